This design comes from an exercise in tuning for small area and a short achievable clock period on the open sky130 flow, not from production work.
At most, simulation tests tie the RTL to the original design; equivalence was not proved.
The runs stand in the order in which they began. Some may have run side by side, so a run need not build on the results above it, and the first need not be the original design.
Some runs may be left out. An edit can pass the tests and still lose a function that they never use.
Only the layout flow was run in runs 3 to 8, 11, 18, 20 to 24, 27, 28, 31, 33, 34 and 37; the RTL was not checked for function there.
Power and IR drop assume default switching activity.

===== flow/run.sh =====
#!/bin/bash
# synth_recipe.tcl (not shown) runs the flow's synth.tcl, then flattens the netlist and writes it again
# the make line also repeats each setting of config.mk as NAME=value (left out here)
make -C /OpenROAD-flow-scripts/flow DESIGN_CONFIG=/design/flow/config.mk WORK_HOME=/design/flow/orfs CLKGATE_MAP_FILE= SYNTH_SCRIPT=/design/flow/synth_recipe.tcl finish

===== flow/config.mk =====
export PLATFORM = sky130hd
export DESIGN_NAME = rtc_top
export DESIGN_NICKNAME = rtc_top
export VERILOG_FILES = /design/flow/design.v
export SDC_FILE = /design/flow/constraint.sdc
export NUM_CORES = 4
export LEC_CHECK = 0
export CAP_MARGIN = 20
export CORE_MARGIN = 2
export CORE_UTILIZATION = 40
export SLEW_MARGIN = 20

===== flow/constraint.sdc =====
create_clock -name core_clock -period 5.0 [get_ports {clk_i}]
set_input_delay 1.0000 -clock core_clock [delete_from_list [all_inputs] [get_ports {clk_i}]]
set_output_delay 1.0000 -clock core_clock [all_outputs]
set_load 0.01 [all_outputs]

===== flow/design.v =====
module rtc_clock (
                  input logic         clk_i,
                  input logic         rstn_i,
                  input logic         clock_update_i,
                  output logic [21:0] clock_o,
                  input logic [21:0]  clock_i,
                  input logic [9:0]   init_sec_cnt_i,
                  input logic         calibre_update_i,
                  input logic [15:0]  calibre_sec_cnt_i,
                  output logic [15:0] calibre_sec_cnt_o,
                  input logic         timer_update_i,
                  input logic         timer_enable_i,
                  input logic         timer_retrig_i,
                  input logic [16:0]  timer_target_i,
                  output logic [16:0] timer_value_o,
                  input logic         alarm_enable_i,
                  input logic [5:0]   alarm_mask_i,
                  input logic         alarm_update_clock_i,
                  input logic [21:0]  alarm_clock_i,
                  output logic [21:0] alarm_clock_o,
                  input logic         alarm_update_date_i,
                  input logic [31:0]  alarm_date_i,
                  output logic [31:0] alarm_date_o,
                  input logic [31:0]  date_i,
                  input logic         event_flag_update_i,
                  input logic [1:0]   event_flag_i ,
                  output logic [1:0]  event_flag_o,
                  output logic        event_o,
                  output logic        update_day_o
                  );
   logic [7:0]                        r_seconds;
   logic [7:0]                        r_minutes;
   logic [5:0]                        r_hours;
   logic [7:0]                        s_seconds;
   logic [7:0]                        s_minutes;
   logic [5:0]                        s_hours;
   logic [7:0]                        r_alarm_seconds;
   logic [7:0]                        r_alarm_minutes;
   logic [5:0]                        r_alarm_hours;
   logic [13:0]                       r_alarm_year;
   logic [4:0]                        r_alarm_month;
   logic [5:0]                        r_alarm_day;
   logic [5:0]                        r_alarm_mask;
   logic                              r_alarm_enable;
   logic [7:0]                        s_alarm_seconds;
   logic [7:0]                        s_alarm_minutes;
   logic [5:0]                        s_alarm_hours;
   logic [13:0]                       s_alarm_year;
   logic [4:0]                        s_alarm_month;
   logic [5:0]                        s_alarm_day;
   logic [13:0]                       s_year;
   logic [4:0]                        s_month;
   logic [5:0]                        s_day;
   logic [15:0]                       r_sec_counter;
   logic [15:0]                       r_sec_cnt_calibre;
   logic                              s_update_seconds;
   logic                              s_update_minutes;
   logic                              s_update_hours;
   logic                              s_alarm_match;
   logic                              r_alarm_match;
   logic                              s_alarm_event;
   logic                              s_timer_event;
   logic                              s_match_year;
   logic                              s_match_month;
   logic                              s_match_day;
   logic                              s_match_hours;
   logic                              s_match_minutes;
   logic                              s_match_seconds;
   logic [16:0]                       r_timer;
   logic [16:0]                       r_timer_target;
   logic                              r_timer_en;
   logic                              r_timer_retrig;
   logic [1:0]                        r_event_flag;
   assign s_seconds = clock_i[7:0];
   assign s_minutes = clock_i[15:8];
   assign s_hours   = clock_i[21:16];
   assign s_day    = date_i[5:0];
   assign s_month  = date_i[12:8];
   assign s_year   = date_i[29:16];
   assign s_alarm_seconds = alarm_clock_i[7:0];
   assign s_alarm_minutes = alarm_clock_i[15:8];
   assign s_alarm_hours   = alarm_clock_i[21:16];
   assign s_alarm_day   = alarm_date_i[5:0];
   assign s_alarm_month = alarm_date_i[12:8];
   assign s_alarm_year  = alarm_date_i[29:16];
   assign s_match_year    = r_alarm_mask[5] | ( s_year    == r_alarm_year );
   assign s_match_month   = r_alarm_mask[4] | ( s_month   == r_alarm_month );
   assign s_match_day     = r_alarm_mask[3] | ( s_day     == r_alarm_day );
   assign s_match_hours   = r_alarm_mask[2] | ( r_hours   == r_alarm_hours );
   assign s_match_minutes = r_alarm_mask[1] | ( r_minutes == r_alarm_minutes );
   assign s_match_seconds = r_alarm_mask[0] | ( r_seconds == r_alarm_seconds );
   assign s_alarm_match = s_match_year & s_match_month & s_match_day &
                          s_match_hours & s_match_minutes & s_match_seconds;
   assign s_alarm_event = r_alarm_enable & s_alarm_match & ~r_alarm_match;  
   assign s_timer_match = r_timer == r_timer_target;
   assign s_timer_event = r_timer_en & s_timer_match;
   assign s_update_seconds = (r_sec_counter == r_sec_cnt_calibre);
   assign s_update_minutes = s_update_seconds & (r_seconds == 8'h59);
   assign s_update_hours   = s_update_minutes & (r_minutes == 8'h59);
   assign event_o        = s_alarm_event | s_timer_event;
   assign update_day_o   = s_update_hours & (r_hours == 6'h23);
   assign clock_o        = {r_hours,r_minutes,r_seconds};
   assign alarm_clock_o  = {r_alarm_hours,r_alarm_minutes,r_alarm_seconds};
   assign alarm_date_o   = {2'b00,r_alarm_year,3'b000,r_alarm_month,2'b00,r_alarm_day};
   assign timer_value_o     = r_timer;
   assign calibre_sec_cnt_o = r_sec_cnt_calibre;
   assign event_flag_o      = r_event_flag;
   always @ (posedge clk_i or negedge rstn_i)
     begin
        if(~rstn_i)
          r_event_flag <= 'h0;
        else
          begin
             if (event_flag_update_i)
               begin
                  if (event_flag_i[0])
                    r_event_flag[0] <= 1'b0;
                  if (event_flag_i[1])
                    r_event_flag[1] <= 1'b0;
               end  
             else if (s_alarm_event)
               begin
                  r_event_flag[0] <= 1'b1;
               end
             else if (s_timer_event)
               begin
                  r_event_flag[1] <= 1'b1;
               end
          end
     end
   always @ (posedge clk_i or negedge rstn_i)
     begin
        if(~rstn_i)
          begin
             r_alarm_seconds <= 'h0;
             r_alarm_minutes <= 'h0;
             r_alarm_hours   <= 'h0;
             r_alarm_enable  <= 'h0;
             r_alarm_mask    <= 'h0;
             r_alarm_year    <= 'h0;
             r_alarm_month   <= 'h0;
             r_alarm_day     <= 'h0;
          end
        else
          begin
             if (alarm_update_clock_i)
               begin
                  r_alarm_enable  <= alarm_enable_i;
                  r_alarm_seconds <= s_alarm_seconds;
                  r_alarm_minutes <= s_alarm_minutes;
                  r_alarm_hours   <= s_alarm_hours  ;
                  r_alarm_mask    <= alarm_mask_i;
               end
             else if(s_alarm_event)  
               r_alarm_enable <= 'h0;
             if (alarm_update_date_i)
               begin
                  r_alarm_year    <= s_alarm_year;
                  r_alarm_month   <= s_alarm_month;
                  r_alarm_day     <= s_alarm_day;
               end
          end
     end
   always @ (posedge clk_i or negedge rstn_i)
     begin
        if(~rstn_i)
          r_alarm_match <= 'h0;
        else
          r_alarm_match <= s_alarm_match;
     end
   always @ (posedge clk_i or negedge rstn_i)
     begin
        if(~rstn_i)
          begin
             r_timer_en     <= 'h0;
             r_timer_target <= 'h0;
             r_timer        <= 'h0;
             r_timer_retrig <= 'h0;
          end
        else
          begin
             if (timer_update_i)
               begin
                  r_timer_en     <= timer_enable_i;
                  r_timer_target <= timer_target_i;
                  r_timer_retrig <= timer_retrig_i;
                  r_timer        <= 'h0;
               end
             else if(r_timer_en)
               begin
                  if(s_timer_match)
                    begin
                       if(!r_timer_retrig)
                         r_timer_en <= 0;
                       r_timer    <= 'h0;
                    end
                  else
                    r_timer <= r_timer + 1;
               end
          end
     end
   always @ (posedge clk_i or negedge rstn_i)
     begin
        if(~rstn_i)
          r_sec_cnt_calibre <= 'h7FFF;
        else
          begin
             if (calibre_update_i)
               r_sec_cnt_calibre <= calibre_sec_cnt_i;
          end
     end
   always @ (posedge clk_i or negedge rstn_i)
     begin
        if(~rstn_i)
          r_sec_counter <= 'h0;
        else
          begin
             if (clock_update_i)
               r_sec_counter <= {1'b0, init_sec_cnt_i, 5'h0};
             else
               begin
                  if (s_update_seconds)
                    r_sec_counter <= 'h0;
                  else
                    r_sec_counter <= r_sec_counter + 1;
               end
          end
     end
   always @(posedge clk_i or negedge rstn_i)
     begin
        if(~rstn_i)
          begin
             r_seconds <= 0;
             r_minutes <= 0;
             r_hours   <= 0;
          end
        else
          begin
             if (clock_update_i)
               begin
                  r_seconds <= s_seconds;
                  r_minutes <= s_minutes;
                  r_hours   <= s_hours;
               end
             else
               begin
                  if (s_update_seconds)
                    begin  
                       if (r_seconds[3:0] >= 4'h9)
                         r_seconds[3:0] <= 4'h0;
                       else
                         r_seconds[3:0] <= r_seconds[3:0] + 4'h1;
                       if (r_seconds >= 8'h59)
                         r_seconds[7:4] <= 4'h0;
                       else if (r_seconds[3:0] >= 4'h9)
                         r_seconds[7:4] <= r_seconds[7:4] + 4'h1;
                    end
                  if (s_update_minutes)
                    begin  
                       if (r_minutes[3:0] >= 4'h9)
                         r_minutes[3:0] <= 4'h0;
                       else
                         r_minutes[3:0] <= r_minutes[3:0] + 4'h1;
                       if (r_minutes >= 8'h59)
                         r_minutes[7:4] <= 4'h0;
                       else if (r_minutes[3:0] >= 4'h9)
                         r_minutes[7:4] <= r_minutes[7:4] + 4'h1;
                    end
                  if (s_update_hours)
                    begin  
                       if (r_hours >= 6'h23)
                         begin
                            r_hours <= 6'h00;
                         end else if (r_hours[3:0] >= 4'h9)
                           begin
                              r_hours[3:0] <= 4'h0;
                              r_hours[5:4] <= r_hours[5:4] + 2'h1;
                           end else begin
                              r_hours[3:0] <= r_hours[3:0] + 4'h1;
                           end
                    end
               end
          end
     end
endmodule
module rtc_date(
	input  logic clk_i,
	input  logic rstn_i,
	input  logic        date_update_i,
	input  logic [31:0] date_i,
	output logic [31:0] date_o,
	input logic new_day_i
);
	logic	[5:0]	s_day;
	logic	[4:0]	s_month;
	logic	[13:0]	s_year;
	logic   [5:0]   r_day;
	logic   [4:0]   r_month;
	logic   [13:0]  r_year;
	logic s_end_of_month;
	logic s_end_of_year;
	logic s_year_century;
	logic s_year_400;
	logic s_year_leap;
	logic s_year_div_4;
	assign s_day    = date_i[5:0];
	assign s_month  = date_i[12:8];
	assign s_year   = date_i[29:16];
	assign date_o = {2'b00,r_year,3'b000,r_month,2'b00,r_day};
	assign s_end_of_year = s_end_of_month & (r_month == 5'h12);
	always_comb
	begin
		case(r_month)
		5'h01: s_end_of_month = (r_day == 6'h31);  
		5'h02: s_end_of_month = (r_day == 6'h29) || ((~s_year_leap)&&(r_day == 6'h28));
		5'h03: s_end_of_month = (r_day == 6'h31);  
		5'h04: s_end_of_month = (r_day == 6'h30);  
		5'h05: s_end_of_month = (r_day == 6'h31);  
		5'h06: s_end_of_month = (r_day == 6'h30);  
		5'h07: s_end_of_month = (r_day == 6'h31);  
		5'h08: s_end_of_month = (r_day == 6'h31);  
		5'h09: s_end_of_month = (r_day == 6'h30);  
		5'h10: s_end_of_month = (r_day == 6'h31);  
		5'h11: s_end_of_month = (r_day == 6'h30);  
		5'h12: s_end_of_month = (r_day == 6'h31);  
		default: s_end_of_month = 1'b0;
		endcase
	end
	assign s_year_div_4   = ((~r_year[0])&&(r_year[4]==r_year[1]));
	assign s_year_century = (r_year[7:0] == 8'h00);
	assign s_year_400     = ((~r_year[8])&&((r_year[12]==r_year[9])));
	assign s_year_leap    = (s_year_div_4) && ( (~s_year_century) || ((s_year_century)&&(s_year_400)) );
	always_ff @(posedge clk_i or negedge rstn_i) begin : proc_r_day
		if(~rstn_i) begin
			r_day <= 6'h1;
		end else begin
		if (date_update_i)
			r_day <= s_day;
		else if ((new_day_i)&&(s_end_of_month))
			r_day <= 6'h01;
		else if ((new_day_i)&&(r_day[3:0] != 4'h9))
			r_day[3:0] <= r_day[3:0] + 4'h1;
		else if (new_day_i)
		begin
			r_day[3:0] <= 4'h0;
			r_day[5:4] <= r_day[5:4] + 2'h1;
		end
		end
	end
	always_ff @(posedge clk_i or negedge rstn_i) begin : proc_r_month
		if(~rstn_i) begin
			r_month <= 5'h01;
		end else begin
			if (date_update_i)
				r_month <= s_month;
			else if ((new_day_i)&&(s_end_of_year))
				r_month <= 5'h01;
			else if ((new_day_i)&&(s_end_of_month)&&(r_month[3:0] != 4'h9))
				r_month[3:0] <= r_month[3:0] + 4'h1;
			else if ((new_day_i)&&(s_end_of_month))
			begin
				r_month[3:0] <= 4'h0;
				r_month[4] <= 1;
			end
		end
	end  
	always_ff @(posedge clk_i or negedge rstn_i) begin : proc_r_year
	 	if(~rstn_i) begin
	 		r_year <= 14'h2000;
	 	end else begin
	 		if (date_update_i)
	 			r_year <= s_year;
	 		else if ((new_day_i)&&(s_end_of_year))
			begin
				if (r_year[3:0] != 4'h9)
					r_year[3:0] <= r_year[3:0] + 4'h1;
				else begin
					r_year[3:0] <= 4'h0;
					if (r_year[7:4] != 4'h9)
						r_year[7:4] <= r_year[7:4] + 4'h1;
					else begin
						r_year[7:4] <= 4'h0;
						if (r_year[11:8] != 4'h9)
							r_year[11:8] <= r_year[11:8]+4'h1;
						else begin
							r_year[11:8] <= 4'h0;
							r_year[13:12] <= r_year[13:12]+2'h1;
						end
					end
				end
			end 
	 	end
	end
endmodule
module rtc_top (
                input logic         clk_i,
                input logic         rstn_i,
                input logic         date_update_i,
                input logic [31:0]  date_i,
                output logic [31:0] date_o,
                input logic         clock_update_i,
                output logic [21:0] clock_o,
                input logic [21:0]  clock_i,
                input logic [9:0]   init_sec_cnt_i,
                input logic         calibre_update_i,
                input logic [15:0]  calibre_sec_cnt_i,
                output logic [15:0] calibre_sec_cnt_o,
                input logic         timer_update_i,
                input logic         timer_enable_i,
                input logic         timer_retrig_i,
                input logic [16:0]  timer_target_i,
                output logic [16:0] timer_value_o,
                input logic         alarm_enable_i,
                input logic [5:0]   alarm_mask_i,
                input logic         alarm_update_clock_i,
                input logic [21:0]  alarm_clock_i,
                output logic [21:0] alarm_clock_o,
                input logic         alarm_update_date_i,
                input logic [31:0]  alarm_date_i,
                output logic [31:0] alarm_date_o,
                input logic         event_flag_update_i,
                input logic [1:0]   event_flag_i,
                output logic [1:0]  event_flag_o,
                output logic        event_o
                );
   logic                            s_rtc_update_day;
   logic [31:0]                     s_date;
   assign date_o = s_date;
   rtc_clock i_rtc_clock
     (
      .clk_i                ( clk_i                ),
      .rstn_i               ( rstn_i               ),
      .clock_update_i       ( clock_update_i       ),
      .clock_o              ( clock_o              ),
      .clock_i              ( clock_i              ),
      .init_sec_cnt_i       ( init_sec_cnt_i       ),
      .calibre_update_i     ( calibre_update_i     ),
      .calibre_sec_cnt_i    ( calibre_sec_cnt_i    ),
      .calibre_sec_cnt_o    ( calibre_sec_cnt_o    ),
      .timer_update_i       ( timer_update_i       ),
      .timer_enable_i       ( timer_enable_i       ),
      .timer_retrig_i       ( timer_retrig_i       ),
      .timer_target_i       ( timer_target_i       ),
      .timer_value_o        ( timer_value_o        ),
      .alarm_enable_i       ( alarm_enable_i       ),
      .alarm_mask_i         ( alarm_mask_i         ),
      .alarm_update_clock_i ( alarm_update_clock_i ),
      .alarm_clock_i        ( alarm_clock_i        ),
      .alarm_clock_o        ( alarm_clock_o        ),
      .date_i               ( s_date               ),
      .alarm_update_date_i  ( alarm_update_date_i  ),
      .alarm_date_i         ( alarm_date_i         ),
      .alarm_date_o         ( alarm_date_o         ),
      .event_flag_update_i  ( event_flag_update_i  ),
      .event_flag_i         ( event_flag_i         ),
      .event_flag_o         ( event_flag_o         ),
      .event_o              ( event_o              ),
      .update_day_o         ( s_rtc_update_day     )
      );
   rtc_date i_rtc_date
     (
      .clk_i           ( clk_i            ),
      .rstn_i          ( rstn_i           ),
      .date_update_i   ( date_update_i    ),
      .date_i          ( date_i           ),
      .date_o          ( s_date           ),
      .new_day_i       ( s_rtc_update_day )
      );
endmodule  

==> impl_metrics.env, run 1 <==
export IMPL_status="finished clean"
export IMPL_cts_tree="yes"
export IMPL_drtIter0Drc=332
export IMPL_slew_headroom=0.4962
export IMPL_syn_to_final_growth_pct=38.59
export IMPL_endpoint="event_o"
export IMPL_cp_startpoint="i_rtc_clock.r_seconds[6]"
export IMPL_dp_cells=1491
export IMPL_synth_edff_count=0
export IMPL_fmax_mhz=224.6
export IMPL_ios=315
export IMPL_clock_root_buffer="clkbuf_16"
export IMPL_hold_start="i_rtc_clock.r_alarm_mask[0]"
export IMPL_gp_congestion=0.8191
export IMPL_min_period_ns=4.452
export IMPL_grt_pass1_vias=7562
export IMPL_path_max_fanout=7
export IMPL_synth_seq_cells=172
export IMPL_synth_mux_area_frac=0.1092
export IMPL_final_setup_worst_slack_ns=0.5484
export IMPL_ys_warnings_count=3
export IMPL_setup_tns_ns=0
export IMPL_grt_use_total=0.2121
export IMPL_hold_viol_final=0
export IMPL_synth_xor_xnor_area_share=0.1056
export IMPL_yosysSeqAreaShare=0.4534
export IMPL_via_per_inst=5.058
export IMPL_grt_setup_unrepaired="no"
export IMPL_grt_max_degree=77
export IMPL_cts_setup_buffers=0
export IMPL_ys_top_cells_by_area="dfrtp_1 (40%), mux2_2 (11%), xor2_1 (6.0%), dfstp_2 (5.0%), xnor2_1 (4.6%)"
export IMPL_synth_distinct_cells=77
export IMPL_cp_arrival_ns=3.45
export IMPL_routed_wl_microns=26170
export IMPL_setup_violations=0
export IMPL_final_nets=1388
export IMPL_tightest_slew_ns=0.7556
export IMPL_ctsResizeCount=0
export IMPL_critPathKind="reg2out"
export IMPL_critPathLaunchType="register"
export IMPL_start_util=0.4065
export IMPL_drv_cap=0
export IMPL_clk_pin_slew_ns=0.07
export IMPL_ys_flop_type="dfrtp_1"
export IMPL_detailedPlace_worstSlack_ns=0.9764
export IMPL_die_h_microns=158.4
export IMPL_dp_hpwl_microns=19650
export IMPL_cts_sinks=172
export IMPL_endpoint_kind="output pin"
export IMPL_pwr_density_cell_nw_per_um2=293.2
export IMPL_n_antenna_cell=0
export IMPL_synth_top_family_by_area="simple AND/OR/NAND/NOR gates"
export IMPL_hold_buffers=0
export IMPL_cts_buffers=17
export IMPL_finalClockSkew_ns=0.01774
export IMPL_insertion_delay_ns=0.44
export IMPL_antenna_found_initial=1
export IMPL_grt_overflow=0
export IMPL_drtAntennaViolNets=0
export IMPL_drive_gt1_frac=0.1337
export IMPL_wl_per_cell_microns=17.18
export IMPL_fin_cells=1523
export IMPL_syn_area_sq_um=9542
export IMPL_required_ns=4.00
export IMPL_p_leak_nw=5.340
export IMPL_min_period_over_period=0.8903
export IMPL_hold_path_class="reg2reg"
export IMPL_synthArstFlopShare=1.000
export IMPL_r2r_worst_path_cells=9
export IMPL_cts_htree_levels=4
export IMPL_grt_first_pass_wirelength_microns=41260
export IMPL_ctsLongestPathBuffers=2
export IMPL_fillCellCount=2157
export IMPL_final_max_slew_viol_count=0
export IMPL_synth_compound_area_frac=0.1159
export IMPL_synth_fa_ha_area_frac=0.03409
export IMPL_vias=7703
export IMPL_drc=0
export IMPL_r2r_end="i_rtc_date.r_day[5]"
export IMPL_die_x_microns=158.4
export IMPL_synth_top_cell_area_share=0.4039
export IMPL_dieArea_sq_um=25100
export IMPL_syn_instance_count=922
export IMPL_holdWs_ns=0.5159
export IMPL_firstDrtPassIters=4
export IMPL_netlist_top_cell_by_area="dfrtp_1"
export IMPL_synth_simple_area_share=0.1374
export IMPL_r2r_slack_ns=1.96
export IMPL_utilization=0.5634
export IMPL_r2r_start="i_rtc_clock.r_seconds[5]"
export IMPL_ir_drop_v=0.0001507
export IMPL_rows=56
export IMPL_io_buffer_count=286
export IMPL_core_sq_um=23470
export IMPL_syn_avg_cell_area_sq_um=10.35
[per-stage QoR]
stage | cell area, sq um | power [W]
floorplan | 9590 | 0.002101
global placement | 12620 | 0.002544
detailed placement | 12620 | 0.002553
global route | 13220 | 0.004079
CTS | 13220 | 0.003930
finish | 13220 | 0.003878
[power by group]
group | leakage, nW | switching (W) | internal, W
Combinational | 2.99 | 0.000336 | 0.000482
Sequential | 2.06 | 0.000176 | 0.00153
Clock | 0.292 | 0.000599 | 0.000760
Total | 5.34 | 0.00111 | 0.00277
[worst max-delay path, cell delays in order (launching register included)]
cell and delay (ns):
dfrtp_1 0.45, xor2_1 0.20, nor4_2 0.33, a21oi_1 0.11, or3_1 0.43, or4_1 0.46
or3b_4 0.43, nand2_1 0.08, clkdlybuf4s50_1 0.53
[cell usage in the layout, fill, tap and decap left out, types with 5 or more instances in the layout]
cell             Yosys  layout
clkdlybuf4s50_1      0     284
dfrtp_1            154     154
mux2_2              89      89
nand2_1             81      81
xor2_1              65      65
nor2_1              55      55
xnor2_1             50      50
o21ai_1             45      45
inv_1               31      31
a21oi_1             27      27
ha_1                26      26
nand3_1             24      24
clkbuf_16            0      18
dfstp_2             18      18
o21ai_0             16      16
nand4_1             15      15
conb_1               1      14
nor4_1              13      12
a31oi_1             11      11
o31ai_1             10      10
nor2b_1              9       9
o21a_1               9       9
buf_4               14       8
nor3_1               7       7
nand2b_1             7       7
nor3b_1              6       6
a211oi_1             6       6
and2_1               5       5
a22oi_1              5       5
[synth_stat cells, types with 13 or more instances]
library cell  count
nor2_1           55
xor2_1           65
inv_1            31
dfstp_2          18
xnor2_1          50
nand2_1          81
a21oi_1          27
nand4_1          15
dfrtp_1         154
buf_4            14
nand3_1          24
ha_1             26
o21ai_1          45
o21ai_0          16
clkbuf_1         33
mux2_2           89
nor4_1           13
[layout make-up]
| cell class | count | area (sq um) | share of cell area |
|---|---|---|---|
| clock buffers | 21 | 481.7 | 0.03643 |
| clock inverters | 11 | 122.6 | 0.009272 |
| inverters | 33 | 123.9 | 0.009367 |
| multi-input cells | 673 | 4851 | 0.3668 |
| flip-flops and latches | 172 | 4327 | 0.3272 |
| well taps | 319 | 399.1 | 0.03018 |
| repair buffers | 294 | 2919 | 0.2207 |
[kinds of logic (layout without fill, tap and decap cells)]
family | Yosys count | in the layout
simple gates | 256 | 256
flops | 172 | 172
compound gates | 169 | 169
xor+xnor | 115 | 115
mux | 93 | 93
buf+inv | 90 | 359
fa+ha+maj | 26 | 26
other cells | 1 | 14
[sequential cells by signal, indices dropped and copies added, names as in the netlist, 2 cells and up]
name,count
i_rtc_clock.r_alarm_month,5
i_rtc_clock.r_sec_counter,16
i_rtc_clock.r_event_flag,2
i_rtc_clock.r_timer_target,17
i_rtc_clock.r_alarm_year,14
i_rtc_clock.r_sec_cnt_calibre,16
i_rtc_date.r_day,6
i_rtc_clock.r_alarm_mask,6
i_rtc_clock.r_seconds,8
i_rtc_clock.r_alarm_day,6
i_rtc_clock.r_alarm_hours,6
i_rtc_clock.r_alarm_seconds,8
i_rtc_clock.r_alarm_minutes,8
i_rtc_date.r_year,14
i_rtc_clock.r_hours,6
i_rtc_clock.r_timer,17
i_rtc_date.r_month,5
i_rtc_clock.r_minutes,8
[layer usage]
layer | vias up | GRT usage | wire length, microns
li1 | 3755 | - | -
met1 | 3700 | 0.2904 | 12080
met2 | 216 | 0.3335 | 12030
met3 | 30 | 0.05471 | 1591
met4 | 2 | 0.05877 | 449
met5 | - | 0 | 13
[how the worst min path moves through the flow]
stage | end | cells after the start
6_report | i_rtc_clock.r_alarm_mask[0] | 1
4_1_cts | i_rtc_clock.r_alarm_mask[0] | 1
3_3_place_gp | i_rtc_clock.r_alarm_mask[0] | 1
2_1_floorplan | i_rtc_clock.r_timer_retrig | 1
5_1_grt | i_rtc_clock.r_alarm_mask[0] | 1
3_5_place_dp | i_rtc_clock.r_timer_retrig | 1
==> run 2, diff against run 1 <==
==> flow/flow/run.sh (new file) <==
#!/bin/bash
set -euo pipefail
export BUFFER_PORTS_ARGS="-buffer_cell sky130_fd_sc_hd__buf_1"
bash standard.sh finish > standard.log 2>&1
==> flow/standard.sh (new file) <==
#!/bin/bash
# synth_recipe.tcl (not shown) runs the flow's synth.tcl, then flattens the netlist and writes it again
# the make line also repeats each setting of config.mk as NAME=value (left out here)
make -C /OpenROAD-flow-scripts/flow DESIGN_CONFIG=/design/flow/config.mk WORK_HOME=/design/flow/orfs CLKGATE_MAP_FILE= SYNTH_SCRIPT=/design/flow/synth_recipe.tcl "${@:-finish}"
removed: flow/run.sh
==> run 2 against run 1 <==
- still clean
- clock skew fell by 0.0023 ns
- global-route usage fell by 1.4 points
- power fell by 4.2%
- clock-buffer cell count fell by 2
- clock power barely moved
- fmax rose by 7.7%
- sequential share of layout area rose by 5.0 points
- worst setup slack improved by 0.32 ns
- flip-flop and latch count did not move
- critical path depth did not move
- register-to-register slack got worse by 0.22 ns
==> impl_metrics.env, run 2 <==
export IMPL_drtAntennaViolNets=0
export IMPL_drv_cap=0
export IMPL_antenna_found_initial=2
export IMPL_slew_headroom=0.4010
export IMPL_syn_to_final_growth_pct=20.10
export IMPL_synth_edff_count=0
export IMPL_netlist_top_cell_by_area="dfrtp_1"
export IMPL_grt_setup_unrepaired="no"
export IMPL_syn_instance_count=922
export IMPL_crit_chain="xor2_1 -> nor4_1 -> a21oi_1 -> or3_1 -> or4_1 -> or3b_4 -> nand2_1 -> buf_1"
export IMPL_tightest_slew_ns=0.8985
export IMPL_whs_path_depth=1
export IMPL_r2r_end="i_rtc_date.r_year[3]"
export IMPL_r2r_worst_path_cells=7
export IMPL_hold_path_class="reg2reg"
export IMPL_required_ns=4.00
export IMPL_fin_cells=1523
export IMPL_syn_area_sq_um=9542
export IMPL_r2r_start="i_rtc_clock.r_sec_cnt_calibre[5]"
export IMPL_critPathLaunchType="register"
export IMPL_clk_pin_slew_ns=0.08
export IMPL_setup_tns_ns=0
export IMPL_cts_tree="yes"
export IMPL_dp_hpwl_microns=18310
export IMPL_grt_use_total=0.1978
export IMPL_fmax_mhz=241.9
export IMPL_yosysSeqAreaShare=0.4534
export IMPL_hold_viol_final=0
export IMPL_insertion_delay_ns=0.43
export IMPL_rows=56
export IMPL_core_sq_um=23470
export IMPL_p_leak_nw=4.582
export IMPL_whs_endpoint="i_rtc_clock.r_timer_retrig"
export IMPL_dieArea_sq_um=25100
export IMPL_ctsResizeCount=0
export IMPL_slowest_delay_ns=0.51
export IMPL_cts_htree_levels=4
export IMPL_cp_arrival_ns=3.13
export IMPL_pwr_density_cell_nw_per_um2=324.2
export IMPL_ys_top_cells_by_area="dfrtp_1 (40%), mux2_2 (11%), xor2_1 (6.0%), dfstp_2 (5.0%), xnor2_1 (4.6%)"
export IMPL_firstDrtPassIters=4
export IMPL_hold_buffers=0
export IMPL_synth_top_cell_area_share=0.4039
export IMPL_wl_per_cell_microns=16.26
export IMPL_cp_top_family="simple AND/OR/NAND/NOR gates"
export IMPL_min_period_ns=4.134
export IMPL_synth_seq_cells=172
export IMPL_ctsLongestPathBuffers=2
export IMPL_grt_first_pass_wirelength_microns=38850
export IMPL_clock_root_buffer="clkbuf_16"
export IMPL_mostFrequentLayoutCells="buf_1 (282), dfrtp_1 (154), mux2_2 (89)"
export IMPL_min_period_over_period=0.8267
export IMPL_synth_distinct_cells=77
export IMPL_final_setup_worst_slack_ns=0.8663
export IMPL_io_buffer_count=286
export IMPL_die_h_microns=158.4
export IMPL_cts_sinks=172
export IMPL_utilization=0.4882
export IMPL_grt_max_degree=127
export IMPL_drtIter0Drc=292
export IMPL_ys_flop_type="dfrtp_1"
export IMPL_drc=0
export IMPL_cp_buffers_inverters=1
export IMPL_setup_violations=0
export IMPL_synth_most_common_cell="dfrtp_1"
export IMPL_detailedPlace_worstSlack_ns=1.296
export IMPL_cts_setup_buffers=0
export IMPL_hold_start="i_rtc_clock.r_timer_retrig"
export IMPL_dp_cells=1490
export IMPL_final_nets=1387
export IMPL_ios=315
export IMPL_drive_gt1_frac=0.1338
export IMPL_critPathKind="reg2out"
export IMPL_final_max_slew_viol_count=0
export IMPL_ys_top_cells_by_count="dfrtp_1 (154), mux2_2 (89), nand2_1 (81)"
export IMPL_status="finished clean"
export IMPL_grt_overflow=0
export IMPL_final_common_cell="buf_1"
export IMPL_vias=7674
export IMPL_r2r_slack_ns=1.74
export IMPL_syn_avg_cell_area_sq_um=10.35
export IMPL_holdWs_ns=0.5154
export IMPL_routed_wl_microns=24770
export IMPL_start_util=0.4065
export IMPL_ys_warnings_count=3
export IMPL_grt_pass1_vias=7361
export IMPL_finalClockSkew_ns=0.01539
export IMPL_die_x_microns=158.4
export IMPL_path_max_fanout=6
export IMPL_synthArstFlopShare=1.000
export IMPL_cp_slowest_cell="or4_1"
export IMPL_cts_buffers=17
export IMPL_via_per_inst=5.039
export IMPL_gp_congestion=0.8218
export IMPL_top_regs="i_rtc_clock.r_timer x17, i_rtc_clock.r_timer_target x17"
export IMPL_endpoint_kind="output pin"
export IMPL_ir_drop_v=0.0001476
==> run 2: cell counts after synthesis <==
No cell type changed its count.
==> run 2: metal layers <==
| metal | GRT usage | share of wire | vias up |
|---|---|---|---|
| li1 | - | - | 3761 |
| met1 | 0.2723 | 0.47 | 3679 |
| met2 | 0.3199 | 0.46 | 213 |
| met3 | 0.04083 | 0.054 | 19 |
| met4 | 0.04934 | 0.0097 | 2 |
| met5 | 0 | 0.00048 | - |
==> run 2: layout make-up <==
class / count / area [sq um]
flip-flops and latches: 172 / 4327
well taps: 319 / 399.1
fillers: 2263 / 12010
multi-input cells: 673 / 4851
clock inverters: 13 / 177.7
diodes: 1 / 2.502
repair buffers: 293 / 1146
clock buffers: 19 / 432.9
inverters: 33 / 123.9
==> run 2: cells by family (layout without fill, tap and decap cells) <==
| kind of cell | Yosys count | after routing | synth area share |
|---|---|---|---|
| AND/OR/NAND/NOR | 256 | 256 | 0.1374 |
| flip-flops | 172 | 172 | 0.4534 |
| AO/OA/AOI/OAI | 169 | 169 | 0.1159 |
| XOR/XNOR | 115 | 115 | 0.1056 |
| multiplexers | 93 | 93 | 0.1092 |
| buffers and inverters | 90 | 358 | 0.04393 |
| adder cells (fa/ha/maj) | 26 | 26 | 0.03409 |
| other | 1 | 15 | 0.0003930 |
==> run 2: worst max path at each step <==
| stage | start | to | slack, ns | cells past startpoint |
|---|---|---|---|---|
| after CTS | i_rtc_clock.r_minutes[5] | event_o | 0.81 | 8 |
| after detailed placement | i_rtc_clock.r_seconds[6] | event_o | 1.30 | 8 |
| after global routing | i_rtc_clock.r_minutes[5] | event_o | 0.74 | 8 |
| final | i_rtc_clock.r_minutes[4] | event_o | 0.87 | 8 |
| after floorplan | i_rtc_clock.r_seconds[3] | event_o | 1.71 | 8 |
| after global placement | i_rtc_clock.r_minutes[5] | event_o | 1.31 | 8 |
==> run 2: power breakdown <==
group / internal [W] / total (W) / switching [W]
combinational: 0.000289 / 0.000618 / 0.000329
sequential: 0.00153 / 0.00170 / 0.000177
clock: 0.000800 / 0.00139 / 0.000595
total: 0.00261 / 0.00371 / 0.00110
==> run 2: stage by stage <==
step           power (W)  area, sq um
2_1_floorplan   0.002101         9590
3_3_place_gp    0.002342        10850
3_5_place_dp    0.002355        10850
4_1_cts         0.003769        11460
5_1_grt         0.003914        11460
6_report        0.003715        11460
==> run 3, diff against run 2 <==
==> flow/design.v (replaced) <==
module rtc_top (
                input logic         clk_i,
                input logic         rstn_i,
                input logic         date_update_i,
                input logic [31:0]  date_i,
                output logic [31:0] date_o,
                input logic         clock_update_i,
                output logic [21:0] clock_o,
                input logic [21:0]  clock_i,
                input logic [9:0]   init_sec_cnt_i,
                input logic         calibre_update_i,
                input logic [15:0]  calibre_sec_cnt_i,
                output logic [15:0] calibre_sec_cnt_o,
                input logic         timer_update_i,
                input logic         timer_enable_i,
                input logic         timer_retrig_i,
                input logic [16:0]  timer_target_i,
                output logic [16:0] timer_value_o,
                input logic         alarm_enable_i,
                input logic [5:0]   alarm_mask_i,
                input logic         alarm_update_clock_i,
                input logic [21:0]  alarm_clock_i,
                output logic [21:0] alarm_clock_o,
                input logic         alarm_update_date_i,
                input logic [31:0]  alarm_date_i,
                output logic [31:0] alarm_date_o,
                input logic         event_flag_update_i,
                input logic [1:0]   event_flag_i,
                output logic [1:0]  event_flag_o,
                output logic        event_o
                );
   logic [7:0]  r_seconds, r_minutes;
   logic [5:0]  r_hours;
   logic [5:0]  r_day;
   logic [4:0]  r_month;
   logic [13:0] r_year;
   logic [15:0] r_sec_counter, r_sec_cnt_calibre;
   logic        r_tick;           
   logic [16:0] r_timer, r_timer_target;
   logic        r_timer_en, r_timer_retrig;
   logic        r_timer_match;    
   logic [7:0]  r_alarm_seconds, r_alarm_minutes;
   logic [5:0]  r_alarm_hours;
   logic [13:0] r_alarm_year;
   logic [4:0]  r_alarm_month;
   logic [5:0]  r_alarm_day;
   logic [5:0]  r_alarm_mask;
   logic        r_alarm_enable;
   logic        r_match;          
   logic        r_alarm_match;    
   logic [1:0]  r_event_flag;
   logic [7:0]  n_seconds, n_minutes;
   logic [5:0]  n_hours;
   logic [5:0]  n_day;
   logic [4:0]  n_month;
   logic [13:0] n_year;
   logic [15:0] n_sec_counter, n_sec_cnt_calibre;
   logic [16:0] n_timer, n_timer_target;
   logic        n_timer_en;
   logic [7:0]  n_alarm_seconds, n_alarm_minutes;
   logic [5:0]  n_alarm_hours;
   logic [13:0] n_alarm_year;
   logic [4:0]  n_alarm_month;
   logic [5:0]  n_alarm_day;
   logic [5:0]  n_alarm_mask;
   logic        n_alarm_enable;
   logic        n_match;
   logic [1:0]  n_event_flag;
   logic        s_alarm_event, s_timer_event;
   logic        s_upd_min, s_upd_hour, s_new_day;
   logic        s_end_of_month, s_end_of_year, s_leap;
   assign s_alarm_event = r_alarm_enable & r_match & ~r_alarm_match;
   assign s_timer_event = r_timer_en & r_timer_match;
   assign event_o       = s_alarm_event | s_timer_event;
   assign date_o            = {2'b00, r_year, 3'b000, r_month, 2'b00, r_day};
   assign clock_o           = {r_hours, r_minutes, r_seconds};
   assign calibre_sec_cnt_o = r_sec_cnt_calibre;
   assign timer_value_o     = r_timer;
   assign alarm_clock_o     = {r_alarm_hours, r_alarm_minutes, r_alarm_seconds};
   assign alarm_date_o      = {2'b00, r_alarm_year, 3'b000, r_alarm_month, 2'b00, r_alarm_day};
   assign event_flag_o      = r_event_flag;
   always_comb begin
      n_sec_cnt_calibre = calibre_update_i ? calibre_sec_cnt_i : r_sec_cnt_calibre;
      if (clock_update_i)
        n_sec_counter = {1'b0, init_sec_cnt_i, 5'h0};
      else if (r_tick)
        n_sec_counter = 16'h0;
      else
        n_sec_counter = r_sec_counter + 16'h1;
   end
   assign s_upd_min  = r_tick & (r_seconds == 8'h59);
   assign s_upd_hour = s_upd_min & (r_minutes == 8'h59);
   assign s_new_day  = s_upd_hour & (r_hours == 6'h23);
   always_comb begin
      n_seconds = r_seconds;
      n_minutes = r_minutes;
      n_hours   = r_hours;
      if (clock_update_i) begin
         n_seconds = clock_i[7:0];
         n_minutes = clock_i[15:8];
         n_hours   = clock_i[21:16];
      end else begin
         if (r_tick) begin
            n_seconds[3:0] = (r_seconds[3:0] >= 4'h9) ? 4'h0 : r_seconds[3:0] + 4'h1;
            if (r_seconds >= 8'h59)
              n_seconds[7:4] = 4'h0;
            else if (r_seconds[3:0] >= 4'h9)
              n_seconds[7:4] = r_seconds[7:4] + 4'h1;
         end
         if (s_upd_min) begin
            n_minutes[3:0] = (r_minutes[3:0] >= 4'h9) ? 4'h0 : r_minutes[3:0] + 4'h1;
            if (r_minutes >= 8'h59)
              n_minutes[7:4] = 4'h0;
            else if (r_minutes[3:0] >= 4'h9)
              n_minutes[7:4] = r_minutes[7:4] + 4'h1;
         end
         if (s_upd_hour) begin
            if (r_hours >= 6'h23)
              n_hours = 6'h00;
            else if (r_hours[3:0] >= 4'h9)
              n_hours = {r_hours[5:4] + 2'h1, 4'h0};
            else
              n_hours[3:0] = r_hours[3:0] + 4'h1;
         end
      end
   end
   assign s_leap = (~r_year[0] & (r_year[4] == r_year[1])) &
                   ((r_year[7:0] != 8'h00) | (~r_year[8] & (r_year[12] == r_year[9])));
   always_comb begin
      case (r_month)
        5'h01, 5'h03, 5'h05, 5'h07, 5'h08, 5'h10, 5'h12:
          s_end_of_month = (r_day == 6'h31);
        5'h04, 5'h06, 5'h09, 5'h11:
          s_end_of_month = (r_day == 6'h30);
        5'h02:
          s_end_of_month = (r_day == 6'h29) | (~s_leap & (r_day == 6'h28));
        default:
          s_end_of_month = 1'b0;
      endcase
   end
   assign s_end_of_year = s_end_of_month & (r_month == 5'h12);
   always_comb begin
      n_day   = r_day;
      n_month = r_month;
      n_year  = r_year;
      if (date_update_i) begin
         n_day   = date_i[5:0];
         n_month = date_i[12:8];
         n_year  = date_i[29:16];
      end else if (s_new_day) begin
         if (s_end_of_month)
           n_day = 6'h01;
         else if (r_day[3:0] != 4'h9)
           n_day[3:0] = r_day[3:0] + 4'h1;
         else
           n_day = {r_day[5:4] + 2'h1, 4'h0};
         if (s_end_of_year)
           n_month = 5'h01;
         else if (s_end_of_month) begin
            if (r_month[3:0] != 4'h9)
              n_month[3:0] = r_month[3:0] + 4'h1;
            else
              n_month = {1'b1, 4'h0};
         end
         if (s_end_of_year) begin
            if (r_year[3:0] != 4'h9)
              n_year[3:0] = r_year[3:0] + 4'h1;
            else begin
               n_year[3:0] = 4'h0;
               if (r_year[7:4] != 4'h9)
                 n_year[7:4] = r_year[7:4] + 4'h1;
               else begin
                  n_year[7:4] = 4'h0;
                  if (r_year[11:8] != 4'h9)
                    n_year[11:8] = r_year[11:8] + 4'h1;
                  else begin
                     n_year[11:8]  = 4'h0;
                     n_year[13:12] = r_year[13:12] + 2'h1;
                  end
               end
            end
         end
      end
   end
   always_comb begin
      n_alarm_seconds = r_alarm_seconds;
      n_alarm_minutes = r_alarm_minutes;
      n_alarm_hours   = r_alarm_hours;
      n_alarm_mask    = r_alarm_mask;
      n_alarm_enable  = r_alarm_enable;
      if (alarm_update_clock_i) begin
         n_alarm_enable  = alarm_enable_i;
         n_alarm_seconds = alarm_clock_i[7:0];
         n_alarm_minutes = alarm_clock_i[15:8];
         n_alarm_hours   = alarm_clock_i[21:16];
         n_alarm_mask    = alarm_mask_i;
      end else if (s_alarm_event)
        n_alarm_enable = 1'b0;
      n_alarm_year  = r_alarm_year;
      n_alarm_month = r_alarm_month;
      n_alarm_day   = r_alarm_day;
      if (alarm_update_date_i) begin
         n_alarm_year  = alarm_date_i[29:16];
         n_alarm_month = alarm_date_i[12:8];
         n_alarm_day   = alarm_date_i[5:0];
      end
   end
   assign n_match = (n_alarm_mask[5] | (n_year    == n_alarm_year))    &
                    (n_alarm_mask[4] | (n_month   == n_alarm_month))   &
                    (n_alarm_mask[3] | (n_day     == n_alarm_day))     &
                    (n_alarm_mask[2] | (n_hours   == n_alarm_hours))   &
                    (n_alarm_mask[1] | (n_minutes == n_alarm_minutes)) &
                    (n_alarm_mask[0] | (n_seconds == n_alarm_seconds));
   always_comb begin
      n_timer_target = r_timer_target;
      n_timer_en     = r_timer_en;
      n_timer        = r_timer;
      if (timer_update_i) begin
         n_timer_en     = timer_enable_i;
         n_timer_target = timer_target_i;
         n_timer        = 17'h0;
      end else if (r_timer_en) begin
         if (r_timer_match) begin
            if (!r_timer_retrig)
              n_timer_en = 1'b0;
            n_timer = 17'h0;
         end else
           n_timer = r_timer + 17'h1;
      end
   end
   always_comb begin
      n_event_flag = r_event_flag;
      if (event_flag_update_i) begin
         if (event_flag_i[0]) n_event_flag[0] = 1'b0;
         if (event_flag_i[1]) n_event_flag[1] = 1'b0;
      end else if (s_alarm_event)
        n_event_flag[0] = 1'b1;
      else if (s_timer_event)
        n_event_flag[1] = 1'b1;
   end
   always_ff @(posedge clk_i or negedge rstn_i) begin
      if (~rstn_i) begin
         r_seconds         <= 8'h0;
         r_minutes         <= 8'h0;
         r_hours           <= 6'h0;
         r_day             <= 6'h01;
         r_month           <= 5'h01;
         r_year            <= 14'h2000;
         r_sec_counter     <= 16'h0;
         r_sec_cnt_calibre <= 16'h7FFF;
         r_tick            <= 1'b0;
         r_timer           <= 17'h0;
         r_timer_target    <= 17'h0;
         r_timer_en        <= 1'b0;
         r_timer_retrig    <= 1'b0;
         r_timer_match     <= 1'b1;
         r_alarm_seconds   <= 8'h0;
         r_alarm_minutes   <= 8'h0;
         r_alarm_hours     <= 6'h0;
         r_alarm_year      <= 14'h0;
         r_alarm_month     <= 5'h0;
         r_alarm_day       <= 6'h0;
         r_alarm_mask      <= 6'h0;
         r_alarm_enable    <= 1'b0;
         r_match           <= 1'b0;
         r_alarm_match     <= 1'b0;
         r_event_flag      <= 2'h0;
      end else begin
         r_seconds         <= n_seconds;
         r_minutes         <= n_minutes;
         r_hours           <= n_hours;
         r_day             <= n_day;
         r_month           <= n_month;
         r_year            <= n_year;
         r_sec_counter     <= n_sec_counter;
         r_sec_cnt_calibre <= n_sec_cnt_calibre;
         r_tick            <= (n_sec_counter == n_sec_cnt_calibre);
         r_timer           <= n_timer;
         r_timer_target    <= n_timer_target;
         r_timer_en        <= n_timer_en;
         if (timer_update_i)
           r_timer_retrig  <= timer_retrig_i;
         r_timer_match     <= (n_timer == n_timer_target);
         r_alarm_seconds   <= n_alarm_seconds;
         r_alarm_minutes   <= n_alarm_minutes;
         r_alarm_hours     <= n_alarm_hours;
         r_alarm_year      <= n_alarm_year;
         r_alarm_month     <= n_alarm_month;
         r_alarm_day       <= n_alarm_day;
         r_alarm_mask      <= n_alarm_mask;
         r_alarm_enable    <= n_alarm_enable;
         r_match           <= n_match;
         r_alarm_match     <= r_match;
         r_event_flag      <= n_event_flag;
      end
   end
endmodule  
==> run 3 against run 2 <==
- still clean
- sequential power shrank 2%
- first-iteration DRC count is 100% higher
- die area up 3.9%
- area after synthesis rose by 4.0%
- critical path type is now reg2reg
- critical endpoint is now r_match
==> impl_metrics.env, run 3 <==
export IMPL_clock_root_buffer="clkbuf_16"
export IMPL_synthArstFlopShare=1.000
export IMPL_ys_top_cells_by_area="dfrtp_1 (39%), mux2_2 (9.8%), xnor2_1 (5.9%), dfstp_2 (5.0%), xor2_1 (4.0%)"
export IMPL_share_comb_of_total_power=0.187
export IMPL_top_regs="r_timer x17, r_timer_target x17"
export IMPL_final_nets=1449
export IMPL_r2r_worst_path_cells=13
export IMPL_critPathKind="reg2reg"
export IMPL_finalClockSkew_ns=0.01523
export IMPL_grt_overflow=0
export IMPL_min_period_ns=3.837
export IMPL_start_util=0.4081
export IMPL_dieArea_sq_um=26090
export IMPL_ys_warnings_count=1
export IMPL_crit_chain="inv_1 -> ha_1 -> nand4_1 -> or3_1 -> nor3_2 -> buf_4 -> o2111ai_1 -> or4b_1 -> nand4_1 -> o2111ai_1 -> or4_1 -> nor2_1 -> o2111a_1"
export IMPL_rows=57
export IMPL_synth_edff_count=0
export IMPL_utilization=0.4906
export IMPL_wl_per_cell_microns=16.77
export IMPL_syn_instance_count=978
export IMPL_final_max_slew_viol_count=0
export IMPL_min_period_over_period=0.7673
export IMPL_wl_met1_microns=11950
export IMPL_mostFrequentLayoutCells="buf_1 (282), dfrtp_1 (156), mux2_2 (86)"
export IMPL_required_ns=5.36
export IMPL_antenna_found_initial=1
export IMPL_syn_area_sq_um=9925
export IMPL_pwr_density_cell_nw_per_um2=312.5
export IMPL_r2r_start="r_seconds[1]"
export IMPL_slowest_delay_ns=0.58
export IMPL_grt_first_pass_wirelength_microns=42650
export IMPL_drtIter0Drc=596
export IMPL_p_leak_nw=4.772
export IMPL_pwr_share_seq=0.446
export IMPL_dp_hpwl_microns=20250
export IMPL_drc=0
export IMPL_ys_top_cells_by_count="dfrtp_1 (156), mux2_2 (86), nand2_1 (79)"
export IMPL_netlist_top_cell_by_area="dfrtp_1"
export IMPL_cp_startpoint="r_seconds[1]"
export IMPL_synth_distinct_cells=80
export IMPL_setup_violations=0
export IMPL_seqCellArea_sq_um=4403
export IMPL_ys_flop_type="dfrtp_1"
export IMPL_path_max_fanout=16
export IMPL_synth_most_common_cell="dfrtp_1"
export IMPL_cts_htree_levels=4
export IMPL_synth_seq_cells=175
export IMPL_met2_wirelength_microns=12730
export IMPL_grt_pass1_vias=8238
export IMPL_core_sq_um=24320
export IMPL_hold_viol_final=0
export IMPL_die_x_microns=161.5
export IMPL_routed_wl_microns=26720
export IMPL_setup_tns_ns=0
export IMPL_insertion_delay_ns=0.43
export IMPL_io_buffer_count=286
export IMPL_cts_buffers=17
export IMPL_endpoint="r_match"
export IMPL_p_int_w=0.002530
export IMPL_die_h_microns=161.5
export IMPL_hold_path_class="reg2reg"
export IMPL_critPathLaunchType="register"
export IMPL_syn_avg_cell_area_sq_um=10.15
export IMPL_fmax_mhz=260.6
export IMPL_cts_sinks=175
export IMPL_cp_arrival_ns=4.19
export IMPL_via_per_inst=5.175
export IMPL_fillCellCount=2382
export IMPL_wl_met3_microns=1778
export IMPL_r2r_slack_ns=1.16
export IMPL_switchingPower_w=0.001198
export IMPL_cts_setup_buffers=0
export IMPL_power_switching_share=0.3214
export IMPL_clkPwrFrac=0.368
export IMPL_firstDrtPassIters=5
export IMPL_topRoutingLayerUsed="met4"
export IMPL_gp_congestion=0.8371
export IMPL_clk_pin_slew_ns=0.08
export IMPL_status="finished clean"
export IMPL_syn_to_final_growth_pct=20.21
export IMPL_grt_setup_unrepaired="no"
export IMPL_ir_drop_v=0.0001549
export IMPL_tightest_slew_ns=0.6887
export IMPL_endpoint_kind="register"
export IMPL_ctsResizeCount=0
export IMPL_ios=315
export IMPL_multi_input_area_sq_um=5132
export IMPL_vias=8249
export IMPL_grt_max_degree=73
export IMPL_cp_slowest_cell="or3_1"
export IMPL_drive_gt1_frac=0.1316
export IMPL_ctsLongestPathBuffers=2
export IMPL_drtAntennaViolNets=0
export IMPL_slew_headroom=0.5409
export IMPL_hold_buffers=0
export IMPL_r2r_end="r_match"
export IMPL_yosysSeqAreaShare=0.4436
export IMPL_cts_tree="yes"
export IMPL_synth_top_cell_area_share=0.3933
export IMPL_grt_use_total=0.2045
export IMPL_drv_cap=0
export IMPL_final_common_cell="buf_1"
## run 3: changes by cell type after synthesis, sizes merged, moves of 7 or more
cell    previous run  this run
nor3               7        23
xor2              65        45
mux2i              4        13
o211ai             1        14
inv               32        42
nor2              55        62
a41oi              0         8
and3               4        14
o21ai             62        53
xnor2             50        67
## run 3: kinds of logic (layout without fill, tap and decap cells)
| group | Yosys count | after routing | synth area share |
|---|---|---|---|
| compound gates | 175 | 175 | 0.1194 |
| xor+xnor | 112 | 112 | 0.09884 |
| buf+inv | 99 | 377 | 0.04463 |
| other cells | 1 | 15 | 0.0003779 |
| fa+ha+maj | 22 | 22 | 0.02774 |
| simple gates | 294 | 294 | 0.1536 |
| flops | 175 | 175 | 0.4436 |
| mux | 100 | 100 | 0.1118 |
## run 3: layer usage
metal	up-vias	track usage
met5	-	0
met4	0	0.04099
met3	15	0.05033
met2	257	0.3411
met1	3973	0.2714
li1	4004	-
## run 3: worst max-delay path: cells and delay by family (launching register included)
| family | cells | cell delay, ns |
|---|---|---|
| fa+ha+maj | 1 | 0.18 |
| simple gates | 7 | 2.29 |
| compound gates | 3 | 0.56 |
| buf+inv | 2 | 0.32 |
| flops | 1 | 0.43 |
## run 3: worst min-delay path by stage
stage,to,cells past startpoint,from
floorplan,r_alarm_match,0,r_match
global placement,r_alarm_match,0,r_match
detailed placement,r_alarm_match,0,r_match
CTS,r_alarm_match,0,r_match
global route,r_alarm_match,0,r_match
finish,r_alarm_match,0,r_match
## run 3: layout make-up
cell class,instances,area share
flip-flops and latches,175,0.3691
clock inverters,15,0.01594
diodes,1,0.0002098
inverters,44,0.01384
repair buffers,301,0.1011
well taps,324,0.03398
multi-input cells,717,0.4302
clock buffers,17,0.03566
## run 3: metrics by stage
step	hold slack [ns]	setup slack [ns]	std cells	total power [W]	instance area, sq um
2_1_floorplan	0.3537	1.630	991	0.002131	9973
3_3_place_gp	0.3668	1.156	1561	0.002376	11310
3_5_place_dp	0.3661	1.119	1561	0.002388	11310
4_1_cts	0.3835	1.094	1593	0.003775	11930
5_1_grt	0.3926	0.8473	1594	0.003940	11930
6_report	0.3789	1.163	1594	0.003728	11930
## run 3: power groups by stage
| stage | clock network [W] | logic (W) | registers, W |
|---|---|---|---|
| 4_1_cts | 0.00141 | 0.000706 | 0.00166 |
| 6_report | 0.00137 | 0.000696 | 0.00166 |
| 5_1_grt | 0.00148 | 0.000779 | 0.00168 |
| 3_5_place_dp | 0 | 0.000701 | 0.00169 |
| 3_3_place_gp | 0 | 0.000694 | 0.00168 |
| 2_1_floorplan | 0 | 0.000434 | 0.00170 |
==> run 4, diff against run 3 <==
--- a/flow/config.mk
+++ b/flow/config.mk
@@ -5,7 +5,9 @@
 export SDC_FILE = /design/flow/constraint.sdc
 export NUM_CORES = 4
 export LEC_CHECK = 0
+export ABC_CLOCK_PERIOD_IN_PS = 2000
 export CAP_MARGIN = 20
 export CORE_MARGIN = 2
 export CORE_UTILIZATION = 40
+export SETUP_SLACK_MARGIN = 2.8
 export SLEW_MARGIN = 20
==> run 4 against run 3 <==
- clock skew is 0.0028 ns lower
- worst setup slack better by 0.33 ns
- hold slack better by 0.062 ns
- still clean on timing, DRC and antenna
==> impl_metrics.env, run 4 <==
export IMPL_utilization=0.5348
export IMPL_ys_warnings_count=1
export IMPL_synthArstFlopShare=1.000
export IMPL_drive_gt1_frac=0.2496
export IMPL_min_period_over_period=0.7014
export IMPL_grt_use_total=0.2154
export IMPL_start_util=0.4081
export IMPL_clock_root_buffer="clkbuf_16"
export IMPL_whs_path_depth=0
export IMPL_critPathKind="reg2reg"
export IMPL_share_comb_of_total_power=0.214
export IMPL_antenna_found_initial=1
export IMPL_gp_congestion=0.8360
export IMPL_core_sq_um=24320
export IMPL_grt_setup_unrepaired="yes"
export IMPL_ys_top_cells_by_count="dfrtp_1 (156), mux2_2 (86), nand2_1 (79)"
export IMPL_fin_area_sq_um=13010
export IMPL_ys_flop_type="dfrtp_1"
export IMPL_slowest_delay_ns=0.50
export IMPL_top_regs="r_timer x17, r_timer_target x17"
export IMPL_rows=57
export IMPL_dieArea_sq_um=26090
export IMPL_path_max_fanout=7
export IMPL_r2r_end="r_match"
export IMPL_insertion_delay_ns=0.43
export IMPL_required_ns=5.36
export IMPL_critPathLaunchType="register"
export IMPL_synth_most_common_cell="dfrtp_1"
export IMPL_yosysSeqAreaShare=0.4436
export IMPL_pwr_share_seq=0.447
export IMPL_io_buffer_count=286
export IMPL_final_max_slew_viol_count=0
export IMPL_hold_buffers=0
export IMPL_final_nets=1516
export IMPL_die_x_microns=161.5
export IMPL_clkPwrFrac=0.339
export IMPL_die_h_microns=161.5
export IMPL_drv_cap=0
export IMPL_power_switching_share=0.3142
export IMPL_grt_overflow=0
export IMPL_p_leak_nw=5.235
export IMPL_status="finished clean"
export IMPL_pwr_density_cell_nw_per_um2=286.0
export IMPL_r2r_start="r_day[3]"
export IMPL_grt_pass1_vias=8691
export IMPL_vias=8599
export IMPL_cp_slowest_cell="or4b_4"
export IMPL_ys_top_cells_by_area="dfrtp_1 (39%), mux2_2 (9.8%), xnor2_1 (5.9%), dfstp_2 (5.0%), xor2_1 (4.0%)"
export IMPL_cts_htree_levels=4
export IMPL_slew_headroom=0.4221
export IMPL_fmax_mhz=285.1
export IMPL_endpoint_kind="register"
export IMPL_switchingPower_w=0.001169
export IMPL_ir_drop_v=0.0001681
export IMPL_grt_max_degree=81
export IMPL_r2r_worst_path_cells=12
export IMPL_wl_per_cell_microns=17.10
export IMPL_cts_sinks=175
export IMPL_endpoint="r_match"
export IMPL_synth_top_cell_area_share=0.3933
export IMPL_synth_edff_count=0
export IMPL_hold_viol_final=0
export IMPL_setup_tns_ns=0
export IMPL_p_int_w=0.002551
export IMPL_ios=315
export IMPL_dp_hpwl_microns=20310
export IMPL_via_per_inst=5.183
export IMPL_syn_instance_count=978
export IMPL_cp_arrival_ns=3.87
export IMPL_hold_path_class="reg2reg"
export IMPL_cts_tree="yes"
export IMPL_drtIter0Drc=487
export IMPL_synth_distinct_cells=80
export IMPL_netlist_top_cell_by_area="dfrtp_1"
export IMPL_drc=0
export IMPL_drtAntennaViolNets=0
export IMPL_cp_startpoint="r_day[3]"
export IMPL_final_common_cell="buf_1"
export IMPL_mostFrequentLayoutCells="buf_1 (275), dfrtp_1 (141), mux2_2 (83)"
export IMPL_finalClockSkew_ns=0.01247
export IMPL_cp_common_cell="buf_4"
export IMPL_r2r_slack_ns=1.49
export IMPL_clk_pin_slew_ns=0.07
export IMPL_syn_to_final_growth_pct=31.05
export IMPL_setup_violations=0
export IMPL_cts_buffers=17
export IMPL_syn_area_sq_um=9925
export IMPL_ctsLongestPathBuffers=2
export IMPL_crit_chain="or4b_4 -> a221o_1 -> buf_4 -> a311oi_4 -> buf_4 -> a41oi_2 -> o31a_1 -> xnor2_1 -> o2111ai_1 -> or4_4 -> nor2_4 -> o2111a_1"
export IMPL_dpl_cell_area_sq_um=11400
export IMPL_syn_avg_cell_area_sq_um=10.15
export IMPL_synth_seq_cells=175
export IMPL_grt_first_pass_wirelength_microns=44690
export IMPL_tightest_slew_ns=0.8669
export IMPL_routed_wl_microns=28360
export IMPL_min_period_ns=3.507
export IMPL_firstDrtPassIters=7
## run 4: cell types whose count changed in the layout (fill, tap and decap cells not counted), sizes merged
cell and delta:
clkinv -6, inv +3, buf +67, clkinvlp +1
## run 4: worst min path at each step
stage,to,slack (ns),startpoint
after floorplan,r_alarm_match,0.35,r_match
after detailed placement,r_alarm_match,0.42,r_match
after global routing,r_alarm_match,0.47,r_match
after CTS,r_alarm_match,0.47,r_match
after global placement,r_alarm_match,0.43,r_match
final,r_alarm_match,0.44,r_match
## run 4: stage by stage
stage | setup slack (ns) | instances | hold WS (ns) | power (W)
floorplan | 1.788 | 991 | 0.3537 | 0.002145
global placement | 1.120 | 1559 | 0.4263 | 0.002388
detailed placement | 1.062 | 1559 | 0.4231 | 0.002399
CTS | 1.483 | 1639 | 0.4696 | 0.003732
global route | 1.372 | 1658 | 0.4731 | 0.003921
finish | 1.493 | 1659 | 0.4409 | 0.003720
## run 4: cells by family after synthesis
family / count (synthesis) / synth area share
other: 1 / 0.0003779
adders and majority gates: 22 / 0.02774
DFF: 175 / 0.4436
buffers and inverters: 99 / 0.04463
muxes: 100 / 0.1118
and+or+nand+nor: 294 / 0.1536
xor gates and xnor gates: 112 / 0.09884
AOI/OAI and AO/OA: 175 / 0.1194
## run 4: repair_timing
| action | CTS | global route |
|---|---|---|
| resized for setup | 104 | 50 |
| buffers inserted | 50 | 19 |
| endpoints found under the setup margin | 61 | 45 |
| pin swaps | 50 | 35 |
## run 4: critical path: cells and delay by family (launching register included)
family,cells,cell delay (ns)
AOI/OAI and AO/OA,6,1.34
and+or+nand+nor,3,1.13
DFF,1,0.46
buffers and inverters,2,0.35
xor gates and xnor gates,1,0.16
## run 4: area by class of cell
class / count / area (sq um)
Antenna cell: 1 / 2.502
Clock buffer: 17 / 425.4
Tap cell: 324 / 405.4
Timing Repair Buffer: 368 / 1821
Fill cell: 2271 / 11310
Clock inverter: 13 / 106.4
Inverter: 44 / 172.7
Sequential cell: 175 / 4422
Multi-Input combinational cell: 717 / 5652
## run 4: per-layer routing
layer | routed length, microns | global-route usage | part of all wire
met3 | 1705 | 0.05342 | 0.060
met4 | 295 | 0.05519 | 0.010
met2 | 14130 | 0.3656 | 0.50
met1 | 12230 | 0.2755 | 0.43
met5 | 0 | 0 | 0
## run 4: power by group through the flow
stage	clock network [W]	logic (W)	registers, W
2_1_floorplan	0	0.000447	0.00170
3_3_place_gp	0	0.000703	0.00168
3_5_place_dp	0	0.000711	0.00169
4_1_cts	0.00130	0.000776	0.00166
5_1_grt	0.00136	0.000879	0.00168
6_report	0.00126	0.000794	0.00166
==> run 5, diff against run 4 <==
--- a/flow/design.v
+++ b/flow/design.v
@@ -46,6 +46,9 @@
    logic [5:0]  r_alarm_day;
    logic [5:0]  r_alarm_mask;
    logic        r_alarm_enable;
+   logic        r_sec59, r_min59, r_hour23;   
+   logic        r_eom, r_eoy;     
+   logic        n_eom;
    logic        r_match;          
    logic        r_alarm_match;    
    logic [1:0]  r_event_flag;
@@ -68,7 +71,7 @@
    logic [1:0]  n_event_flag;
    logic        s_alarm_event, s_timer_event;
    logic        s_upd_min, s_upd_hour, s_new_day;
-   logic        s_end_of_month, s_end_of_year, s_leap;
+   logic        s_end_of_month, s_end_of_year;
    assign s_alarm_event = r_alarm_enable & r_match & ~r_alarm_match;
    assign s_timer_event = r_timer_en & r_timer_match;
    assign event_o       = s_alarm_event | s_timer_event;
@@ -79,6 +82,31 @@
    assign alarm_clock_o     = {r_alarm_hours, r_alarm_minutes, r_alarm_seconds};
    assign alarm_date_o      = {2'b00, r_alarm_year, 3'b000, r_alarm_month, 2'b00, r_alarm_day};
    assign event_flag_o      = r_event_flag;
+   function automatic [16:0] inc17(input [16:0] x);
+      logic [16:0] c;
+      integer i;
+      c[0] = 1'b1;
+      for (i = 1; i < 17; i = i + 1) c[i] = c[i-1] & x[i-1];
+      inc17 = x ^ c;
+   endfunction
+   function automatic [3:0] inc4(input [3:0] x);
+      inc4 = {x[3] ^ (&x[2:0]), x[2] ^ (&x[1:0]), x[1] ^ x[0], ~x[0]};
+   endfunction
+   function automatic [1:0] inc2(input [1:0] x);
+      inc2 = {x[1] ^ x[0], ~x[0]};
+   endfunction
+   function automatic eom(input [5:0] d, input [4:0] m, input [13:0] y);
+      logic leap;
+      leap = (~y[0] & (y[4] == y[1])) & ((y[7:0] != 8'h00) | (~y[8] & (y[12] == y[9])));
+      case (m)
+        5'h01, 5'h03, 5'h05, 5'h07, 5'h08, 5'h10, 5'h12: eom = (d == 6'h31);
+        5'h04, 5'h06, 5'h09, 5'h11:                      eom = (d == 6'h30);
+        5'h02:   eom = (d == 6'h29) | (~leap & (d == 6'h28));
+        default: eom = 1'b0;
+      endcase
+   endfunction
+   logic [16:0] s_cnt_inc;
+   assign s_cnt_inc = inc17({1'b0, r_sec_counter});
    always_comb begin
       n_sec_cnt_calibre = calibre_update_i ? calibre_sec_cnt_i : r_sec_cnt_calibre;
       if (clock_update_i)
@@ -86,11 +114,11 @@
       else if (r_tick)
         n_sec_counter = 16'h0;
       else
-        n_sec_counter = r_sec_counter + 16'h1;
+        n_sec_counter = s_cnt_inc[15:0];
    end
-   assign s_upd_min  = r_tick & (r_seconds == 8'h59);
-   assign s_upd_hour = s_upd_min & (r_minutes == 8'h59);
-   assign s_new_day  = s_upd_hour & (r_hours == 6'h23);
+   assign s_upd_min  = r_tick & r_sec59;
+   assign s_upd_hour = r_tick & r_sec59 & r_min59;
+   assign s_new_day  = r_tick & r_sec59 & r_min59 & r_hour23;
    always_comb begin
       n_seconds = r_seconds;
       n_minutes = r_minutes;
@@ -101,44 +129,41 @@
          n_hours   = clock_i[21:16];
       end else begin
          if (r_tick) begin
-            n_seconds[3:0] = (r_seconds[3:0] >= 4'h9) ? 4'h0 : r_seconds[3:0] + 4'h1;
+            n_seconds[3:0] = (r_seconds[3:0] >= 4'h9) ? 4'h0 : inc4(r_seconds[3:0]);
             if (r_seconds >= 8'h59)
               n_seconds[7:4] = 4'h0;
             else if (r_seconds[3:0] >= 4'h9)
-              n_seconds[7:4] = r_seconds[7:4] + 4'h1;
+              n_seconds[7:4] = inc4(r_seconds[7:4]);
          end
          if (s_upd_min) begin
-            n_minutes[3:0] = (r_minutes[3:0] >= 4'h9) ? 4'h0 : r_minutes[3:0] + 4'h1;
+            n_minutes[3:0] = (r_minutes[3:0] >= 4'h9) ? 4'h0 : inc4(r_minutes[3:0]);
             if (r_minutes >= 8'h59)
               n_minutes[7:4] = 4'h0;
             else if (r_minutes[3:0] >= 4'h9)
-              n_minutes[7:4] = r_minutes[7:4] + 4'h1;
+              n_minutes[7:4] = inc4(r_minutes[7:4]);
          end
          if (s_upd_hour) begin
             if (r_hours >= 6'h23)
               n_hours = 6'h00;
             else if (r_hours[3:0] >= 4'h9)
-              n_hours = {r_hours[5:4] + 2'h1, 4'h0};
+              n_hours = {inc2(r_hours[5:4]), 4'h0};
             else
-              n_hours[3:0] = r_hours[3:0] + 4'h1;
+              n_hours[3:0] = inc4(r_hours[3:0]);
          end
       end
    end
-   assign s_leap = (~r_year[0] & (r_year[4] == r_year[1])) &
-                   ((r_year[7:0] != 8'h00) | (~r_year[8] & (r_year[12] == r_year[9])));
+   assign s_end_of_month = r_eom;
+   assign s_end_of_year  = r_eoy;
    always_comb begin
-      case (r_month)
-        5'h01, 5'h03, 5'h05, 5'h07, 5'h08, 5'h10, 5'h12:
-          s_end_of_month = (r_day == 6'h31);
-        5'h04, 5'h06, 5'h09, 5'h11:
-          s_end_of_month = (r_day == 6'h30);
-        5'h02:
-          s_end_of_month = (r_day == 6'h29) | (~s_leap & (r_day == 6'h28));
-        default:
-          s_end_of_month = 1'b0;
-      endcase
+      if (date_update_i)
+        n_eom = eom(date_i[5:0], date_i[12:8], date_i[29:16]);
+      else if (s_new_day)
+        n_eom = ~r_eom & eom((r_day[3:0] != 4'h9) ? {r_day[5:4], inc4(r_day[3:0])}
+                                                  : {inc2(r_day[5:4]), 4'h0},
+                             r_month, r_year);
+      else
+        n_eom = r_eom;
    end
-   assign s_end_of_year = s_end_of_month & (r_month == 5'h12);
    always_comb begin
       n_day   = r_day;
       n_month = r_month;
@@ -151,31 +176,31 @@
          if (s_end_of_month)
            n_day = 6'h01;
          else if (r_day[3:0] != 4'h9)
-           n_day[3:0] = r_day[3:0] + 4'h1;
+           n_day[3:0] = inc4(r_day[3:0]);
          else
-           n_day = {r_day[5:4] + 2'h1, 4'h0};
+           n_day = {inc2(r_day[5:4]), 4'h0};
          if (s_end_of_year)
            n_month = 5'h01;
          else if (s_end_of_month) begin
             if (r_month[3:0] != 4'h9)
-              n_month[3:0] = r_month[3:0] + 4'h1;
+              n_month[3:0] = inc4(r_month[3:0]);
             else
               n_month = {1'b1, 4'h0};
          end
          if (s_end_of_year) begin
             if (r_year[3:0] != 4'h9)
-              n_year[3:0] = r_year[3:0] + 4'h1;
+              n_year[3:0] = inc4(r_year[3:0]);
             else begin
                n_year[3:0] = 4'h0;
                if (r_year[7:4] != 4'h9)
-                 n_year[7:4] = r_year[7:4] + 4'h1;
+                 n_year[7:4] = inc4(r_year[7:4]);
                else begin
                   n_year[7:4] = 4'h0;
                   if (r_year[11:8] != 4'h9)
-                    n_year[11:8] = r_year[11:8] + 4'h1;
+                    n_year[11:8] = inc4(r_year[11:8]);
                   else begin
                      n_year[11:8]  = 4'h0;
-                     n_year[13:12] = r_year[13:12] + 2'h1;
+                     n_year[13:12] = inc2(r_year[13:12]);
                   end
                end
             end
@@ -225,7 +250,7 @@
               n_timer_en = 1'b0;
             n_timer = 17'h0;
          end else
-           n_timer = r_timer + 17'h1;
+           n_timer = inc17(r_timer);
       end
    end
    always_comb begin
@@ -262,6 +287,11 @@
          r_alarm_day       <= 6'h0;
          r_alarm_mask      <= 6'h0;
          r_alarm_enable    <= 1'b0;
+         r_sec59           <= 1'b0;
+         r_min59           <= 1'b0;
+         r_hour23          <= 1'b0;
+         r_eom             <= 1'b0;
+         r_eoy             <= 1'b0;
          r_match           <= 1'b0;
          r_alarm_match     <= 1'b0;
          r_event_flag      <= 2'h0;
@@ -289,6 +319,11 @@
          r_alarm_day       <= n_alarm_day;
          r_alarm_mask      <= n_alarm_mask;
          r_alarm_enable    <= n_alarm_enable;
+         r_sec59           <= (n_seconds == 8'h59);
+         r_min59           <= (n_minutes == 8'h59);
+         r_hour23          <= (n_hours == 6'h23);
+         r_eom             <= n_eom;
+         r_eoy             <= n_eom & (n_month == 5'h12);
          r_match           <= n_match;
          r_alarm_match     <= r_match;
          r_event_flag      <= n_event_flag;
==> flow/config.mk (replaced) <==
export PLATFORM = sky130hd
export DESIGN_NAME = rtc_top
export DESIGN_NICKNAME = rtc_top
export VERILOG_FILES = /design/flow/design.v
export SDC_FILE = /design/flow/constraint.sdc
export NUM_CORES = 4
export LEC_CHECK = 0
export CAP_MARGIN = 20
export CORE_MARGIN = 2
export CORE_UTILIZATION = 40
export SLEW_MARGIN = 20
==> run 5 against run 4 <==
- via count shrank 2.6%
- clock-buffer cell count grew 1
- fmax shrank 17%
- largest power group unchanged
==> impl_metrics.env, run 5 <==
export IMPL_syn_area_sq_um=10310
export IMPL_fin_cells=1590
export IMPL_r2r_end="r_timer_match"
export IMPL_yosysSeqAreaShare=0.4390
export IMPL_io_buffer_count=286
export IMPL_drtIter0Drc=564
export IMPL_ctsLongestPathBuffers=2
export IMPL_hold_viol_final=0
export IMPL_synth_seq_cells=180
export IMPL_dp_cells=1558
export IMPL_hold_buffers=0
export IMPL_n_antenna_cell=0
export IMPL_synth_edff_count=0
export IMPL_met2_wirelength_microns=13220
export IMPL_ys_warnings_count=1
export IMPL_setup_violations=0
export IMPL_finalClockSkew_ns=0.01129
export IMPL_cp_arrival_ns=4.59
export IMPL_clk_pin_slew_ns=0.08
export IMPL_syn_to_final_growth_pct=19.04
export IMPL_mostFrequentLayoutCells="buf_1 (282), dfrtp_1 (161), mux2_2 (80)"
export IMPL_drive_gt1_frac=0.1317
export IMPL_grt_pass1_vias=8329
export IMPL_synth_distinct_cells=78
export IMPL_drc=0
export IMPL_ir_drop_v=0.0002196
export IMPL_cts_buffers=17
export IMPL_clock_root_buffer="clkbuf_16"
export IMPL_p_int_w=0.002591
export IMPL_power_switching_share=0.3198
export IMPL_ys_top_cells_by_count="dfrtp_1 (161), mux2_2 (80), nand2_1 (64)"
export IMPL_die_x_microns=164.6
export IMPL_cts_tree="yes"
export IMPL_grt_first_pass_wirelength_microns=44730
export IMPL_endpoint_kind="register"
export IMPL_grt_use_total=0.2113
export IMPL_ctsResizeCount=0
export IMPL_gp_congestion=0.8892
export IMPL_netlist_top_cell_by_area="dfrtp_1"
export IMPL_start_util=0.4084
export IMPL_endpoint="r_timer_match"
export IMPL_min_period_ns=4.220
export IMPL_rows=58
export IMPL_critPathKind="reg2reg"
export IMPL_final_max_slew_viol_count=0
export IMPL_r2r_slack_ns=0.78
export IMPL_pwr_density_cell_nw_per_um2=310.2
export IMPL_core_sq_um=25250
export IMPL_cp_startpoint="r_timer[0]"
export IMPL_utilization=0.4862
export IMPL_path_max_fanout=3
export IMPL_grt_overflow=0
export IMPL_via_per_inst=5.266
export IMPL_min_period_over_period=0.8440
export IMPL_pwr_share_seq=0.444
export IMPL_firstDrtPassIters=5
export IMPL_r2r_worst_path_cells=20
export IMPL_cts_htree_levels=4
export IMPL_wl_met3_microns=1860
export IMPL_cts_sinks=180
export IMPL_critPathLaunchType="register"
export IMPL_grt_max_degree=109
export IMPL_status="finished clean"
export IMPL_antenna_found_initial=0
export IMPL_grt_setup_unrepaired="no"
export IMPL_synth_top_cell_area_share=0.3906
export IMPL_routed_wl_microns=28200
export IMPL_share_comb_of_total_power=0.190
export IMPL_synth_most_common_cell="dfrtp_1"
export IMPL_vias=8373
export IMPL_required_ns=5.37
export IMPL_fin_total_pwr_w=0.003809
export IMPL_wl_met1_microns=12590
export IMPL_setup_tns_ns=0
export IMPL_p_leak_nw=5.159
export IMPL_switchingPower_w=0.001218
export IMPL_fmax_mhz=237.0
export IMPL_synthArstFlopShare=1.000
export IMPL_topRoutingLayerUsed="met4"
export IMPL_drv_cap=0
export IMPL_dp_hpwl_microns=21410
export IMPL_tightest_slew_ns=0.9884
export IMPL_die_h_microns=164.6
export IMPL_clkPwrFrac=0.365
export IMPL_hold_path_class="reg2reg"
export IMPL_ys_top_cells_by_area="dfrtp_1 (39%), mux2_2 (8.7%), ha_1 (6.6%), dfstp_2 (4.8%), xnor2_1 (4.2%)"
export IMPL_ios=315
export IMPL_dieArea_sq_um=27090
export IMPL_insertion_delay_ns=0.43
export IMPL_wl_per_cell_microns=17.74
export IMPL_ys_flop_type="dfrtp_1"
export IMPL_slew_headroom=0.3321
export IMPL_syn_instance_count=973
export IMPL_final_nets=1472
export IMPL_cts_setup_buffers=0
export IMPL_top_regs="r_timer x17, r_timer_target x17"
export IMPL_drtAntennaViolNets=0
export IMPL_r2r_start="r_timer[0]"
export IMPL_syn_avg_cell_area_sq_um=10.60
export IMPL_final_common_cell="buf_1"
export IMPL_holdWs_ns=0.4078
-- run 5: worst min-delay path by stage --
stage          depth (start not counted)                to     from  slack (ns)
2_1_floorplan                          0     r_alarm_match  r_match        0.35
3_3_place_gp                           0     r_alarm_match  r_match        0.40
3_5_place_dp                           0     r_alarm_match  r_match        0.40
4_1_cts                                1  r_alarm_hours[0]   rstn_i        0.42
5_1_grt                                1  r_alarm_hours[0]   rstn_i        0.43
6_report                               0     r_alarm_match  r_match        0.41
-- run 5: per-layer routing --
metal / vias to the layer above / global-route usage
met4: 0 / 0.06126
met1: 4044 / 0.2804
met5: - / 0
li1: 4034 / -
met2: 259 / 0.3437
met3: 36 / 0.05148
-- run 5: area by class of cell --
class                   instances  area [sq um]
clock inverters                14         177.7
well taps                     330         412.9
multi-input cells             713          5403
flip-flops and latches        180          4528
clock buffers                  18         439.2
fillers                      2441         12970
inverters                      38         142.6
repair buffers                297          1176
-- run 5: cells by family (layout without fill, tap and decap cells) --
group,Yosys count,count (layout),synth area share
xor gates and xnor gates,84,84,0.07132
muxes,112,112,0.1196
DFF,180,180,0.4390
adders and majority gates,54,54,0.06550
buffers and inverters,93,367,0.04197
other,1,14,0.0003636
and+or+nand+nor,282,282,0.1517
AOI/OAI and AO/OA,167,167,0.1105
-- run 5: critical path, cell delays in order, from the launching register on --
cell	delay, ns
dfrtp_1	0.41
ha_1	0.21
ha_1	0.18
ha_1	0.18
ha_1	0.19
ha_1	0.18
ha_1	0.18
ha_1	0.18
ha_1	0.18
ha_1	0.18
ha_1	0.18
ha_1	0.19
ha_1	0.18
ha_1	0.18
ha_1	0.27
mux2i_1	0.16
nor2_1	0.10
xnor2_1	0.19
nand4_1	0.12
nor3_1	0.31
and4b_1	0.23
-- run 5: power by group through the flow --
stage / clock [W] / combinational (W) / sequential [W]
finish: 0.00139 / 0.000725 / 0.00169
global route: 0.00150 / 0.000814 / 0.00171
CTS: 0.00144 / 0.000735 / 0.00169
detailed placement: 0 / 0.000731 / 0.00172
global placement: 0 / 0.000724 / 0.00171
floorplan: 0 / 0.000441 / 0.00173
-- run 5: stage by stage --
stage                     area, sq um  setup slack (ns)
after floorplan                 10360             1.183
after global placement          11660            0.8648
after detailed placement        11660            0.7749
after CTS                       12280            0.7539
after global routing            12280            0.5132
final                           12280            0.7801
==> run 6, diff against run 5 <==
--- a/flow/config.mk
+++ b/flow/config.mk
@@ -5,6 +5,7 @@
 export SDC_FILE = /design/flow/constraint.sdc
 export NUM_CORES = 4
 export LEC_CHECK = 0
+export ABC_CLOCK_PERIOD_IN_PS = 1800
 export CAP_MARGIN = 20
 export CORE_MARGIN = 2
 export CORE_UTILIZATION = 40
==> run 6 against run 5 <==
- area after synthesis unchanged
- still clean
- clock skew unchanged
- hold slack unchanged
- first-iteration DRC count unchanged
- combinational power about the same
==> impl_metrics.env, run 6 <==
export IMPL_finalClockSkew_ns=0.01129
export IMPL_ys_flop_type="dfrtp_1"
export IMPL_syn_area_sq_um=10310
export IMPL_clock_root_buffer="clkbuf_16"
export IMPL_min_period_ns=4.220
export IMPL_fillCellCount=2441
export IMPL_hold_path_class="reg2reg"
export IMPL_ios=315
export IMPL_start_util=0.4084
export IMPL_grt_max_degree=109
export IMPL_ir_drop_v=0.0002196
export IMPL_final_common_cell="buf_1"
export IMPL_rows=58
export IMPL_cts_htree_levels=4
export IMPL_grt_overflow=0
export IMPL_critPathLaunchType="register"
export IMPL_wl_per_cell_microns=17.74
export IMPL_grt_setup_unrepaired="no"
export IMPL_fmax_mhz=237.0
export IMPL_grt_use_total=0.2113
export IMPL_syn_instance_count=973
export IMPL_min_period_over_period=0.8440
export IMPL_synth_edff_count=0
export IMPL_cts_buffers=17
export IMPL_setup_tns_ns=0
export IMPL_synth_seq_cells=180
export IMPL_tightest_slew_ns=0.9884
export IMPL_grt_first_pass_wirelength_microns=44730
export IMPL_routed_wl_microns=28200
export IMPL_cts_setup_buffers=0
export IMPL_insertion_delay_ns=0.43
export IMPL_drive_gt1_frac=0.1317
export IMPL_grt_pass1_vias=8329
export IMPL_mostFrequentLayoutCells="buf_1 (282), dfrtp_1 (161), mux2_2 (80)"
export IMPL_final_max_slew_viol_count=0
export IMPL_endpoint_kind="register"
export IMPL_status="finished clean"
export IMPL_n_antenna_cell=0
export IMPL_synth_distinct_cells=78
export IMPL_synth_most_common_cell="dfrtp_1"
export IMPL_detailedPlace_worstSlack_ns=0.7749
export IMPL_drc=0
export IMPL_clk_pin_slew_ns=0.08
export IMPL_ys_top_cells_by_count="dfrtp_1 (161), mux2_2 (80), nand2_1 (64)"
export IMPL_pwr_density_cell_nw_per_um2=310.2
export IMPL_holdWs_ns=0.4078
export IMPL_firstDrtPassIters=5
export IMPL_netlist_top_cell_by_area="dfrtp_1"
export IMPL_gp_congestion=0.8892
export IMPL_top_regs="r_timer x17, r_timer_target x17"
export IMPL_die_x_microns=164.6
export IMPL_ctsLongestPathBuffers=2
export IMPL_cts_sinks=180
export IMPL_synth_top_cell_area_share=0.3906
export IMPL_path_max_fanout=3
export IMPL_setup_violations=0
export IMPL_final_nets=1472
export IMPL_cp_arrival_ns=4.59
export IMPL_syn_to_final_growth_pct=19.04
export IMPL_slew_headroom=0.3321
export IMPL_ys_warnings_count=1
export IMPL_dp_hpwl_microns=21410
export IMPL_cts_tree="yes"
export IMPL_p_leak_nw=5.159
export IMPL_hold_buffers=0
export IMPL_drv_cap=0
export IMPL_drtIter0Drc=564
export IMPL_yosysSeqAreaShare=0.4390
export IMPL_ctsResizeCount=0
export IMPL_synthArstFlopShare=1.000
export IMPL_core_sq_um=25250
export IMPL_final_setup_worst_slack_ns=0.7801
export IMPL_via_per_inst=5.266
export IMPL_critPathKind="reg2reg"
export IMPL_dieArea_sq_um=27090
export IMPL_hold_viol_final=0
export IMPL_ys_top_cells_by_area="dfrtp_1 (39%), mux2_2 (8.7%), ha_1 (6.6%), dfstp_2 (4.8%), xnor2_1 (4.2%)"
export IMPL_drtAntennaViolNets=0
export IMPL_required_ns=5.37
export IMPL_die_h_microns=164.6
export IMPL_antenna_found_initial=0
export IMPL_vias=8373
export IMPL_syn_avg_cell_area_sq_um=10.60
export IMPL_io_buffer_count=286
run 6: cell counts in the layout (fill, tap and decap cells not counted):
Identical to the previous run, type by type.
run 6: path summary, 6_finish.rpt:
kind,cells past startpoint,slack [ns],from,endpoint
worst min register to register,0,0.41,r_match,r_alarm_match
worst max register to register,20,0.78,r_timer[0],r_timer_match
min in group asynchronous,1,0.44,rstn_i,r_alarm_hours[0]
worst min-delay path,0,0.41,r_match,r_alarm_match
worst max-delay path,20,0.78,r_timer[0],r_timer_match
max in group asynchronous,2,3.50,rstn_i,r_timer_target[7]
run 6: final cells by class:
cell class | count | area (sq um) | area share
Sequential cell | 180 | 4528 | 0.3688
Tap cell | 330 | 412.9 | 0.03363
Multi-Input combinational cell | 713 | 5403 | 0.4400
Timing Repair Buffer | 297 | 1176 | 0.09578
Inverter | 38 | 142.6 | 0.01162
Clock buffer | 18 | 439.2 | 0.03577
Clock inverter | 14 | 177.7 | 0.01447
run 6: per-stage QoR:
| step | power (W) | utilization | cell area [sq um] | std cells |
|---|---|---|---|---|
| floorplan | 0.002173 | - | 10360 | 986 |
| global placement | 0.002439 | 0.4618 | 11660 | 1558 |
| global route | 0.004025 | 0.4862 | 12280 | 1590 |
| detailed placement | 0.002449 | 0.4618 | 11660 | 1558 |
| finish | 0.003809 | 0.4862 | 12280 | 1590 |
| CTS | 0.003868 | 0.4862 | 12280 | 1590 |
run 6: critical path: stages (launching register included):
cell and delay [ns]:
dfrtp_1 0.41, ha_1 0.21, ha_1 0.18, ha_1 0.18
ha_1 0.19, ha_1 0.18, ha_1 0.18, ha_1 0.18
ha_1 0.18, ha_1 0.18, ha_1 0.18, ha_1 0.19
ha_1 0.18, ha_1 0.18, ha_1 0.27, mux2i_1 0.16
nor2_1 0.10, xnor2_1 0.19, nand4_1 0.12, nor3_1 0.31
and4b_1 0.23
run 6: metal layers:
layer  track usage  up-vias  wire length [microns]
li1              -     4034                      -
met1        0.2804     4044                  12590
met2        0.3437      259                  13220
met3       0.05148       36                   1860
met4       0.06126        0                    527
met5             0        -                      0
run 6: cells by family after synthesis:
group,after synthesis,synth area share
muxes,112,0.1196
other,1,0.0003636
and+or+nand+nor,282,0.1517
adders and majority gates,54,0.06550
buffers and inverters,93,0.04197
AOI/OAI and AO/OA,167,0.1105
xor gates and xnor gates,84,0.07132
DFF,180,0.4390
run 6: where the power goes:
| part | switching (W) | internal (W) |
|---|---|---|
| sequential | 0.000107 | 0.00158 |
| clock | 0.000696 | 0.000695 |
| combinational | 0.000415 | 0.000311 |
==> run 7, diff against run 6 <==
--- a/flow/design.v
+++ b/flow/design.v
@@ -82,13 +82,6 @@
    assign alarm_clock_o     = {r_alarm_hours, r_alarm_minutes, r_alarm_seconds};
    assign alarm_date_o      = {2'b00, r_alarm_year, 3'b000, r_alarm_month, 2'b00, r_alarm_day};
    assign event_flag_o      = r_event_flag;
-   function automatic [16:0] inc17(input [16:0] x);
-      logic [16:0] c;
-      integer i;
-      c[0] = 1'b1;
-      for (i = 1; i < 17; i = i + 1) c[i] = c[i-1] & x[i-1];
-      inc17 = x ^ c;
-   endfunction
    function automatic [3:0] inc4(input [3:0] x);
       inc4 = {x[3] ^ (&x[2:0]), x[2] ^ (&x[1:0]), x[1] ^ x[0], ~x[0]};
    endfunction
@@ -105,16 +98,35 @@
         default: eom = 1'b0;
       endcase
    endfunction
-   logic [16:0] s_cnt_inc;
-   assign s_cnt_inc = inc17({1'b0, r_sec_counter});
+   logic [15:0] s_cnt_inc, n_count;
+   assign s_cnt_inc[0] = ~r_sec_counter[0];
+   assign s_cnt_inc[1] = r_sec_counter[1] ^ (&r_sec_counter[0:0]);
+   assign s_cnt_inc[2] = r_sec_counter[2] ^ (&r_sec_counter[1:0]);
+   assign s_cnt_inc[3] = r_sec_counter[3] ^ (&r_sec_counter[2:0]);
+   assign s_cnt_inc[4] = r_sec_counter[4] ^ (&r_sec_counter[3:0]);
+   assign s_cnt_inc[5] = r_sec_counter[5] ^ (&r_sec_counter[4:0]);
+   assign s_cnt_inc[6] = r_sec_counter[6] ^ (&r_sec_counter[5:0]);
+   assign s_cnt_inc[7] = r_sec_counter[7] ^ (&r_sec_counter[6:0]);
+   assign s_cnt_inc[8] = r_sec_counter[8] ^ (&r_sec_counter[7:0]);
+   assign s_cnt_inc[9] = r_sec_counter[9] ^ (&r_sec_counter[8:0]);
+   assign s_cnt_inc[10] = r_sec_counter[10] ^ (&r_sec_counter[9:0]);
+   assign s_cnt_inc[11] = r_sec_counter[11] ^ (&r_sec_counter[10:0]);
+   assign s_cnt_inc[12] = r_sec_counter[12] ^ (&r_sec_counter[11:0]);
+   assign s_cnt_inc[13] = r_sec_counter[13] ^ (&r_sec_counter[12:0]);
+   assign s_cnt_inc[14] = r_sec_counter[14] ^ (&r_sec_counter[13:0]);
+   assign s_cnt_inc[15] = r_sec_counter[15] ^ (&r_sec_counter[14:0]);
    always_comb begin
       n_sec_cnt_calibre = calibre_update_i ? calibre_sec_cnt_i : r_sec_cnt_calibre;
-      if (clock_update_i)
-        n_sec_counter = {1'b0, init_sec_cnt_i, 5'h0};
-      else if (r_tick)
-        n_sec_counter = 16'h0;
-      else
-        n_sec_counter = s_cnt_inc[15:0];
+      if (clock_update_i) begin
+         n_count       = {1'b0, init_sec_cnt_i, 5'h0};
+         n_sec_counter = {1'b0, init_sec_cnt_i, 5'h1};
+      end else if (r_tick) begin
+         n_count       = 16'h0;
+         n_sec_counter = 16'h1;
+      end else begin
+         n_count       = r_sec_counter;
+         n_sec_counter = s_cnt_inc;
+      end
    end
    assign s_upd_min  = r_tick & r_sec59;
    assign s_upd_hour = r_tick & r_sec59 & r_min59;
@@ -236,6 +248,24 @@
                     (n_alarm_mask[2] | (n_hours   == n_alarm_hours))   &
                     (n_alarm_mask[1] | (n_minutes == n_alarm_minutes)) &
                     (n_alarm_mask[0] | (n_seconds == n_alarm_seconds));
+   logic [16:0] s_timer_inc;
+   assign s_timer_inc[0] = ~r_timer[0];
+   assign s_timer_inc[1] = r_timer[1] ^ (&r_timer[0:0]);
+   assign s_timer_inc[2] = r_timer[2] ^ (&r_timer[1:0]);
+   assign s_timer_inc[3] = r_timer[3] ^ (&r_timer[2:0]);
+   assign s_timer_inc[4] = r_timer[4] ^ (&r_timer[3:0]);
+   assign s_timer_inc[5] = r_timer[5] ^ (&r_timer[4:0]);
+   assign s_timer_inc[6] = r_timer[6] ^ (&r_timer[5:0]);
+   assign s_timer_inc[7] = r_timer[7] ^ (&r_timer[6:0]);
+   assign s_timer_inc[8] = r_timer[8] ^ (&r_timer[7:0]);
+   assign s_timer_inc[9] = r_timer[9] ^ (&r_timer[8:0]);
+   assign s_timer_inc[10] = r_timer[10] ^ (&r_timer[9:0]);
+   assign s_timer_inc[11] = r_timer[11] ^ (&r_timer[10:0]);
+   assign s_timer_inc[12] = r_timer[12] ^ (&r_timer[11:0]);
+   assign s_timer_inc[13] = r_timer[13] ^ (&r_timer[12:0]);
+   assign s_timer_inc[14] = r_timer[14] ^ (&r_timer[13:0]);
+   assign s_timer_inc[15] = r_timer[15] ^ (&r_timer[14:0]);
+   assign s_timer_inc[16] = r_timer[16] ^ (&r_timer[15:0]);
    always_comb begin
       n_timer_target = r_timer_target;
       n_timer_en     = r_timer_en;
@@ -250,7 +280,7 @@
               n_timer_en = 1'b0;
             n_timer = 17'h0;
          end else
-           n_timer = inc17(r_timer);
+           n_timer = s_timer_inc;
       end
    end
    always_comb begin
@@ -271,7 +301,7 @@
          r_day             <= 6'h01;
          r_month           <= 5'h01;
          r_year            <= 14'h2000;
-         r_sec_counter     <= 16'h0;
+         r_sec_counter     <= 16'h1;
          r_sec_cnt_calibre <= 16'h7FFF;
          r_tick            <= 1'b0;
          r_timer           <= 17'h0;
@@ -304,7 +334,7 @@
          r_year            <= n_year;
          r_sec_counter     <= n_sec_counter;
          r_sec_cnt_calibre <= n_sec_cnt_calibre;
-         r_tick            <= (n_sec_counter == n_sec_cnt_calibre);
+         r_tick            <= (n_count == n_sec_cnt_calibre);
          r_timer           <= n_timer;
          r_timer_target    <= n_timer_target;
          r_timer_en        <= n_timer_en;
--- a/flow/config.mk
+++ b/flow/config.mk
@@ -5,7 +5,6 @@
 export SDC_FILE = /design/flow/constraint.sdc
 export NUM_CORES = 4
 export LEC_CHECK = 0
-export ABC_CLOCK_PERIOD_IN_PS = 1800
 export CAP_MARGIN = 20
 export CORE_MARGIN = 2
 export CORE_UTILIZATION = 40
==> run 7 against run 6 <==
- combinational power is 3.9% higher
- highest routed layer unchanged
- largest power group unchanged
- critical endpoint is now r_match
- area after synthesis is 1.6% higher
- register-to-register slack better by 0.96 ns
- clock skew is 0.0055 ns higher
- power is 0.58% higher
- clock-buffer cell count is 1 higher
- wire length is 1.2% higher
- global-route usage is 0.48 points lower
==> impl_metrics.env, run 7 <==
export IMPL_status="finished clean"
export IMPL_tightest_slew_ns=0.9493
export IMPL_syn_area_sq_um=10480
export IMPL_cts_tree="yes"
export IMPL_synth_distinct_cells=79
export IMPL_mostFrequentLayoutCells="buf_1 (283), dfrtp_1 (160), mux2_2 (77)"
export IMPL_ys_top_cells_by_area="dfrtp_1 (38%), mux2_2 (8.3%), dfstp_2 (5.0%), xnor2_1 (4.9%), ha_1 (4.9%)"
export IMPL_grt_first_pass_wirelength_microns=45910
export IMPL_io_buffer_count=286
export IMPL_top_regs="r_timer x17, r_timer_target x17"
export IMPL_grt_overflow=0
export IMPL_rows=59
export IMPL_r2r_worst_path_cells=8
export IMPL_drv_cap=0
export IMPL_synthArstFlopShare=1.000
export IMPL_fin_total_pwr_w=0.003831
export IMPL_crit_chain="and4_4 -> nand4_1 -> mux2i_1 -> a211o_1 -> a32o_1 -> nor4_1 -> a41oi_1 -> nor4b_2"
export IMPL_final_setup_worst_slack_ns=1.742
export IMPL_grt_setup_unrepaired="no"
export IMPL_endpoint="r_match"
export IMPL_dp_hpwl_microns=21820
export IMPL_ir_drop_v=0.0001688
export IMPL_p_int_w=0.002669
export IMPL_r2r_end="r_match"
export IMPL_fmax_mhz=307.0
export IMPL_pwr_share_seq=0.443
export IMPL_ys_flop_type="dfrtp_1"
export IMPL_switchingPower_w=0.001162
export IMPL_r2r_slack_ns=1.74
export IMPL_synth_top_cell_area_share=0.3821
export IMPL_via_per_inst=5.242
export IMPL_ctsResizeCount=0
export IMPL_hold_start="r_match"
export IMPL_setup_violations=0
export IMPL_cts_htree_levels=4
export IMPL_grt_pass1_vias=8653
export IMPL_utilization=0.4801
export IMPL_setup_tns_ns=0
export IMPL_power_switching_share=0.3034
export IMPL_netlist_top_cell_by_area="dfrtp_1"
export IMPL_cp_buffers_inverters=0
export IMPL_final_common_cell="buf_1"
export IMPL_finalClockSkew_ns=0.01682
export IMPL_core_sq_um=25910
export IMPL_firstDrtPassIters=5
export IMPL_synth_seq_cells=180
export IMPL_critPathKind="reg2reg"
export IMPL_hold_path_class="reg2reg"
export IMPL_die_h_microns=165.9
export IMPL_drc=0
export IMPL_drtIter0Drc=466
export IMPL_wl_per_cell_microns=17.38
export IMPL_critPathLaunchType="register"
export IMPL_dieArea_sq_um=27510
export IMPL_synth_most_common_cell="dfrtp_1"
export IMPL_hold_buffers=0
export IMPL_required_ns=5.33
export IMPL_path_max_fanout=22
export IMPL_cp_arrival_ns=3.59
export IMPL_p_leak_nw=5.212
export IMPL_drive_gt1_frac=0.1209
export IMPL_vias=8608
export IMPL_ios=315
export IMPL_grt_max_degree=73
export IMPL_endpoint_kind="register"
export IMPL_grt_use_total=0.2065
export IMPL_n_antenna_cell=0
export IMPL_ys_top_cells_by_count="dfrtp_1 (160), mux2_2 (77), nand2_1 (75)"
export IMPL_cp_top_family="simple AND/OR/NAND/NOR gates"
export IMPL_cts_sinks=180
export IMPL_clock_root_buffer="clkbuf_16"
export IMPL_routed_wl_microns=28540
export IMPL_antenna_found_initial=0
export IMPL_syn_avg_cell_area_sq_um=10.26
export IMPL_final_max_slew_viol_count=0
export IMPL_drtAntennaViolNets=0
export IMPL_insertion_delay_ns=0.43
export IMPL_synth_edff_count=0
export IMPL_syn_to_final_growth_pct=18.72
export IMPL_cts_buffers=17
export IMPL_clk_pin_slew_ns=0.08
export IMPL_cp_slowest_cell="dfrtp_1"
export IMPL_detailedPlace_worstSlack_ns=1.128
export IMPL_start_util=0.4044
export IMPL_min_period_over_period=0.6515
export IMPL_r2r_start="r_tick"
export IMPL_crit_cells=8
export IMPL_die_x_microns=165.9
export IMPL_ctsLongestPathBuffers=2
export IMPL_hold_viol_final=0
export IMPL_min_period_ns=3.258
export IMPL_slew_headroom=0.3671
export IMPL_slowest_delay_ns=0.65
export IMPL_ys_warnings_count=1
export IMPL_gp_congestion=0.8956
export IMPL_cp_startpoint="r_tick"
export IMPL_cts_setup_buffers=0
export IMPL_share_comb_of_total_power=0.196
export IMPL_clkPwrFrac=0.361
export IMPL_holdWs_ns=0.3754
export IMPL_final_nets=1506
export IMPL_yosysSeqAreaShare=0.4322
export IMPL_syn_instance_count=1021
export IMPL_pwr_density_cell_nw_per_um2=307.9
-- run 7: cell count changes after synthesis, moves of 7 or more --
cell	previous run	this run
a21boi_0	0	10
clkbuf_1	20	27
ha_1	54	41
inv_1	38	47
mux2i_1	31	24
nand2_1	64	75
nand2b_1	17	10
xnor2_1	49	59
xor2_1	35	44
-- run 7: through the flow --
stage	instance area, sq um	cells
finish	12440	1642
global route	12440	1642
detailed placement	11850	1610
CTS	12440	1642
global placement	11850	1610
floorplan	10530	1034
-- run 7: worst register-to-register path, cell delays in order (launching register included) --
cell and delay [ns]:
dfrtp_1 0.65, and4_4 0.50, nand4_1 0.36, mux2i_1 0.25, a211o_1 0.32, a32o_1 0.23
nor4_1 0.30, a41oi_1 0.24, nor4b_2 0.32
-- run 7: how the worst min path moves through the flow --
| stage | to | slack (ns) | cells after the start |
|---|---|---|---|
| floorplan | r_alarm_match | 0.35 | 0 |
| CTS | r_alarm_match | 0.38 | 0 |
| global placement | r_alarm_match | 0.38 | 0 |
| global route | r_alarm_match | 0.39 | 0 |
| finish | r_alarm_match | 0.38 | 0 |
| detailed placement | r_alarm_match | 0.36 | 0 |
-- run 7: final cells by class --
type,count,area (sq um)
inverter,47,176.4
clock buffer,19,442.9
timing repair buffer,298,1182
tap,335,419.2
sequential,180,4529
multi-input combinational,750,5543
clock inverter,13,147.6
fill,2489,13470
-- run 7: metal layers --
layer	vias up	GRT usage	wire length (microns)
met5	-	0	0
met4	0	0.05860	465
met3	24	0.03241	1349
met2	247	0.3338	13250
met1	4164	0.2885	13480
li1	4173	-	-
-- run 7: cells by family (layout without fill, tap and decap cells) --
group / Yosys count / count (layout) / synth area share
AO/OA/AOI/OAI: 193 / 193 / 0.1264
XOR/XNOR: 103 / 103 / 0.08609
adder cells (fa/ha/maj): 41 / 41 / 0.04896
buffers and inverters: 104 / 377 / 0.04394
flip-flops: 180 / 180 / 0.4322
multiplexers: 101 / 101 / 0.1057
other: 1 / 14 / 0.0003579
AND/OR/NAND/NOR: 298 / 298 / 0.1563
-- run 7: power by group through the flow --
| stage | Combinational, W | Clock, W | Sequential [W] |
|---|---|---|---|
| floorplan | 0.000458 | 0 | 0.00174 |
| CTS | 0.000762 | 0.00142 | 0.00170 |
| finish | 0.000753 | 0.00138 | 0.00170 |
| detailed placement | 0.000757 | 0 | 0.00172 |
| global route | 0.000841 | 0.00148 | 0.00172 |
| global placement | 0.000748 | 0 | 0.00172 |
==> run 8, diff against run 7 <==
--- a/flow/design.v
+++ b/flow/design.v
@@ -49,7 +49,8 @@
    logic        r_sec59, r_min59, r_hour23;   
    logic        r_eom, r_eoy;     
    logic        n_eom;
-   logic        r_match;          
+   logic        r_match_date;     
+   logic        r_match_time;     
    logic        r_alarm_match;    
    logic [1:0]  r_event_flag;
    logic [7:0]  n_seconds, n_minutes;
@@ -67,12 +68,12 @@
    logic [5:0]  n_alarm_day;
    logic [5:0]  n_alarm_mask;
    logic        n_alarm_enable;
-   logic        n_match;
+   logic        n_match_date, n_match_time;
    logic [1:0]  n_event_flag;
    logic        s_alarm_event, s_timer_event;
    logic        s_upd_min, s_upd_hour, s_new_day;
    logic        s_end_of_month, s_end_of_year;
-   assign s_alarm_event = r_alarm_enable & r_match & ~r_alarm_match;
+   assign s_alarm_event = r_alarm_enable & r_match_date & r_match_time & ~r_alarm_match;
    assign s_timer_event = r_timer_en & r_timer_match;
    assign event_o       = s_alarm_event | s_timer_event;
    assign date_o            = {2'b00, r_year, 3'b000, r_month, 2'b00, r_day};
@@ -242,12 +243,12 @@
          n_alarm_day   = alarm_date_i[5:0];
       end
    end
-   assign n_match = (n_alarm_mask[5] | (n_year    == n_alarm_year))    &
-                    (n_alarm_mask[4] | (n_month   == n_alarm_month))   &
-                    (n_alarm_mask[3] | (n_day     == n_alarm_day))     &
-                    (n_alarm_mask[2] | (n_hours   == n_alarm_hours))   &
-                    (n_alarm_mask[1] | (n_minutes == n_alarm_minutes)) &
-                    (n_alarm_mask[0] | (n_seconds == n_alarm_seconds));
+   assign n_match_date = (n_alarm_mask[5] | (n_year    == n_alarm_year))    &
+                         (n_alarm_mask[4] | (n_month   == n_alarm_month))   &
+                         (n_alarm_mask[3] | (n_day     == n_alarm_day));
+   assign n_match_time = (n_alarm_mask[2] | (n_hours   == n_alarm_hours))   &
+                         (n_alarm_mask[1] | (n_minutes == n_alarm_minutes)) &
+                         (n_alarm_mask[0] | (n_seconds == n_alarm_seconds));
    logic [16:0] s_timer_inc;
    assign s_timer_inc[0] = ~r_timer[0];
    assign s_timer_inc[1] = r_timer[1] ^ (&r_timer[0:0]);
@@ -322,7 +323,8 @@
          r_hour23          <= 1'b0;
          r_eom             <= 1'b0;
          r_eoy             <= 1'b0;
-         r_match           <= 1'b0;
+         r_match_date      <= 1'b0;
+         r_match_time      <= 1'b0;
          r_alarm_match     <= 1'b0;
          r_event_flag      <= 2'h0;
       end else begin
@@ -354,8 +356,9 @@
          r_hour23          <= (n_hours == 6'h23);
          r_eom             <= n_eom;
          r_eoy             <= n_eom & (n_month == 5'h12);
-         r_match           <= n_match;
-         r_alarm_match     <= r_match;
+         r_match_date      <= n_match_date;
+         r_match_time      <= n_match_time;
+         r_alarm_match     <= r_match_date & r_match_time;
          r_event_flag      <= n_event_flag;
       end
    end
==> run 8 against run 7 <==
- still clean
- hold slack gained 0.088 ns
- die area grew 0.66%
- sequential power is essentially flat
- final cell count grew 1.6%
- area after synthesis grew 0.68%
- power shrank 0.45%
- worst setup slack lost 0.43 ns
- clock power is essentially flat
- cell area grew 0.48%
- largest cell class unchanged
==> impl_metrics.env, run 8 <==
export IMPL_tightest_slew_ns=0.9577
export IMPL_grt_max_degree=72
export IMPL_synthArstFlopShare=1.000
export IMPL_r2r_start="r_tick"
export IMPL_syn_instance_count=1053
export IMPL_dieArea_sq_um=27690
export IMPL_synth_edff_count=0
export IMPL_cts_sinks=181
export IMPL_r2r_worst_path_cells=8
export IMPL_cp_startpoint="r_tick"
export IMPL_fillCellCount=2591
export IMPL_fmax_mhz=271.4
export IMPL_cp_top_family="simple AND/OR/NAND/NOR gates"
export IMPL_antenna_found_initial=0
export IMPL_cts_setup_buffers=0
export IMPL_ys_warnings_count=1
export IMPL_final_nets=1533
export IMPL_hold_path_class="in2async"
export IMPL_fin_total_pwr_w=0.003814
export IMPL_cts_buffers=17
export IMPL_final_max_slew_viol_count=0
export IMPL_ios=315
export IMPL_wl_per_cell_microns=16.74
export IMPL_start_util=0.4060
export IMPL_rows=59
export IMPL_r2r_slack_ns=1.32
export IMPL_drc=0
export IMPL_ir_drop_v=0.0001836
export IMPL_ys_top_cells_by_count="dfrtp_1 (161), nand2_1 (70), mux2_2 (68)"
export IMPL_crit_chain="nand4_4 -> nor2_1 -> a31oi_1 -> o21ai_0 -> xnor2_1 -> nand4_1 -> or4b_1 -> a222oi_1"
export IMPL_min_period_over_period=0.7369
export IMPL_min_period_ns=3.684
export IMPL_cts_tree="yes"
export IMPL_syn_to_final_growth_pct=18.49
export IMPL_utilization=0.4811
export IMPL_critPathLaunchType="register"
export IMPL_drtAntennaViolNets=0
export IMPL_multi_input_area_sq_um=5485
export IMPL_gp_congestion=0.8771
export IMPL_r2r_end="r_match_date"
export IMPL_grt_setup_unrepaired="no"
export IMPL_clock_root_buffer="clkbuf_16"
export IMPL_insertion_delay_ns=0.42
export IMPL_synth_top_cell_area_share=0.3819
export IMPL_ctsLongestPathBuffers=2
export IMPL_synth_most_common_cell="dfrtp_1"
export IMPL_drv_cap=0
export IMPL_die_h_microns=166.4
export IMPL_drtIter0Drc=549
export IMPL_final_common_cell="buf_1"
export IMPL_grt_first_pass_wirelength_microns=44750
export IMPL_slew_headroom=0.3615
export IMPL_grt_use_total=0.1995
export IMPL_vias=8681
export IMPL_mostFrequentLayoutCells="buf_1 (283), dfrtp_1 (161), nand2_1 (70)"
export IMPL_n_antenna_cell=0
export IMPL_synth_distinct_cells=81
export IMPL_finalClockSkew_ns=0.01245
export IMPL_netlist_top_cell_by_area="dfrtp_1"
export IMPL_via_per_inst=5.201
export IMPL_cp_slowest_cell="dfrtp_1"
export IMPL_holdWs_ns=0.4639
export IMPL_grt_overflow=0
export IMPL_ctsResizeCount=0
export IMPL_critPathKind="reg2reg"
export IMPL_required_ns=5.31
export IMPL_grt_pass1_vias=8321
export IMPL_status="finished clean"
export IMPL_cts_htree_levels=4
export IMPL_ys_flop_type="dfrtp_1"
export IMPL_hold_buffers=0
export IMPL_seqCellArea_sq_um=4554
export IMPL_ys_top_cells_by_area="dfrtp_1 (38%), mux2_2 (7.3%), dfstp_2 (5.0%), ha_1 (4.9%), xnor2_1 (4.5%)"
export IMPL_io_buffer_count=286
export IMPL_slowest_delay_ns=0.78
export IMPL_hold_viol_final=0
export IMPL_setup_tns_ns=0
export IMPL_setup_violations=0
export IMPL_core_sq_um=25980
export IMPL_syn_avg_cell_area_sq_um=10.02
export IMPL_endpoint_kind="register"
export IMPL_cp_buffers_inverters=0
export IMPL_pwr_density_cell_nw_per_um2=305.1
export IMPL_die_x_microns=166.4
export IMPL_dp_hpwl_microns=21290
export IMPL_clk_pin_slew_ns=0.08
export IMPL_cp_arrival_ns=3.99
export IMPL_synth_seq_cells=181
export IMPL_routed_wl_microns=27940
export IMPL_syn_area_sq_um=10550
export IMPL_yosysSeqAreaShare=0.4317
export IMPL_p_leak_nw=5.186
export IMPL_path_max_fanout=24
export IMPL_firstDrtPassIters=5
export IMPL_drive_gt1_frac=0.1117
export IMPL_top_regs="r_timer x17, r_timer_target x17"
run 8: cell count changes after synthesis, sizes merged, moves of 10 or more:
cell   previous run  this run
a21oi            29        63
inv              47        68
mux2i            24        35
nor4              8        18
run 8: power breakdown:
part           total [W]  internal (W)  switching, W
logic           0.000722      0.000306      0.000416
clock network    0.00139      0.000722      0.000670
registers        0.00170       0.00159      0.000105
run 8: how the worst max path moves through the flow:
stage	to	slack (ns)	depth (start not counted)
after floorplan	r_match_date	1.80	8
after global placement	r_match_date	1.10	9
after global routing	r_match_date	0.96	8
final	r_match_date	1.32	8
after detailed placement	r_match_date	1.06	9
after CTS	r_match_date	1.30	8
run 8: routing by layer:
metal / GRT usage / vias up / part of all wire
li1: - / 4248 / -
met1: 0.2811 / 4169 / 0.47
met2: 0.3148 / 245 / 0.46
met3: 0.04361 / 19 / 0.057
met4: 0.04648 / 0 / 0.013
met5: 0 / - / 0
run 8: cell families after synthesis:
family,share of synthesized area
AO/OA/AOI/OAI,0.1292
XOR/XNOR,0.07471
adder cells (fa/ha/maj),0.04862
AND/OR/NAND/NOR,0.1552
buffers and inverters,0.05301
flip-flops,0.4317
multiplexers,0.1072
other,0.0003554
run 8: layout make-up:
class / instances / area share
clock buffers: 17 / 0.03403
flip-flops and latches: 181 / 0.3643
well taps: 335 / 0.03353
repair buffers: 297 / 0.09399
inverters: 68 / 0.02042
multi-input cells: 756 / 0.4388
clock inverters: 15 / 0.01491
run 8: through the flow:
stage / cell area [sq um] / cells / setup slack [ns]
6_report: 12500 / 1669 / 1.316
4_1_cts: 12500 / 1669 / 1.298
5_1_grt: 12500 / 1669 / 0.9562
3_3_place_gp: 11890 / 1637 / 1.098
2_1_floorplan: 10600 / 1066 / 1.797
3_5_place_dp: 11890 / 1637 / 1.057
==> run 9, diff against run 8 <==
--- a/flow/design.v
+++ b/flow/design.v
@@ -165,6 +165,18 @@
          end
       end
    end
+   logic n_sec59, n_min59, n_hour23;
+   always_comb begin
+      if (clock_update_i) begin
+         n_sec59  = (clock_i[7:0]   == 8'h59);
+         n_min59  = (clock_i[15:8]  == 8'h59);
+         n_hour23 = (clock_i[21:16] == 6'h23);
+      end else begin
+         n_sec59  = r_tick     ? (r_seconds == 8'h58) : r_sec59;
+         n_min59  = s_upd_min  ? (r_minutes == 8'h58) : r_min59;
+         n_hour23 = s_upd_hour ? (r_hours   == 6'h22) : r_hour23;
+      end
+   end
    assign s_end_of_month = r_eom;
    assign s_end_of_year  = r_eoy;
    always_comb begin
@@ -267,6 +279,17 @@
    assign s_timer_inc[14] = r_timer[14] ^ (&r_timer[13:0]);
    assign s_timer_inc[15] = r_timer[15] ^ (&r_timer[14:0]);
    assign s_timer_inc[16] = r_timer[16] ^ (&r_timer[15:0]);
+   logic n_timer_match;
+   always_comb begin
+      if (timer_update_i)
+        n_timer_match = (timer_target_i == 17'h0);
+      else if (r_timer_en & r_timer_match)
+        n_timer_match = (r_timer_target == 17'h0);
+      else if (r_timer_en)
+        n_timer_match = (s_timer_inc == r_timer_target);
+      else
+        n_timer_match = r_timer_match;
+   end
    always_comb begin
       n_timer_target = r_timer_target;
       n_timer_en     = r_timer_en;
@@ -342,7 +365,7 @@
          r_timer_en        <= n_timer_en;
          if (timer_update_i)
            r_timer_retrig  <= timer_retrig_i;
-         r_timer_match     <= (n_timer == n_timer_target);
+         r_timer_match     <= n_timer_match;
          r_alarm_seconds   <= n_alarm_seconds;
          r_alarm_minutes   <= n_alarm_minutes;
          r_alarm_hours     <= n_alarm_hours;
@@ -351,11 +374,11 @@
          r_alarm_day       <= n_alarm_day;
          r_alarm_mask      <= n_alarm_mask;
          r_alarm_enable    <= n_alarm_enable;
-         r_sec59           <= (n_seconds == 8'h59);
-         r_min59           <= (n_minutes == 8'h59);
-         r_hour23          <= (n_hours == 6'h23);
+         r_sec59           <= n_sec59;
+         r_min59           <= n_min59;
+         r_hour23          <= n_hour23;
          r_eom             <= n_eom;
-         r_eoy             <= n_eom & (n_month == 5'h12);
+         r_eoy             <= n_eom & (date_update_i ? (date_i[12:8] == 5'h12) : (r_month == 5'h12));
          r_match_date      <= n_match_date;
          r_match_time      <= n_match_time;
          r_alarm_match     <= r_match_date & r_match_time;
==> run 9 against run 8 <==
- still clean on timing, DRC and antenna
- core utilization is 0.42 points lower
- hold slack better by 0.018 ns
- global-route usage is 0.50 points higher
- synthesized cell count is 2.8% higher
- clock-buffer cell count is 2 higher
- non-clock buffer count is 1 higher
- fmax is 6.5% higher
- die area is 4.0% higher
- area after synthesis is 4.1% higher
- critical path type unchanged
==> impl_metrics.env, run 9 <==
export IMPL_required_ns=5.31
export IMPL_ys_top_cells_by_area="dfrtp_1 (37%), mux2_2 (7.6%), dfstp_2 (4.8%), ha_1 (4.8%), xnor2_1 (3.7%)"
export IMPL_ios=315
export IMPL_clkPwrFrac=0.354
export IMPL_path_max_fanout=17
export IMPL_ir_drop_v=0.0002431
export IMPL_core_sq_um=26950
export IMPL_rows=60
export IMPL_syn_avg_cell_area_sq_um=10.14
export IMPL_final_max_slew_viol_count=0
export IMPL_netlist_top_cell_by_area="dfrtp_1"
export IMPL_slew_headroom=0.3832
export IMPL_synth_top_family_by_area="simple AND/OR/NAND/NOR gates"
export IMPL_synth_top_cell_area_share=0.3669
export IMPL_cp_arrival_ns=3.77
export IMPL_clock_root_buffer="clkbuf_16"
export IMPL_gp_congestion=0.8637
export IMPL_min_period_ns=3.460
export IMPL_ys_flop_type="dfrtp_1"
export IMPL_yosysSeqAreaShare=0.4148
export IMPL_final_nets=1556
export IMPL_switchingPower_w=0.001233
export IMPL_finalClockSkew_ns=0.01317
export IMPL_dp_hpwl_microns=21900
export IMPL_via_per_inst=5.484
export IMPL_top_regs="r_timer x17, r_timer_target x17"
export IMPL_syn_to_final_growth_pct=17.04
export IMPL_setup_violations=0
export IMPL_dieArea_sq_um=28790
export IMPL_synth_fa_ha_area_frac=0.04786
export IMPL_endpoint_kind="register"
export IMPL_synth_most_common_cell="dfrtp_1"
export IMPL_hold_buffers=0
export IMPL_ys_top_cells_by_count="dfrtp_1 (161), mux2_2 (74), nand2_1 (73)"
export IMPL_r2r_worst_path_cells=7
export IMPL_cts_htree_levels=4
export IMPL_critPathKind="reg2reg"
export IMPL_whs_path_depth=1
export IMPL_drive_gt1_frac=0.1261
export IMPL_fin_cells=1697
export IMPL_share_comb_of_total_power=0.198
export IMPL_synth_xor_xnor_area_share=0.07338
export IMPL_cts_sinks=181
export IMPL_cts_setup_buffers=0
export IMPL_firstDrtPassIters=7
export IMPL_clk_pin_slew_ns=0.08
export IMPL_grt_pass1_vias=8865
export IMPL_grt_overflow=0
export IMPL_drv_cap=0
export IMPL_power_switching_share=0.3200
export IMPL_drc=0
export IMPL_hold_path_class="reg2reg"
export IMPL_syn_area_sq_um=10980
export IMPL_drtIter0Drc=659
export IMPL_die_x_microns=169.7
export IMPL_grt_first_pass_wirelength_microns=47150
export IMPL_synth_edff_count=0
export IMPL_pwr_density_cell_nw_per_um2=299.9
export IMPL_synth_simple_area_share=0.1578
export IMPL_ys_warnings_count=1
export IMPL_status="finished clean"
export IMPL_mostFrequentLayoutCells="buf_1 (282), dfrtp_1 (161), mux2_2 (74)"
export IMPL_synth_seq_cells=181
export IMPL_ctsResizeCount=0
export IMPL_min_period_over_period=0.6920
export IMPL_p_int_w=0.002621
export IMPL_ctsLongestPathBuffers=2
export IMPL_die_h_microns=169.7
export IMPL_fillCellCount=2599
export IMPL_cts_buffers=17
export IMPL_setup_tns_ns=0
export IMPL_drtAntennaViolNets=0
export IMPL_critPathLaunchType="register"
export IMPL_cts_tree="yes"
export IMPL_grt_setup_unrepaired="no"
export IMPL_synth_distinct_cells=88
export IMPL_insertion_delay_ns=0.43
export IMPL_start_util=0.4074
export IMPL_dp_cells=1664
export IMPL_vias=9306
export IMPL_grt_max_degree=182
export IMPL_holdWs_ns=0.4814
export IMPL_pwr_share_seq=0.448
export IMPL_synth_compound_area_frac=0.1558
export IMPL_synthArstFlopShare=1.000
export IMPL_wl_per_cell_microns=17.53
export IMPL_io_buffer_count=286
export IMPL_hold_viol_final=0
export IMPL_n_antenna_cell=0
export IMPL_tightest_slew_ns=0.9252
export IMPL_p_leak_nw=5.261
export IMPL_synth_mux_area_frac=0.09594
export IMPL_routed_wl_microns=29740
export IMPL_syn_instance_count=1083
export IMPL_grt_use_total=0.2045
export IMPL_fmax_mhz=289.0
export IMPL_antenna_found_initial=0
export IMPL_final_common_cell="buf_1"
run 9: final timing paths:
check	start	end	slack [ns]
setup / recovery	r_sec59	r_match_date	1.54
hold / removal	r_sec_counter[0]	r_sec_counter[0]	0.48
setup reg to reg	r_sec59	r_match_date	1.54
hold reg to reg	r_sec_counter[0]	r_sec_counter[0]	0.48
max in group asynchronous	rstn_i	r_tick	3.48
min in group asynchronous	rstn_i	r_timer[7]	0.57
run 9: area by class of cell:
type,count,area [sq um],share of cell area
Tap cell,341,426.7,0.03320
Sequential cell,181,4554,0.3544
Clock inverter,13,128.9,0.01003
Multi-Input combinational cell,791,5881,0.4576
Inverter,54,202.7,0.01577
Clock buffer,19,454.2,0.03534
Timing Repair Buffer,298,1204,0.09366
run 9: cells by family after synthesis:
| group | count (synthesis) |
|---|---|
| and+or+nand+nor | 306 |
| AOI/OAI and AO/OA | 241 |
| DFF | 181 |
| buffers and inverters | 124 |
| muxes | 96 |
| xor gates and xnor gates | 92 |
| adders and majority gates | 42 |
| other | 1 |
run 9: worst max-delay path: stages, from the launching register on:
cell	delay, ns
dfrtp_1	0.55
nand4_1	0.62
buf_4	0.44
or4_1	0.58
o311a_1	0.35
a22oi_1	0.23
nand4_1	0.23
a222oi_1	0.33
run 9: power groups by stage:
| stage | Sequential, W | Combinational (W) | Clock (W) |
|---|---|---|---|
| finish | 0.00173 | 0.000763 | 0.00136 |
| floorplan | 0.00176 | 0.000469 | 0 |
| detailed placement | 0.00175 | 0.000764 | 0 |
| global placement | 0.00175 | 0.000755 | 0 |
| CTS | 0.00173 | 0.000769 | 0.00140 |
| global route | 0.00175 | 0.000850 | 0.00146 |
run 9: through the flow:
step	util	setup slack, ns	total power, W	area, sq um
final	0.4768	1.540	0.003854	12850
after global routing	0.4768	1.222	0.004058	12850
after CTS	0.4758	1.490	0.003897	12820
after detailed placement	0.4542	1.452	0.002517	12240
after global placement	0.4542	1.470	0.002504	12240
after floorplan	-	1.976	0.002230	11030
run 9: metal layers:
| metal | global-route usage | wire length (microns) |
|---|---|---|
| met5 | 0 | 0 |
| met2 | 0.3363 | 14290 |
| met3 | 0.04174 | 1715 |
| met1 | 0.2800 | 13420 |
| met4 | 0.04236 | 314 |
==> run 10, diff against run 9 <==
--- a/flow/config.mk
+++ b/flow/config.mk
@@ -7,5 +7,6 @@
 export LEC_CHECK = 0
 export CAP_MARGIN = 20
 export CORE_MARGIN = 2
-export CORE_UTILIZATION = 40
+export CORE_UTILIZATION = 65
+export SETUP_SLACK_MARGIN = 2.6
 export SLEW_MARGIN = 20
==> run 10 against run 9 <==
- still clean on timing, DRC and antenna
- non-clock buffer count is 38 higher
- clock skew is 0.00093 ns lower
- wire length is 2.7% higher
- critical path depth is 2 higher
- final cell count is 4.8% lower
==> impl_metrics.env, run 10 <==
export IMPL_final_common_cell="buf_1"
export IMPL_r2r_slack_ns=2.20
export IMPL_path_max_fanout=4
export IMPL_cp_top_family="compound AO/OA/AOI/OAI gates"
export IMPL_crit_chain="inv_1 -> ha_1 -> or3b_2 -> a21oi_4 -> o221a_2 -> xor2_1 -> or2_2 -> o41a_1 -> a211oi_2"
export IMPL_ys_top_cells_by_count="dfrtp_1 (161), mux2_2 (74), nand2_1 (73)"
export IMPL_start_util=0.6645
export IMPL_io_buffer_count=286
export IMPL_syn_instance_count=1083
export IMPL_ys_warnings_count=1
export IMPL_cp_arrival_ns=3.15
export IMPL_final_nets=1594
export IMPL_cts_tree="yes"
export IMPL_ir_drop_v=0.0002696
export IMPL_wl_per_cell_microns=18.89
export IMPL_finalClockSkew_ns=0.01224
export IMPL_clk_pin_slew_ns=0.07
export IMPL_critPathKind="reg2reg"
export IMPL_required_ns=5.35
export IMPL_yosysSeqAreaShare=0.4148
export IMPL_ys_top_cells_by_area="dfrtp_1 (37%), mux2_2 (7.6%), dfstp_2 (4.8%), ha_1 (4.8%), xnor2_1 (3.7%)"
export IMPL_slew_headroom=0.3964
export IMPL_setup_tns_ns=0
export IMPL_dp_cells=1541
export IMPL_synth_seq_cells=181
export IMPL_routed_wl_microns=30530
export IMPL_cp_buffers_inverters=1
export IMPL_cp_slowest_cell="or3b_2"
export IMPL_hold_path_class="reg2reg"
export IMPL_drtIter0Drc=878
export IMPL_critPathLaunchType="register"
export IMPL_synth_edff_count=0
export IMPL_final_max_slew_viol_count=0
export IMPL_syn_to_final_growth_pct=21.74
export IMPL_fmax_mhz=356.6
export IMPL_cts_buffers=17
export IMPL_p_leak_nw=5.555
export IMPL_cts_htree_levels=4
export IMPL_dp_hpwl_microns=21580
export IMPL_ios=315
export IMPL_pwr_density_cell_nw_per_um2=297.9
export IMPL_syn_area_sq_um=10980
export IMPL_gp_congestion=0.9139
export IMPL_drive_gt1_frac=0.1923
export IMPL_drtAntennaViolNets=0
export IMPL_netlist_top_cell_by_area="dfrtp_1"
export IMPL_tightest_slew_ns=0.9054
export IMPL_via_per_inst=6.130
export IMPL_synth_distinct_cells=88
export IMPL_grt_use_total=0.3357
export IMPL_status="finished clean"
export IMPL_min_period_over_period=0.5609
export IMPL_synth_most_common_cell="dfrtp_1"
export IMPL_mostFrequentLayoutCells="buf_1 (279), dfrtp_1 (152), nand2_1 (73)"
export IMPL_firstDrtPassIters=8
export IMPL_ctsLongestPathBuffers=2
export IMPL_endpoint_kind="register"
export IMPL_synth_top_cell_area_share=0.3669
export IMPL_min_period_ns=2.804
export IMPL_slowest_delay_ns=0.53
export IMPL_grt_max_degree=82
export IMPL_r2r_start="r_seconds[0]"
export IMPL_core_sq_um=16520
export IMPL_drc=0
export IMPL_r2r_worst_path_cells=9
export IMPL_synthArstFlopShare=1.000
export IMPL_holdWs_ns=0.4791
export IMPL_dieArea_sq_um=17950
export IMPL_setup_violations=0
export IMPL_hold_start="r_alarm_mask[3]"
export IMPL_top_regs="r_timer x17, r_timer_target x17"
export IMPL_syn_avg_cell_area_sq_um=10.14
export IMPL_ys_flop_type="dfrtp_1"
export IMPL_r2r_end="r_match_time"
export IMPL_grt_setup_unrepaired="yes"
export IMPL_hold_buffers=0
export IMPL_hold_viol_final=0
export IMPL_cts_sinks=181
export IMPL_insertion_delay_ns=0.44
export IMPL_fillCellCount=1098
export IMPL_grt_overflow=0
export IMPL_whs_path_depth=2
export IMPL_fin_cells=1616
export IMPL_antenna_found_initial=0
export IMPL_grt_pass1_vias=9597
export IMPL_die_h_microns=134.0
export IMPL_rows=47
export IMPL_fin_area_sq_um=13370
export IMPL_drv_cap=0
export IMPL_die_x_microns=134.0
export IMPL_whs_endpoint="r_alarm_mask[3]"
export IMPL_dpl_cell_area_sq_um=12180
export IMPL_vias=9906
export IMPL_clock_root_buffer="clkbuf_16"
export IMPL_grt_first_pass_wirelength_microns=48060
-- run 10: cell counts after synthesis --
No cell type changed its count.
-- run 10: cells by family after synthesis --
kind of cell,share of synthesized area
buf+inv,0.05412
compound gates,0.1558
fa+ha+maj,0.04786
other cells,0.0003415
xor+xnor,0.07338
flops,0.4148
simple gates,0.1578
mux,0.09594
-- run 10: layout make-up --
type	count	area, sq um	share of cell area
multi-input cells	791	6218	0.4652
flip-flops and latches	181	4566	0.3415
repair buffers	336	1493	0.1117
clock buffers	19	432.9	0.03238
well taps	220	275.3	0.02059
inverters	54	205.2	0.01535
clock inverters	13	172.7	0.01292
diodes	2	5.005	0.0003744
-- run 10: timing repair --
item / in CTS / in global routing
gates resized for setup: 32 / 43
endpoints found under the setup margin: 6 / 10
pin swaps: 8 / 24
setup buffers: 20 / 21
-- run 10: through the flow --
stage,utilization,power [W],worst slack [ns]
2_1_floorplan,-,0.002246,2.250
3_3_place_gp,0.7370,0.002495,1.499
3_5_place_dp,0.7370,0.002521,1.466
4_1_cts,0.7894,0.003949,2.206
5_1_grt,0.8087,0.004144,2.139
6_report,0.8090,0.003982,2.196
-- run 10: where the power goes --
part / internal, W / total (W) / switching, W
combinational: 0.000369 / 0.000839 / 0.000470
clock: 0.000797 / 0.00141 / 0.000616
sequential: 0.00160 / 0.00173 / 0.000130
total: 0.00277 / 0.00398 / 0.00122
-- run 10: worst max path at each step --
stage | startpoint | to | depth (start not counted)
finish | r_seconds[0] | r_match_time | 9
floorplan | r_minutes[1] | r_match_time | 10
CTS | r_day[1] | r_match_date | 8
global route | r_day[1] | r_match_date | 8
global placement | alarm_update_date_i | r_match_date | 8
detailed placement | alarm_update_clock_i | r_match_time | 8
-- run 10: tightest hold or removal path, stage by stage (launching register included) --
cell and delay, ns:
dfrtp_1 0.32, mux2i_1 0.07, inv_1 0.05
-- run 10: routing by layer --
metal,track usage,wire length (microns),up-vias,part of all wire
met5,0,0,-,0
met4,0.1407,1024,0,0.034
met3,0.07370,2456,77,0.080
met2,0.5547,15100,489,0.49
met1,0.4297,11960,4786,0.39
li1,-,-,4554,-
==> run 11, diff against run 10 <==
--- a/flow/design.v
+++ b/flow/design.v
@@ -365,7 +365,7 @@
          r_timer_en        <= n_timer_en;
          if (timer_update_i)
            r_timer_retrig  <= timer_retrig_i;
-         r_timer_match     <= n_timer_match;
+         r_timer_match     <= (n_timer == n_timer_target);
          r_alarm_seconds   <= n_alarm_seconds;
          r_alarm_minutes   <= n_alarm_minutes;
          r_alarm_hours     <= n_alarm_hours;
--- a/flow/config.mk
+++ b/flow/config.mk
@@ -7,6 +7,6 @@
 export LEC_CHECK = 0
 export CAP_MARGIN = 20
 export CORE_MARGIN = 2
-export CORE_UTILIZATION = 65
+export CORE_UTILIZATION = 40
 export SETUP_SLACK_MARGIN = 2.6
 export SLEW_MARGIN = 20
==> run 11 against run 10 <==
- still clean on timing, DRC and antenna
- clock power down 4%
- combinational power down 6.0%
- wire length down 6.5%
- synthesized cell count fell by 7.5%
- worst setup slack worse by 0.25 ns
- final cell count increased by 3.6%
- register-to-register slack got worse by 0.25 ns
- first-iteration DRC count shrank 31%
- area after synthesis is 6.8% lower
- critical path type unchanged
- highest routed layer is now met5
==> impl_metrics.env, run 11 <==
export IMPL_hold_start="r_sec_counter[0]"
export IMPL_cts_sinks=181
export IMPL_ios=315
export IMPL_synth_fa_ha_area_frac=0.05137
export IMPL_cp_arrival_ns=3.39
export IMPL_setup_violations=0
export IMPL_hold_buffers=0
export IMPL_hold_path_class="reg2reg"
export IMPL_hold_viol_final=0
export IMPL_r2r_slack_ns=1.94
export IMPL_cts_buffers=17
export IMPL_syn_avg_cell_area_sq_um=10.21
export IMPL_cp_slowest_cell="or4_1"
export IMPL_drtIter0Drc=606
export IMPL_synth_simple_area_share=0.1588
export IMPL_synth_compound_area_frac=0.1101
export IMPL_drtAntennaViolNets=0
export IMPL_slew_headroom=0.5820
export IMPL_grt_overflow=0
export IMPL_path_max_fanout=4
export IMPL_min_period_over_period=0.6118
export IMPL_synth_most_common_cell="dfrtp_1"
export IMPL_top_regs="r_timer x17, r_timer_target x17"
export IMPL_ctsLongestPathBuffers=2
export IMPL_final_common_cell="buf_1"
export IMPL_antenna_found_initial=3
export IMPL_dieArea_sq_um=26870
export IMPL_via_per_inst=5.195
export IMPL_start_util=0.4062
export IMPL_pwr_density_cell_nw_per_um2=294.3
export IMPL_cts_htree_levels=4
export IMPL_mostFrequentLayoutCells="buf_1 (277), dfrtp_1 (155), nand2_1 (72)"
export IMPL_final_max_slew_viol_count=0
export IMPL_syn_instance_count=1002
export IMPL_grt_max_degree=106
export IMPL_required_ns=5.33
export IMPL_grt_first_pass_wirelength_microns=44620
export IMPL_min_period_ns=3.059
export IMPL_setup_tns_ns=0
export IMPL_routed_wl_microns=28540
export IMPL_cp_startpoint="r_year[0]"
export IMPL_cts_tree="yes"
export IMPL_grt_pass1_vias=8550
export IMPL_drive_gt1_frac=0.2191
export IMPL_firstDrtPassIters=5
export IMPL_ys_top_cells_by_area="dfrtp_1 (39%), mux2_2 (8.5%), xnor2_1 (5.5%), dfstp_2 (5.1%), ha_1 (5.1%)"
export IMPL_vias=8697
export IMPL_synth_top_cell_area_share=0.3938
export IMPL_insertion_delay_ns=0.43
export IMPL_critPathKind="reg2reg"
export IMPL_r2r_start="r_year[0]"
export IMPL_ys_warnings_count=1
export IMPL_clk_pin_slew_ns=0.08
export IMPL_fmax_mhz=326.9
export IMPL_synth_top_family_by_area="simple AND/OR/NAND/NOR gates"
export IMPL_synthArstFlopShare=1.000
export IMPL_slowest_delay_ns=0.52
export IMPL_synth_seq_cells=181
export IMPL_p_leak_nw=5.398
export IMPL_die_h_microns=163.9
export IMPL_dp_hpwl_microns=20950
export IMPL_fin_total_pwr_w=0.003856
export IMPL_tightest_slew_ns=0.6269
export IMPL_syn_area_sq_um=10230
export IMPL_ys_top_cells_by_count="dfrtp_1 (161), mux2_2 (77), nand2_1 (73)"
export IMPL_synth_mux_area_frac=0.1053
export IMPL_synth_edff_count=0
export IMPL_critPathLaunchType="register"
export IMPL_syn_to_final_growth_pct=28.08
export IMPL_detailedPlace_worstSlack_ns=1.389
export IMPL_synth_distinct_cells=69
export IMPL_final_nets=1542
export IMPL_synth_xor_xnor_area_share=0.08647
export IMPL_drc=0
export IMPL_crit_chain="ha_4 -> and3b_2 -> nand4_4 -> buf_4 -> nor4_2 -> a221o_1 -> xor2_1 -> or4_1 -> or4_4 -> a222oi_1"
export IMPL_rows=58
export IMPL_finalClockSkew_ns=0.01182
export IMPL_holdWs_ns=0.4793
export IMPL_core_sq_um=25180
export IMPL_gp_congestion=0.8393
export IMPL_ys_flop_type="dfrtp_1"
export IMPL_grt_use_total=0.2116
export IMPL_die_x_microns=163.9
export IMPL_endpoint_kind="register"
export IMPL_io_buffer_count=286
export IMPL_drv_cap=0
export IMPL_status="finished clean"
export IMPL_netlist_top_cell_by_area="dfrtp_1"
export IMPL_yosysSeqAreaShare=0.4452
export IMPL_grt_setup_unrepaired="yes"
export IMPL_wl_per_cell_microns=17.05
export IMPL_ir_drop_v=0.0001567
export IMPL_final_setup_worst_slack_ns=1.941
export IMPL_clock_root_buffer="clkbuf_16"
export IMPL_utilization=0.5203
## run 11: cell count changes in the layout (fill, tap and decap cells not counted), sizes merged, moves of 11 or more
| cell | previous run | this run |
|---|---|---|
| a21oi | 31 | 45 |
| nor4 | 24 | 13 |
| nor2 | 45 | 63 |
| buf | 332 | 348 |
| nand4 | 21 | 10 |
| xnor2 | 46 | 64 |
## run 11: cell type report
| type | count | area (sq um) |
|---|---|---|
| antenna | 2 | 5.005 |
| clock buffer | 18 | 429.2 |
| clock inverter | 14 | 161.4 |
| fill | 2343 | 12080 |
| inverter | 44 | 168.9 |
| multi-input combinational | 733 | 5733 |
| sequential | 181 | 4562 |
| tap | 330 | 412.9 |
| timing repair buffer | 351 | 1625 |
| timing repair inverter | 1 | 5.005 |
## run 11: stage by stage
step                      area, sq um  cells
after global placement          11720   1583
after detailed placement        11720   1583
final                           13100   1674
after floorplan                 10510   1015
after CTS                       12910   1665
after global routing            13100   1672
## run 11: where the power goes
| part | switching [W] | internal, W |
|---|---|---|
| combinational | 0.000435 | 0.000353 |
| clock | 0.000688 | 0.000675 |
| sequential | 0.000107 | 0.00160 |
| total | 0.00123 | 0.00263 |
## run 11: cell families (layout without fill, tap and decap cells)
logic type               after synthesis  count (layout)
other                                  1              16
XOR/XNOR                             101             101
buffers and inverters                101             428
AO/OA/AOI/OAI                        179             179
multiplexers                          98              98
AND/OR/NAND/NOR                      299             299
flip-flops                           181             181
adder cells (fa/ha/maj)               42              42
## run 11: critical path, delay by kind of cell (launching register included)
family	cells	cell delay, ns
flip-flops	1	0.43
AO/OA/AOI/OAI	2	0.63
AND/OR/NAND/NOR	5	1.45
XOR/XNOR	1	0.15
adder cells (fa/ha/maj)	1	0.17
buffers and inverters	1	0.12
## run 11: worst paths after layout
| path | end | cells after the start |
|---|---|---|
| min reg2reg | r_sec_counter[0] | 1 |
| max reg2reg | r_match_date | 10 |
| min | r_sec_counter[0] | 1 |
| max | r_match_date | 10 |
| max in group asynchronous | r_year[0] | 2 |
| min in group asynchronous | r_minutes[7] | 1 |
## run 11: per-layer routing
layer	global-route usage	share of wire	wire, microns	vias to the layer above
met5	0	0.00046	13	-
met4	0.05662	0.013	379	2
met3	0.05328	0.061	1743	24
met2	0.3466	0.47	13540	255
met1	0.2793	0.45	12870	4225
li1	-	-	-	4191
## run 11: timing repair
| item | in CTS | in global routing |
|---|---|---|
| setup endpoints to repair | 6 | 10 |
| pin swaps | 37 | 27 |
| setup buffers | 49 | 7 |
| gates cloned | 1 | 0 |
| resized for setup | 56 | 40 |
==> run 12, diff against run 11 <==
--- a/flow/design.v
+++ b/flow/design.v
@@ -365,7 +365,7 @@
          r_timer_en        <= n_timer_en;
          if (timer_update_i)
            r_timer_retrig  <= timer_retrig_i;
-         r_timer_match     <= (n_timer == n_timer_target);
+         r_timer_match     <= n_timer_match;
          r_alarm_seconds   <= n_alarm_seconds;
          r_alarm_minutes   <= n_alarm_minutes;
          r_alarm_hours     <= n_alarm_hours;
==> run 12 against run 11 <==
- via count rose by 9.4%
- largest power group unchanged
- register-to-register slack improved by 0.21 ns
- flip-flop and latch count did not move
- sequential share of layout area fell by 0.67 points
==> impl_metrics.env, run 12 <==
export IMPL_ios=315
export IMPL_ctsLongestPathBuffers=2
export IMPL_drtAntennaViolNets=0
export IMPL_routed_wl_microns=31060
export IMPL_grt_setup_unrepaired="yes"
export IMPL_path_max_fanout=6
export IMPL_syn_area_sq_um=10980
export IMPL_r2r_start="r_minutes[0]"
export IMPL_drc=0
export IMPL_cp_arrival_ns=3.19
export IMPL_syn_instance_count=1083
export IMPL_hold_buffers=0
export IMPL_vias=9512
export IMPL_grt_use_total=0.2139
export IMPL_hold_start="r_sec_counter[0]"
export IMPL_clk_pin_slew_ns=0.09
export IMPL_drv_cap=0
export IMPL_synth_distinct_cells=88
export IMPL_crit_chain="inv_2 -> ha_4 -> or3b_4 -> a221o_1 -> a21oi_4 -> a221oi_2 -> a211o_1 -> or4_4 -> a211oi_2"
export IMPL_setup_tns_ns=0
export IMPL_cts_tree="yes"
export IMPL_ir_drop_v=0.0001948
export IMPL_antenna_found_initial=0
export IMPL_grt_first_pass_wirelength_microns=48950
export IMPL_n_antenna_cell=0
export IMPL_pwr_density_cell_nw_per_um2=291.1
export IMPL_final_nets=1585
export IMPL_cts_htree_levels=4
export IMPL_grt_pass1_vias=9046
export IMPL_grt_max_degree=80
export IMPL_whs_endpoint="r_sec_counter[0]"
export IMPL_cts_buffers=17
export IMPL_syn_to_final_growth_pct=21.64
export IMPL_ys_top_cells_by_area="dfrtp_1 (37%), mux2_2 (7.6%), dfstp_2 (4.8%), ha_1 (4.8%), xnor2_1 (3.7%)"
export IMPL_r2r_worst_path_cells=9
export IMPL_ys_warnings_count=1
export IMPL_status="finished clean"
export IMPL_via_per_inst=5.511
export IMPL_synthArstFlopShare=1.000
export IMPL_synth_seq_cells=181
export IMPL_critPathLaunchType="register"
export IMPL_firstDrtPassIters=5
export IMPL_insertion_delay_ns=0.44
export IMPL_whs_path_depth=1
export IMPL_min_period_ns=2.848
export IMPL_drtIter0Drc=573
export IMPL_slew_headroom=0.5270
export IMPL_synth_most_common_cell="dfrtp_1"
export IMPL_cp_buffers_inverters=1
export IMPL_final_max_slew_viol_count=0
export IMPL_hold_path_class="reg2reg"
export IMPL_start_util=0.4074
export IMPL_ys_flop_type="dfrtp_1"
export IMPL_top_regs="r_timer x17, r_timer_target x17"
export IMPL_netlist_top_cell_by_area="dfrtp_1"
export IMPL_critPathKind="reg2reg"
export IMPL_final_common_cell="buf_1"
export IMPL_io_buffer_count=286
export IMPL_dieArea_sq_um=28790
export IMPL_dp_hpwl_microns=23100
export IMPL_drive_gt1_frac=0.1812
export IMPL_synth_edff_count=0
export IMPL_mostFrequentLayoutCells="buf_1 (278), dfrtp_1 (156), nand2_1 (72)"
export IMPL_core_sq_um=26950
export IMPL_min_period_over_period=0.5697
export IMPL_ys_top_cells_by_count="dfrtp_1 (161), mux2_2 (74), nand2_1 (73)"
export IMPL_holdWs_ns=0.4834
export IMPL_endpoint_kind="register"
export IMPL_fmax_mhz=351.1
export IMPL_rows=60
export IMPL_cts_sinks=181
export IMPL_tightest_slew_ns=0.7087
export IMPL_grt_overflow=0
export IMPL_yosysSeqAreaShare=0.4148
export IMPL_slowest_delay_ns=0.52
export IMPL_die_x_microns=169.7
export IMPL_die_h_microns=169.7
export IMPL_synth_top_cell_area_share=0.3669
export IMPL_setup_violations=0
export IMPL_r2r_slack_ns=2.15
export IMPL_finalClockSkew_ns=0.01730
export IMPL_gp_congestion=0.8586
export IMPL_hold_viol_final=0
export IMPL_cp_top_family="compound AO/OA/AOI/OAI gates"
export IMPL_required_ns=5.34
export IMPL_r2r_end="r_match_time"
export IMPL_clock_root_buffer="clkbuf_16"
export IMPL_cp_slowest_cell="or4_4"
export IMPL_wl_per_cell_microns=18.00
export IMPL_p_leak_nw=5.465
export IMPL_syn_avg_cell_area_sq_um=10.14
[run 12: worst reg2reg max path: stages, from the launching register on]
cell and delay [ns]:
dfrtp_2 0.43, inv_2 0.08, ha_4 0.13, or3b_4 0.40
a221o_1 0.35, a21oi_4 0.27, a221oi_2 0.10, a211o_1 0.32
or4_4 0.52, a211oi_2 0.18
[run 12: worst max path at each step]
stage / start / to / slack [ns] / cells past startpoint
finish: r_minutes[0] / r_match_time / 2.15 / 9
global placement: r_tick / r_match_date / 1.35 / 8
floorplan: r_minutes[1] / r_match_time / 2.25 / 10
global route: r_year[1] / r_match_date / 2.06 / 9
detailed placement: r_tick / r_match_date / 1.27 / 8
CTS: r_minutes[0] / r_match_time / 2.11 / 9
[run 12: layout make-up]
class | instances | area [sq um]
fill | 2573 | 13590
multi-input combinational | 791 | 6153
sequential | 181 | 4561
timing repair buffer | 327 | 1419
tap | 341 | 426.7
clock buffer | 17 | 425.4
inverter | 54 | 209.0
clock inverter | 15 | 162.7
[run 12: where the power goes]
group          internal [W]  total [W]  switching [W]
Sequential          0.00160    0.00173       0.000132
Combinational      0.000352   0.000803       0.000451
Clock              0.000672    0.00135       0.000683
[run 12: per-layer routing]
metal / share of wire / global-route usage / wire length, microns
met1: 0.45 / 0.2905 / 14110
met5: 0 / 0 / 0
met2: 0.47 / 0.3505 / 14630
met3: 0.064 / 0.04967 / 1997
met4: 0.010 / 0.04348 / 322
[run 12: through the flow]
step	instances	area (sq um)	worst slack (ns)	util	total power, W
final	1726	13360	2.152	0.4956	0.003888
after global placement	1664	12350	1.350	0.4581	0.002519
after global routing	1726	13360	2.063	0.4956	0.004095
after floorplan	1096	11190	2.250	-	0.002246
after CTS	1715	13160	2.108	0.4884	0.003916
after detailed placement	1664	12350	1.270	0.4581	0.002532
[run 12: logic make-up after synthesis]
family                     Yosys count  synth area share
buffers and inverters              124           0.05412
DFF                                181            0.4148
AOI/OAI and AO/OA                  241            0.1558
xor gates and xnor gates            92           0.07338
other                                1         0.0003415
adders and majority gates           42           0.04786
muxes                               96           0.09594
and+or+nand+nor                    306            0.1578
[run 12: what timing repair did]
item / in CTS / in global routing
resized for setup: 20 / 31
buffers inserted: 19 / 11
pin swaps: 10 / 13
gates cloned: 0 / 0
endpoints found under the hold margin: 0 / 0
endpoints found under the setup margin: 29 / 10
==> run 13, diff against run 12 <==
--- a/flow/config.mk
+++ b/flow/config.mk
@@ -8,5 +8,5 @@
 export CAP_MARGIN = 20
 export CORE_MARGIN = 2
 export CORE_UTILIZATION = 40
-export SETUP_SLACK_MARGIN = 2.6
+export SETUP_SLACK_MARGIN = 3.0
 export SLEW_MARGIN = 20
==> run 13 against run 12 <==
- register-to-register slack better by 0.03 ns
- global-route usage grew 0.29 points
- clock power up 3%
- wire length up 2.6%
- final cell count increased by 3.4%
- sequential share of layout area shrank 2.4 points
- combinational power grew 17%
- die area stayed put
- worst setup slack improved by 0.031 ns
- critical endpoint unchanged
- largest cell class unchanged
==> impl_metrics.env, run 13 <==
export IMPL_status="finished clean"
export IMPL_endpoint_kind="register"
export IMPL_ir_drop_v=0.0002039
export IMPL_ys_flop_type="dfrtp_1"
export IMPL_min_period_over_period=0.5635
export IMPL_required_ns=5.35
export IMPL_drive_gt1_frac=0.3075
export IMPL_syn_area_sq_um=10980
export IMPL_drtIter0Drc=543
export IMPL_mostFrequentLayoutCells="buf_1 (203), dfrtp_1 (121), buf_4 (81)"
export IMPL_hold_path_class="reg2reg"
export IMPL_path_max_fanout=8
export IMPL_setup_tns_ns=0
export IMPL_core_sq_um=26950
export IMPL_clock_root_buffer="clkbuf_16"
export IMPL_netlist_top_cell_by_area="dfrtp_1"
export IMPL_grt_overflow=0
export IMPL_grt_first_pass_wirelength_microns=50070
export IMPL_fin_total_pwr_w=0.004060
export IMPL_hold_buffers=0
export IMPL_die_h_microns=169.7
export IMPL_yosysSeqAreaShare=0.4148
export IMPL_n_antenna_cell=0
export IMPL_ys_top_cells_by_area="dfrtp_1 (37%), mux2_2 (7.6%), dfstp_2 (4.8%), ha_1 (4.8%), xnor2_1 (3.7%)"
export IMPL_vias=9787
export IMPL_top_regs="r_timer x17, r_timer_target x17"
export IMPL_syn_instance_count=1083
export IMPL_min_period_ns=2.818
export IMPL_ios=315
export IMPL_cts_buffers=17
export IMPL_whs_path_depth=2
export IMPL_final_max_slew_viol_count=0
export IMPL_synth_distinct_cells=88
export IMPL_cp_arrival_ns=3.16
export IMPL_hold_viol_final=0
export IMPL_ys_warnings_count=1
export IMPL_critPathKind="reg2reg"
export IMPL_drtAntennaViolNets=0
export IMPL_cts_sinks=181
export IMPL_dp_hpwl_microns=22600
export IMPL_synth_edff_count=0
export IMPL_insertion_delay_ns=0.44
export IMPL_synth_most_common_cell="dfrtp_1"
export IMPL_cts_htree_levels=4
export IMPL_r2r_worst_path_cells=9
export IMPL_p_leak_nw=6.114
export IMPL_via_per_inst=5.483
export IMPL_start_util=0.4074
export IMPL_syn_to_final_growth_pct=32.21
export IMPL_ys_top_cells_by_count="dfrtp_1 (161), mux2_2 (74), nand2_1 (73)"
export IMPL_slew_headroom=0.5598
export IMPL_cts_tree="yes"
export IMPL_grt_max_degree=107
export IMPL_grt_use_total=0.2168
export IMPL_wl_per_cell_microns=17.85
export IMPL_grt_setup_unrepaired="yes"
export IMPL_finalClockSkew_ns=0.01779
export IMPL_critPathLaunchType="register"
export IMPL_clk_pin_slew_ns=0.07
export IMPL_gp_congestion=0.8430
export IMPL_routed_wl_microns=31860
export IMPL_synthArstFlopShare=1.000
export IMPL_fmax_mhz=354.9
export IMPL_firstDrtPassIters=5
export IMPL_synth_top_cell_area_share=0.3669
export IMPL_synth_seq_cells=181
export IMPL_final_nets=1644
export IMPL_io_buffer_count=286
export IMPL_pwr_density_cell_nw_per_um2=279.6
export IMPL_final_common_cell="buf_1"
export IMPL_setup_violations=0
export IMPL_drv_cap=0
export IMPL_dieArea_sq_um=28790
export IMPL_syn_avg_cell_area_sq_um=10.14
export IMPL_rows=60
export IMPL_ctsLongestPathBuffers=2
export IMPL_die_x_microns=169.7
export IMPL_grt_pass1_vias=9535
export IMPL_drc=0
export IMPL_antenna_found_initial=0
export IMPL_tightest_slew_ns=0.6603
==> run 13: cell types whose count changed in the layout (fill, tap and decap cells not counted), sizes merged <==
cell / before / now
clkinv: 9 / 8
clkbuf: 24 / 35
bufinv: 0 / 1
inv: 59 / 58
buf: 320 / 369
==> run 13: report_power, final <==
part / leakage (nW) / switching [W] / total (W) / internal [W]
clock: 0.299 / 0.000663 / 0.00139 / 0.000728
sequential: 2.12 / 0.000128 / 0.00173 / 0.00160
combinational: 3.70 / 0.000485 / 0.000937 / 0.000452
==> run 13: cells by family (layout without fill, tap and decap cells) <==
kind of cell	after synthesis	count (layout)	synth area share
multiplexers	96	96	0.09594
adder cells (fa/ha/maj)	42	42	0.04786
other	1	14	0.0003415
buffers and inverters	124	472	0.05412
XOR/XNOR	92	92	0.07338
AO/OA/AOI/OAI	241	241	0.1558
flip-flops	181	181	0.4148
AND/OR/NAND/NOR	306	306	0.1578
==> run 13: area by class of cell <==
class	count	area [sq um]
fill	2473	12430
multi-input combinational	791	6306
sequential	181	4604
timing repair buffer	386	2366
clock buffer	18	439.2
tap	341	426.7
inverter	54	209.0
clock inverter	14	166.4
==> run 13: what timing repair did <==
action / in CTS / in global routing
gates cloned: 0 / 0
resized for setup: 182 / 110
setup endpoints to repair: 130 / 114
pin swaps: 23 / 16
setup buffers: 64 / 26
==> run 13: worst max-delay path, stage by stage, from the launching register on <==
cell      delay, ns
dfrtp_2        0.44
inv_2          0.08
ha_4           0.12
or3b_4         0.43
a221o_1        0.35
a21oi_4        0.24
a221oi_2       0.09
a211o_1        0.30
or4_4          0.49
a211oi_2       0.19
==> run 13: metal layers <==
metal,up-vias,track usage,routed length [microns]
li1,4654,-,-
met1,4800,0.2895,14140
met2,303,0.3626,15380
met3,30,0.03871,1829
met4,0,0.05946,507
met5,-,0,0
==> run 13: final timing paths <==
path	startpoint	to	slack [ns]
min in group asynchronous	rstn_i	r_alarm_year[13]	0.58
worst max register to register	r_minutes[0]	r_match_time	2.18
worst min register to register	r_alarm_mask[3]	r_alarm_mask[3]	0.49
worst max-delay path	r_minutes[0]	r_match_time	2.18
worst min-delay path	r_alarm_mask[3]	r_alarm_mask[3]	0.49
max in group asynchronous	rstn_i	r_minutes[3]	3.79
==> run 13: through the flow <==
stage                     worst slack (ns)  cell area, sq um  hold slack, ns    util  std cells
after global placement               1.456             12380          0.4655  0.4595       1662
after global routing                 2.080             14520          0.5100  0.5387       1785
final                                2.182             14520          0.4865  0.5387       1785
after detailed placement             1.398             12390          0.4663  0.4596       1662
after floorplan                      2.250             11320          0.4455       -       1096
after CTS                            2.156             13950          0.4953  0.5178       1758
==> run 14, diff against run 13 <==
==> flow/flow/run.sh (replaced) <==
#!/bin/bash
# The standard layout, with two changes:
#  - synthesis maps the logic with flow/abc_map.script instead of ORFS's abc_speed.script
#    (flow/synth_abc.tcl is synth_recipe.tcl with that abc call swapped);
#  - the port buffers are made from the smallest buffer cell.
# Each tool writes its full log under orfs/logs; the make output goes to standard.log.
set -euo pipefail
HERE=$(pwd)
export ABC_SCRIPT=$HERE/flow/abc_map.script
export ABC_D=2000
export BUFFER_PORTS_ARGS="-buffer_cell sky130_fd_sc_hd__buf_1"
bash standard.sh SYNTH_SCRIPT=$HERE/flow/synth_abc.tcl finish > standard.log 2>&1
==> flow/flow/abc_map.script (new file) <==
strash
&get -n
&fraig -x
&put
scorr
dc2
dretime
strash
&get -n
&dch -f
&nf {D}
&put
buffer -c
upsize {D}
dnsize {D}
stime -p
==> flow/flow/synth_abc.tcl (new file) <==
proc synth {args} { yosys synth -nofsm -noshare {*}$args }
# abc with the mapping script named by ABC_SCRIPT and the delay target ABC_D (ps);
# the rest is synth_recipe.tcl unchanged
proc abc {args} {
  set i [lsearch -exact $args -script]
  if { $i >= 0 } { set args [lreplace $args [expr {$i + 1}] [expr {$i + 1}] $::env(ABC_SCRIPT)] }
  set j [lsearch -exact $args -D]
  if { $j >= 0 && [info exists ::env(ABC_D)] } { set args [lreplace $args [expr {$j + 1}] [expr {$j + 1}] $::env(ABC_D)] }
  yosys abc {*}$args
}
source $::env(SCRIPTS_DIR)/synth.tcl
# left out here: clear keep_hierarchy, flatten, clean up, hide names made inside functions, write 1_2_yosys.v
--- a/flow/config.mk
+++ b/flow/config.mk
@@ -8,5 +8,5 @@
 export CAP_MARGIN = 20
 export CORE_MARGIN = 2
 export CORE_UTILIZATION = 40
-export SETUP_SLACK_MARGIN = 3.0
+export SETUP_SLACK_MARGIN = 2.6
 export SLEW_MARGIN = 20
==> run 14 against run 13 <==
- power decreased by 4.5%
- via count decreased by 14%
- hold slack got worse by 0.0011 ns
- non-clock buffer count decreased by 63
- flip-flop and latch count unchanged
- final cell count decreased by 10%
- clock power increased by 3%
- critical path type is now in2reg
- largest power group unchanged
==> impl_metrics.env, run 14 <==
export IMPL_status="finished clean"
export IMPL_power_switching_share=0.3068
export IMPL_slew_headroom=0.5007
export IMPL_p_leak_nw=5.282
export IMPL_synth_distinct_cells=81
export IMPL_via_per_inst=5.213
export IMPL_required_ns=5.34
export IMPL_synth_most_common_cell="dfrtp_1"
export IMPL_mostFrequentLayoutCells="buf_1 (281), dfrtp_1 (155), nand2_1 (85)"
export IMPL_wl_per_cell_microns=17.10
export IMPL_start_util=0.4047
export IMPL_syn_area_sq_um=10100
export IMPL_pwr_share_seq=0.441
export IMPL_hold_buffers=0
export IMPL_die_x_microns=162.9
export IMPL_yosysSeqAreaShare=0.4508
export IMPL_drc=0
export IMPL_cp_common_cell="nor3_1"
export IMPL_routed_wl_microns=27480
export IMPL_path_max_fanout=21
export IMPL_core_sq_um=24960
export IMPL_slowest_delay_ns=0.42
export IMPL_fmax_mhz=371.2
export IMPL_drtIter0Drc=530
export IMPL_drv_cap=0
export IMPL_syn_to_final_growth_pct=24.57
export IMPL_die_h_microns=162.9
export IMPL_drtAntennaViolNets=0
export IMPL_ys_flop_type="dfrtp_1"
export IMPL_grt_use_total=0.2062
export IMPL_critPathKind="in2reg"
export IMPL_setup_tns_ns=0
export IMPL_cp_top_family="compound AO/OA/AOI/OAI gates"
export IMPL_hold_viol_final=0
export IMPL_synth_top_cell_area_share=0.3988
export IMPL_cp_buffers_inverters=2
export IMPL_setup_violations=0
export IMPL_insertion_delay_ns=0.44
export IMPL_ir_drop_v=0.0001811
export IMPL_share_comb_of_total_power=0.190
export IMPL_grt_max_degree=108
export IMPL_tightest_slew_ns=0.7482
export IMPL_firstDrtPassIters=5
export IMPL_final_nets=1476
export IMPL_cts_htree_levels=4
export IMPL_netlist_top_cell_by_area="dfrtp_1"
export IMPL_endpoint_kind="register"
export IMPL_cts_tree="yes"
export IMPL_grt_first_pass_wirelength_microns=43130
export IMPL_gp_congestion=0.8370
export IMPL_io_buffer_count=286
export IMPL_synth_seq_cells=181
export IMPL_top_regs="r_timer x17, r_timer_target x17"
export IMPL_synthArstFlopShare=1.000
export IMPL_fillCellCount=2395
export IMPL_ys_top_cells_by_count="dfrtp_1 (161), nand2_1 (86), mux2_2 (79)"
export IMPL_holdWs_ns=0.4854
export IMPL_cp_slowest_cell="a221o_1"
export IMPL_vias=8377
export IMPL_seqCellArea_sq_um=4564
export IMPL_pwr_density_cell_nw_per_um2=307.9
export IMPL_dieArea_sq_um=26540
export IMPL_grt_overflow=0
export IMPL_ctsLongestPathBuffers=2
export IMPL_clk_pin_slew_ns=0.07
export IMPL_drive_gt1_frac=0.1857
export IMPL_multi_input_area_sq_um=5450
export IMPL_switchingPower_w=0.001189
export IMPL_syn_avg_cell_area_sq_um=10.56
export IMPL_cts_sinks=181
export IMPL_clock_root_buffer="clkbuf_16"
export IMPL_min_period_ns=2.694
export IMPL_p_int_w=0.002686
export IMPL_critPathLaunchType="primary input"
export IMPL_min_period_over_period=0.5388
export IMPL_final_common_cell="buf_1"
export IMPL_cts_buffers=17
export IMPL_ys_warnings_count=1
export IMPL_crit_chain="buf_1 -> buf_6 -> a21oi_2 -> a221o_1 -> xor2_1 -> nor3_1 -> o211ai_1 -> nand4b_1 -> o21ba_1 -> nor3_1"
export IMPL_ys_top_cells_by_area="dfrtp_1 (40%), mux2_2 (8.8%), dfstp_2 (5.2%), ha_1 (5.2%), xnor2_1 (3.5%)"
export IMPL_antenna_found_initial=1
export IMPL_clkPwrFrac=0.369
export IMPL_synth_edff_count=0
export IMPL_finalClockSkew_ns=0.01278
export IMPL_cp_arrival_ns=3.03
export IMPL_syn_instance_count=957
export IMPL_grt_setup_unrepaired="yes"
export IMPL_dp_hpwl_microns=20670
export IMPL_final_max_slew_viol_count=0
export IMPL_rows=58
export IMPL_hold_path_class="reg2reg"
export IMPL_ios=315
export IMPL_grt_pass1_vias=8313
-- run 14: changes by cell type after synthesis, moves of 7 or more --
cell      delta
inv_1       -17
nand2_1     +13
o21ai_0     -11
mux2i_1      -9
nand4_1     -10
xor2_1       -7
nor4_1       -7
a31oi_1      -7
nor4b_1      -9
clkbuf_1    -15
-- run 14: worst reg2reg max path: cells and delay by family, from the launching register on --
| kind | cells | cell delay, ns |
|---|---|---|
| and+or+nand+nor | 5 | 1.15 |
| adders and majority gates | 1 | 0.19 |
| xor gates and xnor gates | 1 | 0.20 |
| buffers and inverters | 1 | 0.09 |
| AOI/OAI and AO/OA | 2 | 0.55 |
| DFF | 1 | 0.44 |
-- run 14: path summary, 6_finish.rpt --
check / startpoint / end / slack [ns] / depth (start not counted)
worst max register to register: r_year[1] / r_match_date / 2.31 / 10
max in group asynchronous: rstn_i / r_tick / 3.38 / 2
worst min register to register: r_event_flag[1] / r_event_flag[1] / 0.49 / 2
min in group asynchronous: rstn_i / r_alarm_year[3] / 0.58 / 1
worst min-delay path: r_event_flag[1] / r_event_flag[1] / 0.49 / 2
worst max-delay path: date_update_i / r_match_date / 2.31 / 10
-- run 14: cell type report --
class | count | share of cell area
well taps | 330 | 0.03281
multi-input cells | 702 | 0.4331
clock inverters | 14 | 0.01462
clock buffers | 18 | 0.03410
repair buffers | 323 | 0.1109
diodes | 1 | 0.0001988
inverters | 38 | 0.01163
flip-flops and latches | 181 | 0.3627
-- run 14: per-layer routing --
metal  track usage  part of all wire  up-vias
met1        0.2792              0.46     4066
met2        0.3301              0.47      239
met4       0.07039             0.018        0
met3       0.04202             0.053       28
li1              -                 -     4044
met5             0                 0        -
-- run 14: repair_timing --
action | 4_1_cts | 5_1_grt
endpoints found under the hold margin | 0 | 0
setup buffers | 14 | 14
cloned | 0 | 0
resized for setup | 33 | 25
endpoints found under the setup margin | 9 | 9
pin swaps | 17 | 14
-- run 14: per-stage QoR --
stage	util	setup slack (ns)	total power (W)	instances	instance area [sq um]
floorplan	-	2.315	0.002163	970	10230
global placement	0.4612	1.422	0.002426	1546	11510
detailed placement	0.4613	1.479	0.002434	1546	11520
CTS	0.4958	2.179	0.003902	1592	12380
global route	0.5041	2.144	0.004076	1607	12580
finish	0.5041	2.306	0.003875	1607	12580
-- run 14: logic make-up (layout without fill, tap and decap cells) --
logic type,Yosys count,after routing,synth area share
xor gates and xnor gates,86,86,0.08360
adders and majority gates,42,42,0.05202
AOI/OAI and AO/OA,194,194,0.1315
and+or+nand+nor,274,274,0.1417
DFF,181,181,0.4508
other,1,15,0.0003712
muxes,92,92,0.1009
buffers and inverters,87,393,0.03901
-- run 14: power groups by stage --
| stage | Clock, W | Combinational [W] | Sequential, W |
|---|---|---|---|
| after floorplan | 0 | 0.000405 | 0.00176 |
| after global placement | 0 | 0.000691 | 0.00173 |
| after detailed placement | 0 | 0.000696 | 0.00174 |
| after CTS | 0.00147 | 0.000727 | 0.00171 |
| after global routing | 0.00153 | 0.000819 | 0.00173 |
| final | 0.00143 | 0.000735 | 0.00171 |
==> run 15, diff against run 14 <==
--- a/flow/config.mk
+++ b/flow/config.mk
@@ -8,5 +8,5 @@
 export CAP_MARGIN = 20
 export CORE_MARGIN = 2
 export CORE_UTILIZATION = 40
-export SETUP_SLACK_MARGIN = 2.6
+export SETUP_SLACK_MARGIN = 2.3
 export SLEW_MARGIN = 20
==> run 15 against run 14 <==
- still clean
- core utilization fell by 0.40 points
- cell area fell by 0.80%
- non-clock buffer count fell by 7
- register-to-register slack improved by 0.04 ns
- global-route usage fell by 0.22 points
- worst setup slack improved by 0.017 ns
- area after synthesis did not move
- flip-flop and latch count did not move
- hold slack got worse by 0.0033 ns
- first-iteration DRC count fell by 2.8%
- critical path type unchanged
- largest power group unchanged
==> impl_metrics.env, run 15 <==
export IMPL_r2r_slack_ns=2.35
export IMPL_wl_per_cell_microns=17.21
export IMPL_synth_top_cell_area_share=0.3988
export IMPL_synth_edff_count=0
export IMPL_final_common_cell="buf_1"
export IMPL_start_util=0.4047
export IMPL_clock_root_buffer="clkbuf_16"
export IMPL_setup_tns_ns=0
export IMPL_ir_drop_v=0.0001698
export IMPL_ys_top_cells_by_count="dfrtp_1 (161), nand2_1 (86), mux2_2 (79)"
export IMPL_finalClockSkew_ns=0.01548
export IMPL_ys_top_cells_by_area="dfrtp_1 (40%), mux2_2 (8.8%), dfstp_2 (5.2%), ha_1 (5.2%), xnor2_1 (3.5%)"
export IMPL_pwr_share_seq=0.448
export IMPL_core_sq_um=24960
export IMPL_firstDrtPassIters=6
export IMPL_endpoint_kind="register"
export IMPL_syn_instance_count=957
export IMPL_whs_path_depth=1
export IMPL_mostFrequentLayoutCells="buf_1 (281), dfrtp_1 (156), nand2_1 (86)"
export IMPL_ios=315
export IMPL_hold_start="r_sec_counter[3]"
export IMPL_path_max_fanout=34
export IMPL_grt_pass1_vias=8193
export IMPL_dp_hpwl_microns=20700
export IMPL_critPathLaunchType="primary input"
export IMPL_die_h_microns=162.9
export IMPL_via_per_inst=5.195
export IMPL_grt_max_degree=87
export IMPL_cp_buffers_inverters=2
export IMPL_tightest_slew_ns=0.8544
export IMPL_ctsLongestPathBuffers=2
export IMPL_ys_flop_type="dfrtp_1"
export IMPL_whs_endpoint="r_sec_counter[3]"
export IMPL_switchingPower_w=0.001148
export IMPL_drv_cap=0
export IMPL_synth_seq_cells=181
export IMPL_status="finished clean"
export IMPL_syn_avg_cell_area_sq_um=10.56
export IMPL_slowest_delay_ns=0.52
export IMPL_netlist_top_cell_by_area="dfrtp_1"
export IMPL_grt_first_pass_wirelength_microns=42660
export IMPL_synth_distinct_cells=81
export IMPL_ys_warnings_count=1
export IMPL_cts_tree="yes"
export IMPL_r2r_worst_path_cells=11
export IMPL_min_period_over_period=0.5353
export IMPL_synth_most_common_cell="dfrtp_1"
export IMPL_grt_overflow=0
export IMPL_p_int_w=0.002677
export IMPL_r2r_end="r_match_time"
export IMPL_fillCellCount=2414
export IMPL_min_period_ns=2.677
export IMPL_vias=8317
export IMPL_cts_buffers=17
export IMPL_syn_to_final_growth_pct=23.58
export IMPL_routed_wl_microns=27560
export IMPL_cp_slowest_cell="or4_4"
export IMPL_fmax_mhz=373.6
export IMPL_yosysSeqAreaShare=0.4508
export IMPL_crit_chain="clkbuf_8 -> buf_6 -> nor2_1 -> a32o_1 -> xor2_1 -> or4_4 -> nor4_4 -> a21oi_2 -> nor3_2"
export IMPL_cts_htree_levels=4
export IMPL_synthArstFlopShare=1.000
export IMPL_cts_sinks=181
export IMPL_die_x_microns=162.9
export IMPL_final_max_slew_viol_count=0
export IMPL_clkPwrFrac=0.360
export IMPL_grt_use_total=0.2040
export IMPL_cp_top_family="simple AND/OR/NAND/NOR gates"
export IMPL_insertion_delay_ns=0.43
export IMPL_rows=58
export IMPL_pwr_density_cell_nw_per_um2=306.3
export IMPL_hold_buffers=0
export IMPL_gp_congestion=0.8670
export IMPL_dieArea_sq_um=26540
export IMPL_top_regs="r_timer x17, r_timer_target x17"
export IMPL_drc=0
export IMPL_fin_cells=1601
export IMPL_p_leak_nw=5.210
export IMPL_drtAntennaViolNets=0
export IMPL_cp_arrival_ns=3.02
export IMPL_power_switching_share=0.3002
export IMPL_antenna_found_initial=3
export IMPL_r2r_start="r_minutes[0]"
export IMPL_syn_area_sq_um=10100
export IMPL_hold_viol_final=0
export IMPL_share_comb_of_total_power=0.192
export IMPL_final_nets=1469
export IMPL_required_ns=5.35
export IMPL_critPathKind="in2reg"
export IMPL_io_buffer_count=286
export IMPL_drtIter0Drc=515
export IMPL_dp_cells=1546
export IMPL_clk_pin_slew_ns=0.08
export IMPL_hold_path_class="reg2reg"
export IMPL_setup_violations=0
export IMPL_grt_setup_unrepaired="yes"
export IMPL_drive_gt1_frac=0.1781
export IMPL_slew_headroom=0.4304
[run 15: cells by family after synthesis]
family / Yosys count / synth area share
compound gates: 194 / 0.1315
xor+xnor: 86 / 0.08360
fa+ha+maj: 42 / 0.05202
buf+inv: 87 / 0.03901
flops: 181 / 0.4508
mux: 92 / 0.1009
other cells: 1 / 0.0003712
simple gates: 274 / 0.1417
[run 15: final cells by class]
| class | instances | area (sq um) | area share |
|---|---|---|---|
| Sequential cell | 181 | 4563 | 0.3655 |
| Inverter | 38 | 146.4 | 0.01173 |
| Antenna cell | 2 | 5.005 | 0.0004009 |
| Tap cell | 330 | 412.9 | 0.03307 |
| Multi-Input combinational cell | 702 | 5429 | 0.4349 |
| Clock buffer | 19 | 442.9 | 0.03548 |
| Timing Repair Buffer | 316 | 1343 | 0.1075 |
| Clock inverter | 13 | 142.6 | 0.01143 |
[run 15: worst max-delay path by stage]
stage,endpoint,slack [ns],depth (start not counted),start
after global routing,r_timer_match,2.14,13,r_timer[1]
after floorplan,r_timer_match,2.31,13,r_timer[0]
after CTS,r_timer_match,2.21,13,r_timer[1]
after detailed placement,r_match_date,1.15,10,date_update_i
after global placement,r_match_date,1.18,10,date_update_i
final,r_match_time,2.32,9,clock_update_i
[run 15: worst register-to-register path, delay by kind of cell (launching register included)]
family,cells,cell delay (ns)
simple gates,5,1.29
compound gates,3,0.52
flops,1,0.43
fa+ha+maj,1,0.15
xor+xnor,1,0.12
buf+inv,1,0.06
[run 15: repair_timing]
action | 4_1_cts | 5_1_grt
setup endpoints to repair | 4 | 4
pin swaps | 13 | 15
buffers inserted | 13 | 8
resized for setup | 32 | 34
[run 15: power by group through the flow]
stage                     Clock [W]  Combinational [W]  Sequential [W]
final                       0.00138           0.000734         0.00171
after global routing        0.00148           0.000817         0.00173
after CTS                   0.00142           0.000720         0.00171
after detailed placement          0           0.000693         0.00174
after global placement            0           0.000684         0.00174
after floorplan                   0           0.000400         0.00176
[run 15: through the flow]
stage / setup slack, ns / util / hold WS, ns / area, sq um / power (W)
finish: 2.323 / 0.5001 / 0.4821 / 12480 / 0.003825
global route: 2.140 / 0.5000 / 0.5110 / 12480 / 0.004028
CTS: 2.205 / 0.4921 / 0.4871 / 12290 / 0.003851
detailed placement: 1.148 / 0.4598 / 0.4767 / 11480 / 0.002431
global placement: 1.177 / 0.4598 / 0.4623 / 11480 / 0.002420
floorplan: 2.306 / - / 0.4472 / 10160 / 0.002157
[run 15: layer usage]
layer / global-route usage / share of wire / vias to the layer above
met4: 0.06516 / 0.022 / 2
met2: 0.3249 / 0.47 / 241
li1: - / - / 4017
met3: 0.04456 / 0.050 / 35
met1: 0.2775 / 0.46 / 4022
met5: 0 / 0.00047 / -
==> run 16, diff against run 15 <==
--- a/flow/config.mk
+++ b/flow/config.mk
@@ -8,5 +8,5 @@
 export CAP_MARGIN = 20
 export CORE_MARGIN = 2
 export CORE_UTILIZATION = 40
-export SETUP_SLACK_MARGIN = 2.3
+export SETUP_SLACK_MARGIN = 2.7
 export SLEW_MARGIN = 20
==> run 16 against run 15 <==
- non-clock buffer count increased by 23
- synthesized cell count stayed put
- via count grew 2.1%
- clock-buffer cell count decreased by 1
- hold slack worse by 0.0079 ns
- combinational power increased by 3.4%
- largest power group unchanged
- register-to-register slack worse by 0.08 ns
- sequential share of layout area is 1.0 points lower
- still clean on timing, DRC and antenna
- wire length grew 1.2%
- clock power about the same
- final cell count grew 1.4%
==> impl_metrics.env, run 16 <==
export IMPL_ir_drop_v=0.0001964
export IMPL_synth_seq_cells=181
export IMPL_synth_distinct_cells=81
export IMPL_routed_wl_microns=27890
export IMPL_power_switching_share=0.3169
export IMPL_finalClockSkew_ns=0.01214
export IMPL_min_period_ns=2.728
export IMPL_pwr_density_cell_nw_per_um2=297.4
export IMPL_critPathLaunchType="primary input"
export IMPL_pwr_share_seq=0.449
export IMPL_synth_edff_count=0
export IMPL_crit_cells=10
export IMPL_firstDrtPassIters=5
export IMPL_p_int_w=0.002609
export IMPL_crit_chain="buf_4 -> buf_6 -> a21oi_2 -> a221o_1 -> xor2_1 -> nor3_2 -> o211ai_1 -> nand4b_1 -> o21ba_1 -> nor3_1"
export IMPL_detailedPlace_worstSlack_ns=1.291
export IMPL_drive_gt1_frac=0.2128
export IMPL_whs_path_depth=2
export IMPL_insertion_delay_ns=0.43
export IMPL_rows=58
export IMPL_drv_cap=0
export IMPL_drtAntennaViolNets=0
export IMPL_hold_buffers=0
export IMPL_drtIter0Drc=466
export IMPL_ys_top_cells_by_area="dfrtp_1 (40%), mux2_2 (8.8%), dfstp_2 (5.2%), ha_1 (5.2%), xnor2_1 (3.5%)"
export IMPL_synth_most_common_cell="dfrtp_1"
export IMPL_required_ns=5.35
export IMPL_synthArstFlopShare=1.000
export IMPL_mostFrequentLayoutCells="buf_1 (279), dfrtp_1 (155), nand2_1 (84)"
export IMPL_syn_to_final_growth_pct=27.14
export IMPL_grt_pass1_vias=8264
export IMPL_start_util=0.4047
export IMPL_io_buffer_count=286
export IMPL_syn_avg_cell_area_sq_um=10.56
export IMPL_ios=315
export IMPL_netlist_top_cell_by_area="dfrtp_1"
export IMPL_dieArea_sq_um=26540
export IMPL_endpoint_kind="register"
export IMPL_die_x_microns=162.9
export IMPL_min_period_over_period=0.5457
export IMPL_holdWs_ns=0.4742
export IMPL_syn_instance_count=957
export IMPL_switchingPower_w=0.001211
export IMPL_clock_root_buffer="clkbuf_16"
export IMPL_cp_arrival_ns=3.08
export IMPL_syn_area_sq_um=10100
export IMPL_status="finished clean"
export IMPL_slowest_delay_ns=0.42
export IMPL_grt_max_degree=73
export IMPL_cp_slowest_cell="a221o_1"
export IMPL_fillCellCount=2374
export IMPL_setup_violations=0
export IMPL_final_nets=1492
export IMPL_hold_viol_final=0
export IMPL_share_comb_of_total_power=0.199
export IMPL_clk_pin_slew_ns=0.07
export IMPL_seqCellArea_sq_um=4564
export IMPL_cts_tree="yes"
export IMPL_tightest_slew_ns=0.6710
export IMPL_cts_htree_levels=4
export IMPL_ys_warnings_count=1
export IMPL_critPathKind="in2reg"
export IMPL_cp_top_family="compound AO/OA/AOI/OAI gates"
export IMPL_dpl_cell_area_sq_um=11540
export IMPL_slew_headroom=0.5526
export IMPL_vias=8488
export IMPL_r2r_worst_path_cells=9
export IMPL_hold_path_class="reg2reg"
export IMPL_synth_top_cell_area_share=0.3988
export IMPL_final_max_slew_viol_count=0
export IMPL_ys_flop_type="dfrtp_1"
export IMPL_cts_buffers=17
export IMPL_ys_top_cells_by_count="dfrtp_1 (161), nand2_1 (86), mux2_2 (79)"
export IMPL_yosysSeqAreaShare=0.4508
export IMPL_grt_use_total=0.2076
export IMPL_drc=0
export IMPL_fin_area_sq_um=12840
export IMPL_multi_input_area_sq_um=5578
export IMPL_final_setup_worst_slack_ns=2.272
export IMPL_wl_per_cell_microns=17.18
export IMPL_final_common_cell="buf_1"
export IMPL_cp_buffers_inverters=2
export IMPL_grt_first_pass_wirelength_microns=43170
export IMPL_fmax_mhz=366.5
export IMPL_clkPwrFrac=0.353
export IMPL_utilization=0.5145
export IMPL_p_leak_nw=5.327
export IMPL_grt_setup_unrepaired="yes"
export IMPL_dp_hpwl_microns=20950
export IMPL_ctsLongestPathBuffers=2
export IMPL_die_h_microns=162.9
export IMPL_gp_congestion=0.8689
export IMPL_antenna_found_initial=1
export IMPL_top_regs="r_timer x17, r_timer_target x17"
export IMPL_setup_tns_ns=0
export IMPL_via_per_inst=5.230
export IMPL_cts_sinks=181
export IMPL_core_sq_um=24960
export IMPL_path_max_fanout=24
export IMPL_grt_overflow=0
==> run 16: cell counts after synthesis <==
No cell type changed its count.
==> run 16: routing by layer <==
| metal | vias to the layer above | part of all wire | global-route usage |
|---|---|---|---|
| met5 | - | 0 | 0 |
| met4 | 0 | 0.020 | 0.07160 |
| met3 | 35 | 0.056 | 0.04456 |
| met2 | 238 | 0.48 | 0.3409 |
| met1 | 4140 | 0.45 | 0.2720 |
| li1 | 4075 | - | - |
==> run 16: per-stage QoR <==
stage | power [W] | std cells
after global routing | 0.004017 | 1623
after global placement | 0.002427 | 1548
after detailed placement | 0.002438 | 1549
after floorplan | 0.002167 | 970
after CTS | 0.003828 | 1612
final | 0.003820 | 1623
==> run 16: cell type report <==
cell class	instances	share of cell area
clock buffer	18	0.03419
timing repair buffer	339	0.1218
clock inverter	14	0.01062
tap	330	0.03215
sequential	181	0.3554
inverter	38	0.01140
multi-input combinational	702	0.4343
antenna	1	0.0001948
==> run 16: final timing paths <==
| path | startpoint | to | slack, ns |
|---|---|---|---|
| worst max-delay path | date_update_i | r_match_date | 2.27 |
| worst min register to register | r_event_flag[1] | r_event_flag[1] | 0.47 |
| min in group asynchronous | rstn_i | r_alarm_year[13] | 0.61 |
| worst max register to register | r_tick | r_match_date | 2.27 |
| worst min-delay path | r_event_flag[1] | r_event_flag[1] | 0.47 |
| max in group asynchronous | rstn_i | r_tick | 3.30 |
==> run 16: power groups by stage <==
| stage | Combinational (W) | Sequential (W) | Clock (W) |
|---|---|---|---|
| floorplan | 0.000410 | 0.00176 | 0 |
| global placement | 0.000690 | 0.00174 | 0 |
| detailed placement | 0.000699 | 0.00174 | 0 |
| CTS | 0.000737 | 0.00171 | 0.00138 |
| global route | 0.000838 | 0.00173 | 0.00145 |
| finish | 0.000759 | 0.00171 | 0.00135 |
==> run 16: cell families (layout without fill, tap and decap cells) <==
logic type               Yosys count  after routing  synth area share
AND/OR/NAND/NOR                  274            274            0.1417
AO/OA/AOI/OAI                    194            194            0.1315
flip-flops                       181            181            0.4508
multiplexers                      92             92            0.1009
buffers and inverters             87            409           0.03901
XOR/XNOR                          86             86           0.08360
adder cells (fa/ha/maj)           42             42           0.05202
other                              1             15         0.0003712
==> run 16: timing repair <==
action,4_1_cts,5_1_grt
buffers inserted,31,10
endpoints found under the setup margin,15,17
resized for setup,41,66
pin swaps,21,35
cloned,0,0
==> run 16: worst reg2reg max path: cells and delay by family, from the launching register on <==
kind,cells,cell delay (ns)
AO/OA/AOI/OAI,3,0.65
XOR/XNOR,1,0.17
flip-flops,1,0.58
AND/OR/NAND/NOR,5,1.23
==> run 17, diff against run 16 <==
--- a/flow/config.mk
+++ b/flow/config.mk
@@ -8,5 +8,7 @@
 export CAP_MARGIN = 20
 export CORE_MARGIN = 2
 export CORE_UTILIZATION = 40
-export SETUP_SLACK_MARGIN = 2.7
+export CTS_BUF_LIST = sky130_fd_sc_hd__clkbuf_8
+export CTS_CLUSTER_SIZE = 10
+export SETUP_SLACK_MARGIN = 2.3
 export SLEW_MARGIN = 20
==> run 17 against run 16 <==
- sequential power about the same
- highest routed layer is now met5
- sequential share of layout area increased by 1.5 points
- clock power down 23%
- register-to-register slack improved by 0.06 ns
- still clean
- power shrank 8.8%
==> impl_metrics.env, run 17 <==
export IMPL_rows=58
export IMPL_p_leak_nw=5.145
export IMPL_status="finished clean"
export IMPL_ios=315
export IMPL_synth_top_cell_area_share=0.3988
export IMPL_p_int_w=0.002381
export IMPL_grt_overflow=0
export IMPL_pwr_share_seq=0.492
export IMPL_slew_headroom=0.4322
export IMPL_synth_most_common_cell="dfrtp_1"
export IMPL_synth_edff_count=0
export IMPL_start_util=0.4047
export IMPL_netlist_top_cell_by_area="dfrtp_1"
export IMPL_clock_root_buffer="clkbuf_8"
export IMPL_drtAntennaViolNets=0
export IMPL_grt_pass1_vias=8192
export IMPL_r2r_start="r_minutes[0]"
export IMPL_grt_first_pass_wirelength_microns=42710
export IMPL_top_regs="r_timer x17, r_timer_target x17"
export IMPL_cts_tree="yes"
export IMPL_gp_congestion=0.8670
export IMPL_wl_per_cell_microns=17.17
export IMPL_ctsLongestPathBuffers=2
export IMPL_drc=0
export IMPL_synthArstFlopShare=1.000
export IMPL_hold_buffers=0
export IMPL_yosysSeqAreaShare=0.4508
export IMPL_grt_setup_unrepaired="yes"
export IMPL_ys_warnings_count=1
export IMPL_switchingPower_w=0.001102
export IMPL_ys_flop_type="dfrtp_1"
export IMPL_syn_avg_cell_area_sq_um=10.56
export IMPL_share_comb_of_total_power=0.211
export IMPL_clk_pin_slew_ns=0.10
export IMPL_routed_wl_microns=27550
export IMPL_setup_violations=0
export IMPL_min_period_over_period=0.5385
export IMPL_ys_top_cells_by_count="dfrtp_1 (161), nand2_1 (86), mux2_2 (79)"
export IMPL_core_sq_um=24960
export IMPL_cts_buffers=17
export IMPL_power_switching_share=0.3164
export IMPL_die_h_microns=162.9
export IMPL_tightest_slew_ns=0.8517
export IMPL_detailedPlace_worstSlack_ns=1.148
export IMPL_die_x_microns=162.9
export IMPL_endpoint_kind="register"
export IMPL_drtIter0Drc=537
export IMPL_fmax_mhz=371.4
export IMPL_grt_use_total=0.2043
export IMPL_mostFrequentLayoutCells="buf_1 (281), dfrtp_1 (156), nand2_1 (85)"
export IMPL_dpl_cell_area_sq_um=11480
export IMPL_cp_arrival_ns=3.08
export IMPL_firstDrtPassIters=5
export IMPL_insertion_delay_ns=0.46
export IMPL_syn_instance_count=957
export IMPL_min_period_ns=2.692
export IMPL_dp_hpwl_microns=20700
export IMPL_final_max_slew_viol_count=0
export IMPL_hold_start="r_sec_counter[3]"
export IMPL_final_nets=1473
export IMPL_dieArea_sq_um=26540
export IMPL_clkPwrFrac=0.298
export IMPL_multi_input_area_sq_um=5439
export IMPL_holdWs_ns=0.4833
export IMPL_hold_viol_final=0
export IMPL_pwr_density_cell_nw_per_um2=282.6
export IMPL_syn_area_sq_um=10100
export IMPL_cp_startpoint="clock_update_i"
export IMPL_final_setup_worst_slack_ns=2.308
export IMPL_fin_area_sq_um=12320
export IMPL_synth_seq_cells=181
export IMPL_seqCellArea_sq_um=4563
export IMPL_drive_gt1_frac=0.1838
export IMPL_final_common_cell="buf_1"
export IMPL_cts_htree_levels=4
export IMPL_io_buffer_count=286
export IMPL_required_ns=5.39
export IMPL_critPathLaunchType="primary input"
export IMPL_grt_max_degree=87
export IMPL_vias=8353
export IMPL_ys_top_cells_by_area="dfrtp_1 (40%), mux2_2 (8.8%), dfstp_2 (5.2%), ha_1 (5.2%), xnor2_1 (3.5%)"
export IMPL_via_per_inst=5.204
export IMPL_syn_to_final_growth_pct=21.97
export IMPL_drv_cap=0
export IMPL_finalClockSkew_ns=0.01905
export IMPL_critPathKind="in2reg"
export IMPL_synth_distinct_cells=81
export IMPL_hold_path_class="reg2reg"
export IMPL_path_max_fanout=34
export IMPL_cts_sinks=181
export IMPL_fillCellCount=2426
export IMPL_ir_drop_v=0.0001316
export IMPL_antenna_found_initial=3
export IMPL_setup_tns_ns=0
[run 17: through the flow]
step	utilization	std cells	power, W
after floorplan	-	970	0.002157
after global placement	0.4598	1546	0.002420
after detailed placement	0.4598	1546	0.002431
after CTS	0.4846	1591	0.003511
after global routing	0.4935	1604	0.003689
final	0.4936	1605	0.003483
[run 17: layer usage]
layer / vias up / part of all wire / track usage
li1: 4032 / - / -
met1: 4043 / 0.45 / 0.2771
met2: 242 / 0.47 / 0.3292
met3: 34 / 0.052 / 0.04125
met4: 2 / 0.019 / 0.06436
met5: - / 0.00047 / 0
[run 17: path summary, 6_finish.rpt]
check,end,slack (ns),depth (start not counted)
min in group asynchronous,r_sec_counter[1],0.66,1
worst min-delay path,r_sec_counter[3],0.48,1
max in group asynchronous,r_day[0],3.29,2
worst max-delay path,r_match_time,2.31,9
worst max register to register,r_match_time,2.33,11
worst min register to register,r_sec_counter[3],0.48,1
[run 17: kinds of logic (layout without fill, tap and decap cells)]
logic type | count (synthesis) | after routing | share of synthesized area
and+or+nand+nor | 274 | 274 | 0.1417
AOI/OAI and AO/OA | 194 | 194 | 0.1315
DFF | 181 | 181 | 0.4508
muxes | 92 | 92 | 0.1009
buffers and inverters | 87 | 390 | 0.03901
xor gates and xnor gates | 86 | 86 | 0.08360
adders and majority gates | 42 | 42 | 0.05202
other | 1 | 16 | 0.0003712
[run 17: cell type report]
cell class,instances,share of cell area
Multi-Input combinational cell,702,0.4414
Sequential cell,181,0.3703
Timing Repair Buffer,320,0.1108
Tap cell,330,0.03351
Clock buffer,18,0.02011
Clock inverter,14,0.01188
Inverter,38,0.01158
Antenna cell,2,0.0004062
[run 17: critical path: stages]
cell and delay [ns]:
clkbuf_8 0.25, buf_4 0.26, nor2_1 0.07, a32o_1 0.28, xor2_1 0.15, or4_4 0.52
nor4_4 0.29, a21oi_2 0.09, nor3_2 0.15
[run 17: what timing repair did]
| item | 4_1_cts | 5_1_grt |
|---|---|---|
| endpoints found under the setup margin | 3 | 4 |
| setup buffers | 13 | 12 |
| resized for setup | 33 | 35 |
| pin swaps | 16 | 15 |
[run 17: power by group through the flow]
stage | Clock, W | Combinational [W] | Sequential (W)
after global placement | 0 | 0.000684 | 0.00174
after global routing | 0.00114 | 0.000819 | 0.00173
after CTS | 0.00108 | 0.000720 | 0.00171
after detailed placement | 0 | 0.000693 | 0.00174
final | 0.00104 | 0.000734 | 0.00171
after floorplan | 0 | 0.000400 | 0.00176
==> run 18, diff against run 17 <==
--- a/flow/design.v
+++ b/flow/design.v
@@ -262,6 +262,24 @@
                          (n_alarm_mask[1] | (n_minutes == n_alarm_minutes)) &
                          (n_alarm_mask[0] | (n_seconds == n_alarm_seconds));
    logic [16:0] s_timer_inc;
+   logic [16:0] s_timer_carry;
+   assign s_timer_carry[0] = 1'b1;
+   assign s_timer_carry[1] = &r_timer[0:0];
+   assign s_timer_carry[2] = &r_timer[1:0];
+   assign s_timer_carry[3] = &r_timer[2:0];
+   assign s_timer_carry[4] = &r_timer[3:0];
+   assign s_timer_carry[5] = &r_timer[4:0];
+   assign s_timer_carry[6] = &r_timer[5:0];
+   assign s_timer_carry[7] = &r_timer[6:0];
+   assign s_timer_carry[8] = &r_timer[7:0];
+   assign s_timer_carry[9] = &r_timer[8:0];
+   assign s_timer_carry[10] = &r_timer[9:0];
+   assign s_timer_carry[11] = &r_timer[10:0];
+   assign s_timer_carry[12] = &r_timer[11:0];
+   assign s_timer_carry[13] = &r_timer[12:0];
+   assign s_timer_carry[14] = &r_timer[13:0];
+   assign s_timer_carry[15] = &r_timer[14:0];
+   assign s_timer_carry[16] = &r_timer[15:0];
    assign s_timer_inc[0] = ~r_timer[0];
    assign s_timer_inc[1] = r_timer[1] ^ (&r_timer[0:0]);
    assign s_timer_inc[2] = r_timer[2] ^ (&r_timer[1:0]);
@@ -286,7 +304,7 @@
       else if (r_timer_en & r_timer_match)
         n_timer_match = (r_timer_target == 17'h0);
       else if (r_timer_en)
-        n_timer_match = (s_timer_inc == r_timer_target);
+        n_timer_match = ((r_timer ^ r_timer_target) == s_timer_carry);
       else
         n_timer_match = r_timer_match;
    end
--- a/flow/config.mk
+++ b/flow/config.mk
@@ -8,7 +8,5 @@
 export CAP_MARGIN = 20
 export CORE_MARGIN = 2
 export CORE_UTILIZATION = 40
-export CTS_BUF_LIST = sky130_fd_sc_hd__clkbuf_8
-export CTS_CLUSTER_SIZE = 10
 export SETUP_SLACK_MARGIN = 2.3
 export SLEW_MARGIN = 20
==> run 18 against run 17 <==
- still clean on timing, DRC and antenna
- worst setup slack lost 0.17 ns
- core utilization increased by 0.37 points
- area after synthesis is 0.26% higher
- sequential power is essentially flat
- clock power up 29%
- sequential share of layout area is 0.37 points lower
- non-clock buffer count fell by 4
- fmax is 6.0% lower
- die area increased by 0.25%
==> impl_metrics.env, run 18 <==
export IMPL_status="finished clean"
export IMPL_switchingPower_w=0.001199
export IMPL_n_antenna_cell=0
export IMPL_syn_to_final_growth_pct=22.93
export IMPL_final_common_cell="buf_1"
export IMPL_cts_htree_levels=4
export IMPL_dpl_cell_area_sq_um=11510
export IMPL_ir_drop_v=0.0002274
export IMPL_synth_top_cell_area_share=0.3978
export IMPL_r2r_start="r_year[1]"
export IMPL_grt_overflow=0
export IMPL_drc=0
export IMPL_drtAntennaViolNets=0
export IMPL_ys_top_cells_by_count="dfrtp_1 (161), nand2_1 (82), mux2_2 (71)"
export IMPL_synth_seq_cells=181
export IMPL_insertion_delay_ns=0.43
export IMPL_slowest_delay_ns=0.52
export IMPL_r2r_end="r_match_date"
export IMPL_setup_tns_ns=0
export IMPL_cp_arrival_ns=3.20
export IMPL_grt_use_total=0.2119
export IMPL_via_per_inst=5.284
export IMPL_cts_buffers=17
export IMPL_top_regs="r_timer x17, r_timer_target x17"
export IMPL_endpoint_kind="register"
export IMPL_mostFrequentLayoutCells="buf_1 (282), dfrtp_1 (153), nand2_1 (82)"
export IMPL_ys_top_cells_by_area="dfrtp_1 (40%), mux2_2 (7.9%), dfstp_2 (5.2%), ha_1 (5.2%), xnor2_1 (3.9%)"
export IMPL_hold_viol_final=0
export IMPL_clk_pin_slew_ns=0.07
export IMPL_ctsLongestPathBuffers=2
export IMPL_whs_endpoint="r_event_flag[1]"
export IMPL_multi_input_area_sq_um=5400
export IMPL_ys_flop_type="dfrtp_1"
export IMPL_pwr_share_seq=0.451
export IMPL_min_period_ns=2.863
export IMPL_finalClockSkew_ns=0.01301
export IMPL_die_h_microns=163.1
export IMPL_rows=58
export IMPL_share_comb_of_total_power=0.194
export IMPL_ys_warnings_count=1
export IMPL_grt_first_pass_wirelength_microns=44150
export IMPL_min_period_over_period=0.5727
export IMPL_synthArstFlopShare=1.000
export IMPL_hold_buffers=0
export IMPL_dieArea_sq_um=26610
export IMPL_io_buffer_count=286
export IMPL_slew_headroom=0.4142
export IMPL_syn_area_sq_um=10130
export IMPL_synth_distinct_cells=74
export IMPL_cts_sinks=181
export IMPL_clock_root_buffer="clkbuf_16"
export IMPL_required_ns=5.33
export IMPL_firstDrtPassIters=5
export IMPL_tightest_slew_ns=0.8788
export IMPL_fmax_mhz=349.2
export IMPL_netlist_top_cell_by_area="dfrtp_1"
export IMPL_dp_hpwl_microns=21310
export IMPL_grt_max_degree=107
export IMPL_seqCellArea_sq_um=4564
export IMPL_cp_slowest_cell="or4b_4"
export IMPL_hold_start="r_event_flag[1]"
export IMPL_power_switching_share=0.3165
export IMPL_drv_cap=0
export IMPL_setup_violations=0
export IMPL_antenna_found_initial=1
export IMPL_grt_pass1_vias=8324
export IMPL_synth_most_common_cell="dfrtp_1"
export IMPL_critPathLaunchType="register"
export IMPL_drtIter0Drc=466
export IMPL_core_sq_um=25040
export IMPL_syn_instance_count=962
export IMPL_synth_edff_count=0
export IMPL_p_int_w=0.002589
export IMPL_drive_gt1_frac=0.1671
export IMPL_p_leak_nw=5.234
export IMPL_start_util=0.4045
export IMPL_critPathKind="reg2reg"
export IMPL_syn_avg_cell_area_sq_um=10.53
export IMPL_fin_area_sq_um=12450
export IMPL_final_setup_worst_slack_ns=2.137
export IMPL_pwr_density_cell_nw_per_um2=304.2
export IMPL_clkPwrFrac=0.354
export IMPL_path_max_fanout=4
export IMPL_vias=8449
export IMPL_fillCellCount=2375
export IMPL_crit_chain="inv_2 -> ha_4 -> nand3b_1 -> o41a_1 -> o31ai_4 -> xnor2_1 -> nand4_1 -> or4b_4 -> nor4_4 -> a31oi_1 -> nor3_1"
export IMPL_whs_path_depth=2
export IMPL_cts_tree="yes"
export IMPL_ios=315
export IMPL_r2r_worst_path_cells=11
export IMPL_die_x_microns=163.1
export IMPL_routed_wl_microns=28210
export IMPL_final_max_slew_viol_count=0
export IMPL_gp_congestion=0.8580
export IMPL_grt_setup_unrepaired="yes"
export IMPL_detailedPlace_worstSlack_ns=1.348
export IMPL_r2r_slack_ns=2.14
export IMPL_final_nets=1469
export IMPL_hold_path_class="reg2reg"
export IMPL_yosysSeqAreaShare=0.4497
export IMPL_wl_per_cell_microns=17.64
run 18: cell types whose count changed in the layout (fill, tap and decap cells not counted), moves of 6 or more:
cell / before / now
mux2_2: 79 / 71
xor2_1: 39 / 33
mux2i_1: 13 / 19
inv_1: 35 / 43
o21ai_1: 3 / 12
nor2_1: 47 / 39
clkbuf_8: 19 / 1
clkbuf_16: 0 / 17
run 18: metal layers:
layer / routed length, microns / global-route usage / share of wire
met1: 12540 / 0.2797 / 0.44
met2: 13630 / 0.3534 / 0.48
met3: 1456 / 0.03809 / 0.052
met4: 588 / 0.06838 / 0.021
met5: 0 / 0 / 0
run 18: worst max path at each step:
stage / from / to
6_report: r_year[1] / r_match_date
5_1_grt: r_timer[0] / r_timer_match
4_1_cts: r_year[1] / r_match_date
3_5_place_dp: r_tick / r_match_date
3_3_place_gp: date_update_i / r_match_date
2_1_floorplan: r_timer[0] / r_timer_match
run 18: power groups by stage:
stage	Sequential, W	Clock [W]	Combinational (W)
2_1_floorplan	0.00176	0	0.000402
3_3_place_gp	0.00174	0	0.000690
3_5_place_dp	0.00174	0	0.000700
4_1_cts	0.00171	0.00138	0.000735
5_1_grt	0.00173	0.00143	0.000822
6_report	0.00171	0.00134	0.000736
run 18: kinds of logic (layout without fill, tap and decap cells):
logic type / after synthesis / after routing / share of synthesized area
buffers and inverters: 99 / 393 / 0.04422
AO/OA/AOI/OAI: 208 / 208 / 0.1405
flip-flops: 181 / 181 / 0.4497
AND/OR/NAND/NOR: 255 / 255 / 0.1330
adder cells (fa/ha/maj): 42 / 42 / 0.05188
other: 1 / 14 / 0.0003702
XOR/XNOR: 86 / 86 / 0.08264
multiplexers: 90 / 90 / 0.09771
run 18: through the flow:
step | instances | power (W) | hold WS [ns] | util
after floorplan | 975 | 0.002159 | 0.4470 | -
after CTS | 1598 | 0.003821 | 0.4906 | 0.4946
after detailed placement | 1547 | 0.002439 | 0.4748 | 0.4599
final | 1599 | 0.003788 | 0.4847 | 0.4973
after global routing | 1599 | 0.003977 | 0.5154 | 0.4973
after global placement | 1547 | 0.002426 | 0.4604 | 0.4599
run 18: cell type report:
class,count,area share
Inverter,45,0.01357
Clock buffer,18,0.03527
Sequential cell,181,0.3666
Timing Repair Buffer,316,0.1066
Multi-Input combinational cell,695,0.4337
Clock inverter,14,0.01105
Tap cell,330,0.03316
run 18: critical path: cells and delay by family, from the launching register on:
family	cells	cell delay (ns)
fa+ha+maj	1	0.12
buf+inv	1	0.09
simple gates	5	1.10
xor+xnor	1	0.16
flops	1	0.44
compound gates	3	0.86
run 18: what timing repair did:
item / CTS / global route
gates resized for setup: 42 / 24
endpoints found under the setup margin: 4 / 4
buffers inserted: 19 / 1
pin swaps: 16 / 7
hold endpoints to repair: 0 / 0
==> run 19, diff against run 18 <==
--- a/flow/design.v
+++ b/flow/design.v
@@ -262,24 +262,6 @@
                          (n_alarm_mask[1] | (n_minutes == n_alarm_minutes)) &
                          (n_alarm_mask[0] | (n_seconds == n_alarm_seconds));
    logic [16:0] s_timer_inc;
-   logic [16:0] s_timer_carry;
-   assign s_timer_carry[0] = 1'b1;
-   assign s_timer_carry[1] = &r_timer[0:0];
-   assign s_timer_carry[2] = &r_timer[1:0];
-   assign s_timer_carry[3] = &r_timer[2:0];
-   assign s_timer_carry[4] = &r_timer[3:0];
-   assign s_timer_carry[5] = &r_timer[4:0];
-   assign s_timer_carry[6] = &r_timer[5:0];
-   assign s_timer_carry[7] = &r_timer[6:0];
-   assign s_timer_carry[8] = &r_timer[7:0];
-   assign s_timer_carry[9] = &r_timer[8:0];
-   assign s_timer_carry[10] = &r_timer[9:0];
-   assign s_timer_carry[11] = &r_timer[10:0];
-   assign s_timer_carry[12] = &r_timer[11:0];
-   assign s_timer_carry[13] = &r_timer[12:0];
-   assign s_timer_carry[14] = &r_timer[13:0];
-   assign s_timer_carry[15] = &r_timer[14:0];
-   assign s_timer_carry[16] = &r_timer[15:0];
    assign s_timer_inc[0] = ~r_timer[0];
    assign s_timer_inc[1] = r_timer[1] ^ (&r_timer[0:0]);
    assign s_timer_inc[2] = r_timer[2] ^ (&r_timer[1:0]);
@@ -304,7 +286,7 @@
       else if (r_timer_en & r_timer_match)
         n_timer_match = (r_timer_target == 17'h0);
       else if (r_timer_en)
-        n_timer_match = ((r_timer ^ r_timer_target) == s_timer_carry);
+        n_timer_match = (s_timer_inc == r_timer_target);
       else
         n_timer_match = r_timer_match;
    end
--- a/flow/config.mk
+++ b/flow/config.mk
@@ -8,5 +8,7 @@
 export CAP_MARGIN = 20
 export CORE_MARGIN = 2
 export CORE_UTILIZATION = 40
-export SETUP_SLACK_MARGIN = 2.3
+export CTS_BUF_LIST = sky130_fd_sc_hd__clkbuf_8
+export CTS_CLUSTER_SIZE = 10
+export SETUP_SLACK_MARGIN = 2.0
 export SLEW_MARGIN = 20
==> run 19 against run 18 <==
- largest power group unchanged
- sequential power hardly changed
- critical endpoint unchanged
- sequential share of layout area grew 1.0 points
- final cell count fell by 0.94%
- combinational power decreased by 5.6%
==> impl_metrics.env, run 19 <==
export IMPL_hold_viol_final=0
export IMPL_synth_mux_area_frac=0.1009
export IMPL_setup_tns_ns=0
export IMPL_syn_instance_count=957
export IMPL_cts_sinks=181
export IMPL_grt_first_pass_wirelength_microns=42500
export IMPL_mostFrequentLayoutCells="buf_1 (283), dfrtp_1 (158), nand2_1 (86)"
export IMPL_cts_htree_levels=4
export IMPL_grt_overflow=0
export IMPL_fin_cells=1584
export IMPL_via_per_inst=5.221
export IMPL_fmax_mhz=350.2
export IMPL_hold_path_class="in2async"
export IMPL_synth_edff_count=0
export IMPL_cp_arrival_ns=3.22
export IMPL_ys_flop_type="dfrtp_1"
export IMPL_drv_cap=0
export IMPL_required_ns=5.37
export IMPL_grt_use_total=0.2030
export IMPL_final_setup_worst_slack_ns=2.144
export IMPL_synth_top_family_by_area="simple AND/OR/NAND/NOR gates"
export IMPL_yosysSeqAreaShare=0.4508
export IMPL_synthArstFlopShare=1.000
export IMPL_tightest_slew_ns=0.8859
export IMPL_antenna_found_initial=1
export IMPL_path_max_fanout=33
export IMPL_r2r_worst_path_cells=9
export IMPL_grt_setup_unrepaired="yes"
export IMPL_drtIter0Drc=494
export IMPL_synth_most_common_cell="dfrtp_1"
export IMPL_setup_violations=0
export IMPL_holdWs_ns=0.4873
export IMPL_clk_pin_slew_ns=0.10
export IMPL_final_common_cell="buf_1"
export IMPL_synth_top_cell_area_share=0.3988
export IMPL_fin_area_sq_um=12090
export IMPL_synth_fa_ha_area_frac=0.05202
export IMPL_drc=0
export IMPL_routed_wl_microns=27080
export IMPL_ys_warnings_count=1
export IMPL_dpl_cell_area_sq_um=11470
export IMPL_grt_max_degree=155
export IMPL_syn_avg_cell_area_sq_um=10.56
export IMPL_insertion_delay_ns=0.45
export IMPL_drive_gt1_frac=0.1476
export IMPL_fillCellCount=2411
export IMPL_grt_pass1_vias=8116
export IMPL_slew_headroom=0.4094
export IMPL_seqCellArea_sq_um=4558
export IMPL_die_x_microns=162.9
export IMPL_ir_drop_v=0.0001511
export IMPL_endpoint_kind="register"
export IMPL_cts_buffers=17
export IMPL_gp_congestion=0.8725
export IMPL_die_h_microns=162.9
export IMPL_min_period_over_period=0.5712
export IMPL_vias=8270
export IMPL_cts_tree="yes"
export IMPL_ctsLongestPathBuffers=2
export IMPL_firstDrtPassIters=7
export IMPL_ys_top_cells_by_area="dfrtp_1 (40%), mux2_2 (8.8%), dfstp_2 (5.2%), ha_1 (5.2%), xnor2_1 (3.5%)"
export IMPL_multi_input_area_sq_um=5286
export IMPL_final_max_slew_viol_count=0
export IMPL_min_period_ns=2.856
export IMPL_final_nets=1453
export IMPL_synth_compound_area_frac=0.1315
export IMPL_p_leak_nw=5.060
export IMPL_detailedPlace_worstSlack_ns=1.442
export IMPL_r2r_slack_ns=2.17
export IMPL_wl_per_cell_microns=17.10
export IMPL_dp_hpwl_microns=20560
export IMPL_synth_simple_area_share=0.1417
export IMPL_core_sq_um=24960
export IMPL_clock_root_buffer="clkbuf_8"
export IMPL_status="finished clean"
export IMPL_syn_to_final_growth_pct=19.67
export IMPL_start_util=0.4047
export IMPL_dp_cells=1545
export IMPL_pwr_density_cell_nw_per_um2=298.8
export IMPL_critPathKind="in2reg"
export IMPL_syn_area_sq_um=10100
export IMPL_netlist_top_cell_by_area="dfrtp_1"
export IMPL_synth_xor_xnor_area_share=0.08360
export IMPL_top_regs="r_timer x17, r_timer_target x17"
export IMPL_dieArea_sq_um=26540
export IMPL_synth_seq_cells=181
export IMPL_io_buffer_count=286
export IMPL_finalClockSkew_ns=0.01726
export IMPL_rows=58
export IMPL_critPathLaunchType="primary input"
export IMPL_ios=315
export IMPL_drtAntennaViolNets=0
export IMPL_ys_top_cells_by_count="dfrtp_1 (161), nand2_1 (86), mux2_2 (79)"
export IMPL_synth_distinct_cells=81
[run 19: changes by cell type after synthesis, moves of 5 or more]
| cell | delta |
|---|---|
| a22o_1 | -5 |
| clkbuf_1 | -5 |
| inv_1 | -8 |
| mux2_2 | +8 |
| mux2i_1 | -6 |
| nand2b_1 | +5 |
| nor2_1 | +10 |
| xnor2_1 | -5 |
[run 19: path summary, 6_finish.rpt]
kind | start | to
max | date_update_i | r_match_date
min | rstn_i | r_seconds[6]
max reg2reg | r_minutes[1] | r_match_time
min reg2reg | r_event_flag[1] | r_event_flag[1]
max in group asynchronous | rstn_i | r_timer[0]
min in group core_clock | r_event_flag[1] | r_event_flag[1]
[run 19: logic make-up (layout without fill, tap and decap cells)]
group                      Yosys count  in the layout
and+or+nand+nor                    274            274
AOI/OAI and AO/OA                  194            194
DFF                                181            181
muxes                               92             92
buffers and inverters               87            370
xor gates and xnor gates            86             86
adders and majority gates           42             42
other                                1             15
[run 19: per-stage QoR]
stage | total power (W) | util
CTS | 0.003651 | 0.4791
global placement | 0.002419 | 0.4593
global route | 0.003811 | 0.4842
detailed placement | 0.002430 | 0.4594
finish | 0.003613 | 0.4843
floorplan | 0.002156 | -
[run 19: cell type report]
class | count | area share
clock buffers | 19 | 0.02163
inverters | 38 | 0.01180
repair buffers | 300 | 0.1002
flip-flops and latches | 181 | 0.3770
clock inverters | 13 | 0.01770
multi-input cells | 702 | 0.4373
diodes | 1 | 0.0002070
well taps | 330 | 0.03415
[run 19: critical path, stage by stage]
cell and delay [ns]:
buf_1 0.31, buf_6 0.30, a31oi_1 0.11, a32o_1 0.29, xor2_1 0.16, nor3_1 0.26, o211ai_1 0.12, nand4b_1 0.20
o21ba_1 0.24, nor3_1 0.21
[run 19: metal layers]
layer | up-vias | GRT usage | part of all wire
met4 | 0 | 0.07160 | 0.021
met5 | - | 0 | 0
met3 | 38 | 0.04278 | 0.058
met1 | 3979 | 0.2762 | 0.46
li1 | 3991 | - | -
met2 | 262 | 0.3213 | 0.46
[run 19: power breakdown]
group / total (W) / internal (W) / switching [W]
Clock: 0.00120 / 0.000631 / 0.000573
Combinational: 0.000695 / 0.000298 / 0.000397
Sequential: 0.00171 / 0.00160 / 0.000115
Total: 0.00361 / 0.00253 / 0.00109
[run 19: what timing repair did]
| item | 4_1_cts | 5_1_grt |
|---|---|---|
| gates resized for setup | 6 | 22 |
| endpoints found under the setup margin | 3 | 3 |
| pin swaps | 0 | 6 |
| hold buffers | 0 | 0 |
| hold endpoints to repair | 0 | 0 |
| setup buffers | 0 | 6 |
==> run 20, diff against run 19 <==
--- a/flow/design.v
+++ b/flow/design.v
@@ -332,7 +332,7 @@
          r_timer_target    <= 17'h0;
          r_timer_en        <= 1'b0;
          r_timer_retrig    <= 1'b0;
-         r_timer_match     <= 1'b1;
+         r_timer_match     <= 1'b0;   
          r_alarm_seconds   <= 8'h0;
          r_alarm_minutes   <= 8'h0;
          r_alarm_hours     <= 6'h0;
--- a/flow/config.mk
+++ b/flow/config.mk
@@ -10,5 +10,5 @@
 export CORE_UTILIZATION = 40
 export CTS_BUF_LIST = sky130_fd_sc_hd__clkbuf_8
 export CTS_CLUSTER_SIZE = 10
-export SETUP_SLACK_MARGIN = 2.0
+export SETUP_SLACK_MARGIN = 2.3
 export SLEW_MARGIN = 20
==> run 20 against run 19 <==
- still clean
- core utilization up 0.77 points
- final cell count up 1.1%
- critical path depth unchanged
- cell area up 1.6%
- highest routed layer unchanged
==> impl_metrics.env, run 20 <==
export IMPL_status="finished clean"
export IMPL_cts_htree_levels=4
export IMPL_hold_viol_final=0
export IMPL_endpoint_kind="register"
export IMPL_min_period_ns=2.775
export IMPL_final_nets=1471
export IMPL_path_max_fanout=21
export IMPL_cp_slowest_cell="nor4_1"
export IMPL_drc=0
export IMPL_r2r_slack_ns=2.24
export IMPL_cts_buffers=17
export IMPL_top_regs="r_timer x17, r_timer_target x17"
export IMPL_syn_avg_cell_area_sq_um=10.55
export IMPL_yosysSeqAreaShare=0.4508
export IMPL_insertion_delay_ns=0.47
export IMPL_grt_setup_unrepaired="yes"
export IMPL_ys_top_cells_by_area="dfrtp_1 (40%), mux2_2 (8.8%), ha_1 (5.2%), dfstp_2 (4.9%), xnor2_1 (3.5%)"
export IMPL_p_leak_nw=5.142
export IMPL_ir_drop_v=0.0001320
export IMPL_clk_pin_slew_ns=0.12
export IMPL_syn_instance_count=957
export IMPL_io_buffer_count=286
export IMPL_crit_chain="clkbuf_4 -> buf_6 -> nor4_1 -> a221o_1 -> xor2_1 -> nor3_1 -> o211ai_1 -> nand4b_1 -> o21ba_1 -> nor3_1"
export IMPL_grt_max_degree=53
export IMPL_n_antenna_cell=0
export IMPL_r2r_end="r_match_date"
export IMPL_ys_warnings_count=1
export IMPL_gp_congestion=0.8608
export IMPL_synth_edff_count=0
export IMPL_detailedPlace_worstSlack_ns=1.261
export IMPL_wl_per_cell_microns=17.02
export IMPL_drive_gt1_frac=0.1684
export IMPL_netlist_top_cell_by_area="dfrtp_1"
export IMPL_slew_headroom=0.4905
export IMPL_mostFrequentLayoutCells="buf_1 (281), dfrtp_1 (159), nand2_1 (86)"
export IMPL_ctsLongestPathBuffers=2
export IMPL_critPathLaunchType="primary input"
export IMPL_holdWs_ns=0.4929
export IMPL_hold_path_class="reg2reg"
export IMPL_final_max_slew_viol_count=0
export IMPL_synth_top_cell_area_share=0.4013
export IMPL_ys_top_cells_by_count="dfrtp_1 (162), nand2_1 (86), mux2_2 (79)"
export IMPL_r2r_worst_path_cells=9
export IMPL_vias=8367
export IMPL_synth_distinct_cells=81
export IMPL_dp_hpwl_microns=20620
export IMPL_via_per_inst=5.226
export IMPL_tightest_slew_ns=0.7643
export IMPL_cts_sinks=181
export IMPL_grt_overflow=0
export IMPL_core_sq_um=24960
export IMPL_critPathKind="in2reg"
export IMPL_required_ns=5.37
export IMPL_min_period_over_period=0.5550
export IMPL_clock_root_buffer="clkbuf_8"
export IMPL_hold_buffers=0
export IMPL_pwr_density_cell_nw_per_um2=284.9
export IMPL_final_setup_worst_slack_ns=2.225
export IMPL_drtAntennaViolNets=0
export IMPL_setup_tns_ns=0
export IMPL_grt_first_pass_wirelength_microns=42550
export IMPL_firstDrtPassIters=5
export IMPL_drtIter0Drc=440
export IMPL_synth_most_common_cell="dfrtp_1"
export IMPL_grt_use_total=0.2041
export IMPL_utilization=0.4920
export IMPL_final_common_cell="buf_1"
export IMPL_cts_tree="yes"
export IMPL_start_util=0.4046
export IMPL_rows=58
export IMPL_drv_cap=0
export IMPL_cp_startpoint="date_update_i"
export IMPL_antenna_found_initial=0
export IMPL_fmax_mhz=360.4
export IMPL_cp_common_cell="nor3_1"
export IMPL_ys_flop_type="dfrtp_1"
export IMPL_grt_pass1_vias=8168
export IMPL_dieArea_sq_um=26540
export IMPL_ios=315
export IMPL_r2r_start="r_tick"
export IMPL_synth_seq_cells=181
export IMPL_synthArstFlopShare=1.000
export IMPL_syn_to_final_growth_pct=21.59
export IMPL_setup_violations=0
export IMPL_finalClockSkew_ns=0.02035
export IMPL_cp_arrival_ns=3.15
export IMPL_syn_area_sq_um=10100
export IMPL_die_x_microns=162.9
export IMPL_routed_wl_microns=27250
export IMPL_die_h_microns=162.9
export IMPL_endpoint="r_match_date"
export IMPL_slowest_delay_ns=0.37
-- run 20: metal layers --
| layer | wire [microns] | track usage |
|---|---|---|
| met5 | 0 | 0 |
| met4 | 369 | 0.05471 |
| met3 | 1396 | 0.03565 |
| met2 | 13120 | 0.3384 |
| met1 | 12360 | 0.2765 |
-- run 20: final cells by class --
class                           instances  area [sq um]
Inverter                               38         142.6
Timing Repair Buffer                  318          1370
Multi-Input combinational cell        702          5376
Fill cell                            2424         12680
Sequential cell                       181          4559
Tap cell                              330         412.9
Clock buffer                           17         234.0
Clock inverter                         15         186.4
-- run 20: critical path, delay by kind of cell --
family / cells / cell delay (ns)
buffers and inverters: 2 / 0.43
XOR/XNOR: 1 / 0.08
AO/OA/AOI/OAI: 3 / 0.61
AND/OR/NAND/NOR: 4 / 1.03
-- run 20: what timing repair did --
action | 4_1_cts | 5_1_grt
hold endpoints to repair | 0 | 0
pin swaps | 14 | 10
endpoints found under the setup margin | 3 | 5
gates resized for setup | 26 | 20
setup buffers | 14 | 6
-- run 20: worst min path at each step --
stage,start,depth (start not counted),slack [ns],end
after global placement,r_event_flag[1],2,0.46,r_event_flag[1]
after global routing,r_sec_counter[3],1,0.51,r_sec_counter[3]
after floorplan,r_alarm_mask[1],2,0.45,r_alarm_mask[1]
final,r_sec_counter[3],1,0.49,r_sec_counter[3]
after detailed placement,r_sec_counter[3],1,0.47,r_sec_counter[3]
after CTS,r_sec_counter[3],1,0.49,r_sec_counter[3]
-- run 20: cell families (layout without fill, tap and decap cells) --
logic type,Yosys count,after routing,synth area share
compound gates,194,194,0.1316
xor+xnor,86,86,0.08361
fa+ha+maj,42,42,0.05202
buf+inv,87,388,0.03902
flops,181,181,0.4508
mux,92,92,0.1010
other cells,1,14,0.0003713
simple gates,274,274,0.1417
-- run 20: stage by stage --
step / cells / total power [W] / cell area [sq um]
2_1_floorplan: 970 / 0.002156 / 10160
3_3_place_gp: 1549 / 0.002426 / 11510
3_5_place_dp: 1549 / 0.002434 / 11510
4_1_cts: 1595 / 0.003530 / 12150
5_1_grt: 1601 / 0.003702 / 12280
6_report: 1601 / 0.003499 / 12280
-- run 20: power breakdown --
group          internal (W)  switching [W]  leakage (nW)
registers           0.00160       0.000114          2.17
clock network      0.000428       0.000631         0.212
logic              0.000316       0.000413          2.76
==> run 21, diff against run 20 <==
==> flow/flow/abc_map.script (replaced) <==
strash
&get -n
&fraig -x
&put
dc2
dc2
strash
&get -n
&dch -f
&nf {D}
&put
buffer -c
upsize {D}
dnsize {D}
stime -p
==> run 21 against run 20 <==
- still clean on timing, DRC and antenna
- critical path depth is 3 higher
- via count fell by 0.62%
- hold slack got worse by 0.018 ns
- sequential share of layout area shrank 0.21 points
- worst setup slack worse by 0.17 ns
- sequential power hardly changed
- clock power increased by 8%
- synthesized cell count shrank 0.73%
- clock skew up 0.0055 ns
- core utilization rose by 1.3 points
- die area fell by 0.67%
- fmax down 5.9%
==> impl_metrics.env, run 21 <==
export IMPL_final_common_cell="buf_1"
export IMPL_setup_violations=0
export IMPL_grt_max_degree=85
export IMPL_min_period_over_period=0.5898
export IMPL_critPathLaunchType="register"
export IMPL_ys_warnings_count=1
export IMPL_syn_area_sq_um=10030
export IMPL_r2r_worst_path_cells=13
export IMPL_cp_arrival_ns=3.32
export IMPL_switchingPower_w=0.001116
export IMPL_ys_top_cells_by_area="dfrtp_1 (40%), mux2_2 (8.5%), ha_1 (5.2%), dfstp_2 (5.0%), xnor2_1 (4.9%)"
export IMPL_p_int_w=0.002483
export IMPL_drv_cap=0
export IMPL_synth_distinct_cells=76
export IMPL_share_comb_of_total_power=0.206
export IMPL_power_switching_share=0.3101
export IMPL_wl_per_cell_microns=17.63
export IMPL_utilization=0.5050
export IMPL_min_period_ns=2.949
export IMPL_io_buffer_count=286
export IMPL_drtIter0Drc=523
export IMPL_clock_root_buffer="clkbuf_8"
export IMPL_vias=8315
export IMPL_grt_setup_unrepaired="yes"
export IMPL_r2r_end="r_timer_match"
export IMPL_whs_endpoint="r_sec_counter[15]"
export IMPL_syn_instance_count=950
export IMPL_fin_total_pwr_w=0.003599
export IMPL_synth_seq_cells=181
export IMPL_die_x_microns=162.4
export IMPL_insertion_delay_ns=0.47
export IMPL_die_h_microns=162.4
export IMPL_tightest_slew_ns=0.9497
export IMPL_hold_path_class="reg2reg"
export IMPL_synthArstFlopShare=1.000
export IMPL_hold_viol_final=0
export IMPL_via_per_inst=5.246
export IMPL_mostFrequentLayoutCells="buf_1 (280), dfrtp_1 (156), nand2_1 (86)"
export IMPL_drc=0
export IMPL_fin_area_sq_um=12350
export IMPL_rows=57
export IMPL_holdWs_ns=0.4747
export IMPL_p_leak_nw=5.140
export IMPL_syn_avg_cell_area_sq_um=10.56
export IMPL_whs_path_depth=1
export IMPL_cts_tree="yes"
export IMPL_clkPwrFrac=0.318
export IMPL_synth_most_common_cell="dfrtp_1"
export IMPL_core_sq_um=24460
export IMPL_grt_overflow=0
export IMPL_clk_pin_slew_ns=0.11
export IMPL_fmax_mhz=339.1
export IMPL_hold_buffers=0
export IMPL_r2r_slack_ns=2.05
export IMPL_cts_sinks=181
export IMPL_drtAntennaViolNets=0
export IMPL_grt_first_pass_wirelength_microns=43580
export IMPL_antenna_found_initial=0
export IMPL_gp_congestion=0.8542
export IMPL_synth_edff_count=0
export IMPL_final_nets=1461
export IMPL_hold_start="r_sec_counter[15]"
export IMPL_setup_tns_ns=0
export IMPL_ys_top_cells_by_count="dfrtp_1 (162), nand2_1 (86), mux2_2 (76)"
export IMPL_synth_top_cell_area_share=0.4041
export IMPL_grt_use_total=0.2090
export IMPL_critPathKind="reg2reg"
export IMPL_ys_flop_type="dfrtp_1"
export IMPL_dpl_cell_area_sq_um=11410
export IMPL_r2r_start="r_timer[0]"
export IMPL_ctsLongestPathBuffers=2
export IMPL_start_util=0.4101
export IMPL_status="finished clean"
export IMPL_dieArea_sq_um=26360
export IMPL_n_antenna_cell=0
export IMPL_cts_htree_levels=4
export IMPL_path_max_fanout=3
export IMPL_syn_to_final_growth_pct=23.15
export IMPL_ios=315
export IMPL_yosysSeqAreaShare=0.4539
export IMPL_pwr_share_seq=0.475
export IMPL_netlist_top_cell_by_area="dfrtp_1"
export IMPL_pwr_density_cell_nw_per_um2=291.3
export IMPL_final_max_slew_viol_count=0
export IMPL_top_regs="r_timer x17, r_timer_target x17"
export IMPL_cts_buffers=17
export IMPL_firstDrtPassIters=5
export IMPL_routed_wl_microns=27950
export IMPL_required_ns=5.38
export IMPL_ir_drop_v=0.0001626
export IMPL_endpoint_kind="register"
export IMPL_drive_gt1_frac=0.1800
export IMPL_finalClockSkew_ns=0.02589
export IMPL_dp_hpwl_microns=21110
export IMPL_slew_headroom=0.3645
export IMPL_grt_pass1_vias=8296
[run 21: final cells by class]
| class | instances | area, sq um |
|---|---|---|
| multi-input combinational | 685 | 5429 |
| clock buffer | 18 | 247.7 |
| timing repair buffer | 317 | 1341 |
| fill | 2321 | 12110 |
| inverter | 46 | 172.7 |
| sequential | 181 | 4561 |
| clock inverter | 14 | 197.7 |
| tap | 324 | 405.4 |
[run 21: power by group through the flow]
stage               combinational (W)  clock (W)  sequential [W]
detailed placement           0.000696          0         0.00174
global placement             0.000688          0         0.00173
floorplan                    0.000404          0         0.00175
CTS                          0.000722    0.00119         0.00171
global route                 0.000824    0.00124         0.00173
finish                       0.000743    0.00115         0.00171
[run 21: worst max-delay path by stage]
stage	from	endpoint	slack, ns	cells past startpoint
after floorplan	r_timer[0]	r_timer_match	2.22	14
after global placement	clock_update_i	r_tick	1.60	10
after CTS	r_timer[0]	r_timer_match	2.08	13
after global routing	r_timer[0]	r_timer_match	1.87	13
after detailed placement	clock_update_i	r_tick	1.53	10
final	r_timer[0]	r_timer_match	2.05	13
[run 21: through the flow]
step           cells  worst slack (ns)
5_1_grt         1585             1.873
3_3_place_gp    1532             1.604
6_report        1585             2.051
2_1_floorplan    963             2.216
3_5_place_dp    1532             1.531
4_1_cts         1576             2.081
[run 21: cells by family (layout without fill, tap and decap cells)]
kind of cell | Yosys count | in the layout | share of synthesized area
AND/OR/NAND/NOR | 252 | 252 | 0.1321
AO/OA/AOI/OAI | 204 | 204 | 0.1411
flip-flops | 181 | 181 | 0.4539
buffers and inverters | 97 | 395 | 0.04378
multiplexers | 93 | 93 | 0.1023
XOR/XNOR | 80 | 80 | 0.07421
adder cells (fa/ha/maj) | 42 | 42 | 0.05238
other | 1 | 14 | 0.0003738
[run 21: routing by layer]
layer	wire length [microns]	global-route usage
met1	12420	0.2754
met2	13470	0.3456
met3	1744	0.05500
met4	320	0.04907
met5	0	0
[run 21: repair_timing]
action | in CTS | in global routing
endpoints found under the setup margin | 4 | 5
buffers inserted | 12 | 9
gates resized for setup | 44 | 42
pin swaps | 9 | 28
[run 21: worst max-delay path: stages, from the launching register on]
cell	delay [ns]
dfrtp_2	0.44
ha_4	0.17
and3_4	0.19
and4_4	0.19
ha_4	0.17
xor2_4	0.16
xnor2_2	0.20
o2111ai_2	0.15
a2111oi_4	0.36
and4_1	0.25
nand4_1	0.10
nor4b_2	0.25
o21bai_1	0.11
a21oi_1	0.13
==> run 22, diff against run 21 <==
==> flow/flow/abc_map.script (replaced) <==
strash
&get -n
&fraig -x
&put
scorr
dc2
dretime
strash
&get -n
&dch -f
&nf {D}
&put
buffer -c
upsize {D}
dnsize {D}
stime -p
--- a/flow/config.mk
+++ b/flow/config.mk
@@ -10,5 +10,5 @@
 export CORE_UTILIZATION = 40
 export CTS_BUF_LIST = sky130_fd_sc_hd__clkbuf_8
 export CTS_CLUSTER_SIZE = 10
-export SETUP_SLACK_MARGIN = 2.3
+export SETUP_SLACK_MARGIN = 2.45
 export SLEW_MARGIN = 20
==> run 22 against run 21 <==
- first-iteration DRC count decreased by 3.8%
- critical path depth decreased by 2
- synthesized cell count increased by 0.74%
- hold slack improved by 0.015 ns
- global-route usage decreased by 0.48 points
- via count increased by 1.4%
- cell area increased by 1.4%
- core utilization decreased by 0.34 points
- power decreased by 4.1%
- fmax increased by 9.9%
- highest routed layer unchanged
==> impl_metrics.env, run 22 <==
export IMPL_crit_chain="ha_2 -> and3_4 -> and4_4 -> buf_4 -> and4_1 -> and3_1 -> and3_1 -> xnor3_1 -> a31oi_1 -> nor2_1 -> o32a_1"
export IMPL_dpl_cell_area_sq_um=11530
export IMPL_slowest_delay_ns=0.37
export IMPL_ios=315
export IMPL_syn_area_sq_um=10100
export IMPL_cp_slowest_cell="dfrtp_1"
export IMPL_ir_drop_v=0.0001886
export IMPL_insertion_delay_ns=0.46
export IMPL_path_max_fanout=5
export IMPL_synthArstFlopShare=1.000
export IMPL_hold_start="r_event_flag[1]"
export IMPL_vias=8428
export IMPL_critPathLaunchType="register"
export IMPL_dp_hpwl_microns=20830
export IMPL_ys_warnings_count=1
export IMPL_mostFrequentLayoutCells="buf_1 (281), dfrtp_1 (156), nand2_1 (84)"
export IMPL_drtAntennaViolNets=0
export IMPL_critPathKind="reg2reg"
export IMPL_min_period_over_period=0.5365
export IMPL_cp_common_cell="and3_1"
export IMPL_drtIter0Drc=503
export IMPL_clock_root_buffer="clkbuf_8"
export IMPL_p_leak_nw=5.224
export IMPL_setup_tns_ns=0
export IMPL_fmax_mhz=372.8
export IMPL_cts_sinks=181
export IMPL_fin_area_sq_um=12520
export IMPL_status="finished clean"
export IMPL_tightest_slew_ns=0.7841
export IMPL_ys_top_cells_by_area="dfrtp_1 (40%), mux2_2 (8.8%), ha_1 (5.2%), dfstp_2 (4.9%), xnor2_1 (3.5%)"
export IMPL_die_x_microns=162.9
export IMPL_hold_path_class="reg2reg"
export IMPL_grt_use_total=0.2042
export IMPL_required_ns=5.35
export IMPL_syn_avg_cell_area_sq_um=10.55
export IMPL_io_buffer_count=286
export IMPL_grt_max_degree=82
export IMPL_wl_per_cell_microns=17.12
export IMPL_hold_viol_final=0
export IMPL_drive_gt1_frac=0.2065
export IMPL_final_setup_worst_slack_ns=2.318
export IMPL_n_antenna_cell=0
export IMPL_cts_tree="yes"
export IMPL_detailedPlace_worstSlack_ns=1.526
export IMPL_firstDrtPassIters=5
export IMPL_drc=0
export IMPL_min_period_ns=2.682
export IMPL_ys_top_cells_by_count="dfrtp_1 (162), nand2_1 (86), mux2_2 (79)"
export IMPL_routed_wl_microns=27620
export IMPL_synth_seq_cells=181
export IMPL_grt_first_pass_wirelength_microns=42670
export IMPL_final_max_slew_viol_count=0
export IMPL_ctsLongestPathBuffers=2
export IMPL_core_sq_um=24960
export IMPL_synth_distinct_cells=81
export IMPL_grt_setup_unrepaired="yes"
export IMPL_start_util=0.4046
export IMPL_synth_top_cell_area_share=0.4013
export IMPL_antenna_found_initial=0
export IMPL_finalClockSkew_ns=0.01711
export IMPL_yosysSeqAreaShare=0.4508
export IMPL_slew_headroom=0.4772
export IMPL_syn_instance_count=957
export IMPL_rows=58
export IMPL_synth_most_common_cell="dfrtp_1"
export IMPL_netlist_top_cell_by_area="dfrtp_1"
export IMPL_setup_violations=0
export IMPL_gp_congestion=0.8864
export IMPL_cp_arrival_ns=3.03
export IMPL_grt_pass1_vias=8150
export IMPL_clk_pin_slew_ns=0.10
export IMPL_cts_buffers=17
export IMPL_ys_flop_type="dfrtp_1"
export IMPL_syn_to_final_growth_pct=23.98
export IMPL_final_nets=1483
export IMPL_synth_edff_count=0
export IMPL_cts_htree_levels=4
export IMPL_grt_overflow=0
export IMPL_drv_cap=0
export IMPL_die_h_microns=162.9
export IMPL_top_regs="r_timer x17, r_timer_target x17"
export IMPL_dieArea_sq_um=26540
export IMPL_final_common_cell="buf_1"
export IMPL_cp_startpoint="r_timer[0]"
export IMPL_pwr_density_cell_nw_per_um2=275.6
export IMPL_r2r_start="r_timer[0]"
export IMPL_endpoint_kind="register"
export IMPL_via_per_inst=5.225
==> run 22: changes by cell type in the layout (fill, tap and decap cells not counted), moves of 6 or more <==
cell / before / now
a22o_1: 19 / 11
buf_4: 28 / 38
inv_1: 45 / 32
nand3_1: 12 / 21
o21ai_0: 31 / 45
o22ai_1: 7 / 1
xnor2_1: 55 / 40
xor2_1: 20 / 37
==> run 22: cell type report <==
cell class | count | area, sq um
Multi-Input combinational cell | 702 | 5550
Clock inverter | 15 | 141.4
Sequential cell | 181 | 4563
Inverter | 38 | 146.4
Tap cell | 330 | 412.9
Timing Repair Buffer | 330 | 1475
Clock buffer | 17 | 234.0
Fill cell | 2352 | 12440
==> run 22: per-layer routing <==
metal	GRT usage	wire [microns]
met5	0	0
met4	0.05873	451
met3	0.04507	1731
met2	0.3338	13150
met1	0.2729	12290
==> run 22: cells by family after synthesis <==
kind of cell | synth area share
and+or+nand+nor | 0.1417
AOI/OAI and AO/OA | 0.1316
DFF | 0.4508
muxes | 0.1010
buffers and inverters | 0.03902
xor gates and xnor gates | 0.08361
adders and majority gates | 0.05202
other | 0.0003713
==> run 22: power by group <==
group | total, W | internal (W) | switching, W | leakage [nW]
Combinational | 0.000758 | 0.000335 | 0.000423 | 2.86
Clock | 0.000980 | 0.000368 | 0.000613 | 0.192
Sequential | 0.00171 | 0.00160 | 0.000115 | 2.17
Total | 0.00345 | 0.00230 | 0.00115 | 5.22
==> run 22: timing repair <==
action                                  in CTS  in global routing
resized for setup                           35                 56
endpoints found under the setup margin       4                  6
hold buffers                                 0                  0
pin swaps                                   19                 33
cloned                                       0                  1
buffers inserted                            12                 20
==> run 22: worst max-delay path, delay by kind of cell (launching register included) <==
family	cells	cell delay, ns
compound gates	2	0.38
xor+xnor	1	0.24
fa+ha+maj	1	0.19
buf+inv	1	0.12
flops	1	0.37
simple gates	6	1.26
==> run 22: final timing paths <==
| kind | endpoint | slack (ns) | depth (start not counted) |
|---|---|---|---|
| max | r_timer_match | 2.32 | 11 |
| min | r_event_flag[1] | 0.49 | 2 |
| max reg2reg | r_timer_match | 2.32 | 11 |
| min reg2reg | r_event_flag[1] | 0.49 | 2 |
| max in group asynchronous | r_sec_cnt_calibre[14] | 3.45 | 2 |
| min in group asynchronous | r_alarm_year[13] | 0.62 | 1 |
==> run 22: metrics by stage <==
stage	hold WS (ns)	utilization	std cells	total power (W)
2_1_floorplan	0.4472	-	970	0.002160
3_3_place_gp	0.4607	0.4618	1548	0.002425
3_5_place_dp	0.4667	0.4619	1548	0.002435
4_1_cts	0.4900	0.4862	1592	0.003445
5_1_grt	0.5014	0.5017	1613	0.003650
6_report	0.4897	0.5017	1613	0.003452
==> run 23, diff against run 22 <==
--- a/flow/design.v
+++ b/flow/design.v
@@ -35,10 +35,12 @@
    logic [4:0]  r_month;
    logic [13:0] r_year;
    logic [15:0] r_sec_counter, r_sec_cnt_calibre;
-   logic        r_tick;           
+   logic        r_tick_lo, r_tick_hi;   
+   logic        r_tick;
    logic [16:0] r_timer, r_timer_target;
    logic        r_timer_en, r_timer_retrig;
-   logic        r_timer_match;    
+   logic        r_tmatch_lo, r_tmatch_hi;   
+   logic        r_timer_match;
    logic [7:0]  r_alarm_seconds, r_alarm_minutes;
    logic [5:0]  r_alarm_hours;
    logic [13:0] r_alarm_year;
@@ -49,8 +51,7 @@
    logic        r_sec59, r_min59, r_hour23;   
    logic        r_eom, r_eoy;     
    logic        n_eom;
-   logic        r_match_date;     
-   logic        r_match_time;     
+   logic        r_match_a, r_match_b, r_match_c;
    logic        r_alarm_match;    
    logic [1:0]  r_event_flag;
    logic [7:0]  n_seconds, n_minutes;
@@ -68,12 +69,14 @@
    logic [5:0]  n_alarm_day;
    logic [5:0]  n_alarm_mask;
    logic        n_alarm_enable;
-   logic        n_match_date, n_match_time;
+   logic        n_match_a, n_match_b, n_match_c;
    logic [1:0]  n_event_flag;
    logic        s_alarm_event, s_timer_event;
    logic        s_upd_min, s_upd_hour, s_new_day;
    logic        s_end_of_month, s_end_of_year;
-   assign s_alarm_event = r_alarm_enable & r_match_date & r_match_time & ~r_alarm_match;
+   assign r_tick        = r_tick_lo & r_tick_hi;
+   assign r_timer_match = r_tmatch_lo & r_tmatch_hi;
+   assign s_alarm_event = r_alarm_enable & r_match_a & r_match_b & r_match_c & ~r_alarm_match;
    assign s_timer_event = r_timer_en & r_timer_match;
    assign event_o       = s_alarm_event | s_timer_event;
    assign date_o            = {2'b00, r_year, 3'b000, r_month, 2'b00, r_day};
@@ -255,12 +258,12 @@
          n_alarm_day   = alarm_date_i[5:0];
       end
    end
-   assign n_match_date = (n_alarm_mask[5] | (n_year    == n_alarm_year))    &
-                         (n_alarm_mask[4] | (n_month   == n_alarm_month))   &
-                         (n_alarm_mask[3] | (n_day     == n_alarm_day));
-   assign n_match_time = (n_alarm_mask[2] | (n_hours   == n_alarm_hours))   &
-                         (n_alarm_mask[1] | (n_minutes == n_alarm_minutes)) &
-                         (n_alarm_mask[0] | (n_seconds == n_alarm_seconds));
+   assign n_match_a = (n_alarm_mask[5] | (n_year    == n_alarm_year))    &
+                      (n_alarm_mask[4] | (n_month   == n_alarm_month));
+   assign n_match_b = (n_alarm_mask[3] | (n_day     == n_alarm_day))     &
+                      (n_alarm_mask[2] | (n_hours   == n_alarm_hours));
+   assign n_match_c = (n_alarm_mask[1] | (n_minutes == n_alarm_minutes)) &
+                      (n_alarm_mask[0] | (n_seconds == n_alarm_seconds));
    logic [16:0] s_timer_inc;
    assign s_timer_inc[0] = ~r_timer[0];
    assign s_timer_inc[1] = r_timer[1] ^ (&r_timer[0:0]);
@@ -279,16 +282,21 @@
    assign s_timer_inc[14] = r_timer[14] ^ (&r_timer[13:0]);
    assign s_timer_inc[15] = r_timer[15] ^ (&r_timer[14:0]);
    assign s_timer_inc[16] = r_timer[16] ^ (&r_timer[15:0]);
-   logic n_timer_match;
+   logic n_tmatch_lo, n_tmatch_hi;
    always_comb begin
-      if (timer_update_i)
-        n_timer_match = (timer_target_i == 17'h0);
-      else if (r_timer_en & r_timer_match)
-        n_timer_match = (r_timer_target == 17'h0);
-      else if (r_timer_en)
-        n_timer_match = (s_timer_inc == r_timer_target);
-      else
-        n_timer_match = r_timer_match;
+      if (timer_update_i) begin
+         n_tmatch_lo = (timer_target_i[8:0]  == 9'h0);
+         n_tmatch_hi = (timer_target_i[16:9] == 8'h0);
+      end else if (r_timer_en & r_timer_match) begin
+         n_tmatch_lo = (r_timer_target[8:0]  == 9'h0);
+         n_tmatch_hi = (r_timer_target[16:9] == 8'h0);
+      end else if (r_timer_en) begin
+         n_tmatch_lo = (s_timer_inc[8:0]  == r_timer_target[8:0]);
+         n_tmatch_hi = (s_timer_inc[16:9] == r_timer_target[16:9]);
+      end else begin
+         n_tmatch_lo = r_tmatch_lo;
+         n_tmatch_hi = r_tmatch_hi;
+      end
    end
    always_comb begin
       n_timer_target = r_timer_target;
@@ -327,12 +335,14 @@
          r_year            <= 14'h2000;
          r_sec_counter     <= 16'h1;
          r_sec_cnt_calibre <= 16'h7FFF;
-         r_tick            <= 1'b0;
+         r_tick_lo         <= 1'b0;
+         r_tick_hi         <= 1'b0;
          r_timer           <= 17'h0;
          r_timer_target    <= 17'h0;
          r_timer_en        <= 1'b0;
          r_timer_retrig    <= 1'b0;
-         r_timer_match     <= 1'b0;   
+         r_tmatch_lo       <= 1'b0;   
+         r_tmatch_hi       <= 1'b0;
          r_alarm_seconds   <= 8'h0;
          r_alarm_minutes   <= 8'h0;
          r_alarm_hours     <= 6'h0;
@@ -346,8 +356,9 @@
          r_hour23          <= 1'b0;
          r_eom             <= 1'b0;
          r_eoy             <= 1'b0;
-         r_match_date      <= 1'b0;
-         r_match_time      <= 1'b0;
+         r_match_a         <= 1'b0;
+         r_match_b         <= 1'b0;
+         r_match_c         <= 1'b0;
          r_alarm_match     <= 1'b0;
          r_event_flag      <= 2'h0;
       end else begin
@@ -359,13 +370,15 @@
          r_year            <= n_year;
          r_sec_counter     <= n_sec_counter;
          r_sec_cnt_calibre <= n_sec_cnt_calibre;
-         r_tick            <= (n_count == n_sec_cnt_calibre);
+         r_tick_lo         <= (n_count[7:0]  == n_sec_cnt_calibre[7:0]);
+         r_tick_hi         <= (n_count[15:8] == n_sec_cnt_calibre[15:8]);
          r_timer           <= n_timer;
          r_timer_target    <= n_timer_target;
          r_timer_en        <= n_timer_en;
          if (timer_update_i)
            r_timer_retrig  <= timer_retrig_i;
-         r_timer_match     <= n_timer_match;
+         r_tmatch_lo       <= n_tmatch_lo;
+         r_tmatch_hi       <= n_tmatch_hi;
          r_alarm_seconds   <= n_alarm_seconds;
          r_alarm_minutes   <= n_alarm_minutes;
          r_alarm_hours     <= n_alarm_hours;
@@ -379,9 +392,10 @@
          r_hour23          <= n_hour23;
          r_eom             <= n_eom;
          r_eoy             <= n_eom & (date_update_i ? (date_i[12:8] == 5'h12) : (r_month == 5'h12));
-         r_match_date      <= n_match_date;
-         r_match_time      <= n_match_time;
-         r_alarm_match     <= r_match_date & r_match_time;
+         r_match_a         <= n_match_a;
+         r_match_b         <= n_match_b;
+         r_match_c         <= n_match_c;
+         r_alarm_match     <= r_match_a & r_match_b & r_match_c;
          r_event_flag      <= n_event_flag;
       end
    end
--- a/flow/config.mk
+++ b/flow/config.mk
@@ -10,5 +10,5 @@
 export CORE_UTILIZATION = 40
 export CTS_BUF_LIST = sky130_fd_sc_hd__clkbuf_8
 export CTS_CLUSTER_SIZE = 10
-export SETUP_SLACK_MARGIN = 2.45
+export SETUP_SLACK_MARGIN = 2.3
 export SLEW_MARGIN = 20
==> run 23 against run 22 <==
- via count is 0.65% higher
- cell area is 3.1% lower
- register-to-register slack worse by 0.03 ns
- sequential power hardly changed
- critical path type unchanged
- largest cell class unchanged
- highest routed layer unchanged
==> impl_metrics.env, run 23 <==
export IMPL_status="finished clean"
export IMPL_r2r_start="r_year[1]"
export IMPL_critPathKind="reg2reg"
export IMPL_syn_avg_cell_area_sq_um=10.20
export IMPL_syn_instance_count=986
export IMPL_grt_pass1_vias=8334
export IMPL_tightest_slew_ns=0.8646
export IMPL_ir_drop_v=0.0001478
export IMPL_setup_violations=0
export IMPL_antenna_found_initial=0
export IMPL_path_max_fanout=4
export IMPL_synth_most_common_cell="dfrtp_1"
export IMPL_gp_congestion=0.8510
export IMPL_slew_headroom=0.4236
export IMPL_yosysSeqAreaShare=0.4601
export IMPL_hold_viol_final=0
export IMPL_drtIter0Drc=431
export IMPL_final_nets=1490
export IMPL_dp_hpwl_microns=20310
export IMPL_p_leak_nw=5.086
export IMPL_synthArstFlopShare=1.000
export IMPL_cp_top_family="compound AO/OA/AOI/OAI gates"
export IMPL_clock_root_buffer="clkbuf_8"
export IMPL_ctsLongestPathBuffers=2
export IMPL_grt_max_degree=117
export IMPL_ys_top_cells_by_count="dfrtp_1 (165), nand2_1 (90), nor2_1 (69)"
export IMPL_synth_seq_cells=184
export IMPL_use_met3=0.03794
export IMPL_grt_overflow=0
export IMPL_cts_htree_levels=4
export IMPL_cp_arrival_ns=3.10
export IMPL_endpoint_kind="register"
export IMPL_cp_buffers_inverters=1
export IMPL_core_sq_um=24960
export IMPL_netlist_top_cell_by_area="dfrtp_1"
export IMPL_cts_buffers=17
export IMPL_min_period_over_period=0.5420
export IMPL_required_ns=5.39
export IMPL_rows=58
export IMPL_synth_mux_area_frac=0.09204
export IMPL_grt_setup_unrepaired="yes"
export IMPL_crit_chain="inv_2 -> ha_4 -> and3b_2 -> and4_4 -> a21boi_2 -> o31a_1 -> xor2_1 -> a2111oi_2 -> and4bb_1 -> nand4_1 -> a21oi_1"
export IMPL_dieArea_sq_um=26430
export IMPL_critPathLaunchType="register"
export IMPL_use_met1=0.2700
export IMPL_final_max_slew_viol_count=0
export IMPL_pwr_density_cell_nw_per_um2=282.9
export IMPL_fmax_mhz=369.0
export IMPL_drive_gt1_frac=0.1450
export IMPL_synth_top_family_by_area="simple AND/OR/NAND/NOR gates"
export IMPL_grt_use_met2=0.3340
export IMPL_firstDrtPassIters=5
export IMPL_ys_flop_type="dfrtp_1"
export IMPL_insertion_delay_ns=0.47
export IMPL_ios=315
export IMPL_drv_cap=0
export IMPL_final_common_cell="buf_1"
export IMPL_die_x_microns=162.6
export IMPL_grt_use_total=0.2028
export IMPL_ys_warnings_count=1
export IMPL_hold_path_class="in2async"
export IMPL_wl_per_cell_microns=16.61
export IMPL_slowest_delay_ns=0.42
export IMPL_grt_first_pass_wirelength_microns=42830
export IMPL_min_period_ns=2.710
export IMPL_finalClockSkew_ns=0.02853
export IMPL_synth_fa_ha_area_frac=0.05224
export IMPL_cp_startpoint="r_year[1]"
export IMPL_synth_top_cell_area_share=0.4104
export IMPL_synth_simple_area_share=0.1445
export IMPL_vias=8483
export IMPL_ys_top_cells_by_area="dfrtp_1 (41%), mux2_2 (7.6%), ha_1 (5.2%), dfstp_2 (5.0%), xor2_1 (3.9%)"
export IMPL_clk_pin_slew_ns=0.11
export IMPL_top_regs="r_timer x17, r_timer_target x17"
export IMPL_grt_busiest_layer="met2"
export IMPL_drtAntennaViolNets=0
export IMPL_io_buffer_count=286
export IMPL_drc=0
export IMPL_die_h_microns=162.6
export IMPL_setup_tns_ns=0
export IMPL_start_util=0.4030
export IMPL_cts_tree="yes"
export IMPL_syn_area_sq_um=10060
export IMPL_fin_area_sq_um=12140
export IMPL_dpl_cell_area_sq_um=11440
export IMPL_via_per_inst=5.233
export IMPL_cts_sinks=184
export IMPL_hold_buffers=0
export IMPL_routed_wl_microns=26920
export IMPL_mostFrequentLayoutCells="buf_1 (282), dfrtp_1 (161), nand2_1 (90)"
export IMPL_r2r_slack_ns=2.29
export IMPL_synth_compound_area_frac=0.1368
export IMPL_cp_slowest_cell="dfrtp_1"
export IMPL_synth_distinct_cells=66
export IMPL_synth_xor_xnor_area_share=0.07139
export IMPL_syn_to_final_growth_pct=20.67
export IMPL_synth_edff_count=0
-- run 23: changes by cell type after synthesis, moves of 6 or more --
cell	delta
xor2_1	+6
mux2_2	-11
nand3_1	-6
nor2_1	+20
inv_1	+8
and3_1	+11
o21ai_0	+6
-- run 23: cell families after synthesis --
| group | after synthesis |
|---|---|
| AO/OA/AOI/OAI | 205 |
| XOR/XNOR | 82 |
| adder cells (fa/ha/maj) | 42 |
| buffers and inverters | 97 |
| flip-flops | 184 |
| multiplexers | 84 |
| other | 1 |
| AND/OR/NAND/NOR | 291 |
-- run 23: area by class of cell --
type | instances | area [sq um]
fill | 2441 | 12820
multi-input combinational | 718 | 5254
sequential | 184 | 4633
timing repair buffer | 311 | 1295
tap | 330 | 412.9
clock buffer | 17 | 234.0
inverter | 45 | 168.9
clock inverter | 15 | 138.9
antenna | 1 | 2.502
-- run 23: stage by stage --
step           worst slack [ns]  power [W]  std cells  utilization  hold WS [ns]
2_1_floorplan             2.293   0.002172        999            -        0.4334
3_3_place_gp              1.589   0.002428       1574       0.4582        0.4500
3_5_place_dp              1.535   0.002441       1574       0.4582        0.4606
4_1_cts                   2.294   0.003468       1615       0.4798        0.3649
5_1_grt                   2.144   0.003639       1620       0.4862        0.3607
6_report                  2.290   0.003434       1621       0.4863        0.3975
-- run 23: what timing repair did --
| action | CTS | global route |
|---|---|---|
| hold endpoints to repair | 0 | 0 |
| gates resized for setup | 26 | 27 |
| pin swaps | 11 | 12 |
| setup buffers | 9 | 5 |
| setup endpoints to repair | 5 | 5 |
-- run 23: path summary, 6_finish.rpt --
path,cells past startpoint,endpoint
hold reg to reg,1,r_sec_counter[15]
setup reg to reg,11,r_match_a
hold / removal,1,r_timer[14]
setup / recovery,11,r_match_a
max in group asynchronous,2,r_tick_lo
min in group core_clock,1,r_sec_counter[15]
-- run 23: metal layers --
layer / vias to the layer above / routed length (microns)
met3: 28 / 1169
met1: 4128 / 12260
met2: 233 / 12940
met5: - / 0
met4: 0 / 544
li1: 4094 / -
-- run 23: power breakdown --
part / internal [W] / total (W) / switching, W
Combinational: 0.000297 / 0.000708 / 0.000411
Sequential: 0.00162 / 0.00173 / 0.000110
Clock: 0.000367 / 0.000992 / 0.000625
==> run 24, diff against run 23 <==
--- a/flow/config.mk
+++ b/flow/config.mk
@@ -7,7 +7,7 @@
 export LEC_CHECK = 0
 export CAP_MARGIN = 20
 export CORE_MARGIN = 2
-export CORE_UTILIZATION = 40
+export CORE_UTILIZATION = 55
 export CTS_BUF_LIST = sky130_fd_sc_hd__clkbuf_8
 export CTS_CLUSTER_SIZE = 10
 export SETUP_SLACK_MARGIN = 2.3
==> run 24 against run 23 <==
- still clean
- die area fell by 27%
- cell area is 0.30% lower
- critical path depth unchanged
- critical endpoint unchanged
==> impl_metrics.env, run 24 <==
export IMPL_fillCellCount=1548
export IMPL_holdWs_ns=0.4751
export IMPL_firstDrtPassIters=5
export IMPL_cts_tree="yes"
export IMPL_dp_hpwl_microns=19210
export IMPL_drive_gt1_frac=0.1502
export IMPL_synth_seq_cells=184
export IMPL_required_ns=5.39
export IMPL_clk_pin_slew_ns=0.10
export IMPL_cts_buffers=17
export IMPL_start_util=0.5600
export IMPL_syn_avg_cell_area_sq_um=10.20
export IMPL_gp_congestion=0.8846
export IMPL_syn_to_final_growth_pct=20.31
export IMPL_grt_overflow=0
export IMPL_netlist_top_cell_by_area="dfrtp_1"
export IMPL_via_per_inst=5.594
export IMPL_hold_buffers=0
export IMPL_endpoint_kind="register"
export IMPL_setup_tns_ns=0
export IMPL_cts_htree_levels=4
export IMPL_status="finished clean"
export IMPL_seqCellArea_sq_um=4632
export IMPL_fmax_mhz=370.9
export IMPL_ys_flop_type="dfrtp_1"
export IMPL_min_period_ns=2.696
export IMPL_min_period_over_period=0.5392
export IMPL_ys_warnings_count=1
export IMPL_cp_top_family="simple AND/OR/NAND/NOR gates"
export IMPL_synth_edff_count=0
export IMPL_critPathKind="reg2reg"
export IMPL_tightest_slew_ns=0.8655
export IMPL_die_h_microns=139.2
export IMPL_syn_instance_count=986
export IMPL_die_x_microns=139.2
export IMPL_grt_setup_unrepaired="yes"
export IMPL_antenna_found_initial=3
export IMPL_mostFrequentLayoutCells="buf_1 (281), dfrtp_1 (162), nand2_1 (90)"
export IMPL_critPathLaunchType="register"
export IMPL_synth_most_common_cell="dfrtp_1"
export IMPL_clock_root_buffer="clkbuf_8"
export IMPL_routed_wl_microns=25760
export IMPL_syn_area_sq_um=10060
export IMPL_ys_top_cells_by_area="dfrtp_1 (41%), mux2_2 (7.6%), ha_1 (5.2%), dfstp_2 (5.0%), xor2_1 (3.9%)"
export IMPL_grt_max_degree=66
export IMPL_synthArstFlopShare=1.000
export IMPL_vias=8525
export IMPL_finalClockSkew_ns=0.01722
export IMPL_grt_first_pass_wirelength_microns=41060
export IMPL_yosysSeqAreaShare=0.4601
export IMPL_cp_slowest_cell="dfrtp_1"
export IMPL_drc=0
export IMPL_pwr_density_cell_nw_per_um2=289.4
export IMPL_dieArea_sq_um=19390
export IMPL_cp_arrival_ns=3.09
export IMPL_final_max_slew_viol_count=0
export IMPL_ios=315
export IMPL_slew_headroom=0.4230
export IMPL_hold_path_class="reg2reg"
export IMPL_ctsLongestPathBuffers=2
export IMPL_grt_use_total=0.2620
export IMPL_rows=49
export IMPL_insertion_delay_ns=0.47
export IMPL_ys_top_cells_by_count="dfrtp_1 (165), nand2_1 (90), nor2_1 (69)"
export IMPL_top_regs="r_timer x17, r_timer_target x17"
export IMPL_cp_buffers_inverters=1
export IMPL_slowest_delay_ns=0.41
export IMPL_io_buffer_count=286
export IMPL_final_nets=1492
export IMPL_drv_cap=0
export IMPL_ir_drop_v=0.0002230
export IMPL_synth_distinct_cells=66
export IMPL_synth_top_cell_area_share=0.4104
export IMPL_final_common_cell="buf_1"
export IMPL_core_sq_um=17960
export IMPL_wl_per_cell_microns=16.90
export IMPL_path_max_fanout=8
export IMPL_grt_pass1_vias=8122
export IMPL_setup_violations=0
export IMPL_cts_sinks=184
export IMPL_drtIter0Drc=395
export IMPL_multi_input_area_sq_um=5298
export IMPL_drtAntennaViolNets=0
export IMPL_crit_chain="inv_2 -> ha_1 -> and3b_2 -> and4_4 -> a21boi_1 -> o31a_1 -> xor2_1 -> a2111oi_2 -> and4bb_1 -> nand4_1 -> a21oi_1"
export IMPL_p_leak_nw=5.116
export IMPL_hold_viol_final=0
run 24: cell types whose count changed in the layout (fill, tap and decap cells not counted), sizes merged:
| cell | delta |
|---|---|
| bufinv | +2 |
| clkinv | -2 |
| inv | -2 |
| clkbuf | +1 |
| clkinvlp | +1 |
| buf | +2 |
| diode | +2 |
run 24: what timing repair did:
item / CTS / global route
resized for setup: 29 / 30
setup buffers: 4 / 14
endpoints found under the setup margin: 7 / 6
pin swaps: 8 / 23
run 24: area by class of cell:
class | instances | share of cell area
Tap cell | 229 | 0.02367
Clock inverter | 14 | 0.01365
Inverter | 45 | 0.01396
Clock buffer | 18 | 0.02047
Multi-Input combinational cell | 718 | 0.4377
Sequential cell | 184 | 0.3827
Timing Repair Buffer | 313 | 0.1072
Antenna cell | 3 | 0.0006203
run 24: report_power, final:
group / internal (W) / switching (W) / total (W)
Combinational: 0.000302 / 0.000402 / 0.000704
Clock: 0.000472 / 0.000586 / 0.00106
Sequential: 0.00162 / 0.000115 / 0.00174
run 24: final timing paths:
check / slack [ns] / depth (start not counted) / startpoint / to
max reg2reg: 2.30 / 11 / r_year[1] / r_match_a
max: 2.30 / 11 / r_year[1] / r_match_a
min: 0.48 / 1 / r_sec_counter[15] / r_sec_counter[15]
max in group asynchronous: 3.18 / 2 / rstn_i / r_year[0]
min in group asynchronous: 0.60 / 1 / rstn_i / r_timer[11]
min reg2reg: 0.48 / 1 / r_sec_counter[15] / r_sec_counter[15]
run 24: cell families (layout without fill, tap and decap cells):
logic type	Yosys count	count (layout)	share of synthesized area
other	1	17	0.0003728
AO/OA/AOI/OAI	205	205	0.1368
flip-flops	184	184	0.4601
multiplexers	84	84	0.09204
AND/OR/NAND/NOR	291	291	0.1445
buffers and inverters	97	390	0.04254
XOR/XNOR	82	82	0.07139
adder cells (fa/ha/maj)	42	42	0.05224
run 24: layer usage:
layer,part of all wire,global-route usage,vias to the layer above
met2,0.48,0.4257,285
li1,-,-,4097
met5,0,0,-
met1,0.43,0.3493,4097
met3,0.056,0.05299,46
met4,0.028,0.09942,0
run 24: worst register-to-register path, delay by kind of cell (launching register included):
family                   cells  cell delay (ns)
AND/OR/NAND/NOR              4             0.95
AO/OA/AOI/OAI                4             0.92
flip-flops                   1             0.41
XOR/XNOR                     1             0.16
adder cells (fa/ha/maj)      1             0.13
buffers and inverters        1             0.07
run 24: through the flow:
step	instance area [sq um]	utilization	setup slack, ns	total power [W]	instances
3_5_place_dp	11300	0.6288	1.561	0.002432	1471
3_3_place_gp	11300	0.6288	1.575	0.002422	1471
4_1_cts	11850	0.6595	2.226	0.003507	1507
6_report	12100	0.6737	2.304	0.003503	1524
5_1_grt	12100	0.6736	2.203	0.003685	1523
2_1_floorplan	10110	-	2.293	0.002172	999
==> run 25, diff against run 24 <==
--- a/flow/design.v
+++ b/flow/design.v
@@ -51,7 +51,7 @@
    logic        r_sec59, r_min59, r_hour23;   
    logic        r_eom, r_eoy;     
    logic        n_eom;
-   logic        r_match_a, r_match_b, r_match_c;
+   logic [5:0]  r_match;          
    logic        r_alarm_match;    
    logic [1:0]  r_event_flag;
    logic [7:0]  n_seconds, n_minutes;
@@ -69,14 +69,14 @@
    logic [5:0]  n_alarm_day;
    logic [5:0]  n_alarm_mask;
    logic        n_alarm_enable;
-   logic        n_match_a, n_match_b, n_match_c;
+   logic [5:0]  n_match;
    logic [1:0]  n_event_flag;
    logic        s_alarm_event, s_timer_event;
    logic        s_upd_min, s_upd_hour, s_new_day;
    logic        s_end_of_month, s_end_of_year;
    assign r_tick        = r_tick_lo & r_tick_hi;
    assign r_timer_match = r_tmatch_lo & r_tmatch_hi;
-   assign s_alarm_event = r_alarm_enable & r_match_a & r_match_b & r_match_c & ~r_alarm_match;
+   assign s_alarm_event = r_alarm_enable & (&r_match) & ~r_alarm_match;
    assign s_timer_event = r_timer_en & r_timer_match;
    assign event_o       = s_alarm_event | s_timer_event;
    assign date_o            = {2'b00, r_year, 3'b000, r_month, 2'b00, r_day};
@@ -258,12 +258,12 @@
          n_alarm_day   = alarm_date_i[5:0];
       end
    end
-   assign n_match_a = (n_alarm_mask[5] | (n_year    == n_alarm_year))    &
-                      (n_alarm_mask[4] | (n_month   == n_alarm_month));
-   assign n_match_b = (n_alarm_mask[3] | (n_day     == n_alarm_day))     &
-                      (n_alarm_mask[2] | (n_hours   == n_alarm_hours));
-   assign n_match_c = (n_alarm_mask[1] | (n_minutes == n_alarm_minutes)) &
-                      (n_alarm_mask[0] | (n_seconds == n_alarm_seconds));
+   assign n_match[5] = n_alarm_mask[5] | (n_year    == n_alarm_year);
+   assign n_match[4] = n_alarm_mask[4] | (n_month   == n_alarm_month);
+   assign n_match[3] = n_alarm_mask[3] | (n_day     == n_alarm_day);
+   assign n_match[2] = n_alarm_mask[2] | (n_hours   == n_alarm_hours);
+   assign n_match[1] = n_alarm_mask[1] | (n_minutes == n_alarm_minutes);
+   assign n_match[0] = n_alarm_mask[0] | (n_seconds == n_alarm_seconds);
    logic [16:0] s_timer_inc;
    assign s_timer_inc[0] = ~r_timer[0];
    assign s_timer_inc[1] = r_timer[1] ^ (&r_timer[0:0]);
@@ -356,9 +356,7 @@
          r_hour23          <= 1'b0;
          r_eom             <= 1'b0;
          r_eoy             <= 1'b0;
-         r_match_a         <= 1'b0;
-         r_match_b         <= 1'b0;
-         r_match_c         <= 1'b0;
+         r_match           <= 6'b0;   
          r_alarm_match     <= 1'b0;
          r_event_flag      <= 2'h0;
       end else begin
@@ -392,10 +390,8 @@
          r_hour23          <= n_hour23;
          r_eom             <= n_eom;
          r_eoy             <= n_eom & (date_update_i ? (date_i[12:8] == 5'h12) : (r_month == 5'h12));
-         r_match_a         <= n_match_a;
-         r_match_b         <= n_match_b;
-         r_match_c         <= n_match_c;
-         r_alarm_match     <= r_match_a & r_match_b & r_match_c;
+         r_match           <= n_match;
+         r_alarm_match     <= &r_match;
          r_event_flag      <= n_event_flag;
       end
    end
--- a/flow/config.mk
+++ b/flow/config.mk
@@ -7,8 +7,8 @@
 export LEC_CHECK = 0
 export CAP_MARGIN = 20
 export CORE_MARGIN = 2
-export CORE_UTILIZATION = 55
+export CORE_UTILIZATION = 40
 export CTS_BUF_LIST = sky130_fd_sc_hd__clkbuf_8
-export CTS_CLUSTER_SIZE = 10
-export SETUP_SLACK_MARGIN = 2.3
+export CTS_CLUSTER_SIZE = 8
+export SETUP_SLACK_MARGIN = 2.5
 export SLEW_MARGIN = 20
==> run 25 against run 24 <==
- still clean
- combinational power rose by 5.8%
- area after synthesis grew 1.4%
- hold slack better by 0.010 ns
- sequential share of layout area decreased by 0.42 points
- core utilization fell by 18 points
- clock skew grew 0.0040 ns
- cell area is 2.8% higher
- first-iteration DRC count is 24% higher
- global-route usage down 5.8 points
- clock power about the same
- power increased by 1.8%
- critical path depth stayed put
- largest cell class unchanged
==> impl_metrics.env, run 25 <==
export IMPL_status="finished clean"
export IMPL_use_met3=0.05256
export IMPL_finalClockSkew_ns=0.02121
export IMPL_share_comb_of_total_power=0.209
export IMPL_multi_input_area_sq_um=5365
export IMPL_cts_htree_levels=4
export IMPL_ios=315
export IMPL_cp_buffers_inverters=1
export IMPL_min_period_ns=2.544
export IMPL_min_period_over_period=0.5089
export IMPL_holdWs_ns=0.4854
export IMPL_hold_viol_final=0
export IMPL_drtAntennaViolNets=0
export IMPL_ys_flop_type="dfrtp_1"
export IMPL_dp_hpwl_microns=20730
export IMPL_r2r_start="r_year[1]"
export IMPL_drive_gt1_frac=0.1829
export IMPL_syn_avg_cell_area_sq_um=10.42
export IMPL_clk_pin_slew_ns=0.11
export IMPL_grt_use_met2=0.3440
export IMPL_syn_instance_count=979
export IMPL_clock_root_buffer="clkbuf_8"
export IMPL_pwr_density_cell_nw_per_um2=286.6
export IMPL_ir_drop_v=0.0001489
export IMPL_seqCellArea_sq_um=4710
export IMPL_r2r_worst_path_cells=11
export IMPL_synth_edff_count=0
export IMPL_synth_top_family_by_area="simple AND/OR/NAND/NOR gates"
export IMPL_final_max_slew_viol_count=0
export IMPL_fin_total_pwr_w=0.003567
export IMPL_rows=58
export IMPL_fillCellCount=2429
export IMPL_cts_sinks=187
export IMPL_yosysSeqAreaShare=0.4611
export IMPL_slew_headroom=0.4045
export IMPL_vias=8379
export IMPL_grt_busiest_layer="met2"
export IMPL_cts_tree="yes"
export IMPL_via_per_inst=5.153
export IMPL_grt_setup_unrepaired="yes"
export IMPL_path_max_fanout=5
export IMPL_hold_start="r_event_flag[1]"
export IMPL_synth_xor_xnor_area_share=0.07569
export IMPL_required_ns=5.39
export IMPL_drtIter0Drc=488
export IMPL_synth_compound_area_frac=0.1310
export IMPL_crit_chain="inv_2 -> ha_1 -> and3b_2 -> and4_4 -> nor2_4 -> a22o_1 -> xnor2_1 -> nor3b_4 -> nand4_1 -> nor4b_2 -> a21o_1"
export IMPL_p_int_w=0.002398
export IMPL_ys_top_cells_by_count="dfrtp_1 (168), nand2_1 (95), mux2_2 (73)"
export IMPL_setup_violations=0
export IMPL_dieArea_sq_um=26790
export IMPL_grt_first_pass_wirelength_microns=43180
export IMPL_switchingPower_w=0.001168
export IMPL_start_util=0.4062
export IMPL_syn_to_final_growth_pct=21.99
export IMPL_final_nets=1496
export IMPL_gp_congestion=0.8751
export IMPL_mostFrequentLayoutCells="buf_1 (279), dfrtp_1 (163), nand2_1 (93)"
export IMPL_synth_mux_area_frac=0.09630
export IMPL_ys_warnings_count=1
export IMPL_io_buffer_count=286
export IMPL_use_met1=0.2636
export IMPL_grt_overflow=0
export IMPL_cts_buffers=17
export IMPL_hold_buffers=0
export IMPL_cp_arrival_ns=2.93
export IMPL_drc=0
export IMPL_clkPwrFrac=0.295
export IMPL_cp_startpoint="r_year[1]"
export IMPL_die_h_microns=163.7
export IMPL_tightest_slew_ns=0.8932
export IMPL_pwr_share_seq=0.497
export IMPL_netlist_top_cell_by_area="dfrtp_1"
export IMPL_top_regs="r_timer x17, r_timer_target x17"
export IMPL_synth_fa_ha_area_frac=0.05152
export IMPL_core_sq_um=25110
export IMPL_cp_top_family="simple AND/OR/NAND/NOR gates"
export IMPL_crit_cells=11
export IMPL_synth_most_common_cell="dfrtp_1"
export IMPL_whs_path_depth=2
export IMPL_grt_use_total=0.2041
export IMPL_grt_pass1_vias=8326
export IMPL_slowest_delay_ns=0.47
export IMPL_wl_per_cell_microns=16.97
export IMPL_die_x_microns=163.7
export IMPL_synth_simple_area_share=0.1429
export IMPL_synth_seq_cells=187
export IMPL_syn_area_sq_um=10200
export IMPL_synthArstFlopShare=1.000
export IMPL_synth_distinct_cells=77
export IMPL_ys_top_cells_by_area="dfrtp_1 (41%), mux2_2 (8.1%), ha_1 (5.2%), dfstp_2 (4.9%), xnor2_1 (3.9%)"
export IMPL_cp_slowest_cell="dfrtp_2"
export IMPL_antenna_found_initial=0
export IMPL_routed_wl_microns=27590
export IMPL_drv_cap=0
export IMPL_p_leak_nw=5.196
export IMPL_critPathLaunchType="register"
export IMPL_setup_tns_ns=0
export IMPL_fmax_mhz=393.0
export IMPL_final_common_cell="buf_1"
export IMPL_insertion_delay_ns=0.46
export IMPL_grt_max_degree=99
export IMPL_power_switching_share=0.3276
export IMPL_endpoint_kind="register"
export IMPL_firstDrtPassIters=5
export IMPL_synth_top_cell_area_share=0.4122
export IMPL_hold_path_class="reg2reg"
export IMPL_n_antenna_cell=0
export IMPL_critPathKind="reg2reg"
export IMPL_ctsLongestPathBuffers=2
==> run 25: cell count changes after synthesis, sizes merged, moves of 7 or more <==
| cell | previous run | this run |
|---|---|---|
| nor4 | 19 | 11 |
| xor2 | 45 | 37 |
| o41ai | 8 | 1 |
| xnor2 | 37 | 46 |
| a21oi | 34 | 42 |
| nor2 | 69 | 53 |
==> run 25: metrics by stage <==
step / utilization / instances / area (sq um) / setup WS (ns)
final: 0.4956 / 1626 / 12440 / 2.456
after global routing: 0.4956 / 1626 / 12440 / 2.324
after floorplan: - / 992 / 10260 / 2.505
after CTS: 0.4844 / 1611 / 12160 / 2.439
after global placement: 0.4601 / 1566 / 11550 / 1.445
after detailed placement: 0.4601 / 1566 / 11550 / 1.410
==> run 25: power groups by stage <==
stage,combinational [W],sequential (W),clock (W)
detailed placement,0.000693,0.00180,0
finish,0.000745,0.00177,0.00105
CTS,0.000720,0.00177,0.00109
global placement,0.000684,0.00180,0
floorplan,0.000404,0.00181,0
global route,0.000832,0.00179,0.00115
==> run 25: kinds of logic (layout without fill, tap and decap cells) <==
kind of cell | Yosys count | in the layout
simple gates | 281 | 281
compound gates | 202 | 202
flops | 187 | 187
buf+inv | 92 | 396
mux | 89 | 89
xor+xnor | 85 | 85
fa+ha+maj | 42 | 42
other cells | 1 | 14
==> run 25: timing repair <==
action,in CTS,in global routing
buffers inserted,13,15
setup endpoints to repair,11,12
pin swaps,12,37
gates resized for setup,35,56
==> run 25: cell type report <==
cell class              instances  area share
multi-input cells             713      0.4312
flip-flops and latches        187      0.3785
repair buffers                322      0.1113
well taps                     330     0.03318
clock buffers                  17     0.01880
clock inverters                15     0.01408
inverters                      42     0.01297
==> run 25: final timing paths <==
kind | to | slack (ns)
worst min register to register | r_event_flag[1] | 0.49
worst max register to register | r_match[5] | 2.46
max in group asynchronous | r_year[1] | 3.24
worst min-delay path | r_event_flag[1] | 0.49
min in group asynchronous | r_alarm_minutes[7] | 0.67
worst max-delay path | r_match[5] | 2.46
==> run 25: per-layer routing <==
metal	wire length, microns	share of wire
met3	1733	0.063
met1	12080	0.44
met5	0	0
met2	13500	0.49
met4	278	0.010
==> run 25: tightest hold or removal path, delay by kind of cell, from the launching register on <==
kind,cells,cell delay [ns]
compound gates,1,0.05
simple gates,1,0.05
flops,1,0.36
==> run 26, diff against run 25 <==
--- a/flow/config.mk
+++ b/flow/config.mk
@@ -9,6 +9,6 @@
 export CORE_MARGIN = 2
 export CORE_UTILIZATION = 40
 export CTS_BUF_LIST = sky130_fd_sc_hd__clkbuf_8
-export CTS_CLUSTER_SIZE = 8
-export SETUP_SLACK_MARGIN = 2.5
+export CTS_CLUSTER_SIZE = 10
+export SETUP_SLACK_MARGIN = 2.3
 export SLEW_MARGIN = 20
==> run 26 against run 25 <==
- global-route usage down 0.20 points
- via count up 1.2%
- critical path type unchanged
- clock skew about the same
- area after synthesis unchanged
- largest cell class unchanged
- flip-flop and latch count unchanged
- synthesized cell count unchanged
- sequential share of layout area up 0.89 points
- critical endpoint is now r_tmatch_hi
==> impl_metrics.env, run 26 <==
export IMPL_cp_top_family="simple AND/OR/NAND/NOR gates"
export IMPL_synth_distinct_cells=77
export IMPL_clk_pin_slew_ns=0.11
export IMPL_pwr_density_cell_nw_per_um2=287.4
export IMPL_insertion_delay_ns=0.48
export IMPL_via_per_inst=5.275
export IMPL_slew_headroom=0.4150
export IMPL_drc=0
export IMPL_grt_pass1_vias=8060
export IMPL_min_period_over_period=0.5168
export IMPL_vias=8477
export IMPL_met2_wirelength_microns=12810
export IMPL_min_period_ns=2.584
export IMPL_synth_most_common_cell="dfrtp_1"
export IMPL_syn_instance_count=979
export IMPL_topRoutingLayerUsed="met4"
export IMPL_path_max_fanout=5
export IMPL_grt_first_pass_wirelength_microns=42690
export IMPL_syn_area_sq_um=10200
export IMPL_hold_viol_final=0
export IMPL_synth_edff_count=0
export IMPL_start_util=0.4062
export IMPL_dieArea_sq_um=26790
export IMPL_setup_violations=0
export IMPL_grt_overflow=0
export IMPL_die_h_microns=163.7
export IMPL_dp_hpwl_microns=20550
export IMPL_die_x_microns=163.7
export IMPL_rows=58
export IMPL_top_regs="r_timer x17, r_timer_target x17"
export IMPL_yosysSeqAreaShare=0.4611
export IMPL_drive_gt1_frac=0.1441
export IMPL_routed_wl_microns=27460
export IMPL_drv_cap=0
export IMPL_wl_per_cell_microns=17.09
export IMPL_hold_path_class="reg2reg"
export IMPL_cp_common_cell="ha_4"
export IMPL_endpoint_kind="register"
export IMPL_synthArstFlopShare=1.000
export IMPL_drtIter0Drc=432
export IMPL_grt_setup_unrepaired="yes"
export IMPL_final_common_cell="buf_1"
export IMPL_ir_drop_v=0.0001282
export IMPL_synth_seq_cells=187
export IMPL_clock_root_buffer="clkbuf_8"
export IMPL_ys_top_cells_by_area="dfrtp_1 (41%), mux2_2 (8.1%), ha_1 (5.2%), dfstp_2 (4.9%), xnor2_1 (3.9%)"
export IMPL_final_setup_worst_slack_ns=2.416
export IMPL_wl_met3_microns=1973
export IMPL_ctsLongestPathBuffers=2
export IMPL_cp_arrival_ns=2.98
export IMPL_cp_slowest_cell="dfrtp_2"
export IMPL_slowest_delay_ns=0.47
export IMPL_cts_tree="yes"
export IMPL_antenna_found_initial=0
export IMPL_cts_htree_levels=4
export IMPL_final_max_slew_viol_count=0
export IMPL_io_buffer_count=286
export IMPL_finalClockSkew_ns=0.02149
export IMPL_p_leak_nw=5.062
export IMPL_drtAntennaViolNets=0
export IMPL_n_antenna_cell=0
export IMPL_ios=315
export IMPL_ys_flop_type="dfrtp_1"
export IMPL_critPathLaunchType="register"
export IMPL_cp_buffers_inverters=0
export IMPL_netlist_top_cell_by_area="dfrtp_1"
export IMPL_synth_top_cell_area_share=0.4122
export IMPL_cts_buffers=17
export IMPL_ys_top_cells_by_count="dfrtp_1 (168), nand2_1 (95), mux2_2 (73)"
export IMPL_status="finished clean"
export IMPL_syn_avg_cell_area_sq_um=10.42
export IMPL_fmax_mhz=387.0
export IMPL_ys_warnings_count=1
export IMPL_grt_max_degree=188
export IMPL_crit_chain="ha_4 -> and3_4 -> and4_4 -> ha_4 -> xnor2_2 -> xor2_1 -> nand2_1 -> nand4b_1 -> nor4b_2 -> nand4_1 -> a31oi_1 -> o32a_1"
export IMPL_grt_use_total=0.2021
export IMPL_tightest_slew_ns=0.8775
export IMPL_gp_congestion=0.8736
export IMPL_firstDrtPassIters=5
export IMPL_core_sq_um=25110
export IMPL_final_nets=1477
export IMPL_detailedPlace_worstSlack_ns=1.463
export IMPL_critPathKind="reg2reg"
export IMPL_wl_met1_microns=12280
export IMPL_syn_to_final_growth_pct=19.17
export IMPL_required_ns=5.40
export IMPL_setup_tns_ns=0
export IMPL_cts_sinks=187
export IMPL_mostFrequentLayoutCells="buf_1 (281), dfrtp_1 (164), nand2_1 (95)"
-- run 26: cell counts after synthesis --
Identical to the previous run, type by type.
-- run 26: logic make-up after synthesis --
group / Yosys count / share of synthesized area
buf+inv: 92 / 0.04109
fa+ha+maj: 42 / 0.05152
mux: 89 / 0.09630
xor+xnor: 85 / 0.07569
compound gates: 202 / 0.1310
flops: 187 / 0.4611
simple gates: 281 / 0.1429
other cells: 1 / 0.0003677
-- run 26: timing repair --
| action | in CTS | in global routing |
|---|---|---|
| hold buffers | 0 | 0 |
| gates resized for setup | 5 | 33 |
| pin swaps | 0 | 10 |
| cloned | 0 | 1 |
| endpoints found under the setup margin | 4 | 8 |
| buffers inserted | 0 | 8 |
-- run 26: path summary, 6_finish.rpt --
check	from	endpoint	slack (ns)	cells after the start
setup reg to reg	r_timer[0]	r_tmatch_hi	2.42	12
setup / recovery	r_timer[0]	r_tmatch_hi	2.42	12
hold reg to reg	r_event_flag[1]	r_event_flag[1]	0.49	2
min in group asynchronous	rstn_i	r_minutes[4]	0.56	2
hold / removal	r_event_flag[1]	r_event_flag[1]	0.49	2
max in group asynchronous	rstn_i	r_year[1]	3.53	3
-- run 26: routing by layer --
metal	vias up	GRT usage
li1	4054	-
met1	4126	0.2759
met2	271	0.3197
met3	26	0.05688
met4	0	0.04585
met5	-	0
-- run 26: metrics by stage --
step	area (sq um)	hold slack, ns	instances	total power [W]	util
floorplan	10250	0.4470	992	0.002217	-
global placement	11540	0.4592	1565	0.002482	0.4598
detailed placement	11550	0.4687	1565	0.002493	0.4599
CTS	11960	0.4945	1597	0.003522	0.4763
global route	12160	0.5209	1607	0.003700	0.4841
finish	12160	0.4923	1607	0.003493	0.4841
-- run 26: final cells by class --
class / count / area [sq um]
fill: 2446 / 12950
timing repair buffer: 302 / 1235
inverter: 42 / 161.4
clock inverter: 15 / 153.9
clock buffer: 17 / 234.0
tap: 330 / 412.9
multi-input combinational: 714 / 5250
sequential: 187 / 4708
-- run 26: tightest hold or removal path: cells and delay by family (launching register included) --
kind / cells / cell delay (ns)
flip-flops: 1 / 0.36
AND/OR/NAND/NOR: 1 / 0.05
AO/OA/AOI/OAI: 1 / 0.05
-- run 26: power by group --
part | switching (W) | internal (W)
sequential | 0.000122 | 0.00165
combinational | 0.000406 | 0.000301
clock | 0.000636 | 0.000374
total | 0.00116 | 0.00233
==> run 27, diff against run 26 <==
--- a/flow/design.v
+++ b/flow/design.v
@@ -283,6 +283,15 @@
    assign s_timer_inc[15] = r_timer[15] ^ (&r_timer[14:0]);
    assign s_timer_inc[16] = r_timer[16] ^ (&r_timer[15:0]);
    logic n_tmatch_lo, n_tmatch_hi;
+   logic [7:0] s_timer_inc_hi;        
+   assign s_timer_inc_hi[0] = ~r_timer[9];
+   assign s_timer_inc_hi[1] = r_timer[10] ^ (&r_timer[9:9]);
+   assign s_timer_inc_hi[2] = r_timer[11] ^ (&r_timer[10:9]);
+   assign s_timer_inc_hi[3] = r_timer[12] ^ (&r_timer[11:9]);
+   assign s_timer_inc_hi[4] = r_timer[13] ^ (&r_timer[12:9]);
+   assign s_timer_inc_hi[5] = r_timer[14] ^ (&r_timer[13:9]);
+   assign s_timer_inc_hi[6] = r_timer[15] ^ (&r_timer[14:9]);
+   assign s_timer_inc_hi[7] = r_timer[16] ^ (&r_timer[15:9]);
    always_comb begin
       if (timer_update_i) begin
          n_tmatch_lo = (timer_target_i[8:0]  == 9'h0);
@@ -292,7 +301,7 @@
          n_tmatch_hi = (r_timer_target[16:9] == 8'h0);
       end else if (r_timer_en) begin
          n_tmatch_lo = (s_timer_inc[8:0]  == r_timer_target[8:0]);
-         n_tmatch_hi = (s_timer_inc[16:9] == r_timer_target[16:9]);
+         n_tmatch_hi = (&r_timer[8:0]) ? (s_timer_inc_hi == r_timer_target[16:9]) : r_tmatch_hi;
       end else begin
          n_tmatch_lo = r_tmatch_lo;
          n_tmatch_hi = r_tmatch_hi;
==> run 27 against run 26 <==
- still clean
- final cell count grew 0.62%
- global-route usage about the same
- core utilization grew 0.22 points
- sequential share of layout area is 0.29 points lower
- flip-flop and latch count unchanged
- critical path depth decreased by 3
- sequential power barely moved
- clock power grew 7%
- die area rose by 0.51%
- synthesized cell count up 0.82%
- clock-buffer cell count rose by 2
- power increased by 1.9%
- largest cell class unchanged
- largest power group unchanged
==> impl_metrics.env, run 27 <==
export IMPL_hold_path_class="reg2reg"
export IMPL_cp_arrival_ns=2.93
export IMPL_utilization=0.4863
export IMPL_ctsLongestPathBuffers=2
export IMPL_ys_top_cells_by_count="dfrtp_1 (168), nand2_1 (93), mux2_2 (72)"
export IMPL_pwr_density_cell_nw_per_um2=290.5
export IMPL_dp_cells=1573
export IMPL_via_per_inst=5.233
export IMPL_drtAntennaViolNets=0
export IMPL_dieArea_sq_um=26930
export IMPL_dp_hpwl_microns=21080
export IMPL_setup_violations=0
export IMPL_critPathLaunchType="primary input"
export IMPL_drv_cap=0
export IMPL_setup_tns_ns=0
export IMPL_firstDrtPassIters=5
export IMPL_drc=0
export IMPL_ys_flop_type="dfrtp_1"
export IMPL_crit_chain="buf_1 -> buf_4 -> clkinvlp_4 -> and4_1 -> a221o_1 -> xnor2_1 -> nor3b_2 -> nand4_1 -> o31ai_1"
export IMPL_grt_use_total=0.2020
export IMPL_hold_buffers=0
export IMPL_min_period_ns=2.591
export IMPL_synth_edff_count=0
export IMPL_drtIter0Drc=439
export IMPL_syn_instance_count=987
export IMPL_syn_to_final_growth_pct=19.44
export IMPL_synth_distinct_cells=70
export IMPL_cts_tree="yes"
export IMPL_cts_buffers=17
export IMPL_ys_warnings_count=1
export IMPL_cp_slowest_cell="buf_4"
export IMPL_p_leak_nw=5.137
export IMPL_drive_gt1_frac=0.1431
export IMPL_synth_most_common_cell="dfrtp_1"
export IMPL_cts_htree_levels=4
export IMPL_fin_cells=1617
export IMPL_mostFrequentLayoutCells="buf_1 (280), dfrtp_1 (164), nand2_1 (93)"
export IMPL_fillCellCount=2451
export IMPL_slew_headroom=0.4478
export IMPL_synthArstFlopShare=1.000
export IMPL_final_nets=1489
export IMPL_ios=315
export IMPL_grt_setup_unrepaired="yes"
export IMPL_insertion_delay_ns=0.46
export IMPL_grt_pass1_vias=8320
export IMPL_grt_max_degree=91
export IMPL_rows=58
export IMPL_grt_first_pass_wirelength_microns=42880
export IMPL_fmax_mhz=386.0
export IMPL_wl_per_cell_microns=16.94
export IMPL_ys_top_cells_by_area="dfrtp_1 (41%), mux2_2 (7.9%), ha_1 (5.5%), dfstp_2 (4.9%), xnor2_1 (4.5%)"
export IMPL_cts_sinks=187
export IMPL_path_max_fanout=35
export IMPL_gp_congestion=0.8351
export IMPL_final_max_slew_viol_count=0
export IMPL_synth_top_cell_area_share=0.4100
export IMPL_slowest_delay_ns=0.37
export IMPL_final_common_cell="buf_1"
export IMPL_tightest_slew_ns=0.8282
export IMPL_endpoint_kind="register"
export IMPL_fin_area_sq_um=12250
export IMPL_yosysSeqAreaShare=0.4587
export IMPL_clk_pin_slew_ns=0.10
export IMPL_syn_avg_cell_area_sq_um=10.39
export IMPL_start_util=0.4072
export IMPL_die_h_microns=164.1
export IMPL_cp_top_family="buffers and inverters"
export IMPL_fin_total_pwr_w=0.003558
export IMPL_finalClockSkew_ns=0.01980
export IMPL_critPathKind="in2reg"
export IMPL_grt_overflow=0
export IMPL_io_buffer_count=286
export IMPL_min_period_over_period=0.5181
export IMPL_antenna_found_initial=0
export IMPL_clock_root_buffer="clkbuf_8"
export IMPL_core_sq_um=25180
export IMPL_syn_area_sq_um=10250
export IMPL_dpl_cell_area_sq_um=11600
export IMPL_hold_viol_final=0
export IMPL_routed_wl_microns=27390
export IMPL_cp_buffers_inverters=3
export IMPL_top_regs="r_timer x17, r_timer_target x17"
export IMPL_required_ns=5.34
export IMPL_status="finished clean"
export IMPL_vias=8462
export IMPL_die_x_microns=164.1
export IMPL_netlist_top_cell_by_area="dfrtp_1"
export IMPL_synth_seq_cells=187
export IMPL_ir_drop_v=0.0001410
==> run 27: logic make-up (layout without fill, tap and decap cells) <==
group	count (synthesis)	after routing	synth area share
multiplexers	86	86	0.09274
other	1	15	0.0003657
AND/OR/NAND/NOR	271	271	0.1330
buffers and inverters	101	387	0.04551
adder cells (fa/ha/maj)	45	45	0.05491
flip-flops	187	187	0.4587
AO/OA/AOI/OAI	208	208	0.1396
XOR/XNOR	88	88	0.07517
==> run 27: layout make-up <==
type | instances | area [sq um] | share of cell area
inverters | 48 | 183.9 | 0.01502
diodes | 1 | 2.502 | 0.0002043
well taps | 330 | 412.9 | 0.03371
multi-input cells | 712 | 5260 | 0.4295
clock buffers | 19 | 261.5 | 0.02135
clock inverters | 13 | 155.1 | 0.01267
repair buffers | 307 | 1262 | 0.1031
flip-flops and latches | 187 | 4708 | 0.3845
==> run 27: stage by stage <==
stage	worst slack, ns	hold slack (ns)
floorplan	2.302	0.4470
global placement	1.681	0.4649
detailed placement	1.714	0.4639
CTS	2.217	0.4857
global route	2.259	0.5125
finish	2.409	0.4818
==> run 27: final timing paths <==
check / start / endpoint / slack (ns) / cells after the start
max reg2reg: r_timer[0] / r_tmatch_lo / 2.42 / 11
min: r_event_flag[1] / r_event_flag[1] / 0.48 / 2
max in group asynchronous: rstn_i / r_hours[0] / 3.76 / 2
max: date_update_i / r_match[5] / 2.41 / 9
min in group asynchronous: rstn_i / r_tick_hi / 0.61 / 2
min reg2reg: r_event_flag[1] / r_event_flag[1] / 0.48 / 2
==> run 27: what timing repair did <==
item                       in CTS  in global routing
setup endpoints to repair       6                  9
resized for setup               9                 32
pin swaps                       0                 11
buffers inserted                0                 11
==> run 27: routing by layer <==
metal / track usage / wire length (microns) / share of wire
met1: 0.2714 / 12480 / 0.46
met2: 0.3321 / 13110 / 0.48
met3: 0.04040 / 1413 / 0.052
met4: 0.05542 / 387 / 0.014
met5: 0 / 0 / 0
==> run 27: worst reg2reg max path, delay by kind of cell, from the launching register on <==
| family | cells | cell delay (ns) |
|---|---|---|
| adder cells (fa/ha/maj) | 2 | 0.55 |
| XOR/XNOR | 1 | 0.18 |
| AO/OA/AOI/OAI | 5 | 0.81 |
| AND/OR/NAND/NOR | 3 | 0.55 |
| flip-flops | 1 | 0.45 |
==> run 27: where the power goes <==
part	leakage, nW	switching (W)	internal, W
clock network	0.214	0.000596	0.000486
logic	2.68	0.000406	0.000302
registers	2.24	0.000117	0.00165
==> run 28, diff against run 27 <==
--- a/flow/design.v
+++ b/flow/design.v
@@ -182,16 +182,7 @@
    end
    assign s_end_of_month = r_eom;
    assign s_end_of_year  = r_eoy;
-   always_comb begin
-      if (date_update_i)
-        n_eom = eom(date_i[5:0], date_i[12:8], date_i[29:16]);
-      else if (s_new_day)
-        n_eom = ~r_eom & eom((r_day[3:0] != 4'h9) ? {r_day[5:4], inc4(r_day[3:0])}
-                                                  : {inc2(r_day[5:4]), 4'h0},
-                             r_month, r_year);
-      else
-        n_eom = r_eom;
-   end
+   assign n_eom = eom(n_day, n_month, n_year);
    always_comb begin
       n_day   = r_day;
       n_month = r_month;
==> run 28 against run 27 <==
- global-route usage fell by 0.89 points
- synthesized cell count fell by 2.7%
- clock power fell by 6%
- flip-flop and latch count did not move
- final cell count fell by 1.7%
- largest power group unchanged
- combinational power fell by 2%
- hold slack got worse by 0.14 ns
- die area fell by 1.4%
- register-to-register slack got worse by 0.10 ns
- fmax fell by 5.1%
- wire length fell by 5.6%
- clock skew fell by 0.0047 ns
- still clean
==> impl_metrics.env, run 28 <==
export IMPL_grt_use_total=0.1930
export IMPL_ios=315
export IMPL_fmax_mhz=366.3
export IMPL_cp_buffers_inverters=3
export IMPL_syn_area_sq_um=10100
export IMPL_synth_top_cell_area_share=0.4162
export IMPL_cp_slowest_cell="or4_1"
export IMPL_yosysSeqAreaShare=0.4656
export IMPL_cts_tree="yes"
export IMPL_ys_top_cells_by_count="dfrtp_1 (168), nand2_1 (97), mux2_2 (76)"
export IMPL_grt_setup_unrepaired="yes"
export IMPL_cts_htree_levels=4
export IMPL_syn_to_final_growth_pct=19.31
export IMPL_pwr_share_seq=0.505
export IMPL_synth_most_common_cell="dfrtp_1"
export IMPL_fillCellCount=2435
export IMPL_routed_wl_microns=25840
export IMPL_met2_wirelength_microns=12220
export IMPL_slew_headroom=0.4159
export IMPL_drc=0
export IMPL_core_sq_um=24960
export IMPL_drive_gt1_frac=0.1500
export IMPL_netlist_top_cell_by_area="dfrtp_1"
export IMPL_final_nets=1461
export IMPL_syn_instance_count=960
export IMPL_p_leak_nw=5.058
export IMPL_critPathKind="in2reg"
export IMPL_ctsLongestPathBuffers=2
export IMPL_ys_top_cells_by_area="dfrtp_1 (42%), mux2_2 (8.5%), ha_1 (5.3%), dfstp_2 (4.9%), xnor2_1 (4.9%)"
export IMPL_rows=58
export IMPL_wl_per_cell_microns=16.25
export IMPL_firstDrtPassIters=5
export IMPL_required_ns=5.39
export IMPL_antenna_found_initial=1
export IMPL_pwr_density_cell_nw_per_um2=288.2
export IMPL_clkPwrFrac=0.295
export IMPL_status="finished clean"
export IMPL_io_buffer_count=286
export IMPL_ys_flop_type="dfrtp_1"
export IMPL_critPathLaunchType="primary input"
export IMPL_dp_hpwl_microns=19580
export IMPL_finalClockSkew_ns=0.01513
export IMPL_drv_cap=0
export IMPL_synth_edff_count=0
export IMPL_cts_sinks=187
export IMPL_wl_met1_microns=11720
export IMPL_fin_area_sq_um=12050
export IMPL_final_common_cell="buf_1"
export IMPL_start_util=0.4047
export IMPL_crit_chain="buf_1 -> buf_6 -> clkinv_2 -> o22a_4 -> or4_1 -> a211oi_2 -> o21bai_1 -> a31o_1 -> a21oi_2"
export IMPL_die_h_microns=162.9
export IMPL_dpl_cell_area_sq_um=11450
export IMPL_cp_top_family="compound AO/OA/AOI/OAI gates"
export IMPL_setup_tns_ns=0
export IMPL_synthArstFlopShare=1.000
export IMPL_gp_congestion=0.8716
export IMPL_via_per_inst=5.145
export IMPL_hold_viol_final=0
export IMPL_min_period_over_period=0.5460
export IMPL_setup_violations=0
export IMPL_vias=8180
export IMPL_switchingPower_w=0.001106
export IMPL_wl_met3_microns=1520
export IMPL_slowest_delay_ns=0.49
export IMPL_topRoutingLayerUsed="met5"
export IMPL_grt_max_degree=123
export IMPL_clock_root_buffer="clkbuf_8"
export IMPL_hold_path_class="in2async"
export IMPL_power_switching_share=0.3184
export IMPL_synth_distinct_cells=79
export IMPL_die_x_microns=162.9
export IMPL_tightest_slew_ns=0.8729
export IMPL_top_regs="r_timer x17, r_timer_target x17"
export IMPL_min_period_ns=2.730
export IMPL_endpoint_kind="register"
export IMPL_p_int_w=0.002368
export IMPL_cts_buffers=17
export IMPL_grt_overflow=0
export IMPL_path_max_fanout=37
export IMPL_syn_avg_cell_area_sq_um=10.52
export IMPL_n_antenna_cell=0
export IMPL_clk_pin_slew_ns=0.11
export IMPL_mostFrequentLayoutCells="buf_1 (283), dfrtp_1 (163), nand2_1 (96)"
export IMPL_final_max_slew_viol_count=0
export IMPL_drtAntennaViolNets=0
export IMPL_ys_warnings_count=1
export IMPL_dieArea_sq_um=26540
export IMPL_grt_pass1_vias=7802
export IMPL_insertion_delay_ns=0.47
export IMPL_share_comb_of_total_power=0.200
export IMPL_cp_arrival_ns=3.12
export IMPL_drtIter0Drc=394
export IMPL_grt_first_pass_wirelength_microns=40470
export IMPL_synth_seq_cells=187
export IMPL_ir_drop_v=0.0001572
==> run 28: changes by cell type after synthesis, sizes merged, moves of 5 or more <==
cell	change
a21oi	-8
and3	+5
o41ai	-6
xor2	-10
==> run 28: metrics by stage <==
stage | power [W] | hold slack (ns) | utilization | setup slack, ns | cells
after floorplan | 0.002205 | 0.4335 | - | 2.304 | 973
after global placement | 0.002451 | 0.4514 | 0.4586 | 1.533 | 1549
after detailed placement | 0.002463 | 0.4540 | 0.4586 | 1.524 | 1549
after CTS | 0.003513 | 0.3108 | 0.4789 | 2.223 | 1587
after global routing | 0.003680 | 0.2962 | 0.4828 | 2.172 | 1590
final | 0.003474 | 0.3430 | 0.4828 | 2.270 | 1590
==> run 28: power groups by stage <==
stage	logic (W)	clock network, W	registers (W)
after floorplan	0.000402	0	0.00180
after global placement	0.000673	0	0.00178
after detailed placement	0.000679	0	0.00178
after CTS	0.000693	0.00107	0.00175
after global routing	0.000775	0.00113	0.00177
final	0.000695	0.00102	0.00175
==> run 28: area by class of cell <==
cell class	count	area, sq um	area share
well taps	330	412.9	0.03426
clock inverters	14	136.4	0.01132
repair buffers	303	1249	0.1036
flip-flops and latches	187	4710	0.3907
inverters	47	186.4	0.01547
multi-input cells	691	5111	0.4241
clock buffers	18	247.7	0.02055
==> run 28: cells by family after synthesis <==
group | share of synthesized area
AOI/OAI and AO/OA | 0.1262
xor gates and xnor gates | 0.07109
adders and majority gates | 0.05326
buffers and inverters | 0.04459
DFF | 0.4656
muxes | 0.1026
other | 0.0003712
and+or+nand+nor | 0.1364
==> run 28: timing repair <==
item / in CTS / in global routing
pin swaps: 2 / 6
endpoints found under the setup margin: 7 / 9
setup buffers: 6 / 3
hold buffers: 0 / 0
gates resized for setup: 20 / 23
==> run 28: metal layers <==
layer	global-route usage	vias up
met1	0.2568	3953
met3	0.05169	25
met5	0	-
met4	0.04827	2
met2	0.3136	231
li1	-	3969
==> run 28: final timing paths <==
path / from / endpoint / slack [ns] / cells after the start
min: rstn_i / r_alarm_hours[5] / 0.34 / 1
max in group asynchronous: rstn_i / r_timer_retrig / 3.66 / 2
max: date_update_i / r_eoy / 2.27 / 9
min reg2reg: r_sec_counter[15] / r_sec_counter[15] / 0.47 / 1
min in group core_clock: r_sec_counter[15] / r_sec_counter[15] / 0.47 / 1
max reg2reg: r_year[0] / r_eoy / 2.32 / 11
==> run 29, diff against run 28 <==
--- a/flow/design.v
+++ b/flow/design.v
@@ -182,7 +182,16 @@
    end
    assign s_end_of_month = r_eom;
    assign s_end_of_year  = r_eoy;
-   assign n_eom = eom(n_day, n_month, n_year);
+   always_comb begin
+      if (date_update_i)
+        n_eom = eom(date_i[5:0], date_i[12:8], date_i[29:16]);
+      else if (s_new_day)
+        n_eom = ~r_eom & eom((r_day[3:0] != 4'h9) ? {r_day[5:4], inc4(r_day[3:0])}
+                                                  : {inc2(r_day[5:4]), 4'h0},
+                             r_month, r_year);
+      else
+        n_eom = r_eom;
+   end
    always_comb begin
       n_day   = r_day;
       n_month = r_month;
@@ -274,15 +283,6 @@
    assign s_timer_inc[15] = r_timer[15] ^ (&r_timer[14:0]);
    assign s_timer_inc[16] = r_timer[16] ^ (&r_timer[15:0]);
    logic n_tmatch_lo, n_tmatch_hi;
-   logic [7:0] s_timer_inc_hi;        
-   assign s_timer_inc_hi[0] = ~r_timer[9];
-   assign s_timer_inc_hi[1] = r_timer[10] ^ (&r_timer[9:9]);
-   assign s_timer_inc_hi[2] = r_timer[11] ^ (&r_timer[10:9]);
-   assign s_timer_inc_hi[3] = r_timer[12] ^ (&r_timer[11:9]);
-   assign s_timer_inc_hi[4] = r_timer[13] ^ (&r_timer[12:9]);
-   assign s_timer_inc_hi[5] = r_timer[14] ^ (&r_timer[13:9]);
-   assign s_timer_inc_hi[6] = r_timer[15] ^ (&r_timer[14:9]);
-   assign s_timer_inc_hi[7] = r_timer[16] ^ (&r_timer[15:9]);
    always_comb begin
       if (timer_update_i) begin
          n_tmatch_lo = (timer_target_i[8:0]  == 9'h0);
@@ -292,7 +292,7 @@
          n_tmatch_hi = (r_timer_target[16:9] == 8'h0);
       end else if (r_timer_en) begin
          n_tmatch_lo = (s_timer_inc[8:0]  == r_timer_target[8:0]);
-         n_tmatch_hi = (&r_timer[8:0]) ? (s_timer_inc_hi == r_timer_target[16:9]) : r_tmatch_hi;
+         n_tmatch_hi = (s_timer_inc[16:9] == r_timer_target[16:9]);
       end else begin
          n_tmatch_lo = r_tmatch_lo;
          n_tmatch_hi = r_tmatch_hi;
--- a/flow/config.mk
+++ b/flow/config.mk
@@ -10,5 +10,6 @@
 export CORE_UTILIZATION = 40
 export CTS_BUF_LIST = sky130_fd_sc_hd__clkbuf_8
 export CTS_CLUSTER_SIZE = 10
+export PLACE_DENSITY = 0.75
 export SETUP_SLACK_MARGIN = 2.3
 export SLEW_MARGIN = 20
==> run 29 against run 28 <==
- highest routed layer is now met4
- flip-flop and latch count is the same
- wire length grew 5.0%
- first-iteration DRC count grew 44%
- still clean on timing, DRC and antenna
- cell area grew 0.73%
- core utilization grew 0.070 points
- die area grew 0.94%
- critical path depth grew 2
- largest power group unchanged
- global-route usage grew 0.63 points
- clock-buffer cell count is the same
- clock power grew 4%
- synthesized cell count grew 2.0%
- power grew 1.8%
==> impl_metrics.env, run 29 <==
export IMPL_status="finished clean"
export IMPL_fmax_mhz=386.9
export IMPL_ir_drop_v=0.0001531
export IMPL_p_int_w=0.002352
export IMPL_fillCellCount=2397
export IMPL_die_h_microns=163.7
export IMPL_tightest_slew_ns=0.9214
export IMPL_ys_flop_type="dfrtp_1"
export IMPL_whs_endpoint="r_alarm_mask[4]"
export IMPL_synth_distinct_cells=77
export IMPL_drive_gt1_frac=0.1442
export IMPL_io_buffer_count=286
export IMPL_final_max_slew_viol_count=0
export IMPL_syn_to_final_growth_pct=19.03
export IMPL_vias=8406
export IMPL_insertion_delay_ns=0.46
export IMPL_power_switching_share=0.3353
export IMPL_syn_avg_cell_area_sq_um=10.42
export IMPL_endpoint_kind="register"
export IMPL_pwr_share_seq=0.502
export IMPL_hold_start="r_alarm_mask[4]"
export IMPL_firstDrtPassIters=5
export IMPL_cp_arrival_ns=2.99
export IMPL_rows=58
export IMPL_synthArstFlopShare=1.000
export IMPL_wl_per_cell_microns=16.89
export IMPL_r2r_end="r_match[5]"
export IMPL_synth_edff_count=0
export IMPL_ys_warnings_count=1
export IMPL_cts_buffers=17
export IMPL_grt_max_degree=82
export IMPL_slew_headroom=0.3857
export IMPL_yosysSeqAreaShare=0.4611
export IMPL_required_ns=5.41
export IMPL_final_nets=1476
export IMPL_drtIter0Drc=569
export IMPL_hold_buffers=0
export IMPL_p_leak_nw=5.068
export IMPL_drtAntennaViolNets=0
export IMPL_path_max_fanout=6
export IMPL_core_sq_um=25110
export IMPL_ys_top_cells_by_area="dfrtp_1 (41%), mux2_2 (8.1%), ha_1 (5.2%), dfstp_2 (4.9%), xnor2_1 (3.9%)"
export IMPL_grt_first_pass_wirelength_microns=42080
export IMPL_whs_path_depth=2
export IMPL_grt_use_total=0.1993
export IMPL_synth_most_common_cell="dfrtp_1"
export IMPL_detailedPlace_worstSlack_ns=1.487
export IMPL_dieArea_sq_um=26790
export IMPL_dp_hpwl_microns=20720
export IMPL_critPathKind="reg2reg"
export IMPL_via_per_inst=5.234
export IMPL_netlist_top_cell_by_area="dfrtp_1"
export IMPL_mostFrequentLayoutCells="buf_1 (281), dfrtp_1 (161), nand2_1 (95)"
export IMPL_cts_tree="yes"
export IMPL_r2r_start="r_year[1]"
export IMPL_gp_congestion=0.9136
export IMPL_grt_pass1_vias=8212
export IMPL_setup_violations=0
export IMPL_grt_overflow=0
export IMPL_r2r_worst_path_cells=11
export IMPL_syn_instance_count=979
export IMPL_critPathLaunchType="register"
export IMPL_routed_wl_microns=27130
export IMPL_drv_cap=0
export IMPL_setup_tns_ns=0
export IMPL_min_period_ns=2.585
export IMPL_start_util=0.4062
export IMPL_clock_root_buffer="clkbuf_8"
export IMPL_min_period_over_period=0.5169
export IMPL_clk_pin_slew_ns=0.12
export IMPL_cts_htree_levels=4
export IMPL_cts_sinks=187
export IMPL_n_antenna_cell=0
export IMPL_ys_top_cells_by_count="dfrtp_1 (168), nand2_1 (95), mux2_2 (73)"
export IMPL_hold_path_class="reg2reg"
export IMPL_top_regs="r_timer x17, r_timer_target x17"
export IMPL_die_x_microns=163.7
export IMPL_final_setup_worst_slack_ns=2.416
export IMPL_share_comb_of_total_power=0.199
export IMPL_ctsLongestPathBuffers=2
export IMPL_clkPwrFrac=0.299
export IMPL_antenna_found_initial=0
export IMPL_drc=0
export IMPL_ios=315
export IMPL_hold_viol_final=0
export IMPL_synth_top_cell_area_share=0.4122
export IMPL_switchingPower_w=0.001186
export IMPL_grt_setup_unrepaired="yes"
export IMPL_finalClockSkew_ns=0.01551
export IMPL_pwr_density_cell_nw_per_um2=291.4
export IMPL_final_common_cell="buf_1"
export IMPL_syn_area_sq_um=10200
export IMPL_r2r_slack_ns=2.42
export IMPL_synth_seq_cells=187
-- run 29: worst max-delay path: stages, from the launching register on --
cell     delay [ns]
dfrtp_2        0.46
inv_1          0.10
ha_1           0.14
and3b_1        0.25
and4_4         0.29
nor2_1         0.08
a22o_1         0.23
xnor2_1        0.18
nor3b_4        0.24
nand4_1        0.13
nor4b_2        0.31
a21o_1         0.15
-- run 29: layout make-up --
type | count | area [sq um] | share of cell area
timing repair buffer | 302 | 1224 | 0.1008
multi-input combinational | 713 | 5214 | 0.4295
sequential | 187 | 4712 | 0.3881
clock inverter | 14 | 172.7 | 0.01422
inverter | 42 | 157.7 | 0.01299
clock buffer | 18 | 247.7 | 0.02041
tap | 330 | 412.9 | 0.03401
-- run 29: cells by family (layout without fill, tap and decap cells) --
logic type               Yosys count  after routing  synth area share
AO/OA/AOI/OAI                    202            202            0.1310
XOR/XNOR                          85             85           0.07569
adder cells (fa/ha/maj)           42             42           0.05152
buffers and inverters             92            376           0.04109
flip-flops                       187            187            0.4611
multiplexers                      89             89           0.09630
other                              1             14         0.0003677
AND/OR/NAND/NOR                  281            281            0.1429
-- run 29: metrics by stage --
| step | total power (W) | hold slack (ns) | cell area, sq um | std cells | util |
|---|---|---|---|---|---|
| finish | 0.003538 | 0.4962 | 12140 | 1606 | 0.4835 |
| global route | 0.003732 | 0.5221 | 12140 | 1606 | 0.4835 |
| CTS | 0.003561 | 0.5019 | 11990 | 1598 | 0.4774 |
| detailed placement | 0.002494 | 0.4747 | 11550 | 1566 | 0.4601 |
| global placement | 0.002472 | 0.4683 | 11550 | 1566 | 0.4601 |
| floorplan | 0.002217 | 0.4470 | 10250 | 992 | - |
-- run 29: repair_timing --
action | in CTS | in global routing
endpoints found under the setup margin | 3 | 9
gates cloned | 0 | 0
setup buffers | 0 | 8
gates resized for setup | 5 | 31
pin swaps | 0 | 9
-- run 29: worst max-delay path by stage --
stage               cells past startpoint  slack (ns)      startpoint          to
finish                                 11        2.42       r_year[1]  r_match[5]
global route                           10        2.25    r_seconds[0]  r_match[0]
CTS                                     5        2.31      r_match[5]     event_o
detailed placement                     10        1.49   date_update_i  r_match[5]
global placement                       10        1.51   date_update_i  r_match[5]
floorplan                               8        2.34  clock_update_i     r_sec59
-- run 29: power groups by stage --
| stage | Sequential [W] | Combinational [W] | Clock, W |
|---|---|---|---|
| 2_1_floorplan | 0.00181 | 0.000403 | 0 |
| 3_3_place_gp | 0.00180 | 0.000674 | 0 |
| 3_5_place_dp | 0.00180 | 0.000689 | 0 |
| 4_1_cts | 0.00178 | 0.000693 | 0.00109 |
| 5_1_grt | 0.00179 | 0.000791 | 0.00115 |
| 6_report | 0.00178 | 0.000705 | 0.00106 |
-- run 29: per-layer routing --
layer  GRT usage  vias up  share of wire
met5           0        -              0
met4     0.05502        0          0.015
met2      0.3367      289           0.49
li1            -     4029              -
met1      0.2571     4055           0.44
met3     0.04469       33          0.062
==> run 30, diff against run 29 <==
--- a/flow/config.mk
+++ b/flow/config.mk
@@ -10,6 +10,6 @@
 export CORE_UTILIZATION = 40
 export CTS_BUF_LIST = sky130_fd_sc_hd__clkbuf_8
 export CTS_CLUSTER_SIZE = 10
-export PLACE_DENSITY = 0.75
+export GPL_TIMING_DRIVEN = 1
 export SETUP_SLACK_MARGIN = 2.3
 export SLEW_MARGIN = 20
==> run 30 against run 29 <==
- still clean on timing, DRC and antenna
- fmax about the same
- flip-flop and latch count unchanged
- via count up 0.84%
- area after synthesis unchanged
- global-route usage up 0.28 points
- clock skew up 0.0060 ns
- critical path type unchanged
- critical endpoint is now r_tmatch_hi
- largest cell class unchanged
==> impl_metrics.env, run 30 <==
export IMPL_status="finished clean"
export IMPL_ys_top_cells_by_area="dfrtp_1 (41%), mux2_2 (8.1%), ha_1 (5.2%), dfstp_2 (4.9%), xnor2_1 (3.9%)"
export IMPL_pwr_density_cell_nw_per_um2=287.4
export IMPL_drc=0
export IMPL_use_met1=0.2759
export IMPL_synthArstFlopShare=1.000
export IMPL_setup_tns_ns=0
export IMPL_ios=315
export IMPL_finalClockSkew_ns=0.02149
export IMPL_tightest_slew_ns=0.8775
export IMPL_final_max_slew_viol_count=0
export IMPL_cp_startpoint="r_timer[0]"
export IMPL_p_int_w=0.002328
export IMPL_pwr_share_seq=0.508
export IMPL_syn_avg_cell_area_sq_um=10.42
export IMPL_holdWs_ns=0.4923
export IMPL_utilization=0.4841
export IMPL_power_switching_share=0.3335
export IMPL_dp_hpwl_microns=20550
export IMPL_cts_tree="yes"
export IMPL_yosysSeqAreaShare=0.4611
export IMPL_firstDrtPassIters=5
export IMPL_endpoint_kind="register"
export IMPL_path_max_fanout=5
export IMPL_cts_sinks=187
export IMPL_ys_warnings_count=1
export IMPL_ys_top_cells_by_count="dfrtp_1 (168), nand2_1 (95), mux2_2 (73)"
export IMPL_top_regs="r_timer x17, r_timer_target x17"
export IMPL_synth_distinct_cells=77
export IMPL_drive_gt1_frac=0.1441
export IMPL_wl_per_cell_microns=17.09
export IMPL_detailedPlace_worstSlack_ns=1.463
export IMPL_io_buffer_count=286
export IMPL_cts_htree_levels=4
export IMPL_ys_flop_type="dfrtp_1"
export IMPL_slew_headroom=0.4150
export IMPL_critPathLaunchType="register"
export IMPL_hold_viol_final=0
export IMPL_r2r_worst_path_cells=12
export IMPL_mostFrequentLayoutCells="buf_1 (281), dfrtp_1 (164), nand2_1 (95)"
export IMPL_grt_pass1_vias=8060
export IMPL_die_h_microns=163.7
export IMPL_grt_busiest_layer="met2"
export IMPL_cp_slowest_cell="dfrtp_2"
export IMPL_use_met3=0.05688
export IMPL_netlist_top_cell_by_area="dfrtp_1"
export IMPL_switchingPower_w=0.001165
export IMPL_final_setup_worst_slack_ns=2.416
export IMPL_fmax_mhz=387.0
export IMPL_dieArea_sq_um=26790
export IMPL_die_x_microns=163.7
export IMPL_rows=58
export IMPL_clk_pin_slew_ns=0.11
export IMPL_core_sq_um=25110
export IMPL_slowest_delay_ns=0.47
export IMPL_start_util=0.4062
export IMPL_min_period_over_period=0.5168
export IMPL_synth_most_common_cell="dfrtp_1"
export IMPL_share_comb_of_total_power=0.203
export IMPL_vias=8477
export IMPL_grt_use_met2=0.3197
export IMPL_r2r_slack_ns=2.42
export IMPL_synth_seq_cells=187
export IMPL_hold_path_class="reg2reg"
export IMPL_syn_instance_count=979
export IMPL_drtIter0Drc=432
export IMPL_cp_arrival_ns=2.98
export IMPL_cts_buffers=17
export IMPL_r2r_end="r_tmatch_hi"
export IMPL_syn_to_final_growth_pct=19.17
export IMPL_synth_edff_count=0
export IMPL_final_common_cell="buf_1"
export IMPL_final_nets=1477
export IMPL_grt_use_total=0.2021
export IMPL_insertion_delay_ns=0.48
export IMPL_critPathKind="reg2reg"
export IMPL_drv_cap=0
export IMPL_crit_chain="ha_4 -> and3_4 -> and4_4 -> ha_4 -> xnor2_2 -> xor2_1 -> nand2_1 -> nand4b_1 -> nor4b_2 -> nand4_1 -> a31oi_1 -> o32a_1"
export IMPL_drtAntennaViolNets=0
export IMPL_cp_common_cell="ha_4"
export IMPL_grt_max_degree=188
export IMPL_synth_top_cell_area_share=0.4122
export IMPL_p_leak_nw=5.062
export IMPL_gp_congestion=0.8736
export IMPL_ir_drop_v=0.0001282
export IMPL_clock_root_buffer="clkbuf_8"
export IMPL_r2r_start="r_timer[0]"
export IMPL_grt_overflow=0
export IMPL_ctsLongestPathBuffers=2
export IMPL_required_ns=5.40
export IMPL_n_antenna_cell=0
export IMPL_endpoint="r_tmatch_hi"
export IMPL_grt_setup_unrepaired="yes"
export IMPL_grt_first_pass_wirelength_microns=42690
export IMPL_fillCellCount=2446
export IMPL_syn_area_sq_um=10200
export IMPL_via_per_inst=5.275
export IMPL_setup_violations=0
export IMPL_clkPwrFrac=0.289
export IMPL_routed_wl_microns=27460
export IMPL_antenna_found_initial=0
export IMPL_min_period_ns=2.584
## run 30: power groups by stage
stage / clock network, W / registers, W / logic, W
2_1_floorplan: 0 / 0.00181 / 0.000403
3_3_place_gp: 0 / 0.00180 / 0.000683
3_5_place_dp: 0 / 0.00180 / 0.000692
4_1_cts: 0.00105 / 0.00177 / 0.000698
5_1_grt: 0.00111 / 0.00180 / 0.000796
6_report: 0.00101 / 0.00178 / 0.000708
## run 30: logic make-up (layout without fill, tap and decap cells)
| group | Yosys count | count (layout) | synth area share |
|---|---|---|---|
| fa+ha+maj | 42 | 42 | 0.05152 |
| mux | 89 | 89 | 0.09630 |
| flops | 187 | 187 | 0.4611 |
| simple gates | 281 | 282 | 0.1429 |
| xor+xnor | 85 | 85 | 0.07569 |
| compound gates | 202 | 202 | 0.1310 |
| other cells | 1 | 14 | 0.0003677 |
| buf+inv | 92 | 376 | 0.04109 |
## run 30: layer usage
layer | vias to the layer above | routed length (microns)
li1 | 4054 | -
met1 | 4126 | 12280
met2 | 271 | 12810
met3 | 26 | 1973
met4 | 0 | 391
met5 | - | 0
## run 30: critical path: cells and delay by family (launching register included)
family / cells / cell delay [ns]
and+or+nand+nor: 6 / 1.05
AOI/OAI and AO/OA: 2 / 0.34
DFF: 1 / 0.47
xor gates and xnor gates: 2 / 0.33
adders and majority gates: 2 / 0.34
## run 30: final cells by class
class	instances	area [sq um]	share of cell area
clock inverter	15	153.9	0.01266
multi-input combinational	714	5250	0.4319
sequential	187	4708	0.3873
inverter	42	161.4	0.01328
timing repair buffer	302	1235	0.1016
tap	330	412.9	0.03397
clock buffer	17	234.0	0.01925
## run 30: through the flow
| step | total power, W | std cells | area, sq um |
|---|---|---|---|
| floorplan | 0.002217 | 992 | 10250 |
| global placement | 0.002482 | 1565 | 11540 |
| detailed placement | 0.002493 | 1565 | 11550 |
| CTS | 0.003522 | 1597 | 11960 |
| global route | 0.003700 | 1607 | 12160 |
| finish | 0.003493 | 1607 | 12160 |
## run 30: worst min-delay path by stage
stage | from | end | slack [ns] | cells past startpoint
2_1_floorplan | r_alarm_mask[0] | r_alarm_mask[0] | 0.45 | 2
3_3_place_gp | r_event_flag[1] | r_event_flag[1] | 0.46 | 2
3_5_place_dp | r_event_flag[1] | r_event_flag[1] | 0.47 | 2
4_1_cts | r_event_flag[1] | r_event_flag[1] | 0.49 | 2
5_1_grt | r_sec_counter[0] | r_sec_counter[0] | 0.52 | 1
6_report | r_event_flag[1] | r_event_flag[1] | 0.49 | 2
## run 30: timing repair
item                                    CTS  global route
hold buffers                              0             0
buffers inserted                          0             8
resized for setup                         5            33
gates cloned                              0             1
endpoints found under the setup margin    4             8
pin swaps                                 0            10
==> run 31, diff against run 30 <==
--- a/flow/design.v
+++ b/flow/design.v
@@ -52,7 +52,7 @@
    logic        r_eom, r_eoy;     
    logic        n_eom;
    logic [5:0]  r_match;          
-   logic        r_alarm_match;    
+   logic        r_alarm_armed;    
    logic [1:0]  r_event_flag;
    logic [7:0]  n_seconds, n_minutes;
    logic [5:0]  n_hours;
@@ -76,7 +76,7 @@
    logic        s_end_of_month, s_end_of_year;
    assign r_tick        = r_tick_lo & r_tick_hi;
    assign r_timer_match = r_tmatch_lo & r_tmatch_hi;
-   assign s_alarm_event = r_alarm_enable & (&r_match) & ~r_alarm_match;
+   assign s_alarm_event = r_alarm_armed & (&r_match);
    assign s_timer_event = r_timer_en & r_timer_match;
    assign event_o       = s_alarm_event | s_timer_event;
    assign date_o            = {2'b00, r_year, 3'b000, r_month, 2'b00, r_day};
@@ -357,7 +357,7 @@
          r_eom             <= 1'b0;
          r_eoy             <= 1'b0;
          r_match           <= 6'b0;   
-         r_alarm_match     <= 1'b0;
+         r_alarm_armed     <= 1'b0;
          r_event_flag      <= 2'h0;
       end else begin
          r_seconds         <= n_seconds;
@@ -391,7 +391,7 @@
          r_eom             <= n_eom;
          r_eoy             <= n_eom & (date_update_i ? (date_i[12:8] == 5'h12) : (r_month == 5'h12));
          r_match           <= n_match;
-         r_alarm_match     <= &r_match;
+         r_alarm_armed     <= n_alarm_enable & ~(&r_match);
          r_event_flag      <= n_event_flag;
       end
    end
--- a/flow/config.mk
+++ b/flow/config.mk
@@ -10,6 +10,5 @@
 export CORE_UTILIZATION = 40
 export CTS_BUF_LIST = sky130_fd_sc_hd__clkbuf_8
 export CTS_CLUSTER_SIZE = 10
-export GPL_TIMING_DRIVEN = 1
 export SETUP_SLACK_MARGIN = 2.3
 export SLEW_MARGIN = 20
==> run 31 against run 30 <==
- register-to-register slack got worse by 0.14 ns
- sequential power about the same
- highest routed layer unchanged
- still clean
- largest power group unchanged
- critical path type is now in2reg
- worst setup slack worse by 0.16 ns
- largest cell class unchanged
- critical endpoint is now r_match[5]
==> impl_metrics.env, run 31 <==
export IMPL_drc=0
export IMPL_syn_area_sq_um=10140
export IMPL_synth_mux_area_frac=0.09737
export IMPL_hold_buffers=0
export IMPL_endpoint_kind="register"
export IMPL_start_util=0.4049
export IMPL_critPathLaunchType="primary input"
export IMPL_final_nets=1471
export IMPL_syn_to_final_growth_pct=20.10
export IMPL_setup_violations=0
export IMPL_synth_seq_cells=187
export IMPL_ys_top_cells_by_count="dfrtp_1 (168), nand2_1 (92), mux2_2 (77)"
export IMPL_pwr_density_cell_nw_per_um2=296.4
export IMPL_cts_tree="yes"
export IMPL_ys_warnings_count=1
export IMPL_core_sq_um=25040
export IMPL_rows=58
export IMPL_path_max_fanout=15
export IMPL_drive_gt1_frac=0.1448
export IMPL_synth_distinct_cells=74
export IMPL_clk_pin_slew_ns=0.10
export IMPL_gp_congestion=0.8957
export IMPL_synth_most_common_cell="dfrtp_1"
export IMPL_wl_per_cell_microns=16.94
export IMPL_slew_headroom=0.3816
export IMPL_ir_drop_v=0.0001711
export IMPL_vias=8262
export IMPL_io_buffer_count=286
export IMPL_dieArea_sq_um=26640
export IMPL_grt_use_total=0.2037
export IMPL_mostFrequentLayoutCells="buf_1 (282), dfrtp_1 (168), nand2_1 (92)"
export IMPL_fin_total_pwr_w=0.003609
export IMPL_via_per_inst=5.157
export IMPL_r2r_slack_ns=2.28
export IMPL_hold_viol_final=0
export IMPL_insertion_delay_ns=0.46
export IMPL_detailedPlace_worstSlack_ns=1.675
export IMPL_cts_htree_levels=4
export IMPL_grt_overflow=0
export IMPL_min_period_ns=2.742
export IMPL_synth_simple_area_share=0.1398
export IMPL_synth_compound_area_frac=0.1251
export IMPL_min_period_over_period=0.5483
export IMPL_ys_top_cells_by_area="dfrtp_1 (41%), mux2_2 (8.6%), ha_1 (5.2%), dfstp_2 (4.9%), xnor2_1 (4.9%)"
export IMPL_drtAntennaViolNets=0
export IMPL_antenna_found_initial=0
export IMPL_yosysSeqAreaShare=0.4639
export IMPL_final_setup_worst_slack_ns=2.258
export IMPL_cts_buffers=17
export IMPL_die_h_microns=163.2
export IMPL_required_ns=5.37
export IMPL_synth_top_family_by_area="simple AND/OR/NAND/NOR gates"
export IMPL_ios=315
export IMPL_routed_wl_microns=27140
export IMPL_final_common_cell="buf_1"
export IMPL_tightest_slew_ns=0.9256
export IMPL_fmax_mhz=364.7
export IMPL_ctsLongestPathBuffers=2
export IMPL_syn_avg_cell_area_sq_um=10.47
export IMPL_status="finished clean"
export IMPL_clock_root_buffer="clkbuf_8"
export IMPL_p_leak_nw=5.049
export IMPL_synth_xor_xnor_area_share=0.08404
export IMPL_fillCellCount=2423
export IMPL_grt_max_degree=81
export IMPL_grt_first_pass_wirelength_microns=42940
export IMPL_critPathKind="in2reg"
export IMPL_firstDrtPassIters=5
export IMPL_grt_pass1_vias=8216
export IMPL_cts_sinks=187
export IMPL_netlist_top_cell_by_area="dfrtp_1"
export IMPL_die_x_microns=163.2
export IMPL_cp_arrival_ns=3.11
export IMPL_drtIter0Drc=427
export IMPL_hold_path_class="reg2reg"
export IMPL_synth_fa_ha_area_frac=0.05183
export IMPL_dp_hpwl_microns=20530
export IMPL_ys_flop_type="dfrtp_1"
export IMPL_synth_edff_count=0
export IMPL_setup_tns_ns=0
export IMPL_drv_cap=0
export IMPL_grt_setup_unrepaired="yes"
export IMPL_synthArstFlopShare=1.000
export IMPL_finalClockSkew_ns=0.01840
export IMPL_top_regs="r_timer x17, r_timer_target x17"
export IMPL_syn_instance_count=968
export IMPL_final_max_slew_viol_count=0
export IMPL_synth_top_cell_area_share=0.4147
[run 31: changes by cell type after synthesis, moves of 4 or more]
cell	before	now
a21oi_1	42	29
xnor2_1	46	57
clkbuf_1	20	30
nand4_1	7	15
inv_1	42	36
nor2b_1	6	11
nor3_1	17	12
a22o_1	11	15
buf_2	8	4
mux2_2	73	77
mux2i_1	16	12
o31ai_1	12	8
[run 31: what timing repair did]
item                                    4_1_cts  5_1_grt
gates resized for setup                      21       22
buffers inserted                             12        1
endpoints found under the hold margin         0        0
endpoints found under the setup margin        5        7
pin swaps                                     8        4
gates cloned                                  0        0
[run 31: logic make-up after synthesis]
family / Yosys count
muxes: 89
adders and majority gates: 42
xor gates and xnor gates: 94
and+or+nand+nor: 281
DFF: 187
buffers and inverters: 86
other: 1
AOI/OAI and AO/OA: 188
[run 31: area by class of cell]
cell class	instances	area, sq um	share of cell area
Clock buffer	17	234.0	0.01921
Timing Repair Buffer	308	1274	0.1046
Sequential cell	187	4703	0.3863
Multi-Input combinational cell	708	5220	0.4287
Clock inverter	15	195.2	0.01603
Antenna cell	1	2.502	0.0002055
Tap cell	330	412.9	0.03391
Inverter	36	135.1	0.01110
[run 31: final timing paths]
check	from	depth (start not counted)	endpoint
worst max register to register	r_year[1]	11	r_match[5]
worst min-delay path	r_alarm_mask[4]	1	r_alarm_mask[4]
min in group asynchronous	rstn_i	1	r_alarm_minutes[3]
worst min register to register	r_alarm_mask[4]	1	r_alarm_mask[4]
worst max-delay path	date_update_i	9	r_match[5]
max in group asynchronous	rstn_i	2	r_sec_cnt_calibre[5]
[run 31: stage by stage]
step / instances / utilization / area (sq um) / hold WS [ns]
global placement: 1556 / 0.4607 / 11530 / 0.4594
CTS: 1600 / 0.4836 / 12110 / 0.5096
floorplan: 981 / - / 10200 / 0.4611
finish: 1602 / 0.4864 / 12180 / 0.5057
global route: 1601 / 0.4863 / 12170 / 0.5285
detailed placement: 1556 / 0.4607 / 11530 / 0.4851
[run 31: where the power goes]
group          leakage (nW)  internal (W)  switching, W
clock network         0.221      0.000547      0.000584
registers              2.25       0.00165      0.000113
logic                  2.58      0.000307      0.000406
total                  5.05       0.00251       0.00110
[run 31: critical path, stage by stage]
cell,delay [ns]
buf_1,0.10
buf_4,0.21
nor2_2,0.11
a221o_1,0.39
xor2_1,0.18
or3b_4,0.41
a2111oi_4,0.22
nand4bb_1,0.23
o31ai_2,0.25
[run 31: routing by layer]
metal,vias up,wire length [microns],global-route usage
li1,4011,-,-
met2,226,12590,0.3188
met3,29,1453,0.04368
met4,0,510,0.06235
met5,-,0,0
met1,3996,12590,0.2834
==> run 32, diff against run 31 <==
--- a/flow/design.v
+++ b/flow/design.v
@@ -52,7 +52,7 @@
    logic        r_eom, r_eoy;     
    logic        n_eom;
    logic [5:0]  r_match;          
-   logic        r_alarm_armed;    
+   logic        r_alarm_match;    
    logic [1:0]  r_event_flag;
    logic [7:0]  n_seconds, n_minutes;
    logic [5:0]  n_hours;
@@ -76,7 +76,7 @@
    logic        s_end_of_month, s_end_of_year;
    assign r_tick        = r_tick_lo & r_tick_hi;
    assign r_timer_match = r_tmatch_lo & r_tmatch_hi;
-   assign s_alarm_event = r_alarm_armed & (&r_match);
+   assign s_alarm_event = r_alarm_enable & (&r_match) & ~r_alarm_match;
    assign s_timer_event = r_timer_en & r_timer_match;
    assign event_o       = s_alarm_event | s_timer_event;
    assign date_o            = {2'b00, r_year, 3'b000, r_month, 2'b00, r_day};
@@ -357,7 +357,7 @@
          r_eom             <= 1'b0;
          r_eoy             <= 1'b0;
          r_match           <= 6'b0;   
-         r_alarm_armed     <= 1'b0;
+         r_alarm_match     <= 1'b0;
          r_event_flag      <= 2'h0;
       end else begin
          r_seconds         <= n_seconds;
@@ -391,7 +391,7 @@
          r_eom             <= n_eom;
          r_eoy             <= n_eom & (date_update_i ? (date_i[12:8] == 5'h12) : (r_month == 5'h12));
          r_match           <= n_match;
-         r_alarm_armed     <= n_alarm_enable & ~(&r_match);
+         r_alarm_match     <= &r_match;
          r_event_flag      <= n_event_flag;
       end
    end
--- a/flow/config.mk
+++ b/flow/config.mk
@@ -10,5 +10,5 @@
 export CORE_UTILIZATION = 40
 export CTS_BUF_LIST = sky130_fd_sc_hd__clkbuf_8
 export CTS_CLUSTER_SIZE = 10
-export SETUP_SLACK_MARGIN = 2.3
+export SETUP_SLACK_MARGIN = 2.4
 export SLEW_MARGIN = 20
==> run 32 against run 31 <==
- highest routed layer unchanged
- still clean
- critical path depth grew 3
- combinational power grew 2%
- die area grew 0.59%
- critical endpoint is now r_tmatch_hi
- area after synthesis grew 0.60%
- synthesized cell count grew 1.1%
- via count grew 1.3%
- core utilization grew 0.70 points
- fmax grew 9.2%
==> impl_metrics.env, run 32 <==
export IMPL_syn_area_sq_um=10200
export IMPL_ios=315
export IMPL_tightest_slew_ns=0.7854
export IMPL_r2r_slack_ns=2.49
export IMPL_vias=8370
export IMPL_synth_top_cell_area_share=0.4122
export IMPL_antenna_found_initial=0
export IMPL_n_antenna_cell=0
export IMPL_final_nets=1489
export IMPL_min_period_over_period=0.5020
export IMPL_clock_root_buffer="clkbuf_8"
export IMPL_hold_path_class="reg2reg"
export IMPL_hold_buffers=0
export IMPL_cts_buffers=17
export IMPL_core_sq_um=25110
export IMPL_insertion_delay_ns=0.47
export IMPL_firstDrtPassIters=5
export IMPL_ys_top_cells_by_area="dfrtp_1 (41%), mux2_2 (8.1%), ha_1 (5.2%), dfstp_2 (4.9%), xnor2_1 (3.9%)"
export IMPL_synth_distinct_cells=77
export IMPL_top_regs="r_timer x17, r_timer_target x17"
export IMPL_fin_area_sq_um=12390
export IMPL_syn_to_final_growth_pct=21.44
export IMPL_setup_violations=0
export IMPL_dieArea_sq_um=26790
export IMPL_via_per_inst=5.170
export IMPL_finalClockSkew_ns=0.02211
export IMPL_cts_tree="yes"
export IMPL_path_max_fanout=4
export IMPL_fmax_mhz=398.4
export IMPL_setup_tns_ns=0
export IMPL_mostFrequentLayoutCells="buf_1 (280), dfrtp_1 (162), nand2_1 (93)"
export IMPL_cp_slowest_cell="dfrtp_1"
export IMPL_wl_per_cell_microns=16.96
export IMPL_required_ns=5.41
export IMPL_hold_viol_final=0
export IMPL_grt_first_pass_wirelength_microns=42300
export IMPL_synth_seq_cells=187
export IMPL_synth_most_common_cell="dfrtp_1"
export IMPL_ys_flop_type="dfrtp_1"
export IMPL_slowest_delay_ns=0.41
export IMPL_slew_headroom=0.4753
export IMPL_critPathKind="reg2reg"
export IMPL_critPathLaunchType="register"
export IMPL_grt_setup_unrepaired="yes"
export IMPL_io_buffer_count=286
export IMPL_start_util=0.4062
export IMPL_cp_buffers_inverters=0
export IMPL_dp_hpwl_microns=20710
export IMPL_ir_drop_v=0.0001484
export IMPL_final_common_cell="buf_1"
export IMPL_status="finished clean"
export IMPL_cp_top_family="simple AND/OR/NAND/NOR gates"
export IMPL_ys_top_cells_by_count="dfrtp_1 (168), nand2_1 (95), mux2_2 (73)"
export IMPL_p_leak_nw=5.169
export IMPL_fin_total_pwr_w=0.003611
export IMPL_grt_pass1_vias=8086
export IMPL_grt_overflow=0
export IMPL_ctsLongestPathBuffers=2
export IMPL_cts_htree_levels=4
export IMPL_clk_pin_slew_ns=0.12
export IMPL_ys_warnings_count=1
export IMPL_drv_cap=0
export IMPL_drc=0
export IMPL_yosysSeqAreaShare=0.4611
export IMPL_final_max_slew_viol_count=0
export IMPL_grt_use_total=0.2014
export IMPL_pwr_density_cell_nw_per_um2=291.5
export IMPL_crit_chain="ha_2 -> and3_4 -> and4_4 -> ha_4 -> xnor2_2 -> xor2_1 -> nand2_1 -> nand4b_1 -> nor4b_2 -> nand4_1 -> a31oi_1 -> o32a_1"
export IMPL_drtIter0Drc=523
export IMPL_netlist_top_cell_by_area="dfrtp_1"
export IMPL_cp_arrival_ns=2.92
export IMPL_routed_wl_microns=27460
export IMPL_syn_instance_count=979
export IMPL_cts_sinks=187
export IMPL_die_h_microns=163.7
export IMPL_drtAntennaViolNets=0
export IMPL_synth_edff_count=0
export IMPL_rows=58
export IMPL_syn_avg_cell_area_sq_um=10.42
export IMPL_grt_max_degree=105
export IMPL_min_period_ns=2.510
export IMPL_die_x_microns=163.7
export IMPL_utilization=0.4933
export IMPL_gp_congestion=0.8615
export IMPL_dpl_cell_area_sq_um=11550
export IMPL_drive_gt1_frac=0.1707
export IMPL_endpoint_kind="register"
export IMPL_synthArstFlopShare=1.000
## run 32: kinds of logic after synthesis
group	count (synthesis)	synth area share
xor gates and xnor gates	85	0.07569
other	1	0.0003677
DFF	187	0.4611
adders and majority gates	42	0.05152
AOI/OAI and AO/OA	202	0.1310
and+or+nand+nor	281	0.1429
muxes	89	0.09630
buffers and inverters	92	0.04109
## run 32: cell type report
cell class | count | area (sq um)
Fill cell | 2423 | 12720
Timing Repair Buffer | 315 | 1321
Inverter | 42 | 157.7
Multi-Input combinational cell | 713 | 5346
Clock buffer | 19 | 261.5
Sequential cell | 187 | 4711
Clock inverter | 13 | 176.4
Tap cell | 330 | 412.9
## run 32: per-layer routing
layer  vias up  track usage  share of wire
li1       4063            -              -
met1      4059       0.2711           0.45
met2       228       0.3218           0.47
met3        20      0.05587          0.065
met4         0      0.04944          0.011
met5         -            0              0
## run 32: worst register-to-register path: cells and delay by family, from the launching register on
kind                     cells  cell delay (ns)
AO/OA/AOI/OAI                2             0.34
XOR/XNOR                     2             0.33
adder cells (fa/ha/maj)      2             0.36
AND/OR/NAND/NOR              6             1.02
flip-flops                   1             0.41
## run 32: final timing paths
| check | start | to | cells after the start |
|---|---|---|---|
| max reg2reg | r_timer[1] | r_tmatch_hi | 12 |
| max | r_timer[1] | r_tmatch_hi | 12 |
| min | r_event_flag[1] | r_event_flag[1] | 2 |
| max in group asynchronous | rstn_i | r_tick_lo | 2 |
| min reg2reg | r_event_flag[1] | r_event_flag[1] | 2 |
| min in group asynchronous | rstn_i | r_minutes[4] | 1 |
## run 32: power by group
group	switching, W	internal [W]	leakage (nW)	total [W]
Combinational	0.000414	0.000316	2.71	0.000730
Clock	0.000609	0.000496	0.221	0.00111
Sequential	0.000122	0.00165	2.24	0.00178
## run 32: through the flow
stage / hold WS, ns / std cells / setup slack (ns)
after floorplan: 0.4470 / 992 / 2.418
after global placement: 0.4632 / 1566 / 1.769
after detailed placement: 0.4726 / 1566 / 1.745
after CTS: 0.4803 / 1601 / 2.404
after global routing: 0.4895 / 1619 / 2.291
final: 0.4933 / 1619 / 2.490
## run 32: repair_timing
action / in CTS / in global routing
buffers inserted: 3 / 18
pin swaps: 0 / 23
setup endpoints to repair: 7 / 10
cloned: 0 / 0
gates resized for setup: 13 / 63
==> run 33, diff against run 32 <==
--- a/flow/design.v
+++ b/flow/design.v
@@ -51,7 +51,7 @@
    logic        r_sec59, r_min59, r_hour23;   
    logic        r_eom, r_eoy;     
    logic        n_eom;
-   logic [5:0]  r_match;          
+   logic [6:0]  r_match;          
    logic        r_alarm_match;    
    logic [1:0]  r_event_flag;
    logic [7:0]  n_seconds, n_minutes;
@@ -69,7 +69,7 @@
    logic [5:0]  n_alarm_day;
    logic [5:0]  n_alarm_mask;
    logic        n_alarm_enable;
-   logic [5:0]  n_match;
+   logic [6:0]  n_match;
    logic [1:0]  n_event_flag;
    logic        s_alarm_event, s_timer_event;
    logic        s_upd_min, s_upd_hour, s_new_day;
@@ -258,7 +258,8 @@
          n_alarm_day   = alarm_date_i[5:0];
       end
    end
-   assign n_match[5] = n_alarm_mask[5] | (n_year    == n_alarm_year);
+   assign n_match[6] = n_alarm_mask[5] | (n_year[13:8] == n_alarm_year[13:8]);
+   assign n_match[5] = n_alarm_mask[5] | (n_year[7:0]  == n_alarm_year[7:0]);
    assign n_match[4] = n_alarm_mask[4] | (n_month   == n_alarm_month);
    assign n_match[3] = n_alarm_mask[3] | (n_day     == n_alarm_day);
    assign n_match[2] = n_alarm_mask[2] | (n_hours   == n_alarm_hours);
@@ -356,7 +357,7 @@
          r_hour23          <= 1'b0;
          r_eom             <= 1'b0;
          r_eoy             <= 1'b0;
-         r_match           <= 6'b0;   
+         r_match           <= 7'b0;   
          r_alarm_match     <= 1'b0;
          r_event_flag      <= 2'h0;
       end else begin
--- a/flow/config.mk
+++ b/flow/config.mk
@@ -8,7 +8,5 @@
 export CAP_MARGIN = 20
 export CORE_MARGIN = 2
 export CORE_UTILIZATION = 40
-export CTS_BUF_LIST = sky130_fd_sc_hd__clkbuf_8
-export CTS_CLUSTER_SIZE = 10
-export SETUP_SLACK_MARGIN = 2.4
+export SETUP_SLACK_MARGIN = 2.3
 export SLEW_MARGIN = 20
==> run 33 against run 32 <==
- core utilization shrank 0.41 points
- global-route usage is 0.64 points lower
- synthesized cell count down 1.3%
- first-iteration DRC count is 0.57% higher
- combinational power decreased by 5.1%
- die area is 0.41% higher
- power up 7.9%
- wire length down 4.7%
- largest power group unchanged
==> impl_metrics.env, run 33 <==
export IMPL_status="finished clean"
export IMPL_cts_tree="yes"
export IMPL_via_per_inst=5.205
export IMPL_grt_max_degree=103
export IMPL_synth_top_cell_area_share=0.4129
export IMPL_ys_warnings_count=1
export IMPL_final_common_cell="buf_1"
export IMPL_cts_htree_levels=4
export IMPL_min_period_over_period=0.5255
export IMPL_vias=8276
export IMPL_syn_avg_cell_area_sq_um=10.60
export IMPL_min_period_ns=2.627
export IMPL_grt_setup_unrepaired="yes"
export IMPL_grt_overflow=0
export IMPL_r2r_end="r_match[1]"
export IMPL_ys_top_cells_by_count="dfrtp_1 (169), nand2_1 (92), mux2_2 (77)"
export IMPL_r2r_worst_path_cells=11
export IMPL_hold_path_class="reg2reg"
export IMPL_ys_flop_type="dfrtp_1"
export IMPL_insertion_delay_ns=0.44
export IMPL_fillCellCount=2386
export IMPL_syn_to_final_growth_pct=20.29
export IMPL_core_sq_um=25180
export IMPL_drv_cap=0
export IMPL_cts_buffers=17
export IMPL_dieArea_sq_um=26900
export IMPL_n_antenna_cell=0
export IMPL_synthArstFlopShare=1.000
export IMPL_gp_congestion=0.8683
export IMPL_start_util=0.4067
export IMPL_antenna_found_initial=0
export IMPL_ctsLongestPathBuffers=2
export IMPL_syn_area_sq_um=10240
export IMPL_ios=315
export IMPL_slew_headroom=0.3723
export IMPL_clock_root_buffer="clkbuf_16"
export IMPL_holdWs_ns=0.4846
export IMPL_endpoint_kind="register"
export IMPL_syn_instance_count=966
export IMPL_routed_wl_microns=26180
export IMPL_required_ns=5.36
export IMPL_r2r_slack_ns=2.37
export IMPL_firstDrtPassIters=5
export IMPL_drtAntennaViolNets=0
export IMPL_hold_buffers=0
export IMPL_setup_violations=0
export IMPL_io_buffer_count=286
export IMPL_cp_slowest_cell="dfrtp_1"
export IMPL_dp_hpwl_microns=20070
export IMPL_drive_gt1_frac=0.1437
export IMPL_endpoint="r_match[1]"
export IMPL_cp_startpoint="r_minutes[1]"
export IMPL_clk_pin_slew_ns=0.08
export IMPL_synth_distinct_cells=81
export IMPL_critPathLaunchType="register"
export IMPL_setup_tns_ns=0
export IMPL_top_regs="r_timer x17, r_timer_target x17"
export IMPL_final_max_slew_viol_count=0
export IMPL_hold_viol_final=0
export IMPL_fmax_mhz=380.6
export IMPL_critPathKind="reg2reg"
export IMPL_wl_per_cell_microns=16.46
export IMPL_grt_use_total=0.1950
export IMPL_mostFrequentLayoutCells="buf_1 (280), dfrtp_1 (168), nand2_1 (92)"
export IMPL_tightest_slew_ns=0.9395
export IMPL_grt_pass1_vias=8044
export IMPL_synth_most_common_cell="dfrtp_1"
export IMPL_netlist_top_cell_by_area="dfrtp_1"
export IMPL_yosysSeqAreaShare=0.4616
export IMPL_slowest_delay_ns=0.41
export IMPL_die_x_microns=164.0
export IMPL_r2r_start="r_minutes[1]"
export IMPL_rows=58
export IMPL_die_h_microns=164.0
export IMPL_pwr_density_cell_nw_per_um2=316.3
export IMPL_finalClockSkew_ns=0.02165
export IMPL_synth_edff_count=0
export IMPL_p_leak_nw=5.133
export IMPL_cts_sinks=188
export IMPL_drtIter0Drc=526
export IMPL_final_nets=1457
export IMPL_drc=0
export IMPL_crit_chain="inv_1 -> ha_1 -> inv_1 -> o311a_4 -> a221oi_4 -> o21ai_0 -> o21ai_1 -> xor2_1 -> a221o_1 -> nor3_1 -> a21o_1"
export IMPL_cp_common_cell="inv_1"
export IMPL_path_max_fanout=8
export IMPL_ys_top_cells_by_area="dfrtp_1 (41%), mux2_2 (8.5%), dfstp_2 (4.9%), ha_1 (4.8%), xnor2_1 (4.4%)"
export IMPL_synth_seq_cells=188
export IMPL_ir_drop_v=0.0002212
export IMPL_cp_arrival_ns=2.99
export IMPL_grt_first_pass_wirelength_microns=41330
## run 33: metal layers
| layer | track usage | share of wire | up-vias |
|---|---|---|---|
| li1 | - | - | 4003 |
| met1 | 0.2574 | 0.45 | 4011 |
| met2 | 0.3172 | 0.47 | 240 |
| met3 | 0.05682 | 0.073 | 22 |
| met4 | 0.04545 | 0.012 | 0 |
| met5 | 0 | 0 | - |
## run 33: repair_timing
item / CTS / global route
setup endpoints to repair: 2 / 7
pin swaps: 0 / 3
resized for setup: 3 / 21
buffers inserted: 0 / 5
## run 33: final cells by class
class	count	area, sq um	share of cell area
inverters	36	135.1	0.01097
repair buffers	299	1202	0.09759
well taps	330	412.9	0.03351
multi-input cells	705	5211	0.4230
clock buffers	17	425.4	0.03453
flip-flops and latches	188	4730	0.3839
clock inverters	15	203.9	0.01655
## run 33: critical path: cells and delay by family, from the launching register on
kind                       cells  cell delay [ns]
AOI/OAI and AO/OA              6             1.60
DFF                            1             0.41
buffers and inverters          2             0.16
adders and majority gates      1             0.15
and+or+nand+nor                1             0.13
xor gates and xnor gates       1             0.10
## run 33: cells by family (layout without fill, tap and decap cells)
logic type	Yosys count	in the layout	synth area share
simple gates	278	278	0.1391
compound gates	195	195	0.1334
flops	188	188	0.4616
xor+xnor	92	92	0.08136
mux	87	87	0.09443
buf+inv	86	367	0.04202
fa+ha+maj	39	39	0.04764
other cells	1	14	0.0003661
## run 33: how the worst min path moves through the flow
stage               slack, ns              from               end  depth (start not counted)
floorplan                0.46  r_sec_counter[0]  r_sec_counter[0]                          1
global placement         0.46   r_event_flag[1]   r_event_flag[1]                          2
detailed placement       0.47   r_event_flag[1]   r_event_flag[1]                          2
CTS                      0.48   r_event_flag[1]   r_event_flag[1]                          2
global route             0.50   r_event_flag[1]   r_event_flag[1]                          2
finish                   0.48   r_event_flag[1]   r_event_flag[1]                          2
## run 33: metrics by stage
stage,cells,util,setup WS (ns),area [sq um],power (W)
2_1_floorplan,979,-,2.352,10290,0.002234
3_3_place_gp,1553,0.4592,1.580,11560,0.002487
6_report,1590,0.4893,2.373,12320,0.003896
5_1_grt,1590,0.4893,2.270,12320,0.004106
3_5_place_dp,1553,0.4592,1.595,11560,0.002498
4_1_cts,1585,0.4847,2.299,12210,0.003947
## run 33: power by group
group | internal (W) | switching, W
clock | 0.000695 | 0.000726
combinational | 0.000300 | 0.000393
sequential | 0.00166 | 0.000121
total | 0.00266 | 0.00124
==> run 34, diff against run 33 <==
--- a/flow/config.mk
+++ b/flow/config.mk
@@ -8,5 +8,6 @@
 export CAP_MARGIN = 20
 export CORE_MARGIN = 2
 export CORE_UTILIZATION = 40
+export CTS_BUF_LIST = sky130_fd_sc_hd__clkbuf_8 sky130_fd_sc_hd__clkbuf_16
 export SETUP_SLACK_MARGIN = 2.3
 export SLEW_MARGIN = 20
==> run 34 against run 33 <==
- synthesized cell count unchanged
- critical path depth unchanged
- combinational power barely moved
- global-route usage is the same
- sequential share of layout area stayed put
- register-to-register slack barely moved
- via count unchanged
- worst setup slack did not move
- largest power group unchanged
==> impl_metrics.env, run 34 <==
export IMPL_status="finished clean"
export IMPL_cts_htree_levels=4
export IMPL_path_max_fanout=8
export IMPL_drv_cap=0
export IMPL_synth_fa_ha_area_frac=0.04764
export IMPL_grt_pass1_vias=8044
export IMPL_synth_seq_cells=188
export IMPL_critPathLaunchType="register"
export IMPL_vias=8276
export IMPL_r2r_slack_ns=2.37
export IMPL_r2r_start="r_minutes[1]"
export IMPL_finalClockSkew_ns=0.02165
export IMPL_synth_edff_count=0
export IMPL_gp_congestion=0.8683
export IMPL_dp_hpwl_microns=20070
export IMPL_pwr_share_seq=0.457
export IMPL_p_leak_nw=5.133
export IMPL_final_nets=1457
export IMPL_grt_max_degree=103
export IMPL_power_switching_share=0.3183
export IMPL_synth_simple_area_share=0.1391
export IMPL_fillCellCount=2386
export IMPL_synth_xor_xnor_area_share=0.08136
export IMPL_syn_to_final_growth_pct=20.29
export IMPL_switchingPower_w=0.001240
export IMPL_firstDrtPassIters=5
export IMPL_fmax_mhz=380.6
export IMPL_synth_top_cell_area_share=0.4129
export IMPL_tightest_slew_ns=0.9395
export IMPL_ys_flop_type="dfrtp_1"
export IMPL_holdWs_ns=0.4846
export IMPL_n_antenna_cell=0
export IMPL_clk_pin_slew_ns=0.08
export IMPL_endpoint_kind="register"
export IMPL_synth_top_family_by_area="simple AND/OR/NAND/NOR gates"
export IMPL_slew_headroom=0.3723
export IMPL_clock_root_buffer="clkbuf_16"
export IMPL_synth_most_common_cell="dfrtp_1"
export IMPL_cts_tree="yes"
export IMPL_drtAntennaViolNets=0
export IMPL_p_int_w=0.002656
export IMPL_r2r_worst_path_cells=11
export IMPL_synthArstFlopShare=1.000
export IMPL_synth_mux_area_frac=0.09443
export IMPL_ir_drop_v=0.0002212
export IMPL_hold_viol_final=0
export IMPL_syn_area_sq_um=10240
export IMPL_final_common_cell="buf_1"
export IMPL_ctsLongestPathBuffers=2
export IMPL_grt_setup_unrepaired="yes"
export IMPL_min_period_over_period=0.5255
export IMPL_synth_compound_area_frac=0.1334
export IMPL_drive_gt1_frac=0.1437
export IMPL_mostFrequentLayoutCells="buf_1 (280), dfrtp_1 (168), nand2_1 (92)"
export IMPL_yosysSeqAreaShare=0.4616
export IMPL_setup_violations=0
export IMPL_share_comb_of_total_power=0.178
export IMPL_routed_wl_microns=26180
export IMPL_die_h_microns=164.0
export IMPL_netlist_top_cell_by_area="dfrtp_1"
export IMPL_hold_path_class="reg2reg"
export IMPL_grt_first_pass_wirelength_microns=41330
export IMPL_core_sq_um=25180
export IMPL_synth_distinct_cells=81
export IMPL_cp_arrival_ns=2.99
export IMPL_drc=0
export IMPL_min_period_ns=2.627
export IMPL_hold_start="r_event_flag[1]"
export IMPL_final_max_slew_viol_count=0
export IMPL_syn_avg_cell_area_sq_um=10.60
export IMPL_r2r_end="r_match[1]"
export IMPL_ys_warnings_count=1
export IMPL_pwr_density_cell_nw_per_um2=316.3
export IMPL_antenna_found_initial=0
export IMPL_grt_overflow=0
export IMPL_start_util=0.4067
export IMPL_ys_top_cells_by_area="dfrtp_1 (41%), mux2_2 (8.5%), dfstp_2 (4.9%), ha_1 (4.8%), xnor2_1 (4.4%)"
export IMPL_setup_tns_ns=0
export IMPL_whs_endpoint="r_event_flag[1]"
export IMPL_cts_buffers=17
export IMPL_via_per_inst=5.205
export IMPL_insertion_delay_ns=0.44
export IMPL_cts_sinks=188
export IMPL_wl_per_cell_microns=16.46
export IMPL_dieArea_sq_um=26900
export IMPL_clkPwrFrac=0.365
export IMPL_ios=315
export IMPL_drtIter0Drc=526
export IMPL_critPathKind="reg2reg"
export IMPL_top_regs="r_timer x17, r_timer_target x17"
export IMPL_ys_top_cells_by_count="dfrtp_1 (169), nand2_1 (92), mux2_2 (77)"
export IMPL_io_buffer_count=286
export IMPL_die_x_microns=164.0
export IMPL_grt_use_total=0.1950
export IMPL_rows=58
export IMPL_syn_instance_count=966
export IMPL_required_ns=5.36
export IMPL_fin_total_pwr_w=0.003896
export IMPL_whs_path_depth=2
==> run 34: per-stage QoR <==
stage,setup slack [ns],instances,util,area (sq um)
finish,2.373,1590,0.4893,12320
global route,2.270,1590,0.4893,12320
CTS,2.299,1585,0.4847,12210
detailed placement,1.595,1553,0.4592,11560
global placement,1.580,1553,0.4592,11560
floorplan,2.352,979,-,10290
==> run 34: how the worst max path moves through the flow <==
stage	startpoint	to	slack [ns]	depth (start not counted)
detailed placement	date_update_i	r_match[5]	1.60	8
CTS	date_update_i	r_match[5]	2.30	9
finish	r_minutes[1]	r_match[1]	2.37	11
floorplan	alarm_update_date_i	r_match[3]	2.35	8
global placement	date_update_i	r_match[5]	1.58	8
global route	r_timer[0]	r_tmatch_hi	2.27	10
==> run 34: logic make-up after synthesis <==
| kind of cell | Yosys count |
|---|---|
| XOR/XNOR | 92 |
| flip-flops | 188 |
| adder cells (fa/ha/maj) | 39 |
| buffers and inverters | 86 |
| AO/OA/AOI/OAI | 195 |
| multiplexers | 87 |
| AND/OR/NAND/NOR | 278 |
| other | 1 |
==> run 34: power groups by stage <==
stage	sequential, W	clock, W	combinational [W]
2_1_floorplan	0.00182	0	0.000413
3_3_place_gp	0.00181	0	0.000678
3_5_place_dp	0.00181	0	0.000687
4_1_cts	0.00178	0.00147	0.000693
5_1_grt	0.00180	0.00152	0.000777
6_report	0.00178	0.00142	0.000693
==> run 34: final cells by class <==
| cell class | instances | area (sq um) | area share |
|---|---|---|---|
| clock buffer | 17 | 425.4 | 0.03453 |
| timing repair buffer | 299 | 1202 | 0.09759 |
| sequential | 188 | 4730 | 0.3839 |
| multi-input combinational | 705 | 5211 | 0.4230 |
| tap | 330 | 412.9 | 0.03351 |
| clock inverter | 15 | 203.9 | 0.01655 |
| inverter | 36 | 135.1 | 0.01097 |
==> run 34: what timing repair did <==
action / 4_1_cts / 5_1_grt
pin swaps: 0 / 3
buffers inserted: 0 / 5
endpoints found under the setup margin: 2 / 7
hold buffers: 0 / 0
resized for setup: 3 / 21
endpoints found under the hold margin: 0 / 0
==> run 34: worst max-delay path, stage by stage (launching register included) <==
cell and delay (ns):
dfrtp_1 0.41, inv_1 0.10, ha_1 0.15, inv_1 0.06, o311a_4 0.40, a221oi_4 0.35
o21ai_0 0.14, o21ai_1 0.28, xor2_1 0.10, a221o_1 0.27, nor3_1 0.13, a21o_1 0.16
==> run 34: routing by layer <==
| layer | wire (microns) | track usage | vias to the layer above |
|---|---|---|---|
| li1 | - | - | 4003 |
| met1 | 11670 | 0.2574 | 4011 |
| met2 | 12280 | 0.3172 | 240 |
| met3 | 1900 | 0.05682 | 22 |
| met4 | 327 | 0.04545 | 0 |
| met5 | 0 | 0 | - |
==> run 35, diff against run 34 <==
--- a/flow/design.v
+++ b/flow/design.v
@@ -51,7 +51,7 @@
    logic        r_sec59, r_min59, r_hour23;   
    logic        r_eom, r_eoy;     
    logic        n_eom;
-   logic [6:0]  r_match;          
+   logic [5:0]  r_match;          
    logic        r_alarm_match;    
    logic [1:0]  r_event_flag;
    logic [7:0]  n_seconds, n_minutes;
@@ -69,7 +69,7 @@
    logic [5:0]  n_alarm_day;
    logic [5:0]  n_alarm_mask;
    logic        n_alarm_enable;
-   logic [6:0]  n_match;
+   logic [5:0]  n_match;
    logic [1:0]  n_event_flag;
    logic        s_alarm_event, s_timer_event;
    logic        s_upd_min, s_upd_hour, s_new_day;
@@ -258,8 +258,7 @@
          n_alarm_day   = alarm_date_i[5:0];
       end
    end
-   assign n_match[6] = n_alarm_mask[5] | (n_year[13:8] == n_alarm_year[13:8]);
-   assign n_match[5] = n_alarm_mask[5] | (n_year[7:0]  == n_alarm_year[7:0]);
+   assign n_match[5] = n_alarm_mask[5] | (n_year    == n_alarm_year);
    assign n_match[4] = n_alarm_mask[4] | (n_month   == n_alarm_month);
    assign n_match[3] = n_alarm_mask[3] | (n_day     == n_alarm_day);
    assign n_match[2] = n_alarm_mask[2] | (n_hours   == n_alarm_hours);
@@ -357,7 +356,7 @@
          r_hour23          <= 1'b0;
          r_eom             <= 1'b0;
          r_eoy             <= 1'b0;
-         r_match           <= 7'b0;   
+         r_match           <= 6'b0;   
          r_alarm_match     <= 1'b0;
          r_event_flag      <= 2'h0;
       end else begin
==> run 35 against run 34 <==
- still clean
- die area is 0.41% lower
- synthesized cell count is 1.3% higher
- clock power is 5% lower
- clock-buffer cell count stayed put
- worst setup slack better by 0.045 ns
- clock skew is 0.00081 ns higher
- via count is 1.7% higher
- critical path type unchanged
- highest routed layer unchanged
==> impl_metrics.env, run 35 <==
export IMPL_ys_top_cells_by_count="dfrtp_1 (168), nand2_1 (95), mux2_2 (73)"
export IMPL_hold_viol_final=0
export IMPL_dp_hpwl_microns=20550
export IMPL_synth_fa_ha_area_frac=0.05152
export IMPL_drtAntennaViolNets=0
export IMPL_routed_wl_microns=27610
export IMPL_gp_congestion=0.8736
export IMPL_synth_xor_xnor_area_share=0.07569
export IMPL_start_util=0.4062
export IMPL_finalClockSkew_ns=0.02247
export IMPL_yosysSeqAreaShare=0.4611
export IMPL_cp_slowest_cell="dfrtp_2"
export IMPL_hold_buffers=0
export IMPL_drc=0
export IMPL_grt_busiest_layer="met2"
export IMPL_syn_instance_count=979
export IMPL_share_comb_of_total_power=0.185
export IMPL_ys_flop_type="dfrtp_1"
export IMPL_synth_mux_area_frac=0.09630
export IMPL_slew_headroom=0.4154
export IMPL_switchingPower_w=0.001215
export IMPL_ios=315
export IMPL_antenna_found_initial=0
export IMPL_synth_edff_count=0
export IMPL_power_switching_share=0.3165
export IMPL_clk_pin_slew_ns=0.08
export IMPL_hold_path_class="reg2reg"
export IMPL_via_per_inst=5.236
export IMPL_synth_seq_cells=187
export IMPL_slowest_delay_ns=0.45
export IMPL_top_regs="r_timer x17, r_timer_target x17"
export IMPL_insertion_delay_ns=0.44
export IMPL_grt_pass1_vias=8055
export IMPL_use_met1=0.2775
export IMPL_ys_warnings_count=1
export IMPL_grt_overflow=0
export IMPL_p_leak_nw=5.153
export IMPL_required_ns=5.36
export IMPL_die_h_microns=163.7
export IMPL_cp_top_family="simple AND/OR/NAND/NOR gates"
export IMPL_cp_buffers_inverters=0
export IMPL_dpl_cell_area_sq_um=11550
export IMPL_fin_area_sq_um=12350
export IMPL_die_x_microns=163.7
export IMPL_fin_total_pwr_w=0.003839
export IMPL_cts_sinks=187
export IMPL_synth_compound_area_frac=0.1310
export IMPL_firstDrtPassIters=5
export IMPL_drv_cap=0
export IMPL_min_period_over_period=0.5164
export IMPL_final_common_cell="buf_1"
export IMPL_cts_buffers=17
export IMPL_grt_setup_unrepaired="yes"
export IMPL_synth_top_cell_area_share=0.4122
export IMPL_holdWs_ns=0.4842
export IMPL_clkPwrFrac=0.353
export IMPL_final_nets=1478
export IMPL_grt_use_total=0.2028
export IMPL_io_buffer_count=286
export IMPL_cp_arrival_ns=2.94
export IMPL_synth_most_common_cell="dfrtp_1"
export IMPL_ir_drop_v=0.0001610
export IMPL_path_max_fanout=5
export IMPL_syn_avg_cell_area_sq_um=10.42
export IMPL_min_period_ns=2.582
export IMPL_use_met3=0.05028
export IMPL_rows=58
export IMPL_crit_chain="ha_4 -> and3_4 -> and4_4 -> ha_4 -> xnor2_2 -> xor2_1 -> nand2_1 -> nand4b_1 -> nor4b_2 -> nand4_1 -> a31oi_1 -> o32a_1"
export IMPL_syn_to_final_growth_pct=21.10
export IMPL_pwr_share_seq=0.463
export IMPL_tightest_slew_ns=0.8769
export IMPL_endpoint_kind="register"
export IMPL_grt_use_met2=0.3212
export IMPL_fmax_mhz=387.3
export IMPL_pwr_density_cell_nw_per_um2=310.8
export IMPL_synth_distinct_cells=77
export IMPL_cp_common_cell="ha_4"
export IMPL_synth_simple_area_share=0.1429
export IMPL_setup_violations=0
export IMPL_wl_per_cell_microns=17.17
export IMPL_cts_htree_levels=4
export IMPL_n_antenna_cell=0
export IMPL_cts_tree="yes"
export IMPL_status="finished clean"
export IMPL_drtIter0Drc=428
export IMPL_grt_first_pass_wirelength_microns=42830
export IMPL_grt_max_degree=188
export IMPL_syn_area_sq_um=10200
export IMPL_final_max_slew_viol_count=0
export IMPL_final_setup_worst_slack_ns=2.418
export IMPL_ys_top_cells_by_area="dfrtp_1 (41%), mux2_2 (8.1%), ha_1 (5.2%), dfstp_2 (4.9%), xnor2_1 (3.9%)"
export IMPL_synth_top_family_by_area="simple AND/OR/NAND/NOR gates"
export IMPL_critPathKind="reg2reg"
export IMPL_clock_root_buffer="clkbuf_16"
export IMPL_netlist_top_cell_by_area="dfrtp_1"
export IMPL_synthArstFlopShare=1.000
export IMPL_core_sq_um=25110
export IMPL_ctsLongestPathBuffers=2
export IMPL_dieArea_sq_um=26790
export IMPL_vias=8420
export IMPL_detailedPlace_worstSlack_ns=1.463
export IMPL_drive_gt1_frac=0.1448
export IMPL_p_int_w=0.002624
export IMPL_critPathLaunchType="register"
export IMPL_mostFrequentLayoutCells="buf_1 (281), dfrtp_1 (164), nand2_1 (95)"
export IMPL_setup_tns_ns=0
==> run 35: per-stage QoR <==
| step | std cells | utilization |
|---|---|---|
| 6_report | 1608 | 0.4919 |
| 5_1_grt | 1608 | 0.4919 |
| 4_1_cts | 1597 | 0.4837 |
| 3_5_place_dp | 1565 | 0.4599 |
| 3_3_place_gp | 1565 | 0.4598 |
| 2_1_floorplan | 992 | - |
==> run 35: tightest hold or removal path, cell delays in order, from the launching register on <==
cell     delay, ns
dfrtp_1       0.35
nand2_1       0.05
o31ai_1       0.05
==> run 35: cell type report <==
class	instances	area, sq um
Fill cell	2415	12760
Multi-Input combinational cell	714	5248
Clock inverter	15	153.9
Sequential cell	187	4708
Timing Repair Buffer	303	1242
Tap cell	330	412.9
Clock buffer	17	425.4
Inverter	42	161.4
==> run 35: final timing paths <==
| path | endpoint | slack [ns] | cells after the start | start |
|---|---|---|---|---|
| min in group asynchronous | r_alarm_minutes[7] | 0.56 | 2 | rstn_i |
| max in group asynchronous | r_tick_hi | 3.36 | 3 | rstn_i |
| hold / removal | r_event_flag[1] | 0.48 | 2 | r_event_flag[1] |
| setup reg to reg | r_tmatch_hi | 2.42 | 12 | r_timer[0] |
| hold reg to reg | r_event_flag[1] | 0.48 | 2 | r_event_flag[1] |
| setup / recovery | r_tmatch_hi | 2.42 | 12 | r_timer[0] |
==> run 35: layer usage <==
metal	wire length, microns	vias up
li1	-	4052
met1	12420	4074
met2	12850	268
met3	1888	26
met4	441	0
met5	0	-
==> run 35: repair_timing <==
action                                  CTS  global route
gates resized for setup                   5            30
gates cloned                              0             1
endpoints found under the setup margin    4             8
setup buffers                             0             9
pin swaps                                 0            10
==> run 35: cells by family after synthesis <==
kind of cell / after synthesis
AOI/OAI and AO/OA: 202
DFF: 187
other: 1
and+or+nand+nor: 281
adders and majority gates: 42
muxes: 89
buffers and inverters: 92
xor gates and xnor gates: 85
==> run 35: power by group through the flow <==
stage,registers [W],logic [W],clock network [W]
6_report,0.00178,0.000709,0.00135
2_1_floorplan,0.00181,0.000403,0
3_3_place_gp,0.00180,0.000683,0
4_1_cts,0.00177,0.000698,0.00139
5_1_grt,0.00180,0.000797,0.00145
3_5_place_dp,0.00180,0.000692,0
==> run 36, diff against run 35 <==
--- a/flow/design.v
+++ b/flow/design.v
@@ -51,7 +51,7 @@
    logic        r_sec59, r_min59, r_hour23;   
    logic        r_eom, r_eoy;     
    logic        n_eom;
-   logic [5:0]  r_match;          
+   logic [6:0]  r_match;          
    logic        r_alarm_match;    
    logic [1:0]  r_event_flag;
    logic [7:0]  n_seconds, n_minutes;
@@ -69,7 +69,7 @@
    logic [5:0]  n_alarm_day;
    logic [5:0]  n_alarm_mask;
    logic        n_alarm_enable;
-   logic [5:0]  n_match;
+   logic [6:0]  n_match;
    logic [1:0]  n_event_flag;
    logic        s_alarm_event, s_timer_event;
    logic        s_upd_min, s_upd_hour, s_new_day;
@@ -258,7 +258,8 @@
          n_alarm_day   = alarm_date_i[5:0];
       end
    end
-   assign n_match[5] = n_alarm_mask[5] | (n_year    == n_alarm_year);
+   assign n_match[6] = n_alarm_mask[5] | (n_year[13:8] == n_alarm_year[13:8]);
+   assign n_match[5] = n_alarm_mask[5] | (n_year[7:0]  == n_alarm_year[7:0]);
    assign n_match[4] = n_alarm_mask[4] | (n_month   == n_alarm_month);
    assign n_match[3] = n_alarm_mask[3] | (n_day     == n_alarm_day);
    assign n_match[2] = n_alarm_mask[2] | (n_hours   == n_alarm_hours);
@@ -283,6 +284,15 @@
    assign s_timer_inc[15] = r_timer[15] ^ (&r_timer[14:0]);
    assign s_timer_inc[16] = r_timer[16] ^ (&r_timer[15:0]);
    logic n_tmatch_lo, n_tmatch_hi;
+   logic [7:0] s_timer_inc_hi;        
+   assign s_timer_inc_hi[0] = ~r_timer[9];
+   assign s_timer_inc_hi[1] = r_timer[10] ^ (&r_timer[9:9]);
+   assign s_timer_inc_hi[2] = r_timer[11] ^ (&r_timer[10:9]);
+   assign s_timer_inc_hi[3] = r_timer[12] ^ (&r_timer[11:9]);
+   assign s_timer_inc_hi[4] = r_timer[13] ^ (&r_timer[12:9]);
+   assign s_timer_inc_hi[5] = r_timer[14] ^ (&r_timer[13:9]);
+   assign s_timer_inc_hi[6] = r_timer[15] ^ (&r_timer[14:9]);
+   assign s_timer_inc_hi[7] = r_timer[16] ^ (&r_timer[15:9]);
    always_comb begin
       if (timer_update_i) begin
          n_tmatch_lo = (timer_target_i[8:0]  == 9'h0);
@@ -292,7 +302,7 @@
          n_tmatch_hi = (r_timer_target[16:9] == 8'h0);
       end else if (r_timer_en) begin
          n_tmatch_lo = (s_timer_inc[8:0]  == r_timer_target[8:0]);
-         n_tmatch_hi = (s_timer_inc[16:9] == r_timer_target[16:9]);
+         n_tmatch_hi = (&r_timer[8:0]) ? (s_timer_inc_hi == r_timer_target[16:9]) : r_tmatch_hi;
       end else begin
          n_tmatch_lo = r_tmatch_lo;
          n_tmatch_hi = r_tmatch_hi;
@@ -356,7 +366,7 @@
          r_hour23          <= 1'b0;
          r_eom             <= 1'b0;
          r_eoy             <= 1'b0;
-         r_match           <= 6'b0;   
+         r_match           <= 7'b0;   
          r_alarm_match     <= 1'b0;
          r_event_flag      <= 2'h0;
       end else begin
--- a/flow/config.mk
+++ b/flow/config.mk
@@ -8,6 +8,7 @@
 export CAP_MARGIN = 20
 export CORE_MARGIN = 2
 export CORE_UTILIZATION = 40
-export CTS_BUF_LIST = sky130_fd_sc_hd__clkbuf_8 sky130_fd_sc_hd__clkbuf_16
+export CTS_BUF_LIST = sky130_fd_sc_hd__clkbuf_8
+export CTS_CLUSTER_SIZE = 10
 export SETUP_SLACK_MARGIN = 2.3
 export SLEW_MARGIN = 20
==> run 36 against run 35 <==
- worst setup slack gained 0.011 ns
- still clean on timing, DRC and antenna
- hold slack improved by 0.014 ns
- synthesized cell count increased by 1.2%
- critical path depth shrank 7
- cell area down 1.6%
- critical path type is now reg2out
- clock skew decreased by 0.0039 ns
- power decreased by 6.1%
==> impl_metrics.env, run 36 <==
export IMPL_clk_pin_slew_ns=0.11
export IMPL_hold_path_class="reg2reg"
export IMPL_pwr_density_cell_nw_per_um2=296.6
export IMPL_final_setup_worst_slack_ns=2.429
export IMPL_cp_arrival_ns=1.57
export IMPL_cts_buffers=17
export IMPL_final_nets=1482
export IMPL_grt_setup_unrepaired="no"
export IMPL_tightest_slew_ns=0.9657
export IMPL_drtAntennaViolNets=0
export IMPL_insertion_delay_ns=0.47
export IMPL_min_period_over_period=0.5142
export IMPL_gp_congestion=0.8655
export IMPL_antenna_found_initial=0
export IMPL_drv_cap=0
export IMPL_ys_flop_type="dfrtp_1"
export IMPL_ios=315
export IMPL_grt_overflow=0
export IMPL_synth_distinct_cells=78
export IMPL_ys_warnings_count=1
export IMPL_dpl_cell_area_sq_um=11600
export IMPL_mostFrequentLayoutCells="buf_1 (281), dfrtp_1 (168), nand2_1 (91)"
export IMPL_hold_viol_final=0
export IMPL_detailedPlace_worstSlack_ns=1.935
export IMPL_p_leak_nw=5.046
export IMPL_slew_headroom=0.3562
export IMPL_setup_tns_ns=0
export IMPL_critPathKind="reg2out"
export IMPL_synth_mux_area_frac=0.09712
export IMPL_synth_xor_xnor_area_share=0.07260
export IMPL_synth_fa_ha_area_frac=0.05124
export IMPL_ys_top_cells_by_count="dfrtp_1 (169), nand2_1 (91), mux2_2 (75)"
export IMPL_cts_htree_levels=4
export IMPL_drtIter0Drc=546
export IMPL_drc=0
export IMPL_die_x_microns=164.1
export IMPL_critPathLaunchType="register"
export IMPL_ys_top_cells_by_area="dfrtp_1 (41%), mux2_2 (8.2%), ha_1 (5.1%), dfstp_2 (4.9%), xnor2_1 (4.6%)"
export IMPL_crit_chain="nand4_1 -> nor2_2 -> nand3b_1 -> nand2_1 -> clkbuf_2"
export IMPL_routed_wl_microns=27180
export IMPL_dieArea_sq_um=26930
export IMPL_cts_tree="yes"
export IMPL_n_antenna_cell=0
export IMPL_syn_instance_count=991
export IMPL_start_util=0.4072
export IMPL_io_buffer_count=286
export IMPL_final_common_cell="buf_1"
export IMPL_core_sq_um=25180
export IMPL_synth_top_family_by_area="compound AO/OA/AOI/OAI gates"
export IMPL_r2r_worst_path_cells=10
export IMPL_synth_top_cell_area_share=0.4124
export IMPL_path_max_fanout=2
export IMPL_dp_cells=1576
export IMPL_setup_violations=0
export IMPL_final_max_slew_viol_count=0
export IMPL_synth_most_common_cell="dfrtp_1"
export IMPL_syn_area_sq_um=10250
export IMPL_synth_compound_area_frac=0.1382
export IMPL_vias=8380
export IMPL_via_per_inst=5.199
export IMPL_ir_drop_v=0.0001711
export IMPL_synthArstFlopShare=1.000
export IMPL_holdWs_ns=0.4985
export IMPL_min_period_ns=2.571
export IMPL_synth_simple_area_share=0.1370
export IMPL_slowest_delay_ns=0.39
export IMPL_r2r_end="r_tmatch_lo"
export IMPL_fmax_mhz=388.9
export IMPL_synth_seq_cells=188
export IMPL_dp_hpwl_microns=20580
export IMPL_rows=58
export IMPL_cts_sinks=188
export IMPL_cp_top_family="simple AND/OR/NAND/NOR gates"
export IMPL_r2r_slack_ns=2.49
export IMPL_fillCellCount=2445
export IMPL_grt_use_total=0.1993
export IMPL_firstDrtPassIters=5
export IMPL_whs_path_depth=2
export IMPL_status="finished clean"
export IMPL_netlist_top_cell_by_area="dfrtp_1"
export IMPL_yosysSeqAreaShare=0.4611
export IMPL_hold_buffers=0
export IMPL_syn_to_final_growth_pct=18.48
export IMPL_grt_max_degree=95
export IMPL_fin_cells=1612
export IMPL_finalClockSkew_ns=0.01861
export IMPL_drive_gt1_frac=0.1342
export IMPL_cp_buffers_inverters=1
export IMPL_synth_edff_count=0
export IMPL_syn_avg_cell_area_sq_um=10.35
export IMPL_endpoint_kind="output pin"
export IMPL_wl_per_cell_microns=16.86
export IMPL_ctsLongestPathBuffers=2
export IMPL_clock_root_buffer="clkbuf_8"
export IMPL_fin_area_sq_um=12150
export IMPL_cp_slowest_cell="dfrtp_1"
export IMPL_hold_start="r_event_flag[1]"
export IMPL_top_regs="r_timer x17, r_timer_target x17"
export IMPL_grt_first_pass_wirelength_microns=42400
export IMPL_grt_pass1_vias=8080
export IMPL_r2r_start="r_timer[0]"
export IMPL_whs_endpoint="r_event_flag[1]"
export IMPL_required_ns=4.00
export IMPL_die_h_microns=164.1
run 36: cell count changes after synthesis, sizes merged, moves of 5 or more:
cell   before  now
xnor2      46   54
xor2       37   31
nor2       53   63
nand4       8   13
o21ai      61   51
run 36: power by group:
part / switching (W) / internal (W) / total (W)
registers: 0.000123 / 0.00166 / 0.00179
clock network: 0.000651 / 0.000475 / 0.00113
logic: 0.000398 / 0.000295 / 0.000692
total: 0.00117 / 0.00243 / 0.00360
run 36: worst max path at each step:
stage,start,end,cells past startpoint
floorplan,alarm_update_date_i,r_match[6],7
global placement,alarm_update_date_i,r_match[5],5
detailed placement,alarm_update_date_i,r_match[5],5
CTS,r_match[3],event_o,5
global route,r_tick_lo,r_match[6],8
finish,r_match[3],event_o,5
run 36: metal layers:
layer / global-route usage / routed length [microns] / up-vias
li1: - / - / 4081
met1: 0.2819 / 12640 / 4067
met2: 0.3180 / 12900 / 210
met3: 0.03106 / 1288 / 22
met4: 0.05423 / 354 / 0
met5: 0 / 0 / -
run 36: final cells by class:
type | count | area, sq um | share of cell area
multi-input cells | 721 | 5224 | 0.4299
flip-flops and latches | 188 | 4730 | 0.3892
repair buffers | 298 | 1189 | 0.09783
well taps | 330 | 412.9 | 0.03398
clock buffers | 17 | 234.0 | 0.01926
clock inverters | 15 | 196.4 | 0.01617
inverters | 43 | 165.2 | 0.01359
run 36: stage by stage:
stage	total power (W)	util
6_report	0.003604	0.4825
3_3_place_gp	0.002492	0.4605
5_1_grt	0.003808	0.4825
4_1_cts	0.003645	0.4781
2_1_floorplan	0.002232	-
3_5_place_dp	0.002503	0.4605
run 36: worst min-delay path, stage by stage (launching register included):
cell and delay (ns):
dfrtp_1 0.36, nand2_1 0.05, o31ai_1 0.06
run 36: logic make-up (layout without fill, tap and decap cells):
| group | count (synthesis) | count (layout) |
|---|---|---|
| xor+xnor | 85 | 85 |
| other cells | 1 | 14 |
| compound gates | 208 | 208 |
| simple gates | 282 | 282 |
| fa+ha+maj | 42 | 42 |
| buf+inv | 95 | 373 |
| flops | 188 | 188 |
| mux | 90 | 90 |
run 36: timing repair:
action,in CTS,in global routing
setup endpoints to repair,4,10
gates resized for setup,2,23
buffers inserted,1,3
pin swaps,1,5
==> run 37, diff against run 36 <==
--- a/flow/design.v
+++ b/flow/design.v
@@ -52,7 +52,7 @@
    logic        r_eom, r_eoy;     
    logic        n_eom;
    logic [6:0]  r_match;          
-   logic        r_alarm_match;    
+   logic        r_alarm_armed;    
    logic [1:0]  r_event_flag;
    logic [7:0]  n_seconds, n_minutes;
    logic [5:0]  n_hours;
@@ -76,7 +76,7 @@
    logic        s_end_of_month, s_end_of_year;
    assign r_tick        = r_tick_lo & r_tick_hi;
    assign r_timer_match = r_tmatch_lo & r_tmatch_hi;
-   assign s_alarm_event = r_alarm_enable & (&r_match) & ~r_alarm_match;
+   assign s_alarm_event = r_alarm_armed & (&r_match);
    assign s_timer_event = r_timer_en & r_timer_match;
    assign event_o       = s_alarm_event | s_timer_event;
    assign date_o            = {2'b00, r_year, 3'b000, r_month, 2'b00, r_day};
@@ -367,7 +367,7 @@
          r_eom             <= 1'b0;
          r_eoy             <= 1'b0;
          r_match           <= 7'b0;   
-         r_alarm_match     <= 1'b0;
+         r_alarm_armed     <= 1'b0;
          r_event_flag      <= 2'h0;
       end else begin
          r_seconds         <= n_seconds;
@@ -401,7 +401,7 @@
          r_eom             <= n_eom;
          r_eoy             <= n_eom & (date_update_i ? (date_i[12:8] == 5'h12) : (r_month == 5'h12));
          r_match           <= n_match;
-         r_alarm_match     <= &r_match;
+         r_alarm_armed     <= n_alarm_enable & ~(&r_match);
          r_event_flag      <= n_event_flag;
       end
    end
==> run 37 against run 36 <==
- still clean on timing, DRC and antenna
- core utilization grew 0.23 points
- register-to-register slack got worse by 0.13 ns
- flip-flop and latch count unchanged
- critical endpoint is now r_match[5]
- largest cell class unchanged
==> impl_metrics.env, run 37 <==
export IMPL_grt_setup_unrepaired="yes"
export IMPL_syn_avg_cell_area_sq_um=10.42
export IMPL_setup_tns_ns=0
export IMPL_synth_top_cell_area_share=0.4095
export IMPL_ios=315
export IMPL_cts_htree_levels=4
export IMPL_fin_total_pwr_w=0.003574
export IMPL_dp_cells=1572
export IMPL_grt_max_degree=97
export IMPL_p_leak_nw=5.087
export IMPL_core_sq_um=25250
export IMPL_synth_edff_count=0
export IMPL_n_antenna_cell=0
export IMPL_cp_buffers_inverters=3
export IMPL_switchingPower_w=0.001140
export IMPL_via_per_inst=5.269
export IMPL_wl_per_cell_microns=17.22
export IMPL_synth_seq_cells=188
export IMPL_routed_wl_microns=27740
export IMPL_drv_cap=0
export IMPL_critPathKind="in2reg"
export IMPL_cts_tree="yes"
export IMPL_grt_pass1_vias=8193
export IMPL_whs_path_depth=1
export IMPL_slowest_delay_ns=0.59
export IMPL_clk_pin_slew_ns=0.11
export IMPL_antenna_found_initial=1
export IMPL_final_nets=1481
export IMPL_final_max_slew_viol_count=0
export IMPL_io_buffer_count=286
export IMPL_required_ns=5.39
export IMPL_die_x_microns=164.7
export IMPL_cts_buffers=17
export IMPL_mostFrequentLayoutCells="buf_1 (283), dfrtp_1 (167), nand2_1 (79)"
export IMPL_dp_hpwl_microns=21220
export IMPL_min_period_ns=2.648
export IMPL_slew_headroom=0.3423
export IMPL_insertion_delay_ns=0.48
export IMPL_critPathLaunchType="primary input"
export IMPL_p_int_w=0.002433
export IMPL_dieArea_sq_um=27120
export IMPL_syn_to_final_growth_pct=18.56
export IMPL_rows=58
export IMPL_final_common_cell="buf_1"
export IMPL_vias=8489
export IMPL_drtIter0Drc=541
export IMPL_status="finished clean"
export IMPL_fmax_mhz=377.6
export IMPL_crit_cells=8
export IMPL_top_regs="r_timer x17, r_timer_target x17"
export IMPL_synth_distinct_cells=75
export IMPL_clkPwrFrac=0.307
export IMPL_cts_sinks=188
export IMPL_grt_use_total=0.2044
export IMPL_syn_instance_count=991
export IMPL_ys_warnings_count=1
export IMPL_pwr_density_cell_nw_per_um2=291.9
export IMPL_syn_area_sq_um=10330
export IMPL_r2r_worst_path_cells=9
export IMPL_min_period_over_period=0.5297
export IMPL_cp_top_family="compound AO/OA/AOI/OAI gates"
export IMPL_holdWs_ns=0.4777
export IMPL_path_max_fanout=35
export IMPL_drive_gt1_frac=0.1358
export IMPL_clock_root_buffer="clkbuf_8"
export IMPL_firstDrtPassIters=6
export IMPL_finalClockSkew_ns=0.01561
export IMPL_drtAntennaViolNets=0
export IMPL_synthArstFlopShare=1.000
export IMPL_yosysSeqAreaShare=0.4579
export IMPL_netlist_top_cell_by_area="dfrtp_1"
export IMPL_gp_congestion=0.8410
export IMPL_pwr_share_seq=0.499
export IMPL_grt_first_pass_wirelength_microns=43540
export IMPL_endpoint_kind="register"
export IMPL_ys_flop_type="dfrtp_1"
export IMPL_grt_overflow=0
export IMPL_fin_cells=1611
export IMPL_crit_chain="buf_1 -> buf_6 -> clkinvlp_4 -> a31o_2 -> xor2_1 -> a221o_1 -> or4b_1 -> o31ai_2"
export IMPL_tightest_slew_ns=0.9865
export IMPL_ctsLongestPathBuffers=2
export IMPL_cp_arrival_ns=3.04
export IMPL_hold_buffers=0
export IMPL_share_comb_of_total_power=0.194
export IMPL_setup_violations=0
export IMPL_drc=0
export IMPL_die_h_microns=164.7
export IMPL_start_util=0.4089
export IMPL_ys_top_cells_by_count="dfrtp_1 (169), nand2_1 (79), mux2_2 (74)"
export IMPL_power_switching_share=0.3191
export IMPL_synth_most_common_cell="dfrtp_1"
export IMPL_hold_viol_final=0
export IMPL_cp_slowest_cell="or4b_1"
export IMPL_ir_drop_v=0.0001282
export IMPL_hold_path_class="reg2reg"
export IMPL_ys_top_cells_by_area="dfrtp_1 (41%), mux2_2 (8.1%), ha_1 (5.1%), dfstp_2 (4.8%), xor2_1 (3.5%)"
-- run 37: changes by cell type after synthesis, moves of 9 or more --
cell      delta
xnor2_1     -14
nor2_1      -10
xor2_1      +10
nand2_1     -12
clkbuf_1     +9
-- run 37: per-layer routing --
layer  share of wire  vias up  global-route usage  wire (microns)
li1                -     4125                   -               -
met1            0.46     4111              0.2780           12700
met2            0.47      218              0.3302           13130
met3           0.055       33             0.04596            1518
met4           0.014        2             0.05375             376
met5         0.00043        -                   0              12
-- run 37: final timing paths --
check | start | to | slack (ns)
setup reg to reg | r_tick_lo | r_match[5] | 2.36
setup / recovery | date_update_i | r_match[5] | 2.35
max in group asynchronous | rstn_i | r_year[3] | 3.34
hold reg to reg | r_sec_counter[15] | r_sec_counter[15] | 0.48
hold / removal | r_sec_counter[15] | r_sec_counter[15] | 0.48
min in group asynchronous | rstn_i | r_sec_cnt_calibre[15] | 0.57
-- run 37: cell families after synthesis --
group | after synthesis | synth area share
XOR/XNOR | 81 | 0.06870
buffers and inverters | 101 | 0.04302
adder cells (fa/ha/maj) | 42 | 0.05089
AO/OA/AOI/OAI | 215 | 0.1443
multiplexers | 92 | 0.09815
other | 1 | 0.0003632
flip-flops | 188 | 0.4579
AND/OR/NAND/NOR | 271 | 0.1367
-- run 37: through the flow --
stage	utilization	instance area, sq um	setup slack, ns
6_report	0.4848	12240	2.352
5_1_grt	0.4848	12240	2.265
4_1_cts	0.4821	12170	2.308
3_5_place_dp	0.4620	11670	1.622
3_3_place_gp	0.4620	11670	1.629
2_1_floorplan	-	10380	2.269
-- run 37: power groups by stage --
| stage | logic, W | clock network (W) | registers, W |
|---|---|---|---|
| 2_1_floorplan | 0.000403 | 0 | 0.00182 |
| 3_5_place_dp | 0.000691 | 0 | 0.00181 |
| 5_1_grt | 0.000778 | 0.00119 | 0.00180 |
| 3_3_place_gp | 0.000682 | 0 | 0.00181 |
| 4_1_cts | 0.000698 | 0.00114 | 0.00178 |
| 6_report | 0.000694 | 0.00110 | 0.00178 |
-- run 37: timing repair --
| action | CTS | global route |
|---|---|---|
| hold endpoints to repair | 0 | 0 |
| setup buffers | 7 | 0 |
| resized for setup | 8 | 15 |
| pin swaps | 1 | 0 |
| setup endpoints to repair | 5 | 7 |
| cloned | 0 | 0 |
-- run 37: cell type report --
type                    instances  area [sq um]
clock buffers                  18         247.7
inverters                      44         168.9
repair buffers                302          1235
well taps                     330         412.9
multi-input cells             715          5271
flip-flops and latches        188          4731
clock inverters                14         176.4
fillers                      2419         13010
-- run 37: worst reg2reg max path: cells and delay by family, from the launching register on --
kind,cells,cell delay (ns)
AND/OR/NAND/NOR,3,1.02
AO/OA/AOI/OAI,4,0.78
flip-flops,1,0.46
buffers and inverters,2,0.29

## re-timing with driven ports
How much do the figures lean on ideal ports? The routed layouts below were timed once more, with nothing changed but the port constraints.
Step 1: set_driving_cell puts a clkbuf_16 on clk_i and a buf_2 on each other input, an assumption about the parent block.
Step 2 also shifts input and output timing later by t, the mid clock arrival at the registers, as if the neighbouring blocks saw the same clock.
a / b / c = ideal ports / drivers / drivers and shift; a / b = the first two.
| run | t, ns | setup WS [ns] | hold WS [ns] |
|---|---|---|---|
| run 1 | 0.473 | 0.548 / 0.502 / 0.975 | 0.516 / 0.516 / 0.516 |
| run 2 | 0.466 | 0.866 / 0.821 / 1.287 | 0.515 / 0.515 / 0.515 |
| run 3 | 0.466 | 1.163 / 1.163 / 1.163 | 0.379 / 0.379 / 0.379 |
| run 4 | 0.466 | 1.493 / 1.493 / 1.349 | 0.441 / 0.441 / 0.441 |
| run 5 | 0.470 | 0.780 / 0.780 / 0.780 | 0.408 / 0.408 / 0.408 |
| run 6 | 0.470 | 0.780 / 0.780 / 0.780 | 0.408 / 0.408 / 0.408 |
| run 7 | 0.474 | 1.742 / 1.742 / 1.330 | 0.375 / 0.375 / 0.375 |
| run 8 | 0.469 | 1.316 / 1.316 / 1.075 | 0.464 / 0.442 / 0.478 |
| run 9 | 0.472 | 1.540 / 1.540 / 1.440 | 0.481 / 0.481 / 0.481 |
| run 10 | 0.481 | 2.196 / 2.196 / 1.787 | 0.479 / 0.479 / 0.479 |
| run 11 | 0.477 | 1.941 / 1.941 / 1.563 | 0.479 / 0.479 / 0.479 |
| run 12 | 0.475 | 2.152 / 2.152 / 1.756 | 0.483 / 0.483 / 0.483 |
| run 13 | 0.480 | 2.182 / 2.182 / 1.771 | 0.487 / 0.487 / 0.487 |
| run 14 | 0.474 | 2.306 / 2.301 / 1.827 | 0.485 / 0.485 / 0.485 |
| run 15 | 0.465 | 2.323 / 2.328 / 1.863 | 0.482 / 0.482 / 0.482 |
| run 16 | 0.477 | 2.272 / 2.274 / 1.808 | 0.474 / 0.474 / 0.474 |
| run 17 | 0.491 | 2.308 / 2.308 / 1.817 | 0.483 / 0.483 / 0.483 |
| run 18 | 0.464 | 2.137 / 2.137 / 1.728 | 0.485 / 0.485 / 0.485 |
| run 19 | 0.489 | 2.144 / 2.159 / 1.670 | 0.487 / 0.481 / 0.494 |
| run 20 | 0.499 | 2.225 / 2.236 / 1.740 | 0.493 / 0.493 / 0.493 |
| run 21 | 0.499 | 2.051 / 2.051 / 1.930 | 0.475 / 0.475 / 0.475 |
| run 22 | 0.496 | 2.318 / 2.318 / 1.873 | 0.490 / 0.490 / 0.490 |
| run 23 | 0.500 | 2.290 / 2.290 / 1.899 | 0.398 / 0.380 / 0.479 |
| run 24 | 0.506 | 2.304 / 2.304 / 1.906 | 0.475 / 0.475 / 0.475 |
| run 25 | 0.488 | 2.456 / 2.456 / 2.022 | 0.485 / 0.485 / 0.485 |
| run 26 | 0.504 | 2.416 / 2.416 / 1.985 | 0.492 / 0.492 / 0.492 |
| run 27 | 0.490 | 2.409 / 2.404 / 1.938 | 0.482 / 0.482 / 0.482 |
| run 28 | 0.500 | 2.270 / 2.280 / 1.780 | 0.343 / 0.336 / 0.469 |
| run 29 | 0.496 | 2.416 / 2.391 / 1.976 | 0.496 / 0.496 / 0.496 |
| run 30 | 0.504 | 2.416 / 2.416 / 1.985 | 0.492 / 0.492 / 0.492 |
| run 31 | 0.497 | 2.258 / 2.274 / 1.777 | 0.506 / 0.506 / 0.506 |
| run 32 | 0.497 | 2.490 / 2.483 / 2.039 | 0.493 / 0.479 / 0.493 |
| run 33 | 0.480 | 2.373 / 2.373 / 1.991 | 0.485 / 0.485 / 0.485 |
| run 34 | 0.480 | 2.373 / 2.373 / 1.991 | 0.485 / 0.485 / 0.485 |
| run 35 | 0.474 | 2.418 / 2.418 / 2.000 | 0.484 / 0.484 / 0.484 |
| run 36 | 0.498 | 2.429 / 2.390 / 1.961 | 0.499 / 0.499 / 0.499 |
| run 37 | 0.511 | 2.352 / 2.356 / 1.859 | 0.478 / 0.478 / 0.478 |
After both steps every run listed still meets setup and hold. For run 37, which loses most, drivers alone change the setup slack by +0.004 ns; drivers and shift together by -0.493 ns.
